What follows belongs to an exercise in optimizing a design on an open flow for small area and a short achievable clock period; a production flow would make more cautious choices.
At most, simulation tests tie the RTL to the original design; equivalence was not proved.
The runs stand in the order in which they began. Some may have run side by side, so a run need not build on the results above it, and the first need not be the original design.
Some runs may be left out. An edit can pass the tests and still lose a function that they never use.
Only the layout flow was run in runs 2, 7, 9, 16, 20 to 23, 26, 45 and 47; the RTL was not checked for function there.

==> design/flow/constraint.sdc <==
create_clock -name core_clock -period 15.0 [get_ports {clk}]
set_input_delay 3.0000 -clock core_clock [delete_from_list [all_inputs] [get_ports {clk}]]
set_output_delay 3.0000 -clock core_clock [all_outputs]
set_load 0.01 [all_outputs]
==> design/flow/design.v <==
module hsv2rgb (
        input [7:0] h,
        input [7:0] s,
        input [7:0] v,
        output [7:0] r,
        output [7:0] g,
        output [7:0] b
    );
    wire [7:0] region = h / 43;
    wire [7:0] remainder = (h - (region *43)) * 6;
    wire [7:0] p = (v * (255 - s)) >> 8;
    wire [7:0] q = (v * (255 - ((s * remainder) >> 8))) >> 8;
    wire [7:0] t = (v * (255 - ((s * (255 - remainder)) >> 8))) >> 8;
    reg [23:0] out;
    assign {r,g,b} = out;
    always @* begin
        if (s == 0) begin
            out = {v,v,v};
        end
        else begin
            case (region)
                0: begin
                    out = {v,t,p};
                end
                1: begin
                    out = {q,v,p};
                end
                2: begin
                    out = {p,v,t};
                end
                3: begin
                    out = {p,q,v};
                end
                4: begin
                    out = {t,p,v};
                end
                default: begin
                    out = {v,p,q};
                end
            endcase
        end
    end
endmodule
module hsv2rgb_pipe (
        input clk,
        input rst_n,
        input in_valid,
        input [7:0] h,
        input [7:0] s,
        input [7:0] v,
        output reg out_valid,
        output reg [7:0] r,
        output reg [7:0] g,
        output reg [7:0] b
    );
    reg in_valid_q;
    reg [7:0] h_q, s_q, v_q;
    wire [7:0] r_c, g_c, b_c;
    hsv2rgb core (
        .h(h_q),
        .s(s_q),
        .v(v_q),
        .r(r_c),
        .g(g_c),
        .b(b_c)
    );
    always @(posedge clk or negedge rst_n) begin
        if (!rst_n) begin
            in_valid_q <= 1'b0;
            out_valid <= 1'b0;
        end else begin
            in_valid_q <= in_valid;
            out_valid <= in_valid_q;
        end
    end
    always @(posedge clk) begin
        h_q <= h;
        s_q <= s;
        v_q <= v;
        r <= r_c;
        g <= g_c;
        b <= b_c;
    end
endmodule
==> design/flow/run.sh <==
#!/bin/bash
# synth_recipe.tcl (not shown) runs the flow's synth.tcl, then flattens the netlist and writes it again
# the make line also repeats each setting of config.mk as NAME=value (left out here)
make -C /OpenROAD-flow-scripts/flow DESIGN_CONFIG=/design/flow/config.mk WORK_HOME=/design/flow/orfs CLKGATE_MAP_FILE= SYNTH_SCRIPT=/design/flow/synth_recipe.tcl finish
==> design/flow/config.mk <==
export PLATFORM = sky130hd
export DESIGN_NAME = hsv2rgb_pipe
export DESIGN_NICKNAME = hsv2rgb_pipe
export VERILOG_FILES = /design/flow/design.v
export SDC_FILE = /design/flow/constraint.sdc
export NUM_CORES = 4
export LEC_CHECK = 0
export CAP_MARGIN = 20
export CORE_MARGIN = 2
export CORE_UTILIZATION = 40
export SLEW_MARGIN = 20
==> results.cfg, run 1 <==
[yosys]
yosysWarnings = 2
synthCells = 1532
ys_types = 72
syn_area_um2 = 13150
syn_avg_cell_area_um2 = 8.585
ys_seq_area_frac = 0.07686
synth_edf_count = 0
yosysTopAreaCell = fa_1
synthTopCellsByCount = inv_1 (287), fa_1 (195), ha_1 (181)
async_reset_ff_frac = 0.04000
synth_top_area_frac = 0.2968
synth_seq_cells = 50
ys.flop_type = dfxtp_1
ys_top_cells_by_area = fa_1 (30%), ha_1 (17%), inv_1 (8.2%), dfxtp_1 (7.3%), nor2b_1 (5.3%)
yosysMostFrequentCell = inv_1

[cells_and_area]
drive_gt1_frac = 0.05307
register_area_um2 = 1022
nFillCells = 3214
multi_input_area_um2 = 10980
layout.nets = 1966
diodes = 0
syn_to_final_growth_pct = 10.30

[placement]
routabilityCongestion = 0.9370
post-dp-hpwl_mm = 25.31
portBuffers = 51
dp_slack_ps = 232.7

[clock_tree]
clock_path_buffers = 2
clock_latency_ps = 330
cts_tree = built
root_buffer = clkbuf_16
numCtsBuffers = 5
cts_num_sinks = 50
htreeDepth = 2
path_clk_slew_ps = 90

[global_routing]
grt_usage = 0.2098
grt_overflow = 0
grt_pass1_wl_mm = 56.56
antenna_found_initial = 0
grt_max_degree = 33
grt_pass1_vias = 10910

[timing]
setup_ws_ps = 738.9
worst_pin_slew_ps = 1069
relSlewSlack = 0.2861
finalCritPeriodShare = 0.9507
slew_violations = 0
layout_min_cycle_time_ps = 14260
final.setup_skew_ps = 17.16
fmax_mhz = 70.12
setup_viol = 0
final_hold_viol_count = 0

[route]
wl_per_cell_um = 16.85
via_per_inst = 5.140
drt_iter0_markers = 443
via_count = 10310
totalWireLength_mm = 33.80
drc = 0
antenna_left = 0
drt_first_pass_iters = 5

[floorplan]
die-area_um2 = 34350
die_h_um = 185.3
coreArea_um2 = 32450
die_x_um = 185.3
ios = 52
rows = 66
initial_core_util = 0.4053

[critical_path]
r2r_slack_ps = 740
endpoint_kind = flip-flop
cp-startpoint = h_q[3]$_DFF_P_
worst-setup-path-type = reg2reg
required_ps = 15230
startpoint_type = flip-flop
worst-path-max-fanout = 16
max_stage_delay_ps = 560
slowest_stage = fa_1
r2r_start = h_q[3]$_DFF_P_
arrival_ps = 14490

[status]
status = no timing/DRC/antenna violations

[run]
cap_viol_max_count = 0

[worst_hold_path]
hold_class = reg2reg
min-delay-start = in_valid_q$_DFF_PN0_
## per-layer routing
layer,track usage,vias up,part of all wire
met1,0.2839,5145,0.47
met5,0,-,0
li1,-,4883,-
met4,0.05905,0,0.021
met2,0.3494,241,0.47
met3,0.02949,42,0.043
## worst max-delay path: cells and delay by family (launching register included)
kind | cells | cell delay, ps
adder cells (fa/ha/maj) | 16 | 6750
flip-flops | 1 | 420
XOR/XNOR | 4 | 610
multiplexers | 1 | 240
AO/OA/AOI/OAI | 18 | 3620
AND/OR/NAND/NOR | 8 | 1740
buffers and inverters | 10 | 770
## registers in the layout (all words and copies together) (netlist names)
signal      count
s_q             8
r               8
g               8
b               8
in_valid_q      1
out_valid       1
h_q             8
v_q             8
## cell families after synthesis
kind of cell	count (synthesis)	share of synthesized area
AO/OA/AOI/OAI	192	0.1049
XOR/XNOR	67	0.04623
adder cells (fa/ha/maj)	376	0.4690
buffers and inverters	343	0.09836
flip-flops	50	0.07686
multiplexers	5	0.003805
AND/OR/NAND/NOR	499	0.2008
## placed cells by master, fill, tap and decap left out, drive strengths merged, types with 5 or more instances in the layout
cell type        n
o31ai            5
ha             181
mux2i            5
nor2b          112
fa             195
xor2            20
dfxtp           48
a31oi            9
clkbuf           6
and2            74
nor4             6
nor2            48
a211oi           8
nand2b          62
inv            289
nor3            14
a221oi          15
buf             29
a21oi           50
xnor2           46
o21ai           40
nand3           10
and3             6
or2              9
nand2          141
a221o            7
a21o            15
clkdlybuf4s50   51
## worst paths after layout
path / cells after the start / endpoint
min reg2reg: 0 / out_valid$_DFF_PN0_
min: 0 / out_valid$_DFF_PN0_
max in group asynchronous: 1 / in_valid_q$_DFF_PN0_
max: 57 / r[7]$_DFF_P_
min in group asynchronous: 1 / out_valid$_DFF_PN0_
max reg2reg: 57 / r[7]$_DFF_P_
## metrics by stage
| stage | TNS [ps] | hold slack (ps) | cell area, µm² | util | instances |
|---|---|---|---|---|---|
| after floorplan | 0 | 331.2 | 13150 | - | 1532 |
| after detailed placement | 0 | 346.5 | 14190 | 0.4372 | 1994 |
| after global routing | -24.84 | 377.6 | 14510 | 0.4470 | 2006 |
| final | 0 | 364.2 | 14510 | 0.4470 | 2006 |
| after global placement | 0 | 336.2 | 14190 | 0.4372 | 1994 |
| after CTS | 0 | 365.2 | 14330 | 0.4417 | 2002 |
## final cells by class
class                           count  area share
Clock buffer                        6    0.008883
Clock inverter                      2    0.001207
Inverter                          287     0.07426
Multi-Input combinational cell   1139      0.7569
Sequential cell                    50     0.07046
Tap cell                          442     0.03812
Timing Repair Buffer               80     0.05019
## what timing repair did
| action | 4_1_cts | 5_1_grt |
|---|---|---|
| endpoints found under the setup margin | 0 | 24 |
| setup buffers | 0 | 4 |
| hold buffers | 0 | 0 |
| resized for setup | 0 | 33 |
Power of run 1 is not shown: default switching activity piles up to over one toggle a cycle in this logic, so the estimate is an artifact.
==> run 2, diff against run 1 <==
==> design/flow/design.v (replaced) <==
module hsv2rgb_hue (
        input [7:0] h,
        output [2:0] region,
        output [7:0] x
    );
    wire [7:0] rg = h / 43;
    wire [7:0] rem = (h - rg * 43) * 6;
    assign region = rg[2:0];
    assign x = rg[0] ? rem : ~rem;
endmodule
module hsv2rgb_scale (
        input [7:0] a,
        input [7:0] b,
        output [7:0] y
    );
    wire [7:0] nb = ~b;
    wire [15:0] prod = a * nb;
    assign y = prod[15:8];
endmodule
module hsv2rgb_pipe (
        input clk,
        input rst_n,
        input in_valid,
        input [7:0] h,
        input [7:0] s,
        input [7:0] v,
        output reg out_valid,
        output reg [7:0] r,
        output reg [7:0] g,
        output reg [7:0] b
    );
    reg v0, v1;
    reg [7:0] h0, s0, v0d;
    wire [2:0] region;
    wire [7:0] x;
    hsv2rgb_hue hue (.h(h0), .region(region), .x(x));
    wire [15:0] sx = s0 * x;
    wire [7:0] p_c;
    hsv2rgb_scale sp (.a(v0d), .b(s0), .y(p_c));
    reg [7:0] u1, p1, v1d;
    reg [2:0] rg1;
    reg sz1;
    wire [7:0] w_c;
    hsv2rgb_scale sw (.a(v1d), .b(u1), .y(w_c));
    reg [23:0] o;
    always @* begin
        if (sz1) o = {v1d, v1d, v1d};
        else case (rg1)
            3'd0: o = {v1d, w_c, p1};
            3'd1: o = {w_c, v1d, p1};
            3'd2: o = {p1, v1d, w_c};
            3'd3: o = {p1, w_c, v1d};
            3'd4: o = {w_c, p1, v1d};
            default: o = {v1d, p1, w_c};
        endcase
    end
    always @(posedge clk or negedge rst_n) begin
        if (!rst_n) begin
            v0 <= 1'b0;
            v1 <= 1'b0;
            out_valid <= 1'b0;
        end else begin
            v0 <= in_valid;
            v1 <= v0;
            out_valid <= v1;
        end
    end
    always @(posedge clk) begin
        h0 <= h;
        s0 <= s;
        v0d <= v;
        u1 <= sx[15:8];
        p1 <= p_c;
        v1d <= v0d;
        rg1 <= region;
        sz1 <= (s0 == 8'd0);
        {r, g, b} <= o;
    end
endmodule
==> run 2 against run 1 <==
Effect of this change:
- maximum frequency up 37%
- sequential cell count up 29
- wire length down 41%
- highest routed layer unchanged
- count of clock-buffer cells in the layout up 4
- register-to-register slack better by 3800 ps
==> results.cfg, run 2 <==
[cells_and_area]
layout.nets = 1286
mostFrequentLayoutCells = inv_1 (173), ha_1 (121), fa_1 (108)
drive_gt1_frac = 0.02899
syn_to_final_growth_pct = 11.37
layout_commonest_cell = inv_1
post-route-util = 0.4509
diodes = 0
nFillCells = 2208

[timing]
layout_min_cycle_time_ps = 10430
worst_pin_slew_ps = 947.0
setup_tns_ps = 0
fmax_mhz = 95.86
finalCritPeriodShare = 0.6955
relSlewSlack = 0.3641
setup_viol = 0
final_hold_viol_count = 0
rsz0062_at_grt = no
final.setup_skew_ps = 9.782
slew_violations = 0

[critical_path]
cp-startpoint = h0[7]$_DFF_P_
crit_cells = 42
crit_path_frequent_cell = ha_1
r2r_slack_ps = 4570
endpoint = u1[6]$_DFF_P_
r2r.worst_path.cells = 42
arrival_ps = 10670
worst-setup-path-type = reg2reg
path_buf_inv = 6
r2r_start = h0[7]$_DFF_P_
startpoint_type = flip-flop
max_stage_delay_ps = 580
slowest_stage = dfxtp_1
required_ps = 15240
worst-path-max-fanout = 14
endpoint_kind = flip-flop
worstReg2RegEnd = u1[6]$_DFF_P_
path_delay_family = adder cells

[floorplan]
coreArea_um2 = 22500
die_h_um = 154.9
die-area_um2 = 24000
ios = 52
rows = 55
initial_core_util = 0.4048
die_x_um = 154.9

[yosys]
synth_seq_cells = 79
ys_seq_area_frac = 0.1753
ys_top_cells_by_area = fa_1 (24%), dfxtp_1 (17%), ha_1 (17%), inv_1 (7.1%), nor2b_1 (4.9%)
synthXorXnorAreaFrac = 0.04134
synth_top_family_by_area = adder cells
synth_adder_area_share = 0.4035
synth-compound-area-share = 0.1194
synthCells = 998
syn_area_um2 = 9110
synthSimpleGateAreaFrac = 0.1739
yosysTopAreaCell = fa_1
synth_edf_count = 0
ys_types = 66
yosysMostFrequentCell = inv_1
syn_avg_cell_area_um2 = 9.128
ys.flop_type = dfxtp_1
synth.area.mux_share = 0.001099
yosysWarnings = 1
synthTopCellsByCount = inv_1 (173), ha_1 (121), fa_1 (108)
async_reset_ff_frac = 0.03797
synth_top_area_frac = 0.2373

[run]
cap_viol_max_count = 0

[route]
via_per_inst = 5.108
antenna_left = 0
via_count = 6743
drt_first_pass_iters = 5
totalWireLength_mm = 19.98
wl_per_cell_um = 15.14
drt_iter0_markers = 319
drc = 0

[clock_tree]
cts_num_sinks = 79
clock_path_buffers = 2
root_buffer = clkbuf_16
numCtsBuffers = 9
htreeDepth = 3
post_cts_buffers = 0
hold_buffers = 0
path_clk_slew_ps = 70
cts_tree = built
postCtsResizedCells = 0
clock_latency_ps = 350

[global_routing]
grt_pass1_wl_mm = 33.96
grt_pass1_vias = 6874
antenna_found_initial = 0
grt_usage = 0.1757
grt_max_degree = 24
grt_overflow = 0

[placement]
post-dp-hpwl_mm = 15.65
portBuffers = 51
routabilityCongestion = 0.8380

[worst_hold_path]
hold_class = reg2reg

[status]
status = no timing/DRC/antenna violations
## run 2: worst register-to-register path, delay by kind of cell, from the launching register on
family                     cells  cell delay [ps]
AOI/OAI and AO/OA             10             1880
xor gates and xnor gates       5             1080
adders and majority gates     12             4560
buffers and inverters          6              460
DFF                            1              580
and+or+nand+nor                9             1760
## run 2: cells by family after synthesis
logic type / count (synthesis)
DFF: 79
muxes: 1
buffers and inverters: 204
xor gates and xnor gates: 43
and+or+nand+nor: 293
adders and majority gates: 229
AOI/OAI and AO/OA: 149
## run 2: layout make-up
type | count | area, µm² | area share
Sequential cell | 79 | 1597 | 0.1574
Inverter | 173 | 649.4 | 0.06400
Clock inverter | 6 | 52.55 | 0.005179
Clock buffer | 10 | 239.0 | 0.02355
Timing Repair Buffer | 52 | 518.0 | 0.05105
Multi-Input combinational cell | 715 | 6734 | 0.6637
Tap cell | 285 | 356.6 | 0.03515
## run 2: worst min-delay path by stage
| stage | startpoint | end | depth (start not counted) |
|---|---|---|---|
| floorplan | v1$_DFF_PN0_ | out_valid$_DFF_PN0_ | 0 |
| global placement | v1$_DFF_PN0_ | out_valid$_DFF_PN0_ | 0 |
| detailed placement | v1$_DFF_PN0_ | out_valid$_DFF_PN0_ | 0 |
| CTS | v1$_DFF_PN0_ | out_valid$_DFF_PN0_ | 0 |
| global route | v0$_DFF_PN0_ | v1$_DFF_PN0_ | 0 |
| finish | v1$_DFF_PN0_ | out_valid$_DFF_PN0_ | 0 |
## run 2: routing by layer
metal / share of wire / track usage
met5: 0 / 0
met4: 0.014 / 0.04365
met3: 0.050 / 0.03370
met2: 0.47 / 0.2899
met1: 0.46 / 0.2382
## run 2: per-stage QoR
step,cell area (µm²),instances,setup WS (ps),hold WS [ps]
CTS,10150,1320,4549,355.1
detailed placement,9854,1304,4564,340.3
global route,10150,1320,3671,367.8
finish,10150,1320,4568,349.9
floorplan,9110,998,5303,331.2
global placement,9854,1304,4826,335.9
Power of run 2 is left out for the same reason.
==> run 3, diff against run 2 <==
==> design/flow/design.v (replaced) <==
module hsv_mulh (input [7:0] a, input [7:0] b, output [7:0] y);
    wire pp0_0 = a[0] & b[0];
    wire pp0_1 = a[0] & b[1];
    wire pp0_2 = a[0] & b[2];
    wire pp0_3 = a[0] & b[3];
    wire pp0_4 = a[0] & b[4];
    wire pp0_5 = a[0] & b[5];
    wire pp0_6 = a[0] & b[6];
    wire pp0_7 = a[0] & b[7];
    wire pp1_0 = a[1] & b[0];
    wire pp1_1 = a[1] & b[1];
    wire pp1_2 = a[1] & b[2];
    wire pp1_3 = a[1] & b[3];
    wire pp1_4 = a[1] & b[4];
    wire pp1_5 = a[1] & b[5];
    wire pp1_6 = a[1] & b[6];
    wire pp1_7 = a[1] & b[7];
    wire pp2_0 = a[2] & b[0];
    wire pp2_1 = a[2] & b[1];
    wire pp2_2 = a[2] & b[2];
    wire pp2_3 = a[2] & b[3];
    wire pp2_4 = a[2] & b[4];
    wire pp2_5 = a[2] & b[5];
    wire pp2_6 = a[2] & b[6];
    wire pp2_7 = a[2] & b[7];
    wire pp3_0 = a[3] & b[0];
    wire pp3_1 = a[3] & b[1];
    wire pp3_2 = a[3] & b[2];
    wire pp3_3 = a[3] & b[3];
    wire pp3_4 = a[3] & b[4];
    wire pp3_5 = a[3] & b[5];
    wire pp3_6 = a[3] & b[6];
    wire pp3_7 = a[3] & b[7];
    wire pp4_0 = a[4] & b[0];
    wire pp4_1 = a[4] & b[1];
    wire pp4_2 = a[4] & b[2];
    wire pp4_3 = a[4] & b[3];
    wire pp4_4 = a[4] & b[4];
    wire pp4_5 = a[4] & b[5];
    wire pp4_6 = a[4] & b[6];
    wire pp4_7 = a[4] & b[7];
    wire pp5_0 = a[5] & b[0];
    wire pp5_1 = a[5] & b[1];
    wire pp5_2 = a[5] & b[2];
    wire pp5_3 = a[5] & b[3];
    wire pp5_4 = a[5] & b[4];
    wire pp5_5 = a[5] & b[5];
    wire pp5_6 = a[5] & b[6];
    wire pp5_7 = a[5] & b[7];
    wire pp6_0 = a[6] & b[0];
    wire pp6_1 = a[6] & b[1];
    wire pp6_2 = a[6] & b[2];
    wire pp6_3 = a[6] & b[3];
    wire pp6_4 = a[6] & b[4];
    wire pp6_5 = a[6] & b[5];
    wire pp6_6 = a[6] & b[6];
    wire pp6_7 = a[6] & b[7];
    wire pp7_0 = a[7] & b[0];
    wire pp7_1 = a[7] & b[1];
    wire pp7_2 = a[7] & b[2];
    wire pp7_3 = a[7] & b[3];
    wire pp7_4 = a[7] & b[4];
    wire pp7_5 = a[7] & b[5];
    wire pp7_6 = a[7] & b[6];
    wire pp7_7 = a[7] & b[7];
    wire t1, t2;
    hsv_ha ht1 (.a(pp0_6), .b(pp1_5), .s(t1), .co(t2));
    wire t3, t4;
    hsv_fa ft3 (.a(pp0_7), .b(pp1_6), .c(pp2_5), .s(t3), .co(t4));
    wire t5, t6;
    hsv_ha ht5 (.a(pp3_4), .b(pp4_3), .s(t5), .co(t6));
    wire t7, t8;
    hsv_fa ft7 (.a(pp1_7), .b(pp2_6), .c(pp3_5), .s(t7), .co(t8));
    wire t9, t10;
    hsv_ha ht9 (.a(pp4_4), .b(pp5_3), .s(t9), .co(t10));
    wire t11, t12;
    hsv_fa ft11 (.a(pp2_7), .b(pp3_6), .c(pp4_5), .s(t11), .co(t12));
    wire t13, t14;
    hsv_ha ht13 (.a(pp0_4), .b(pp1_3), .s(t13), .co(t14));
    wire t15, t16;
    hsv_fa ft15 (.a(pp0_5), .b(pp1_4), .c(pp2_3), .s(t15), .co(t16));
    wire t17, t18;
    hsv_ha ht17 (.a(pp3_2), .b(pp4_1), .s(t17), .co(t18));
    wire t19, t20;
    hsv_fa ft19 (.a(t1), .b(pp2_4), .c(pp3_3), .s(t19), .co(t20));
    wire t21, t22;
    hsv_fa ft21 (.a(pp4_2), .b(pp5_1), .c(pp6_0), .s(t21), .co(t22));
    wire t23, t24;
    hsv_fa ft23 (.a(t2), .b(t3), .c(t5), .s(t23), .co(t24));
    wire t25, t26;
    hsv_fa ft25 (.a(pp5_2), .b(pp6_1), .c(pp7_0), .s(t25), .co(t26));
    wire t27, t28;
    hsv_fa ft27 (.a(t4), .b(t6), .c(t7), .s(t27), .co(t28));
    wire t29, t30;
    hsv_fa ft29 (.a(t9), .b(pp6_2), .c(pp7_1), .s(t29), .co(t30));
    wire t31, t32;
    hsv_fa ft31 (.a(t8), .b(t10), .c(t11), .s(t31), .co(t32));
    wire t33, t34;
    hsv_fa ft33 (.a(pp5_4), .b(pp6_3), .c(pp7_2), .s(t33), .co(t34));
    wire t35, t36;
    hsv_fa ft35 (.a(t12), .b(pp3_7), .c(pp4_6), .s(t35), .co(t36));
    wire t37, t38;
    hsv_fa ft37 (.a(pp5_5), .b(pp6_4), .c(pp7_3), .s(t37), .co(t38));
    wire t39, t40;
    hsv_fa ft39 (.a(pp4_7), .b(pp5_6), .c(pp6_5), .s(t39), .co(t40));
    wire t41, t42;
    hsv_ha ht41 (.a(pp0_3), .b(pp1_2), .s(t41), .co(t42));
    wire t43, t44;
    hsv_fa ft43 (.a(t13), .b(pp2_2), .c(pp3_1), .s(t43), .co(t44));
    wire t45, t46;
    hsv_fa ft45 (.a(t14), .b(t15), .c(t17), .s(t45), .co(t46));
    wire t47, t48;
    hsv_fa ft47 (.a(t16), .b(t18), .c(t19), .s(t47), .co(t48));
    wire t49, t50;
    hsv_fa ft49 (.a(t20), .b(t22), .c(t23), .s(t49), .co(t50));
    wire t51, t52;
    hsv_fa ft51 (.a(t24), .b(t26), .c(t27), .s(t51), .co(t52));
    wire t53, t54;
    hsv_fa ft53 (.a(t28), .b(t30), .c(t31), .s(t53), .co(t54));
    wire t55, t56;
    hsv_fa ft55 (.a(t32), .b(t34), .c(t35), .s(t55), .co(t56));
    wire t57, t58;
    hsv_fa ft57 (.a(t36), .b(t38), .c(t39), .s(t57), .co(t58));
    wire t59, t60;
    hsv_fa ft59 (.a(t40), .b(pp5_7), .c(pp6_6), .s(t59), .co(t60));
    wire t61, t62;
    hsv_ha ht61 (.a(pp0_2), .b(pp1_1), .s(t61), .co(t62));
    wire t63, t64;
    hsv_fa ft63 (.a(t41), .b(pp2_1), .c(pp3_0), .s(t63), .co(t64));
    wire t65, t66;
    hsv_fa ft65 (.a(t42), .b(t43), .c(pp4_0), .s(t65), .co(t66));
    wire t67, t68;
    hsv_fa ft67 (.a(t44), .b(t45), .c(pp5_0), .s(t67), .co(t68));
    wire t69, t70;
    hsv_fa ft69 (.a(t46), .b(t47), .c(t21), .s(t69), .co(t70));
    wire t71, t72;
    hsv_fa ft71 (.a(t48), .b(t49), .c(t25), .s(t71), .co(t72));
    wire t73, t74;
    hsv_fa ft73 (.a(t50), .b(t51), .c(t29), .s(t73), .co(t74));
    wire t75, t76;
    hsv_fa ft75 (.a(t52), .b(t53), .c(t33), .s(t75), .co(t76));
    wire t77, t78;
    hsv_fa ft77 (.a(t54), .b(t55), .c(t37), .s(t77), .co(t78));
    wire t79, t80;
    hsv_fa ft79 (.a(t56), .b(t57), .c(pp7_4), .s(t79), .co(t80));
    wire t81, t82;
    hsv_fa ft81 (.a(t58), .b(t59), .c(pp7_5), .s(t81), .co(t82));
    wire t83, t84;
    hsv_fa ft83 (.a(t60), .b(pp6_7), .c(pp7_6), .s(t83), .co(t84));
    wire [15:0] ra = {1'b0, t84, t82, t80, t78, t76, t74, t72, t70, t68, t66, t64, t62, t61, pp0_1, pp0_0};
    wire [15:0] rb = {1'b0, pp7_7, t83, t81, t79, t77, t75, t73, t71, t69, t67, t65, t63, pp2_0, pp1_0, 1'b0};
    wire [15:0] sum = ra + rb;
    assign y = sum[15:8];
endmodule
module hsv_fa (input a, input b, input c, output s, output co);
    assign s = a ^ b ^ c;
    assign co = (a & b) | (c & (a ^ b));
endmodule
module hsv_ha (input a, input b, output s, output co);
    assign s = a ^ b;
    assign co = a & b;
endmodule
module hsv_hue (input [7:0] h, input [7:0] s, output [2:0] sel, output [7:0] x);
    wire [2:0] region = (h >= 8'd215) ? 3'd5 : (h >= 8'd172) ? 3'd4 :
                        (h >= 8'd129) ? 3'd3 : (h >= 8'd86) ? 3'd2 :
                        (h >= 8'd43) ? 3'd1 : 3'd0;
    wire [6:0] h3 = h[6:0] + {h[5:0], 1'b0};
    wire [6:0] k3 = h3 - {4'd0, region};
    wire even = ~region[0];
    assign x = {k3 ^ {7{even}}, even};
    assign sel = (s == 8'd0) ? 3'd7 : region;
endmodule
module hsv2rgb_pipe (
        input clk,
        input rst_n,
        input in_valid,
        input [7:0] h,
        input [7:0] s,
        input [7:0] v,
        output reg out_valid,
        output reg [7:0] r,
        output reg [7:0] g,
        output reg [7:0] b
    );
    reg vld0, vld1;
    wire [2:0] sel_c;
    wire [7:0] x_c;
    hsv_hue hue (.h(h), .s(s), .sel(sel_c), .x(x_c));
    reg [2:0] sel0;
    reg [7:0] x0, s0, v0;
    wire [7:0] u_c, p_c;
    hsv_mulh mu (.a(s0), .b(x0), .y(u_c));
    hsv_mulh mp (.a(v0), .b(~s0), .y(p_c));
    reg [2:0] sel1;
    reg [7:0] nu1, p1, v1;
    wire [7:0] w_c;
    hsv_mulh mw (.a(v1), .b(nu1), .y(w_c));
    reg [23:0] o;
    always @* begin
        case (sel1)
            3'd0: o = {v1, w_c, p1};
            3'd1: o = {w_c, v1, p1};
            3'd2: o = {p1, v1, w_c};
            3'd3: o = {p1, w_c, v1};
            3'd4: o = {w_c, p1, v1};
            3'd5: o = {v1, p1, w_c};
            default: o = {v1, v1, v1};
        endcase
    end
    always @(posedge clk or negedge rst_n) begin
        if (!rst_n) begin
            vld0 <= 1'b0;
            vld1 <= 1'b0;
            out_valid <= 1'b0;
        end else begin
            vld0 <= in_valid;
            vld1 <= vld0;
            out_valid <= vld1;
        end
    end
    always @(posedge clk) begin
        sel0 <= sel_c;
        x0 <= x_c;
        s0 <= s;
        v0 <= v;
        sel1 <= sel0;
        nu1 <= ~u_c;
        p1 <= p_c;
        v1 <= v0;
        {r, g, b} <= o;
    end
endmodule
--- a/design/flow/config.mk
+++ b/design/flow/config.mk
@@ -9,3 +9,5 @@
 export CORE_MARGIN = 2
 export CORE_UTILIZATION = 40
 export SLEW_MARGIN = 20
+export SYNTH_HIERARCHICAL = 1
+export SYNTH_MINIMUM_KEEP_SIZE = 0
==> run 3 against run 2 <==
Effect of this change:
- die area is 4.8% lower
- critical path depth is 27 lower
- worst hold slack worse by 16 ps
- count of clock-buffer cells in the layout is 1 lower
- critical path type is now in2reg
==> results.cfg, run 3 <==
[clock_tree]
hold_buffers = 0
numCtsBuffers = 9
clock_latency_ps = 350
cts_num_sinks = 81
root_buffer = clkbuf_16
post_cts_buffers = 0
cts_tree = built
postCtsResizedCells = 0
clock_path_buffers = 2
htreeDepth = 3
path_clk_slew_ps = 70

[route]
wl_per_cell_um = 15.82
drt_iter0_markers = 281
via_per_inst = 5.212
via_count = 6077
drc = 0
antenna_left = 0
totalWireLength_mm = 18.44
drt_first_pass_iters = 4

[global_routing]
grt_pass1_vias = 6251
grt_usage = 0.1740
grt_max_degree = 47
antenna_found_initial = 0
grt_use_met2 = 0.2852
grt_overflow = 0
met3_usage = 0.02892
grt.busiest_layer = met2
grt_pass1_wl_mm = 31.51
use_met1 = 0.2413

[run]
cap_viol_max_count = 0

[critical_path]
arrival_ps = 6640
startpoint_type = input port
worst-setup-path-type = in2reg
worst-path-max-fanout = 10
required_ps = 15220
endpoint_kind = flip-flop

[floorplan]
die-area_um2 = 22840
die_h_um = 151.1
die_x_um = 151.1
rows = 53
ios = 52
coreArea_um2 = 21150
initial_core_util = 0.4094

[yosys]
ys.flop_type = dfxtp_1
syn_avg_cell_area_um2 = 10.27
synth_top_area_frac = 0.2497
synth_edf_count = 0
ys_types = 50
yosysWarnings = 7
synth_seq_cells = 81
syn_area_um2 = 8660
ys_seq_area_frac = 0.1890
async_reset_ff_frac = 0.03704
yosysTopAreaCell = fa_1
synthTopCellsByCount = and2_1 (165), fa_1 (108), dfxtp_1 (78), ha_1 (78)
ys_top_cells_by_area = fa_1 (25%), dfxtp_1 (18%), and2_1 (12%), ha_1 (11%), a211oi_2 (2.2%)
synthCells = 843
yosysMostFrequentCell = and2_1

[cells_and_area]
register_area_um2 = 1637
syn_to_final_growth_pct = 11.70
mostFrequentLayoutCells = and2_1 (165), fa_1 (108), ha_1 (78), dfxtp_1 (78), clkdlybuf4s50_1 (51)
post-route-util = 0.4573
nFillCells = 2000
stdcell_area_um2 = 9673
drive_gt1_frac = 0.09315
final_cells = 1166
layout.nets = 1099
layout_commonest_cell = and2_1
diodes = 0
multi_input_area_um2 = 6710

[timing]
setup_viol = 0
setup_tns_ps = 0
worst_pin_slew_ps = 692.7
layout_min_cycle_time_ps = 6423
whs_ps = 334.4
rsz0062_at_grt = no
setup_ws_ps = 8577
final.setup_skew_ps = 10.18
finalCritPeriodShare = 0.4282
fmax_mhz = 155.7
final_hold_viol_count = 0
relSlewSlack = 0.5382
slew_violations = 0

[placement]
portBuffers = 51
dp_slack_ps = 8168
place_inst = 1150
routabilityCongestion = 0.8157
post-dp-hpwl_mm = 14.36
placed_cell_area_um2 = 9363

[worst_hold_path]
hold_class = reg2reg

[status]
status = no timing/DRC/antenna violations
-- run 3: changes by cell type after synthesis, moves of 11 or more --
| cell | previous run | this run |
|---|---|---|
| xnor2_1 | 28 | 10 |
| inv_1 | 173 | 36 |
| a22oi_1 | 26 | 0 |
| nor2b_1 | 71 | 13 |
| and2_2 | 0 | 18 |
| clkbuf_1 | 26 | 2 |
| o21ai_0 | 26 | 10 |
| ha_1 | 121 | 78 |
| nor2_1 | 40 | 29 |
| and2_1 | 31 | 165 |
| nand2b_1 | 53 | 13 |
| a211oi_2 | 1 | 15 |
| nand2_1 | 61 | 36 |
| a211oi_1 | 3 | 22 |
-- run 3: metal layers --
metal,vias up,wire (µm)
met1,3006,9054
met4,0,193
met3,13,565
li1,2974,-
met5,-,0
met2,84,8626
-- run 3: area by class of cell --
cell class / instances / area share
well taps: 275 / 0.03557
multi-input cells: 703 / 0.6937
repair buffers: 54 / 0.05510
clock inverters: 7 / 0.008796
flip-flops and latches: 81 / 0.1692
inverters: 37 / 0.01436
clock buffers: 9 / 0.02328
-- run 3: cells by family after synthesis --
logic type,Yosys count,synth area share
AOI/OAI and AO/OA,148,0.1399
xor gates and xnor gates,33,0.03858
adders and majority gates,186,0.3624
buffers and inverters,59,0.03612
DFF,81,0.1890
muxes,8,0.009248
and+or+nand+nor,328,0.2248
-- run 3: modules after synthesis (local to each module, per instance) --
module	cells	flip-flops and latches	cell area (µm²)	copies in the design
hsv_ha	1	0	12.51	21
hsv2rgb_pipe	253	81	2868	1
hsv_mulh	127	0	909.6	3
hsv_fa	1	0	20.02	105
hsv_hue	83	0	698.2	1
-- run 3: final timing paths --
| kind | from | end | slack [ps] | depth (start not counted) |
|---|---|---|---|---|
| min in group asynchronous | rst_n | vld0$_DFF_PN0_ | 2830 | 1 |
| worst min-delay path | sel0[2]$_DFF_P_ | sel1[2]$_DFF_P_ | 330 | 0 |
| worst min register to register | sel0[2]$_DFF_P_ | sel1[2]$_DFF_P_ | 330 | 0 |
| max in group asynchronous | rst_n | vld1$_DFF_PN0_ | 12030 | 1 |
| worst max register to register | v1[2]$_DFF_P_ | r[5]$_DFF_P_ | 9890 | 13 |
| worst max-delay path | h[3] | x0[6]$_DFF_P_ | 8580 | 15 |
-- run 3: critical path: stages --
cell and delay [ps]:
clkdlybuf4s50_1 550, inv_1 130, ha_1 190, a211oi_1 290
nor2_1 80, nor3_1 210, a22o_1 630, ha_1 260
inv_1 40, ha_1 200, fa_1 400, a21o_1 190
a21oi_1 180, xnor2_1 190, xnor2_2 80
Power of run 3 is left out for the same reason.
==> run 4, diff against run 3 <==
--- a/design/flow/config.mk
+++ b/design/flow/config.mk
@@ -9,5 +9,3 @@
 export CORE_MARGIN = 2
 export CORE_UTILIZATION = 40
 export SLEW_MARGIN = 20
-export SYNTH_HIERARCHICAL = 1
-export SYNTH_MINIMUM_KEEP_SIZE = 0
==> run 4 against run 3 <==
Effect of this change:
- clock skew is 1.2 ps higher
- register-to-register slack worse by 170 ps
- maximum frequency is 9.0% higher
- still clean
==> results.cfg, run 4 <==
[run]
cap_viol_max_count = 0

[critical_path]
worst-setup-path-type = in2reg
endpoint_kind = flip-flop
slowest_stage = clkdlybuf4s50_1
crit_path_frequent_cell = nor2_1
arrival_ps = 6160
r2r.worst_path.cells = 16
required_ps = 15270
worst-path-max-fanout = 5
startpoint_type = input port
max_stage_delay_ps = 530
path_cells = clkdlybuf4s50_1, inv_1, ha_1, nand2_1, nand2_1, a21oi_1, nor2_1, o21a_1, fa_1, inv_1, ha_1, fa_1, a21oi_1, nor2_1, nor2_1, xor2_1, xnor2_1

[yosys]
syn_avg_cell_area_um2 = 8.671
async_reset_ff_frac = 0.03704
synth_top_area_frac = 0.2576
synthCells = 968
synth_seq_cells = 81
synthTopCellsByCount = inv_1 (182), nand2_1 (109), fa_1 (108)
yosysTopAreaCell = fa_1
yosysMostFrequentCell = inv_1
ys_types = 58
yosysWarnings = 1
ys_top_cells_by_area = fa_1 (26%), dfxtp_1 (19%), ha_1 (12%), inv_1 (8.1%), nand2_1 (4.9%)
ys.flop_type = dfxtp_1
ys_seq_area_frac = 0.1950
syn_area_um2 = 8393
synth_edf_count = 0

[floorplan]
rows = 52
coreArea_um2 = 20430
die_h_um = 148.9
ios = 52
initial_core_util = 0.4108
die_x_um = 148.9
die-area_um2 = 22160

[placement]
dp_slack_ps = 8750
post-dp-hpwl_mm = 13.91
routabilityCongestion = 0.8090
portBuffers = 51

[global_routing]
grt_pass1_wl_mm = 31.42
grt_overflow = 0
grt_use_met2 = 0.3016
grt.busiest_layer = met2
use_met1 = 0.2317
met3_usage = 0.03303
grt_pass1_vias = 6609
grt_usage = 0.1758
antenna_found_initial = 0
grt_max_degree = 50

[clock_tree]
cts_tree = built
htreeDepth = 3
root_buffer = clkbuf_16
numCtsBuffers = 9
clock_latency_ps = 340
path_clk_slew_ps = 50
cts_num_sinks = 81
clock_path_buffers = 2
hold_buffers = 0
post_cts_buffers = 0
postCtsResizedCells = 0

[cells_and_area]
register_area_um2 = 1637
drive_gt1_frac = 0.02979
layout.nets = 1215
mostFrequentLayoutCells = inv_1 (182), nand2_1 (109), fa_1 (108)
post-route-util = 0.4623
multi_input_area_um2 = 5947
diodes = 0
syn_to_final_growth_pct = 12.52
layout_commonest_cell = inv_1
nFillCells = 2076

[status]
status = no timing/DRC/antenna violations

[timing]
worst_pin_slew_ps = 691.0
finalCritPeriodShare = 0.3928
setup_viol = 0
final_hold_viol_count = 0
fmax_mhz = 169.7
setup_tns_ps = 0
relSlewSlack = 0.5376
final.setup_skew_ps = 11.42
setup_ws_ps = 9108
slew_violations = 0
layout_min_cycle_time_ps = 5892
rsz0062_at_grt = no

[route]
via_count = 6330
wl_per_cell_um = 13.95
drt_iter0_markers = 315
totalWireLength_mm = 17.81
via_per_inst = 4.957
drt_first_pass_iters = 5
antenna_left = 0
drc = 0

[worst_hold_path]
hold_class = reg2reg
whs_path_depth = 0
-- run 4: cell types whose count changed after synthesis, sizes merged, moves of 15 or more --
cell	change
a211oi	-34
and2	-125
buf	-16
clkbuf	+27
inv	+145
nand2	+73
nand2b	+15
nor2b	+27
o21ai	+30
-- run 4: per-stage QoR --
stage / std cells / hold WS [ps] / cell area [µm²]
after floorplan: 968 / 309.6 / 8393
after global placement: 1261 / 314.8 / 9153
after detailed placement: 1261 / 314.4 / 9153
after CTS: 1277 / 327.0 / 9444
after global routing: 1277 / 326.9 / 9444
final: 1277 / 326.0 / 9444
-- run 4: final cells by class --
class / count / share of cell area
tap: 270 / 0.03577
sequential: 81 / 0.1733
inverter: 182 / 0.07234
timing repair buffer: 56 / 0.05803
multi-input combinational: 672 / 0.6297
clock inverter: 4 / 0.003710
clock buffer: 12 / 0.02716
-- run 4: per-layer routing --
layer	wire length [µm]	vias to the layer above
met1	8259	3076
met5	0	-
li1	-	3120
met4	148	0
met3	849	12
met2	8552	122
-- run 4: cells by family after synthesis --
family                   share of synthesized area
AO/OA/AOI/OAI                               0.1228
XOR/XNOR                                   0.03011
adder cells (fa/ha/maj)                     0.3739
buffers and inverters                      0.09645
flip-flops                                  0.1950
multiplexers                              0.003578
AND/OR/NAND/NOR                             0.1781
-- run 4: path summary, 6_finish.rpt --
| path | startpoint | to | slack, ps |
|---|---|---|---|
| min in group asynchronous | rst_n | vld1$_DFF_PN0_ | 2830 |
| min | sel0[0]$_SDFF_PN1_ | sel1[0]$_DFF_P_ | 330 |
| max reg2reg | v1[1]$_DFF_P_ | b[7]$_DFF_P_ | 9720 |
| min reg2reg | sel0[0]$_SDFF_PN1_ | sel1[0]$_DFF_P_ | 330 |
| max | h[3] | x0[6]$_DFF_P_ | 9110 |
| max in group asynchronous | rst_n | out_valid$_DFF_PN0_ | 12030 |
-- run 4: worst max-delay path, delay by kind of cell --
kind	cells	cell delay, ps
compound gates	3	510
xor+xnor	2	310
fa+ha+maj	4	1290
buf+inv	3	690
simple gates	5	350
Power of run 4 is not shown: the default activity estimate is doubtful for this run.
==> run 5, diff against run 4 <==
==> design/flow/flow/run.sh (new file) <==
#!/bin/bash
# The standard layout, with plain buffers on the ports instead of the
# delay buffers buffer_ports picks by default.
set -euo pipefail
export BUFFER_PORTS_ARGS="-buffer_cell sky130_fd_sc_hd__buf_2"
bash standard.sh > standard.log 2>&1
==> design/flow/standard.sh (new file) <==
#!/bin/bash
# synth_recipe.tcl (not shown) runs the flow's synth.tcl, then flattens the netlist and writes it again
# the make line also repeats each setting of config.mk as NAME=value (left out here)
make -C /OpenROAD-flow-scripts/flow DESIGN_CONFIG=/design/flow/config.mk WORK_HOME=/design/flow/orfs CLKGATE_MAP_FILE= SYNTH_SCRIPT=/design/flow/synth_recipe.tcl "${@:-finish}"
removed: design/flow/run.sh
==> run 5 against run 4 <==
Effect of this change:
- via count fell by 1.2%
- worst setup slack improved by 400 ps
- sequential cell count did not move
- clock skew fell by 0.67 ps
- worst hold slack improved by 8.2 ps
- first-iteration DRC count fell by 1.6%
- synthesized cell count did not move
- maximum frequency rose by 7.4%
- die area did not move
- critical path type unchanged
- critical endpoint unchanged
==> results.cfg, run 5 <==
[status]
status = no timing/DRC/antenna violations

[route]
totalWireLength_mm = 17.64
dr_wl_met2_mm = 8.202
drt-met1-wl_mm = 8.377
via_count = 6254
wl_per_cell_um = 13.82
topRoutingLayerUsed = met4
drc = 0
drt_iter0_markers = 310
via_per_inst = 4.897
met3_length_um = 846
antenna_left = 0
drt_first_pass_iters = 4

[floorplan]
die_x_um = 148.9
rows = 52
die-area_um2 = 22160
coreArea_um2 = 20430
ios = 52
die_h_um = 148.9
initial_core_util = 0.4108

[yosys]
yosysWarnings = 1
syn_area_um2 = 8393
async_reset_ff_frac = 0.03704
syn_avg_cell_area_um2 = 8.671
synth_top_area_frac = 0.2576
yosysMostFrequentCell = inv_1
synthXorXnorAreaFrac = 0.03011
synthCells = 968
ys.flop_type = dfxtp_1
ys_types = 58
synth-compound-area-share = 0.1228
ys_seq_area_frac = 0.1950
synth_seq_cells = 81
synth_top_family_by_area = adder cells
synthSimpleGateAreaFrac = 0.1781
yosysTopAreaCell = fa_1
ys_top_cells_by_area = fa_1 (26%), dfxtp_1 (19%), ha_1 (12%), inv_1 (8.1%), nand2_1 (4.9%)
synth_adder_area_share = 0.3739
synthTopCellsByCount = inv_1 (182), nand2_1 (109), fa_1 (108)
synth_edf_count = 0
synth.area.mux_share = 0.003578

[critical_path]
max_stage_delay_ps = 480
crit_path_frequent_cell = nor2_1
worst-setup-path-type = in2reg
endpoint_kind = flip-flop
path_buf_inv = 3
worstReg2RegEnd = r[6]$_DFF_P_
r2r_slack_ps = 9760
arrival_ps = 5760
required_ps = 15270
slowest_stage = fa_1
path_delay_family = adder cells
path_cells = buf_2, inv_1, ha_1, nand2_1, nand2_1, a21oi_1, nor2_1, o21a_1, fa_1, inv_1, ha_1, fa_1, a21oi_1, nor2_1, nor2_1, xor2_1, xnor2_1
startpoint_type = input port
r2r_start = v1[0]$_DFF_P_
r2r.worst_path.cells = 16
worst-path-max-fanout = 5

[clock_tree]
postCtsResizedCells = 0
clock_latency_ps = 340
clock_path_buffers = 2
path_clk_slew_ps = 60
htreeDepth = 3
cts_num_sinks = 81
root_buffer = clkbuf_16
numCtsBuffers = 9
cts_tree = built
post_cts_buffers = 0
hold_buffers = 0

[timing]
setup_tns_ps = 0
whs_ps = 334.1
final_hold_viol_count = 0
layout_min_cycle_time_ps = 5487
slew_violations = 0
rsz0062_at_grt = no
fmax_mhz = 182.2
relSlewSlack = 0.4893
setup_viol = 0
final.setup_skew_ps = 10.75
worst_pin_slew_ps = 763.2
finalCritPeriodShare = 0.3658
setup_ws_ps = 9513

[cells_and_area]
layout_commonest_cell = inv_1
nFillCells = 2051
final_cells = 1277
mostFrequentLayoutCells = inv_1 (182), nand2_1 (109), fa_1 (108)
syn_to_final_growth_pct = 9.362
layout.nets = 1215
drive_gt1_frac = 0.07944
diodes = 0

[worst_hold_path]
whs_path_depth = 0
min-delay-start = sel0[1]$_SDFF_PN1_
holdPathEnd = sel1[1]$_DFF_P_
hold_class = reg2reg

[global_routing]
grt_pass1_vias = 6318
antenna_found_initial = 0
grt_overflow = 0
grt_pass1_wl_mm = 30.50
grt_max_degree = 50
grt_usage = 0.1714

[placement]
portBuffers = 51
dp_slack_ps = 9143
routabilityCongestion = 0.8284
place_inst = 1261
post-dp-hpwl_mm = 13.67

[run]
cap_viol_max_count = 0
-- run 5: cell types whose count changed in the layout (fill, tap and decap cells not counted), sizes merged --
cell / change
buf: +51
clkdlybuf4s50: -51
-- run 5: worst max path at each step --
stage / depth (start not counted) / startpoint / end / slack [ps]
after floorplan: 19 / h[4] / x0[6]$_DFF_P_ / 9510
after global placement: 17 / h[3] / x0[6]$_DFF_P_ / 9250
after detailed placement: 17 / h[3] / x0[6]$_DFF_P_ / 9140
after CTS: 17 / h[3] / x0[6]$_DFF_P_ / 9510
after global routing: 17 / h[3] / x0[6]$_DFF_P_ / 9290
final: 17 / h[3] / x0[6]$_DFF_P_ / 9510
-- run 5: cell families after synthesis --
kind of cell | Yosys count
simple gates | 298
flops | 81
compound gates | 157
fa+ha+maj | 186
xor+xnor | 28
buf+inv | 215
mux | 3
-- run 5: routing by layer --
metal	track usage	vias to the layer above
met1	0.2359	2997
met2	0.2826	118
met5	0	-
met3	0.02936	13
li1	-	3126
met4	0.04143	0
-- run 5: cell type report --
class / instances / area [µm²] / area share
Timing Repair Buffer: 56 / 292.8 / 0.03190
Inverter: 182 / 683.2 / 0.07443
Clock buffer: 12 / 246.5 / 0.02685
Tap cell: 270 / 337.8 / 0.03680
Sequential cell: 81 / 1637 / 0.1783
Clock inverter: 4 / 35.03 / 0.003817
Multi-Input combinational cell: 672 / 5947 / 0.6479
-- run 5: stage by stage --
| stage | instance area, µm² | utilization |
|---|---|---|
| after floorplan | 8393 | - |
| after global placement | 8897 | 0.4355 |
| after detailed placement | 8897 | 0.4355 |
| after CTS | 9179 | 0.4493 |
| after global routing | 9179 | 0.4493 |
| final | 9179 | 0.4493 |
Power of run 5 is not shown: the default activity estimate is doubtful for this run.
==> run 6, diff against run 5 <==
==> design/flow/flow/run.sh (replaced) <==
#!/bin/bash
# The standard layout, with plain buffers on the ports, and timing repair
# aiming for setup slack of 11 ns at the design's clock period.
set -euo pipefail
export BUFFER_PORTS_ARGS="-buffer_cell sky130_fd_sc_hd__buf_2"
bash standard.sh SETUP_SLACK_MARGIN=11 finish > standard.log 2>&1
==> run 6 against run 5 <==
Effect of this change:
- still clean
- cell count increased by 3.4%
- area after synthesis unchanged
- critical path depth unchanged
==> results.cfg, run 6 <==
[status]
status = no timing/DRC/antenna violations

[floorplan]
initial_core_util = 0.4108
die-area_um2 = 22160
rows = 52
die_h_um = 148.9
ios = 52
die_x_um = 148.9
coreArea_um2 = 20430

[route]
antenna_left = 0
totalWireLength_mm = 19.11
via_per_inst = 4.963
drt_iter0_markers = 261
wl_per_cell_um = 14.47
drc = 0
via_count = 6551
drt_first_pass_iters = 4

[cells_and_area]
layout.nets = 1258
drive_gt1_frac = 0.2133
layout_commonest_cell = inv_1
stdcell_area_um2 = 10160
syn_to_final_growth_pct = 21.05
diodes = 0
nFillCells = 1988
mostFrequentLayoutCells = inv_1 (171), fa_1 (107), nand2_1 (104)

[timing]
rsz0062_at_grt = yes
setup_viol = 0
fmax_mhz = 194.3
slew_violations = 0
relSlewSlack = 0.5318
final.setup_skew_ps = 14.43
layout_min_cycle_time_ps = 5146
finalCritPeriodShare = 0.3431
worst_pin_slew_ps = 699.8
final_hold_viol_count = 0
setup_tns_ps = 0

[global_routing]
grt_pass1_wl_mm = 32.58
grt_usage = 0.1842
grt_pass1_vias = 6802
grt_overflow = 0
antenna_found_initial = 0
grt_max_degree = 50

[yosys]
synth_edf_count = 0
synth-compound-area-share = 0.1228
synthTopCellsByCount = inv_1 (182), nand2_1 (109), fa_1 (108)
synthSimpleGateAreaFrac = 0.1781
syn_avg_cell_area_um2 = 8.671
yosysMostFrequentCell = inv_1
ys_top_cells_by_area = fa_1 (26%), dfxtp_1 (19%), ha_1 (12%), inv_1 (8.1%), nand2_1 (4.9%)
ys_types = 58
syn_area_um2 = 8393
synth.area.mux_share = 0.003578
ys.flop_type = dfxtp_1
synth_top_area_frac = 0.2576
yosysTopAreaCell = fa_1
synthXorXnorAreaFrac = 0.03011
async_reset_ff_frac = 0.03704
ys_seq_area_frac = 0.1950
synth_adder_area_share = 0.3739
synth_seq_cells = 81
synthCells = 968
synth_top_family_by_area = adder cells
yosysWarnings = 1

[clock_tree]
path_clk_slew_ps = 60
root_buffer = clkbuf_16
hold_buffers = 0
clock_latency_ps = 350
htreeDepth = 3
cts_num_sinks = 81
clock_path_buffers = 2
cts_tree = built
numCtsBuffers = 9

[critical_path]
required_ps = 15280
r2r_slack_ps = 10250
path_cells = buf_12, inv_12, ha_4, nand2_4, nand2_2, a21oi_2, nor2_2, o21a_1, fa_1, inv_2, ha_4, fa_2, a21oi_2, nor2_1, nor2_1, xor2_1, xnor2_1
path_buf_inv = 3
worstReg2RegEnd = r[6]$_DFF_P_
r2r.worst_path.cells = 16
path_delay_family = adder cells
arrival_ps = 5420
r2r_start = nu1[5]$_DFF_P_
startpoint_type = input port
slowest_stage = fa_1
endpoint_kind = flip-flop
max_stage_delay_ps = 500
worst-path-max-fanout = 2
worst-setup-path-type = in2reg

[worst_hold_path]
holdPathEnd = sel1[1]$_DFF_P_
whs_path_depth = 0
hold_class = reg2reg
min-delay-start = sel0[1]$_SDFF_PN1_

[placement]
post-dp-hpwl_mm = 14.02
portBuffers = 51
placed_cell_area_um2 = 9149
routabilityCongestion = 0.8208

[run]
cap_viol_max_count = 0
run 6: cell counts after synthesis:
Identical to the previous run, type by type.
run 6: cells by family (layout without fill, tap and decap cells):
| logic type | count (synthesis) | after routing |
|---|---|---|
| AO/OA/AOI/OAI | 157 | 157 |
| flip-flops | 81 | 81 |
| AND/OR/NAND/NOR | 298 | 298 |
| XOR/XNOR | 28 | 28 |
| multiplexers | 3 | 3 |
| buffers and inverters | 215 | 297 |
| adder cells (fa/ha/maj) | 186 | 186 |
run 6: routing by layer:
| metal | routed length [µm] | global-route usage |
|---|---|---|
| met1 | 8793 | 0.2416 |
| met2 | 9357 | 0.3185 |
| met3 | 646 | 0.02783 |
| met4 | 309 | 0.04905 |
| met5 | 0 | 0 |
run 6: per-stage QoR:
| step | hold WS (ps) | instances | utilization | worst slack [ps] |
|---|---|---|---|---|
| after floorplan | 309.6 | 968 | - | 9673 |
| after global placement | 315.2 | 1259 | 0.4478 | 9106 |
| after detailed placement | 312.1 | 1259 | 0.4478 | 9006 |
| after CTS | 335.5 | 1305 | 0.4840 | 9853 |
| after global routing | 339.4 | 1320 | 0.4973 | 9699 |
| final | 333.5 | 1320 | 0.4973 | 9854 |
run 6: what timing repair did:
item	4_1_cts	5_1_grt
setup endpoints to repair	47	45
pin swaps	36	27
gates resized for setup	73	36
setup buffers	30	15
run 6: worst max path at each step:
stage | startpoint | end | slack (ps) | depth (start not counted)
final | h[3] | x0[6]$_DFF_P_ | 9850 | 17
after global routing | h[3] | x0[6]$_DFF_P_ | 9700 | 17
after CTS | h[3] | x0[6]$_DFF_P_ | 9850 | 17
after detailed placement | h[3] | x0[6]$_DFF_P_ | 9010 | 19
after global placement | h[4] | x0[6]$_DFF_P_ | 9110 | 16
after floorplan | h[3] | x0[6]$_DFF_P_ | 9670 | 16
run 6: area by class of cell:
| type | instances | area, µm² | area share |
|---|---|---|---|
| inverters | 182 | 716.9 | 0.07057 |
| clock inverters | 5 | 40.04 | 0.003941 |
| repair buffers | 99 | 694.4 | 0.06835 |
| clock buffers | 11 | 232.7 | 0.02291 |
| flip-flops and latches | 81 | 1710 | 0.1684 |
| well taps | 270 | 337.8 | 0.03325 |
| multi-input cells | 672 | 6427 | 0.6326 |
Power of run 6 is not shown: default switching activity piles up to over one toggle a cycle in this logic, so the estimate is an artifact.
==> run 7, diff against run 6 <==
--- a/design/flow/design.v
+++ b/design/flow/design.v
@@ -160,15 +160,17 @@
     assign s = a ^ b;
     assign co = a & b;
 endmodule
-module hsv_hue (input [7:0] h, input [7:0] s, output [2:0] sel, output [7:0] x);
+module hsv_hue0 (input [7:0] h, input [7:0] s, output [2:0] sel, output [6:0] h3);
     wire [2:0] region = (h >= 8'd215) ? 3'd5 : (h >= 8'd172) ? 3'd4 :
                         (h >= 8'd129) ? 3'd3 : (h >= 8'd86) ? 3'd2 :
                         (h >= 8'd43) ? 3'd1 : 3'd0;
-    wire [6:0] h3 = h[6:0] + {h[5:0], 1'b0};
-    wire [6:0] k3 = h3 - {4'd0, region};
-    wire even = ~region[0];
+    assign h3 = h[6:0] + {h[5:0], 1'b0};
+    assign sel = (s == 8'd0) ? 3'd7 : region;
+endmodule
+module hsv_hue1 (input [6:0] h3, input [2:0] sel, output [7:0] x);
+    wire [6:0] k3 = h3 - {4'd0, sel};
+    wire even = ~sel[0];
     assign x = {k3 ^ {7{even}}, even};
-    assign sel = (s == 8'd0) ? 3'd7 : region;
 endmodule
 module hsv2rgb_pipe (
         input clk,
@@ -184,12 +186,15 @@
     );
     reg vld0, vld1;
     wire [2:0] sel_c;
+    wire [6:0] h3_c;
+    hsv_hue0 hue0 (.h(h), .s(s), .sel(sel_c), .h3(h3_c));
+    reg [2:0] sel0;
+    reg [6:0] h30;
+    reg [7:0] s0, v0;
     wire [7:0] x_c;
-    hsv_hue hue (.h(h), .s(s), .sel(sel_c), .x(x_c));
-    reg [2:0] sel0;
-    reg [7:0] x0, s0, v0;
+    hsv_hue1 hue1 (.h3(h30), .sel(sel0), .x(x_c));
     wire [7:0] u_c, p_c;
-    hsv_mulh mu (.a(s0), .b(x0), .y(u_c));
+    hsv_mulh mu (.a(s0), .b(x_c), .y(u_c));
     hsv_mulh mp (.a(v0), .b(~s0), .y(p_c));
     reg [2:0] sel1;
     reg [7:0] nu1, p1, v1;
@@ -220,7 +225,7 @@
     end
     always @(posedge clk) begin
         sel0 <= sel_c;
-        x0 <= x_c;
+        h30 <= h3_c;
         s0 <= s;
         v0 <= v;
         sel1 <= sel0;
==> design/flow/flow/run.sh (replaced) <==
#!/bin/bash
# The standard layout, with plain buffers on the ports instead of the
# delay buffers buffer_ports picks by default.
set -euo pipefail
export BUFFER_PORTS_ARGS="-buffer_cell sky130_fd_sc_hd__buf_2"
bash standard.sh > standard.log 2>&1
==> run 7 against run 6 <==
Effect of this change:
- via count down 3.4%
- non-clock buffer count decreased by 45
- first-iteration DRC count grew 20%
- design area is 8.5% lower
- wire length is 4.4% lower
- still clean
- cell count fell by 3.9%
- worst hold slack improved by 17 ps
- global-route usage is 0.85 points lower
==> results.cfg, run 7 <==
[placement]
post-dp-hpwl_mm = 14.27
dp_slack_ps = 8820
routabilityCongestion = 0.7900
portBuffers = 51
placed_cell_area_um2 = 8987

[critical_path]
endpoint_kind = flip-flop
worst-path-max-fanout = 16
startpoint_type = flip-flop
path_buf_inv = 4
path_delay_family = adder cells
arrival_ps = 6370
path_cells = ha_1, inv_1, fa_1, a211o_1, nor3_1, xnor2_1, nand2_1, fa_1, inv_1, fa_1, fa_1, inv_1, fa_1, inv_1, ha_1, a21o_1, a21oi_1, nor2b_1, a211oi_2, a21oi_1, a21o_1, xnor2_1
crit_path_frequent_cell = fa_1
slowest_stage = dfxtp_1
worst-setup-path-type = reg2reg
max_stage_delay_ps = 700
required_ps = 15230

[yosys]
ys.flop_type = dfxtp_1
yosysMostFrequentCell = inv_1
synthTopCellsByCount = inv_1 (175), fa_1 (107), nand2_1 (98)
synth_top_area_frac = 0.2524
ys_top_cells_by_area = fa_1 (25%), dfxtp_1 (18%), ha_1 (12%), inv_1 (7.7%), nand2_1 (4.3%)
synth_seq_cells = 80
ys_types = 63
synth_edf_count = 0
async_reset_ff_frac = 0.03750
synthCells = 954
yosysTopAreaCell = fa_1
syn_area_um2 = 8486
yosysWarnings = 1
ys_seq_area_frac = 0.1905
syn_avg_cell_area_um2 = 8.895

[floorplan]
die_x_um = 149.7
rows = 53
die_h_um = 149.7
ios = 52
coreArea_um2 = 20890
die-area_um2 = 22400
initial_core_util = 0.4062

[cells_and_area]
syn_to_final_growth_pct = 9.540
layout.nets = 1203
mostFrequentLayoutCells = inv_1 (175), fa_1 (107), nand2_1 (98)
drive_gt1_frac = 0.08661
diodes = 0
layout_commonest_cell = inv_1
post-route-util = 0.4450
stdcell_area_um2 = 9295

[timing]
worst_pin_slew_ps = 772.4
final_hold_viol_count = 0
layout_min_cycle_time_ps = 6141
fmax_mhz = 162.8
slew_violations = 0
setup_tns_ps = 0
finalCritPeriodShare = 0.4094
relSlewSlack = 0.4814
final.setup_skew_ps = 8.595
rsz0062_at_grt = no
setup_ws_ps = 8859
setup_viol = 0

[clock_tree]
cts_tree = built
clock_path_buffers = 2
clock_latency_ps = 340
path_clk_slew_ps = 70
hold_buffers = 0
cts_num_sinks = 80
postCtsResizedCells = 0
post_cts_buffers = 0
htreeDepth = 3
numCtsBuffers = 9
root_buffer = clkbuf_16

[run]
cap_viol_max_count = 0

[status]
status = no timing/DRC/antenna violations

[worst_hold_path]
hold_class = reg2reg

[global_routing]
grt_max_degree = 39
grt_overflow = 0
grt_pass1_vias = 6437
grt_usage = 0.1757
grt_pass1_wl_mm = 31.51
antenna_found_initial = 0

[route]
antenna_left = 0
drt_first_pass_iters = 7
via_per_inst = 4.989
wl_per_cell_um = 14.41
totalWireLength_mm = 18.27
drt_iter0_markers = 313
drc = 0
via_count = 6326
run 7: path summary, 6_finish.rpt:
check                                   start                   to  slack [ps]  depth (start not counted)
max in group asynchronous               rst_n       vld1$_DFF_PN0_       12460                          1
hold / removal             sel0[2]$_SDFF_PP1_      sel1[2]$_DFF_P_         350                          0
setup reg to reg           sel0[0]$_SDFF_PP1_       nu1[6]$_DFF_P_        8860                         22
setup / recovery           sel0[0]$_SDFF_PP1_       nu1[6]$_DFF_P_        8860                         22
min in group asynchronous               rst_n  out_valid$_DFF_PN0_        2440                          1
hold reg to reg            sel0[2]$_SDFF_PP1_      sel1[2]$_DFF_P_         350                          0
run 7: kinds of logic after synthesis:
kind of cell,after synthesis,share of synthesized area
XOR/XNOR,33,0.03495
adder cells (fa/ha/maj),188,0.3719
AO/OA/AOI/OAI,159,0.1315
AND/OR/NAND/NOR,282,0.1731
buffers and inverters,207,0.09201
multiplexers,5,0.006046
flip-flops,80,0.1905
run 7: worst register-to-register path, cell delays in order, from the launching register on:
cell      delay (ps)
dfxtp_1          700
ha_1             280
inv_1             60
fa_1             400
a211o_1          310
nor3_1           180
xnor2_1          340
nand2_1          170
fa_1             570
inv_1             50
fa_1             460
fa_1             480
inv_1             50
fa_1             490
inv_1             40
ha_1             320
a21o_1           190
a21oi_1          130
nor2b_1           70
a211oi_2         240
a21oi_1          150
a21o_1           220
xnor2_1          120
run 7: stage by stage:
| stage | std cells | hold WS [ps] |
|---|---|---|
| finish | 1268 | 350.2 |
| global route | 1268 | 352.3 |
| CTS | 1268 | 350.6 |
| detailed placement | 1252 | 340.0 |
| global placement | 1252 | 338.2 |
| floorplan | 954 | 330.8 |
run 7: area by class of cell:
cell class,count,area (µm²)
Fill cell,2069,11590
Multi-Input combinational cell,667,6088
Sequential cell,80,1617
Inverter,176,660.6
Tap cell,275,344.1
Timing Repair Buffer,54,277.8
Clock buffer,9,225.2
Clock inverter,7,82.58
run 7: per-layer routing:
| metal | share of wire | global-route usage | up-vias |
|---|---|---|---|
| li1 | - | - | 3110 |
| met1 | 0.48 | 0.2349 | 3052 |
| met2 | 0.45 | 0.2906 | 146 |
| met3 | 0.045 | 0.03232 | 18 |
| met4 | 0.022 | 0.05236 | 0 |
| met5 | 0 | 0 | - |
Power of run 7 is not shown: the default activity estimate is doubtful for this run.
==> run 8, diff against run 7 <==
--- a/design/flow/design.v
+++ b/design/flow/design.v
@@ -160,17 +160,15 @@
     assign s = a ^ b;
     assign co = a & b;
 endmodule
-module hsv_hue0 (input [7:0] h, input [7:0] s, output [2:0] sel, output [6:0] h3);
+module hsv_hue (input [7:0] h, input [7:0] s, output [2:0] sel, output [7:0] x);
     wire [2:0] region = (h >= 8'd215) ? 3'd5 : (h >= 8'd172) ? 3'd4 :
                         (h >= 8'd129) ? 3'd3 : (h >= 8'd86) ? 3'd2 :
                         (h >= 8'd43) ? 3'd1 : 3'd0;
-    assign h3 = h[6:0] + {h[5:0], 1'b0};
+    wire [6:0] h3 = h[6:0] + {h[5:0], 1'b0};
+    wire [6:0] k3 = h3 - {4'd0, region};
+    wire even = ~region[0];
+    assign x = {k3 ^ {7{even}}, even};
     assign sel = (s == 8'd0) ? 3'd7 : region;
-endmodule
-module hsv_hue1 (input [6:0] h3, input [2:0] sel, output [7:0] x);
-    wire [6:0] k3 = h3 - {4'd0, sel};
-    wire even = ~sel[0];
-    assign x = {k3 ^ {7{even}}, even};
 endmodule
 module hsv2rgb_pipe (
         input clk,
@@ -186,15 +184,12 @@
     );
     reg vld0, vld1;
     wire [2:0] sel_c;
-    wire [6:0] h3_c;
-    hsv_hue0 hue0 (.h(h), .s(s), .sel(sel_c), .h3(h3_c));
+    wire [7:0] x_c;
+    hsv_hue hue (.h(h), .s(s), .sel(sel_c), .x(x_c));
     reg [2:0] sel0;
-    reg [6:0] h30;
-    reg [7:0] s0, v0;
-    wire [7:0] x_c;
-    hsv_hue1 hue1 (.h3(h30), .sel(sel0), .x(x_c));
+    reg [7:0] x0, s0, v0;
     wire [7:0] u_c, p_c;
-    hsv_mulh mu (.a(s0), .b(x_c), .y(u_c));
+    hsv_mulh mu (.a(s0), .b(x0), .y(u_c));
     hsv_mulh mp (.a(v0), .b(~s0), .y(p_c));
     reg [2:0] sel1;
     reg [7:0] nu1, p1, v1;
@@ -225,7 +220,7 @@
     end
     always @(posedge clk) begin
         sel0 <= sel_c;
-        h30 <= h3_c;
+        x0 <= x_c;
         s0 <= s;
         v0 <= v;
         sel1 <= sel0;
==> design/flow/flow/run.sh (replaced) <==
#!/bin/bash
# The standard layout, with plain buffers on the ports, and timing repair
# aiming for setup slack of 10 ns at the design's clock period.
set -euo pipefail
export BUFFER_PORTS_ARGS="-buffer_cell sky130_fd_sc_hd__buf_2"
bash standard.sh SETUP_SLACK_MARGIN=10 finish > standard.log 2>&1
==> run 8 against run 7 <==
Effect of this change:
- first-iteration DRC count is 23% higher
- sequential cell count is 1 higher
- worst hold slack worse by 19 ps
- maximum frequency is 18% higher
- register-to-register slack better by 1100 ps
- design area is 1.6% higher
==> results.cfg, run 8 <==
[yosys]
synth_seq_cells = 81
synthTopCellsByCount = inv_1 (182), nand2_1 (109), fa_1 (108)
async_reset_ff_frac = 0.03704
ys_seq_area_frac = 0.1950
yosysWarnings = 1
synth_top_area_frac = 0.2576
syn_avg_cell_area_um2 = 8.671
synth_edf_count = 0
yosysMostFrequentCell = inv_1
ys_types = 58
syn_area_um2 = 8393
yosysTopAreaCell = fa_1
ys_top_cells_by_area = fa_1 (26%), dfxtp_1 (19%), ha_1 (12%), inv_1 (8.1%), nand2_1 (4.9%)
ys.flop_type = dfxtp_1
synthCells = 968

[placement]
post-dp-hpwl_mm = 13.83
portBuffers = 51
routabilityCongestion = 0.8116

[critical_path]
arrival_ps = 5420
worst-setup-path-type = in2reg
endpoint_kind = flip-flop
required_ps = 15230
startpoint_type = input port
path_cells = buf_12, inv_12, ha_4, nand2_2, nand2_2, a21oi_2, nor2_2, o21a_1, fa_1, inv_2, ha_4, fa_2, a21oi_2, nor2_1, nor2_1, xor2_1, xnor2_1
slowest_stage = fa_1
max_stage_delay_ps = 490
worst-path-max-fanout = 4

[route]
antenna_left = 0
via_count = 6370
drt_iter0_markers = 385
drt_first_pass_iters = 6
drc = 0
totalWireLength_mm = 18.20
via_per_inst = 4.953
wl_per_cell_um = 14.15

[global_routing]
grt_pass1_vias = 6594
grt_overflow = 0
grt_pass1_wl_mm = 31.53
grt_usage = 0.1761
antenna_found_initial = 0
grt_max_degree = 50

[cells_and_area]
multi_input_area_um2 = 6082
layout_commonest_cell = inv_1
register_area_um2 = 1657
nFillCells = 2018
drive_gt1_frac = 0.1270
mostFrequentLayoutCells = inv_1 (177), nand2_1 (106), fa_1 (106)
syn_to_final_growth_pct = 12.48
layout.nets = 1225
diodes = 0

[timing]
fmax_mhz = 192.6
finalCritPeriodShare = 0.3462
worst_pin_slew_ps = 745.6
layout_min_cycle_time_ps = 5193
final.setup_skew_ps = 13.65
setup_tns_ps = 0
rsz0062_at_grt = yes
relSlewSlack = 0.5011
slew_violations = 0
final_hold_viol_count = 0
setup_viol = 0

[clock_tree]
cts_num_sinks = 81
clock_path_buffers = 2
cts_tree = built
clock_latency_ps = 350
htreeDepth = 3
numCtsBuffers = 9
root_buffer = clkbuf_16
path_clk_slew_ps = 70
hold_buffers = 0

[status]
status = no timing/DRC/antenna violations

[run]
cap_viol_max_count = 0

[floorplan]
rows = 52
die_h_um = 148.9
coreArea_um2 = 20430
die-area_um2 = 22160
initial_core_util = 0.4108
ios = 52
die_x_um = 148.9

[worst_hold_path]
hold_class = reg2reg
-- run 8: stage by stage --
stage          hold WS [ps]  area [µm²]  worst slack [ps]  std cells    util
2_1_floorplan         309.6        8439              9670        968       -
5_1_grt               338.1        9440              9717       1286  0.4621
6_report              331.3        9440              9807       1286  0.4621
3_5_place_dp          316.1        8932              8929       1260  0.4372
4_1_cts               332.0        9321              9853       1283  0.4563
3_3_place_gp          314.3        8932              9022       1260  0.4372
-- run 8: timing repair --
action,CTS,global route
setup endpoints to repair,24,23
resized for setup,23,22
setup buffers,8,3
pin swaps,14,10
-- run 8: path summary, 6_finish.rpt --
kind / start / endpoint / slack (ps) / cells past startpoint
setup / recovery: h[3] / x0[6]$_DFF_P_ / 9810 / 17
hold / removal: sel0[1]$_SDFF_PN1_ / sel1[1]$_DFF_P_ / 330 / 0
setup reg to reg: v1[2]$_DFF_P_ / b[6]$_DFF_P_ / 10000 / 16
hold reg to reg: sel0[1]$_SDFF_PN1_ / sel1[1]$_DFF_P_ / 330 / 0
max in group asynchronous: rst_n / vld1$_DFF_PN0_ / 12470 / 1
min in group asynchronous: rst_n / out_valid$_DFF_PN0_ / 2430 / 1
-- run 8: cell type report --
type                    instances  area share
repair buffers                 66     0.04188
inverters                     182     0.07396
clock inverters                 6    0.004771
multi-input cells             672      0.6443
well taps                     270     0.03579
clock buffers                   9     0.02386
flip-flops and latches         81      0.1755
-- run 8: cells by family after synthesis --
family	share of synthesized area
flip-flops	0.1950
XOR/XNOR	0.03011
adder cells (fa/ha/maj)	0.3739
AO/OA/AOI/OAI	0.1228
buffers and inverters	0.09645
multiplexers	0.003578
AND/OR/NAND/NOR	0.1781
-- run 8: worst max-delay path: cells and delay by family --
family / cells / cell delay (ps)
AOI/OAI and AO/OA: 3 / 470
buffers and inverters: 3 / 180
xor gates and xnor gates: 2 / 280
adders and majority gates: 4 / 1140
and+or+nand+nor: 5 / 360
-- run 8: metal layers --
layer	wire length (µm)	global-route usage	vias to the layer above
met5	0	0	-
met4	139	0.03857	0
met3	748	0.03119	12
met2	8601	0.2984	133
met1	8706	0.2367	3082
li1	-	-	3143
Power of run 8 is not shown: default switching activity piles up to over one toggle a cycle in this logic, so the estimate is an artifact.
==> run 9, diff against run 8 <==
--- a/design/flow/design.v
+++ b/design/flow/design.v
@@ -182,51 +182,63 @@
         output reg [7:0] g,
         output reg [7:0] b
     );
-    reg vld0, vld1;
+    reg vld0, vld1, vld2;
+    reg [7:0] h0, s0, v0;
     wire [2:0] sel_c;
     wire [7:0] x_c;
-    hsv_hue hue (.h(h), .s(s), .sel(sel_c), .x(x_c));
-    reg [2:0] sel0;
-    reg [7:0] x0, s0, v0;
+    hsv_hue hue (.h(h0), .s(s0), .sel(sel_c), .x(x_c));
+    reg [2:0] sel1;
+    reg [7:0] x1, s1, v1;
     wire [7:0] u_c, p_c;
-    hsv_mulh mu (.a(s0), .b(x0), .y(u_c));
-    hsv_mulh mp (.a(v0), .b(~s0), .y(p_c));
-    reg [2:0] sel1;
-    reg [7:0] nu1, p1, v1;
+    hsv_mulh mu (.a(s1), .b(x1), .y(u_c));
+    hsv_mulh mp (.a(v1), .b(~s1), .y(p_c));
+    reg [2:0] sel2;
+    reg [7:0] nu2, p2, v2;
     wire [7:0] w_c;
-    hsv_mulh mw (.a(v1), .b(nu1), .y(w_c));
-    reg [23:0] o;
+    hsv_mulh mw (.a(v2), .b(nu2), .y(w_c));
+    reg [2:0] wsel;
+    reg [2:0] vsel;
     always @* begin
-        case (sel1)
-            3'd0: o = {v1, w_c, p1};
-            3'd1: o = {w_c, v1, p1};
-            3'd2: o = {p1, v1, w_c};
-            3'd3: o = {p1, w_c, v1};
-            3'd4: o = {w_c, p1, v1};
-            3'd5: o = {v1, p1, w_c};
-            default: o = {v1, v1, v1};
+        case (sel2)
+            3'd0: begin wsel = 3'b010; vsel = 3'b100; end
+            3'd1: begin wsel = 3'b100; vsel = 3'b010; end
+            3'd2: begin wsel = 3'b001; vsel = 3'b010; end
+            3'd3: begin wsel = 3'b010; vsel = 3'b001; end
+            3'd4: begin wsel = 3'b100; vsel = 3'b001; end
+            3'd5: begin wsel = 3'b001; vsel = 3'b100; end
+            default: begin wsel = 3'b000; vsel = 3'b111; end
         endcase
     end
+    wire [7:0] r_n = vsel[2] ? v2 : p2;
+    wire [7:0] g_n = vsel[1] ? v2 : p2;
+    wire [7:0] b_n = vsel[0] ? v2 : p2;
     always @(posedge clk or negedge rst_n) begin
         if (!rst_n) begin
             vld0 <= 1'b0;
             vld1 <= 1'b0;
+            vld2 <= 1'b0;
             out_valid <= 1'b0;
         end else begin
             vld0 <= in_valid;
             vld1 <= vld0;
-            out_valid <= vld1;
+            vld2 <= vld1;
+            out_valid <= vld2;
         end
     end
     always @(posedge clk) begin
-        sel0 <= sel_c;
-        x0 <= x_c;
+        h0 <= h;
         s0 <= s;
         v0 <= v;
-        sel1 <= sel0;
-        nu1 <= ~u_c;
-        p1 <= p_c;
+        sel1 <= sel_c;
+        x1 <= x_c;
+        s1 <= s0;
         v1 <= v0;
-        {r, g, b} <= o;
+        sel2 <= sel1;
+        nu2 <= ~u_c;
+        p2 <= p_c;
+        v2 <= v1;
+        r <= wsel[2] ? w_c : r_n;
+        g <= wsel[1] ? w_c : g_n;
+        b <= wsel[0] ? w_c : b_n;
     end
 endmodule
==> design/flow/flow/run.sh (replaced) <==
#!/bin/bash
# The standard layout, with plain buffers on the ports instead of the
# delay buffers buffer_ports picks by default.
set -euo pipefail
export BUFFER_PORTS_ARGS="-buffer_cell sky130_fd_sc_hd__buf_2"
bash standard.sh > standard.log 2>&1
==> run 9 against run 8 <==
Effect of this change:
- area after synthesis rose by 5.6%
- via count fell by 1.1%
- non-clock buffer count fell by 14
- synthesized cell count rose by 2.2%
- first-iteration DRC count fell by 22%
- register-to-register slack improved by 390 ps
- sequential share of layout area rose by 4.6 points
- design area rose by 2.5%
- wire length fell by 0.52%
- sequential cell count rose by 25
- cell count rose by 2.1%
==> results.cfg, run 9 <==
[clock_tree]
root_buffer = clkbuf_16
postCtsResizedCells = 0
numCtsBuffers = 9
hold_buffers = 0
htreeDepth = 3
path_clk_slew_ps = 70
post_cts_buffers = 0
cts_num_sinks = 106
clock_path_buffers = 2
clock_latency_ps = 350
cts_tree = built

[critical_path]
endpoint_kind = flip-flop
r2r_slack_ps = 10390
r2r.worst_path.cells = 16
cp-startpoint = s1[4]$_DFF_P_
worst-path-max-fanout = 16
worst-setup-path-type = reg2reg
startpoint_type = flip-flop
arrival_ps = 4880
required_ps = 15280
worstReg2RegEnd = nu2[7]$_DFF_P_
r2r_start = s1[4]$_DFF_P_

[global_routing]
grt_overflow = 0
grt_pass1_wl_mm = 30.88
grt_usage = 0.1605
grt.busiest_layer = met2
grt_pass1_vias = 6395
grt_use_met2 = 0.2663
antenna_found_initial = 0
met3_usage = 0.02240
grt_max_degree = 19
use_met1 = 0.2229

[yosys]
synthTopCellsByCount = inv_1 (217), fa_1 (108), nand2_1 (105)
synth_edf_count = 0
ys_seq_area_frac = 0.2416
async_reset_ff_frac = 0.03774
synth_top_area_frac = 0.2438
syn_avg_cell_area_um2 = 8.966
ys_types = 54
ys.flop_type = dfxtp_1
yosysWarnings = 1
synthCells = 989
ys_top_cells_by_area = fa_1 (24%), dfxtp_1 (23%), ha_1 (11%), inv_1 (9.2%), nand2_1 (4.4%)
yosysMostFrequentCell = inv_1
synth_seq_cells = 106
syn_area_um2 = 8867
yosysTopAreaCell = fa_1

[cells_and_area]
drive_gt1_frac = 0.07164
layout.nets = 1241
mostFrequentLayoutCells = inv_1 (217), fa_1 (108), nand2_1 (105)
layout_commonest_cell = inv_1
syn_to_final_growth_pct = 9.172
diodes = 0

[timing]
slew_violations = 0
setup_viol = 0
layout_min_cycle_time_ps = 4606
final.setup_skew_ps = 7.972
fmax_mhz = 217.1
relSlewSlack = 0.2891
finalCritPeriodShare = 0.3071
final_hold_viol_count = 0
worst_pin_slew_ps = 1064
rsz0062_at_grt = no
whs_ps = 327.5
setup_tns_ps = 0

[worst_hold_path]
min-delay-start = v0[6]$_DFF_P_
whs_path_depth = 0
hold_class = reg2reg
holdPathEnd = v1[6]$_DFF_P_

[floorplan]
die_x_um = 152.9
coreArea_um2 = 21820
initial_core_util = 0.4063
die-area_um2 = 23380
ios = 52
die_h_um = 152.9
rows = 54

[route]
drt_first_pass_iters = 7
antenna_left = 0
via_per_inst = 4.799
totalWireLength_mm = 18.10
drc = 0
wl_per_cell_um = 13.79
drt_iter0_markers = 302
via_count = 6301

[placement]
routabilityCongestion = 0.8478
post-dp-hpwl_mm = 14.49
portBuffers = 51

[status]
status = no timing/DRC/antenna violations

[run]
cap_viol_max_count = 0
-- run 9: layout make-up --
class | count | area, µm²
fill | 2167 | 12140
tap | 280 | 350.3
inverter | 217 | 814.5
clock buffer | 10 | 239.0
timing repair buffer | 52 | 262.8
sequential | 106 | 2142
clock inverter | 6 | 51.30
multi-input combinational | 642 | 5821
-- run 9: routing by layer --
metal / vias up / routed length (µm)
met3: 18 / 571
met1: 3044 / 8937
li1: 3130 / -
met5: - / 0
met4: 0 / 255
met2: 109 / 8335
-- run 9: worst max-delay path by stage --
stage	endpoint
2_1_floorplan	nu2[7]$_DFF_P_
3_3_place_gp	r[4]$_DFF_P_
3_5_place_dp	r[4]$_DFF_P_
4_1_cts	r[4]$_DFF_P_
5_1_grt	r[4]$_DFF_P_
6_report	nu2[7]$_DFF_P_
-- run 9: per-stage QoR --
stage	util	worst slack (ps)	std cells	cell area (µm²)
floorplan	-	10720	989	8867
global placement	0.4303	10400	1297	9390
detailed placement	0.4303	10390	1297	9390
CTS	0.4436	10380	1313	9681
global route	0.4436	10040	1313	9681
finish	0.4436	10390	1313	9681
-- run 9: cells by family (layout without fill, tap and decap cells) --
family                   Yosys count  in the layout  share of synthesized area
AND/OR/NAND/NOR                  295            295                     0.1736
buffers and inverters            241            285                     0.1020
adder cells (fa/ha/maj)          186            186                     0.3539
AO/OA/AOI/OAI                    125            125                    0.09228
flip-flops                       106            106                     0.2416
XOR/XNOR                          28             28                    0.02766
multiplexers                       8              8                   0.009031
-- run 9: worst max-delay path: stages, from the launching register on --
cell and delay [ps]:
dfxtp_1 540, and2_1 270, fa_1 480, inv_1 50, fa_1 480, inv_1 50
fa_1 470, inv_1 50, fa_1 490, inv_1 50, ha_1 340, a21oi_1 150
o21ai_0 120, a21oi_1 200, o211ai_2 180, a2111o_1 440, a31oi_1 150
Power of run 9 is left out for the same reason.
==> run 10: too many edits to list; what changed since run 9 <==
design/flow/design.v: 244 -> 539 lines; modules unchanged: 2
  hsv_han: new, 4 lines
  hsv2rgb_pipe: edited, 72 -> 527 lines, not shown
  removed: hsv_mulh, hsv_hue
==> module hsv_han as of run 10 <==
module hsv_han (input a, input b, output s, output co);
    assign s = ~(a ^ b);
    assign co = a | b;
endmodule
--- a/design/flow/config.mk
+++ b/design/flow/config.mk
@@ -9,3 +9,5 @@
 export CORE_MARGIN = 2
 export CORE_UTILIZATION = 40
 export SLEW_MARGIN = 20
+export SYNTH_HIERARCHICAL = 1
+export SYNTH_MINIMUM_KEEP_SIZE = 0
==> run 10 against run 9 <==
Effect of this change:
- first-iteration DRC count is 43% lower
- wire length is 17% lower
- register-to-register slack better by 80 ps
- sequential cell count stayed put
- critical path type unchanged
- critical endpoint is now nu2[5]$_DFF_P_
==> results.cfg, run 10 <==
[timing]
finalCritPeriodShare = 0.3014
final.setup_skew_ps = 9.702
fmax_mhz = 221.2
slew_violations = 0
worst_pin_slew_ps = 1054
final_hold_viol_count = 0
setup_viol = 0
rsz0062_at_grt = no
setup_ws_ps = 10480
layout_min_cycle_time_ps = 4521
setup_tns_ps = 0
relSlewSlack = 0.2950

[clock_tree]
root_buffer = clkbuf_16
cts_num_sinks = 106
path_clk_slew_ps = 70
hold_buffers = 0
post_cts_buffers = 0
postCtsResizedCells = 0
clock_latency_ps = 360
cts_tree = built
htreeDepth = 3
clock_path_buffers = 2
numCtsBuffers = 9

[worst_hold_path]
min-delay-start = v0[5]$_DFF_P_
hold_class = reg2reg
holdPathEnd = v1[5]$_DFF_P_
whs_path_depth = 0

[yosys]
synth.area.mux_share = 0.03034
synthXorXnorAreaFrac = 0.03359
synth_adder_area_share = 0.4077
ys_types = 54
yosysTopAreaCell = fa_1
yosysWarnings = 7
synth_top_area_frac = 0.3195
synthSimpleGateAreaFrac = 0.1559
synth_edf_count = 0
ys_top_cells_by_area = fa_1 (32%), dfxtp_1 (25%), ha_1 (8.8%), nand2_1 (6.7%), nand2b_1 (5.0%)
synthCells = 765
syn_avg_cell_area_um2 = 10.57
syn_area_um2 = 8084
synth_top_family_by_area = adder cells
synth-compound-area-share = 0.07770
synthTopCellsByCount = nand2_1 (144), fa_1 (129), dfxtp_1 (102)
async_reset_ff_frac = 0.03774
ys.flop_type = dfxtp_1
ys_seq_area_frac = 0.2650
synth_seq_cells = 106
yosysMostFrequentCell = nand2_1

[critical_path]
worst-path-max-fanout = 16
r2r.worst_path.cells = 12
r2r_slack_ps = 10480
worst-setup-path-type = reg2reg
r2r_start = s1[1]$_DFF_P_
required_ps = 15240
endpoint_kind = flip-flop
arrival_ps = 4760
startpoint_type = flip-flop
worstReg2RegEnd = nu2[5]$_DFF_P_

[cells_and_area]
nFillCells = 1969
final_cells = 1086
diodes = 0
layout.nets = 1024
mostFrequentLayoutCells = nand2_1 (144), fa_1 (129), dfxtp_1 (102)
stdcell_area_um2 = 8931
syn_to_final_growth_pct = 10.48
layout_commonest_cell = nand2_1
drive_gt1_frac = 0.1164

[global_routing]
grt_use_met2 = 0.2552
use_met1 = 0.2048
grt_pass1_vias = 5630
grt_pass1_wl_mm = 26.54
grt.busiest_layer = met2
grt_overflow = 0
grt_usage = 0.1529
antenna_found_initial = 0
grt_max_degree = 23
met3_usage = 0.03031

[floorplan]
die_h_um = 146.2
rows = 52
initial_core_util = 0.4034
die-area_um2 = 21360
die_x_um = 146.2
ios = 52
coreArea_um2 = 20040

[route]
via_per_inst = 4.850
totalWireLength_mm = 14.99
antenna_left = 0
wl_per_cell_um = 13.80
drc = 0
drt_first_pass_iters = 4
via_count = 5267
drt_iter0_markers = 171

[placement]
routabilityCongestion = 0.7759
placed_cell_area_um2 = 8612
dp_slack_ps = 10450
post-dp-hpwl_mm = 12.05
portBuffers = 51
place_inst = 1070

[run]
cap_viol_max_count = 0

[status]
status = no timing/DRC/antenna violations
run 10: kinds of logic (layout without fill, tap and decap cells):
family,after synthesis,count (layout)
AND/OR/NAND/NOR,266,266
other,1,21
buffers and inverters,60,91
XOR/XNOR,31,31
AO/OA/AOI/OAI,92,92
adder cells (fa/ha/maj),186,186
multiplexers,23,23
flip-flops,106,106
run 10: layer usage:
metal / vias up / part of all wire
li1: 2554 / -
met1: 2624 / 0.48
met2: 77 / 0.47
met3: 12 / 0.032
met4: 0 / 0.015
met5: - / 0
run 10: layout make-up:
| cell class | instances | area, µm² | share of cell area |
|---|---|---|---|
| clock buffers | 9 | 225.2 | 0.02522 |
| clock inverters | 7 | 88.84 | 0.009947 |
| inverters | 23 | 86.33 | 0.009667 |
| multi-input cells | 619 | 5788 | 0.6481 |
| flip-flops and latches | 106 | 2142 | 0.2398 |
| well taps | 270 | 337.8 | 0.03783 |
| repair buffers | 52 | 262.8 | 0.02942 |
run 10: how the worst max path moves through the flow:
stage / from / end / slack, ps / cells past startpoint
after floorplan: v2[1]$_DFF_P_ / b[6]$_DFF_P_ / 10780 / 14
after global placement: v2[0]$_DFF_P_ / b[6]$_DFF_P_ / 10570 / 13
after detailed placement: s1[1]$_DFF_P_ / nu2[5]$_DFF_P_ / 10450 / 12
after CTS: s1[1]$_DFF_P_ / nu2[5]$_DFF_P_ / 10440 / 12
after global routing: s1[0]$_DFF_P_ / nu2[5]$_DFF_P_ / 10140 / 12
final: s1[1]$_DFF_P_ / nu2[5]$_DFF_P_ / 10480 / 12
run 10: critical path, cell delays in order, from the launching register on:
cell	delay [ps]
dfxtp_1	690
nand2_1	150
fa_1	510
fa_1	560
fa_1	430
fa_1	460
ha_1	300
a211oi_1	300
and3b_1	240
nor3b_2	80
a311oi_1	410
o21bai_1	130
xor2_1	150
run 10: Yosys stat by module, one instance, submodules excluded:
module	copies in the design	cells
hsv2rgb_pipe	1	639
hsv_fa	126	1
run 10: per-stage QoR:
stage	hold WS (ps)	utilization
6_report	328.6	0.4457
5_1_grt	333.9	0.4457
4_1_cts	332.1	0.4454
3_5_place_dp	313.2	0.4298
3_3_place_gp	310.0	0.4296
2_1_floorplan	309.6	-
Power of run 10 is left out for the same reason.
## Run 11: large edit since run 10, in outline
design/flow/design.v: 539 -> 539 lines; modules unchanged: 3
  hsv2rgb_pipe: edited, 527 -> 527 lines, shown in part
==> module hsv2rgb_pipe as of run 11, first 54 of 527 lines <==
module hsv2rgb_pipe (
        input clk,
        input rst_n,
        input in_valid,
        input [7:0] h,
        input [7:0] s,
        input [7:0] v,
        output reg out_valid,
        output reg [7:0] r,
        output reg [7:0] g,
        output reg [7:0] b
    );
    reg vld0, vld1, vld2;
    reg [7:0] h0, s0, v0;
    wire [2:0] region = (h0 >= 8'd215) ? 3'd5 : (h0 >= 8'd172) ? 3'd4 :
                        (h0 >= 8'd129) ? 3'd3 : (h0 >= 8'd86) ? 3'd2 :
                        (h0 >= 8'd43) ? 3'd1 : 3'd0;
    wire [6:0] h3 = h0[6:0] + {h0[5:0], 1'b0};
    wire [6:0] k3 = h3 - {4'd0, region};
    wire even = ~region[0];
    wire [7:0] x_c = {k3 ^ {7{even}}, even};
    wire [2:0] sel_c = (s0 == 8'd0) ? 3'd7 : region;
    reg [2:0] sel1;
    reg [7:0] x1, s1, v1;
    wire [7:0] u_c, p_c;
    wire mu_pp01 = s1[0] & x1[1];
    wire mu_pp02 = s1[0] & x1[2];
    wire mu_pp03 = s1[0] & x1[3];
    wire mu_pp04 = s1[0] & x1[4];
    wire mu_pp05 = s1[0] & x1[5];
    wire mu_pp06 = s1[0] & x1[6];
    wire mu_pp07 = s1[0] & x1[7];
    wire mu_pp10 = s1[1] & x1[0];
    wire mu_pp11 = s1[1] & x1[1];
    wire mu_pp12 = s1[1] & x1[2];
    wire mu_pp13 = s1[1] & x1[3];
    wire mu_pp14 = s1[1] & x1[4];
    wire mu_pp15 = s1[1] & x1[5];
    wire mu_pp16 = s1[1] & x1[6];
    wire mu_pp17 = s1[1] & x1[7];
    wire mu_pp20 = s1[2] & x1[0];
    wire mu_pp21 = s1[2] & x1[1];
    wire mu_pp22 = s1[2] & x1[2];
    wire mu_pp23 = s1[2] & x1[3];
    wire mu_pp24 = s1[2] & x1[4];
    wire mu_pp25 = s1[2] & x1[5];
    wire mu_pp26 = s1[2] & x1[6];
    wire mu_pp27 = s1[2] & x1[7];
    wire mu_pp30 = s1[3] & x1[0];
    wire mu_pp31 = s1[3] & x1[1];
    wire mu_pp32 = s1[3] & x1[2];
    wire mu_pp33 = s1[3] & x1[3];
    wire mu_pp34 = s1[3] & x1[4];
    wire mu_pp35 = s1[3] & x1[5];
==> run 11 against run 10 <==
Effect of this change:
- still clean
- via count up 3.3%
- clock skew barely moved
- synthesized cell count up 1.7%
- non-clock buffer count stayed put
- cell count rose by 0.74%
- critical path depth unchanged
- worst hold slack got worse by 0.99 ps
- die area up 2.6%
- count of clock-buffer cells in the layout grew 2
- sequential share of layout area down 0.49 points
- area after synthesis is 2.6% higher
- critical path type unchanged
- critical endpoint is now g[4]$_DFF_P_
- highest routed layer unchanged
==> results.cfg, run 11 <==
[placement]
routabilityCongestion = 0.8094
post-dp-hpwl_mm = 13.36
dp_slack_ps = 10670
portBuffers = 51

[timing]
worst_pin_slew_ps = 1063
setup_viol = 0
setup_tns_ps = 0
finalCritPeriodShare = 0.2905
setup_ws_ps = 10640
final.setup_skew_ps = 10.19
layout_min_cycle_time_ps = 4357
slew_violations = 0
final_hold_viol_count = 0
rsz0062_at_grt = no
whs_ps = 327.6
relSlewSlack = 0.2885
fmax_mhz = 229.5

[clock_tree]
path_clk_slew_ps = 80
cts_tree = built
post_cts_buffers = 0
postCtsResizedCells = 0
numCtsBuffers = 9
clock_path_buffers = 2
root_buffer = clkbuf_16
cts_num_sinks = 106
clock_latency_ps = 350
htreeDepth = 3
hold_buffers = 0

[worst_hold_path]
hold_class = reg2reg
min-delay-start = v0[3]$_DFF_P_

[global_routing]
grt_pass1_wl_mm = 28.58
antenna_found_initial = 0
grt_overflow = 0
grt_usage = 0.1623
grt_max_degree = 19
grt_pass1_vias = 5799

[yosys]
syn_area_um2 = 8298
ys_seq_area_frac = 0.2581
yosysWarnings = 7
synthTopCellsByCount = and2_1 (121), fa_1 (108), dfxtp_1 (102)
async_reset_ff_frac = 0.03774
synth_edf_count = 0
ys.flop_type = dfxtp_1
synth_adder_area_share = 0.3782
syn_avg_cell_area_um2 = 10.67
synth.area.mux_share = 0.01824
synth-compound-area-share = 0.09620
synthXorXnorAreaFrac = 0.03679
synth_top_family_by_area = adder cells
synthSimpleGateAreaFrac = 0.1906
yosysTopAreaCell = fa_1
ys_types = 53
synth_top_area_frac = 0.2606
ys_top_cells_by_area = fa_1 (26%), dfxtp_1 (25%), ha_1 (12%), and2_1 (9.1%), nor2b_1 (5.9%)
yosysMostFrequentCell = and2_1
synthCells = 778
synth_seq_cells = 106

[floorplan]
die_x_um = 148.0
die_h_um = 148.0
coreArea_um2 = 20300
die-area_um2 = 21910
initial_core_util = 0.4088
ios = 52
rows = 52

[cells_and_area]
mostFrequentLayoutCells = and2_1 (121), fa_1 (108), dfxtp_1 (102)
drive_gt1_frac = 0.1032
diodes = 0
register_area_um2 = 2142
nFillCells = 1976
layout.nets = 1032
multi_input_area_um2 = 5981
layout_commonest_cell = and2_1
syn_to_final_growth_pct = 9.876

[critical_path]
path_delay_family = adder cells
crit_path_frequent_cell = fa_1
path_buf_inv = 0
arrival_ps = 4550
worst-path-max-fanout = 10
cp-startpoint = v2[1]$_DFF_P_
worst-setup-path-type = reg2reg
path_cells = and2_1, fa_1, fa_1, fa_1, fa_1, ha_1, o2111ai_1, nor2_1, o2bb2ai_1, mux2i_1, xor2_1, a21oi_1
endpoint_kind = flip-flop
required_ps = 15200
max_stage_delay_ps = 560
r2r_start = v2[1]$_DFF_P_
slowest_stage = dfxtp_1
startpoint_type = flip-flop

[route]
via_per_inst = 4.974
totalWireLength_mm = 16.49
via_count = 5442
drt_first_pass_iters = 4
drc = 0
wl_per_cell_um = 15.07
antenna_left = 0
drt_iter0_markers = 217

[run]
cap_viol_max_count = 0

[status]
status = no timing/DRC/antenna violations
## run 11: changes by cell type after synthesis, sizes merged, moves of 14 or more
cell    change
and2      +122
nand2     -116
nor2b      +67
nand2b     -59
fa         -21
ha         +21
clkbuf     -14
## run 11: per-layer routing
metal / vias up / GRT usage / wire length (µm)
li1: 2689 / - / -
met5: - / 0 / 0
met2: 78 / 0.2745 / 7822
met3: 22 / 0.02253 / 521
met4: 0 / 0.04429 / 272
met1: 2653 / 0.2191 / 7872
## run 11: Yosys stat by module, one instance, submodules excluded
| module | times used | area, µm² | flip-flops and latches | cells |
|---|---|---|---|---|
| hsv_ha | 21 | 12.51 | 0 | 1 |
| hsv2rgb_pipe | 1 | 5933 | 106 | 652 |
| hsv_fa | 105 | 20.02 | 0 | 1 |
## run 11: area by class of cell
cell class	count	share of cell area
Clock buffer	11	0.02896
Sequential cell	106	0.2349
Timing Repair Buffer	52	0.02882
Inverter	24	0.009881
Clock inverter	5	0.004391
Tap cell	270	0.03705
Multi-Input combinational cell	626	0.6560
## run 11: logic make-up after synthesis
family | Yosys count
fa+ha+maj | 186
compound gates | 122
xor+xnor | 34
mux | 14
buf+inv | 46
simple gates | 270
flops | 106
## run 11: through the flow
stage / area (µm²) / util / instances
2_1_floorplan: 8298 / - / 778
6_report: 9117 / 0.4491 / 1094
3_3_place_gp: 8807 / 0.4339 / 1078
5_1_grt: 9117 / 0.4491 / 1094
3_5_place_dp: 8811 / 0.4340 / 1078
4_1_cts: 9115 / 0.4490 / 1094
## run 11: path summary, 6_finish.rpt
check / end / slack [ps] / depth (start not counted)
min in group asynchronous: out_valid$_DFF_PN0_ / 2440 / 1
setup / recovery: g[4]$_DFF_P_ / 10640 / 12
setup reg to reg: g[4]$_DFF_P_ / 10640 / 12
hold reg to reg: v1[3]$_DFF_P_ / 330 / 0
hold / removal: v1[3]$_DFF_P_ / 330 / 0
max in group asynchronous: vld1$_DFF_PN0_ / 12450 / 1
## run 11: worst register-to-register path: stages (launching register included)
cell       delay [ps]
dfxtp_1           560
and2_1            220
fa_1              450
fa_1              540
fa_1              440
fa_1              480
ha_1              330
o2111ai_1         220
nor2_1            150
o2bb2ai_1         150
mux2i_1           240
xor2_1            310
a21oi_1           130
Power of run 11 is left out for the same reason.
==> run 12, diff against run 11 <==
==> design/flow/design.v: back to that of run 10 <==
==> design/flow/flow/run.sh (replaced) <==
#!/bin/bash
# The standard layout (standard.sh), with plain buffers on the ports
# instead of the delay buffers buffer_ports picks by default, and timing
# repair aiming for 11 ns of setup slack at the design's clock period.
set -euo pipefail
export BUFFER_PORTS_ARGS="-buffer_cell sky130_fd_sc_hd__buf_2"
bash standard.sh SETUP_SLACK_MARGIN=11 finish > standard.log 2>&1
==> run 12 against run 11 <==
Effect of this change:
- worst setup slack improved by 290 ps
- still clean on timing, DRC and antenna
- maximum frequency increased by 7.0%
- sequential cell count stayed put
- design area increased by 8.4%
==> results.cfg, run 12 <==
[status]
status = no timing/DRC/antenna violations

[yosys]
synthCells = 765
syn_area_um2 = 8084
yosysTopAreaCell = fa_1
synth_adder_area_share = 0.4077
syn_avg_cell_area_um2 = 10.57
synthTopCellsByCount = nand2_1 (144), fa_1 (129), dfxtp_1 (102)
synth-compound-area-share = 0.07770
synth_edf_count = 0
synthXorXnorAreaFrac = 0.03359
synth_top_family_by_area = adder cells
ys_top_cells_by_area = fa_1 (32%), dfxtp_1 (25%), ha_1 (8.8%), nand2_1 (6.7%), nand2b_1 (5.0%)
synth_top_area_frac = 0.3195
yosysMostFrequentCell = nand2_1
ys.flop_type = dfxtp_1
synthSimpleGateAreaFrac = 0.1559
yosysWarnings = 7
ys_seq_area_frac = 0.2650
synth_seq_cells = 106
synth.area.mux_share = 0.03034
ys_types = 54
async_reset_ff_frac = 0.03774

[cells_and_area]
syn_to_final_growth_pct = 22.27
nFillCells = 1916
mostFrequentLayoutCells = nand2_1 (135), fa_1 (122), dfxtp_1 (73)
layout_commonest_cell = nand2_1
layout.nets = 1082
diodes = 0
drive_gt1_frac = 0.2700

[clock_tree]
root_buffer = clkbuf_16
clock_path_buffers = 2
numCtsBuffers = 9
path_clk_slew_ps = 70
clock_latency_ps = 360
htreeDepth = 3
cts_num_sinks = 106
cts_tree = built

[critical_path]
path_buf_inv = 1
slowest_stage = fa_1
path_delay_family = adder cells
max_stage_delay_ps = 520
endpoint_kind = flip-flop
arrival_ps = 4280
worst-setup-path-type = reg2reg
startpoint_type = flip-flop
worst-path-max-fanout = 3
crit_path_frequent_cell = fa_1
path_cells = buf_12, nand2_4, fa_1, fa_1, fa_1, fa_1, ha_4, a21oi_4, and3_4, o41a_1, o21bai_2, a21o_1, mux2i_1
required_ps = 15210

[global_routing]
grt_max_degree = 20
use_met1 = 0.2146
grt_overflow = 0
grt_pass1_vias = 5902
antenna_found_initial = 0
grt_pass1_wl_mm = 28.49
grt_use_met2 = 0.2870
grt.busiest_layer = met2
grt_usage = 0.1641
met3_usage = 0.02313

[placement]
routabilityCongestion = 0.7821
post-dp-hpwl_mm = 12.36
portBuffers = 51

[timing]
worst_pin_slew_ps = 731.3
layout_min_cycle_time_ps = 4071
slew_violations = 0
relSlewSlack = 0.5119
setup_tns_ps = 0
rsz0062_at_grt = yes
final.setup_skew_ps = 12.32
finalCritPeriodShare = 0.2714
final_hold_viol_count = 0
fmax_mhz = 245.7
setup_viol = 0

[route]
antenna_left = 0
via_count = 5546
totalWireLength_mm = 16.44
via_per_inst = 4.848
drt_first_pass_iters = 5
wl_per_cell_um = 14.37
drc = 0
drt_iter0_markers = 156

[floorplan]
die_x_um = 146.2
rows = 52
die_h_um = 146.2
ios = 52
die-area_um2 = 21360
initial_core_util = 0.4034
coreArea_um2 = 20040

[worst_hold_path]
hold_class = reg2reg

[run]
cap_viol_max_count = 0
## run 12: cell types whose count changed after synthesis, moves of 8 or more
cell / before / now
nor2_1: 14 / 22
clkbuf_1: 17 / 31
nand2b_1: 6 / 65
and2_1: 121 / 0
ha_1: 78 / 57
fa_1: 108 / 129
nor2b_1: 78 / 11
o21ai_0: 18 / 9
nand2_1: 27 / 144
## run 12: routing by layer
layer	wire (µm)	up-vias	part of all wire
met1	7430	2765	0.45
met5	0	-	0
met2	8215	90	0.50
li1	-	2676	-
met4	281	0	0.017
met3	516	15	0.031
## run 12: layout make-up
cell class / instances / area [µm²] / area share
multi-input cells: 619 / 6162 / 0.6234
flip-flops and latches: 106 / 2248 / 0.2275
repair buffers: 110 / 718.2 / 0.07266
well taps: 270 / 337.8 / 0.03418
clock buffers: 9 / 225.2 / 0.02278
clock inverters: 7 / 106.4 / 0.01076
inverters: 23 / 86.33 / 0.008734
## run 12: final timing paths
| check | start | to | slack, ps | depth (start not counted) |
|---|---|---|---|---|
| max in group asynchronous | rst_n | vld1$_DFF_PN0_ | 12460 | 1 |
| worst max register to register | nu2[6]$_DFF_P_ | r[7]$_DFF_P_ | 10930 | 13 |
| worst max-delay path | nu2[6]$_DFF_P_ | r[7]$_DFF_P_ | 10930 | 13 |
| worst min-delay path | v0[4]$_DFF_P_ | v1[4]$_DFF_P_ | 330 | 0 |
| min in group asynchronous | rst_n | out_valid$_DFF_PN0_ | 2430 | 1 |
| worst min register to register | v0[4]$_DFF_P_ | v1[4]$_DFF_P_ | 330 | 0 |
## run 12: per-stage QoR
step | utilization | hold slack (ps) | area [µm²] | cells | setup slack [ps]
3_3_place_gp | 0.4304 | 311.7 | 8626 | 1069 | 10610
6_report | 0.4933 | 325.1 | 9884 | 1144 | 10930
5_1_grt | 0.4933 | 330.0 | 9884 | 1144 | 10790
3_5_place_dp | 0.4304 | 313.8 | 8626 | 1069 | 10550
4_1_cts | 0.4784 | 327.5 | 9587 | 1131 | 10880
2_1_floorplan | - | 309.6 | 8233 | 785 | 11000
## run 12: what timing repair did
item / 4_1_cts / 5_1_grt
pin swaps: 42 / 42
hold endpoints to repair: 0 / 0
resized for setup: 86 / 39
hold buffers: 0 / 0
endpoints found under the setup margin: 38 / 33
setup buffers: 46 / 12
## run 12: per-module statistics from Yosys (local to each module, per instance)
module	flip-flops and latches	area, µm²	copies in the design
hsv2rgb_pipe	106	5562	1
hsv_fa	0	20.02	126
Power of run 12 is left out for the same reason.
==> run 13, diff against run 12 <==
==> design/flow/design.v: back to that of run 11 <==
==> run 13 against run 12 <==
Effect of this change:
- maximum frequency up 2.0%
- count of clock-buffer cells in the layout up 2
- area after synthesis up 2.6%
- synthesized cell count up 1.7%
- sequential share of layout area up 0.15 points
- worst setup slack better by 80 ps
- largest cell class unchanged
- via count up 1.2%
- design area down 1.9%
- die area up 2.6%
- critical path type unchanged
- non-clock buffer count down 35
- still clean
- global-route usage up 0.11 points
- worst hold slack better by 1.0 ps
==> results.cfg, run 13 <==
[timing]
relSlewSlack = 0.2781
layout_min_cycle_time_ps = 3991
rsz0062_at_grt = yes
setup_ws_ps = 11010
whs_ps = 326.1
setup_viol = 0
slew_violations = 0
fmax_mhz = 250.6
finalCritPeriodShare = 0.2660
final.setup_skew_ps = 10.18
worst_pin_slew_ps = 1079
setup_tns_ps = 0
final_hold_viol_count = 0

[cells_and_area]
layout.nets = 1055
mostFrequentLayoutCells = and2_1 (119), fa_1 (104), dfxtp_1 (78)
layout_commonest_cell = and2_1
final_cells = 1117
syn_to_final_growth_pct = 16.84
stdcell_area_um2 = 9696
nFillCells = 1904
post-route-util = 0.4776
drive_gt1_frac = 0.2102
diodes = 0

[yosys]
synth_edf_count = 0
ys_seq_area_frac = 0.2581
ys_top_cells_by_area = fa_1 (26%), dfxtp_1 (25%), ha_1 (12%), and2_1 (9.1%), nor2b_1 (5.9%)
async_reset_ff_frac = 0.03774
ys_types = 53
syn_area_um2 = 8298
syn_avg_cell_area_um2 = 10.67
synthTopCellsByCount = and2_1 (121), fa_1 (108), dfxtp_1 (102)
ys.flop_type = dfxtp_1
yosysMostFrequentCell = and2_1
synth_seq_cells = 106
yosysTopAreaCell = fa_1
synthCells = 778
yosysWarnings = 7
synth_top_area_frac = 0.2606

[global_routing]
grt.busiest_layer = met2
grt_pass1_vias = 5881
use_met1 = 0.2212
antenna_found_initial = 0
grt_pass1_wl_mm = 29.03
met3_usage = 0.02284
grt_usage = 0.1652
grt_overflow = 0
grt_use_met2 = 0.2813
grt_max_degree = 19

[route]
wl_per_cell_um = 15.34
antenna_left = 0
drc = 0
totalWireLength_mm = 17.14
via_per_inst = 5.026
via_count = 5614
drt_iter0_markers = 203
drt_first_pass_iters = 4

[clock_tree]
clock_latency_ps = 350
hold_buffers = 0
cts_num_sinks = 106
root_buffer = clkbuf_16
htreeDepth = 3
cts_tree = built
clock_path_buffers = 2
path_clk_slew_ps = 70
numCtsBuffers = 9

[floorplan]
die-area_um2 = 21910
die_x_um = 148.0
initial_core_util = 0.4088
coreArea_um2 = 20300
ios = 52
die_h_um = 148.0
rows = 52

[run]
cap_viol_max_count = 0

[critical_path]
worst-setup-path-type = reg2reg
required_ps = 15210
slowest_stage = fa_1
path_buf_inv = 1
arrival_ps = 4200
max_stage_delay_ps = 550
path_cells = and2_4, fa_1, fa_1, fa_1, fa_1, ha_4, o2111ai_4, nor2_2, o2bb2ai_2, mux2i_1, xor2_1, buf_4, mux2i_1
worst-path-max-fanout = 8
endpoint_kind = flip-flop
path_delay_family = adder cells
startpoint_type = flip-flop
crit_path_frequent_cell = fa_1

[status]
status = no timing/DRC/antenna violations

[placement]
routabilityCongestion = 0.8094
post-dp-hpwl_mm = 13.36
placed_cell_area_um2 = 8811
place_inst = 1078
portBuffers = 51
dp_slack_ps = 10670

[worst_hold_path]
hold_class = reg2reg
==> run 13: cell count changes after synthesis, moves of 14 or more <==
cell | before | now
nor2b_1 | 11 | 78
and2_1 | 0 | 121
clkbuf_1 | 31 | 17
nand2b_1 | 65 | 6
ha_1 | 57 | 78
fa_1 | 129 | 108
nand2_1 | 144 | 27
==> run 13: per-module statistics from Yosys, one instance, submodules excluded <==
| module | cells | area (µm²) | flip-flops and latches |
|---|---|---|---|
| hsv_ha | 1 | 12.51 | 0 |
| hsv2rgb_pipe | 652 | 5933 | 106 |
| hsv_fa | 1 | 20.02 | 0 |
==> run 13: path summary, 6_finish.rpt <==
path                                start             endpoint  slack [ps]  cells after the start
max in group asynchronous           rst_n       vld1$_DFF_PN0_       12450                      1
min in group asynchronous           rst_n  out_valid$_DFF_PN0_        2440                      1
min                         v0[1]$_DFF_P_        v1[1]$_DFF_P_         330                      0
min reg2reg                 v0[1]$_DFF_P_        v1[1]$_DFF_P_         330                      0
max reg2reg                nu2[6]$_DFF_P_         b[4]$_DFF_P_       11010                     13
max                        nu2[6]$_DFF_P_         b[4]$_DFF_P_       11010                     13
==> run 13: cell families after synthesis <==
logic type / count (synthesis) / synth area share
multiplexers: 14 / 0.01824
AO/OA/AOI/OAI: 122 / 0.09620
flip-flops: 106 / 0.2581
AND/OR/NAND/NOR: 270 / 0.1906
adder cells (fa/ha/maj): 186 / 0.3782
XOR/XNOR: 34 / 0.03679
buffers and inverters: 46 / 0.02186
==> run 13: layout make-up <==
type / instances / area [µm²] / area share
Timing Repair Buffer: 75 / 435.4 / 0.04491
Inverter: 24 / 90.09 / 0.009292
Tap cell: 270 / 337.8 / 0.03484
Multi-Input combinational cell: 626 / 6309 / 0.6507
Sequential cell: 106 / 2220 / 0.2289
Clock buffer: 11 / 264.0 / 0.02723
Clock inverter: 5 / 40.04 / 0.004130
==> run 13: repair_timing <==
item / CTS / global route
pin swaps: 7 / 19
cloned: 0 / 0
gates resized for setup: 52 / 49
buffers inserted: 3 / 20
endpoints found under the setup margin: 34 / 33
==> run 13: per-layer routing <==
layer | share of wire | vias to the layer above
met2 | 0.49 | 81
met4 | 0.018 | 0
met1 | 0.47 | 2772
met5 | 0 | -
met3 | 0.025 | 26
li1 | - | 2735
Power of run 13 is left out for the same reason.
==> run 14, diff against run 13 <==
==> design/flow/flow/run.sh (replaced) <==
#!/bin/bash
# The standard layout (standard.sh), with plain buffers on the ports
# instead of the delay buffers buffer_ports picks by default.
set -euo pipefail
export BUFFER_PORTS_ARGS="-buffer_cell sky130_fd_sc_hd__buf_1"
bash standard.sh SETUP_SLACK_MARGIN=10.7 finish > standard.log 2>&1
--- a/design/flow/config.mk
+++ b/design/flow/config.mk
@@ -8,6 +8,7 @@
 export CAP_MARGIN = 20
 export CORE_MARGIN = 2
 export CORE_UTILIZATION = 40
+export CTS_BUF_LIST = sky130_fd_sc_hd__clkbuf_8
 export SLEW_MARGIN = 20
 export SYNTH_HIERARCHICAL = 1
 export SYNTH_MINIMUM_KEEP_SIZE = 0
==> run 14 against run 13 <==
Effect of this change:
- still clean
- clock skew grew 7.4 ps
- critical path depth shrank 1
- cell count shrank 2.1%
- global-route usage shrank 0.24 points
- worst setup slack lost 150 ps
- sequential cell count is the same
- wire length shrank 3.4%
- design area shrank 6.7%
- critical path type unchanged
- largest cell class unchanged
==> results.cfg, run 14 <==
[critical_path]
endpoint_kind = flip-flop
max_stage_delay_ps = 570
worst-setup-path-type = reg2reg
endpoint = b[4]$_DFF_P_
required_ps = 15240
r2r.worst_path.cells = 12
r2r_start = v2[0]$_DFF_P_
startpoint_type = flip-flop
r2r_slack_ps = 10860
path_cells = and2_1, fa_1, fa_1, fa_1, fa_1, ha_4, o2111ai_2, nor2_1, o2bb2ai_1, mux2i_1, xor2_1, mux2i_1
cp-startpoint = v2[0]$_DFF_P_
worst-path-max-fanout = 10
slowest_stage = fa_1
arrival_ps = 4380
worstReg2RegEnd = b[4]$_DFF_P_
crit_path_frequent_cell = fa_1

[route]
drt_iter0_markers = 232
totalWireLength_mm = 16.55
drc = 0
via_count = 5497
antenna_left = 0
wl_per_cell_um = 15.13
drt_first_pass_iters = 5
via_per_inst = 5.025

[clock_tree]
hold_buffers = 0
clock_latency_ps = 380
htreeDepth = 3
path_clk_slew_ps = 110
numCtsBuffers = 9
cts_tree = built
cts_num_sinks = 106
root_buffer = clkbuf_8
post_cts_buffers = 0
clock_path_buffers = 2

[timing]
worst_pin_slew_ps = 790.7
setup_viol = 0
final_hold_viol_count = 0
layout_min_cycle_time_ps = 4141
rsz0062_at_grt = yes
relSlewSlack = 0.4624
setup_tns_ps = 0
slew_violations = 0
fmax_mhz = 241.5
final.setup_skew_ps = 17.59
whs_ps = 329.9
finalCritPeriodShare = 0.2761

[floorplan]
ios = 52
rows = 52
die_x_um = 148.0
die_h_um = 148.0
initial_core_util = 0.4088
die-area_um2 = 21910
coreArea_um2 = 20300

[yosys]
ys.flop_type = dfxtp_1
syn_area_um2 = 8298
yosysTopAreaCell = fa_1
synth_top_area_frac = 0.2606
ys_seq_area_frac = 0.2581
ys_top_cells_by_area = fa_1 (26%), dfxtp_1 (25%), ha_1 (12%), and2_1 (9.1%), nor2b_1 (5.9%)
yosysWarnings = 7
yosysMostFrequentCell = and2_1
async_reset_ff_frac = 0.03774
synthTopCellsByCount = and2_1 (121), fa_1 (108), dfxtp_1 (102)
synth_edf_count = 0
synthCells = 778
synth_seq_cells = 106
ys_types = 53
syn_avg_cell_area_um2 = 10.67

[placement]
portBuffers = 51
post-dp-hpwl_mm = 13.25
routabilityCongestion = 0.8176

[global_routing]
grt_overflow = 0
grt_usage = 0.1628
grt_pass1_vias = 5774
grt_pass1_wl_mm = 28.53
antenna_found_initial = 0
grt_max_degree = 19

[run]
cap_viol_max_count = 0

[cells_and_area]
drive_gt1_frac = 0.07524
syn_to_final_growth_pct = 9.002
layout.nets = 1032
diodes = 0
layout_commonest_cell = and2_1
mostFrequentLayoutCells = and2_1 (121), fa_1 (108), dfxtp_1 (83)

[worst_hold_path]
hold_class = reg2reg

[status]
status = no timing/DRC/antenna violations
run 14: cell count changes in the layout (fill, tap and decap cells not counted), sizes merged:
| cell | previous run | this run |
|---|---|---|
| clkbuf | 11 | 10 |
| buf | 75 | 52 |
| clkinv | 2 | 3 |
| inv | 27 | 26 |
| bufinv | 0 | 1 |
run 14: per-layer routing:
layer,global-route usage,wire length [µm],vias up
li1,-,-,2691
met1,0.2222,7838,2669
met2,0.2662,7816,118
met3,0.02901,628,19
met4,0.04762,264,0
met5,0,0,-
run 14: final cells by class:
class                      instances  area, µm²
fill                            1968      11250
multi-input combinational        626       6037
sequential                       106       2171
tap                              270      337.8
timing repair buffer              52      198.9
clock buffer                      10      137.6
inverter                          24      90.09
clock inverter                     6      72.57
run 14: cell families after synthesis:
family / count (synthesis) / share of synthesized area
buf+inv: 46 / 0.02186
fa+ha+maj: 186 / 0.3782
compound gates: 122 / 0.09620
simple gates: 270 / 0.1906
flops: 106 / 0.2581
mux: 14 / 0.01824
xor+xnor: 34 / 0.03679
run 14: how the worst min path moves through the flow:
stage	startpoint	to	slack, ps	cells after the start
after CTS	v0[1]$_DFF_P_	v1[1]$_DFF_P_	340	0
after detailed placement	v0[1]$_DFF_P_	v1[1]$_DFF_P_	310	0
final	v0[2]$_DFF_P_	v1[2]$_DFF_P_	330	0
after global placement	v0[6]$_DFF_P_	v1[6]$_DFF_P_	310	0
after floorplan	sel1[0]$_SDFF_PN1_	sel2[0]$_DFF_P_	310	0
after global routing	v0[2]$_DFF_P_	v1[2]$_DFF_P_	330	0
run 14: repair_timing:
| item | in CTS | in global routing |
|---|---|---|
| cloned | 0 | 0 |
| pin swaps | 0 | 2 |
| resized for setup | 4 | 25 |
| endpoints found under the setup margin | 5 | 30 |
run 14: Yosys stat by module, one instance, submodules excluded:
module,cells inside,copies in the design
hsv2rgb_pipe,652,1
hsv_fa,1,105
hsv_ha,1,21
run 14: through the flow:
stage          std cells  instance area (µm²)  setup WS [ps]  utilization
6_report            1094                 9045          10860       0.4456
5_1_grt             1094                 9045          10640       0.4456
4_1_cts             1093                 8951          10700       0.4410
3_5_place_dp        1077                 8736          10660       0.4304
3_3_place_gp        1077                 8736          10670       0.4304
2_1_floorplan        778                 8298          11020            -
run 14: worst max-delay path, delay by kind of cell, from the launching register on:
family | cells | cell delay (ps)
compound gates | 2 | 310
mux | 2 | 370
flops | 1 | 400
fa+ha+maj | 5 | 2270
xor+xnor | 1 | 320
simple gates | 2 | 300
Power of run 14 is left out for the same reason.
==> run 15, diff against run 14 <==
==> design/flow/flow/run.sh (replaced) <==
#!/bin/bash
# The standard layout (standard.sh), with plain buffers on the ports
# instead of the delay buffers buffer_ports picks by default.
set -euo pipefail
export BUFFER_PORTS_ARGS="-buffer_cell sky130_fd_sc_hd__buf_2"
bash standard.sh  finish > standard.log 2>&1
==> run 15 against run 14 <==
Effect of this change:
- still clean on timing, DRC and antenna
- clock skew is 3.0 ps lower
- cell count did not move
- die area is the same
- worst setup slack lost 220 ps
- worst hold slack gained 4.8 ps
- synthesized cell count did not move
- sequential share of layout area fell by 0.26 points
- via count decreased by 0.42%
- global-route usage decreased by 0.054 points
- maximum frequency decreased by 5.1%
- design area down 0.26%
==> results.cfg, run 15 <==
[status]
status = no timing/DRC/antenna violations

[cells_and_area]
stdcell_area_um2 = 9021
diodes = 0
layout.nets = 1032
layout_commonest_cell = and2_1
syn_to_final_growth_pct = 8.715
drive_gt1_frac = 0.1032
nFillCells = 1981
multi_input_area_um2 = 5981
register_area_um2 = 2142
mostFrequentLayoutCells = and2_1 (121), fa_1 (108), dfxtp_1 (102)

[yosys]
ys.flop_type = dfxtp_1
synthTopCellsByCount = and2_1 (121), fa_1 (108), dfxtp_1 (102)
synth_edf_count = 0
yosysTopAreaCell = fa_1
ys_top_cells_by_area = fa_1 (26%), dfxtp_1 (25%), ha_1 (12%), and2_1 (9.1%), nor2b_1 (5.9%)
async_reset_ff_frac = 0.03774
yosysMostFrequentCell = and2_1
ys_seq_area_frac = 0.2581
synth_top_area_frac = 0.2606
syn_area_um2 = 8298
ys_types = 53
synthCells = 778
synth_seq_cells = 106
syn_avg_cell_area_um2 = 10.67
yosysWarnings = 7

[route]
via_count = 5474
met3_length_um = 396
drt-met1-wl_mm = 7.979
via_per_inst = 5.004
antenna_left = 0
drt_iter0_markers = 251
wl_per_cell_um = 15.10
drc = 0
dr_wl_met2_mm = 7.865
totalWireLength_mm = 16.52
topRoutingLayerUsed = met4
drt_first_pass_iters = 4

[placement]
placed_cell_area_um2 = 8811
post-dp-hpwl_mm = 13.36
routabilityCongestion = 0.8094
portBuffers = 51

[worst_hold_path]
holdPathEnd = v1[2]$_DFF_P_
hold_class = reg2reg
min-delay-start = v0[2]$_DFF_P_
whs_path_depth = 0

[clock_tree]
cts_tree = built
postCtsResizedCells = 0
post_cts_buffers = 0
clock_latency_ps = 390
numCtsBuffers = 9
clock_path_buffers = 2
htreeDepth = 3
hold_buffers = 0
root_buffer = clkbuf_8
path_clk_slew_ps = 110
cts_num_sinks = 106

[floorplan]
coreArea_um2 = 20300
rows = 52
die_h_um = 148.0
initial_core_util = 0.4088
die-area_um2 = 21910
ios = 52
die_x_um = 148.0

[critical_path]
arrival_ps = 4600
r2r_slack_ps = 10640
slowest_stage = dfxtp_1
worstReg2RegEnd = g[4]$_DFF_P_
crit_path_frequent_cell = fa_1
r2r_start = v2[1]$_DFF_P_
r2r.worst_path.cells = 12
path_cells = and2_1, fa_1, fa_1, fa_1, fa_1, ha_1, o2111ai_1, nor2_1, o2bb2ai_1, mux2i_1, xor2_1, a21oi_1
startpoint_type = flip-flop
required_ps = 15240
worst-setup-path-type = reg2reg
max_stage_delay_ps = 570
worst-path-max-fanout = 10
endpoint_kind = flip-flop

[timing]
rsz0062_at_grt = no
final.setup_skew_ps = 14.55
slew_violations = 0
relSlewSlack = 0.2771
layout_min_cycle_time_ps = 4365
setup_tns_ps = 0
worst_pin_slew_ps = 1080
setup_viol = 0
final_hold_viol_count = 0
fmax_mhz = 229.1
finalCritPeriodShare = 0.2910

[run]
cap_viol_max_count = 0

[global_routing]
grt_overflow = 0
grt_pass1_vias = 5808
grt_usage = 0.1623
grt_max_degree = 19
grt_pass1_wl_mm = 28.55
antenna_found_initial = 0
## run 15: cell counts after synthesis
No cell type changed its count.
## run 15: cell families after synthesis
family,synth area share
flops,0.2581
fa+ha+maj,0.3782
buf+inv,0.02186
xor+xnor,0.03679
compound gates,0.09620
simple gates,0.1906
mux,0.01824
## run 15: Yosys stat by module (local to each module, per instance)
module,cell area [µm²],flip-flops and latches
hsv2rgb_pipe,5933,106
hsv_ha,12.51,0
hsv_fa,20.02,0
## run 15: layout make-up
| cell class | count | share of cell area |
|---|---|---|
| Sequential cell | 106 | 0.2374 |
| Timing Repair Buffer | 52 | 0.02913 |
| Clock buffer | 10 | 0.01526 |
| Multi-Input combinational cell | 626 | 0.6630 |
| Inverter | 24 | 0.009986 |
| Clock inverter | 6 | 0.007767 |
| Tap cell | 270 | 0.03745 |
## run 15: how the worst max path moves through the flow
| stage | startpoint | end | slack, ps | depth (start not counted) |
|---|---|---|---|---|
| 2_1_floorplan | s1[7]$_DFF_P_ | p2[4]$_DFF_P_ | 11020 | 13 |
| 3_3_place_gp | v2[1]$_DFF_P_ | r[4]$_DFF_P_ | 10700 | 12 |
| 3_5_place_dp | v2[1]$_DFF_P_ | g[4]$_DFF_P_ | 10670 | 12 |
| 4_1_cts | v2[1]$_DFF_P_ | g[4]$_DFF_P_ | 10650 | 12 |
| 5_1_grt | s1[7]$_DFF_P_ | p2[4]$_DFF_P_ | 10380 | 12 |
| 6_report | v2[1]$_DFF_P_ | g[4]$_DFF_P_ | 10640 | 12 |
## run 15: metal layers
layer	global-route usage	up-vias
li1	-	2687
met1	0.2185	2689
met2	0.2750	76
met3	0.02222	22
met4	0.04476	0
met5	0	-
## run 15: per-stage QoR
stage                     hold slack [ps]  utilization  instances  worst slack [ps]
final                               334.7       0.4444       1094             10640
after floorplan                     309.6            -        778             11020
after global routing                341.9       0.4444       1094             10380
after detailed placement            313.8       0.4340       1078             10670
after global placement              311.2       0.4339       1078             10700
after CTS                           337.9       0.4443       1094             10650
## run 15: worst max-delay path, delay by kind of cell (launching register included)
kind                       cells  cell delay (ps)
adders and majority gates      5             2240
muxes                          1              240
xor gates and xnor gates       1              310
and+or+nand+nor                2              360
AOI/OAI and AO/OA              3              500
DFF                            1              570
Power of run 15 is left out for the same reason.
==> run 16: too many edits to list; what changed since run 15 <==
design/flow/design.v: 539 -> 539 lines; modules unchanged: 3
  hsv2rgb_pipe: edited, 527 -> 527 lines, shown in part
==> module hsv2rgb_pipe as of run 16, first 46 of 527 lines <==
module hsv2rgb_pipe (
        input clk,
        input rst_n,
        input in_valid,
        input [7:0] h,
        input [7:0] s,
        input [7:0] v,
        output reg out_valid,
        output reg [7:0] r,
        output reg [7:0] g,
        output reg [7:0] b
    );
    reg vld0, vld1, vld2;
    reg [7:0] h0, s0, v0;
    wire [2:0] region = (h0 >= 8'd215) ? 3'd5 : (h0 >= 8'd172) ? 3'd4 :
                        (h0 >= 8'd129) ? 3'd3 : (h0 >= 8'd86) ? 3'd2 :
                        (h0 >= 8'd43) ? 3'd1 : 3'd0;
    wire [6:0] h3 = h0[6:0] + {h0[5:0], 1'b0};
    wire [6:0] k3 = h3 - {4'd0, region};
    wire even = ~region[0];
    wire [7:0] x_c = {k3 ^ {7{even}}, even};
    wire [2:0] sel_c = (s0 == 8'd0) ? 3'd7 : region;
    reg [2:0] sel1;
    reg [7:0] x1, s1, v1;
    wire [7:0] u_c, p_c;
    wire mu_pp01 = ~(s1[0] & x1[1]);
    wire mu_pp02 = ~(s1[0] & x1[2]);
    wire mu_pp03 = ~(s1[0] & x1[3]);
    wire mu_pp04 = ~(s1[0] & x1[4]);
    wire mu_pp05 = ~(s1[0] & x1[5]);
    wire mu_pp06 = ~(s1[0] & x1[6]);
    wire mu_pp07 = ~(s1[0] & x1[7]);
    wire mu_pp10 = ~(s1[1] & x1[0]);
    wire mu_pp11 = ~(s1[1] & x1[1]);
    wire mu_pp12 = ~(s1[1] & x1[2]);
    wire mu_pp13 = ~(s1[1] & x1[3]);
    wire mu_pp14 = ~(s1[1] & x1[4]);
    wire mu_pp15 = ~(s1[1] & x1[5]);
    wire mu_pp16 = ~(s1[1] & x1[6]);
    wire mu_pp17 = ~(s1[1] & x1[7]);
    wire mu_pp20 = ~(s1[2] & x1[0]);
    wire mu_pp21 = ~(s1[2] & x1[1]);
    wire mu_pp22 = ~(s1[2] & x1[2]);
    wire mu_pp23 = ~(s1[2] & x1[3]);
    wire mu_pp24 = ~(s1[2] & x1[4]);
    wire mu_pp25 = ~(s1[2] & x1[5]);
==> design/flow/flow/run.sh (replaced) <==
#!/bin/bash
# The standard layout, with plain buffers on the ports instead of the
# delay buffers buffer_ports picks by default.
set -euo pipefail
export BUFFER_PORTS_ARGS="-buffer_cell sky130_fd_sc_hd__buf_2"
bash standard.sh > standard.log 2>&1
--- a/design/flow/config.mk
+++ b/design/flow/config.mk
@@ -8,7 +8,6 @@
 export CAP_MARGIN = 20
 export CORE_MARGIN = 2
 export CORE_UTILIZATION = 40
-export CTS_BUF_LIST = sky130_fd_sc_hd__clkbuf_8
 export SLEW_MARGIN = 20
 export SYNTH_HIERARCHICAL = 1
 export SYNTH_MINIMUM_KEEP_SIZE = 0
==> run 16 against run 15 <==
Effect of this change:
- still clean on timing, DRC and antenna
- clock skew fell by 7.6 ps
- area after synthesis fell by 7.1%
- cell count fell by 6.2%
- critical path type unchanged
- largest cell class unchanged
- highest routed layer unchanged
==> results.cfg, run 16 <==
[critical_path]
crit_path_frequent_cell = fa_1
max_stage_delay_ps = 620
crit_cells = 13
endpoint_kind = flip-flop
slowest_stage = o31ai_1
path_delay_family = adder cells
worst-path-max-fanout = 10
r2r_start = v2[1]$_DFF_P_
r2r_slack_ps = 9700
path_buf_inv = 0
required_ps = 15210
worst-setup-path-type = reg2reg
r2r.worst_path.cells = 13
path_cells = nand2_1, fa_1, fa_1, fa_1, fa_1, fa_1, fa_1, fa_1, ha_1, o21ai_0, nor3_1, o31ai_1, a31oi_1
worstReg2RegEnd = r[6]$_DFF_P_
startpoint_type = flip-flop
arrival_ps = 5500

[global_routing]
antenna_found_initial = 0
grt_pass1_wl_mm = 26.99
grt_overflow = 0
grt_pass1_vias = 5279
grt_max_degree = 20
grt_usage = 0.1668

[yosys]
synthTopCellsByCount = nand2_1 (146), fa_1 (129), dfxtp_1 (102)
ys.flop_type = dfxtp_1
synth_seq_cells = 106
synthCells = 735
ys_top_cells_by_area = fa_1 (34%), dfxtp_1 (26%), nand2_1 (7.1%), ha_1 (5.8%), nand2b_1 (5.3%)
synth_top_area_frac = 0.3350
yosysMostFrequentCell = nand2_1
yosysWarnings = 7
ys_seq_area_frac = 0.2779
async_reset_ff_frac = 0.03774
syn_avg_cell_area_um2 = 10.49
yosysTopAreaCell = fa_1
ys_types = 45
synth_edf_count = 0
syn_area_um2 = 7709

[clock_tree]
clock_latency_ps = 360
numCtsBuffers = 9
root_buffer = clkbuf_16
postCtsResizedCells = 0
cts_num_sinks = 106
path_clk_slew_ps = 70
post_cts_buffers = 0
htreeDepth = 3
clock_path_buffers = 2
hold_buffers = 0
cts_tree = built

[worst_hold_path]
min-delay-start = v0[2]$_DFF_P_
whs_path_depth = 0
holdPathEnd = v1[2]$_DFF_P_
hold_class = reg2reg

[floorplan]
initial_core_util = 0.4094
die_h_um = 142.8
die_x_um = 142.8
die-area_um2 = 20400
coreArea_um2 = 18830
ios = 52
rows = 50

[timing]
worst_pin_slew_ps = 1063
rsz0062_at_grt = no
fmax_mhz = 188.9
final_hold_viol_count = 0
final.setup_skew_ps = 6.959
setup_tns_ps = 0
layout_min_cycle_time_ps = 5295
finalCritPeriodShare = 0.3530
relSlewSlack = 0.2875
whs_ps = 328.2
setup_viol = 0
slew_violations = 0

[status]
status = no timing/DRC/antenna violations

[placement]
portBuffers = 51
routabilityCongestion = 0.8149
post-dp-hpwl_mm = 12.16

[route]
drt_first_pass_iters = 4
wl_per_cell_um = 15.15
via_per_inst = 4.939
via_count = 5067
totalWireLength_mm = 15.54
drc = 0
drt_iter0_markers = 274
antenna_left = 0

[run]
cap_viol_max_count = 0

[cells_and_area]
layout.nets = 953
diodes = 0
layout_commonest_cell = nand2_1
drive_gt1_frac = 0.1201
syn_to_final_growth_pct = 9.706
post-route-util = 0.4491
mostFrequentLayoutCells = nand2_1 (146), fa_1 (129), dfxtp_1 (102)
-- run 16: logic make-up (layout without fill, tap and decap cells) --
kind of cell | Yosys count | after routing | share of synthesized area
compound gates | 76 | 76 | 0.06363
fa+ha+maj | 165 | 165 | 0.3934
buf+inv | 59 | 90 | 0.02938
simple gates | 281 | 281 | 0.1756
xor+xnor | 27 | 27 | 0.03068
flops | 106 | 106 | 0.2779
mux | 21 | 21 | 0.02938
-- run 16: how the worst max path moves through the flow --
stage | start | endpoint | slack (ps)
2_1_floorplan | v2[0]$_DFF_P_ | b[6]$_DFF_P_ | 10140
3_3_place_gp | v2[1]$_DFF_P_ | b[6]$_DFF_P_ | 9830
3_5_place_dp | v2[1]$_DFF_P_ | r[6]$_DFF_P_ | 9690
4_1_cts | v2[1]$_DFF_P_ | r[6]$_DFF_P_ | 9660
5_1_grt | v2[1]$_DFF_P_ | r[6]$_DFF_P_ | 9300
6_report | v2[1]$_DFF_P_ | r[6]$_DFF_P_ | 9700
-- run 16: final cells by class --
type / instances / area, µm²
sequential: 106 / 2142
fill: 1784 / 10370
clock inverter: 6 / 61.31
inverter: 23 / 86.33
clock buffer: 10 / 229.0
multi-input combinational: 570 / 5358
tap: 260 / 325.3
timing repair buffer: 51 / 255.2
-- run 16: metal layers --
layer / routed length (µm) / share of wire / vias to the layer above / global-route usage
met3: 739 / 0.048 / 20 / 0.03320
met1: 7319 / 0.47 / 2496 / 0.2288
met2: 7284 / 0.47 / 123 / 0.2720
met5: 0 / 0 / - / 0
met4: 199 / 0.013 / 0 / 0.04273
li1: - / - / 2428 / -
-- run 16: per-stage QoR --
step / area [µm²] / setup slack (ps) / instances
floorplan: 7709 / 10140 / 735
global placement: 8154 / 9828 / 1010
detailed placement: 8158 / 9686 / 1010
CTS: 8448 / 9659 / 1026
global route: 8457 / 9304 / 1026
finish: 8457 / 9705 / 1026
-- run 16: modules after synthesis, one instance, submodules excluded --
module        cells  area, µm²  flip-flops and latches  times used
hsv_fa            1      20.02                       0         126
hsv2rgb_pipe    609       5186                     106           1
Power of run 16 is left out for the same reason.
==> run 17, diff against run 16 <==
==> design/flow/design.v: back to that of run 11 <==
==> design/flow/flow/run.sh (replaced) <==
#!/bin/bash
# The standard layout (standard.sh), with plain buffers on the ports
# instead of the delay buffers buffer_ports picks by default.
set -euo pipefail
export BUFFER_PORTS_ARGS="-buffer_cell sky130_fd_sc_hd__buf_1"
bash standard.sh SETUP_SLACK_MARGIN=10.9 finish > standard.log 2>&1
--- a/design/flow/config.mk
+++ b/design/flow/config.mk
@@ -8,6 +8,7 @@
 export CAP_MARGIN = 20
 export CORE_MARGIN = 2
 export CORE_UTILIZATION = 40
+export CTS_BUF_LIST = sky130_fd_sc_hd__clkbuf_8
 export SLEW_MARGIN = 20
 export SYNTH_HIERARCHICAL = 1
 export SYNTH_MINIMUM_KEEP_SIZE = 0
==> run 17 against run 16 <==
Effect of this change:
- sequential share of layout area is 1.8 points lower
- area after synthesis up 7.6%
- die area increased by 7.4%
- via count increased by 9.9%
- sequential cell count unchanged
- cell count up 8.5%
- critical path type unchanged
- critical endpoint is now b[4]$_DFF_P_
==> results.cfg, run 17 <==
[route]
drt_iter0_markers = 245
via_count = 5567
wl_per_cell_um = 15.34
drt_first_pass_iters = 6
drc = 0
via_per_inst = 5.002
totalWireLength_mm = 17.07
antenna_left = 0

[yosys]
yosysTopAreaCell = fa_1
ys_seq_area_frac = 0.2581
synth_seq_cells = 106
ys_top_cells_by_area = fa_1 (26%), dfxtp_1 (25%), ha_1 (12%), and2_1 (9.1%), nor2b_1 (5.9%)
syn_area_um2 = 8298
synth_top_area_frac = 0.2606
synth_edf_count = 0
syn_avg_cell_area_um2 = 10.67
async_reset_ff_frac = 0.03774
yosysWarnings = 7
synthTopCellsByCount = and2_1 (121), fa_1 (108), dfxtp_1 (102)
yosysMostFrequentCell = and2_1
ys.flop_type = dfxtp_1
synthCells = 778
ys_types = 53

[clock_tree]
htreeDepth = 3
cts_tree = built
clock_latency_ps = 380
cts_num_sinks = 106
hold_buffers = 0
numCtsBuffers = 9
clock_path_buffers = 2
path_clk_slew_ps = 110
root_buffer = clkbuf_8

[timing]
worst_pin_slew_ps = 812.9
whs_ps = 330.1
final_hold_viol_count = 0
final.setup_skew_ps = 19.73
finalCritPeriodShare = 0.2688
slew_violations = 0
rsz0062_at_grt = yes
fmax_mhz = 248.0
relSlewSlack = 0.4473
layout_min_cycle_time_ps = 4032
setup_tns_ps = 0
setup_viol = 0

[critical_path]
endpoint_kind = flip-flop
path_cells = and2_4, fa_1, fa_1, fa_1, fa_1, ha_4, o2111ai_4, nor2_2, o2bb2ai_2, mux2i_1, xor2_1, buf_4, mux2i_1
r2r_slack_ps = 10970
path_buf_inv = 1
cp-startpoint = v2[2]$_DFF_P_
slowest_stage = fa_1
startpoint_type = flip-flop
worstReg2RegEnd = b[4]$_DFF_P_
max_stage_delay_ps = 550
worst-path-max-fanout = 4
r2r_start = v2[2]$_DFF_P_
required_ps = 15240
crit_path_frequent_cell = fa_1
r2r.worst_path.cells = 13
path_delay_family = adder cells
worst-setup-path-type = reg2reg
arrival_ps = 4270

[cells_and_area]
drive_gt1_frac = 0.1317
diodes = 0
mostFrequentLayoutCells = and2_1 (118), fa_1 (104), dfxtp_1 (78)
syn_to_final_growth_pct = 13.37
layout.nets = 1051
nFillCells = 1943
layout_commonest_cell = and2_1

[global_routing]
grt.busiest_layer = met2
grt_max_degree = 19
grt_use_met2 = 0.2681
grt_pass1_wl_mm = 28.65
met3_usage = 0.02963
grt_pass1_vias = 5796
grt_usage = 0.1635
grt_overflow = 0
antenna_found_initial = 0
use_met1 = 0.2222

[floorplan]
coreArea_um2 = 20300
rows = 52
die_x_um = 148.0
initial_core_util = 0.4088
die-area_um2 = 21910
ios = 52
die_h_um = 148.0

[worst_hold_path]
min-delay-start = v0[1]$_DFF_P_
hold_class = reg2reg
whs_path_depth = 0
holdPathEnd = v1[1]$_DFF_P_

[placement]
routabilityCongestion = 0.8176
portBuffers = 51
post-dp-hpwl_mm = 13.25

[run]
cap_viol_max_count = 0

[status]
status = no timing/DRC/antenna violations
run 17: worst reg2reg max path, cell delays in order (launching register included):
cell	delay, ps
dfxtp_4	370
and2_4	150
fa_1	550
fa_1	430
fa_1	550
fa_1	460
ha_4	310
o2111ai_4	140
nor2_2	160
o2bb2ai_2	130
mux2i_1	230
xor2_1	180
buf_4	150
mux2i_1	70
run 17: worst max-delay path by stage:
stage / endpoint / slack [ps] / depth (start not counted)
6_report: b[4]$_DFF_P_ / 10970 / 13
5_1_grt: b[4]$_DFF_P_ / 10830 / 13
4_1_cts: b[4]$_DFF_P_ / 10880 / 13
3_5_place_dp: b[4]$_DFF_P_ / 10660 / 12
3_3_place_gp: b[4]$_DFF_P_ / 10670 / 12
2_1_floorplan: p2[4]$_DFF_P_ / 11020 / 13
run 17: layout make-up:
class                      count  area, µm²  area share
tap                          270      337.8     0.03591
inverter                      24      90.09    0.009576
clock buffer                  10      137.6     0.01463
clock inverter                 6      72.57    0.007714
sequential                   106       2217      0.2357
timing repair buffer          71      341.6     0.03631
multi-input combinational    626       6211      0.6602
run 17: per-layer routing:
metal / share of wire / vias up
li1: - / 2727
met5: 0 / -
met4: 0.014 / 0
met2: 0.48 / 85
met3: 0.030 / 17
met1: 0.48 / 2738
run 17: timing repair:
item                       CTS  global route
buffers inserted             1            18
pin swaps                    1            21
setup endpoints to repair   30            32
gates resized for setup     24            59
run 17: logic make-up after synthesis:
| family | count (synthesis) | share of synthesized area |
|---|---|---|
| AO/OA/AOI/OAI | 122 | 0.09620 |
| XOR/XNOR | 34 | 0.03679 |
| adder cells (fa/ha/maj) | 186 | 0.3782 |
| buffers and inverters | 46 | 0.02186 |
| flip-flops | 106 | 0.2581 |
| multiplexers | 14 | 0.01824 |
| AND/OR/NAND/NOR | 270 | 0.1906 |
run 17: per-module statistics from Yosys, one instance, submodules excluded:
module,cells inside,cell area [µm²],copies in the design
hsv_ha,1,12.51,21
hsv_fa,1,20.02,105
hsv2rgb_pipe,652,5933,1
run 17: per-stage QoR:
stage	instances	instance area, µm²	worst slack (ps)	util
5_1_grt	1113	9408	10830	0.4634
3_5_place_dp	1077	8736	10660	0.4304
2_1_floorplan	778	8298	11020	-
4_1_cts	1094	9017	10880	0.4442
6_report	1113	9408	10970	0.4634
3_3_place_gp	1077	8736	10670	0.4304
Power of run 17 is left out for the same reason.
==> run 18, diff against run 17 <==
==> design/flow/flow/run.sh (replaced) <==
#!/bin/bash
# The standard layout (standard.sh), with plain buffers on the ports
# instead of the delay buffers buffer_ports picks by default.
set -euo pipefail
export BUFFER_PORTS_ARGS="-buffer_cell sky130_fd_sc_hd__buf_1"
bash standard.sh SETUP_SLACK_MARGIN=11.1 finish > standard.log 2>&1
==> run 18 against run 17 <==
Effect of this change:
- non-clock buffer count up 34
- core utilization up 2.8 points
- via count up 2.1%
- sequential cell count unchanged
- largest cell class unchanged
- highest routed layer unchanged
==> results.cfg, run 18 <==
[critical_path]
endpoint_kind = flip-flop
startpoint_type = flip-flop
path_buf_inv = 2
max_stage_delay_ps = 570
arrival_ps = 4310
worst-setup-path-type = reg2reg
required_ps = 15260
path_delay_family = adder cells
worst-path-max-fanout = 4
path_cells = buf_4, and2_4, fa_2, fa_1, fa_2, fa_1, ha_4, buf_4, and3_4, o221ai_4, and2_4, o2111ai_4, o21ai_1
slowest_stage = fa_2

[clock_tree]
htreeDepth = 3
numCtsBuffers = 9
clock_latency_ps = 390
cts_tree = built
cts_num_sinks = 106
hold_buffers = 0
path_clk_slew_ps = 100
root_buffer = clkbuf_8
clock_path_buffers = 2

[global_routing]
grt_max_degree = 17
grt_pass1_vias = 5879
antenna_found_initial = 0
grt_usage = 0.1646
grt_overflow = 0
grt_pass1_wl_mm = 29.01

[route]
drc = 0
drt_first_pass_iters = 4
via_per_inst = 4.965
antenna_left = 0
drt_iter0_markers = 263
via_count = 5685
wl_per_cell_um = 15.36
totalWireLength_mm = 17.59

[yosys]
yosysMostFrequentCell = and2_1
ys.flop_type = dfxtp_1
synth_edf_count = 0
syn_area_um2 = 8298
ys_seq_area_frac = 0.2581
ys_top_cells_by_area = fa_1 (26%), dfxtp_1 (25%), ha_1 (12%), and2_1 (9.1%), nor2b_1 (5.9%)
synthCells = 778
synth_adder_area_share = 0.3782
async_reset_ff_frac = 0.03774
synth-compound-area-share = 0.09620
yosysWarnings = 7
synth_top_area_frac = 0.2606
synth_top_family_by_area = adder cells
synth.area.mux_share = 0.01824
synthTopCellsByCount = and2_1 (121), fa_1 (108), dfxtp_1 (102)
synthSimpleGateAreaFrac = 0.1906
syn_avg_cell_area_um2 = 10.67
ys_types = 53
synthXorXnorAreaFrac = 0.03679
yosysTopAreaCell = fa_1
synth_seq_cells = 106

[timing]
slew_violations = 0
final.setup_skew_ps = 11.34
relSlewSlack = 0.2780
worst_pin_slew_ps = 1079
rsz0062_at_grt = yes
setup_viol = 0
layout_min_cycle_time_ps = 4058
finalCritPeriodShare = 0.2705
setup_tns_ps = 0
fmax_mhz = 246.4
final_hold_viol_count = 0

[cells_and_area]
nFillCells = 1893
layout_commonest_cell = and2_1
mostFrequentLayoutCells = and2_1 (114), fa_1 (97), dfxtp_1 (77)
stdcell_area_um2 = 9982
syn_to_final_growth_pct = 20.30
layout.nets = 1085
diodes = 0
drive_gt1_frac = 0.2331

[placement]
routabilityCongestion = 0.8651
placed_cell_area_um2 = 8770
post-dp-hpwl_mm = 13.20
portBuffers = 51

[floorplan]
die_h_um = 148.0
ios = 52
die_x_um = 148.0
rows = 52
die-area_um2 = 21910
coreArea_um2 = 20300
initial_core_util = 0.4088

[status]
status = no timing/DRC/antenna violations

[run]
cap_viol_max_count = 0

[worst_hold_path]
hold_class = reg2reg
[run 18: repair_timing]
action	4_1_cts	5_1_grt
gates resized for setup	82	80
endpoints found under the setup margin	38	47
pin swaps	30	58
setup buffers	24	27
[run 18: final timing paths]
check | cells past startpoint | startpoint | to | slack [ps]
min | 0 | v0[2]$_DFF_P_ | v1[2]$_DFF_P_ | 330
min reg2reg | 0 | v0[2]$_DFF_P_ | v1[2]$_DFF_P_ | 330
max reg2reg | 13 | v2[2]$_DFF_P_ | b[5]$_DFF_P_ | 10940
min in group asynchronous | 1 | rst_n | vld0$_DFF_PN0_ | 2420
max in group asynchronous | 1 | rst_n | out_valid$_DFF_PN0_ | 12400
max | 13 | v2[2]$_DFF_P_ | b[5]$_DFF_P_ | 10940
[run 18: final cells by class]
cell class / count / area [µm²] / area share
clock inverters: 5 / 81.33 / 0.008147
well taps: 270 / 337.8 / 0.03384
clock buffers: 9 / 123.9 / 0.01241
inverters: 24 / 90.09 / 0.009025
repair buffers: 105 / 636.9 / 0.06380
multi-input cells: 626 / 6484 / 0.6495
flip-flops and latches: 106 / 2228 / 0.2232
[run 18: cell families (layout without fill, tap and decap cells)]
kind of cell	after synthesis	in the layout
DFF	106	106
and+or+nand+nor	270	270
AOI/OAI and AO/OA	122	122
muxes	14	14
adders and majority gates	186	186
xor gates and xnor gates	34	34
buffers and inverters	46	143
[run 18: per-stage QoR]
step | utilization | hold WS (ps) | instances | worst slack, ps
final | 0.4917 | 327.6 | 1145 | 10940
after global routing | 0.4917 | 338.3 | 1145 | 10830
after CTS | 0.4670 | 329.9 | 1117 | 10910
after detailed placement | 0.4320 | 313.2 | 1079 | 10650
after global placement | 0.4320 | 311.5 | 1079 | 10680
after floorplan | - | 309.6 | 778 | 11100
[run 18: Yosys stat by module, one instance, submodules excluded]
module        flip-flops and latches  copies in the design  cell area [µm²]  cells inside
hsv2rgb_pipe                     106                     1             5933           652
hsv_fa                             0                   105            20.02             1
hsv_ha                             0                    21            12.51             1
[run 18: worst register-to-register path, cell delays in order (launching register included)]
cell	delay [ps]
dfxtp_4	370
buf_4	140
and2_4	140
fa_2	530
fa_1	440
fa_2	570
fa_1	430
ha_4	320
buf_4	120
and3_4	180
o221ai_4	120
and2_4	210
o2111ai_4	240
o21ai_1	120
[run 18: metal layers]
layer	routed length, µm	GRT usage
met4	194	0.03905
met3	405	0.02500
met5	0	0
met1	8264	0.2235
met2	8723	0.2778
Power of run 18 is left out for the same reason.
==> run 19, diff against run 18 <==
==> design/flow/flow/run.sh (replaced) <==
#!/bin/bash
set -euo pipefail
export BUFFER_PORTS_ARGS="-buffer_cell sky130_fd_sc_hd__buf_1"
bash standard.sh SETUP_SLACK_MARGIN=10.7 finish > standard.log 2>&1
==> run 19 against run 18 <==
Effect of this change:
- wire length shrank 5.9%
- highest routed layer unchanged
- critical path depth shrank 1
- critical endpoint is now b[4]$_DFF_P_
- critical path type unchanged
- global-route usage shrank 0.18 points
- still clean on timing, DRC and antenna
==> results.cfg, run 19 <==
[route]
wl_per_cell_um = 15.13
drt_first_pass_iters = 5
via_per_inst = 5.025
totalWireLength_mm = 16.55
via_count = 5497
drc = 0
antenna_left = 0
drt_iter0_markers = 232

[timing]
final.setup_skew_ps = 17.59
fmax_mhz = 241.5
layout_min_cycle_time_ps = 4141
slew_violations = 0
rsz0062_at_grt = yes
final_hold_viol_count = 0
setup_tns_ps = 0
worst_pin_slew_ps = 790.7
finalCritPeriodShare = 0.2761
relSlewSlack = 0.4624
setup_viol = 0

[cells_and_area]
mostFrequentLayoutCells = and2_1 (121), fa_1 (108), dfxtp_1 (83)
syn_to_final_growth_pct = 9.002
nFillCells = 1968
layout.nets = 1032
drive_gt1_frac = 0.07524
layout_commonest_cell = and2_1
diodes = 0

[critical_path]
arrival_ps = 4380
required_ps = 15240
worst-path-max-fanout = 10
worst-setup-path-type = reg2reg
startpoint_type = flip-flop
r2r.worst_path.cells = 12
endpoint_kind = flip-flop

[run]
cap_viol_max_count = 0

[yosys]
ys_top_cells_by_area = fa_1 (26%), dfxtp_1 (25%), ha_1 (12%), and2_1 (9.1%), nor2b_1 (5.9%)
syn_avg_cell_area_um2 = 10.67
yosysMostFrequentCell = and2_1
syn_area_um2 = 8298
synthCells = 778
synthTopCellsByCount = and2_1 (121), fa_1 (108), dfxtp_1 (102)
synth_edf_count = 0
ys_seq_area_frac = 0.2581
ys.flop_type = dfxtp_1
synth_seq_cells = 106
yosysWarnings = 7
synth_top_area_frac = 0.2606
async_reset_ff_frac = 0.03774
yosysTopAreaCell = fa_1
ys_types = 53

[global_routing]
grt_pass1_vias = 5774
grt_pass1_wl_mm = 28.53
grt_overflow = 0
grt_usage = 0.1628
grt_max_degree = 19
antenna_found_initial = 0

[clock_tree]
hold_buffers = 0
cts_num_sinks = 106
clock_latency_ps = 380
clock_path_buffers = 2
cts_tree = built
root_buffer = clkbuf_8
path_clk_slew_ps = 110
numCtsBuffers = 9
post_cts_buffers = 0
htreeDepth = 3

[placement]
routabilityCongestion = 0.8176
post-dp-hpwl_mm = 13.25
portBuffers = 51

[floorplan]
die-area_um2 = 21910
ios = 52
die_h_um = 148.0
coreArea_um2 = 20300
die_x_um = 148.0
rows = 52
initial_core_util = 0.4088

[worst_hold_path]
whs_path_depth = 0
hold_class = reg2reg

[status]
status = no timing/DRC/antenna violations
==> run 19: layer usage <==
layer | up-vias | GRT usage | part of all wire
li1 | 2691 | - | -
met1 | 2669 | 0.2222 | 0.47
met2 | 118 | 0.2662 | 0.47
met3 | 19 | 0.02901 | 0.038
met4 | 0 | 0.04762 | 0.016
met5 | - | 0 | 0
==> run 19: path summary, 6_finish.rpt <==
kind,start,to,slack (ps)
min,v0[2]$_DFF_P_,v1[2]$_DFF_P_,330
max,v2[0]$_DFF_P_,b[4]$_DFF_P_,10860
max reg2reg,v2[0]$_DFF_P_,b[4]$_DFF_P_,10860
min in group asynchronous,rst_n,vld2$_DFF_PN0_,2430
min reg2reg,v0[2]$_DFF_P_,v1[2]$_DFF_P_,330
max in group asynchronous,rst_n,out_valid$_DFF_PN0_,12390
==> run 19: critical path, stage by stage, from the launching register on <==
cell and delay, ps:
dfxtp_4 400, and2_1 180, fa_1 570, fa_1 430, fa_1 520, fa_1 450
ha_4 300, o2111ai_2 160, nor2_1 120, o2bb2ai_1 150, mux2i_1 230, xor2_1 320
mux2i_1 140
==> run 19: cell type report <==
| class | count | area, µm² | share of cell area |
|---|---|---|---|
| well taps | 270 | 337.8 | 0.03735 |
| clock inverters | 6 | 72.57 | 0.008023 |
| clock buffers | 10 | 137.6 | 0.01522 |
| flip-flops and latches | 106 | 2171 | 0.2400 |
| inverters | 24 | 90.09 | 0.009960 |
| multi-input cells | 626 | 6037 | 0.6675 |
| repair buffers | 52 | 198.9 | 0.02199 |
==> run 19: logic make-up after synthesis <==
group           after synthesis  share of synthesized area
buf+inv                      46                    0.02186
fa+ha+maj                   186                     0.3782
simple gates                270                     0.1906
mux                          14                    0.01824
compound gates              122                    0.09620
flops                       106                     0.2581
xor+xnor                     34                    0.03679
==> run 19: repair_timing <==
item | 4_1_cts | 5_1_grt
resized for setup | 4 | 25
pin swaps | 0 | 2
gates cloned | 0 | 0
endpoints found under the setup margin | 5 | 30
==> run 19: stage by stage <==
| stage | setup slack (ps) | hold WS, ps | util | instances | instance area [µm²] |
|---|---|---|---|---|---|
| finish | 10860 | 329.9 | 0.4456 | 1094 | 9045 |
| global route | 10640 | 329.0 | 0.4456 | 1094 | 9045 |
| CTS | 10700 | 335.5 | 0.4410 | 1093 | 8951 |
| detailed placement | 10660 | 312.1 | 0.4304 | 1077 | 8736 |
| global placement | 10670 | 311.2 | 0.4304 | 1077 | 8736 |
| floorplan | 11020 | 309.6 | - | 778 | 8298 |
Power of run 19 is left out for the same reason.
==> run 20, diff against run 19 <==
--- a/design/flow/design.v
+++ b/design/flow/design.v
@@ -182,10 +182,14 @@
     hsv_fa mu_t81_fa (.a(mu_t58), .b(mu_t59), .c(mu_pp75), .s(mu_t81), .co(mu_t82));
     wire mu_t83, mu_t84;
     hsv_fa mu_t83_fa (.a(mu_t60), .b(mu_pp67), .c(mu_pp76), .s(mu_t83), .co(mu_t84));
-    wire [15:0] mu_ra = {1'b0, mu_t84, mu_t82, mu_t80, mu_t78, mu_t76, mu_t74, mu_t72, mu_t70, mu_t68, mu_t66, mu_t64, mu_t62, mu_t61, mu_pp01, 1'b0};
-    wire [15:0] mu_rb = {1'b0, mu_pp77, mu_t83, mu_t81, mu_t79, mu_t77, mu_t75, mu_t73, mu_t71, mu_t69, mu_t67, mu_t65, mu_t63, mu_pp20, mu_pp10, 1'b0};
-    wire [15:0] mu_sum = mu_ra + mu_rb;
-    assign u_c = mu_sum[15:8];
+    wire mu_c2 = mu_pp01 & mu_pp10;
+    wire mu_c3 = (mu_t61 & mu_pp20) | (mu_c2 & (mu_t61 | mu_pp20));
+    wire mu_c4 = (mu_t62 & mu_t63) | (mu_c3 & (mu_t62 | mu_t63));
+    wire mu_c5 = (mu_t64 & mu_t65) | (mu_c4 & (mu_t64 | mu_t65));
+    wire [10:0] mu_ra = {1'b0, mu_t84, mu_t82, mu_t80, mu_t78, mu_t76, mu_t74, mu_t72, mu_t70, mu_t68, mu_t66};
+    wire [10:0] mu_rb = {1'b0, mu_pp77, mu_t83, mu_t81, mu_t79, mu_t77, mu_t75, mu_t73, mu_t71, mu_t69, mu_t67};
+    wire [10:0] mu_sum = mu_ra + mu_rb + {10'd0, mu_c5};
+    assign u_c = mu_sum[10:3];
     wire mp_pp01 = v1[0] & ~s1[1];
     wire mp_pp02 = v1[0] & ~s1[2];
     wire mp_pp03 = v1[0] & ~s1[3];
@@ -333,10 +337,14 @@
     hsv_fa mp_t81_fa (.a(mp_t58), .b(mp_t59), .c(mp_pp75), .s(mp_t81), .co(mp_t82));
     wire mp_t83, mp_t84;
     hsv_fa mp_t83_fa (.a(mp_t60), .b(mp_pp67), .c(mp_pp76), .s(mp_t83), .co(mp_t84));
-    wire [15:0] mp_ra = {1'b0, mp_t84, mp_t82, mp_t80, mp_t78, mp_t76, mp_t74, mp_t72, mp_t70, mp_t68, mp_t66, mp_t64, mp_t62, mp_t61, mp_pp01, 1'b0};
-    wire [15:0] mp_rb = {1'b0, mp_pp77, mp_t83, mp_t81, mp_t79, mp_t77, mp_t75, mp_t73, mp_t71, mp_t69, mp_t67, mp_t65, mp_t63, mp_pp20, mp_pp10, 1'b0};
-    wire [15:0] mp_sum = mp_ra + mp_rb;
-    assign p_c = mp_sum[15:8];
+    wire mp_c2 = mp_pp01 & mp_pp10;
+    wire mp_c3 = (mp_t61 & mp_pp20) | (mp_c2 & (mp_t61 | mp_pp20));
+    wire mp_c4 = (mp_t62 & mp_t63) | (mp_c3 & (mp_t62 | mp_t63));
+    wire mp_c5 = (mp_t64 & mp_t65) | (mp_c4 & (mp_t64 | mp_t65));
+    wire [10:0] mp_ra = {1'b0, mp_t84, mp_t82, mp_t80, mp_t78, mp_t76, mp_t74, mp_t72, mp_t70, mp_t68, mp_t66};
+    wire [10:0] mp_rb = {1'b0, mp_pp77, mp_t83, mp_t81, mp_t79, mp_t77, mp_t75, mp_t73, mp_t71, mp_t69, mp_t67};
+    wire [10:0] mp_sum = mp_ra + mp_rb + {10'd0, mp_c5};
+    assign p_c = mp_sum[10:3];
     reg [2:0] sel2;
     reg [7:0] nu2, p2, v2;
     wire [7:0] w_c;
@@ -487,10 +495,14 @@
     hsv_fa mw_t81_fa (.a(mw_t58), .b(mw_t59), .c(mw_pp75), .s(mw_t81), .co(mw_t82));
     wire mw_t83, mw_t84;
     hsv_fa mw_t83_fa (.a(mw_t60), .b(mw_pp67), .c(mw_pp76), .s(mw_t83), .co(mw_t84));
-    wire [15:0] mw_ra = {1'b0, mw_t84, mw_t82, mw_t80, mw_t78, mw_t76, mw_t74, mw_t72, mw_t70, mw_t68, mw_t66, mw_t64, mw_t62, mw_t61, mw_pp01, 1'b0};
-    wire [15:0] mw_rb = {1'b0, mw_pp77, mw_t83, mw_t81, mw_t79, mw_t77, mw_t75, mw_t73, mw_t71, mw_t69, mw_t67, mw_t65, mw_t63, mw_pp20, mw_pp10, 1'b0};
-    wire [15:0] mw_sum = mw_ra + mw_rb;
-    assign w_c = mw_sum[15:8];
+    wire mw_c2 = mw_pp01 & mw_pp10;
+    wire mw_c3 = (mw_t61 & mw_pp20) | (mw_c2 & (mw_t61 | mw_pp20));
+    wire mw_c4 = (mw_t62 & mw_t63) | (mw_c3 & (mw_t62 | mw_t63));
+    wire mw_c5 = (mw_t64 & mw_t65) | (mw_c4 & (mw_t64 | mw_t65));
+    wire [10:0] mw_ra = {1'b0, mw_t84, mw_t82, mw_t80, mw_t78, mw_t76, mw_t74, mw_t72, mw_t70, mw_t68, mw_t66};
+    wire [10:0] mw_rb = {1'b0, mw_pp77, mw_t83, mw_t81, mw_t79, mw_t77, mw_t75, mw_t73, mw_t71, mw_t69, mw_t67};
+    wire [10:0] mw_sum = mw_ra + mw_rb + {10'd0, mw_c5};
+    assign w_c = mw_sum[10:3];
     reg [2:0] wsel;
     reg [2:0] vsel;
     always @* begin
==> run 20 against run 19 <==
Effect of this change:
- sequential cell count unchanged
- sequential share of layout area increased by 0.48 points
- critical endpoint is now r[5]$_DFF_P_
- register-to-register slack got worse by 70 ps
- core utilization decreased by 0.13 points
- non-clock buffer count increased by 6
- wire length decreased by 2.0%
- clock skew decreased by 5.7 ps
- global-route usage decreased by 0.29 points
- die area decreased by 2.5%
- synthesized cell count decreased by 3.5%
- count of clock-buffer cells in the layout unchanged
==> results.cfg, run 20 <==
[global_routing]
grt_max_degree = 20
grt_pass1_wl_mm = 27.46
grt_usage = 0.1599
grt_pass1_vias = 5451
antenna_found_initial = 0
grt_overflow = 0

[yosys]
synthCells = 751
ys.flop_type = dfxtp_1
yosysWarnings = 7
syn_avg_cell_area_um2 = 10.77
async_reset_ff_frac = 0.03774
ys_types = 52
synth_edf_count = 0
ys_seq_area_frac = 0.2649
syn_area_um2 = 8087
ys_top_cells_by_area = fa_1 (27%), dfxtp_1 (25%), ha_1 (11%), and2_1 (9.4%), nor2b_1 (5.4%)
synth_seq_cells = 106
synth_top_area_frac = 0.2674
yosysTopAreaCell = fa_1
yosysMostFrequentCell = and2_1
synthTopCellsByCount = and2_1 (122), fa_1 (108), dfxtp_1 (102)

[worst_hold_path]
hold_class = reg2reg

[critical_path]
arrival_ps = 4500
required_ps = 15290
startpoint_type = flip-flop
path_cells = and2_1, fa_1, fa_1, fa_1, fa_1, ha_2, a21oi_2, nor2b_2, nor4_4, a211oi_4, or3_1, a31o_1
path_delay_family = adder cells
path_buf_inv = 0
crit_path_frequent_cell = fa_1
max_stage_delay_ps = 560
slowest_stage = fa_1
worst-setup-path-type = reg2reg
worst-path-max-fanout = 10
endpoint_kind = flip-flop

[placement]
routabilityCongestion = 0.8224
post-dp-hpwl_mm = 12.57
portBuffers = 51

[clock_tree]
cts_num_sinks = 106
cts_tree = built
root_buffer = clkbuf_8
htreeDepth = 3
clock_path_buffers = 2
numCtsBuffers = 9
path_clk_slew_ps = 110
clock_latency_ps = 380

[run]
cap_viol_max_count = 0

[route]
drt_iter0_markers = 205
drc = 0
drt_first_pass_iters = 4
via_count = 5151
wl_per_cell_um = 15.12
antenna_left = 0
via_per_inst = 4.801
totalWireLength_mm = 16.23

[floorplan]
die_x_um = 146.2
initial_core_util = 0.4035
rows = 52
coreArea_um2 = 20040
die_h_um = 146.2
die-area_um2 = 21370
ios = 52

[timing]
setup_viol = 0
layout_min_cycle_time_ps = 4209
relSlewSlack = 0.2809
slew_violations = 0
final.setup_skew_ps = 11.85
final_hold_viol_count = 0
worst_pin_slew_ps = 1049
rsz0062_at_grt = yes
fmax_mhz = 237.6
setup_tns_ps = 0
finalCritPeriodShare = 0.2806

[cells_and_area]
layout.nets = 1002
layout_commonest_cell = and2_1
nFillCells = 1958
syn_to_final_growth_pct = 10.09
mostFrequentLayoutCells = and2_1 (122), fa_1 (107), dfxtp_1 (80)
diodes = 0
drive_gt1_frac = 0.09714

[status]
status = no timing/DRC/antenna violations
run 20: cell count changes after synthesis, moves of 7 or more:
cell / before / now
nor2_1: 14 / 25
ha_1: 78 / 69
a211oi_1: 16 / 8
nor2b_1: 78 / 70
mux2_2: 6 / 13
nand4_1: 7 / 0
run 20: kinds of logic (layout without fill, tap and decap cells):
logic type      Yosys count  after routing  share of synthesized area
flops                   106            106                     0.2649
xor+xnor                 31             31                    0.03358
buf+inv                  48            100                    0.02290
compound gates          102            102                    0.08557
simple gates            266            266                     0.1909
mux                      21             21                    0.02801
fa+ha+maj               177            177                     0.3741
run 20: cell type report:
type                       instances  area [µm²]  share of cell area
clock buffer                      10       137.6             0.01546
clock inverter                     6       60.06            0.006746
inverter                          26       97.59             0.01096
multi-input combinational        597        5833              0.6552
sequential                       106        2180              0.2448
tap                              270       337.8             0.03795
timing repair buffer              58       256.5             0.02881
run 20: worst paths after layout:
kind	start	endpoint	slack [ps]	cells after the start
max reg2reg	v2[0]$_DFF_P_	r[5]$_DFF_P_	10790	12
max	v2[0]$_DFF_P_	r[5]$_DFF_P_	10790	12
min in group asynchronous	rst_n	vld1$_DFF_PN0_	2420	1
min	v0[1]$_DFF_P_	v1[1]$_DFF_P_	330	0
max in group asynchronous	rst_n	vld2$_DFF_PN0_	12410	1
min reg2reg	v0[1]$_DFF_P_	v1[1]$_DFF_P_	330	0
run 20: through the flow:
| stage | std cells | area (µm²) | setup WS (ps) | util | hold slack, ps |
|---|---|---|---|---|---|
| after floorplan | 751 | 8087 | 10850 | - | 309.6 |
| after global placement | 1054 | 8558 | 10660 | 0.4271 | 310.0 |
| after detailed placement | 1054 | 8558 | 10570 | 0.4271 | 312.1 |
| after CTS | 1070 | 8768 | 10710 | 0.4376 | 336.1 |
| after global routing | 1073 | 8902 | 10660 | 0.4442 | 344.9 |
| final | 1073 | 8902 | 10790 | 0.4442 | 331.9 |
run 20: per-layer routing:
| metal | global-route usage | vias up | routed length [µm] |
|---|---|---|---|
| met1 | 0.2256 | 2482 | 8062 |
| met4 | 0.04029 | 0 | 196 |
| met5 | 0 | - | 0 |
| met3 | 0.02844 | 15 | 524 |
| li1 | - | 2575 | - |
| met2 | 0.2566 | 79 | 7441 |
run 20: per-module statistics from Yosys (local to each module, per instance):
module | flops+latches | cells | times used | cell area [µm²]
hsv_ha | 0 | 1 | 21 | 12.51
hsv2rgb_pipe | 106 | 625 | 1 | 5722
hsv_fa | 0 | 1 | 105 | 20.02
run 20: repair_timing:
action                     4_1_cts  5_1_grt
gates resized for setup          6       33
setup buffers                    0        3
setup endpoints to repair        6       27
pin swaps                        0        2
hold buffers                     0        0
Power of run 20 is not shown: the default activity estimate is doubtful for this run.
## Run 21: large edit since run 20, in outline
design/flow/design.v: 551 -> 551 lines; modules unchanged: 3
  hsv2rgb_pipe: edited, 539 -> 539 lines, shown in part
==> module hsv2rgb_pipe as of run 21, first 51 of 539 lines <==
module hsv2rgb_pipe (
        input clk,
        input rst_n,
        input in_valid,
        input [7:0] h,
        input [7:0] s,
        input [7:0] v,
        output reg out_valid,
        output reg [7:0] r,
        output reg [7:0] g,
        output reg [7:0] b
    );
    reg vld0, vld1, vld2;
    reg [7:0] h0, s0, v0;
    wire [2:0] region = (h0 >= 8'd215) ? 3'd5 : (h0 >= 8'd172) ? 3'd4 :
                        (h0 >= 8'd129) ? 3'd3 : (h0 >= 8'd86) ? 3'd2 :
                        (h0 >= 8'd43) ? 3'd1 : 3'd0;
    wire [6:0] h3 = h0[6:0] + {h0[5:0], 1'b0};
    wire [6:0] k3 = h3 - {4'd0, region};
    wire even = ~region[0];
    wire [7:0] x_c = {k3 ^ {7{even}}, even};
    wire [2:0] sel_c = (s0 == 8'd0) ? 3'd7 : region;
    reg [2:0] sel1;
    reg [7:0] x1, s1, v1;
    wire [7:0] u_c, p_c;
    wire mu_pp01 = ~(s1[0] & x1[1]);
    wire mu_pp02 = ~(s1[0] & x1[2]);
    wire mu_pp03 = ~(s1[0] & x1[3]);
    wire mu_pp04 = ~(s1[0] & x1[4]);
    wire mu_pp05 = ~(s1[0] & x1[5]);
    wire mu_pp06 = ~(s1[0] & x1[6]);
    wire mu_pp07 = ~(s1[0] & x1[7]);
    wire mu_pp10 = ~(s1[1] & x1[0]);
    wire mu_pp11 = ~(s1[1] & x1[1]);
    wire mu_pp12 = ~(s1[1] & x1[2]);
    wire mu_pp13 = ~(s1[1] & x1[3]);
    wire mu_pp14 = ~(s1[1] & x1[4]);
    wire mu_pp15 = ~(s1[1] & x1[5]);
    wire mu_pp16 = ~(s1[1] & x1[6]);
    wire mu_pp17 = ~(s1[1] & x1[7]);
    wire mu_pp20 = ~(s1[2] & x1[0]);
    wire mu_pp21 = ~(s1[2] & x1[1]);
    wire mu_pp22 = ~(s1[2] & x1[2]);
    wire mu_pp23 = ~(s1[2] & x1[3]);
    wire mu_pp24 = ~(s1[2] & x1[4]);
    wire mu_pp25 = ~(s1[2] & x1[5]);
    wire mu_pp26 = ~(s1[2] & x1[6]);
    wire mu_pp27 = ~(s1[2] & x1[7]);
    wire mu_pp30 = ~(s1[3] & x1[0]);
    wire mu_pp31 = ~(s1[3] & x1[1]);
    wire mu_pp32 = ~(s1[3] & x1[2]);
==> run 21 against run 20 <==
Effect of this change:
- non-clock buffer count grew 21
- critical path depth grew 2
- via count grew 14%
- register-to-register slack gained 50 ps
- first-iteration DRC count grew 11%
- maximum frequency grew 1.1%
- design area grew 7.6%
- cell count grew 13%
- global-route usage grew 0.51 points
- area after synthesis grew 4.6%
- sequential share of layout area shrank 1.1 points
- sequential cell count is the same
- critical endpoint unchanged
- largest cell class unchanged
==> results.cfg, run 21 <==
[global_routing]
grt_usage = 0.1650
grt_pass1_wl_mm = 29.39
grt_pass1_vias = 6125
grt_overflow = 0
grt_max_degree = 20
antenna_found_initial = 0

[clock_tree]
cts_num_sinks = 106
root_buffer = clkbuf_8
numCtsBuffers = 9
hold_buffers = 0
clock_path_buffers = 2
cts_tree = built
path_clk_slew_ps = 110
clock_latency_ps = 380
htreeDepth = 3

[route]
via_per_inst = 4.845
wl_per_cell_um = 14.05
drt_iter0_markers = 228
drc = 0
totalWireLength_mm = 17.05
via_count = 5877
antenna_left = 0
drt_first_pass_iters = 5

[timing]
fmax_mhz = 240.3
setup_ws_ps = 10840
setup_viol = 0
finalCritPeriodShare = 0.2774
final_hold_viol_count = 0
final.setup_skew_ps = 20.15
relSlewSlack = 0.3503
whs_ps = 330.6
layout_min_cycle_time_ps = 4162
slew_violations = 0
setup_tns_ps = 0
rsz0062_at_grt = no
worst_pin_slew_ps = 947.4

[critical_path]
endpoint_kind = flip-flop
path_cells = buf_4, nand2_1, fa_1, fa_1, fa_1, fa_1, inv_1, ha_4, or2_1, a21oi_2, a2111oi_4, o21ai_2, and3_1, o31ai_1
max_stage_delay_ps = 570
slowest_stage = fa_1
crit_path_frequent_cell = fa_1
startpoint_type = flip-flop
worst-setup-path-type = reg2reg
required_ps = 15300
worst-path-max-fanout = 7
arrival_ps = 4460

[worst_hold_path]
hold_class = reg2reg

[yosys]
ys_top_cells_by_area = fa_1 (31%), dfxtp_1 (24%), ha_1 (7.1%), nand2_1 (6.5%), nand2b_1 (4.8%)
async_reset_ff_frac = 0.03774
synth_top_area_frac = 0.3053
ys_seq_area_frac = 0.2532
syn_area_um2 = 8459
synthCells = 864
ys_types = 61
syn_avg_cell_area_um2 = 9.791
yosysTopAreaCell = fa_1
ys.flop_type = dfxtp_1
synth_seq_cells = 106
synthTopCellsByCount = nand2_1 (147), fa_1 (129), dfxtp_1 (102)
yosysMostFrequentCell = nand2_1
synth_edf_count = 0
yosysWarnings = 7

[cells_and_area]
final_cells = 1213
stdcell_area_um2 = 9579
diodes = 0
layout.nets = 1137
drive_gt1_frac = 0.1322
layout_commonest_cell = nand2_1
syn_to_final_growth_pct = 13.24
mostFrequentLayoutCells = nand2_1 (147), fa_1 (129), inv_1 (80)
post-route-util = 0.4586

[floorplan]
die_h_um = 149.4
die-area_um2 = 22330
rows = 53
die_x_um = 149.4
coreArea_um2 = 20890
initial_core_util = 0.4050
ios = 52

[placement]
routabilityCongestion = 0.8215
post-dp-hpwl_mm = 13.37
place_inst = 1172
placed_cell_area_um2 = 8921
dp_slack_ps = 10330
portBuffers = 51

[status]
status = no timing/DRC/antenna violations

[run]
cap_viol_max_count = 0
## run 21: cell types whose count changed after synthesis, moves of 5 or more
cell | before | now
a21oi_1 | 35 | 40
nand2_1 | 24 | 147
o21ai_1 | 0 | 8
inv_1 | 26 | 80
ha_1 | 69 | 48
fa_1 | 108 | 129
nor2b_1 | 70 | 15
and2_1 | 122 | 6
o21ai_0 | 17 | 8
nand4_1 | 0 | 5
clkbuf_1 | 18 | 35
and3_1 | 1 | 7
xnor2_1 | 20 | 13
nand2b_1 | 5 | 65
## run 21: worst paths after layout
check,startpoint,to,slack (ps),depth (start not counted)
min,v0[0]$_DFF_P_,v1[0]$_DFF_P_,330,0
max,nu2[6]$_DFF_P_,r[5]$_DFF_P_,10840,14
min reg2reg,v0[0]$_DFF_P_,v1[0]$_DFF_P_,330,0
max reg2reg,nu2[6]$_DFF_P_,r[5]$_DFF_P_,10840,14
min in group asynchronous,rst_n,out_valid$_DFF_PN0_,2430,1
max in group asynchronous,rst_n,vld1$_DFF_PN0_,12390,1
## run 21: kinds of logic (layout without fill, tap and decap cells)
| family | after synthesis | after routing | share of synthesized area |
|---|---|---|---|
| compound gates | 107 | 107 | 0.08505 |
| fa+ha+maj | 177 | 177 | 0.3763 |
| simple gates | 303 | 303 | 0.1725 |
| xor+xnor | 26 | 26 | 0.02781 |
| other cells | 1 | 21 | 0.0004433 |
| mux | 22 | 22 | 0.02855 |
| buf+inv | 122 | 176 | 0.05620 |
| flops | 106 | 106 | 0.2532 |
## run 21: what timing repair did
item / in CTS / in global routing
setup endpoints to repair: 34 / 28
pin swaps: 1 / 10
resized for setup: 38 / 45
buffers inserted: 4 / 21
## run 21: critical path, delay by kind of cell, from the launching register on
| kind | cells | cell delay, ps |
|---|---|---|
| AO/OA/AOI/OAI | 4 | 800 |
| buffers and inverters | 2 | 180 |
| adder cells (fa/ha/maj) | 5 | 2230 |
| flip-flops | 1 | 400 |
| AND/OR/NAND/NOR | 3 | 450 |
## run 21: cell type report
type	instances	area [µm²]
fillers	2018	11310
multi-input cells	656	6085
flip-flops and latches	106	2240
repair buffers	79	414.1
well taps	275	344.1
inverters	81	304.0
clock buffers	10	137.6
clock inverters	6	55.05
## run 21: metal layers
metal / up-vias / share of wire / wire length [µm] / track usage
li1: 2876 / - / - / -
met1: 2859 / 0.46 / 7904 / 0.2226
met2: 130 / 0.48 / 8216 / 0.2764
met3: 12 / 0.045 / 767 / 0.02744
met4: 0 / 0.0093 / 159 / 0.04381
met5: - / 0 / 0 / 0
Power of run 21 is not shown: default switching activity piles up to over one toggle a cycle in this logic, so the estimate is an artifact.
==> run 22, diff against run 21 <==
==> design/flow/design.v: back to that of run 20 <==
--- a/design/flow/config.mk
+++ b/design/flow/config.mk
@@ -7,7 +7,7 @@
 export LEC_CHECK = 0
 export CAP_MARGIN = 20
 export CORE_MARGIN = 2
-export CORE_UTILIZATION = 40
+export CORE_UTILIZATION = 65
 export CTS_BUF_LIST = sky130_fd_sc_hd__clkbuf_8
 export SLEW_MARGIN = 20
 export SYNTH_HIERARCHICAL = 1
==> run 22 against run 21 <==
Effect of this change:
- global-route usage increased by 9.6 points
- core utilization increased by 27 points
- worst setup slack got worse by 24 ps
- first-iteration DRC count increased by 61%
- critical path depth decreased by 1
- design area decreased by 8.3%
- worst hold slack improved by 1.6 ps
- die area decreased by 40%
- cell count decreased by 20%
==> results.cfg, run 22 <==
[route]
via_per_inst = 5.566
drt_iter0_markers = 366
wl_per_cell_um = 16.48
antenna_left = 0
totalWireLength_mm = 15.96
via_count = 5388
drt_first_pass_iters = 7
drc = 0

[critical_path]
worstReg2RegEnd = r[3]$_DFF_P_
endpoint_kind = flip-flop
worst-setup-path-type = reg2reg
endpoint = r[3]$_DFF_P_
required_ps = 15300
worst-path-max-fanout = 6
arrival_ps = 4490
cp-startpoint = v2[0]$_DFF_P_
r2r_slack_ps = 10810
r2r_start = v2[0]$_DFF_P_
r2r.worst_path.cells = 13
startpoint_type = flip-flop

[yosys]
yosysMostFrequentCell = and2_1
yosysTopAreaCell = fa_1
async_reset_ff_frac = 0.03774
synthTopCellsByCount = and2_1 (122), fa_1 (108), dfxtp_1 (102)
ys_types = 52
syn_avg_cell_area_um2 = 10.77
synth_edf_count = 0
syn_area_um2 = 8087
ys_top_cells_by_area = fa_1 (27%), dfxtp_1 (25%), ha_1 (11%), and2_1 (9.4%), nor2b_1 (5.4%)
synthCells = 751
synth_top_area_frac = 0.2674
ys.flop_type = dfxtp_1
ys_seq_area_frac = 0.2649
yosysWarnings = 7
synth_seq_cells = 106

[timing]
slew_violations = 0
fmax_mhz = 238.9
setup_tns_ps = 0
layout_min_cycle_time_ps = 4186
finalCritPeriodShare = 0.2790
setup_viol = 0
relSlewSlack = 0.2732
final_hold_viol_count = 0
final.setup_skew_ps = 15.27
worst_pin_slew_ps = 1086
rsz0062_at_grt = yes

[clock_tree]
root_buffer = clkbuf_8
clock_path_buffers = 2
cts_tree = built
numCtsBuffers = 9
cts_num_sinks = 106
clock_latency_ps = 390
htreeDepth = 3
path_clk_slew_ps = 120

[global_routing]
grt_pass1_vias = 5776
antenna_found_initial = 0
grt_pass1_wl_mm = 27.26
grt_max_degree = 22
grt_overflow = 0
grt_usage = 0.2607

[floorplan]
ios = 52
die-area_um2 = 13350
die_h_um = 115.5
initial_core_util = 0.6704
die_x_um = 115.5
coreArea_um2 = 12060
rows = 40

[cells_and_area]
nFillCells = 903
multi_input_area_um2 = 5858
diodes = 0
syn_to_final_growth_pct = 8.665
layout.nets = 999
layout_commonest_cell = and2_1
drive_gt1_frac = 0.1013
mostFrequentLayoutCells = and2_1 (122), fa_1 (106), dfxtp_1 (81)
register_area_um2 = 2191

[status]
status = no timing/DRC/antenna violations

[placement]
post-dp-hpwl_mm = 12.64
routabilityCongestion = 0.8664
portBuffers = 51

[run]
cap_viol_max_count = 0

[worst_hold_path]
whs_path_depth = 0
hold_class = reg2reg
holdPathEnd = v1[2]$_DFF_P_
min-delay-start = v0[2]$_DFF_P_
## run 22: cell count changes in the layout (fill, tap and decap cells not counted), sizes merged, moves of 21 or more
cell / delta
and2: +116
buf: -24
conb: -21
fa: -21
ha: +21
inv: -59
nand2: -123
nand2b: -60
nor2b: +55
## run 22: cell families (layout without fill, tap and decap cells)
group,after synthesis,count (layout),share of synthesized area
xor gates and xnor gates,31,31,0.03358
AOI/OAI and AO/OA,102,102,0.08557
DFF,106,106,0.2649
adders and majority gates,177,177,0.3741
buffers and inverters,48,97,0.02290
and+or+nand+nor,266,266,0.1909
muxes,21,21,0.02801
## run 22: per-module statistics from Yosys (local to each module, per instance)
module | copies in the design | cells inside | flip-flops and latches
hsv2rgb_pipe | 1 | 625 | 106
hsv_ha | 21 | 1 | 0
hsv_fa | 105 | 1 | 0
## run 22: cell type report
type | instances | share of cell area
timing repair buffer | 55 | 0.02520
multi-input combinational | 597 | 0.6667
clock buffer | 9 | 0.01410
inverter | 26 | 0.01111
sequential | 106 | 0.2493
clock inverter | 7 | 0.009682
tap | 168 | 0.02392
## run 22: per-stage QoR
step | instance area (µm²) | worst slack (ps) | hold slack [ps] | util | std cells
global route | 8787 | 10660 | 338.5 | 0.7285 | 968
detailed placement | 8401 | 10570 | 312.1 | 0.6965 | 948
global placement | 8401 | 10640 | 310.5 | 0.6965 | 948
CTS | 8630 | 10730 | 338.6 | 0.7155 | 964
finish | 8787 | 10810 | 332.2 | 0.7285 | 968
floorplan | 8087 | 10850 | 309.6 | - | 751
## run 22: repair_timing
| item | CTS | global route |
|---|---|---|
| endpoints found under the setup margin | 21 | 26 |
| pin swaps | 0 | 5 |
| buffers inserted | 0 | 4 |
| resized for setup | 13 | 36 |
| hold buffers | 0 | 0 |
## run 22: worst max-delay path: stages (launching register included)
cell	delay, ps
dfxtp_4	380
buf_4	150
and2_1	130
ha_1	320
fa_1	560
fa_1	440
fa_1	470
ha_1	210
nor2_1	180
a31oi_2	150
o2111ai_4	360
a21boi_2	140
or3_1	350
a31o_2	250
## run 22: layer usage
| layer | vias up | share of wire | global-route usage | wire [µm] |
|---|---|---|---|---|
| met2 | 115 | 0.50 | 0.4538 | 8000 |
| met5 | - | 0 | 0 | 0 |
| met4 | 0 | 0.023 | 0.09076 | 362 |
| met1 | 2671 | 0.44 | 0.3322 | 7053 |
| li1 | 2573 | - | - | - |
| met3 | 29 | 0.034 | 0.04184 | 538 |
Power of run 22 is left out for the same reason.
--- run 23: outline of the changes from run 22 ---
design/flow/design.v: 551 -> 364 lines; modules unchanged: 3
  hsv2rgb_pipe: edited, 539 -> 352 lines, shown in part
==> module hsv2rgb_pipe as of run 23, first 41 of 352 lines <==
module hsv2rgb_pipe (
        input clk,
        input rst_n,
        input in_valid,
        input [7:0] h,
        input [7:0] s,
        input [7:0] v,
        output reg out_valid,
        output reg [7:0] r,
        output reg [7:0] g,
        output reg [7:0] b
    );
    reg vld0, vld1, vld2;
    reg [7:0] h0, s0, v0;
    wire [2:0] region = (h0 >= 8'd215) ? 3'd5 : (h0 >= 8'd172) ? 3'd4 :
                        (h0 >= 8'd129) ? 3'd3 : (h0 >= 8'd86) ? 3'd2 :
                        (h0 >= 8'd43) ? 3'd1 : 3'd0;
    wire [6:0] h3 = h0[6:0] + {h0[5:0], 1'b0};
    wire [6:0] k3 = h3 - {4'd0, region};
    wire even = ~region[0];
    wire [7:0] x_c = {k3 ^ {7{even}}, even};
    wire [2:0] sel_c = (s0 == 8'd0) ? 3'd7 : region;
    reg [2:0] sel1;
    reg [7:0] x1, s1, v1;
    reg [9:0] s31, v31;      
    wire [7:0] u_c, p_c;
    wire mu_one0 = x1[0] & ~x1[1];
    wire mu_two0 = x1[1] & ~x1[0];
    wire mu_thr0 = x1[1] & x1[0];
    wire mu_pp0_1 = ~((mu_one0 & s1[1]) | (mu_two0 & s1[0]) | (mu_thr0 & s31[1]));
    wire mu_pp0_2 = ~((mu_one0 & s1[2]) | (mu_two0 & s1[1]) | (mu_thr0 & s31[2]));
    wire mu_pp0_3 = ~((mu_one0 & s1[3]) | (mu_two0 & s1[2]) | (mu_thr0 & s31[3]));
    wire mu_pp0_4 = ~((mu_one0 & s1[4]) | (mu_two0 & s1[3]) | (mu_thr0 & s31[4]));
    wire mu_pp0_5 = ~((mu_one0 & s1[5]) | (mu_two0 & s1[4]) | (mu_thr0 & s31[5]));
    wire mu_pp0_6 = ~((mu_one0 & s1[6]) | (mu_two0 & s1[5]) | (mu_thr0 & s31[6]));
    wire mu_pp0_7 = ~((mu_one0 & s1[7]) | (mu_two0 & s1[6]) | (mu_thr0 & s31[7]));
    wire mu_pp0_8 = ~((mu_two0 & s1[7]) | (mu_thr0 & s31[8]));
    wire mu_pp0_9 = ~((mu_thr0 & s31[9]));
    wire mu_one1 = x1[2] & ~x1[3];
    wire mu_two1 = x1[3] & ~x1[2];
    wire mu_thr1 = x1[3] & x1[2];
--- a/design/flow/config.mk
+++ b/design/flow/config.mk
@@ -5,9 +5,10 @@
 export SDC_FILE = /design/flow/constraint.sdc
 export NUM_CORES = 4
 export LEC_CHECK = 0
+export ABC_AREA = 1
 export CAP_MARGIN = 20
 export CORE_MARGIN = 2
-export CORE_UTILIZATION = 65
+export CORE_UTILIZATION = 40
 export CTS_BUF_LIST = sky130_fd_sc_hd__clkbuf_8
 export SLEW_MARGIN = 20
 export SYNTH_HIERARCHICAL = 1
==> run 23 against run 22 <==
Effect of this change:
- first-iteration DRC count up 110%
- worst hold slack worse by 1.1 ps
- core utilization down 28 points
- design area up 12%
- sequential cell count up 27
- cell count up 56%
- wire length up 38%
- sequential share of layout area up 2.3 points
- critical path depth down 12
==> results.cfg, run 23 <==
[yosys]
synthSimpleGateAreaFrac = 0.1673
synthCells = 1140
yosysTopAreaCell = dfxtp_1
synth_seq_cells = 133
synth_top_area_frac = 0.2912
ys_top_cells_by_area = dfxtp_1 (29%), fa_1 (12%), ha_1 (9.9%), inv_1 (9.4%), nand2_1 (8.9%)
yosysWarnings = 7
synth_adder_area_share = 0.2184
synth-compound-area-share = 0.1678
ys_types = 45
async_reset_ff_frac = 0.03008
ys_seq_area_frac = 0.3025
synth.area.mux_share = 0
synth_top_family_by_area = adder cells
yosysMostFrequentCell = inv_1
syn_avg_cell_area_um2 = 7.778
synthTopCellsByCount = inv_1 (223), nand2_1 (211), dfxtp_1 (129)
syn_area_um2 = 8867
synth_edf_count = 0
ys.flop_type = dfxtp_1
synthXorXnorAreaFrac = 0.03993

[global_routing]
grt_max_degree = 17
antenna_found_initial = 1
grt_pass1_vias = 7286
grt_pass1_wl_mm = 36.48
grt_overflow = 0
grt_usage = 0.1925

[route]
drt_first_pass_iters = 5
drc = 0
drt_iter0_markers = 751
wl_per_cell_um = 14.53
via_per_inst = 5.061
drt-met1-wl_mm = 10.38
antenna_left = 0
met3_length_mm = 1.365
totalWireLength_mm = 21.96
topRoutingLayerUsed = met4
via_count = 7652
dr_wl_met2_mm = 9.860

[critical_path]
path_delay_family = flip-flops
endpoint_kind = output port
r2r_slack_ps = 11150
required_ps = 12000
arrival_ps = 960
path_buf_inv = 1
path_cells = buf_1
worst-setup-path-type = reg2out
slowest_stage = dfxtp_1
max_stage_delay_ps = 330
startpoint_type = flip-flop
worst-path-max-fanout = 1

[worst_hold_path]
hold_class = reg2reg

[clock_tree]
root_buffer = clkbuf_8
clock_latency_ps = 460
cts_tree = built
cts_num_sinks = 133
hold_buffers = 0
clock_path_buffers = 2
path_clk_slew_ps = 90
htreeDepth = 4
postCtsResizedCells = 0
post_cts_buffers = 0
numCtsBuffers = 17

[timing]
relSlewSlack = 0.3606
setup_viol = 0
setup_tns_ps = 0
layout_min_cycle_time_ps = 3956
finalCritPeriodShare = 0.2637
worst_pin_slew_ps = 952.7
fmax_mhz = 252.8
rsz0062_at_grt = no
final_hold_viol_count = 0
final.setup_skew_ps = 10.44
slew_violations = 0

[cells_and_area]
diodes = 0
drive_gt1_frac = 0.05925
nFillCells = 2232
layout.nets = 1369
largestRegisters = s31 x10, v31 x10, v32 x10
stdcell_area_um2 = 9866
mostFrequentLayoutCells = inv_1 (224), nand2_1 (211), dfxtp_1 (129)
layout_commonest_cell = inv_1
post-route-util = 0.4521
syn_to_final_growth_pct = 11.26

[floorplan]
initial_core_util = 0.4063
ios = 52
coreArea_um2 = 21820
die-area_um2 = 23380
rows = 54
die_x_um = 152.9
die_h_um = 152.9

[placement]
portBuffers = 51
post-dp-hpwl_mm = 17.71
routabilityCongestion = 0.9643
placed_cell_area_um2 = 9432

[status]
status = no timing/DRC/antenna violations

[run]
cap_viol_max_count = 0
==> run 23: cell count changes after synthesis, sizes merged, moves of 66 or more <==
cell	before	now
and2	122	1
inv	26	231
a21oi	35	101
nor2b	70	0
nand2	24	228
o22ai	4	80
==> run 23: cell families (layout without fill, tap and decap cells) <==
group                    Yosys count  after routing
flip-flops                       133            133
adder cells (fa/ha/maj)          123            123
AND/OR/NAND/NOR                  350            350
XOR/XNOR                          37             37
buffers and inverters            239            317
AO/OA/AOI/OAI                    257            257
other                              1             15
==> run 23: stage by stage <==
step | hold slack [ps] | worst slack (ps) | cells
2_1_floorplan | 309.6 | 11620 | 1154
3_3_place_gp | 316.9 | 11290 | 1480
3_5_place_dp | 314.4 | 11170 | 1480
4_1_cts | 333.7 | 11020 | 1512
5_1_grt | 342.2 | 10870 | 1512
6_report | 331.1 | 11040 | 1512
==> run 23: final timing paths <==
kind | endpoint | start | cells past startpoint
worst max-delay path | r[0] | r[0]$_DFF_P_ | 1
worst max register to register | p2[6]$_DFF_P_ | s31[0]$_DFF_P_ | 16
max in group asynchronous | out_valid$_DFF_PN0_ | rst_n | 1
worst min-delay path | sel2[1]$_DFF_P_ | sel1[1]$_SDFF_PN1_ | 0
worst min register to register | sel2[1]$_DFF_P_ | sel1[1]$_SDFF_PN1_ | 0
min in group asynchronous | vld0$_DFF_PN0_ | rst_n | 1
==> run 23: cell type report <==
| class | instances | area (µm²) | share of cell area |
|---|---|---|---|
| multi-input cells | 782 | 5323 | 0.5395 |
| clock buffers | 17 | 234.0 | 0.02372 |
| well taps | 280 | 350.3 | 0.03551 |
| inverters | 232 | 873.3 | 0.08852 |
| flip-flops and latches | 133 | 2683 | 0.2719 |
| clock inverters | 15 | 196.4 | 0.01991 |
| repair buffers | 53 | 206.4 | 0.02093 |
==> run 23: Yosys stat by module (local to each module, per instance) <==
module / area [µm²] / times used / cells inside / flops+latches
hsv2rgb_pipe: 7906 / 1 / 1092 / 133
hsv_fa: 20.02 / 48 / 1 / 0
==> run 23: routing by layer <==
layer	GRT usage	vias up
met5	0	-
met4	0.05467	0
met3	0.03062	32
met2	0.3133	270
met1	0.2660	3498
li1	-	3852
Power of run 23 is not shown: the default activity estimate is doubtful for this run.
## Run 24: large edit since run 23, in outline
design/flow/design.v: 364 -> 554 lines; modules unchanged: 3
  hsv2rgb_pipe: edited, 352 -> 542 lines, shown in part
==> module hsv2rgb_pipe as of run 24, first 54 of 542 lines <==
module hsv2rgb_pipe (
        input clk,
        input rst_n,
        input in_valid,
        input [7:0] h,
        input [7:0] s,
        input [7:0] v,
        output reg out_valid,
        output reg [7:0] r,
        output reg [7:0] g,
        output reg [7:0] b
    );
    reg vld0, vld1, vld2;
    reg [7:0] h0, s0, v0;
    wire [2:0] region = (h0 >= 8'd215) ? 3'd5 : (h0 >= 8'd172) ? 3'd4 :
                        (h0 >= 8'd129) ? 3'd3 : (h0 >= 8'd86) ? 3'd2 :
                        (h0 >= 8'd43) ? 3'd1 : 3'd0;
    wire [6:0] h3 = h0[6:0] + {h0[5:0], 1'b0};
    wire [6:0] k3 = h3 - {4'd0, region};
    wire even = ~region[0];
    wire [7:0] x_c = {k3 ^ {7{even}}, even};
    wire [2:0] sel_c = (s0 == 8'd0) ? 3'd7 : region;
    reg [2:0] sel1;
    reg [7:0] x1, s1;
    reg [7:0] nv1;       
    wire [7:0] u_c, p_c;
    wire mu_pp01 = s1[0] & x1[1];
    wire mu_pp02 = s1[0] & x1[2];
    wire mu_pp03 = s1[0] & x1[3];
    wire mu_pp04 = s1[0] & x1[4];
    wire mu_pp05 = s1[0] & x1[5];
    wire mu_pp06 = s1[0] & x1[6];
    wire mu_pp07 = s1[0] & x1[7];
    wire mu_pp10 = s1[1] & x1[0];
    wire mu_pp11 = s1[1] & x1[1];
    wire mu_pp12 = s1[1] & x1[2];
    wire mu_pp13 = s1[1] & x1[3];
    wire mu_pp14 = s1[1] & x1[4];
    wire mu_pp15 = s1[1] & x1[5];
    wire mu_pp16 = s1[1] & x1[6];
    wire mu_pp17 = s1[1] & x1[7];
    wire mu_pp20 = s1[2] & x1[0];
    wire mu_pp21 = s1[2] & x1[1];
    wire mu_pp22 = s1[2] & x1[2];
    wire mu_pp23 = s1[2] & x1[3];
    wire mu_pp24 = s1[2] & x1[4];
    wire mu_pp25 = s1[2] & x1[5];
    wire mu_pp26 = s1[2] & x1[6];
    wire mu_pp27 = s1[2] & x1[7];
    wire mu_pp30 = s1[3] & x1[0];
    wire mu_pp31 = s1[3] & x1[1];
    wire mu_pp32 = s1[3] & x1[2];
    wire mu_pp33 = s1[3] & x1[3];
    wire mu_pp34 = s1[3] & x1[4];
--- a/design/flow/config.mk
+++ b/design/flow/config.mk
@@ -5,7 +5,6 @@
 export SDC_FILE = /design/flow/constraint.sdc
 export NUM_CORES = 4
 export LEC_CHECK = 0
-export ABC_AREA = 1
 export CAP_MARGIN = 20
 export CORE_MARGIN = 2
 export CORE_UTILIZATION = 40
==> run 24 against run 23 <==
Effect of this change:
- still clean
- cell count is 26% lower
- via count down 27%
- area after synthesis shrank 9.3%
- worst setup slack got worse by 190 ps
- first-iteration DRC count decreased by 60%
- sequential share of layout area decreased by 2.2 points
- synthesized cell count down 28%
- clock skew up 3.1 ps
==> results.cfg, run 24 <==
[floorplan]
die_x_um = 145.8
coreArea_um2 = 19590
initial_core_util = 0.4104
rows = 51
ios = 52
die_h_um = 145.8
die-area_um2 = 21250

[route]
drc = 0
drt_iter0_markers = 297
drt_first_pass_iters = 4
wl_per_cell_um = 15.35
via_per_inst = 5.021
via_count = 5618
totalWireLength_mm = 17.17
antenna_left = 0

[timing]
fmax_mhz = 241.4
final_hold_viol_count = 0
setup_tns_ps = 0
layout_min_cycle_time_ps = 4143
relSlewSlack = 0.4626
slew_violations = 0
final.setup_skew_ps = 13.55
worst_pin_slew_ps = 804.5
rsz0062_at_grt = yes
setup_viol = 0
whs_ps = 340.3
finalCritPeriodShare = 0.2762
setup_ws_ps = 10860

[status]
status = no timing/DRC/antenna violations

[cells_and_area]
diodes = 0
stdcell_area_um2 = 8771
mostFrequentLayoutCells = nor2_1 (160), fa_1 (108), dfxtp_1 (81)
final_cells = 1119
syn_to_final_growth_pct = 9.105
drive_gt1_frac = 0.07377
layout_commonest_cell = nor2_1
layout.nets = 1053
nFillCells = 1916
post-route-util = 0.4477

[worst_hold_path]
hold_class = reg2reg

[critical_path]
startpoint_type = flip-flop
worst-path-max-fanout = 13
r2r_slack_ps = 10860
required_ps = 15340
endpoint_kind = flip-flop
arrival_ps = 4480
worst-setup-path-type = reg2reg

[yosys]
ys_types = 60
ys.flop_type = dfxtp_1
async_reset_ff_frac = 0.03774
synth_edf_count = 0
synth_seq_cells = 106
yosysWarnings = 7
syn_area_um2 = 8039
synth_top_area_frac = 0.2689
syn_avg_cell_area_um2 = 9.792
synthCells = 821
ys_top_cells_by_area = fa_1 (27%), dfxtp_1 (25%), ha_1 (11%), nor2_1 (7.6%), and2_1 (4.7%)
yosysMostFrequentCell = nor2_1
synthTopCellsByCount = nor2_1 (162), fa_1 (108), dfxtp_1 (102)
yosysTopAreaCell = fa_1
ys_seq_area_frac = 0.2665

[clock_tree]
clock_latency_ps = 390
cts_num_sinks = 106
htreeDepth = 3
root_buffer = clkbuf_8
cts_tree = built
hold_buffers = 0
numCtsBuffers = 9
path_clk_slew_ps = 110
clock_path_buffers = 2

[placement]
routabilityCongestion = 0.8358
portBuffers = 51
placed_cell_area_um2 = 8437
dp_slack_ps = 10420
place_inst = 1101
post-dp-hpwl_mm = 13.53

[global_routing]
grt_max_degree = 22
grt_pass1_wl_mm = 28.97
grt_overflow = 0
grt_usage = 0.1675
grt_pass1_vias = 5722
antenna_found_initial = 0

[run]
cap_viol_max_count = 0
## run 24: cell types whose count changed in the layout (fill, tap and decap cells not counted), sizes merged, moves of 15 or more
cell / previous run / this run
inv: 239 / 36
a211oi: 2 / 19
a21oi: 101 / 35
and2: 1 / 61
o21ai: 45 / 18
conb: 15 / 0
xor2: 27 / 9
dfxtp: 129 / 102
o22ai: 80 / 5
nand2: 228 / 30
nor2: 61 / 162
nand3: 45 / 5
fa: 53 / 108
## run 24: layer usage
layer	routed length, µm	part of all wire	GRT usage
met1	8423	0.49	0.2302
met4	208	0.012	0.04118
met5	0	0	0
met3	562	0.033	0.02665
met2	7980	0.46	0.2774
## run 24: worst max-delay path, cell delays in order (launching register included)
cell,delay (ps)
dfxtp_2,420
and2_1,210
fa_1,560
fa_1,430
fa_1,520
fa_1,420
ha_1,300
nand2_1,60
nor3_1,50
o22a_1,220
o31a_1,350
or4b_1,480
nand3_1,80
## run 24: area by class of cell
cell class / instances / area [µm²] / area share
clock buffer: 9 / 123.9 / 0.01412
clock inverter: 7 / 83.83 / 0.009558
inverter: 33 / 123.9 / 0.01412
multi-input combinational: 640 / 5655 / 0.6448
sequential: 106 / 2196 / 0.2504
tap: 265 / 331.6 / 0.03780
timing repair buffer: 59 / 256.5 / 0.02924
## run 24: timing repair
item                                    4_1_cts  5_1_grt
buffers inserted                              0        2
gates resized for setup                      18       26
pin swaps                                     0        4
endpoints found under the setup margin       27       24
## run 24: worst paths after layout
check | from | to | depth (start not counted)
worst max-delay path | s1[0]$_DFF_P_ | u2[3]$_DFF_P_ | 12
worst min-delay path | sel1[1]$_SDFF_PN1_ | sel2[1]$_DFF_P_ | 0
worst max register to register | s1[0]$_DFF_P_ | u2[3]$_DFF_P_ | 12
worst min register to register | sel1[1]$_SDFF_PN1_ | sel2[1]$_DFF_P_ | 0
max in group asynchronous | rst_n | out_valid$_DFF_PN0_ | 1
min in group asynchronous | rst_n | vld1$_DFF_PN0_ | 1
## run 24: logic make-up (layout without fill, tap and decap cells)
family,after synthesis,in the layout,synth area share
muxes,2,2,0.002490
DFF,106,106,0.2665
buffers and inverters,75,108,0.03658
and+or+nand+nor,303,303,0.1754
adders and majority gates,177,177,0.3763
xor gates and xnor gates,23,23,0.02506
AOI/OAI and AO/OA,135,135,0.1177
## run 24: Yosys stat by module (local to each module, per instance)
module        cell area (µm²)  copies in the design  flip-flops and latches
hsv2rgb_pipe             5674                     1                     106
hsv_fa                  20.02                   105                       0
hsv_ha                  12.51                    21                       0
Power of run 24 is not shown: default switching activity piles up to over one toggle a cycle in this logic, so the estimate is an artifact.
==> run 25, diff against run 24 <==
--- a/design/flow/config.mk
+++ b/design/flow/config.mk
@@ -5,6 +5,7 @@
 export SDC_FILE = /design/flow/constraint.sdc
 export NUM_CORES = 4
 export LEC_CHECK = 0
+export ABC_AREA = 1
 export CAP_MARGIN = 20
 export CORE_MARGIN = 2
 export CORE_UTILIZATION = 40
==> run 25 against run 24 <==
Effect of this change:
- sequential cell count unchanged
- count of clock-buffer cells in the layout unchanged
- largest cell class unchanged
- synthesized cell count increased by 19%
- critical path depth increased by 2
- worst setup slack improved by 69 ps
==> results.cfg, run 25 <==
[status]
status = no timing/DRC/antenna violations

[placement]
post-dp-hpwl_mm = 13.75
placed_cell_area_um2 = 8598
place_inst = 1254
portBuffers = 51
routabilityCongestion = 0.8695

[route]
drc = 0
via_per_inst = 4.754
via_count = 6037
drt_iter0_markers = 235
antenna_left = 0
totalWireLength_mm = 17.03
wl_per_cell_um = 13.41
drt_first_pass_iters = 5

[clock_tree]
root_buffer = clkbuf_8
cts_num_sinks = 106
hold_buffers = 0
htreeDepth = 3
path_clk_slew_ps = 110
clock_latency_ps = 390
numCtsBuffers = 9
clock_path_buffers = 2
cts_tree = built

[global_routing]
grt_usage = 0.1686
grt_pass1_wl_mm = 29.76
grt_max_degree = 21
antenna_found_initial = 0
grt_overflow = 0
grt_pass1_vias = 6329

[floorplan]
die_h_um = 147.7
rows = 52
initial_core_util = 0.4081
die_x_um = 147.7
die-area_um2 = 21810
ios = 52
coreArea_um2 = 20230

[cells_and_area]
diodes = 0
layout.nets = 1199
post-route-util = 0.4356
final_cells = 1270
drive_gt1_frac = 0.05500
layout_commonest_cell = nand2_1
mostFrequentLayoutCells = nand2_1 (206), nor2_1 (144), inv_1 (122)
nFillCells = 2009
stdcell_area_um2 = 8813
syn_to_final_growth_pct = 6.743

[yosys]
yosysMostFrequentCell = nand2_1
synth_edf_count = 0
yosysTopAreaCell = fa_1
synthCells = 979
syn_avg_cell_area_um2 = 8.434
synth_top_area_frac = 0.2619
synth_seq_cells = 106
yosysWarnings = 7
ys_seq_area_frac = 0.2594
ys_types = 38
synthTopCellsByCount = nand2_1 (206), nor2_1 (144), inv_1 (122)
ys.flop_type = dfxtp_1
syn_area_um2 = 8257
async_reset_ff_frac = 0.03774
ys_top_cells_by_area = fa_1 (26%), dfxtp_1 (25%), ha_1 (10%), nand2_1 (9.4%), nor2_1 (6.5%)

[timing]
rsz0062_at_grt = no
layout_min_cycle_time_ps = 4074
final_hold_viol_count = 0
setup_viol = 0
final.setup_skew_ps = 8.610
worst_pin_slew_ps = 705.4
fmax_mhz = 245.4
setup_tns_ps = 0
finalCritPeriodShare = 0.2716
slew_violations = 0
relSlewSlack = 0.5291

[critical_path]
worstReg2RegEnd = u2[4]$_DFF_P_
r2r_slack_ps = 10930
max_stage_delay_ps = 770
arrival_ps = 4360
endpoint_kind = flip-flop
required_ps = 15290
slowest_stage = dfxtp_1
r2r.worst_path.cells = 14
cp-startpoint = s1[4]$_DFF_P_
worst-path-max-fanout = 16
startpoint_type = flip-flop
path_cells = nand2_1, inv_1, fa_1, fa_1, fa_1, fa_1, ha_1, nand2_1, nor2_1, a211oi_1, nand2_1, nand3_1, nand2_1, xor2_1
endpoint = u2[4]$_DFF_P_
r2r_start = s1[4]$_DFF_P_
worst-setup-path-type = reg2reg

[run]
cap_viol_max_count = 0

[worst_hold_path]
hold_class = reg2reg
## run 25: cell types whose count changed after synthesis, sizes merged, moves of 9 or more
cell / previous run / this run
nand2: 30 / 219
inv: 33 / 128
and2: 61 / 0
nand3: 5 / 24
o21ai: 18 / 37
a211oi: 19 / 3
nor2: 162 / 146
xor2: 9 / 19
a21o: 11 / 2
## run 25: layout make-up
| cell class | count | area [µm²] | share of cell area |
|---|---|---|---|
| sequential | 106 | 2155 | 0.2445 |
| multi-input combinational | 699 | 5451 | 0.6185 |
| clock inverter | 7 | 73.82 | 0.008376 |
| clock buffer | 9 | 123.9 | 0.01405 |
| timing repair buffer | 51 | 191.4 | 0.02172 |
| tap | 270 | 337.8 | 0.03833 |
| inverter | 128 | 480.5 | 0.05451 |
## run 25: cell families after synthesis
logic type / synth area share
compound gates: 0.06849
xor+xnor: 0.02925
fa+ha+maj: 0.3664
buf+inv: 0.08092
flops: 0.2594
simple gates: 0.1955
## run 25: worst min-delay path by stage
stage / cells after the start / slack, ps / startpoint / to
after floorplan: 0 / 310 / sel1[0]$_SDFF_PN1_ / sel2[0]$_DFF_P_
after global placement: 0 / 340 / vld1$_DFF_PN0_ / vld2$_DFF_PN0_
after detailed placement: 0 / 340 / vld1$_DFF_PN0_ / vld2$_DFF_PN0_
after CTS: 0 / 360 / s0[3]$_DFF_P_ / s1[3]$_DFF_P_
after global routing: 0 / 370 / s0[3]$_DFF_P_ / s1[3]$_DFF_P_
final: 0 / 350 / s0[3]$_DFF_P_ / s1[3]$_DFF_P_
## run 25: stage by stage
step	hold WS (ps)	worst slack, ps
2_1_floorplan	309.6	11000
3_3_place_gp	335.1	10860
3_5_place_dp	337.9	10790
4_1_cts	359.6	10780
5_1_grt	367.4	10700
6_report	352.6	10930
## run 25: repair_timing
action,CTS,global route
buffers inserted,0,0
setup endpoints to repair,0,12
gates resized for setup,0,11
## run 25: routing by layer
layer | routed length (µm) | global-route usage | up-vias
met5 | 0 | 0 | -
met4 | 285 | 0.05144 | 0
met3 | 560 | 0.02654 | 18
met2 | 8078 | 0.2886 | 104
met1 | 8108 | 0.2204 | 2889
li1 | - | - | 3026
## run 25: per-module statistics from Yosys, one instance, submodules excluded
module | flip-flops and latches | times used | area, µm²
hsv2rgb_pipe | 106 | 1 | 5892
hsv_fa | 0 | 105 | 20.02
hsv_ha | 0 | 21 | 12.51
## run 25: critical path: cells and delay by family, from the launching register on
kind / cells / cell delay [ps]
simple gates: 6 / 550
flops: 1 / 770
fa+ha+maj: 5 / 2230
buf+inv: 1 / 90
compound gates: 1 / 190
xor+xnor: 1 / 140
Power of run 25 is left out for the same reason.
--- run 26: outline of the changes from run 25 ---
design/flow/design.v: 554 -> 484 lines; modules unchanged: 3
  hsv_pp4: new, 3 lines
  hsv2rgb_pipe: edited, 542 -> 469 lines, shown in part
==> module hsv_pp4 as of run 26 <==
module hsv_pp4 (input one, input two, input thr, input a, input b, input c, output y);
    assign y = ~((one & a) | (two & b) | (thr & c));
endmodule
==> module hsv2rgb_pipe as of run 26, first 40 of 469 lines <==
module hsv2rgb_pipe (
        input clk,
        input rst_n,
        input in_valid,
        input [7:0] h,
        input [7:0] s,
        input [7:0] v,
        output reg out_valid,
        output reg [7:0] r,
        output reg [7:0] g,
        output reg [7:0] b
    );
    reg vld0, vld1, vld2;
    reg [7:0] h0, s0, v0;
    wire [2:0] region = (h0 >= 8'd215) ? 3'd5 : (h0 >= 8'd172) ? 3'd4 :
                        (h0 >= 8'd129) ? 3'd3 : (h0 >= 8'd86) ? 3'd2 :
                        (h0 >= 8'd43) ? 3'd1 : 3'd0;
    wire [6:0] h3 = h0[6:0] + {h0[5:0], 1'b0};
    wire [6:0] k3 = h3 - {4'd0, region};
    wire even = ~region[0];
    wire [7:0] x_c = {k3 ^ {7{even}}, even};
    wire [2:0] sel_c = (s0 == 8'd0) ? 3'd7 : region;
    reg [2:0] sel1;
    reg [7:0] x1, s1, v1;
    reg [9:0] s31, v31;      
    wire [7:0] u_c, p_c;
    wire mu_one0 = x1[0] & ~x1[1];
    wire mu_two0 = x1[1] & ~x1[0];
    wire mu_thr0 = x1[1] & x1[0];
    wire mu_pp0_1;
    hsv_pp4 mu_pp0_1_g (.one(mu_one0), .two(mu_two0), .thr(mu_thr0), .a(s1[1]), .b(s1[0]), .c(s31[1]), .y(mu_pp0_1));
    wire mu_pp0_2;
    hsv_pp4 mu_pp0_2_g (.one(mu_one0), .two(mu_two0), .thr(mu_thr0), .a(s1[2]), .b(s1[1]), .c(s31[2]), .y(mu_pp0_2));
    wire mu_pp0_3;
    hsv_pp4 mu_pp0_3_g (.one(mu_one0), .two(mu_two0), .thr(mu_thr0), .a(s1[3]), .b(s1[2]), .c(s31[3]), .y(mu_pp0_3));
    wire mu_pp0_4;
    hsv_pp4 mu_pp0_4_g (.one(mu_one0), .two(mu_two0), .thr(mu_thr0), .a(s1[4]), .b(s1[3]), .c(s31[4]), .y(mu_pp0_4));
    wire mu_pp0_5;
    hsv_pp4 mu_pp0_5_g (.one(mu_one0), .two(mu_two0), .thr(mu_thr0), .a(s1[5]), .b(s1[4]), .c(s31[5]), .y(mu_pp0_5));
    wire mu_pp0_6;
--- a/design/flow/config.mk
+++ b/design/flow/config.mk
@@ -5,7 +5,6 @@
 export SDC_FILE = /design/flow/constraint.sdc
 export NUM_CORES = 4
 export LEC_CHECK = 0
-export ABC_AREA = 1
 export CAP_MARGIN = 20
 export CORE_MARGIN = 2
 export CORE_UTILIZATION = 40
==> run 26 against run 25 <==
Effect of this change:
- still clean on timing, DRC and antenna
- area after synthesis is 0.11% lower
- worst hold slack better by 2.6 ps
- worst setup slack worse by 57 ps
- clock skew is 8.6 ps higher
- critical path type unchanged
- highest routed layer unchanged
==> results.cfg, run 26 <==
[placement]
dp_slack_ps = 10830
place_inst = 1148
post-dp-hpwl_mm = 14.77
routabilityCongestion = 0.8954
placed_cell_area_um2 = 8960
portBuffers = 51

[critical_path]
endpoint_kind = flip-flop
r2r_slack_ps = 10870
required_ps = 15300
worst-path-max-fanout = 10
path_delay_family = compound AO/OA/AOI/OAI gates
crit_path_frequent_cell = fa_1
worst-setup-path-type = reg2reg
arrival_ps = 4430
max_stage_delay_ps = 540
slowest_stage = a222oi_1
path_buf_inv = 0
path_cells = and2_1, a222oi_1, fa_1, fa_1, ha_1, a21o_1, a221oi_2, nor2b_1, o21ai_0, a21oi_1, xor2_1, mux2i_1
startpoint_type = flip-flop

[route]
totalWireLength_mm = 19.57
drt_iter0_markers = 1476
antenna_left = 0
drt_first_pass_iters = 12
via_count = 6673
drc = 0
via_per_inst = 5.655
wl_per_cell_um = 16.58

[yosys]
yosysWarnings = 7
ys_types = 57
syn_avg_cell_area_um2 = 10.59
ys.flop_type = dfxtp_1
synth_edf_count = 0
synth_seq_cells = 133
yosysMostFrequentCell = dfxtp_1
yosysTopAreaCell = dfxtp_1
async_reset_ff_frac = 0.03008
synthCells = 779
synth_top_area_frac = 0.3131
ys_top_cells_by_area = dfxtp_1 (31%), a222oi_1 (14%), fa_1 (13%), ha_1 (11%), xnor2_1 (3.1%)
ys_seq_area_frac = 0.3252
syn_area_um2 = 8248
synthTopCellsByCount = dfxtp_1 (129), a222oi_1 (114), ha_1 (70)

[clock_tree]
numCtsBuffers = 17
cts_tree = built
root_buffer = clkbuf_8
clock_latency_ps = 450
hold_buffers = 0
clock_path_buffers = 2
postCtsResizedCells = 0
cts_num_sinks = 133
htreeDepth = 4
post_cts_buffers = 0
path_clk_slew_ps = 80

[timing]
finalCritPeriodShare = 0.2754
fmax_mhz = 242.1
rsz0062_at_grt = no
setup_tns_ps = 0
setup_ws_ps = 10870
setup_viol = 0
final_hold_viol_count = 0
whs_ps = 355.2
layout_min_cycle_time_ps = 4131
final.setup_skew_ps = 17.19
slew_violations = 0
relSlewSlack = 0.3196
worst_pin_slew_ps = 1021

[run]
cap_viol_max_count = 0

[global_routing]
grt_max_degree = 17
grt_overflow = 0
antenna_found_initial = 0
grt_pass1_wl_mm = 32.32
grt_usage = 0.1830
grt_pass1_vias = 6349

[cells_and_area]
stdcell_area_um2 = 9379
layout_commonest_cell = dfxtp_1
post-route-util = 0.4635
layout.nets = 1047
syn_to_final_growth_pct = 13.71
nFillCells = 1955
largestRegisters = s31 x10, v31 x10, v32 x10
diodes = 0
drive_gt1_frac = 0.06154
mostFrequentLayoutCells = dfxtp_1 (129), a222oi_1 (114), ha_1 (70)
final_cells = 1180

[floorplan]
die_x_um = 147.6
rows = 52
ios = 52
die-area_um2 = 21780
die_h_um = 147.6
coreArea_um2 = 20230
initial_core_util = 0.4076

[status]
status = no timing/DRC/antenna violations

[worst_hold_path]
hold_class = reg2reg
## run 26: cell count changes after synthesis, sizes merged, moves of 7 or more
cell / change
mux2i: +18
inv: -84
dfxtp: +27
clkbuf: -30
a222oi: +114
nor2b: +32
a21o: +17
o21bai: +7
xnor2: +23
nor2: -116
nand2: -191
fa: -55
and2: +10
## run 26: worst register-to-register path: stages, from the launching register on
cell and delay, ps:
dfxtp_1 330, and2_1 270, a222oi_1 540, fa_1 510, fa_1 470, ha_1 400, a21o_1 220, a221oi_2 360
nor2b_1 170, o21ai_0 100, a21oi_1 180, xor2_1 320, mux2i_1 130
## run 26: modules after synthesis (local to each module, per instance)
module | flip-flops and latches | area, µm² | cells inside
hsv2rgb_pipe | 133 | 6146 | 617
hsv_fa | 0 | 20.02 | 1
hsv_pp4 | 0 | 10.01 | 1
## run 26: per-layer routing
layer | vias to the layer above | GRT usage | wire length (µm)
li1 | 3258 | - | -
met1 | 3089 | 0.2480 | 8777
met2 | 309 | 0.2900 | 9075
met3 | 17 | 0.03951 | 1485
met4 | 0 | 0.06346 | 232
met5 | - | 0 | 0
## run 26: kinds of logic (layout without fill, tap and decap cells)
group | count (synthesis) | in the layout | share of synthesized area
AOI/OAI and AO/OA | 254 | 254 | 0.2503
other | 2 | 60 | 0.0009105
adders and majority gates | 124 | 124 | 0.2360
DFF | 133 | 133 | 0.3252
buffers and inverters | 55 | 128 | 0.02518
muxes | 19 | 19 | 0.02321
and+or+nand+nor | 149 | 149 | 0.09345
xor gates and xnor gates | 43 | 43 | 0.04566
## run 26: worst paths after layout
check,depth (start not counted),to,from
worst max-delay path,12,r[7]$_DFF_P_,nu2[3]$_DFF_P_
worst min-delay path,0,vld2$_DFF_PN0_,vld1$_DFF_PN0_
worst max register to register,12,r[7]$_DFF_P_,nu2[3]$_DFF_P_
worst min register to register,0,vld2$_DFF_PN0_,vld1$_DFF_PN0_
max in group asynchronous,1,out_valid$_DFF_PN0_,rst_n
min in group asynchronous,1,vld1$_DFF_PN0_,rst_n
## run 26: final cells by class
type / instances / area [µm²] / area share
Multi-Input combinational cell: 649 / 5600 / 0.5971
Sequential cell: 133 / 2683 / 0.2860
Tap cell: 270 / 337.8 / 0.03602
Clock buffer: 17 / 234.0 / 0.02495
Timing Repair Buffer: 52 / 198.9 / 0.02121
Inverter: 44 / 165.2 / 0.01761
Clock inverter: 15 / 160.2 / 0.01708
Power of run 26 is left out for the same reason.
==> run 27, diff against run 26 <==
==> design/flow/design.v: back to that of run 24 <==
==> design/flow/flow/run.sh (replaced) <==
#!/bin/bash
set -euo pipefail
export BUFFER_PORTS_ARGS="-buffer_cell sky130_fd_sc_hd__buf_1"
bash standard.sh SETUP_SLACK_MARGIN=10.9 finish > standard.log 2>&1
==> run 27 against run 26 <==
Effect of this change:
- still clean on timing, DRC and antenna
- non-clock buffer count up 42
- critical path depth unchanged
- cell count down 2.2%
- design area down 0.80%
- wire length down 7.3%
- worst hold slack worse by 17 ps
- register-to-register slack better by 70 ps
- critical path type unchanged
- critical endpoint is now r[6]$_DFF_P_
- largest cell class unchanged
==> results.cfg, run 27 <==
[status]
status = no timing/DRC/antenna violations

[yosys]
syn_avg_cell_area_um2 = 9.792
yosysWarnings = 7
ys_seq_area_frac = 0.2665
yosysTopAreaCell = fa_1
ys_types = 60
ys.flop_type = dfxtp_1
async_reset_ff_frac = 0.03774
synth_seq_cells = 106
synth_top_area_frac = 0.2689
synthTopCellsByCount = nor2_1 (162), fa_1 (108), dfxtp_1 (102)
ys_top_cells_by_area = fa_1 (27%), dfxtp_1 (25%), ha_1 (11%), nor2_1 (7.6%), and2_1 (4.7%)
syn_area_um2 = 8039
yosysMostFrequentCell = nor2_1
synth_edf_count = 0
synthCells = 821

[cells_and_area]
register_area_um2 = 2228
layout.nets = 1088
nFillCells = 1868
diodes = 0
layout_commonest_cell = nor2_1
mostFrequentLayoutCells = nor2_1 (151), fa_1 (104), dfxtp_1 (77)
final_cells = 1154
drive_gt1_frac = 0.1609
syn_to_final_growth_pct = 15.74
multi_input_area_um2 = 5891

[timing]
final.setup_skew_ps = 12.34
finalCritPeriodShare = 0.2711
layout_min_cycle_time_ps = 4066
setup_viol = 0
final_hold_viol_count = 0
slew_violations = 0
rsz0062_at_grt = yes
setup_tns_ps = 0
worst_pin_slew_ps = 893.2
whs_ps = 338.5
fmax_mhz = 245.9
relSlewSlack = 0.4033

[clock_tree]
numCtsBuffers = 9
root_buffer = clkbuf_8
clock_path_buffers = 2
clock_latency_ps = 390
cts_num_sinks = 106
htreeDepth = 3
path_clk_slew_ps = 110
cts_tree = built

[placement]
portBuffers = 51
routabilityCongestion = 0.8778
post-dp-hpwl_mm = 13.82
place_inst = 1099

[worst_hold_path]
hold_class = reg2reg

[critical_path]
r2r_slack_ps = 10930
r2r.worst_path.cells = 12
endpoint = r[6]$_DFF_P_
cp-startpoint = u2[7]$_DFF_P_
r2r_start = u2[7]$_DFF_P_
worst-path-max-fanout = 9
endpoint_kind = flip-flop
startpoint_type = flip-flop
worst-setup-path-type = reg2reg
required_ps = 15260
arrival_ps = 4330
worstReg2RegEnd = r[6]$_DFF_P_

[route]
via_count = 5872
drt_iter0_markers = 359
wl_per_cell_um = 15.71
antenna_left = 0
totalWireLength_mm = 18.13
drc = 0
via_per_inst = 5.088
drt_first_pass_iters = 5

[global_routing]
grt_overflow = 0
grt_pass1_wl_mm = 29.81
grt_usage = 0.1730
grt_pass1_vias = 5971
grt_max_degree = 21
antenna_found_initial = 0

[floorplan]
die_x_um = 145.8
rows = 51
coreArea_um2 = 19590
die-area_um2 = 21250
initial_core_util = 0.4104
ios = 52
die_h_um = 145.8

[run]
cap_viol_max_count = 0
## run 27: what timing repair did
action | in CTS | in global routing
setup buffers | 13 | 26
gates resized for setup | 40 | 65
setup endpoints to repair | 29 | 26
pin swaps | 5 | 36
hold buffers | 0 | 0
## run 27: layout make-up
| class | count | share of cell area |
|---|---|---|
| clock buffers | 9 | 0.01331 |
| well taps | 265 | 0.03564 |
| repair buffers | 94 | 0.05541 |
| multi-input cells | 640 | 0.6331 |
| inverters | 33 | 0.01331 |
| flip-flops and latches | 106 | 0.2395 |
| clock inverters | 7 | 0.009683 |
## run 27: how the worst min path moves through the flow
stage | startpoint | end | slack [ps] | cells past startpoint
floorplan | sel1[0]$_SDFF_PN1_ | sel2[0]$_DFF_P_ | 310 | 0
global placement | sel1[2]$_SDFF_PN1_ | sel2[2]$_DFF_P_ | 310 | 0
detailed placement | sel1[2]$_SDFF_PN1_ | sel2[2]$_DFF_P_ | 310 | 0
CTS | sel1[2]$_SDFF_PN1_ | sel2[2]$_DFF_P_ | 340 | 0
global route | sel1[1]$_SDFF_PN1_ | sel2[1]$_DFF_P_ | 350 | 0
finish | sel1[2]$_SDFF_PN1_ | sel2[2]$_DFF_P_ | 340 | 0
## run 27: kinds of logic after synthesis
family	count (synthesis)	share of synthesized area
mux	2	0.002490
fa+ha+maj	177	0.3763
simple gates	303	0.1754
flops	106	0.2665
buf+inv	75	0.03658
xor+xnor	23	0.02506
compound gates	135	0.1177
## run 27: layer usage
layer,wire length (µm),up-vias,GRT usage
met4,216,0,0.04608
met5,0,-,0
met3,751,16,0.02727
met1,8503,2856,0.2374
li1,-,2855,-
met2,8661,145,0.2858
## run 27: worst max-delay path, cell delays in order, from the launching register on
cell and delay (ps):
dfxtp_4 440, nor2_2 70, fa_1 450, fa_2 590, fa_2 440, fa_1 450, ha_4 300, a21o_1 180
a21o_1 200, o2bb2ai_2 130, a311o_2 370, xnor2_2 230, a21oi_1 90
## run 27: metrics by stage
step	util	cell area (µm²)	worst slack (ps)
floorplan	-	8071	10920
global placement	0.4305	8434	10620
detailed placement	0.4311	8444	10530
CTS	0.4513	8841	10860
global route	0.4749	9304	10760
finish	0.4749	9304	10930
## run 27: Yosys stat by module, one instance, submodules excluded
module        times used  flip-flops and latches  area, µm²
hsv2rgb_pipe           1                     106       5674
hsv_fa               105                       0      20.02
hsv_ha                21                       0      12.51
Power of run 27 is left out for the same reason.
==> run 28, diff against run 27 <==
==> design/flow/flow/run.sh (replaced) <==
#!/bin/bash
set -euo pipefail
export BUFFER_PORTS_ARGS="-buffer_cell sky130_fd_sc_hd__buf_1"
bash standard.sh SETUP_SLACK_MARGIN=11.05 finish > standard.log 2>&1
==> run 28 against run 27 <==
Effect of this change:
- clock skew hardly changed
- sequential share of layout area is 0.25 points lower
- area after synthesis stayed put
- wire length is 3.5% lower
- largest cell class unchanged
- worst setup slack better by 59 ps
==> results.cfg, run 28 <==
[yosys]
synth_top_area_frac = 0.2689
ys_seq_area_frac = 0.2665
ys_types = 60
yosysWarnings = 7
yosysTopAreaCell = fa_1
synthCells = 821
synthTopCellsByCount = nor2_1 (162), fa_1 (108), dfxtp_1 (102)
syn_area_um2 = 8039
yosysMostFrequentCell = nor2_1
ys_top_cells_by_area = fa_1 (27%), dfxtp_1 (25%), ha_1 (11%), nor2_1 (7.6%), and2_1 (4.7%)
syn_avg_cell_area_um2 = 9.792
synth_edf_count = 0
ys.flop_type = dfxtp_1
async_reset_ff_frac = 0.03774
synth_seq_cells = 106

[global_routing]
grt_overflow = 0
grt_pass1_wl_mm = 29.77
grt_pass1_vias = 5943
grt_max_degree = 22
antenna_found_initial = 0
grt_usage = 0.1707

[critical_path]
arrival_ps = 4270
required_ps = 15260
r2r_start = nv2[1]$_DFF_P_
crit_path_frequent_cell = fa_2
worst-path-max-fanout = 5
max_stage_delay_ps = 550
r2r.worst_path.cells = 12
startpoint_type = flip-flop
r2r_slack_ps = 10990
slowest_stage = fa_2
path_cells = nor2_2, fa_2, fa_2, fa_2, fa_2, ha_4, a21o_1, a21oi_4, o2bb2ai_2, a311o_2, xnor2_2, a21oi_1
endpoint_kind = flip-flop
worst-setup-path-type = reg2reg
worstReg2RegEnd = g[6]$_DFF_P_

[timing]
finalCritPeriodShare = 0.2671
whs_ps = 337.7
setup_viol = 0
slew_violations = 0
final_hold_viol_count = 0
relSlewSlack = 0.4459
worst_pin_slew_ps = 829.4
setup_tns_ps = 0
layout_min_cycle_time_ps = 4007
rsz0062_at_grt = yes
fmax_mhz = 249.6
final.setup_skew_ps = 12.14

[clock_tree]
cts_tree = built
numCtsBuffers = 9
clock_latency_ps = 390
htreeDepth = 3
path_clk_slew_ps = 120
hold_buffers = 0
clock_path_buffers = 2
cts_num_sinks = 106
root_buffer = clkbuf_8

[floorplan]
die_h_um = 145.8
ios = 52
die-area_um2 = 21250
rows = 51
coreArea_um2 = 19590
initial_core_util = 0.4104
die_x_um = 145.8

[worst_hold_path]
hold_class = reg2reg
min-delay-start = sel1[2]$_SDFF_PN1_
holdPathEnd = sel2[2]$_DFF_P_
whs_path_depth = 0

[cells_and_area]
layout_commonest_cell = nor2_1
post-route-util = 0.4806
layout.nets = 1092
nFillCells = 1871
drive_gt1_frac = 0.1926
mostFrequentLayoutCells = nor2_1 (142), fa_1 (96), dfxtp_1 (75)
stdcell_area_um2 = 9414
diodes = 0
syn_to_final_growth_pct = 17.11

[route]
via_per_inst = 5.026
drc = 0
drt_iter0_markers = 305
drt_first_pass_iters = 4
wl_per_cell_um = 15.11
via_count = 5820
totalWireLength_mm = 17.50
antenna_left = 0

[placement]
placed_cell_area_um2 = 8469
routabilityCongestion = 0.7889
post-dp-hpwl_mm = 12.99
portBuffers = 51

[status]
status = no timing/DRC/antenna violations

[run]
cap_viol_max_count = 0
-- run 28: cell counts after synthesis --
No cell type changed its count.
-- run 28: final cells by class --
class	count	area, µm²	share of cell area
Clock buffer	9	123.9	0.01316
Multi-Input combinational cell	640	5969	0.6341
Tap cell	265	331.6	0.03522
Clock inverter	7	80.08	0.008506
Sequential cell	106	2231	0.2370
Inverter	33	123.9	0.01316
Timing Repair Buffer	98	554.3	0.05888
-- run 28: critical path: cells and delay by family (launching register included) --
family	cells	cell delay, ps
fa+ha+maj	5	2110
compound gates	5	990
flops	1	390
simple gates	1	140
xor+xnor	1	230
-- run 28: cell families after synthesis --
kind of cell | Yosys count | synth area share
xor gates and xnor gates | 23 | 0.02506
AOI/OAI and AO/OA | 135 | 0.1177
DFF | 106 | 0.2665
muxes | 2 | 0.002490
adders and majority gates | 177 | 0.3763
buffers and inverters | 75 | 0.03658
and+or+nand+nor | 303 | 0.1754
-- run 28: repair_timing --
item                                    in CTS  in global routing
endpoints found under the setup margin      39                 34
setup buffers                               37                  8
gates resized for setup                     64                 56
pin swaps                                   15                 30
-- run 28: routing by layer --
layer  up-vias  global-route usage  routed length [µm]
met5         -                   0                   0
met4         0             0.03775                 197
met1      2813              0.2366                8187
met3        14             0.02351                 662
li1       2872                   -                   -
met2       121              0.2854                8451
-- run 28: Yosys stat by module, one instance, submodules excluded --
module / copies in the design / flops+latches / cells
hsv_ha: 21 / 0 / 1
hsv2rgb_pipe: 1 / 106 / 695
hsv_fa: 105 / 0 / 1
-- run 28: stage by stage --
step,setup WS [ps],std cells
CTS,10950,1150
finish,10990,1158
floorplan,11050,821
global route,10840,1158
global placement,10470,1097
detailed placement,10460,1097
-- run 28: how the worst max path moves through the flow --
stage	to	slack, ps	depth (start not counted)	startpoint
2_1_floorplan	p2[4]$_DFF_P_	11050	13	s1[6]$_DFF_P_
3_3_place_gp	p2[7]$_DFF_P_	10470	12	s1[6]$_DFF_P_
3_5_place_dp	p2[7]$_DFF_P_	10460	12	s1[6]$_DFF_P_
4_1_cts	u2[3]$_DFF_P_	10950	12	s1[0]$_DFF_P_
5_1_grt	u2[3]$_DFF_P_	10840	12	s1[0]$_DFF_P_
6_report	g[6]$_DFF_P_	10990	12	nv2[1]$_DFF_P_
Power of run 28 is left out for the same reason.
==> run 29, diff against run 28 <==
==> design/flow/flow/run.sh (replaced) <==
#!/bin/bash
set -euo pipefail
export BUFFER_PORTS_ARGS="-buffer_cell sky130_fd_sc_hd__buf_1"
bash standard.sh SETUP_SLACK_MARGIN=10.4 finish > standard.log 2>&1
==> run 29 against run 28 <==
Effect of this change:
- still clean on timing, DRC and antenna
- wire length shrank 2.3%
- die area stayed put
- global-route usage increased by 0.14 points
- largest cell class unchanged
- highest routed layer unchanged
==> results.cfg, run 29 <==
[status]
status = no timing/DRC/antenna violations

[critical_path]
path_cells = and2_1, fa_1, fa_1, fa_1, fa_1, ha_1, a21o_1, a21oi_1, o21bai_1, or4_1, nand4_1
slowest_stage = dfxtp_1
arrival_ps = 4700
worst-setup-path-type = reg2reg
required_ps = 15340
crit_path_frequent_cell = fa_1
startpoint_type = flip-flop
worst-path-max-fanout = 16
max_stage_delay_ps = 760
cp-startpoint = s1[3]$_DFF_P_
r2r_start = s1[3]$_DFF_P_
endpoint_kind = flip-flop

[global_routing]
grt_overflow = 0
grt_pass1_wl_mm = 29.82
grt_pass1_vias = 5982
met3_usage = 0.02821
use_met1 = 0.2348
grt_usage = 0.1721
antenna_found_initial = 0
grt_max_degree = 22
grt_use_met2 = 0.2866
grt.busiest_layer = met2

[cells_and_area]
nFillCells = 1936
register_area_um2 = 2157
drive_gt1_frac = 0.05399
multi_input_area_um2 = 5612
syn_to_final_growth_pct = 7.860
layout.nets = 1051
mostFrequentLayoutCells = nor2_1 (162), fa_1 (108), dfxtp_1 (90)
layout_commonest_cell = nor2_1

[yosys]
synth-compound-area-share = 0.1177
ys_top_cells_by_area = fa_1 (27%), dfxtp_1 (25%), ha_1 (11%), nor2_1 (7.6%), and2_1 (4.7%)
synthXorXnorAreaFrac = 0.02506
synthTopCellsByCount = nor2_1 (162), fa_1 (108), dfxtp_1 (102)
synth_top_family_by_area = adder cells
yosysWarnings = 7
ys.flop_type = dfxtp_1
yosysTopAreaCell = fa_1
synth_adder_area_share = 0.3763
yosysMostFrequentCell = nor2_1
async_reset_ff_frac = 0.03774
syn_area_um2 = 8039
synth.area.mux_share = 0.002490
ys_seq_area_frac = 0.2665
synth_seq_cells = 106
synthSimpleGateAreaFrac = 0.1754
syn_avg_cell_area_um2 = 9.792
synth_edf_count = 0
synthCells = 821
synth_top_area_frac = 0.2689
ys_types = 60

[floorplan]
die_x_um = 145.8
die_h_um = 145.8
rows = 51
coreArea_um2 = 19590
initial_core_util = 0.4104
die-area_um2 = 21250
ios = 52

[clock_tree]
numCtsBuffers = 9
clock_path_buffers = 2
clock_latency_ps = 400
path_clk_slew_ps = 110
htreeDepth = 3
post_cts_buffers = 0
root_buffer = clkbuf_8
cts_tree = built
cts_num_sinks = 106

[placement]
routabilityCongestion = 0.8598
portBuffers = 51
post-dp-hpwl_mm = 13.51

[timing]
final_hold_viol_count = 0
fmax_mhz = 229.0
finalCritPeriodShare = 0.2911
slew_violations = 0
rsz0062_at_grt = no
setup_tns_ps = 0
relSlewSlack = 0.4795
final.setup_skew_ps = 14.49
setup_viol = 0
layout_min_cycle_time_ps = 4366
worst_pin_slew_ps = 779.2

[route]
totalWireLength_mm = 17.10
wl_per_cell_um = 15.30
drt_iter0_markers = 339
via_count = 5722
drc = 0
via_per_inst = 5.118
drt_first_pass_iters = 5
antenna_left = 0

[worst_hold_path]
hold_class = reg2reg
min-delay-start = sel1[1]$_SDFF_PN1_

[run]
cap_viol_max_count = 0
==> run 29: worst paths after layout <==
path                                            end  slack [ps]  depth (start not counted)
worst max-delay path                  u2[6]$_DFF_P_       10630                         11
worst min-delay path                sel2[1]$_DFF_P_         330                          0
worst max register to register        u2[6]$_DFF_P_       10630                         11
worst min register to register      sel2[1]$_DFF_P_         330                          0
max in group asynchronous            vld0$_DFF_PN0_       12410                          1
min in group asynchronous       out_valid$_DFF_PN0_        2420                          1
==> run 29: worst max-delay path: cells and delay by family (launching register included) <==
kind / cells / cell delay (ps)
adder cells (fa/ha/maj): 5 / 2260
AND/OR/NAND/NOR: 3 / 800
flip-flops: 1 / 760
AO/OA/AOI/OAI: 3 / 500
==> run 29: kinds of logic after synthesis <==
logic type / Yosys count
AO/OA/AOI/OAI: 135
buffers and inverters: 75
adder cells (fa/ha/maj): 177
flip-flops: 106
XOR/XNOR: 23
multiplexers: 2
AND/OR/NAND/NOR: 303
==> run 29: through the flow <==
stage	setup slack [ps]	cell area (µm²)	hold WS (ps)	utilization	std cells
after floorplan	10700	8039	309.6	-	821
after global placement	10500	8437	312.2	0.4307	1101
after detailed placement	10420	8437	312.1	0.4307	1101
after CTS	10420	8646	328.2	0.4413	1117
after global routing	10410	8668	330.1	0.4425	1117
final	10630	8671	332.5	0.4426	1118
==> run 29: area by class of cell <==
class                           count  area share
Inverter                           33     0.01429
Clock buffer                        9     0.01429
Timing Repair Buffer               57     0.02727
Antenna cell                        1   0.0002886
Sequential cell                   106      0.2488
Clock inverter                      7    0.009668
Tap cell                          265     0.03824
Multi-Input combinational cell    640      0.6472
==> run 29: routing by layer <==
| metal | part of all wire | routed length, µm | up-vias |
|---|---|---|---|
| met4 | 0.013 | 222 | 0 |
| met5 | 0 | 0 | - |
| met1 | 0.49 | 8314 | 2817 |
| li1 | - | - | 2788 |
| met2 | 0.47 | 7988 | 102 |
| met3 | 0.034 | 575 | 15 |
==> run 29: timing repair <==
action                                  CTS  global route
endpoints found under the setup margin    3            23
resized for setup                         1            13
hold buffers                              0             0
cloned                                    0             0
==> run 29: modules after synthesis (local to each module, per instance) <==
| module | flip-flops and latches | cells | cell area (µm²) | copies in the design |
|---|---|---|---|---|
| hsv_fa | 0 | 1 | 20.02 | 105 |
| hsv_ha | 0 | 1 | 12.51 | 21 |
| hsv2rgb_pipe | 106 | 695 | 5674 | 1 |
Power of run 29 is left out for the same reason.
==> run 30, diff against run 29 <==
==> design/flow/flow/run.sh (replaced) <==
#!/bin/bash
set -euo pipefail
export BUFFER_PORTS_ARGS="-buffer_cell sky130_fd_sc_hd__buf_1"
bash standard.sh SETUP_SLACK_MARGIN=10.6 finish > standard.log 2>&1
==> run 30 against run 29 <==
Effect of this change:
- worst hold slack worse by 1.5 ps
- via count grew 0.16%
- non-clock buffer count did not move
- largest cell class unchanged
==> results.cfg, run 30 <==
[timing]
final_hold_viol_count = 0
fmax_mhz = 238.1
final.setup_skew_ps = 13.14
rsz0062_at_grt = yes
finalCritPeriodShare = 0.2800
setup_viol = 0
setup_tns_ps = 0
slew_violations = 0
whs_ps = 331.0
worst_pin_slew_ps = 791.7
layout_min_cycle_time_ps = 4199
relSlewSlack = 0.4711
setup_ws_ps = 10800

[yosys]
ys_seq_area_frac = 0.2665
yosysMostFrequentCell = nor2_1
ys.flop_type = dfxtp_1
synth_seq_cells = 106
ys_types = 60
synthCells = 821
synth-compound-area-share = 0.1177
synth_top_family_by_area = adder cells
synth_top_area_frac = 0.2689
ys_top_cells_by_area = fa_1 (27%), dfxtp_1 (25%), ha_1 (11%), nor2_1 (7.6%), and2_1 (4.7%)
synthXorXnorAreaFrac = 0.02506
async_reset_ff_frac = 0.03774
synthSimpleGateAreaFrac = 0.1754
yosysTopAreaCell = fa_1
syn_avg_cell_area_um2 = 9.792
synth_adder_area_share = 0.3763
yosysWarnings = 7
synthTopCellsByCount = nor2_1 (162), fa_1 (108), dfxtp_1 (102)
synth.area.mux_share = 0.002490
synth_edf_count = 0
syn_area_um2 = 8039

[floorplan]
ios = 52
die_h_um = 145.8
initial_core_util = 0.4104
die-area_um2 = 21250
die_x_um = 145.8
coreArea_um2 = 19590
rows = 51

[cells_and_area]
nFillCells = 1935
syn_to_final_growth_pct = 8.560
layout_commonest_cell = nor2_1
multi_input_area_um2 = 5638
stdcell_area_um2 = 8727
final_cells = 1118
register_area_um2 = 2187
mostFrequentLayoutCells = nor2_1 (162), fa_1 (108), dfxtp_1 (82)
layout.nets = 1051
post-route-util = 0.4455
drive_gt1_frac = 0.06808

[route]
drt_iter0_markers = 324
via_per_inst = 5.126
drc = 0
totalWireLength_mm = 17.16
via_count = 5731
drt_first_pass_iters = 5
antenna_left = 0
wl_per_cell_um = 15.35

[placement]
portBuffers = 51
placed_cell_area_um2 = 8437
dp_slack_ps = 10420
routabilityCongestion = 0.8598
place_inst = 1101
post-dp-hpwl_mm = 13.51

[status]
status = no timing/DRC/antenna violations

[clock_tree]
htreeDepth = 3
numCtsBuffers = 9
path_clk_slew_ps = 110
clock_path_buffers = 2
clock_latency_ps = 390
cts_num_sinks = 106
root_buffer = clkbuf_8
cts_tree = built

[critical_path]
crit_path_frequent_cell = fa_1
r2r.worst_path.cells = 12
required_ps = 15270
cp-startpoint = u2[7]$_DFF_P_
crit_cells = 12
r2r_slack_ps = 10800
startpoint_type = flip-flop
r2r_start = u2[7]$_DFF_P_
endpoint_kind = flip-flop
endpoint = r[6]$_DFF_P_
worst-setup-path-type = reg2reg
worst-path-max-fanout = 8
path_delay_family = adder cells
arrival_ps = 4470
max_stage_delay_ps = 570
worstReg2RegEnd = r[6]$_DFF_P_
slowest_stage = fa_1
path_cells = nor2_1, fa_1, fa_1, fa_1, fa_1, ha_1, a21o_1, a21oi_4, o2bb2ai_1, a311o_2, xnor2_2, a21oi_1
path_buf_inv = 0

[global_routing]
grt_pass1_wl_mm = 29.82
grt_max_degree = 22
grt_usage = 0.1721
use_met1 = 0.2344
antenna_found_initial = 0
grt_use_met2 = 0.2861
grt_pass1_vias = 5984
met3_usage = 0.02884
grt.busiest_layer = met2
grt_overflow = 0

[worst_hold_path]
hold_class = reg2reg

[run]
cap_viol_max_count = 0
-- run 30: cell types whose count changed in the layout (fill, tap and decap cells not counted) --
| cell | change |
|---|---|
| ha_2 | +1 |
| dfxtp_1 | -8 |
| a21oi_4 | +1 |
| a21oi_1 | -1 |
| ha_1 | -1 |
| nor3_2 | +1 |
| xnor2_1 | -1 |
| nor3_1 | -1 |
| xnor2_2 | +1 |
| dfxtp_4 | +8 |
-- run 30: repair_timing --
item	CTS	global route
hold buffers	0	0
resized for setup	14	21
endpoints found under the setup margin	18	22
buffers inserted	0	0
-- run 30: cells by family (layout without fill, tap and decap cells) --
kind of cell             Yosys count  in the layout
multiplexers                       2              2
adder cells (fa/ha/maj)          177            177
AO/OA/AOI/OAI                    135            135
XOR/XNOR                          23             23
other                              0              1
AND/OR/NAND/NOR                  303            303
flip-flops                       106            106
buffers and inverters             75            106
-- run 30: layer usage --
metal	vias to the layer above	routed length, µm
met5	-	0
met4	0	231
met3	17	629
met2	121	8032
met1	2803	8270
li1	2790	-
-- run 30: worst min-delay path by stage --
stage | startpoint | cells past startpoint | end | slack (ps)
after floorplan | sel1[0]$_SDFF_PN1_ | 0 | sel2[0]$_DFF_P_ | 310
after global placement | sel1[1]$_SDFF_PN1_ | 0 | sel2[1]$_DFF_P_ | 310
after detailed placement | sel1[0]$_SDFF_PN1_ | 0 | sel2[0]$_DFF_P_ | 310
after CTS | sel1[1]$_SDFF_PN1_ | 0 | sel2[1]$_DFF_P_ | 330
after global routing | sel1[1]$_SDFF_PN1_ | 0 | sel2[1]$_DFF_P_ | 330
final | sel1[1]$_SDFF_PN1_ | 0 | sel2[1]$_DFF_P_ | 330
-- run 30: cell type report --
type / count / share of cell area
Multi-Input combinational cell: 640 / 0.6460
Clock inverter: 7 / 0.009606
Antenna cell: 1 / 0.0002867
Timing Repair Buffer: 57 / 0.02710
Sequential cell: 106 / 0.2506
Tap cell: 265 / 0.03799
Inverter: 33 / 0.01419
Clock buffer: 9 / 0.01419
-- run 30: worst reg2reg max path, cell delays in order, from the launching register on --
cell and delay (ps):
dfxtp_2 430, nor2_1 100, fa_1 500, fa_1 430, fa_1 570, fa_1 420, ha_1 350, a21o_1 240
a21oi_4 210, o2bb2ai_1 120, a311o_2 410, xnor2_2 200, a21oi_1 100
-- run 30: modules after synthesis (local to each module, per instance) --
module,flip-flops and latches,cells inside,copies in the design
hsv_fa,0,1,105
hsv_ha,0,1,21
hsv2rgb_pipe,106,695,1
Power of run 30 is left out for the same reason.
==> run 31, diff against run 30 <==
==> design/flow/flow/run.sh (replaced) <==
#!/bin/bash
set -euo pipefail
export BUFFER_PORTS_ARGS="-buffer_cell sky130_fd_sc_hd__buf_1"
bash standard.sh SETUP_SLACK_MARGIN=10.8 finish > standard.log 2>&1
==> run 31 against run 30 <==
Effect of this change:
- first-iteration DRC count grew 8.3%
- still clean
- wire length is 3.7% higher
- worst setup slack better by 140 ps
- count of clock-buffer cells in the layout did not move
- largest cell class unchanged
- sequential cell count did not move
- clock skew decreased by 2.0 ps
==> results.cfg, run 31 <==
[clock_tree]
hold_buffers = 0
root_buffer = clkbuf_8
clock_latency_ps = 390
cts_num_sinks = 106
cts_tree = built
clock_path_buffers = 2
htreeDepth = 3
numCtsBuffers = 9
path_clk_slew_ps = 110

[floorplan]
rows = 51
die_x_um = 145.8
die-area_um2 = 21250
coreArea_um2 = 19590
die_h_um = 145.8
ios = 52
initial_core_util = 0.4104

[critical_path]
max_stage_delay_ps = 540
worstReg2RegEnd = p2[4]$_DFF_P_
cp-startpoint = nv1[1]$_DFF_P_
endpoint_kind = flip-flop
arrival_ps = 4390
path_cells = nor2_4, fa_1, fa_1, fa_1, fa_1, ha_1, nor2b_1, o2111ai_1, a211oi_2, or4_4, a21oi_2, xnor2_1
slowest_stage = fa_1
r2r_slack_ps = 10940
r2r.worst_path.cells = 12
worst-path-max-fanout = 9
r2r_start = nv1[1]$_DFF_P_
worst-setup-path-type = reg2reg
required_ps = 15320
startpoint_type = flip-flop
endpoint = p2[4]$_DFF_P_
crit_path_frequent_cell = fa_1

[timing]
relSlewSlack = 0.4040
fmax_mhz = 246.2
final.setup_skew_ps = 11.16
rsz0062_at_grt = yes
worst_pin_slew_ps = 892.2
final_hold_viol_count = 0
layout_min_cycle_time_ps = 4062
setup_tns_ps = 0
finalCritPeriodShare = 0.2708
slew_violations = 0
setup_viol = 0
setup_ws_ps = 10940

[placement]
routabilityCongestion = 0.8657
place_inst = 1100
post-dp-hpwl_mm = 13.60
dp_slack_ps = 10260
portBuffers = 51

[yosys]
async_reset_ff_frac = 0.03774
synthXorXnorAreaFrac = 0.02506
synth.area.mux_share = 0.002490
synth_edf_count = 0
ys_seq_area_frac = 0.2665
synthSimpleGateAreaFrac = 0.1754
ys.flop_type = dfxtp_1
synth_top_family_by_area = adder cells
synth_top_area_frac = 0.2689
synthTopCellsByCount = nor2_1 (162), fa_1 (108), dfxtp_1 (102)
ys_top_cells_by_area = fa_1 (27%), dfxtp_1 (25%), ha_1 (11%), nor2_1 (7.6%), and2_1 (4.7%)
synthCells = 821
synth-compound-area-share = 0.1177
syn_avg_cell_area_um2 = 9.792
synth_adder_area_share = 0.3763
yosysMostFrequentCell = nor2_1
synth_seq_cells = 106
ys_types = 60
yosysTopAreaCell = fa_1
syn_area_um2 = 8039
yosysWarnings = 7

[cells_and_area]
layout_commonest_cell = nor2_1
nFillCells = 1890
diodes = 0
syn_to_final_growth_pct = 12.54
mostFrequentLayoutCells = nor2_1 (156), fa_1 (107), dfxtp_1 (79)
layout.nets = 1080
drive_gt1_frac = 0.1203
final_cells = 1146

[route]
via_count = 5891
antenna_left = 0
drt_iter0_markers = 351
totalWireLength_mm = 17.80
drc = 0
wl_per_cell_um = 15.53
via_per_inst = 5.140
drt_first_pass_iters = 5

[global_routing]
grt_usage = 0.1726
grt_overflow = 0
grt_pass1_wl_mm = 29.60
grt_pass1_vias = 5921
antenna_found_initial = 0
grt_max_degree = 22

[run]
cap_viol_max_count = 0

[worst_hold_path]
whs_path_depth = 0
hold_class = reg2reg

[status]
status = no timing/DRC/antenna violations
[run 31: layout make-up]
class,instances,area (µm²),area share
well taps,265,331.6,0.03665
multi-input cells,640,5713,0.6314
repair buffers,86,455.4,0.05034
flip-flops and latches,106,2221,0.2455
inverters,33,123.9,0.01369
clock buffers,9,123.9,0.01369
clock inverters,7,78.83,0.008712
[run 31: layer usage]
layer	up-vias	GRT usage	wire length, µm
met2	147	0.2927	8350
met5	-	0	0
li1	2846	-	-
met1	2885	0.2293	8466
met3	13	0.02665	772
met4	0	0.04853	208
[run 31: repair_timing]
item | 4_1_cts | 5_1_grt
endpoints found under the setup margin | 30 | 27
setup buffers | 2 | 28
pin swaps | 0 | 6
gates resized for setup | 31 | 39
[run 31: logic make-up after synthesis]
family / Yosys count
mux: 2
compound gates: 135
flops: 106
xor+xnor: 23
buf+inv: 75
simple gates: 303
fa+ha+maj: 177
[run 31: through the flow]
stage | util | hold slack (ps) | area [µm²]
after CTS | 0.4454 | 350.7 | 8726
after global routing | 0.4618 | 360.2 | 9047
after global placement | 0.4301 | 310.9 | 8426
after floorplan | - | 309.6 | 8049
final | 0.4618 | 346.1 | 9047
after detailed placement | 0.4308 | 318.6 | 8439
[run 31: critical path, delay by kind of cell (launching register included)]
kind,cells,cell delay [ps]
flops,1,410
compound gates,3,460
fa+ha+maj,5,2210
simple gates,3,790
xor+xnor,1,130
[run 31: worst min path at each step]
| stage | startpoint | endpoint |
|---|---|---|
| final | sel1[2]$_SDFF_PN1_ | sel2[2]$_DFF_P_ |
| after global routing | v0[6]$_DFF_P_ | nv1[6]$_DFF_P_ |
| after CTS | sel1[1]$_SDFF_PN1_ | sel2[1]$_DFF_P_ |
| after detailed placement | sel1[1]$_SDFF_PN1_ | sel2[1]$_DFF_P_ |
| after global placement | sel1[1]$_SDFF_PN1_ | sel2[1]$_DFF_P_ |
| after floorplan | sel1[0]$_SDFF_PN1_ | sel2[0]$_DFF_P_ |
[run 31: Yosys stat by module, one instance, submodules excluded]
module        times used  cell area [µm²]  cells inside
hsv_fa               105            20.02             1
hsv2rgb_pipe           1             5674           695
hsv_ha                21            12.51             1
Power of run 31 is not shown: the default activity estimate is doubtful for this run.
==> run 32: too many edits to list; what changed since run 31 <==
design/flow/design.v: 554 -> 554 lines; modules unchanged: 3
  hsv2rgb_pipe: edited, 542 -> 542 lines, not shown
==> design/flow/flow/run.sh (replaced) <==
#!/bin/bash
set -euo pipefail
export BUFFER_PORTS_ARGS="-buffer_cell sky130_fd_sc_hd__buf_1"
bash standard.sh SETUP_SLACK_MARGIN=10.7 finish > standard.log 2>&1
==> run 32 against run 31 <==
Effect of this change:
- via count decreased by 2.8%
- highest routed layer unchanged
- core utilization decreased by 1.7 points
- cell count decreased by 2.6%
- worst hold slack improved by 3.7 ps
- largest cell class unchanged
- die area unchanged
- clock skew increased by 9.3 ps
- critical path type unchanged
- worst setup slack got worse by 46 ps
==> results.cfg, run 32 <==
[worst_hold_path]
min-delay-start = s0[1]$_DFF_P_
holdPathEnd = s1[1]$_DFF_P_
whs_path_depth = 0
hold_class = reg2reg

[timing]
setup_tns_ps = 0
relSlewSlack = 0.4391
layout_min_cycle_time_ps = 4108
rsz0062_at_grt = no
fmax_mhz = 243.4
finalCritPeriodShare = 0.2739
final_hold_viol_count = 0
setup_viol = 0
final.setup_skew_ps = 20.49
worst_pin_slew_ps = 839.7
slew_violations = 0
whs_ps = 349.8

[floorplan]
coreArea_um2 = 19590
die-area_um2 = 21250
rows = 51
die_x_um = 145.8
die_h_um = 145.8
ios = 52
initial_core_util = 0.4104

[placement]
post-dp-hpwl_mm = 13.55
place_inst = 1100
portBuffers = 51
routabilityCongestion = 0.8508
placed_cell_area_um2 = 8432

[critical_path]
arrival_ps = 4370
endpoint_kind = flip-flop
worstReg2RegEnd = r[6]$_DFF_P_
r2r_slack_ps = 10890
startpoint_type = flip-flop
r2r.worst_path.cells = 12
r2r_start = u2[7]$_DFF_P_
worst-path-max-fanout = 8
worst-setup-path-type = reg2reg
required_ps = 15260
cp-startpoint = u2[7]$_DFF_P_

[cells_and_area]
layout.nets = 1050
final_cells = 1116
syn_to_final_growth_pct = 8.296
nFillCells = 1963
stdcell_area_um2 = 8706
mostFrequentLayoutCells = nor2_1 (161), fa_1 (108), dfxtp_1 (85)
drive_gt1_frac = 0.06228
layout_commonest_cell = nor2_1
diodes = 0

[clock_tree]
cts_num_sinks = 106
clock_path_buffers = 2
cts_tree = built
post_cts_buffers = 0
numCtsBuffers = 9
path_clk_slew_ps = 110
htreeDepth = 3
postCtsResizedCells = 7
clock_latency_ps = 400
root_buffer = clkbuf_8
hold_buffers = 0

[yosys]
synth_seq_cells = 106
syn_avg_cell_area_um2 = 9.792
synthTopCellsByCount = nor2_1 (162), fa_1 (108), dfxtp_1 (102)
async_reset_ff_frac = 0.03774
ys_seq_area_frac = 0.2665
synth_edf_count = 0
yosysMostFrequentCell = nor2_1
synth_top_area_frac = 0.2689
ys.flop_type = dfxtp_1
yosysWarnings = 7
ys_top_cells_by_area = fa_1 (27%), dfxtp_1 (25%), ha_1 (11%), nor2_1 (7.6%), and2_1 (4.7%)
synthCells = 821
syn_area_um2 = 8039
yosysTopAreaCell = fa_1
ys_types = 60

[route]
via_count = 5727
wl_per_cell_um = 15.59
drt_first_pass_iters = 5
drc = 0
via_per_inst = 5.132
drt_iter0_markers = 349
antenna_left = 0
totalWireLength_mm = 17.40

[global_routing]
grt_max_degree = 23
grt_overflow = 0
antenna_found_initial = 0
grt_usage = 0.1706
grt_pass1_wl_mm = 29.77
grt_pass1_vias = 5940

[status]
status = no timing/DRC/antenna violations

[run]
cap_viol_max_count = 0
==> run 32: cell counts after synthesis <==
No cell type changed its count.
==> run 32: modules after synthesis (local to each module, per instance) <==
module,cells inside,cell area [µm²],times used
hsv_ha,1,12.51,21
hsv2rgb_pipe,695,5674,1
hsv_fa,1,20.02,105
==> run 32: area by class of cell <==
cell class                 count  area (µm²)  share of cell area
clock inverter                 7       91.34             0.01049
clock buffer                   9       123.9             0.01423
sequential                   106        2176              0.2499
inverter                      33       123.9             0.01423
tap                          265       331.6             0.03809
multi-input combinational    640        5630              0.6467
timing repair buffer          56       229.0             0.02630
==> run 32: critical path, stage by stage, from the launching register on <==
cell	delay (ps)
dfxtp_2	420
nor2_1	90
fa_1	500
fa_1	410
fa_1	510
fa_1	410
ha_1	350
a21o_1	240
a21oi_4	220
o2bb2ai_1	130
a311o_2	410
xnor2_2	180
a21oi_1	100
==> run 32: worst max path at each step <==
stage	cells past startpoint	end	slack, ps
after floorplan	13	b[7]$_DFF_P_	10830
after global placement	12	r[7]$_DFF_P_	10600
after detailed placement	12	r[6]$_DFF_P_	10520
after CTS	12	r[6]$_DFF_P_	10750
after global routing	12	r[6]$_DFF_P_	10700
final	12	r[6]$_DFF_P_	10890
==> run 32: cells by family (layout without fill, tap and decap cells) <==
| family | count (synthesis) | after routing | share of synthesized area |
|---|---|---|---|
| buffers and inverters | 75 | 105 | 0.03658 |
| AOI/OAI and AO/OA | 135 | 135 | 0.1177 |
| and+or+nand+nor | 303 | 303 | 0.1754 |
| DFF | 106 | 106 | 0.2665 |
| muxes | 2 | 2 | 0.002490 |
| adders and majority gates | 177 | 177 | 0.3763 |
| xor gates and xnor gates | 23 | 23 | 0.02506 |
==> run 32: through the flow <==
step	setup slack (ps)	util
after floorplan	10830	-
after global placement	10600	0.4303
after detailed placement	10520	0.4304
after CTS	10750	0.4420
after global routing	10700	0.4444
final	10890	0.4444
==> run 32: routing by layer <==
layer	routed length (µm)	GRT usage	vias to the layer above	share of wire
met2	8194	0.2899	136	0.47
met3	665	0.02226	15	0.038
met4	207	0.03971	0	0.012
met1	8328	0.2324	2790	0.48
met5	0	0	-	0
li1	-	-	2786	-
Power of run 32 is not shown: the default activity estimate is doubtful for this run.
==> run 33, diff against run 32 <==
--- a/design/flow/config.mk
+++ b/design/flow/config.mk
@@ -8,7 +8,7 @@
 export CAP_MARGIN = 20
 export CORE_MARGIN = 2
 export CORE_UTILIZATION = 40
-export CTS_BUF_LIST = sky130_fd_sc_hd__clkbuf_8
+export CTS_BUF_LIST = sky130_fd_sc_hd__clkbuf_8 sky130_fd_sc_hd__clkbuf_16
 export SLEW_MARGIN = 20
 export SYNTH_HIERARCHICAL = 1
 export SYNTH_MINIMUM_KEEP_SIZE = 0
==> run 33 against run 32 <==
Effect of this change:
- area after synthesis did not move
- clock skew fell by 6.4 ps
- core utilization rose by 0.49 points
- sequential share of layout area fell by 0.34 points
- register-to-register slack barely moved
- worst hold slack got worse by 4.6 ps
- worst setup slack improved by 11 ps
- critical path depth did not move
- maximum frequency rose by 0.28%
- count of clock-buffer cells in the layout did not move
- sequential cell count did not move
- largest cell class unchanged
==> results.cfg, run 33 <==
[status]
status = no timing/DRC/antenna violations

[worst_hold_path]
hold_class = reg2reg
min-delay-start = s0[1]$_DFF_P_

[placement]
post-dp-hpwl_mm = 13.55
portBuffers = 51
routabilityCongestion = 0.8508
place_inst = 1100

[critical_path]
crit_cells = 12
path_delay_family = adder cells
r2r.worst_path.cells = 12
required_ps = 15220
worstReg2RegEnd = r[6]$_DFF_P_
path_buf_inv = 0
endpoint_kind = flip-flop
crit_path_frequent_cell = fa_1
cp-startpoint = u2[7]$_DFF_P_
r2r_start = u2[7]$_DFF_P_
path_cells = nor2_1, fa_1, fa_1, fa_1, fa_1, ha_1, a21o_1, a21oi_4, o2bb2ai_1, a311o_2, xnor2_2, a21oi_1
slowest_stage = fa_1
r2r_slack_ps = 10900
endpoint = r[6]$_DFF_P_
arrival_ps = 4310
worst-path-max-fanout = 8
startpoint_type = flip-flop
max_stage_delay_ps = 510
worst-setup-path-type = reg2reg

[cells_and_area]
final_cells = 1116
layout_commonest_cell = nor2_1
mostFrequentLayoutCells = nor2_1 (161), fa_1 (108), dfxtp_1 (86)
diodes = 0
layout.nets = 1050
drive_gt1_frac = 0.06110
syn_to_final_growth_pct = 9.479
nFillCells = 1943

[run]
cap_viol_max_count = 0

[yosys]
synth_edf_count = 0
synthTopCellsByCount = nor2_1 (162), fa_1 (108), dfxtp_1 (102)
syn_avg_cell_area_um2 = 9.792
synth_seq_cells = 106
ys_seq_area_frac = 0.2665
async_reset_ff_frac = 0.03774
ys.flop_type = dfxtp_1
ys_top_cells_by_area = fa_1 (27%), dfxtp_1 (25%), ha_1 (11%), nor2_1 (7.6%), and2_1 (4.7%)
yosysTopAreaCell = fa_1
yosysWarnings = 7
yosysMostFrequentCell = nor2_1
synthCells = 821
synth_top_area_frac = 0.2689
ys_types = 60
syn_area_um2 = 8039

[floorplan]
initial_core_util = 0.4104
coreArea_um2 = 19590
ios = 52
rows = 51
die_h_um = 145.8
die_x_um = 145.8
die-area_um2 = 21250

[clock_tree]
htreeDepth = 3
cts_tree = built
clock_latency_ps = 370
numCtsBuffers = 9
path_clk_slew_ps = 80
post_cts_buffers = 0
clock_path_buffers = 2
root_buffer = clkbuf_16
cts_num_sinks = 106

[route]
via_count = 5693
via_per_inst = 5.101
drt_first_pass_iters = 5
drt-met1-wl_mm = 8.243
antenna_left = 0
drt_iter0_markers = 387
dr_wl_met2_mm = 8.225
totalWireLength_mm = 17.31
met3_length_um = 659
drc = 0
wl_per_cell_um = 15.51
topRoutingLayerUsed = met4

[timing]
slew_violations = 0
fmax_mhz = 244.1
setup_tns_ps = 0
layout_min_cycle_time_ps = 4097
finalCritPeriodShare = 0.2731
worst_pin_slew_ps = 812.8
final.setup_skew_ps = 14.06
rsz0062_at_grt = no
setup_viol = 0
final_hold_viol_count = 0
relSlewSlack = 0.4570

[global_routing]
antenna_found_initial = 0
grt_overflow = 0
grt_max_degree = 23
grt_usage = 0.1713
grt_pass1_wl_mm = 29.81
grt_pass1_vias = 5933
-- run 33: cell counts after synthesis --
No cell type changed its count.
-- run 33: worst register-to-register path: stages (launching register included) --
cell	delay (ps)
dfxtp_2	410
nor2_1	90
fa_1	500
fa_1	410
fa_1	510
fa_1	410
ha_1	350
a21o_1	240
a21oi_4	220
o2bb2ai_1	130
a311o_2	410
xnor2_2	180
a21oi_1	100
-- run 33: cell type report --
| type | instances | area, µm² | area share |
|---|---|---|---|
| clock inverters | 7 | 91.34 | 0.01038 |
| flip-flops and latches | 106 | 2170 | 0.2465 |
| repair buffers | 56 | 229.0 | 0.02602 |
| multi-input cells | 640 | 5630 | 0.6397 |
| inverters | 33 | 123.9 | 0.01407 |
| clock buffers | 9 | 225.2 | 0.02559 |
| well taps | 265 | 331.6 | 0.03767 |
-- run 33: worst min path at each step --
stage / to / slack [ps] / cells past startpoint
3_3_place_gp: vld1$_DFF_PN0_ / 340 / 0
5_1_grt: s1[1]$_DFF_P_ / 350 / 0
4_1_cts: vld2$_DFF_PN0_ / 350 / 0
6_report: s1[1]$_DFF_P_ / 350 / 0
2_1_floorplan: sel2[0]$_DFF_P_ / 310 / 0
3_5_place_dp: vld2$_DFF_PN0_ / 340 / 0
-- run 33: modules after synthesis, one instance, submodules excluded --
module / flip-flops and latches / copies in the design
hsv2rgb_pipe: 106 / 1
hsv_fa: 0 / 105
hsv_ha: 0 / 21
-- run 33: kinds of logic (layout without fill, tap and decap cells) --
logic type	count (synthesis)	after routing	share of synthesized area
adders and majority gates	177	177	0.3763
AOI/OAI and AO/OA	135	135	0.1177
and+or+nand+nor	303	303	0.1754
muxes	2	2	0.002490
xor gates and xnor gates	23	23	0.02506
buffers and inverters	75	105	0.03658
DFF	106	106	0.2665
-- run 33: per-stage QoR --
step	cell area, µm²	setup WS (ps)	hold WS [ps]	util
2_1_floorplan	8039	10830	309.6	-
3_5_place_dp	8432	10520	336.4	0.4304
3_3_place_gp	8429	10600	335.7	0.4303
5_1_grt	8801	10700	349.1	0.4493
6_report	8801	10900	345.2	0.4493
4_1_cts	8758	10700	353.3	0.4471
-- run 33: repair_timing --
item                                    in CTS  in global routing
hold buffers                                 0                  0
gates resized for setup                      6                 18
endpoints found under the setup margin       8                 19
-- run 33: metal layers --
layer | vias to the layer above | GRT usage
met5 | - | 0
li1 | 2782 | -
met4 | 0 | 0.04706
met1 | 2763 | 0.2342
met3 | 14 | 0.02038
met2 | 134 | 0.2882
Power of run 33 is not shown: the default activity estimate is doubtful for this run.
==> run 34, diff against run 33 <==
--- a/design/flow/config.mk
+++ b/design/flow/config.mk
@@ -8,7 +8,8 @@
 export CAP_MARGIN = 20
 export CORE_MARGIN = 2
 export CORE_UTILIZATION = 40
-export CTS_BUF_LIST = sky130_fd_sc_hd__clkbuf_8 sky130_fd_sc_hd__clkbuf_16
+export CTS_BUF_LIST = sky130_fd_sc_hd__clkbuf_8
+export CTS_CLUSTER_SIZE = 15
 export SLEW_MARGIN = 20
 export SYNTH_HIERARCHICAL = 1
 export SYNTH_MINIMUM_KEEP_SIZE = 0
==> run 34 against run 33 <==
Effect of this change:
- still clean
- maximum frequency fell by 0.28%
- wire length up 0.47%
- synthesized cell count unchanged
- sequential cell count did not move
- register-to-register slack hardly changed
- cell count unchanged
- area after synthesis unchanged
- global-route usage fell by 0.075 points
- critical path depth stayed put
- critical path type unchanged
==> results.cfg, run 34 <==
[yosys]
synth_edf_count = 0
ys_types = 60
ys.flop_type = dfxtp_1
yosysMostFrequentCell = nor2_1
ys_top_cells_by_area = fa_1 (27%), dfxtp_1 (25%), ha_1 (11%), nor2_1 (7.6%), and2_1 (4.7%)
syn_area_um2 = 8039
synthTopCellsByCount = nor2_1 (162), fa_1 (108), dfxtp_1 (102)
synthCells = 821
yosysTopAreaCell = fa_1
synth_top_area_frac = 0.2689
ys_seq_area_frac = 0.2665
synth_seq_cells = 106
syn_avg_cell_area_um2 = 9.792
async_reset_ff_frac = 0.03774
yosysWarnings = 7

[timing]
layout_min_cycle_time_ps = 4108
worst_pin_slew_ps = 839.7
fmax_mhz = 243.4
whs_ps = 349.8
rsz0062_at_grt = no
final.setup_skew_ps = 20.49
finalCritPeriodShare = 0.2739
slew_violations = 0
relSlewSlack = 0.4391
setup_tns_ps = 0
final_hold_viol_count = 0
setup_viol = 0

[critical_path]
path_delay_family = adder cells
required_ps = 15260
arrival_ps = 4370
startpoint_type = flip-flop
max_stage_delay_ps = 510
worstReg2RegEnd = r[6]$_DFF_P_
worst-setup-path-type = reg2reg
r2r.worst_path.cells = 12
slowest_stage = fa_1
cp-startpoint = u2[7]$_DFF_P_
r2r_start = u2[7]$_DFF_P_
endpoint = r[6]$_DFF_P_
path_cells = nor2_1, fa_1, fa_1, fa_1, fa_1, ha_1, a21o_1, a21oi_4, o2bb2ai_1, a311o_2, xnor2_2, a21oi_1
endpoint_kind = flip-flop
r2r_slack_ps = 10890
crit_path_frequent_cell = fa_1
path_buf_inv = 0
crit_cells = 12
worst-path-max-fanout = 8

[global_routing]
grt_pass1_wl_mm = 29.77
antenna_found_initial = 0
grt_usage = 0.1706
grt_max_degree = 23
grt_overflow = 0
grt_pass1_vias = 5940

[worst_hold_path]
whs_path_depth = 0
hold_class = reg2reg

[floorplan]
die-area_um2 = 21250
rows = 51
initial_core_util = 0.4104
die_x_um = 145.8
die_h_um = 145.8
coreArea_um2 = 19590
ios = 52

[cells_and_area]
final_cells = 1116
layout_commonest_cell = nor2_1
drive_gt1_frac = 0.06228
mostFrequentLayoutCells = nor2_1 (161), fa_1 (108), dfxtp_1 (85)
diodes = 0
syn_to_final_growth_pct = 8.296
post-route-util = 0.4444
layout.nets = 1050

[clock_tree]
cts_num_sinks = 106
clock_latency_ps = 400
root_buffer = clkbuf_8
hold_buffers = 0
numCtsBuffers = 9
path_clk_slew_ps = 110
clock_path_buffers = 2
cts_tree = built
htreeDepth = 3

[route]
wl_per_cell_um = 15.59
via_count = 5727
drc = 0
drt_first_pass_iters = 5
antenna_left = 0
via_per_inst = 5.132
totalWireLength_mm = 17.40
drt_iter0_markers = 349

[status]
status = no timing/DRC/antenna violations

[placement]
post-dp-hpwl_mm = 13.55
routabilityCongestion = 0.8508
portBuffers = 51
place_inst = 1100

[run]
cap_viol_max_count = 0
==> run 34: cell count changes in the layout (fill, tap and decap cells not counted) <==
| cell | delta |
|---|---|
| clkbuf_8 | +9 |
| clkbuf_16 | -9 |
| dfxtp_2 | -1 |
| dfxtp_4 | +2 |
| dfxtp_1 | -1 |
==> run 34: area by class of cell <==
type	instances	area [µm²]
Sequential cell	106	2176
Clock inverter	7	91.34
Timing Repair Buffer	56	229.0
Clock buffer	9	123.9
Fill cell	1963	10880
Inverter	33	123.9
Tap cell	265	331.6
Multi-Input combinational cell	640	5630
==> run 34: worst register-to-register path: cells and delay by family (launching register included) <==
family	cells	cell delay, ps
and+or+nand+nor	1	90
DFF	1	420
AOI/OAI and AO/OA	5	1100
adders and majority gates	5	2180
xor gates and xnor gates	1	180
==> run 34: per-stage QoR <==
stage	setup WS (ps)	instance area (µm²)
2_1_floorplan	10830	8039
3_3_place_gp	10600	8429
3_5_place_dp	10520	8432
4_1_cts	10750	8658
5_1_grt	10700	8706
6_report	10890	8706
==> run 34: modules after synthesis (local to each module, per instance) <==
module,flip-flops and latches,area [µm²],cells inside,copies in the design
hsv2rgb_pipe,106,5674,695,1
hsv_fa,0,20.02,1,105
hsv_ha,0,12.51,1,21
==> run 34: cell families (layout without fill, tap and decap cells) <==
kind of cell             count (synthesis)  after routing  synth area share
AO/OA/AOI/OAI                          135            135            0.1177
XOR/XNOR                                23             23           0.02506
adder cells (fa/ha/maj)                177            177            0.3763
AND/OR/NAND/NOR                        303            303            0.1754
buffers and inverters                   75            105           0.03658
flip-flops                             106            106            0.2665
multiplexers                             2              2          0.002490
==> run 34: how the worst min path moves through the flow <==
| stage | start | to | slack [ps] |
|---|---|---|---|
| after floorplan | sel1[0]$_SDFF_PN1_ | sel2[0]$_DFF_P_ | 310 |
| after global placement | vld0$_DFF_PN0_ | vld1$_DFF_PN0_ | 340 |
| final | s0[1]$_DFF_P_ | s1[1]$_DFF_P_ | 350 |
| after global routing | s0[1]$_DFF_P_ | s1[1]$_DFF_P_ | 350 |
| after detailed placement | vld1$_DFF_PN0_ | vld2$_DFF_PN0_ | 340 |
| after CTS | s0[1]$_DFF_P_ | s1[1]$_DFF_P_ | 360 |
==> run 34: metal layers <==
metal  global-route usage  vias up  wire, µm
met5                    0        -         0
met3              0.02226       15       665
met2               0.2899      136      8194
met4              0.03971        0       207
met1               0.2324     2790      8328
li1                     -     2786         -
==> run 34: repair_timing <==
action                     4_1_cts  5_1_grt
setup buffers                    0        0
setup endpoints to repair        8       15
resized for setup                7       20
Power of run 34 is not shown: the default activity estimate is doubtful for this run.
==> run 35, diff against run 34 <==
--- a/design/flow/config.mk
+++ b/design/flow/config.mk
@@ -9,7 +9,7 @@
 export CORE_MARGIN = 2
 export CORE_UTILIZATION = 40
 export CTS_BUF_LIST = sky130_fd_sc_hd__clkbuf_8
-export CTS_CLUSTER_SIZE = 15
+export CTS_CLUSTER_SIZE = 22
 export SLEW_MARGIN = 20
 export SYNTH_HIERARCHICAL = 1
 export SYNTH_MINIMUM_KEEP_SIZE = 0
==> run 35 against run 34 <==
Effect of this change:
- sequential cell count is the same
- design area is the same
- critical endpoint unchanged
- register-to-register slack is essentially flat
- die area is the same
- worst hold slack is the same
- core utilization is the same
- cell count is the same
- largest cell class unchanged
==> results.cfg, run 35 <==
[status]
status = no timing/DRC/antenna violations

[cells_and_area]
drive_gt1_frac = 0.06228
layout.nets = 1050
register_area_um2 = 2176
multi_input_area_um2 = 5630
diodes = 0
mostFrequentLayoutCells = nor2_1 (161), fa_1 (108), dfxtp_1 (85)
nFillCells = 1963
layout_commonest_cell = nor2_1
syn_to_final_growth_pct = 8.296

[clock_tree]
numCtsBuffers = 9
cts_tree = built
root_buffer = clkbuf_8
clock_latency_ps = 400
clock_path_buffers = 2
htreeDepth = 3
post_cts_buffers = 0
path_clk_slew_ps = 110
cts_num_sinks = 106

[route]
wl_per_cell_um = 15.59
drt_first_pass_iters = 5
drt_iter0_markers = 349
antenna_left = 0
totalWireLength_mm = 17.40
via_per_inst = 5.132
via_count = 5727
drc = 0

[critical_path]
worst-path-max-fanout = 8
r2r.worst_path.cells = 12
cp-startpoint = u2[7]$_DFF_P_
required_ps = 15260
arrival_ps = 4370
startpoint_type = flip-flop
r2r_start = u2[7]$_DFF_P_
worst-setup-path-type = reg2reg
endpoint_kind = flip-flop

[yosys]
syn_area_um2 = 8039
ys_types = 60
synth_edf_count = 0
synthTopCellsByCount = nor2_1 (162), fa_1 (108), dfxtp_1 (102)
synthCells = 821
syn_avg_cell_area_um2 = 9.792
yosysWarnings = 7
synth_top_area_frac = 0.2689
yosysMostFrequentCell = nor2_1
ys_top_cells_by_area = fa_1 (27%), dfxtp_1 (25%), ha_1 (11%), nor2_1 (7.6%), and2_1 (4.7%)
ys_seq_area_frac = 0.2665
async_reset_ff_frac = 0.03774
ys.flop_type = dfxtp_1
synth_seq_cells = 106
yosysTopAreaCell = fa_1

[floorplan]
coreArea_um2 = 19590
die_h_um = 145.8
ios = 52
initial_core_util = 0.4104
die-area_um2 = 21250
rows = 51
die_x_um = 145.8

[worst_hold_path]
min-delay-start = s0[1]$_DFF_P_
hold_class = reg2reg
whs_path_depth = 0

[timing]
fmax_mhz = 243.4
final.setup_skew_ps = 20.49
finalCritPeriodShare = 0.2739
relSlewSlack = 0.4391
rsz0062_at_grt = no
slew_violations = 0
worst_pin_slew_ps = 839.7
layout_min_cycle_time_ps = 4108
final_hold_viol_count = 0
setup_viol = 0
setup_tns_ps = 0

[placement]
portBuffers = 51
post-dp-hpwl_mm = 13.55
routabilityCongestion = 0.8508

[global_routing]
grt_overflow = 0
grt_usage = 0.1706
grt_pass1_wl_mm = 29.77
antenna_found_initial = 0
grt_pass1_vias = 5940
grt_max_degree = 23

[run]
cap_viol_max_count = 0
run 35: cell counts in the layout (fill, tap and decap cells not counted):
No cell type changed its count.
run 35: Yosys stat by module (local to each module, per instance):
module	area (µm²)	times used	flip-flops and latches
hsv2rgb_pipe	5674	1	106
hsv_fa	20.02	105	0
hsv_ha	12.51	21	0
run 35: logic make-up after synthesis:
logic type | share of synthesized area
AOI/OAI and AO/OA | 0.1177
buffers and inverters | 0.03658
and+or+nand+nor | 0.1754
DFF | 0.2665
xor gates and xnor gates | 0.02506
muxes | 0.002490
adders and majority gates | 0.3763
run 35: final cells by class:
| class | instances | area share |
|---|---|---|
| Sequential cell | 106 | 0.2499 |
| Timing Repair Buffer | 56 | 0.02630 |
| Clock buffer | 9 | 0.01423 |
| Inverter | 33 | 0.01423 |
| Clock inverter | 7 | 0.01049 |
| Tap cell | 265 | 0.03809 |
| Multi-Input combinational cell | 640 | 0.6467 |
run 35: layer usage:
layer,up-vias,track usage,part of all wire
li1,2786,-,-
met1,2790,0.2324,0.48
met2,136,0.2899,0.47
met3,15,0.02226,0.038
met4,0,0.03971,0.012
met5,-,0,0
run 35: final timing paths:
check | endpoint | slack, ps
min | s1[1]$_DFF_P_ | 350
max in group asynchronous | vld1$_DFF_PN0_ | 12420
min in group asynchronous | vld0$_DFF_PN0_ | 2400
max reg2reg | r[6]$_DFF_P_ | 10890
min reg2reg | s1[1]$_DFF_P_ | 350
max | r[6]$_DFF_P_ | 10890
run 35: through the flow:
| stage | hold WS (ps) | cell area, µm² | util | cells | setup WS, ps |
|---|---|---|---|---|---|
| 2_1_floorplan | 309.6 | 8039 | - | 821 | 10830 |
| 3_3_place_gp | 335.7 | 8429 | 0.4303 | 1100 | 10600 |
| 3_5_place_dp | 336.4 | 8432 | 0.4304 | 1100 | 10520 |
| 4_1_cts | 358.7 | 8658 | 0.4420 | 1116 | 10750 |
| 5_1_grt | 354.1 | 8706 | 0.4444 | 1116 | 10700 |
| 6_report | 349.8 | 8706 | 0.4444 | 1116 | 10890 |
run 35: critical path, cell delays in order, from the launching register on:
cell and delay, ps:
dfxtp_2 420, nor2_1 90, fa_1 500, fa_1 410, fa_1 510, fa_1 410, ha_1 350, a21o_1 240
a21oi_4 220, o2bb2ai_1 130, a311o_2 410, xnor2_2 180, a21oi_1 100
run 35: timing repair:
action                                  in CTS  in global routing
cloned                                       0                  0
hold buffers                                 0                  0
gates resized for setup                      7                 20
endpoints found under the setup margin       8                 15
Power of run 35 is not shown: the default activity estimate is doubtful for this run.
==> run 36, diff against run 35 <==
--- a/design/flow/config.mk
+++ b/design/flow/config.mk
@@ -8,8 +8,6 @@
 export CAP_MARGIN = 20
 export CORE_MARGIN = 2
 export CORE_UTILIZATION = 40
-export CTS_BUF_LIST = sky130_fd_sc_hd__clkbuf_8
-export CTS_CLUSTER_SIZE = 22
 export SLEW_MARGIN = 20
 export SYNTH_HIERARCHICAL = 1
 export SYNTH_MINIMUM_KEEP_SIZE = 0
==> run 36 against run 35 <==
Effect of this change:
- largest cell class unchanged
- sequential cell count did not move
- wire length is 0.47% lower
- core utilization grew 0.49 points
- worst setup slack better by 11 ps
- still clean on timing, DRC and antenna
==> results.cfg, run 36 <==
[floorplan]
ios = 52
rows = 51
die_h_um = 145.8
coreArea_um2 = 19590
die_x_um = 145.8
die-area_um2 = 21250
initial_core_util = 0.4104

[timing]
setup_viol = 0
final_hold_viol_count = 0
relSlewSlack = 0.4570
worst_pin_slew_ps = 812.8
layout_min_cycle_time_ps = 4097
slew_violations = 0
finalCritPeriodShare = 0.2731
final.setup_skew_ps = 14.06
fmax_mhz = 244.1
setup_tns_ps = 0
rsz0062_at_grt = no

[critical_path]
slowest_stage = fa_1
arrival_ps = 4310
crit_path_frequent_cell = fa_1
max_stage_delay_ps = 510
worst-setup-path-type = reg2reg
path_buf_inv = 0
startpoint_type = flip-flop
worstReg2RegEnd = r[6]$_DFF_P_
required_ps = 15220
endpoint_kind = flip-flop
path_delay_family = adder cells
worst-path-max-fanout = 8
r2r_start = u2[7]$_DFF_P_
path_cells = nor2_1, fa_1, fa_1, fa_1, fa_1, ha_1, a21o_1, a21oi_4, o2bb2ai_1, a311o_2, xnor2_2, a21oi_1
r2r_slack_ps = 10900
r2r.worst_path.cells = 12

[placement]
placed_cell_area_um2 = 8432
routabilityCongestion = 0.8508
place_inst = 1100
portBuffers = 51
post-dp-hpwl_mm = 13.55

[yosys]
synth_edf_count = 0
synth-compound-area-share = 0.1177
synthTopCellsByCount = nor2_1 (162), fa_1 (108), dfxtp_1 (102)
synth.area.mux_share = 0.002490
syn_area_um2 = 8039
ys.flop_type = dfxtp_1
ys_top_cells_by_area = fa_1 (27%), dfxtp_1 (25%), ha_1 (11%), nor2_1 (7.6%), and2_1 (4.7%)
synth_adder_area_share = 0.3763
synth_top_family_by_area = adder cells
syn_avg_cell_area_um2 = 9.792
synthSimpleGateAreaFrac = 0.1754
synth_seq_cells = 106
synthXorXnorAreaFrac = 0.02506
ys_types = 60
yosysWarnings = 7
yosysMostFrequentCell = nor2_1
synthCells = 821
ys_seq_area_frac = 0.2665
yosysTopAreaCell = fa_1
synth_top_area_frac = 0.2689
async_reset_ff_frac = 0.03774

[cells_and_area]
drive_gt1_frac = 0.06110
nFillCells = 1943
final_cells = 1116
multi_input_area_um2 = 5630
register_area_um2 = 2170
diodes = 0
layout.nets = 1050
mostFrequentLayoutCells = nor2_1 (161), fa_1 (108), dfxtp_1 (86)
stdcell_area_um2 = 8801
post-route-util = 0.4493
syn_to_final_growth_pct = 9.479
layout_commonest_cell = nor2_1

[global_routing]
grt_pass1_wl_mm = 29.81
antenna_found_initial = 0
grt_pass1_vias = 5933
grt_max_degree = 23
grt_overflow = 0
grt_usage = 0.1713

[clock_tree]
path_clk_slew_ps = 80
cts_num_sinks = 106
cts_tree = built
clock_path_buffers = 2
root_buffer = clkbuf_16
htreeDepth = 3
clock_latency_ps = 370
numCtsBuffers = 9

[status]
status = no timing/DRC/antenna violations

[worst_hold_path]
min-delay-start = s0[1]$_DFF_P_
hold_class = reg2reg
whs_path_depth = 0
holdPathEnd = s1[1]$_DFF_P_

[route]
drc = 0
antenna_left = 0
totalWireLength_mm = 17.31
wl_per_cell_um = 15.51
via_per_inst = 5.101
via_count = 5693
drt_first_pass_iters = 5
drt_iter0_markers = 387

[run]
cap_viol_max_count = 0
## run 36: cell counts after synthesis
No cell type changed its count.
## run 36: worst reg2reg max path, delay by kind of cell, from the launching register on
kind	cells	cell delay, ps
AOI/OAI and AO/OA	5	1100
and+or+nand+nor	1	90
xor gates and xnor gates	1	180
adders and majority gates	5	2180
DFF	1	410
## run 36: per-stage QoR
stage / setup WS (ps) / hold WS (ps)
6_report: 10900 / 345.2
5_1_grt: 10700 / 349.1
4_1_cts: 10700 / 353.3
3_5_place_dp: 10520 / 336.4
3_3_place_gp: 10600 / 335.7
2_1_floorplan: 10830 / 309.6
## run 36: Yosys stat by module, one instance, submodules excluded
module | area (µm²) | flops+latches
hsv2rgb_pipe | 5674 | 106
hsv_fa | 20.02 | 0
hsv_ha | 12.51 | 0
## run 36: routing by layer
metal  vias to the layer above  global-route usage  share of wire
met5                         -                   0              0
met4                         0             0.04706          0.011
met3                        14             0.02038          0.038
met2                       134              0.2882           0.48
met1                      2763              0.2342           0.48
li1                       2782                   -              -
## run 36: logic make-up (layout without fill, tap and decap cells)
| family | after synthesis | count (layout) |
|---|---|---|
| compound gates | 135 | 135 |
| xor+xnor | 23 | 23 |
| fa+ha+maj | 177 | 177 |
| buf+inv | 75 | 105 |
| flops | 106 | 106 |
| mux | 2 | 2 |
| simple gates | 303 | 303 |
## run 36: worst max path at each step
stage | endpoint | slack [ps] | cells after the start | startpoint
after floorplan | b[7]$_DFF_P_ | 10830 | 13 | nv2[1]$_DFF_P_
after global placement | r[7]$_DFF_P_ | 10600 | 12 | nv2[2]$_DFF_P_
after detailed placement | r[6]$_DFF_P_ | 10520 | 12 | nv2[2]$_DFF_P_
after CTS | r[6]$_DFF_P_ | 10700 | 12 | u2[7]$_DFF_P_
after global routing | r[6]$_DFF_P_ | 10700 | 12 | u2[7]$_DFF_P_
final | r[6]$_DFF_P_ | 10900 | 12 | u2[7]$_DFF_P_
## run 36: cell type report
cell class                      instances  area share
Tap cell                              265     0.03767
Timing Repair Buffer                   56     0.02602
Clock buffer                            9     0.02559
Sequential cell                       106      0.2465
Clock inverter                          7     0.01038
Inverter                               33     0.01407
Multi-Input combinational cell        640      0.6397
## run 36: repair_timing
item / in CTS / in global routing
setup buffers: 0 / 0
hold buffers: 0 / 0
endpoints found under the setup margin: 8 / 19
gates resized for setup: 6 / 18
gates cloned: 0 / 0
Power of run 36 is not shown: the default activity estimate is doubtful for this run.
==> run 37, diff against run 36 <==
==> design/flow/flow/run.sh (replaced) <==
#!/bin/bash
set -euo pipefail
export BUFFER_PORTS_ARGS="-buffer_cell sky130_fd_sc_hd__buf_1"
bash standard.sh SETUP_SLACK_MARGIN=10.8 finish > standard.log 2>&1
==> run 37 against run 36 <==
Effect of this change:
- critical path depth did not move
- sequential cell count did not move
- die area did not move
- clock skew fell by 1.1 ps
- still clean on timing, DRC and antenna
- via count rose by 0.95%
- first-iteration DRC count fell by 6.2%
- synthesized cell count did not move
- highest routed layer unchanged
==> results.cfg, run 37 <==
[route]
wl_per_cell_um = 15.53
via_per_inst = 5.140
antenna_left = 0
drc = 0
via_count = 5747
drt-met1-wl_mm = 8.348
dr_wl_met2_mm = 8.231
totalWireLength_mm = 17.37
met3_length_um = 569
drt_first_pass_iters = 5
topRoutingLayerUsed = met4
drt_iter0_markers = 363

[critical_path]
arrival_ps = 4260
worst-path-max-fanout = 11
endpoint_kind = flip-flop
worst-setup-path-type = reg2reg
startpoint_type = flip-flop
required_ps = 15220

[cells_and_area]
nFillCells = 1945
layout_commonest_cell = nor2_1
mostFrequentLayoutCells = nor2_1 (161), fa_1 (108), dfxtp_1 (82)
register_area_um2 = 2185
syn_to_final_growth_pct = 9.914
diodes = 0
drive_gt1_frac = 0.06917
layout.nets = 1052
multi_input_area_um2 = 5635

[worst_hold_path]
hold_class = reg2reg

[timing]
fmax_mhz = 247.3
setup_tns_ps = 0
worst_pin_slew_ps = 821.4
final.setup_skew_ps = 12.98
slew_violations = 0
relSlewSlack = 0.4513
finalCritPeriodShare = 0.2695
layout_min_cycle_time_ps = 4043
whs_ps = 344.2
rsz0062_at_grt = yes
final_hold_viol_count = 0
setup_viol = 0

[yosys]
synth_seq_cells = 106
yosysMostFrequentCell = nor2_1
ys.flop_type = dfxtp_1
ys_seq_area_frac = 0.2665
async_reset_ff_frac = 0.03774
yosysWarnings = 7
synth_edf_count = 0
synthTopCellsByCount = nor2_1 (162), fa_1 (108), dfxtp_1 (102)
yosysTopAreaCell = fa_1
ys_types = 60
syn_area_um2 = 8039
synth_top_area_frac = 0.2689
synthCells = 821
ys_top_cells_by_area = fa_1 (27%), dfxtp_1 (25%), ha_1 (11%), nor2_1 (7.6%), and2_1 (4.7%)
syn_avg_cell_area_um2 = 9.792

[clock_tree]
clock_latency_ps = 370
hold_buffers = 0
root_buffer = clkbuf_16
numCtsBuffers = 9
cts_num_sinks = 106
path_clk_slew_ps = 80
htreeDepth = 3
cts_tree = built
clock_path_buffers = 2

[floorplan]
die-area_um2 = 21250
die_h_um = 145.8
initial_core_util = 0.4104
rows = 51
die_x_um = 145.8
ios = 52
coreArea_um2 = 19590

[status]
status = no timing/DRC/antenna violations

[global_routing]
grt_max_degree = 23
grt_pass1_wl_mm = 29.82
grt_usage = 0.1714
grt_overflow = 0
antenna_found_initial = 0
grt_pass1_vias = 5932

[placement]
post-dp-hpwl_mm = 13.55
portBuffers = 51
routabilityCongestion = 0.8508

[run]
cap_viol_max_count = 0
## run 37: changes by cell type in the layout (fill, tap and decap cells not counted)
cell / previous run / this run
dfxtp_1: 86 / 82
a211oi_2: 0 / 1
buf_4: 5 / 7
dfxtp_4: 3 / 7
a211oi_1: 19 / 18
## run 37: timing repair
item | CTS | global route
endpoints found under the setup margin | 18 | 22
resized for setup | 10 | 23
pin swaps | 0 | 1
cloned | 0 | 0
buffers inserted | 0 | 2
## run 37: cells by family after synthesis
family,Yosys count,synth area share
AND/OR/NAND/NOR,303,0.1754
adder cells (fa/ha/maj),177,0.3763
AO/OA/AOI/OAI,135,0.1177
flip-flops,106,0.2665
buffers and inverters,75,0.03658
XOR/XNOR,23,0.02506
multiplexers,2,0.002490
## run 37: path summary, 6_finish.rpt
check	start	endpoint	slack, ps	cells after the start
worst max-delay path	nv2[1]$_DFF_P_	g[7]$_DFF_P_	10960	12
worst min-delay path	s0[1]$_DFF_P_	s1[1]$_DFF_P_	340	0
worst max register to register	nv2[1]$_DFF_P_	g[7]$_DFF_P_	10960	12
max in group asynchronous	rst_n	vld1$_DFF_PN0_	12370	1
min in group asynchronous	rst_n	vld0$_DFF_PN0_	2450	1
worst min register to register	s0[1]$_DFF_P_	s1[1]$_DFF_P_	340	0
## run 37: area by class of cell
cell class,instances,share of cell area
clock buffers,9,0.02549
clock inverters,7,0.01034
inverters,33,0.01402
multi-input cells,640,0.6378
flip-flops and latches,106,0.2472
well taps,265,0.03752
repair buffers,58,0.02761
## run 37: through the flow
stage	util	std cells	setup slack, ps	instance area, µm²
after floorplan	-	821	10830	8039
after global placement	0.4303	1100	10600	8429
after detailed placement	0.4304	1100	10520	8432
after CTS	0.4473	1116	10780	8763
after global routing	0.4510	1118	10760	8836
final	0.4510	1118	10960	8836
## run 37: critical path, cell delays in order, from the launching register on
cell and delay (ps):
dfxtp_4 380, nor2_1 150, fa_1 460, fa_1 410
fa_1 510, fa_1 410, ha_1 350, a21o_1 240
a21oi_4 180, o2bb2ai_1 120, a311o_2 410, a21oi_2 190
a21oi_1 100
## run 37: per-module statistics from Yosys (local to each module, per instance)
| module | cells | area [µm²] | copies in the design |
|---|---|---|---|
| hsv_ha | 1 | 12.51 | 21 |
| hsv2rgb_pipe | 695 | 5674 | 1 |
| hsv_fa | 1 | 20.02 | 105 |
## run 37: routing by layer
layer,GRT usage,vias up
met1,0.2345,2815
met3,0.02038,16
met4,0.04706,0
met5,0,-
met2,0.2882,128
li1,-,2788
Power of run 37 is not shown: the default activity estimate is doubtful for this run.
==> run 38, diff against run 37 <==
==> design/flow/flow/run.sh (replaced) <==
#!/bin/bash
set -euo pipefail
export BUFFER_PORTS_ARGS="-buffer_cell sky130_fd_sc_hd__buf_1"
bash standard.sh SETUP_SLACK_MARGIN=10.95 finish > standard.log 2>&1
==> run 38 against run 37 <==
Effect of this change:
- still clean on timing, DRC and antenna
- via count grew 0.44%
- cell count is 0.54% higher
- wire length grew 0.33%
- clock skew is 2.9 ps lower
- count of clock-buffer cells in the layout is the same
- non-clock buffer count up 6
- register-to-register slack better by 140 ps
- synthesized cell count is the same
- core utilization up 0.68 points
- area after synthesis is the same
- design area increased by 1.5%
- largest cell class unchanged
- highest routed layer unchanged
==> results.cfg, run 38 <==
[placement]
portBuffers = 51
routabilityCongestion = 0.8954
post-dp-hpwl_mm = 13.41

[yosys]
ys_top_cells_by_area = fa_1 (27%), dfxtp_1 (25%), ha_1 (11%), nor2_1 (7.6%), and2_1 (4.7%)
ys_types = 60
yosysWarnings = 7
synth_edf_count = 0
yosysMostFrequentCell = nor2_1
synthTopCellsByCount = nor2_1 (162), fa_1 (108), dfxtp_1 (102)
synth_seq_cells = 106
syn_avg_cell_area_um2 = 9.792
synth_top_area_frac = 0.2689
syn_area_um2 = 8039
async_reset_ff_frac = 0.03774
ys.flop_type = dfxtp_1
synthCells = 821
yosysTopAreaCell = fa_1
ys_seq_area_frac = 0.2665

[timing]
relSlewSlack = 0.4021
layout_min_cycle_time_ps = 3898
rsz0062_at_grt = yes
setup_viol = 0
slew_violations = 0
finalCritPeriodShare = 0.2599
setup_tns_ps = 0
fmax_mhz = 256.6
final.setup_skew_ps = 10.06
final_hold_viol_count = 0
worst_pin_slew_ps = 895.0

[floorplan]
die_h_um = 145.8
ios = 52
initial_core_util = 0.4104
die_x_um = 145.8
coreArea_um2 = 19590
die-area_um2 = 21250
rows = 51

[route]
wl_per_cell_um = 15.50
drc = 0
met3_length_um = 662
via_per_inst = 5.135
drt_iter0_markers = 415
drt_first_pass_iters = 5
totalWireLength_mm = 17.42
topRoutingLayerUsed = met4
antenna_left = 0
drt-met1-wl_mm = 8.449
via_count = 5772
dr_wl_met2_mm = 8.023

[critical_path]
worst-setup-path-type = reg2reg
startpoint_type = flip-flop
r2r_start = u2[4]$_DFF_P_
r2r.worst_path.cells = 11
arrival_ps = 4130
worst-path-max-fanout = 8
required_ps = 15230
worstReg2RegEnd = r[4]$_DFF_P_
r2r_slack_ps = 11100
endpoint_kind = flip-flop

[cells_and_area]
multi_input_area_um2 = 5700
layout.nets = 1058
layout_commonest_cell = nor2_1
nFillCells = 1900
syn_to_final_growth_pct = 11.58
register_area_um2 = 2201
mostFrequentLayoutCells = nor2_1 (159), fa_1 (107), dfxtp_1 (81)
drive_gt1_frac = 0.08731
diodes = 0

[global_routing]
antenna_found_initial = 0
grt_usage = 0.1724
grt_pass1_wl_mm = 29.74
grt_overflow = 0
grt_pass1_vias = 5968
grt_max_degree = 23

[clock_tree]
clock_latency_ps = 360
cts_num_sinks = 106
hold_buffers = 0
path_clk_slew_ps = 80
cts_tree = built
root_buffer = clkbuf_16
numCtsBuffers = 9
clock_path_buffers = 2
htreeDepth = 3

[worst_hold_path]
holdPathEnd = s1[3]$_DFF_P_
hold_class = reg2reg
min-delay-start = s0[3]$_DFF_P_
whs_path_depth = 0

[run]
cap_viol_max_count = 0

[status]
status = no timing/DRC/antenna violations
==> run 38: cell counts after synthesis <==
No cell type changed its count.
==> run 38: metal layers <==
metal / GRT usage / up-vias
met5: 0 / -
met4: 0.04559 / 0
met3: 0.03166 / 22
met2: 0.2811 / 132
met1: 0.2368 / 2817
li1: - / 2801
==> run 38: worst max path at each step <==
stage	from	to	slack, ps	cells past startpoint
2_1_floorplan	u2[6]$_DFF_P_	b[7]$_DFF_P_	10950	14
3_5_place_dp	nv2[2]$_DFF_P_	r[7]$_DFF_P_	10680	12
4_1_cts	nv2[0]$_DFF_P_	r[7]$_DFF_P_	10920	12
5_1_grt	nv2[2]$_DFF_P_	r[4]$_DFF_P_	10930	12
6_report	u2[4]$_DFF_P_	r[4]$_DFF_P_	11100	11
3_3_place_gp	nv2[2]$_DFF_P_	r[7]$_DFF_P_	10750	12
==> run 38: cell families after synthesis <==
family | count (synthesis) | synth area share
fa+ha+maj | 177 | 0.3763
simple gates | 303 | 0.1754
flops | 106 | 0.2665
xor+xnor | 23 | 0.02506
mux | 2 | 0.002490
buf+inv | 75 | 0.03658
compound gates | 135 | 0.1177
==> run 38: area by class of cell <==
type,instances,area share
clock buffers,9,0.02511
clock inverters,7,0.009625
inverters,33,0.01381
multi-input cells,640,0.6355
flip-flops and latches,106,0.2454
well taps,265,0.03696
repair buffers,64,0.03362
==> run 38: per-stage QoR <==
stage | instance area [µm²] | utilization | setup slack (ps) | cells | hold WS [ps]
3_5_place_dp | 8426 | 0.4301 | 10680 | 1099 | 337.1
6_report | 8970 | 0.4579 | 11100 | 1124 | 344.2
2_1_floorplan | 8049 | - | 10950 | 821 | 309.6
4_1_cts | 8788 | 0.4486 | 10920 | 1115 | 345.6
5_1_grt | 8970 | 0.4579 | 10930 | 1124 | 350.5
3_3_place_gp | 8426 | 0.4301 | 10750 | 1099 | 333.9
==> run 38: what timing repair did <==
action	CTS	global route
setup endpoints to repair	25	26
buffers inserted	0	9
resized for setup	26	28
hold endpoints to repair	0	0
pin swaps	0	4
==> run 38: per-module statistics from Yosys, one instance, submodules excluded <==
module | times used | area (µm²) | flops+latches
hsv_ha | 21 | 12.51 | 0
hsv_fa | 105 | 20.02 | 0
hsv2rgb_pipe | 1 | 5674 | 106
==> run 38: worst max-delay path, stage by stage, from the launching register on <==
cell and delay (ps):
dfxtp_1 520, nor2_1 110, fa_1 570, fa_1 450, fa_1 450, ha_1 240
a211oi_1 190, nand2_1 130, o221ai_2 330, o211ai_2 200, and4_1 220, nor3_1 370
Power of run 38 is not shown: the default activity estimate is doubtful for this run.
==> run 39, diff against run 38 <==
==> design/flow/flow/run.sh (replaced) <==
#!/bin/bash
set -euo pipefail
export BUFFER_PORTS_ARGS="-buffer_cell sky130_fd_sc_hd__buf_1"
bash standard.sh SETUP_SLACK_MARGIN=10.8 finish > standard.log 2>&1
--- a/design/flow/config.mk
+++ b/design/flow/config.mk
@@ -5,6 +5,7 @@
 export SDC_FILE = /design/flow/constraint.sdc
 export NUM_CORES = 4
 export LEC_CHECK = 0
+export ABC_AREA = 1
 export CAP_MARGIN = 20
 export CORE_MARGIN = 2
 export CORE_UTILIZATION = 40
==> run 39 against run 38 <==
Effect of this change:
- still clean
- worst hold slack better by 2.0 ps
- critical endpoint is now u2[7]$_DFF_P_
- sequential cell count stayed put
- design area decreased by 0.70%
==> results.cfg, run 39 <==
[critical_path]
r2r.worst_path.cells = 15
startpoint_type = flip-flop
required_ps = 15250
arrival_ps = 4180
worst-setup-path-type = reg2reg
endpoint_kind = flip-flop
worst-path-max-fanout = 12

[timing]
layout_min_cycle_time_ps = 3928
finalCritPeriodShare = 0.2619
fmax_mhz = 254.6
rsz0062_at_grt = no
whs_ps = 346.2
setup_tns_ps = 0
slew_violations = 0
final_hold_viol_count = 0
setup_viol = 0
worst_pin_slew_ps = 732.5
final.setup_skew_ps = 8.800
relSlewSlack = 0.5110

[clock_tree]
cts_tree = built
hold_buffers = 0
clock_path_buffers = 2
post_cts_buffers = 0
path_clk_slew_ps = 80
numCtsBuffers = 9
postCtsResizedCells = 0
cts_num_sinks = 106
root_buffer = clkbuf_16
clock_latency_ps = 360
htreeDepth = 3

[worst_hold_path]
hold_class = reg2reg
whs_path_depth = 0

[floorplan]
die_x_um = 147.7
ios = 52
coreArea_um2 = 20230
die-area_um2 = 21810
die_h_um = 147.7
rows = 52
initial_core_util = 0.4081

[route]
antenna_left = 0
drt_iter0_markers = 344
totalWireLength_mm = 17.35
wl_per_cell_um = 13.66
via_count = 6057
via_per_inst = 4.769
drc = 0
drt_first_pass_iters = 5

[cells_and_area]
syn_to_final_growth_pct = 7.880
layout_commonest_cell = nand2_1
mostFrequentLayoutCells = nand2_1 (206), nor2_1 (144), inv_1 (122)
layout.nets = 1199
post-route-util = 0.4402
diodes = 0
drive_gt1_frac = 0.05100
final_cells = 1270

[global_routing]
grt_usage = 0.1711
grt_max_degree = 21
grt_overflow = 0
antenna_found_initial = 0
grt_pass1_wl_mm = 29.99
grt_pass1_vias = 6147

[yosys]
syn_avg_cell_area_um2 = 8.434
synth_top_area_frac = 0.2619
yosysWarnings = 7
synthCells = 979
yosysTopAreaCell = fa_1
synthTopCellsByCount = nand2_1 (206), nor2_1 (144), inv_1 (122)
synth_seq_cells = 106
ys_types = 38
synth_edf_count = 0
ys.flop_type = dfxtp_1
async_reset_ff_frac = 0.03774
ys_seq_area_frac = 0.2594
yosysMostFrequentCell = nand2_1
syn_area_um2 = 8257
ys_top_cells_by_area = fa_1 (26%), dfxtp_1 (25%), ha_1 (10%), nand2_1 (9.4%), nor2_1 (6.5%)

[placement]
routabilityCongestion = 0.8546
portBuffers = 51
post-dp-hpwl_mm = 13.75
place_inst = 1254

[run]
cap_viol_max_count = 0

[status]
status = no timing/DRC/antenna violations
run 39: cell types whose count changed after synthesis, sizes merged, moves of 8 or more:
| cell | change |
|---|---|
| and2 | -61 |
| nand2 | +189 |
| a21o | -9 |
| xor2 | +10 |
| a211oi | -16 |
| o21ai | +19 |
| nor2 | -16 |
| nand3 | +19 |
| xnor2 | -8 |
| inv | +95 |
| nor2b | -8 |
run 39: path summary, 6_finish.rpt:
path | startpoint | endpoint | slack (ps)
min reg2reg | s0[6]$_DFF_P_ | s1[6]$_DFF_P_ | 350
max in group asynchronous | rst_n | vld0$_DFF_PN0_ | 12370
max reg2reg | s1[0]$_DFF_P_ | u2[7]$_DFF_P_ | 11070
max | s1[0]$_DFF_P_ | u2[7]$_DFF_P_ | 11070
min in group asynchronous | rst_n | vld1$_DFF_PN0_ | 2460
min | s0[6]$_DFF_P_ | s1[6]$_DFF_P_ | 350
run 39: cell type report:
type | count | area [µm²]
Tap cell | 270 | 337.8
Inverter | 128 | 480.5
Multi-Input combinational cell | 699 | 5451
Timing Repair Buffer | 51 | 191.4
Clock inverter | 7 | 71.32
Clock buffer | 9 | 225.2
Sequential cell | 106 | 2150
Fill cell | 1995 | 11330
run 39: routing by layer:
layer,share of wire,vias to the layer above,wire [µm],GRT usage
met3,0.043,14,753,0.02901
met5,0,-,0,0
li1,-,3026,-,-
met1,0.48,2885,8251,0.2309
met2,0.47,132,8174,0.2893
met4,0.0099,0,172,0.03894
run 39: modules after synthesis, one instance, submodules excluded:
module / copies in the design / cell area [µm²] / cells
hsv2rgb_pipe: 1 / 5892 / 853
hsv_fa: 105 / 20.02 / 1
hsv_ha: 21 / 12.51 / 1
run 39: metrics by stage:
stage	cell area, µm²	setup slack, ps
after detailed placement	8598	10930
after global placement	8598	11060
after CTS	8895	10920
after floorplan	8257	11150
after global routing	8907	10810
final	8907	11070
run 39: critical path, cell delays in order, from the launching register on:
cell and delay, ps:
dfxtp_1 700, nand2_1 100, inv_1 100, fa_1 410, fa_1 400, fa_1 520, fa_1 430, ha_1 360
a21oi_1 190, nor2_1 60, a211oi_1 180, nand2_1 110, nand2_1 90, nand2_1 70, nand2_1 60, nand2_1 40
run 39: cells by family (layout without fill, tap and decap cells):
logic type / after synthesis / in the layout / share of synthesized area
adders and majority gates: 177 / 177 / 0.3664
DFF: 106 / 106 / 0.2594
and+or+nand+nor: 402 / 402 / 0.1955
xor gates and xnor gates: 25 / 25 / 0.02925
buffers and inverters: 174 / 195 / 0.08092
AOI/OAI and AO/OA: 95 / 95 / 0.06849
Power of run 39 is not shown: default switching activity piles up to over one toggle a cycle in this logic, so the estimate is an artifact.
==> run 40, diff against run 39 <==
==> design/flow/flow/run.sh (replaced) <==
#!/bin/bash
set -euo pipefail
export BUFFER_PORTS_ARGS="-buffer_cell sky130_fd_sc_hd__buf_1"
bash standard.sh SETUP_SLACK_MARGIN=11.05 finish > standard.log 2>&1
--- a/design/flow/config.mk
+++ b/design/flow/config.mk
@@ -5,7 +5,6 @@
 export SDC_FILE = /design/flow/constraint.sdc
 export NUM_CORES = 4
 export LEC_CHECK = 0
-export ABC_AREA = 1
 export CAP_MARGIN = 20
 export CORE_MARGIN = 2
 export CORE_UTILIZATION = 40
==> run 40 against run 39 <==
Effect of this change:
- die area is 2.6% lower
- non-clock buffer count up 20
- core utilization rose by 2.3 points
- clock skew grew 1.9 ps
- first-iteration DRC count increased by 1.7%
- highest routed layer unchanged
==> results.cfg, run 40 <==
[status]
status = no timing/DRC/antenna violations

[floorplan]
die_x_um = 145.8
ios = 52
rows = 51
die_h_um = 145.8
coreArea_um2 = 19590
initial_core_util = 0.4104
die-area_um2 = 21250

[yosys]
synth_seq_cells = 106
syn_avg_cell_area_um2 = 9.792
ys_top_cells_by_area = fa_1 (27%), dfxtp_1 (25%), ha_1 (11%), nor2_1 (7.6%), and2_1 (4.7%)
synth_edf_count = 0
ys_types = 60
ys_seq_area_frac = 0.2665
yosysMostFrequentCell = nor2_1
async_reset_ff_frac = 0.03774
yosysWarnings = 7
synthTopCellsByCount = nor2_1 (162), fa_1 (108), dfxtp_1 (102)
syn_area_um2 = 8039
synth_top_area_frac = 0.2689
ys.flop_type = dfxtp_1
synthCells = 821
yosysTopAreaCell = fa_1

[timing]
slew_violations = 0
fmax_mhz = 258.8
finalCritPeriodShare = 0.2576
worst_pin_slew_ps = 819.9
relSlewSlack = 0.4523
setup_tns_ps = 0
setup_viol = 0
rsz0062_at_grt = yes
layout_min_cycle_time_ps = 3865
final_hold_viol_count = 0
final.setup_skew_ps = 10.72

[route]
drt_iter0_markers = 350
totalWireLength_mm = 17.54
via_count = 5785
drt_first_pass_iters = 5
wl_per_cell_um = 15.49
antenna_left = 0
via_per_inst = 5.110
drc = 0

[clock_tree]
clock_latency_ps = 360
htreeDepth = 3
root_buffer = clkbuf_16
cts_num_sinks = 106
hold_buffers = 0
clock_path_buffers = 2
path_clk_slew_ps = 80
numCtsBuffers = 9
cts_tree = built

[cells_and_area]
layout.nets = 1066
mostFrequentLayoutCells = nor2_1 (159), fa_1 (106), dfxtp_1 (72)
drive_gt1_frac = 0.1107
diodes = 0
layout_commonest_cell = nor2_1
syn_to_final_growth_pct = 12.79

[critical_path]
path_cells = buf_1
path_buf_inv = 1
max_stage_delay_ps = 340
worst-setup-path-type = reg2out
endpoint_kind = output port
startpoint_type = flip-flop
path_delay_family = flip-flops
worst-path-max-fanout = 1
slowest_stage = dfxtp_1
required_ps = 12000
arrival_ps = 860

[run]
cap_viol_max_count = 0

[worst_hold_path]
hold_class = reg2reg

[global_routing]
grt_usage = 0.1725
antenna_found_initial = 0
grt_pass1_wl_mm = 29.84
grt_max_degree = 21
grt_overflow = 0
grt_pass1_vias = 5879

[placement]
routabilityCongestion = 0.8294
portBuffers = 51
post-dp-hpwl_mm = 13.26
run 40: final timing paths:
path                                from             endpoint  slack [ps]  cells past startpoint
max                         g[7]$_DFF_P_                 g[7]       11140                      1
min                        s0[1]$_DFF_P_        s1[1]$_DFF_P_         350                      0
max reg2reg                u2[7]$_DFF_P_         g[6]$_DFF_P_       11170                     12
min reg2reg                s0[1]$_DFF_P_        s1[1]$_DFF_P_         350                      0
max in group asynchronous          rst_n  out_valid$_DFF_PN0_       12350                      1
min in group asynchronous          rst_n       vld0$_DFF_PN0_        2460                      1
run 40: repair_timing:
item	4_1_cts	5_1_grt
endpoints found under the setup margin	28	24
gates cloned	0	1
resized for setup	33	38
buffers inserted	2	13
pin swaps	0	6
run 40: kinds of logic after synthesis:
family | Yosys count | share of synthesized area
and+or+nand+nor | 303 | 0.1754
adders and majority gates | 177 | 0.3763
AOI/OAI and AO/OA | 135 | 0.1177
DFF | 106 | 0.2665
buffers and inverters | 75 | 0.03658
xor gates and xnor gates | 23 | 0.02506
muxes | 2 | 0.002490
run 40: through the flow:
step / utilization / setup WS, ps / cells / hold slack (ps) / instance area, µm²
after floorplan: - / 11060 / 821 / 309.6 / 8065
after global placement: 0.4311 / 10750 / 1100 / 336.4 / 8444
after detailed placement: 0.4311 / 10720 / 1100 / 336.3 / 8444
after CTS: 0.4505 / 11050 / 1118 / 351.3 / 8825
after global routing: 0.4629 / 11030 / 1132 / 361.7 / 9067
final: 0.4629 / 11140 / 1132 / 346.6 / 9067
run 40: per-module statistics from Yosys (local to each module, per instance):
module	area [µm²]	copies in the design	flip-flops and latches	cells inside
hsv2rgb_pipe	5674	1	106	695
hsv_fa	20.02	105	0	1
hsv_ha	12.51	21	0	1
run 40: layer usage:
metal	GRT usage	share of wire	vias to the layer above
li1	-	-	2816
met1	0.2413	0.47	2813
met2	0.2821	0.47	136
met3	0.02445	0.041	20
met4	0.04412	0.016	0
met5	0	0	-
run 40: layout make-up:
class,instances,area [µm²]
Fill cell,1856,10520
Multi-Input combinational cell,641,5739
Sequential cell,106,2225
Timing Repair Buffer,71,354.1
Tap cell,265,331.6
Clock buffer,9,225.2
Inverter,33,123.9
Clock inverter,7,68.82
Power of run 40 is left out for the same reason.
==> run 41, diff against run 40 <==
==> design/flow/flow/run.sh (replaced) <==
#!/bin/bash
set -euo pipefail
export BUFFER_PORTS_ARGS="-buffer_cell sky130_fd_sc_hd__buf_1"
bash standard.sh SETUP_SLACK_MARGIN=11.2 finish > standard.log 2>&1
==> run 41 against run 40 <==
Effect of this change:
- still clean on timing, DRC and antenna
- maximum frequency is 0.62% higher
- worst setup slack better by 24 ps
- design area is 7.4% higher
- first-iteration DRC count is 0.29% lower
- worst hold slack worse by 23 ps
- highest routed layer unchanged
==> results.cfg, run 41 <==
[worst_hold_path]
hold_class = reg2reg

[timing]
final_hold_viol_count = 0
slew_violations = 0
rsz0062_at_grt = yes
finalCritPeriodShare = 0.2560
setup_viol = 0
whs_ps = 323.5
layout_min_cycle_time_ps = 3841
relSlewSlack = 0.4453
worst_pin_slew_ps = 830.3
final.setup_skew_ps = 6.645
fmax_mhz = 260.4
setup_tns_ps = 0

[floorplan]
coreArea_um2 = 19590
die_h_um = 145.8
initial_core_util = 0.4104
die_x_um = 145.8
die-area_um2 = 21250
rows = 51
ios = 52

[critical_path]
path_buf_inv = 1
max_stage_delay_ps = 370
path_delay_family = flip-flops
arrival_ps = 840
required_ps = 12000
startpoint_type = flip-flop
worst-setup-path-type = reg2out
endpoint_kind = output port
slowest_stage = dfrtp_1
worst-path-max-fanout = 1
path_cells = clkbuf_2

[clock_tree]
clock_path_buffers = 2
hold_buffers = 0
clock_latency_ps = 350
htreeDepth = 3
root_buffer = clkbuf_16
numCtsBuffers = 9
cts_num_sinks = 106
cts_tree = built
path_clk_slew_ps = 80

[status]
status = no timing/DRC/antenna violations

[global_routing]
grt_pass1_vias = 6111
grt_pass1_wl_mm = 30.46
grt_usage = 0.1761
grt_overflow = 0
grt_max_degree = 21
antenna_found_initial = 0

[yosys]
syn_avg_cell_area_um2 = 9.792
syn_area_um2 = 8039
synthTopCellsByCount = nor2_1 (162), fa_1 (108), dfxtp_1 (102)
synth_seq_cells = 106
ys.flop_type = dfxtp_1
yosysWarnings = 7
ys_top_cells_by_area = fa_1 (27%), dfxtp_1 (25%), ha_1 (11%), nor2_1 (7.6%), and2_1 (4.7%)
yosysMostFrequentCell = nor2_1
synth_top_area_frac = 0.2689
ys_types = 60
async_reset_ff_frac = 0.03774
ys_seq_area_frac = 0.2665
yosysTopAreaCell = fa_1
synthCells = 821
synth_edf_count = 0

[placement]
portBuffers = 51
routabilityCongestion = 0.8431
post-dp-hpwl_mm = 13.74

[cells_and_area]
diodes = 0
mostFrequentLayoutCells = nor2_1 (150), fa_1 (98), and2_1 (61), dfxtp_1 (61), ha_1 (57)
layout.nets = 1104
drive_gt1_frac = 0.2265
layout_commonest_cell = nor2_1
syn_to_final_growth_pct = 21.09

[route]
drt_iter0_markers = 349
totalWireLength_mm = 18.51
drt_first_pass_iters = 4
via_per_inst = 5.115
wl_per_cell_um = 15.82
via_count = 5984
antenna_left = 0
drc = 0

[run]
cap_viol_max_count = 0
-- run 41: cell types whose count changed in the layout (fill, tap and decap cells not counted), moves of 8 or more --
| cell | previous run | this run |
|---|---|---|
| buf_6 | 0 | 12 |
| nor2_1 | 159 | 150 |
| dfxtp_1 | 72 | 61 |
| buf_1 | 51 | 26 |
| buf_4 | 19 | 51 |
| buf_2 | 0 | 16 |
| fa_1 | 106 | 98 |
| dfxtp_2 | 12 | 21 |
| fa_2 | 2 | 10 |
-- run 41: metal layers --
| layer | GRT usage | wire length, µm | part of all wire |
|---|---|---|---|
| met1 | 0.2389 | 8668 | 0.47 |
| met2 | 0.2976 | 8973 | 0.48 |
| met3 | 0.02382 | 571 | 0.031 |
| met4 | 0.04510 | 295 | 0.016 |
| met5 | 0 | 0 | 0 |
-- run 41: logic make-up (layout without fill, tap and decap cells) --
kind of cell,Yosys count,count (layout),synth area share
adders and majority gates,177,177,0.3763
and+or+nand+nor,303,303,0.1754
buffers and inverters,75,158,0.03658
AOI/OAI and AO/OA,135,136,0.1177
muxes,2,2,0.002490
DFF,106,106,0.2665
xor gates and xnor gates,23,23,0.02506
-- run 41: through the flow --
step	cells	setup WS, ps	area, µm²	util
3_5_place_dp	1102	10680	8523	0.4351
2_1_floorplan	821	11170	8178	-
4_1_cts	1148	11130	9295	0.4745
5_1_grt	1170	11030	9734	0.4969
6_report	1170	11160	9734	0.4969
3_3_place_gp	1102	10750	8523	0.4351
-- run 41: area by class of cell --
class | count | area, µm²
Multi-Input combinational cell | 641 | 5971
Sequential cell | 106 | 2243
Clock inverter | 7 | 93.84
Fill cell | 1842 | 9856
Timing Repair Buffer | 109 | 745.7
Inverter | 33 | 123.9
Clock buffer | 9 | 225.2
Tap cell | 265 | 331.6
-- run 41: timing repair --
action	in CTS	in global routing
pin swaps	11	36
setup buffers	29	22
cloned	1	0
gates resized for setup	84	69
endpoints found under the setup margin	56	56
-- run 41: modules after synthesis (local to each module, per instance) --
module        times used  flops+latches
hsv_fa               105              0
hsv_ha                21              0
hsv2rgb_pipe           1            106
-- run 41: path summary, 6_finish.rpt --
kind	from	endpoint	slack, ps	depth (start not counted)
setup / recovery	out_valid$_DFF_PN0_	out_valid	11160	1
hold / removal	sel1[0]$_SDFF_PN1_	sel2[0]$_DFF_P_	320	0
setup reg to reg	nv2[4]$_DFF_P_	b[6]$_DFF_P_	11160	12
hold reg to reg	sel1[0]$_SDFF_PN1_	sel2[0]$_DFF_P_	320	0
max in group asynchronous	rst_n	out_valid$_DFF_PN0_	12360	1
min in group asynchronous	rst_n	vld0$_DFF_PN0_	2460	1
Power of run 41 is left out for the same reason.
==> run 42, diff against run 41 <==
==> design/flow/flow/run.sh (replaced) <==
#!/bin/bash
set -euo pipefail
export BUFFER_PORTS_ARGS="-buffer_cell sky130_fd_sc_hd__buf_1"
bash standard.sh SETUP_SLACK_MARGIN=11.1 finish > standard.log 2>&1
--- a/design/flow/config.mk
+++ b/design/flow/config.mk
@@ -5,6 +5,7 @@
 export SDC_FILE = /design/flow/constraint.sdc
 export NUM_CORES = 4
 export LEC_CHECK = 0
+export ABC_AREA = 1
 export CAP_MARGIN = 20
 export CORE_MARGIN = 2
 export CORE_UTILIZATION = 40
==> run 42 against run 41 <==
Effect of this change:
- non-clock buffer count fell by 52
- count of clock-buffer cells in the layout stayed put
- register-to-register slack improved by 120 ps
- critical endpoint unchanged
- via count grew 1.4%
- highest routed layer unchanged
==> results.cfg, run 42 <==
[global_routing]
grt_pass1_wl_mm = 30.10
grt_max_degree = 21
grt_overflow = 0
grt_pass1_vias = 6171
grt_usage = 0.1715
antenna_found_initial = 0

[timing]
final.setup_skew_ps = 6.919
relSlewSlack = 0.5691
slew_violations = 0
setup_viol = 0
layout_min_cycle_time_ps = 3845
setup_tns_ps = 0
rsz0062_at_grt = yes
fmax_mhz = 260.1
worst_pin_slew_ps = 646.4
finalCritPeriodShare = 0.2563
final_hold_viol_count = 0
setup_ws_ps = 11150

[floorplan]
initial_core_util = 0.4081
coreArea_um2 = 20230
ios = 52
die-area_um2 = 21810
die_h_um = 147.7
die_x_um = 147.7
rows = 52

[clock_tree]
root_buffer = clkbuf_16
hold_buffers = 0
cts_num_sinks = 106
numCtsBuffers = 9
clock_latency_ps = 360
htreeDepth = 3
path_clk_slew_ps = 80
cts_tree = built
clock_path_buffers = 2

[critical_path]
startpoint_type = flip-flop
path_buf_inv = 1
slowest_stage = dfrtp_1
path_delay_family = flip-flops
arrival_ps = 850
required_ps = 12000
max_stage_delay_ps = 370
path_cells = buf_1
worst-path-max-fanout = 1
endpoint_kind = output port
worst-setup-path-type = reg2out

[cells_and_area]
mostFrequentLayoutCells = nand2_1 (206), nor2_1 (140), inv_1 (122)
drive_gt1_frac = 0.08250
nFillCells = 1985
diodes = 0
syn_to_final_growth_pct = 9.486
layout_commonest_cell = nand2_1
stdcell_area_um2 = 9040
layout.nets = 1205
post-route-util = 0.4468

[placement]
portBuffers = 51
dp_slack_ps = 10930
placed_cell_area_um2 = 8598
post-dp-hpwl_mm = 13.75
routabilityCongestion = 0.8546

[yosys]
synth_seq_cells = 106
synthCells = 979
synth_edf_count = 0
syn_area_um2 = 8257
synth_top_area_frac = 0.2619
ys_seq_area_frac = 0.2594
ys_top_cells_by_area = fa_1 (26%), dfxtp_1 (25%), ha_1 (10%), nand2_1 (9.4%), nor2_1 (6.5%)
syn_avg_cell_area_um2 = 8.434
ys_types = 38
yosysMostFrequentCell = nand2_1
ys.flop_type = dfxtp_1
synthTopCellsByCount = nand2_1 (206), nor2_1 (144), inv_1 (122)
async_reset_ff_frac = 0.03774
yosysTopAreaCell = fa_1
yosysWarnings = 7

[run]
cap_viol_max_count = 0

[route]
drc = 0
drt_iter0_markers = 330
wl_per_cell_um = 13.66
via_per_inst = 4.754
drt_first_pass_iters = 5
totalWireLength_mm = 17.43
via_count = 6066
antenna_left = 0

[worst_hold_path]
hold_class = reg2reg

[status]
status = no timing/DRC/antenna violations
-- run 42: path summary, 6_finish.rpt --
| kind | from | endpoint | slack, ps | cells after the start |
|---|---|---|---|---|
| worst max-delay path | out_valid$_DFF_PN0_ | out_valid | 11150 | 1 |
| worst min-delay path | s0[6]$_DFF_P_ | s1[6]$_DFF_P_ | 340 | 0 |
| worst max register to register | u2[5]$_DFF_P_ | g[4]$_DFF_P_ | 11280 | 15 |
| worst min register to register | s0[6]$_DFF_P_ | s1[6]$_DFF_P_ | 340 | 0 |
| max in group asynchronous | rst_n | vld0$_DFF_PN0_ | 12370 | 1 |
| min in group asynchronous | rst_n | vld1$_DFF_PN0_ | 2460 | 1 |
-- run 42: cell families after synthesis --
family | Yosys count | share of synthesized area
xor+xnor | 25 | 0.02925
compound gates | 95 | 0.06849
buf+inv | 174 | 0.08092
fa+ha+maj | 177 | 0.3664
flops | 106 | 0.2594
simple gates | 402 | 0.1955
-- run 42: timing repair --
action,in CTS,in global routing
buffers inserted,0,6
setup endpoints to repair,16,29
pin swaps,0,2
gates resized for setup,8,37
gates cloned,0,0
-- run 42: area by class of cell --
type | count | area [µm²] | area share
sequential | 106 | 2198 | 0.2432
multi-input combinational | 699 | 5490 | 0.6073
clock buffer | 9 | 225.2 | 0.02491
timing repair buffer | 57 | 236.5 | 0.02616
clock inverter | 7 | 71.32 | 0.007889
tap | 270 | 337.8 | 0.03737
inverter | 128 | 480.5 | 0.05315
-- run 42: metal layers --
| metal | part of all wire | GRT usage | routed length (µm) |
|---|---|---|---|
| met5 | 0 | 0 | 0 |
| met3 | 0.049 | 0.03025 | 856 |
| met2 | 0.47 | 0.2891 | 8210 |
| met1 | 0.47 | 0.2309 | 8169 |
| met4 | 0.011 | 0.04038 | 191 |
-- run 42: worst register-to-register path, stage by stage (launching register included) --
cell and delay, ps:
dfxtp_2 440, nor2_1 70, ha_1 310, fa_1 410, fa_1 520, fa_1 430, ha_1 350, a21oi_2 200
nor2_1 70, a211oi_2 280, nand2_4 110, nand2_2 70, nand2_2 50, xor2_2 160, nand2_1 60, o21ai_0 70
-- run 42: metrics by stage --
stage	hold WS, ps	std cells
3_5_place_dp	338.8	1254
2_1_floorplan	309.6	979
6_report	340.5	1276
3_3_place_gp	335.4	1254
5_1_grt	355.5	1276
4_1_cts	350.4	1270
-- run 42: per-module statistics from Yosys (local to each module, per instance) --
module / flip-flops and latches / area (µm²) / cells
hsv_fa: 0 / 20.02 / 1
hsv2rgb_pipe: 106 / 5892 / 853
hsv_ha: 0 / 12.51 / 1
Power of run 42 is left out for the same reason.
==> run 43, diff against run 42 <==
==> design/flow/flow/run.sh (replaced) <==
#!/bin/bash
set -euo pipefail
export BUFFER_PORTS_ARGS="-buffer_cell sky130_fd_sc_hd__buf_1"
bash standard.sh SETUP_SLACK_MARGIN=10.95 finish > standard.log 2>&1
==> run 43 against run 42 <==
Effect of this change:
- worst setup slack hardly changed
- cell count is 0.47% lower
- first-iteration DRC count decreased by 0.61%
- design area decreased by 1.3%
- via count shrank 0.20%
- critical path type unchanged
==> results.cfg, run 43 <==
[status]
status = no timing/DRC/antenna violations

[timing]
final_hold_viol_count = 0
slew_violations = 0
relSlewSlack = 0.5705
finalCritPeriodShare = 0.2564
layout_min_cycle_time_ps = 3845
final.setup_skew_ps = 6.623
setup_viol = 0
setup_tns_ps = 0
rsz0062_at_grt = yes
fmax_mhz = 260.0
worst_pin_slew_ps = 644.3

[global_routing]
grt_pass1_wl_mm = 29.99
grt_overflow = 0
grt_max_degree = 21
antenna_found_initial = 0
grt_usage = 0.1711
grt_pass1_vias = 6147

[yosys]
synthTopCellsByCount = nand2_1 (206), nor2_1 (144), inv_1 (122)
syn_area_um2 = 8257
ys_top_cells_by_area = fa_1 (26%), dfxtp_1 (25%), ha_1 (10%), nand2_1 (9.4%), nor2_1 (6.5%)
ys_types = 38
async_reset_ff_frac = 0.03774
yosysMostFrequentCell = nand2_1
yosysTopAreaCell = fa_1
synth_seq_cells = 106
ys.flop_type = dfxtp_1
synth_edf_count = 0
syn_avg_cell_area_um2 = 8.434
synthCells = 979
yosysWarnings = 7
synth_top_area_frac = 0.2619
ys_seq_area_frac = 0.2594

[clock_tree]
htreeDepth = 3
path_clk_slew_ps = 80
numCtsBuffers = 9
clock_latency_ps = 360
cts_tree = built
cts_num_sinks = 106
root_buffer = clkbuf_16
clock_path_buffers = 2

[floorplan]
ios = 52
die_x_um = 147.7
rows = 52
die-area_um2 = 21810
coreArea_um2 = 20230
die_h_um = 147.7
initial_core_util = 0.4081

[route]
drt_iter0_markers = 328
wl_per_cell_um = 13.66
via_count = 6054
antenna_left = 0
totalWireLength_mm = 17.35
drc = 0
via_per_inst = 4.767
drt_first_pass_iters = 5

[cells_and_area]
nFillCells = 1992
drive_gt1_frac = 0.06200
stdcell_area_um2 = 8924
post-route-util = 0.4410
mostFrequentLayoutCells = nand2_1 (206), nor2_1 (144), inv_1 (122)
diodes = 0
layout.nets = 1199
syn_to_final_growth_pct = 8.077
layout_commonest_cell = nand2_1

[placement]
placed_cell_area_um2 = 8598
portBuffers = 51
post-dp-hpwl_mm = 13.75
routabilityCongestion = 0.8546

[critical_path]
path_delay_family = flip-flops
worst-setup-path-type = reg2out
worst-path-max-fanout = 1
r2r_start = u2[5]$_DFF_P_
endpoint_kind = output port
max_stage_delay_ps = 370
arrival_ps = 850
worstReg2RegEnd = g[4]$_DFF_P_
r2r_slack_ps = 11170
path_buf_inv = 1
startpoint_type = flip-flop
slowest_stage = dfrtp_1
path_cells = buf_1
required_ps = 12000
r2r.worst_path.cells = 15

[worst_hold_path]
holdPathEnd = s1[6]$_DFF_P_
whs_path_depth = 0
min-delay-start = s0[6]$_DFF_P_
hold_class = reg2reg

[run]
cap_viol_max_count = 0
## run 43: cell counts after synthesis
No cell type changed its count.
## run 43: worst max path at each step
| stage | startpoint | end | slack [ps] | cells after the start |
|---|---|---|---|---|
| finish | out_valid$_DFF_PN0_ | out_valid | 11150 | 1 |
| global route | nv2[1]$_DFF_P_ | g[4]$_DFF_P_ | 10920 | 15 |
| detailed placement | nv2[1]$_DFF_P_ | g[4]$_DFF_P_ | 10930 | 15 |
| floorplan | nv2[2]$_DFF_P_ | g[4]$_DFF_P_ | 11150 | 16 |
| global placement | nv2[0]$_DFF_P_ | g[4]$_DFF_P_ | 11060 | 15 |
| CTS | nv2[3]$_DFF_P_ | g[4]$_DFF_P_ | 10970 | 15 |
## run 43: kinds of logic (layout without fill, tap and decap cells)
kind of cell             Yosys count  count (layout)  share of synthesized area
AO/OA/AOI/OAI                     95              95                    0.06849
flip-flops                       106             106                     0.2594
AND/OR/NAND/NOR                  402             402                     0.1955
buffers and inverters            174             195                    0.08092
adder cells (fa/ha/maj)          177             177                     0.3664
XOR/XNOR                          25              25                    0.02925
## run 43: area by class of cell
cell class	instances	area [µm²]	area share
multi-input combinational	699	5455	0.6113
sequential	106	2162	0.2423
inverter	128	480.5	0.05384
tap	270	337.8	0.03786
clock buffer	9	225.2	0.02524
timing repair buffer	51	191.4	0.02145
clock inverter	7	71.32	0.007992
## run 43: worst register-to-register path: stages (launching register included)
cell and delay, ps:
dfxtp_1 490, nor2_1 100, fa_1 470, fa_1 410, fa_1 520, fa_1 410
ha_1 370, nand2_1 120, nor2_1 60, a211oi_2 230, nand2_4 110, nand2_2 70
nand2_2 50, xor2_2 160, nand2_1 60, o21ai_0 80
## run 43: through the flow
step	hold slack, ps	setup WS (ps)	instances
finish	341.4	11150	1270
global route	355.5	10920	1270
CTS	350.4	10970	1270
detailed placement	338.8	10930	1254
global placement	335.4	11060	1254
floorplan	309.6	11150	979
## run 43: what timing repair did
action | CTS | global route
gates cloned | 0 | 0
hold buffers | 0 | 0
hold endpoints to repair | 0 | 0
setup buffers | 0 | 0
setup endpoints to repair | 4 | 23
resized for setup | 3 | 15
## run 43: layer usage
layer	wire, µm	part of all wire	vias up	global-route usage
met4	173	0.010	0	0.03894
li1	-	-	3026	-
met2	8169	0.47	148	0.2893
met3	769	0.044	14	0.02901
met1	8235	0.47	2866	0.2309
met5	0	0	-	0
## run 43: modules after synthesis (local to each module, per instance)
module,cells inside,cell area (µm²),times used,flip-flops and latches
hsv_ha,1,12.51,21,0
hsv2rgb_pipe,853,5892,1,106
hsv_fa,1,20.02,105,0
Power of run 43 is left out for the same reason.
==> run 44, diff against run 43 <==
--- a/design/flow/config.mk
+++ b/design/flow/config.mk
@@ -9,6 +9,7 @@
 export CAP_MARGIN = 20
 export CORE_MARGIN = 2
 export CORE_UTILIZATION = 40
+export PLACE_DENSITY = 0.8
 export SLEW_MARGIN = 20
 export SYNTH_HIERARCHICAL = 1
 export SYNTH_MINIMUM_KEEP_SIZE = 0
==> run 44 against run 43 <==
Effect of this change:
- still clean
- core utilization is 0.056 points higher
- wire length shrank 2.4%
- area after synthesis stayed put
- die area unchanged
- design area grew 0.13%
- sequential share of layout area is essentially flat
- critical path type is now reg2reg
==> results.cfg, run 44 <==
[global_routing]
grt_pass1_vias = 6462
antenna_found_initial = 0
grt_max_degree = 24
grt_overflow = 0
grt_pass1_wl_mm = 29.08
grt_usage = 0.1632

[cells_and_area]
syn_to_final_growth_pct = 8.213
drive_gt1_frac = 0.06000
mostFrequentLayoutCells = nand2_1 (206), nor2_1 (144), inv_1 (122)
diodes = 0
layout_commonest_cell = nand2_1
layout.nets = 1199
post-route-util = 0.4416
final_cells = 1270

[clock_tree]
root_buffer = clkbuf_16
cts_tree = built
post_cts_buffers = 0
htreeDepth = 3
clock_latency_ps = 360
numCtsBuffers = 9
cts_num_sinks = 106
clock_path_buffers = 2
hold_buffers = 0
path_clk_slew_ps = 80

[critical_path]
worstReg2RegEnd = g[4]$_DFF_P_
startpoint_type = flip-flop
worst-setup-path-type = reg2reg
arrival_ps = 4080
path_cells = nor2_1, fa_1, fa_1, fa_1, fa_1, ha_1, nand2_1, nor2_1, a211oi_1, nand2_4, nand2_2, nand2_2, xor2_2, nand2_1, o21ai_0
required_ps = 15220
r2r.worst_path.cells = 15
crit_path_frequent_cell = fa_1
endpoint_kind = flip-flop
r2r_slack_ps = 11150
slowest_stage = fa_1
r2r_start = nv2[2]$_DFF_P_
max_stage_delay_ps = 510
cp-startpoint = nv2[2]$_DFF_P_
worst-path-max-fanout = 11

[timing]
finalCritPeriodShare = 0.2570
whs_ps = 340.1
final_hold_viol_count = 0
layout_min_cycle_time_ps = 3855
relSlewSlack = 0.5582
slew_violations = 0
final.setup_skew_ps = 8.355
fmax_mhz = 259.4
setup_tns_ps = 0
setup_viol = 0
rsz0062_at_grt = no
worst_pin_slew_ps = 661.8

[floorplan]
rows = 52
initial_core_util = 0.4081
ios = 52
coreArea_um2 = 20230
die_x_um = 147.7
die_h_um = 147.7
die-area_um2 = 21810

[placement]
portBuffers = 51
routabilityCongestion = 0.9054
place_inst = 1254
post-dp-hpwl_mm = 13.54

[route]
drc = 0
wl_per_cell_um = 13.33
totalWireLength_mm = 16.93
drt_iter0_markers = 576
via_per_inst = 4.950
via_count = 6286
drt_first_pass_iters = 6
antenna_left = 0

[yosys]
async_reset_ff_frac = 0.03774
yosysMostFrequentCell = nand2_1
synth_edf_count = 0
ys.flop_type = dfxtp_1
yosysTopAreaCell = fa_1
synthTopCellsByCount = nand2_1 (206), nor2_1 (144), inv_1 (122)
ys_types = 38
syn_avg_cell_area_um2 = 8.434
yosysWarnings = 7
synth_top_area_frac = 0.2619
synth_seq_cells = 106
syn_area_um2 = 8257
ys_top_cells_by_area = fa_1 (26%), dfxtp_1 (25%), ha_1 (10%), nand2_1 (9.4%), nor2_1 (6.5%)
synthCells = 979
ys_seq_area_frac = 0.2594

[worst_hold_path]
holdPathEnd = s1[6]$_DFF_P_
min-delay-start = s0[6]$_DFF_P_
whs_path_depth = 0
hold_class = reg2reg

[status]
status = no timing/DRC/antenna violations

[run]
cap_viol_max_count = 0
==> run 44: worst max-delay path by stage <==
stage | endpoint | slack, ps | cells after the start
4_1_cts | g[4]$_DFF_P_ | 11030 | 15
5_1_grt | u2[7]$_DFF_P_ | 10920 | 15
3_3_place_gp | g[4]$_DFF_P_ | 11100 | 15
2_1_floorplan | g[4]$_DFF_P_ | 11150 | 16
6_report | g[4]$_DFF_P_ | 11150 | 15
3_5_place_dp | g[4]$_DFF_P_ | 11030 | 15
==> run 44: final cells by class <==
type                       count  area [µm²]
multi-input combinational    699        5446
fill                        1898       11300
inverter                     128       480.5
sequential                   106        2162
timing repair buffer          51       191.4
tap                          270       337.8
clock buffer                   9       225.2
clock inverter                 7       91.34
==> run 44: through the flow <==
stage / cell area, µm² / setup WS, ps
2_1_floorplan: 8257 / 11150
4_1_cts: 8915 / 11030
3_5_place_dp: 8598 / 11030
6_report: 8935 / 11150
3_3_place_gp: 8598 / 11100
5_1_grt: 8935 / 10920
==> run 44: repair_timing <==
| item | CTS | global route |
|---|---|---|
| endpoints found under the hold margin | 0 | 0 |
| gates resized for setup | 0 | 16 |
| setup endpoints to repair | 0 | 19 |
==> run 44: modules after synthesis, one instance, submodules excluded <==
| module | cells inside | cell area (µm²) | flip-flops and latches | copies in the design |
|---|---|---|---|---|
| hsv_fa | 1 | 20.02 | 0 | 105 |
| hsv_ha | 1 | 12.51 | 0 | 21 |
| hsv2rgb_pipe | 853 | 5892 | 106 | 1 |
==> run 44: logic make-up (layout without fill, tap and decap cells) <==
kind of cell,count (synthesis),in the layout,synth area share
buffers and inverters,174,195,0.08092
adder cells (fa/ha/maj),177,177,0.3664
XOR/XNOR,25,25,0.02925
AO/OA/AOI/OAI,95,95,0.06849
AND/OR/NAND/NOR,402,402,0.1955
flip-flops,106,106,0.2594
==> run 44: routing by layer <==
layer / global-route usage / up-vias / wire, µm
met1: 0.2093 / 2990 / 7290
li1: - / 3031 / -
met2: 0.2830 / 246 / 8208
met4: 0.04327 / 0 / 195
met5: 0 / - / 0
met3: 0.03148 / 19 / 1237
==> run 44: critical path: cells and delay by family, from the launching register on <==
kind | cells | cell delay (ps)
AOI/OAI and AO/OA | 2 | 380
xor gates and xnor gates | 1 | 160
adders and majority gates | 5 | 2150
DFF | 1 | 460
and+or+nand+nor | 7 | 550
Power of run 44 is left out for the same reason.
## Run 45: large edit since run 44, in outline
design/flow/design.v: 554 -> 554 lines; modules unchanged: 3
  hsv2rgb_pipe: edited, 542 -> 542 lines, shown in part
==> module hsv2rgb_pipe as of run 45, first 52 of 542 lines <==
module hsv2rgb_pipe (
        input clk,
        input rst_n,
        input in_valid,
        input [7:0] h,
        input [7:0] s,
        input [7:0] v,
        output reg out_valid,
        output reg [7:0] r,
        output reg [7:0] g,
        output reg [7:0] b
    );
    reg vld0, vld1, vld2;
    reg [7:0] h0, s0, v0;
    wire [2:0] region = (h0 >= 8'd215) ? 3'd5 : (h0 >= 8'd172) ? 3'd4 :
                        (h0 >= 8'd129) ? 3'd3 : (h0 >= 8'd86) ? 3'd2 :
                        (h0 >= 8'd43) ? 3'd1 : 3'd0;
    wire [6:0] h3 = h0[6:0] + {h0[5:0], 1'b0};
    wire [6:0] k3 = h3 - {4'd0, region};
    wire even = ~region[0];
    wire [7:0] x_c = {k3 ^ {7{even}}, even};
    wire [2:0] sel_c = (s0 == 8'd0) ? 3'd7 : region;
    reg [2:0] sel1;
    reg [7:0] x1, s1;
    reg [7:0] nv1;       
    wire [7:0] u_c, p_c;
    wire mu_pp01 = ~(s1[0] & x1[1]);
    wire mu_pp02 = ~(s1[0] & x1[2]);
    wire mu_pp03 = ~(s1[0] & x1[3]);
    wire mu_pp04 = ~(s1[0] & x1[4]);
    wire mu_pp05 = ~(s1[0] & x1[5]);
    wire mu_pp06 = ~(s1[0] & x1[6]);
    wire mu_pp07 = ~(s1[0] & x1[7]);
    wire mu_pp10 = ~(s1[1] & x1[0]);
    wire mu_pp11 = ~(s1[1] & x1[1]);
    wire mu_pp12 = ~(s1[1] & x1[2]);
    wire mu_pp13 = ~(s1[1] & x1[3]);
    wire mu_pp14 = ~(s1[1] & x1[4]);
    wire mu_pp15 = ~(s1[1] & x1[5]);
    wire mu_pp16 = ~(s1[1] & x1[6]);
    wire mu_pp17 = ~(s1[1] & x1[7]);
    wire mu_pp20 = ~(s1[2] & x1[0]);
    wire mu_pp21 = ~(s1[2] & x1[1]);
    wire mu_pp22 = ~(s1[2] & x1[2]);
    wire mu_pp23 = ~(s1[2] & x1[3]);
    wire mu_pp24 = ~(s1[2] & x1[4]);
    wire mu_pp25 = ~(s1[2] & x1[5]);
    wire mu_pp26 = ~(s1[2] & x1[6]);
    wire mu_pp27 = ~(s1[2] & x1[7]);
    wire mu_pp30 = ~(s1[3] & x1[0]);
    wire mu_pp31 = ~(s1[3] & x1[1]);
    wire mu_pp32 = ~(s1[3] & x1[2]);
--- a/design/flow/config.mk
+++ b/design/flow/config.mk
@@ -9,7 +9,6 @@
 export CAP_MARGIN = 20
 export CORE_MARGIN = 2
 export CORE_UTILIZATION = 40
-export PLACE_DENSITY = 0.8
 export SLEW_MARGIN = 20
 export SYNTH_HIERARCHICAL = 1
 export SYNTH_MINIMUM_KEEP_SIZE = 0
==> run 45 against run 44 <==
Effect of this change:
- sequential cell count stayed put
- first-iteration DRC count down 40%
- count of clock-buffer cells in the layout unchanged
- design area up 4.3%
- sequential share of layout area decreased by 1.1 points
- cell count increased by 4.6%
- die area rose by 1.9%
- worst hold slack worse by 3.5 ps
- global-route usage grew 0.52 points
- via count shrank 0.62%
- worst setup slack worse by 40 ps
==> results.cfg, run 45 <==
[placement]
routabilityCongestion = 0.8157
dp_slack_ps = 10920
post-dp-hpwl_mm = 14.27
placed_cell_area_um2 = 8930
portBuffers = 51

[cells_and_area]
mostFrequentLayoutCells = nand2_1 (329), inv_1 (138), fa_1 (129)
drive_gt1_frac = 0.06926
layout_commonest_cell = nand2_1
nFillCells = 2090
syn_to_final_growth_pct = 10.72
layout.nets = 1253
diodes = 0
stdcell_area_um2 = 9318

[clock_tree]
root_buffer = clkbuf_16
clock_latency_ps = 360
htreeDepth = 3
cts_num_sinks = 106
path_clk_slew_ps = 90
numCtsBuffers = 9
hold_buffers = 0
cts_tree = built
clock_path_buffers = 2

[yosys]
async_reset_ff_frac = 0.03774
synthTopCellsByCount = nand2_1 (329), inv_1 (150), fa_1 (129)
synth_edf_count = 0
ys_seq_area_frac = 0.2545
syn_avg_cell_area_um2 = 8.535
synthSimpleGateAreaFrac = 0.1939
synth_top_area_frac = 0.3069
yosysTopAreaCell = fa_1
synthCells = 986
yosysWarnings = 7
ys.flop_type = dfxtp_1
synth_adder_area_share = 0.3782
syn_area_um2 = 8416
synth_seq_cells = 106
synthXorXnorAreaFrac = 0.02364
synth_top_family_by_area = adder cells
ys_top_cells_by_area = fa_1 (31%), dfxtp_1 (24%), nand2_1 (15%), ha_1 (7.1%), inv_1 (6.7%)
ys_types = 40
synth-compound-area-share = 0.06765
yosysMostFrequentCell = nand2_1
synth.area.mux_share = 0

[critical_path]
path_cells = buf_1
max_stage_delay_ps = 360
endpoint_kind = output port
worst-path-max-fanout = 1
slowest_stage = dfxtp_1
arrival_ps = 890
path_buf_inv = 1
startpoint_type = flip-flop
worst-setup-path-type = reg2out
required_ps = 12000
path_delay_family = flip-flops

[floorplan]
die_h_um = 149.1
die_x_um = 149.1
die-area_um2 = 22220
rows = 53
ios = 52
initial_core_util = 0.4042
coreArea_um2 = 20820

[global_routing]
grt_pass1_vias = 6239
grt_pass1_wl_mm = 29.93
grt_usage = 0.1684
antenna_found_initial = 0
grt_overflow = 0
grt_max_degree = 22

[status]
status = no timing/DRC/antenna violations

[timing]
final_hold_viol_count = 0
rsz0062_at_grt = no
relSlewSlack = 0.5027
setup_ws_ps = 11110
setup_tns_ps = 0
slew_violations = 0
final.setup_skew_ps = 11.21
finalCritPeriodShare = 0.2596
layout_min_cycle_time_ps = 3894
fmax_mhz = 256.8
worst_pin_slew_ps = 745.8
setup_viol = 0

[route]
via_per_inst = 4.701
drt_first_pass_iters = 5
drc = 0
wl_per_cell_um = 13.11
drt_iter0_markers = 343
via_count = 6247
antenna_left = 0
totalWireLength_mm = 17.43

[run]
cap_viol_max_count = 0

[worst_hold_path]
hold_class = reg2reg
==> run 45: changes by cell type after synthesis, moves of 3 or more <==
cell,before,now
ha_1,69,48
o21ai_2,1,4
a21oi_1,28,31
o21a_1,4,0
fa_1,108,129
o31ai_1,4,1
clkbuf_1,39,13
inv_1,122,150
nand2_1,206,329
nor2_1,144,25
buf_4,0,3
==> run 45: final timing paths <==
path	start	to	slack (ps)	cells past startpoint
max in group asynchronous	rst_n	out_valid$_DFF_PN0_	12370	1
max	b[7]$_DFF_P_	b[7]	11110	1
min in group asynchronous	rst_n	vld2$_DFF_PN0_	2440	1
max reg2reg	nv2[3]$_DFF_P_	g[4]$_DFF_P_	11140	17
min reg2reg	s0[3]$_DFF_P_	s1[3]$_DFF_P_	340	0
min	s0[3]$_DFF_P_	s1[3]$_DFF_P_	340	0
==> run 45: Yosys stat by module (local to each module, per instance) <==
module	cell area (µm²)	flip-flops and latches
hsv_fa	20.02	0
hsv2rgb_pipe	5893	106
==> run 45: metal layers <==
metal  global-route usage  routed length [µm]  vias up
met1               0.2324                8257     2997
met3              0.02538                 685       12
met2               0.2823                8241      139
met4              0.03619                 244        0
met5                    0                   0        -
li1                     -                   -     3099
==> run 45: area by class of cell <==
| cell class | count | area (µm²) | area share |
|---|---|---|---|
| sequential | 106 | 2151 | 0.2308 |
| clock inverter | 7 | 81.33 | 0.008728 |
| multi-input combinational | 722 | 5714 | 0.6133 |
| inverter | 157 | 595.6 | 0.06392 |
| timing repair buffer | 53 | 206.4 | 0.02216 |
| tap | 275 | 344.1 | 0.03693 |
| clock buffer | 9 | 225.2 | 0.02417 |
==> run 45: metrics by stage <==
step	hold WS, ps	cells	util
CTS	342.3	1327	0.4439
detailed placement	336.5	1311	0.4289
global placement	334.8	1311	0.4289
global route	349.0	1329	0.4475
floorplan	309.6	1006	-
finish	336.6	1329	0.4475
==> run 45: repair_timing <==
item | 4_1_cts | 5_1_grt
gates resized for setup | 3 | 28
pin swaps | 0 | 1
cloned | 0 | 0
buffers inserted | 0 | 2
setup endpoints to repair | 5 | 18
==> run 45: kinds of logic (layout without fill, tap and decap cells) <==
group / Yosys count / after routing
AOI/OAI and AO/OA: 95 / 95
xor gates and xnor gates: 21 / 21
adders and majority gates: 177 / 177
buffers and inverters: 178 / 226
DFF: 106 / 106
other: 1 / 21
and+or+nand+nor: 408 / 408
Power of run 45 is left out for the same reason.
==> run 46, diff against run 45 <==
==> design/flow/design.v: back to that of run 32 <==
--- a/design/flow/config.mk
+++ b/design/flow/config.mk
@@ -6,9 +6,9 @@
 export NUM_CORES = 4
 export LEC_CHECK = 0
 export ABC_AREA = 1
-export CAP_MARGIN = 20
+export CAP_MARGIN = 5
 export CORE_MARGIN = 2
 export CORE_UTILIZATION = 40
-export SLEW_MARGIN = 20
+export SLEW_MARGIN = 5
 export SYNTH_HIERARCHICAL = 1
 export SYNTH_MINIMUM_KEEP_SIZE = 0
==> run 46 against run 45 <==
Effect of this change:
- count of clock-buffer cells in the layout stayed put
- core utilization is 0.65 points lower
- cell count is 4.4% lower
- area after synthesis is 1.9% lower
- wire length is 0.46% lower
- critical path type unchanged
- highest routed layer unchanged
==> results.cfg, run 46 <==
[status]
status = no timing/DRC/antenna violations

[timing]
final_hold_viol_count = 0
layout_min_cycle_time_ps = 3845
final.setup_skew_ps = 6.623
rsz0062_at_grt = yes
worst_pin_slew_ps = 644.3
whs_ps = 341.4
setup_tns_ps = 0
finalCritPeriodShare = 0.2564
fmax_mhz = 260.0
slew_violations = 0
relSlewSlack = 0.5705
setup_viol = 0

[clock_tree]
root_buffer = clkbuf_16
clock_latency_ps = 360
cts_num_sinks = 106
clock_path_buffers = 2
cts_tree = built
post_cts_buffers = 0
htreeDepth = 3
numCtsBuffers = 9
path_clk_slew_ps = 80

[placement]
post-dp-hpwl_mm = 13.75
routabilityCongestion = 0.8546
portBuffers = 51

[floorplan]
initial_core_util = 0.4081
ios = 52
die_h_um = 147.7
coreArea_um2 = 20230
rows = 52
die-area_um2 = 21810
die_x_um = 147.7

[yosys]
async_reset_ff_frac = 0.03774
syn_avg_cell_area_um2 = 8.434
synthTopCellsByCount = nand2_1 (206), nor2_1 (144), inv_1 (122)
ys_top_cells_by_area = fa_1 (26%), dfxtp_1 (25%), ha_1 (10%), nand2_1 (9.4%), nor2_1 (6.5%)
yosysWarnings = 7
synth_edf_count = 0
synth_seq_cells = 106
synth_top_area_frac = 0.2619
ys_types = 38
ys_seq_area_frac = 0.2594
syn_area_um2 = 8257
synthCells = 979
yosysMostFrequentCell = nand2_1
ys.flop_type = dfxtp_1
yosysTopAreaCell = fa_1

[route]
via_per_inst = 4.767
drt_first_pass_iters = 5
drt_iter0_markers = 328
topRoutingLayerUsed = met4
antenna_left = 0
drt-met1-wl_mm = 8.235
drc = 0
via_count = 6054
totalWireLength_mm = 17.35
met3_length_um = 769
wl_per_cell_um = 13.66
dr_wl_met2_mm = 8.169

[critical_path]
required_ps = 12000
max_stage_delay_ps = 370
arrival_ps = 850
slowest_stage = dfrtp_1
path_cells = buf_1
endpoint_kind = output port
r2r_start = u2[5]$_DFF_P_
worst-setup-path-type = reg2out
cp-startpoint = out_valid$_DFF_PN0_
worst-path-max-fanout = 1
startpoint_type = flip-flop
path_delay_family = flip-flops
path_buf_inv = 1

[global_routing]
grt_max_degree = 21
antenna_found_initial = 0
grt_overflow = 0
grt_pass1_wl_mm = 29.99
grt_pass1_vias = 6147
grt_usage = 0.1711

[cells_and_area]
mostFrequentLayoutCells = nand2_1 (206), nor2_1 (144), inv_1 (122)
layout_commonest_cell = nand2_1
diodes = 0
syn_to_final_growth_pct = 8.077
nFillCells = 1992
drive_gt1_frac = 0.06200
layout.nets = 1199

[worst_hold_path]
hold_class = reg2reg
min-delay-start = s0[6]$_DFF_P_

[run]
cap_viol_max_count = 0
[run 46: cell types whose count changed after synthesis, sizes merged, moves of 3 or more]
| cell | change |
|---|---|
| clkbuf | +26 |
| fa | -21 |
| ha | +21 |
| inv | -28 |
| nand2 | -121 |
| nand3 | -3 |
| nor2 | +121 |
| o21a | +4 |
| o31ai | +3 |
| xor2 | +3 |
[run 46: path summary, 6_finish.rpt]
path / depth (start not counted) / end / slack, ps
setup / recovery: 1 / out_valid / 11150
hold / removal: 0 / s1[6]$_DFF_P_ / 340
setup reg to reg: 15 / g[4]$_DFF_P_ / 11170
hold reg to reg: 0 / s1[6]$_DFF_P_ / 340
max in group asynchronous: 1 / vld0$_DFF_PN0_ / 12370
min in group asynchronous: 1 / vld1$_DFF_PN0_ / 2460
[run 46: area by class of cell]
| type | count | area (µm²) | share of cell area |
|---|---|---|---|
| Multi-Input combinational cell | 699 | 5455 | 0.6113 |
| Sequential cell | 106 | 2162 | 0.2423 |
| Inverter | 128 | 480.5 | 0.05384 |
| Tap cell | 270 | 337.8 | 0.03786 |
| Clock buffer | 9 | 225.2 | 0.02524 |
| Timing Repair Buffer | 51 | 191.4 | 0.02145 |
| Clock inverter | 7 | 71.32 | 0.007992 |
[run 46: per-module statistics from Yosys (local to each module, per instance)]
| module | flops+latches | area, µm² | cells | times used |
|---|---|---|---|---|
| hsv_fa | 0 | 20.02 | 1 | 105 |
| hsv_ha | 0 | 12.51 | 1 | 21 |
| hsv2rgb_pipe | 106 | 5892 | 853 | 1 |
[run 46: routing by layer]
| metal | track usage | vias up |
|---|---|---|
| met1 | 0.2309 | 2866 |
| met2 | 0.2893 | 148 |
| li1 | - | 3026 |
| met5 | 0 | - |
| met3 | 0.02901 | 14 |
| met4 | 0.03894 | 0 |
[run 46: repair_timing]
item | CTS | global route
setup endpoints to repair | 4 | 23
gates resized for setup | 3 | 15
hold buffers | 0 | 0
[run 46: per-stage QoR]
| step | cells | setup WS, ps | cell area [µm²] | util |
|---|---|---|---|---|
| 3_3_place_gp | 1254 | 11060 | 8598 | 0.4249 |
| 3_5_place_dp | 1254 | 10930 | 8598 | 0.4249 |
| 5_1_grt | 1270 | 10920 | 8924 | 0.4410 |
| 6_report | 1270 | 11150 | 8924 | 0.4410 |
| 4_1_cts | 1270 | 10970 | 8899 | 0.4398 |
| 2_1_floorplan | 979 | 11150 | 8257 | - |
[run 46: cell families after synthesis]
logic type | synth area share
and+or+nand+nor | 0.1955
adders and majority gates | 0.3664
buffers and inverters | 0.08092
DFF | 0.2594
AOI/OAI and AO/OA | 0.06849
xor gates and xnor gates | 0.02925
Power of run 46 is left out for the same reason.
==> run 47, diff against run 46 <==
--- a/design/flow/design.v
+++ b/design/flow/design.v
@@ -186,11 +186,10 @@
     wire mu_c2 = mu_pp01 & mu_pp10;
     wire mu_c3 = (mu_t61 & mu_pp20) | (mu_c2 & (mu_t61 | mu_pp20));
     wire mu_c4 = (mu_t62 & mu_t63) | (mu_c3 & (mu_t62 | mu_t63));
-    wire mu_c5 = (mu_t64 & mu_t65) | (mu_c4 & (mu_t64 | mu_t65));
-    wire [10:0] mu_ra = {1'b0, mu_t84, mu_t82, mu_t80, mu_t78, mu_t76, mu_t74, mu_t72, mu_t70, mu_t68, mu_t66};
-    wire [10:0] mu_rb = {1'b0, mu_pp77, mu_t83, mu_t81, mu_t79, mu_t77, mu_t75, mu_t73, mu_t71, mu_t69, mu_t67};
-    wire [10:0] mu_sum = mu_ra + mu_rb + {10'd0, mu_c5};
-    assign u_c = mu_sum[10:3];
+    wire [11:0] mu_ra = {1'b0, mu_t84, mu_t82, mu_t80, mu_t78, mu_t76, mu_t74, mu_t72, mu_t70, mu_t68, mu_t66, mu_t64};
+    wire [11:0] mu_rb = {1'b0, mu_pp77, mu_t83, mu_t81, mu_t79, mu_t77, mu_t75, mu_t73, mu_t71, mu_t69, mu_t67, mu_t65};
+    wire [11:0] mu_sum = mu_ra + mu_rb + {11'd0, mu_c4};
+    assign u_c = mu_sum[11:4];
     wire mp_pp01 = ~(nv1[0] | s1[1]);
     wire mp_pp02 = ~(nv1[0] | s1[2]);
     wire mp_pp03 = ~(nv1[0] | s1[3]);
@@ -341,11 +340,10 @@
     wire mp_c2 = mp_pp01 & mp_pp10;
     wire mp_c3 = (mp_t61 & mp_pp20) | (mp_c2 & (mp_t61 | mp_pp20));
     wire mp_c4 = (mp_t62 & mp_t63) | (mp_c3 & (mp_t62 | mp_t63));
-    wire mp_c5 = (mp_t64 & mp_t65) | (mp_c4 & (mp_t64 | mp_t65));
-    wire [10:0] mp_ra = {1'b0, mp_t84, mp_t82, mp_t80, mp_t78, mp_t76, mp_t74, mp_t72, mp_t70, mp_t68, mp_t66};
-    wire [10:0] mp_rb = {1'b0, mp_pp77, mp_t83, mp_t81, mp_t79, mp_t77, mp_t75, mp_t73, mp_t71, mp_t69, mp_t67};
-    wire [10:0] mp_sum = mp_ra + mp_rb + {10'd0, mp_c5};
-    assign p_c = mp_sum[10:3];
+    wire [11:0] mp_ra = {1'b0, mp_t84, mp_t82, mp_t80, mp_t78, mp_t76, mp_t74, mp_t72, mp_t70, mp_t68, mp_t66, mp_t64};
+    wire [11:0] mp_rb = {1'b0, mp_pp77, mp_t83, mp_t81, mp_t79, mp_t77, mp_t75, mp_t73, mp_t71, mp_t69, mp_t67, mp_t65};
+    wire [11:0] mp_sum = mp_ra + mp_rb + {11'd0, mp_c4};
+    assign p_c = mp_sum[11:4];
     reg [2:0] sel2;
     reg [7:0] u2, p2;
     reg [7:0] nv2;       
@@ -500,11 +498,10 @@
     wire mw_c2 = mw_pp01 & mw_pp10;
     wire mw_c3 = (mw_t61 & mw_pp20) | (mw_c2 & (mw_t61 | mw_pp20));
     wire mw_c4 = (mw_t62 & mw_t63) | (mw_c3 & (mw_t62 | mw_t63));
-    wire mw_c5 = (mw_t64 & mw_t65) | (mw_c4 & (mw_t64 | mw_t65));
-    wire [10:0] mw_ra = {1'b0, mw_t84, mw_t82, mw_t80, mw_t78, mw_t76, mw_t74, mw_t72, mw_t70, mw_t68, mw_t66};
-    wire [10:0] mw_rb = {1'b0, mw_pp77, mw_t83, mw_t81, mw_t79, mw_t77, mw_t75, mw_t73, mw_t71, mw_t69, mw_t67};
-    wire [10:0] mw_sum = mw_ra + mw_rb + {10'd0, mw_c5};
-    assign w_c = mw_sum[10:3];
+    wire [11:0] mw_ra = {1'b0, mw_t84, mw_t82, mw_t80, mw_t78, mw_t76, mw_t74, mw_t72, mw_t70, mw_t68, mw_t66, mw_t64};
+    wire [11:0] mw_rb = {1'b0, mw_pp77, mw_t83, mw_t81, mw_t79, mw_t77, mw_t75, mw_t73, mw_t71, mw_t69, mw_t67, mw_t65};
+    wire [11:0] mw_sum = mw_ra + mw_rb + {11'd0, mw_c4};
+    assign w_c = mw_sum[11:4];
     reg [2:0] wsel;
     reg [2:0] vsel;
     always @* begin
--- a/design/flow/config.mk
+++ b/design/flow/config.mk
@@ -6,9 +6,9 @@
 export NUM_CORES = 4
 export LEC_CHECK = 0
 export ABC_AREA = 1
-export CAP_MARGIN = 5
+export CAP_MARGIN = 20
 export CORE_MARGIN = 2
 export CORE_UTILIZATION = 40
-export SLEW_MARGIN = 5
+export SLEW_MARGIN = 20
 export SYNTH_HIERARCHICAL = 1
 export SYNTH_MINIMUM_KEEP_SIZE = 0
==> run 47 against run 46 <==
Effect of this change:
- wire length rose by 1.1%
- via count increased by 1.7%
- still clean
- non-clock buffer count rose by 2
- register-to-register slack is essentially flat
- die area up 0.83%
- design area grew 0.69%
- count of clock-buffer cells in the layout grew 1
==> results.cfg, run 47 <==
[floorplan]
ios = 52
rows = 52
coreArea_um2 = 20360
die_h_um = 148.3
die_x_um = 148.3
die-area_um2 = 21990
initial_core_util = 0.4089

[yosys]
ys.flop_type = dfxtp_1
synthTopCellsByCount = nand2_1 (214), nor2_1 (150), inv_1 (117)
syn_area_um2 = 8327
ys_seq_area_frac = 0.2573
yosysWarnings = 7
ys_types = 38
ys_top_cells_by_area = fa_1 (26%), dfxtp_1 (25%), ha_1 (11%), nand2_1 (9.6%), nor2_1 (6.8%)
synth_top_area_frac = 0.2597
yosysTopAreaCell = fa_1
synthCells = 988
syn_avg_cell_area_um2 = 8.428
synth_edf_count = 0
synth_seq_cells = 106
yosysMostFrequentCell = nand2_1
async_reset_ff_frac = 0.03774

[global_routing]
antenna_found_initial = 0
grt_overflow = 0
grt_pass1_wl_mm = 30.60
grt_max_degree = 19
grt_usage = 0.1733
grt_pass1_vias = 6357

[clock_tree]
numCtsBuffers = 9
path_clk_slew_ps = 70
htreeDepth = 3
clock_path_buffers = 2
post_cts_buffers = 0
clock_latency_ps = 360
cts_num_sinks = 106
root_buffer = clkbuf_16
cts_tree = built

[route]
antenna_left = 0
via_count = 6154
drc = 0
wl_per_cell_um = 13.70
drt_iter0_markers = 423
via_per_inst = 4.808
totalWireLength_mm = 17.54
drt_first_pass_iters = 5

[run]
cap_viol_max_count = 0

[timing]
relSlewSlack = 0.5171
rsz0062_at_grt = no
finalCritPeriodShare = 0.2565
setup_viol = 0
slew_violations = 0
worst_pin_slew_ps = 724.3
final_hold_viol_count = 0
final.setup_skew_ps = 15.74
setup_tns_ps = 0
fmax_mhz = 260.0
layout_min_cycle_time_ps = 3847

[cells_and_area]
stdcell_area_um2 = 8985
syn_to_final_growth_pct = 7.904
layout_commonest_cell = nand2_1
mostFrequentLayoutCells = nand2_1 (214), nor2_1 (150), inv_1 (117)
diodes = 0
layout.nets = 1212
drive_gt1_frac = 0.05644

[critical_path]
max_stage_delay_ps = 340
endpoint_kind = output port
startpoint_type = flip-flop
arrival_ps = 850
required_ps = 12000
path_cells = buf_1
cp-startpoint = r[3]$_DFF_P_
path_buf_inv = 1
worst-path-max-fanout = 1
slowest_stage = dfxtp_1
worst-setup-path-type = reg2out
r2r_start = nv2[0]$_DFF_P_
path_delay_family = flip-flops

[placement]
placed_cell_area_um2 = 8672
post-dp-hpwl_mm = 14.09
portBuffers = 51
routabilityCongestion = 0.8443

[worst_hold_path]
hold_class = reg2reg
min-delay-start = sel1[2]$_SDFF_PN1_

[status]
status = no timing/DRC/antenna violations
[run 47: changes by cell type in the layout (fill, tap and decap cells not counted), sizes merged, moves of 4 or more]
| cell | change |
|---|---|
| o21ai | +8 |
| o31ai | -4 |
| inv | -8 |
| nand3 | -5 |
| nor2 | +5 |
| o21bai | +4 |
| nand3b | +4 |
[run 47: worst paths after layout]
path                                   end  slack (ps)  cells past startpoint
max                                   r[3]       11150                      1
min                        sel2[2]$_DFF_P_         330                      0
max reg2reg                   g[7]$_DFF_P_       11170                     16
min reg2reg                sel2[2]$_DFF_P_         330                      0
max in group asynchronous   vld0$_DFF_PN0_       12350                      1
min in group asynchronous   vld2$_DFF_PN0_        2470                      1
[run 47: logic make-up (layout without fill, tap and decap cells)]
family	after synthesis	after routing	synth area share
AOI/OAI and AO/OA	102	102	0.07288
buffers and inverters	168	190	0.07844
DFF	106	106	0.2573
and+or+nand+nor	407	407	0.1937
xor gates and xnor gates	25	25	0.02990
adders and majority gates	180	180	0.3678
[run 47: through the flow]
step	util	hold WS, ps	worst slack, ps	cells
final	0.4412	329.7	11150	1280
after global routing	0.4412	338.0	10960	1280
after CTS	0.4401	330.8	10970	1280
after detailed placement	0.4258	312.1	10920	1264
after global placement	0.4258	313.5	11020	1264
after floorplan	-	309.6	11180	988
[run 47: area by class of cell]
class	count	area, µm²
clock inverter	6	48.80
fill	2031	11380
tap	270	337.8
clock buffer	10	239.0
inverter	121	454.2
timing repair buffer	53	206.4
multi-input combinational	714	5537
sequential	106	2162
[run 47: per-module statistics from Yosys (local to each module, per instance)]
module	cell area (µm²)	flops+latches
hsv_ha	12.51	0
hsv_fa	20.02	0
hsv2rgb_pipe	5962	106
[run 47: repair_timing]
action                     in CTS  in global routing
setup endpoints to repair       4                 26
gates resized for setup         2                 15
hold buffers                    0                  0
[run 47: metal layers]
layer	vias to the layer above	global-route usage	share of wire
li1	3063	-	-
met1	2947	0.2322	0.46
met2	120	0.2931	0.49
met3	24	0.02577	0.035
met4	0	0.04952	0.019
met5	-	0	0
Power of run 47 is left out for the same reason.
==> run 48, diff against run 47 <==
--- a/design/flow/design.v
+++ b/design/flow/design.v
@@ -33,72 +33,71 @@
     wire [7:0] x_c = {k3 ^ {7{even}}, even};
     wire [2:0] sel_c = (s0 == 8'd0) ? 3'd7 : region;
     reg [2:0] sel1;
-    reg [7:0] x1, s1;
-    reg [7:0] nv1;       
-    wire [7:0] u_c, p_c;
-    wire mu_pp01 = s1[0] & x1[1];
-    wire mu_pp02 = s1[0] & x1[2];
-    wire mu_pp03 = s1[0] & x1[3];
-    wire mu_pp04 = s1[0] & x1[4];
-    wire mu_pp05 = s1[0] & x1[5];
-    wire mu_pp06 = s1[0] & x1[6];
-    wire mu_pp07 = s1[0] & x1[7];
-    wire mu_pp10 = s1[1] & x1[0];
-    wire mu_pp11 = s1[1] & x1[1];
-    wire mu_pp12 = s1[1] & x1[2];
-    wire mu_pp13 = s1[1] & x1[3];
-    wire mu_pp14 = s1[1] & x1[4];
-    wire mu_pp15 = s1[1] & x1[5];
-    wire mu_pp16 = s1[1] & x1[6];
-    wire mu_pp17 = s1[1] & x1[7];
-    wire mu_pp20 = s1[2] & x1[0];
-    wire mu_pp21 = s1[2] & x1[1];
-    wire mu_pp22 = s1[2] & x1[2];
-    wire mu_pp23 = s1[2] & x1[3];
-    wire mu_pp24 = s1[2] & x1[4];
-    wire mu_pp25 = s1[2] & x1[5];
-    wire mu_pp26 = s1[2] & x1[6];
-    wire mu_pp27 = s1[2] & x1[7];
-    wire mu_pp30 = s1[3] & x1[0];
-    wire mu_pp31 = s1[3] & x1[1];
-    wire mu_pp32 = s1[3] & x1[2];
-    wire mu_pp33 = s1[3] & x1[3];
-    wire mu_pp34 = s1[3] & x1[4];
-    wire mu_pp35 = s1[3] & x1[5];
-    wire mu_pp36 = s1[3] & x1[6];
-    wire mu_pp37 = s1[3] & x1[7];
-    wire mu_pp40 = s1[4] & x1[0];
-    wire mu_pp41 = s1[4] & x1[1];
-    wire mu_pp42 = s1[4] & x1[2];
-    wire mu_pp43 = s1[4] & x1[3];
-    wire mu_pp44 = s1[4] & x1[4];
-    wire mu_pp45 = s1[4] & x1[5];
-    wire mu_pp46 = s1[4] & x1[6];
-    wire mu_pp47 = s1[4] & x1[7];
-    wire mu_pp50 = s1[5] & x1[0];
-    wire mu_pp51 = s1[5] & x1[1];
-    wire mu_pp52 = s1[5] & x1[2];
-    wire mu_pp53 = s1[5] & x1[3];
-    wire mu_pp54 = s1[5] & x1[4];
-    wire mu_pp55 = s1[5] & x1[5];
-    wire mu_pp56 = s1[5] & x1[6];
-    wire mu_pp57 = s1[5] & x1[7];
-    wire mu_pp60 = s1[6] & x1[0];
-    wire mu_pp61 = s1[6] & x1[1];
-    wire mu_pp62 = s1[6] & x1[2];
-    wire mu_pp63 = s1[6] & x1[3];
-    wire mu_pp64 = s1[6] & x1[4];
-    wire mu_pp65 = s1[6] & x1[5];
-    wire mu_pp66 = s1[6] & x1[6];
-    wire mu_pp67 = s1[6] & x1[7];
-    wire mu_pp70 = s1[7] & x1[0];
-    wire mu_pp71 = s1[7] & x1[1];
-    wire mu_pp72 = s1[7] & x1[2];
-    wire mu_pp73 = s1[7] & x1[3];
-    wire mu_pp74 = s1[7] & x1[4];
-    wire mu_pp75 = s1[7] & x1[5];
-    wire mu_pp76 = s1[7] & x1[6];
-    wire mu_pp77 = s1[7] & x1[7];
+    reg [7:0] nx1, ns1, nv1;     
+    wire [7:0] u_c;
+    wire mu_pp01 = ~(ns1[0] | nx1[1]);
+    wire mu_pp02 = ~(ns1[0] | nx1[2]);
+    wire mu_pp03 = ~(ns1[0] | nx1[3]);
+    wire mu_pp04 = ~(ns1[0] | nx1[4]);
+    wire mu_pp05 = ~(ns1[0] | nx1[5]);
+    wire mu_pp06 = ~(ns1[0] | nx1[6]);
+    wire mu_pp07 = ~(ns1[0] | nx1[7]);
+    wire mu_pp10 = ~(ns1[1] | nx1[0]);
+    wire mu_pp11 = ~(ns1[1] | nx1[1]);
+    wire mu_pp12 = ~(ns1[1] | nx1[2]);
+    wire mu_pp13 = ~(ns1[1] | nx1[3]);
+    wire mu_pp14 = ~(ns1[1] | nx1[4]);
+    wire mu_pp15 = ~(ns1[1] | nx1[5]);
+    wire mu_pp16 = ~(ns1[1] | nx1[6]);
+    wire mu_pp17 = ~(ns1[1] | nx1[7]);
+    wire mu_pp20 = ~(ns1[2] | nx1[0]);
+    wire mu_pp21 = ~(ns1[2] | nx1[1]);
+    wire mu_pp22 = ~(ns1[2] | nx1[2]);
+    wire mu_pp23 = ~(ns1[2] | nx1[3]);
+    wire mu_pp24 = ~(ns1[2] | nx1[4]);
+    wire mu_pp25 = ~(ns1[2] | nx1[5]);
+    wire mu_pp26 = ~(ns1[2] | nx1[6]);
+    wire mu_pp27 = ~(ns1[2] | nx1[7]);
+    wire mu_pp30 = ~(ns1[3] | nx1[0]);
+    wire mu_pp31 = ~(ns1[3] | nx1[1]);
+    wire mu_pp32 = ~(ns1[3] | nx1[2]);
+    wire mu_pp33 = ~(ns1[3] | nx1[3]);
+    wire mu_pp34 = ~(ns1[3] | nx1[4]);
+    wire mu_pp35 = ~(ns1[3] | nx1[5]);
+    wire mu_pp36 = ~(ns1[3] | nx1[6]);
+    wire mu_pp37 = ~(ns1[3] | nx1[7]);
+    wire mu_pp40 = ~(ns1[4] | nx1[0]);
+    wire mu_pp41 = ~(ns1[4] | nx1[1]);
+    wire mu_pp42 = ~(ns1[4] | nx1[2]);
+    wire mu_pp43 = ~(ns1[4] | nx1[3]);
+    wire mu_pp44 = ~(ns1[4] | nx1[4]);
+    wire mu_pp45 = ~(ns1[4] | nx1[5]);
+    wire mu_pp46 = ~(ns1[4] | nx1[6]);
+    wire mu_pp47 = ~(ns1[4] | nx1[7]);
+    wire mu_pp50 = ~(ns1[5] | nx1[0]);
+    wire mu_pp51 = ~(ns1[5] | nx1[1]);
+    wire mu_pp52 = ~(ns1[5] | nx1[2]);
+    wire mu_pp53 = ~(ns1[5] | nx1[3]);
+    wire mu_pp54 = ~(ns1[5] | nx1[4]);
+    wire mu_pp55 = ~(ns1[5] | nx1[5]);
+    wire mu_pp56 = ~(ns1[5] | nx1[6]);
+    wire mu_pp57 = ~(ns1[5] | nx1[7]);
+    wire mu_pp60 = ~(ns1[6] | nx1[0]);
+    wire mu_pp61 = ~(ns1[6] | nx1[1]);
+    wire mu_pp62 = ~(ns1[6] | nx1[2]);
+    wire mu_pp63 = ~(ns1[6] | nx1[3]);
+    wire mu_pp64 = ~(ns1[6] | nx1[4]);
+    wire mu_pp65 = ~(ns1[6] | nx1[5]);
+    wire mu_pp66 = ~(ns1[6] | nx1[6]);
+    wire mu_pp67 = ~(ns1[6] | nx1[7]);
+    wire mu_pp70 = ~(ns1[7] | nx1[0]);
+    wire mu_pp71 = ~(ns1[7] | nx1[1]);
+    wire mu_pp72 = ~(ns1[7] | nx1[2]);
+    wire mu_pp73 = ~(ns1[7] | nx1[3]);
+    wire mu_pp74 = ~(ns1[7] | nx1[4]);
+    wire mu_pp75 = ~(ns1[7] | nx1[5]);
+    wire mu_pp76 = ~(ns1[7] | nx1[6]);
+    wire mu_pp77 = ~(ns1[7] | nx1[7]);
     wire mu_t1, mu_t2;
     hsv_ha mu_t1_ha (.a(mu_pp06), .b(mu_pp15), .s(mu_t1), .co(mu_t2));
     wire mu_t3, mu_t4;
@@ -186,73 +185,78 @@
     wire mu_c2 = mu_pp01 & mu_pp10;
     wire mu_c3 = (mu_t61 & mu_pp20) | (mu_c2 & (mu_t61 | mu_pp20));
     wire mu_c4 = (mu_t62 & mu_t63) | (mu_c3 & (mu_t62 | mu_t63));
-    wire [11:0] mu_ra = {1'b0, mu_t84, mu_t82, mu_t80, mu_t78, mu_t76, mu_t74, mu_t72, mu_t70, mu_t68, mu_t66, mu_t64};
-    wire [11:0] mu_rb = {1'b0, mu_pp77, mu_t83, mu_t81, mu_t79, mu_t77, mu_t75, mu_t73, mu_t71, mu_t69, mu_t67, mu_t65};
-    wire [11:0] mu_sum = mu_ra + mu_rb + {11'd0, mu_c4};
-    assign u_c = mu_sum[11:4];
-    wire mp_pp01 = ~(nv1[0] | s1[1]);
-    wire mp_pp02 = ~(nv1[0] | s1[2]);
-    wire mp_pp03 = ~(nv1[0] | s1[3]);
-    wire mp_pp04 = ~(nv1[0] | s1[4]);
-    wire mp_pp05 = ~(nv1[0] | s1[5]);
-    wire mp_pp06 = ~(nv1[0] | s1[6]);
-    wire mp_pp07 = ~(nv1[0] | s1[7]);
-    wire mp_pp10 = ~(nv1[1] | s1[0]);
-    wire mp_pp11 = ~(nv1[1] | s1[1]);
-    wire mp_pp12 = ~(nv1[1] | s1[2]);
-    wire mp_pp13 = ~(nv1[1] | s1[3]);
-    wire mp_pp14 = ~(nv1[1] | s1[4]);
-    wire mp_pp15 = ~(nv1[1] | s1[5]);
-    wire mp_pp16 = ~(nv1[1] | s1[6]);
-    wire mp_pp17 = ~(nv1[1] | s1[7]);
-    wire mp_pp20 = ~(nv1[2] | s1[0]);
-    wire mp_pp21 = ~(nv1[2] | s1[1]);
-    wire mp_pp22 = ~(nv1[2] | s1[2]);
-    wire mp_pp23 = ~(nv1[2] | s1[3]);
-    wire mp_pp24 = ~(nv1[2] | s1[4]);
-    wire mp_pp25 = ~(nv1[2] | s1[5]);
-    wire mp_pp26 = ~(nv1[2] | s1[6]);
-    wire mp_pp27 = ~(nv1[2] | s1[7]);
-    wire mp_pp30 = ~(nv1[3] | s1[0]);
-    wire mp_pp31 = ~(nv1[3] | s1[1]);
-    wire mp_pp32 = ~(nv1[3] | s1[2]);
-    wire mp_pp33 = ~(nv1[3] | s1[3]);
-    wire mp_pp34 = ~(nv1[3] | s1[4]);
-    wire mp_pp35 = ~(nv1[3] | s1[5]);
-    wire mp_pp36 = ~(nv1[3] | s1[6]);
-    wire mp_pp37 = ~(nv1[3] | s1[7]);
-    wire mp_pp40 = ~(nv1[4] | s1[0]);
-    wire mp_pp41 = ~(nv1[4] | s1[1]);
-    wire mp_pp42 = ~(nv1[4] | s1[2]);
-    wire mp_pp43 = ~(nv1[4] | s1[3]);
-    wire mp_pp44 = ~(nv1[4] | s1[4]);
-    wire mp_pp45 = ~(nv1[4] | s1[5]);
-    wire mp_pp46 = ~(nv1[4] | s1[6]);
-    wire mp_pp47 = ~(nv1[4] | s1[7]);
-    wire mp_pp50 = ~(nv1[5] | s1[0]);
-    wire mp_pp51 = ~(nv1[5] | s1[1]);
-    wire mp_pp52 = ~(nv1[5] | s1[2]);
-    wire mp_pp53 = ~(nv1[5] | s1[3]);
-    wire mp_pp54 = ~(nv1[5] | s1[4]);
-    wire mp_pp55 = ~(nv1[5] | s1[5]);
-    wire mp_pp56 = ~(nv1[5] | s1[6]);
-    wire mp_pp57 = ~(nv1[5] | s1[7]);
-    wire mp_pp60 = ~(nv1[6] | s1[0]);
-    wire mp_pp61 = ~(nv1[6] | s1[1]);
-    wire mp_pp62 = ~(nv1[6] | s1[2]);
-    wire mp_pp63 = ~(nv1[6] | s1[3]);
-    wire mp_pp64 = ~(nv1[6] | s1[4]);
-    wire mp_pp65 = ~(nv1[6] | s1[5]);
-    wire mp_pp66 = ~(nv1[6] | s1[6]);
-    wire mp_pp67 = ~(nv1[6] | s1[7]);
-    wire mp_pp70 = ~(nv1[7] | s1[0]);
-    wire mp_pp71 = ~(nv1[7] | s1[1]);
-    wire mp_pp72 = ~(nv1[7] | s1[2]);
-    wire mp_pp73 = ~(nv1[7] | s1[3]);
-    wire mp_pp74 = ~(nv1[7] | s1[4]);
-    wire mp_pp75 = ~(nv1[7] | s1[5]);
-    wire mp_pp76 = ~(nv1[7] | s1[6]);
-    wire mp_pp77 = ~(nv1[7] | s1[7]);
+    wire mu_c5 = (mu_t64 & mu_t65) | (mu_c4 & (mu_t64 | mu_t65));
+    wire [10:0] mu_ra = {1'b0, mu_t84, mu_t82, mu_t80, mu_t78, mu_t76, mu_t74, mu_t72, mu_t70, mu_t68, mu_t66};
+    wire [10:0] mu_rb = {1'b0, mu_pp77, mu_t83, mu_t81, mu_t79, mu_t77, mu_t75, mu_t73, mu_t71, mu_t69, mu_t67};
+    wire [10:0] mu_sum = mu_ra + mu_rb + {10'd0, mu_c5};
+    assign u_c = mu_sum[10:3];
+    reg [2:0] sel2;
+    reg [7:0] u2, s2;
+    reg [7:0] nv2;       
+    wire [7:0] p_c, w_c;
+    wire mp_pp01 = ~(nv2[0] | s2[1]);
+    wire mp_pp02 = ~(nv2[0] | s2[2]);
+    wire mp_pp03 = ~(nv2[0] | s2[3]);
+    wire mp_pp04 = ~(nv2[0] | s2[4]);
+    wire mp_pp05 = ~(nv2[0] | s2[5]);
+    wire mp_pp06 = ~(nv2[0] | s2[6]);
+    wire mp_pp07 = ~(nv2[0] | s2[7]);
+    wire mp_pp10 = ~(nv2[1] | s2[0]);
+    wire mp_pp11 = ~(nv2[1] | s2[1]);
+    wire mp_pp12 = ~(nv2[1] | s2[2]);
+    wire mp_pp13 = ~(nv2[1] | s2[3]);
+    wire mp_pp14 = ~(nv2[1] | s2[4]);
+    wire mp_pp15 = ~(nv2[1] | s2[5]);
+    wire mp_pp16 = ~(nv2[1] | s2[6]);
+    wire mp_pp17 = ~(nv2[1] | s2[7]);
+    wire mp_pp20 = ~(nv2[2] | s2[0]);
+    wire mp_pp21 = ~(nv2[2] | s2[1]);
+    wire mp_pp22 = ~(nv2[2] | s2[2]);
+    wire mp_pp23 = ~(nv2[2] | s2[3]);
+    wire mp_pp24 = ~(nv2[2] | s2[4]);
+    wire mp_pp25 = ~(nv2[2] | s2[5]);
+    wire mp_pp26 = ~(nv2[2] | s2[6]);
+    wire mp_pp27 = ~(nv2[2] | s2[7]);
+    wire mp_pp30 = ~(nv2[3] | s2[0]);
+    wire mp_pp31 = ~(nv2[3] | s2[1]);
+    wire mp_pp32 = ~(nv2[3] | s2[2]);
+    wire mp_pp33 = ~(nv2[3] | s2[3]);
+    wire mp_pp34 = ~(nv2[3] | s2[4]);
+    wire mp_pp35 = ~(nv2[3] | s2[5]);
+    wire mp_pp36 = ~(nv2[3] | s2[6]);
+    wire mp_pp37 = ~(nv2[3] | s2[7]);
+    wire mp_pp40 = ~(nv2[4] | s2[0]);
+    wire mp_pp41 = ~(nv2[4] | s2[1]);
+    wire mp_pp42 = ~(nv2[4] | s2[2]);
+    wire mp_pp43 = ~(nv2[4] | s2[3]);
+    wire mp_pp44 = ~(nv2[4] | s2[4]);
+    wire mp_pp45 = ~(nv2[4] | s2[5]);
+    wire mp_pp46 = ~(nv2[4] | s2[6]);
+    wire mp_pp47 = ~(nv2[4] | s2[7]);
+    wire mp_pp50 = ~(nv2[5] | s2[0]);
+    wire mp_pp51 = ~(nv2[5] | s2[1]);
+    wire mp_pp52 = ~(nv2[5] | s2[2]);
+    wire mp_pp53 = ~(nv2[5] | s2[3]);
+    wire mp_pp54 = ~(nv2[5] | s2[4]);
+    wire mp_pp55 = ~(nv2[5] | s2[5]);
+    wire mp_pp56 = ~(nv2[5] | s2[6]);
+    wire mp_pp57 = ~(nv2[5] | s2[7]);
+    wire mp_pp60 = ~(nv2[6] | s2[0]);
+    wire mp_pp61 = ~(nv2[6] | s2[1]);
+    wire mp_pp62 = ~(nv2[6] | s2[2]);
+    wire mp_pp63 = ~(nv2[6] | s2[3]);
+    wire mp_pp64 = ~(nv2[6] | s2[4]);
+    wire mp_pp65 = ~(nv2[6] | s2[5]);
+    wire mp_pp66 = ~(nv2[6] | s2[6]);
+    wire mp_pp67 = ~(nv2[6] | s2[7]);
+    wire mp_pp70 = ~(nv2[7] | s2[0]);
+    wire mp_pp71 = ~(nv2[7] | s2[1]);
+    wire mp_pp72 = ~(nv2[7] | s2[2]);
+    wire mp_pp73 = ~(nv2[7] | s2[3]);
+    wire mp_pp74 = ~(nv2[7] | s2[4]);
+    wire mp_pp75 = ~(nv2[7] | s2[5]);
+    wire mp_pp76 = ~(nv2[7] | s2[6]);
+    wire mp_pp77 = ~(nv2[7] | s2[7]);
     wire mp_t1, mp_t2;
     hsv_ha mp_t1_ha (.a(mp_pp06), .b(mp_pp15), .s(mp_t1), .co(mp_t2));
     wire mp_t3, mp_t4;
@@ -340,14 +344,11 @@
     wire mp_c2 = mp_pp01 & mp_pp10;
     wire mp_c3 = (mp_t61 & mp_pp20) | (mp_c2 & (mp_t61 | mp_pp20));
     wire mp_c4 = (mp_t62 & mp_t63) | (mp_c3 & (mp_t62 | mp_t63));
-    wire [11:0] mp_ra = {1'b0, mp_t84, mp_t82, mp_t80, mp_t78, mp_t76, mp_t74, mp_t72, mp_t70, mp_t68, mp_t66, mp_t64};
-    wire [11:0] mp_rb = {1'b0, mp_pp77, mp_t83, mp_t81, mp_t79, mp_t77, mp_t75, mp_t73, mp_t71, mp_t69, mp_t67, mp_t65};
-    wire [11:0] mp_sum = mp_ra + mp_rb + {11'd0, mp_c4};
-    assign p_c = mp_sum[11:4];
-    reg [2:0] sel2;
-    reg [7:0] u2, p2;
-    reg [7:0] nv2;       
-    wire [7:0] w_c;
+    wire mp_c5 = (mp_t64 & mp_t65) | (mp_c4 & (mp_t64 | mp_t65));
+    wire [10:0] mp_ra = {1'b0, mp_t84, mp_t82, mp_t80, mp_t78, mp_t76, mp_t74, mp_t72, mp_t70, mp_t68, mp_t66};
+    wire [10:0] mp_rb = {1'b0, mp_pp77, mp_t83, mp_t81, mp_t79, mp_t77, mp_t75, mp_t73, mp_t71, mp_t69, mp_t67};
+    wire [10:0] mp_sum = mp_ra + mp_rb + {10'd0, mp_c5};
+    assign p_c = mp_sum[10:3];
     wire mw_pp01 = ~(nv2[0] | u2[1]);
     wire mw_pp02 = ~(nv2[0] | u2[2]);
     wire mw_pp03 = ~(nv2[0] | u2[3]);
@@ -498,10 +499,11 @@
     wire mw_c2 = mw_pp01 & mw_pp10;
     wire mw_c3 = (mw_t61 & mw_pp20) | (mw_c2 & (mw_t61 | mw_pp20));
     wire mw_c4 = (mw_t62 & mw_t63) | (mw_c3 & (mw_t62 | mw_t63));
-    wire [11:0] mw_ra = {1'b0, mw_t84, mw_t82, mw_t80, mw_t78, mw_t76, mw_t74, mw_t72, mw_t70, mw_t68, mw_t66, mw_t64};
-    wire [11:0] mw_rb = {1'b0, mw_pp77, mw_t83, mw_t81, mw_t79, mw_t77, mw_t75, mw_t73, mw_t71, mw_t69, mw_t67, mw_t65};
-    wire [11:0] mw_sum = mw_ra + mw_rb + {11'd0, mw_c4};
-    assign w_c = mw_sum[11:4];
+    wire mw_c5 = (mw_t64 & mw_t65) | (mw_c4 & (mw_t64 | mw_t65));
+    wire [10:0] mw_ra = {1'b0, mw_t84, mw_t82, mw_t80, mw_t78, mw_t76, mw_t74, mw_t72, mw_t70, mw_t68, mw_t66};
+    wire [10:0] mw_rb = {1'b0, mw_pp77, mw_t83, mw_t81, mw_t79, mw_t77, mw_t75, mw_t73, mw_t71, mw_t69, mw_t67};
+    wire [10:0] mw_sum = mw_ra + mw_rb + {10'd0, mw_c5};
+    assign w_c = mw_sum[10:3];
     reg [2:0] wsel;
     reg [2:0] vsel;
     always @* begin
@@ -516,9 +518,10 @@
         endcase
     end
     wire [7:0] v2 = ~nv2;
-    wire [7:0] r_n = vsel[2] ? v2 : p2;
-    wire [7:0] g_n = vsel[1] ? v2 : p2;
-    wire [7:0] b_n = vsel[0] ? v2 : p2;
+    wire [2:0] psel = ~(wsel | vsel);
+    wire [7:0] r_c = ({8{wsel[2]}} & w_c) | ({8{vsel[2]}} & v2) | ({8{psel[2]}} & p_c);
+    wire [7:0] g_c = ({8{wsel[1]}} & w_c) | ({8{vsel[1]}} & v2) | ({8{psel[1]}} & p_c);
+    wire [7:0] b_c = ({8{wsel[0]}} & w_c) | ({8{vsel[0]}} & v2) | ({8{psel[0]}} & p_c);
     always @(posedge clk or negedge rst_n) begin
         if (!rst_n) begin
             vld0 <= 1'b0;
@@ -537,15 +540,15 @@
         s0 <= s;
         v0 <= v;
         sel1 <= sel_c;
-        x1 <= x_c;
-        s1 <= s0;
+        nx1 <= ~x_c;
+        ns1 <= ~s0;
         nv1 <= ~v0;
         sel2 <= sel1;
         u2 <= u_c;
-        p2 <= p_c;
+        s2 <= ~ns1;
         nv2 <= nv1;
-        r <= wsel[2] ? w_c : r_n;
-        g <= wsel[1] ? w_c : g_n;
-        b <= wsel[0] ? w_c : b_n;
+        r <= r_c;
+        g <= g_c;
+        b <= b_c;
     end
 endmodule
==> design/flow/flow/run.sh (replaced) <==
#!/bin/bash
set -euo pipefail
export BUFFER_PORTS_ARGS="-buffer_cell sky130_fd_sc_hd__buf_1"
bash standard.sh SETUP_SLACK_MARGIN=11.1 finish > standard.log 2>&1
==> run 48 against run 47 <==
Effect of this change:
- count of clock-buffer cells in the layout is 1 higher
- critical path depth is the same
- die area is 3.8% lower
- area after synthesis down 4.0%
- non-clock buffer count increased by 12
- core utilization grew 1.3 points
- critical path type unchanged
==> results.cfg, run 48 <==
[critical_path]
endpoint = r[2]
path_cells = buf_1
path_delay_family = flip-flops
slowest_stage = dfxtp_1
worstReg2RegEnd = r[7]$_DFF_P_
arrival_ps = 860
required_ps = 12000
max_stage_delay_ps = 340
worst-setup-path-type = reg2out
path_buf_inv = 1
startpoint_type = flip-flop
r2r_start = nv2[1]$_DFF_P_
r2r.worst_path.cells = 13
worst-path-max-fanout = 1
crit_cells = 1
r2r_slack_ps = 11270
endpoint_kind = output port
cp-startpoint = r[2]$_DFF_P_

[yosys]
ys_types = 35
yosysMostFrequentCell = nor2_1
syn_avg_cell_area_um2 = 8.609
yosysWarnings = 7
async_reset_ff_frac = 0.03774
ys_seq_area_frac = 0.2678
syn_area_um2 = 7998
ys_top_cells_by_area = fa_1 (27%), dfxtp_1 (26%), ha_1 (11%), nor2_1 (9.5%), nand2_1 (6.8%)
ys.flop_type = dfxtp_1
synthTopCellsByCount = nor2_1 (203), nand2_1 (145), fa_1 (108)
yosysTopAreaCell = fa_1
synth_seq_cells = 106
synth_edf_count = 0
synth_top_area_frac = 0.2703
synthCells = 929

[floorplan]
initial_core_util = 0.4096
die_x_um = 145.4
die_h_um = 145.4
rows = 51
coreArea_um2 = 19530
die-area_um2 = 21140
ios = 52

[global_routing]
grt_usage = 0.1657
grt_pass1_wl_mm = 28.53
grt_max_degree = 18
grt_pass1_vias = 6049
grt_overflow = 0
antenna_found_initial = 0

[route]
wl_per_cell_um = 13.42
via_per_inst = 4.947
drt_first_pass_iters = 5
totalWireLength_mm = 16.59
via_count = 6115
antenna_left = 0
drt_iter0_markers = 269
drc = 0

[timing]
slew_violations = 0
final_hold_viol_count = 0
final.setup_skew_ps = 7.019
layout_min_cycle_time_ps = 3858
whs_ps = 325.1
finalCritPeriodShare = 0.2572
relSlewSlack = 0.4370
setup_tns_ps = 0
rsz0062_at_grt = no
fmax_mhz = 259.2
setup_viol = 0
worst_pin_slew_ps = 844.5
setup_ws_ps = 11140

[placement]
post-dp-hpwl_mm = 13.53
dp_slack_ps = 10810
routabilityCongestion = 0.9138
portBuffers = 51

[cells_and_area]
diodes = 0
drive_gt1_frac = 0.07415
layout_commonest_cell = nor2_1
syn_to_final_growth_pct = 10.78
nFillCells = 1958
mostFrequentLayoutCells = nor2_1 (202), nand2_1 (145), fa_1 (108)
layout.nets = 1171

[clock_tree]
clock_latency_ps = 350
clock_path_buffers = 2
cts_num_sinks = 106
path_clk_slew_ps = 70
htreeDepth = 3
root_buffer = clkbuf_16
cts_tree = built
numCtsBuffers = 9

[worst_hold_path]
hold_class = reg2reg

[status]
status = no timing/DRC/antenna violations

[run]
cap_viol_max_count = 0
-- run 48: cell count changes after synthesis, sizes merged, moves of 4 or more --
cell    delta
a21oi      -5
buf        -6
inv       -34
nand2     -69
nand3     +47
nand3b     -4
nor2      +54
o211ai     -6
o21ai     -32
-- run 48: cell families after synthesis --
logic type	synth area share
buf+inv	0.05898
compound gates	0.04521
flops	0.2678
fa+ha+maj	0.3783
simple gates	0.2225
xor+xnor	0.02722
-- run 48: how the worst min path moves through the flow --
stage / slack [ps] / start / cells past startpoint / to
2_1_floorplan: 310 / nv1[0]$_DFF_P_ / 0 / nv2[0]$_DFF_P_
3_3_place_gp: 310 / nv1[4]$_DFF_P_ / 0 / nv2[4]$_DFF_P_
3_5_place_dp: 310 / nv1[2]$_DFF_P_ / 0 / nv2[2]$_DFF_P_
4_1_cts: 330 / nv1[2]$_DFF_P_ / 0 / nv2[2]$_DFF_P_
5_1_grt: 330 / nv1[2]$_DFF_P_ / 0 / nv2[2]$_DFF_P_
6_report: 330 / nv1[0]$_DFF_P_ / 0 / nv2[0]$_DFF_P_
-- run 48: final cells by class --
cell class                 count  area [µm²]  share of cell area
multi-input combinational    698        5440              0.6140
sequential                   106        2180              0.2460
tap                          265       331.6             0.03742
inverter                      87       326.6             0.03686
timing repair buffer          65       296.5             0.03347
clock buffer                  11       232.7             0.02627
clock inverter                 4       52.55            0.005931
-- run 48: metal layers --
metal  up-vias  global-route usage  wire [µm]
li1       2969                   -          -
met1      2970              0.2212       7585
met2       158              0.2806       7989
met3        18             0.02508        743
met4         0             0.04853        271
met5         -                   0          0
-- run 48: through the flow --
step | area, µm² | std cells | utilization
global placement | 8376 | 1207 | 0.4289
finish | 8860 | 1236 | 0.4537
CTS | 8683 | 1222 | 0.4447
floorplan | 8000 | 929 | -
global route | 8860 | 1236 | 0.4537
detailed placement | 8376 | 1207 | 0.4289
-- run 48: modules after synthesis (local to each module, per instance) --
module / copies in the design / area, µm²
hsv_fa: 105 / 20.02
hsv2rgb_pipe: 1 / 5633
hsv_ha: 21 / 12.51
-- run 48: repair_timing --
item                       CTS  global route
setup endpoints to repair   19            21
setup buffers                0            14
hold buffers                 0             0
gates resized for setup     14            22
Power of run 48 is left out for the same reason.
==> run 49, diff against run 48 <==
==> design/flow/flow/run.sh (replaced) <==
#!/bin/bash
set -euo pipefail
export BUFFER_PORTS_ARGS="-buffer_cell sky130_fd_sc_hd__buf_1"
bash standard.sh SETUP_SLACK_MARGIN=10.95 finish > standard.log 2>&1
==> run 49 against run 48 <==
Effect of this change:
- first-iteration DRC count up 45%
- core utilization fell by 0.73 points
- count of clock-buffer cells in the layout is the same
- critical path type unchanged
==> results.cfg, run 49 <==
[placement]
portBuffers = 51
routabilityCongestion = 0.8832
post-dp-hpwl_mm = 13.72

[critical_path]
path_cells = buf_1
r2r.worst_path.cells = 13
worst-path-max-fanout = 1
max_stage_delay_ps = 320
endpoint_kind = output port
arrival_ps = 840
r2r_slack_ps = 11200
worstReg2RegEnd = b[2]$_DFF_P_
path_delay_family = flip-flops
r2r_start = nv2[1]$_DFF_P_
path_buf_inv = 1
worst-setup-path-type = reg2out
startpoint_type = flip-flop
slowest_stage = dfxtp_1
required_ps = 12000

[floorplan]
die-area_um2 = 21140
initial_core_util = 0.4096
die_x_um = 145.4
rows = 51
die_h_um = 145.4
coreArea_um2 = 19530
ios = 52

[yosys]
synthXorXnorAreaFrac = 0.02722
yosysMostFrequentCell = nor2_1
yosysWarnings = 7
ys.flop_type = dfxtp_1
ys_seq_area_frac = 0.2678
syn_area_um2 = 7998
syn_avg_cell_area_um2 = 8.609
synth_seq_cells = 106
synth.area.mux_share = 0
yosysTopAreaCell = fa_1
ys_top_cells_by_area = fa_1 (27%), dfxtp_1 (26%), ha_1 (11%), nor2_1 (9.5%), nand2_1 (6.8%)
synth-compound-area-share = 0.04521
async_reset_ff_frac = 0.03774
synth_top_area_frac = 0.2703
synth_top_family_by_area = adder cells
synthSimpleGateAreaFrac = 0.2225
synthCells = 929
synth_adder_area_share = 0.3783
synth_edf_count = 0
synthTopCellsByCount = nor2_1 (203), nand2_1 (145), fa_1 (108)
ys_types = 35

[route]
antenna_left = 0
via_count = 6016
drt_first_pass_iters = 5
via_per_inst = 4.919
drt_iter0_markers = 391
wl_per_cell_um = 13.86
totalWireLength_mm = 16.95
drc = 0

[clock_tree]
hold_buffers = 0
cts_tree = built
numCtsBuffers = 9
post_cts_buffers = 0
htreeDepth = 3
cts_num_sinks = 106
root_buffer = clkbuf_16
clock_path_buffers = 2
path_clk_slew_ps = 70
clock_latency_ps = 350

[timing]
final_hold_viol_count = 0
relSlewSlack = 0.4143
rsz0062_at_grt = no
layout_min_cycle_time_ps = 3841
slew_violations = 0
setup_viol = 0
worst_pin_slew_ps = 878.5
fmax_mhz = 260.3
finalCritPeriodShare = 0.2561
setup_tns_ps = 0
final.setup_skew_ps = 9.306

[worst_hold_path]
holdPathEnd = nv2[0]$_DFF_P_
hold_class = reg2reg
whs_path_depth = 0
min-delay-start = nv1[0]$_DFF_P_

[cells_and_area]
mostFrequentLayoutCells = nor2_1 (203), nand2_1 (145), fa_1 (108)
diodes = 0
drive_gt1_frac = 0.05115
layout_commonest_cell = nor2_1
nFillCells = 1999
syn_to_final_growth_pct = 8.996
layout.nets = 1157

[global_routing]
grt_max_degree = 19
grt_pass1_wl_mm = 29.93
grt_usage = 0.1738
antenna_found_initial = 0
grt_pass1_vias = 6255
grt_overflow = 0

[run]
cap_viol_max_count = 0

[status]
status = no timing/DRC/antenna violations
==> run 49: stage by stage <==
stage               setup WS, ps  std cells  utilization  cell area, µm²  hold slack [ps]
floorplan                  11040        929            -            7998            309.6
global placement           10890       1207       0.4289            8376            311.6
detailed placement         10790       1207       0.4289            8376            312.1
CTS                        10970       1223       0.4444            8678            327.9
global route               10950       1223       0.4464            8717            337.8
finish                     11160       1223       0.4464            8717            325.6
==> run 49: metal layers <==
layer / GRT usage / part of all wire
met5: 0 / 0
met2: 0.2950 / 0.48
met1: 0.2339 / 0.46
met4: 0.05147 / 0.014
met3: 0.02226 / 0.041
==> run 49: kinds of logic (layout without fill, tap and decap cells) <==
family,Yosys count,after routing
xor+xnor,24,24
flops,106,106
fa+ha+maj,177,177
simple gates,437,437
buf+inv,125,154
compound gates,60,60
==> run 49: worst max path at each step <==
stage / from / endpoint / slack, ps / cells after the start
after global placement: nv2[3]$_DFF_P_ / r[7]$_DFF_P_ / 10890 / 12
after CTS: u2[7]$_DFF_P_ / g[7]$_DFF_P_ / 10970 / 12
after floorplan: nv2[3]$_DFF_P_ / b[2]$_DFF_P_ / 11040 / 15
final: g[2]$_DFF_P_ / g[2] / 11160 / 1
after global routing: nv2[2]$_DFF_P_ / g[7]$_DFF_P_ / 10950 / 12
after detailed placement: nv2[4]$_DFF_P_ / g[7]$_DFF_P_ / 10790 / 12
==> run 49: layout make-up <==
class                   instances  area (µm²)  area share
clock inverters                 5       42.54    0.004880
multi-input cells             698        5400      0.6195
well taps                     265       331.6     0.03804
flip-flops and latches        106        2172      0.2492
repair buffers                 51       191.4     0.02196
clock buffers                  11       252.7     0.02899
inverters                      87       326.6     0.03746
==> run 49: modules after synthesis, one instance, submodules excluded <==
module	cells	area (µm²)
hsv_ha	1	12.51
hsv_fa	1	20.02
hsv2rgb_pipe	803	5633
==> run 49: repair_timing <==
action,in CTS,in global routing
pin swaps,0,0
endpoints found under the setup margin,14,17
gates resized for setup,6,17
hold endpoints to repair,0,0
Power of run 49 is left out for the same reason.
==> run 50, diff against run 49 <==
==> design/flow/flow/run.sh (replaced) <==
#!/bin/bash
set -euo pipefail
export BUFFER_PORTS_ARGS="-buffer_cell sky130_fd_sc_hd__buf_1"
bash standard.sh SETUP_SLACK_MARGIN=10.8 finish > standard.log 2>&1
==> run 50 against run 49 <==
Effect of this change:
- cell count did not move
- area after synthesis did not move
- sequential cell count stayed put
- non-clock buffer count unchanged
- first-iteration DRC count decreased by 7.7%
- wire length up 0.24%
- die area unchanged
- critical path type is now reg2reg
- critical path depth up 12
- design area fell by 0.24%
- count of clock-buffer cells in the layout is the same
==> results.cfg, run 50 <==
[floorplan]
die_x_um = 145.4
coreArea_um2 = 19530
die_h_um = 145.4
ios = 52
die-area_um2 = 21140
rows = 51
initial_core_util = 0.4096

[route]
via_per_inst = 4.930
via_count = 6030
wl_per_cell_um = 13.89
antenna_left = 0
drt_iter0_markers = 361
drt_first_pass_iters = 7
drc = 0
totalWireLength_mm = 16.99

[yosys]
synthCells = 929
ys_types = 35
synth_seq_cells = 106
synth_edf_count = 0
synth_top_area_frac = 0.2703
syn_avg_cell_area_um2 = 8.609
yosysMostFrequentCell = nor2_1
syn_area_um2 = 7998
async_reset_ff_frac = 0.03774
ys_seq_area_frac = 0.2678
yosysTopAreaCell = fa_1
ys_top_cells_by_area = fa_1 (27%), dfxtp_1 (26%), ha_1 (11%), nor2_1 (9.5%), nand2_1 (6.8%)
synthTopCellsByCount = nor2_1 (203), nand2_1 (145), fa_1 (108)
yosysWarnings = 7
ys.flop_type = dfxtp_1

[critical_path]
worst-path-max-fanout = 8
max_stage_delay_ps = 520
path_buf_inv = 0
path_cells = nor2_1, fa_1, fa_1, fa_1, fa_1, ha_1, nand2_1, nor2_1, a211oi_1, nand2_2, or2_2, nand3_1, nand3_1
r2r_start = s2[6]$_DFF_P_
crit_path_frequent_cell = fa_1
r2r_slack_ps = 11060
worst-setup-path-type = reg2reg
r2r.worst_path.cells = 13
slowest_stage = dfxtp_1
endpoint = b[2]$_DFF_P_
endpoint_kind = flip-flop
cp-startpoint = s2[6]$_DFF_P_
required_ps = 15240
startpoint_type = flip-flop
path_delay_family = adder cells
arrival_ps = 4180
crit_cells = 13
worstReg2RegEnd = b[2]$_DFF_P_

[timing]
final_hold_viol_count = 0
relSlewSlack = 0.4219
fmax_mhz = 254.0
final.setup_skew_ps = 9.109
setup_tns_ps = 0
setup_viol = 0
layout_min_cycle_time_ps = 3938
worst_pin_slew_ps = 867.1
whs_ps = 326.3
slew_violations = 0
finalCritPeriodShare = 0.2625
rsz0062_at_grt = no

[clock_tree]
clock_path_buffers = 2
clock_latency_ps = 350
cts_tree = built
hold_buffers = 0
path_clk_slew_ps = 70
cts_num_sinks = 106
htreeDepth = 3
root_buffer = clkbuf_16
numCtsBuffers = 9

[cells_and_area]
drive_gt1_frac = 0.04384
layout.nets = 1157
syn_to_final_growth_pct = 8.730
layout_commonest_cell = nor2_1
mostFrequentLayoutCells = nor2_1 (203), nand2_1 (145), fa_1 (108)
diodes = 0
post-route-util = 0.4453

[global_routing]
antenna_found_initial = 0
grt_pass1_vias = 6255
grt_overflow = 0
grt_max_degree = 19
grt_pass1_wl_mm = 29.93
grt_usage = 0.1738

[worst_hold_path]
hold_class = reg2reg

[status]
status = no timing/DRC/antenna violations

[placement]
routabilityCongestion = 0.8832
post-dp-hpwl_mm = 13.72
portBuffers = 51

[run]
cap_viol_max_count = 0
[run 50: how the worst min path moves through the flow]
stage / slack, ps / to / cells past startpoint / start
CTS: 330 / nv2[2]$_DFF_P_ / 0 / nv1[2]$_DFF_P_
finish: 330 / nv2[2]$_DFF_P_ / 0 / nv1[2]$_DFF_P_
global route: 340 / sel2[1]$_DFF_P_ / 0 / sel1[1]$_SDFF_PN1_
detailed placement: 310 / nv2[2]$_DFF_P_ / 0 / nv1[2]$_DFF_P_
floorplan: 310 / nv2[0]$_DFF_P_ / 0 / nv1[0]$_DFF_P_
global placement: 310 / nv2[6]$_DFF_P_ / 0 / nv1[6]$_DFF_P_
[run 50: routing by layer]
metal	wire length, µm	track usage	up-vias
li1	-	-	2945
met1	8027	0.2339	2959
met2	8153	0.2950	111
met3	569	0.02226	15
met4	238	0.05147	0
met5	0	0	-
[run 50: logic make-up after synthesis]
logic type               count (synthesis)  share of synthesized area
AND/OR/NAND/NOR                        437                     0.2225
adder cells (fa/ha/maj)                177                     0.3783
buffers and inverters                  125                    0.05898
flip-flops                             106                     0.2678
AO/OA/AOI/OAI                           60                    0.04521
XOR/XNOR                                24                    0.02722
[run 50: repair_timing]
action | CTS | global route
setup buffers | 0 | 0
gates resized for setup | 3 | 11
pin swaps | 0 | 0
endpoints found under the setup margin | 3 | 18
[run 50: cell type report]
| type | instances | area (µm²) |
|---|---|---|
| clock inverter | 5 | 42.54 |
| clock buffer | 11 | 252.7 |
| timing repair buffer | 51 | 191.4 |
| multi-input combinational | 698 | 5388 |
| inverter | 87 | 326.6 |
| fill | 2004 | 10830 |
| sequential | 106 | 2163 |
| tap | 265 | 331.6 |
[run 50: through the flow]
| step | setup WS [ps] | std cells | cell area [µm²] |
|---|---|---|---|
| floorplan | 11040 | 929 | 7998 |
| global placement | 10890 | 1207 | 8376 |
| detailed placement | 10790 | 1207 | 8376 |
| CTS | 10830 | 1223 | 8675 |
| global route | 10810 | 1223 | 8696 |
| finish | 11060 | 1223 | 8696 |
[run 50: per-module statistics from Yosys, one instance, submodules excluded]
module        area (µm²)  copies in the design
hsv2rgb_pipe        5633                     1
hsv_fa             20.02                   105
hsv_ha             12.51                    21
Power of run 50 is left out for the same reason.
==> run 51, diff against run 50 <==
==> design/flow/flow/run.sh (replaced) <==
#!/bin/bash
set -euo pipefail
export BUFFER_PORTS_ARGS="-buffer_cell sky130_fd_sc_hd__buf_1"
bash standard.sh SETUP_SLACK_MARGIN=10.95 finish > standard.log 2>&1
--- a/design/flow/config.mk
+++ b/design/flow/config.mk
@@ -9,6 +9,7 @@
 export CAP_MARGIN = 20
 export CORE_MARGIN = 2
 export CORE_UTILIZATION = 40
+export CTS_BUF_LIST = sky130_fd_sc_hd__clkbuf_8
 export SLEW_MARGIN = 20
 export SYNTH_HIERARCHICAL = 1
 export SYNTH_MINIMUM_KEEP_SIZE = 0
==> run 51 against run 50 <==
Effect of this change:
- maximum frequency rose by 1.3%
- sequential share of layout area increased by 0.31 points
- area after synthesis unchanged
- critical path depth is 12 lower
- critical path type is now reg2out
- cell count about the same
- highest routed layer unchanged
==> results.cfg, run 51 <==
[yosys]
ys_top_cells_by_area = fa_1 (27%), dfxtp_1 (26%), ha_1 (11%), nor2_1 (9.5%), nand2_1 (6.8%)
yosysTopAreaCell = fa_1
synth_top_family_by_area = adder cells
synth_seq_cells = 106
synth.area.mux_share = 0
ys_types = 35
synthTopCellsByCount = nor2_1 (203), nand2_1 (145), fa_1 (108)
synth_top_area_frac = 0.2703
synthSimpleGateAreaFrac = 0.2225
yosysWarnings = 7
ys.flop_type = dfxtp_1
yosysMostFrequentCell = nor2_1
syn_avg_cell_area_um2 = 8.609
synth_edf_count = 0
ys_seq_area_frac = 0.2678
async_reset_ff_frac = 0.03774
synthXorXnorAreaFrac = 0.02722
synth-compound-area-share = 0.04521
syn_area_um2 = 7998
synthCells = 929
synth_adder_area_share = 0.3783

[timing]
finalCritPeriodShare = 0.2592
slew_violations = 0
worst_pin_slew_ps = 879.8
setup_tns_ps = 0
rsz0062_at_grt = no
layout_min_cycle_time_ps = 3888
whs_ps = 329.5
final_hold_viol_count = 0
setup_viol = 0
relSlewSlack = 0.4134
final.setup_skew_ps = 11.80
fmax_mhz = 257.2

[cells_and_area]
diodes = 0
layout.nets = 1158
stdcell_area_um2 = 8623
mostFrequentLayoutCells = nor2_1 (203), nand2_1 (145), fa_1 (108)
drive_gt1_frac = 0.05214
syn_to_final_growth_pct = 7.822
layout_commonest_cell = nor2_1

[floorplan]
ios = 52
initial_core_util = 0.4096
rows = 51
die_h_um = 145.4
die-area_um2 = 21140
coreArea_um2 = 19530
die_x_um = 145.4

[route]
antenna_left = 0
drt_iter0_markers = 380
wl_per_cell_um = 13.81
via_per_inst = 4.926
totalWireLength_mm = 16.90
drt_first_pass_iters = 5
via_count = 6029
drc = 0

[clock_tree]
clock_path_buffers = 2
path_clk_slew_ps = 90
root_buffer = clkbuf_8
numCtsBuffers = 9
htreeDepth = 3
cts_tree = built
cts_num_sinks = 106
clock_latency_ps = 380

[critical_path]
path_buf_inv = 1
path_cells = buf_1
max_stage_delay_ps = 340
path_delay_family = flip-flops
slowest_stage = dfxtp_1
required_ps = 12000
worst-setup-path-type = reg2out
r2r_slack_ps = 11190
arrival_ps = 890
worst-path-max-fanout = 1
endpoint_kind = output port
startpoint_type = flip-flop

[placement]
post-dp-hpwl_mm = 13.72
routabilityCongestion = 0.8832
placed_cell_area_um2 = 8376
portBuffers = 51

[global_routing]
grt_overflow = 0
grt_max_degree = 19
grt_usage = 0.1727
grt_pass1_vias = 6242
grt_pass1_wl_mm = 29.84
antenna_found_initial = 0

[run]
cap_viol_max_count = 0

[status]
status = no timing/DRC/antenna violations

[worst_hold_path]
hold_class = reg2reg
-- run 51: cell counts after synthesis --
No cell type changed its count.
-- run 51: what timing repair did --
item | 4_1_cts | 5_1_grt
gates resized for setup | 6 | 17
setup buffers | 0 | 1
hold buffers | 0 | 0
setup endpoints to repair | 15 | 17
-- run 51: final timing paths --
path,end,start,cells after the start
setup / recovery,r[5],r[5]$_DFF_P_,1
hold / removal,nv2[0]$_DFF_P_,nv1[0]$_DFF_P_,0
setup reg to reg,b[2]$_DFF_P_,nv2[1]$_DFF_P_,13
hold reg to reg,nv2[0]$_DFF_P_,nv1[0]$_DFF_P_,0
max in group asynchronous,vld2$_DFF_PN0_,rst_n,1
min in group asynchronous,out_valid$_DFF_PN0_,rst_n,1
-- run 51: layout make-up --
type                    count  area [µm²]
multi-input cells         698        5400
inverters                  87       326.6
fillers                  2007       10900
well taps                 265       331.6
clock buffers              11       151.4
clock inverters             5       42.54
flip-flops and latches    106        2172
repair buffers             52       198.9
-- run 51: cells by family after synthesis --
kind of cell,after synthesis
buffers and inverters,125
and+or+nand+nor,437
adders and majority gates,177
xor gates and xnor gates,24
AOI/OAI and AO/OA,60
DFF,106
-- run 51: Yosys stat by module (local to each module, per instance) --
module | flops+latches | cells | area (µm²) | copies in the design
hsv_ha | 0 | 1 | 12.51 | 21
hsv2rgb_pipe | 106 | 803 | 5633 | 1
hsv_fa | 0 | 1 | 20.02 | 105
-- run 51: stage by stage --
step                instances  setup slack, ps    util
global route             1224            10950  0.4416
CTS                      1223            10970  0.4393
global placement         1207            10890  0.4289
finish                   1224            11110  0.4416
floorplan                 929            11040       -
detailed placement       1207            10790  0.4289
-- run 51: layer usage --
layer	vias to the layer above	global-route usage	routed length, µm
met5	-	0	0
met4	0	0.04069	176
met3	11	0.02665	678
met2	121	0.2922	8133
met1	2953	0.2345	7912
li1	2944	-	-
Power of run 51 is left out for the same reason.

[afterwards: timing with drivers on the ports]
Ports are ideal in the flow. The routed layouts listed here were re-timed in OpenROAD. Step 1: set_driving_cell puts a clkbuf_16 on clk and a buf_2 on each other input, an assumption about the parent block. Step 2, shift: input delay + t, output delay - t, t = (earliest + latest rising clock arrival at the registers) / 2. This alone moves slack from input paths to output paths. Three values: ideal, step 1, step 2; two values: the first two.
| run | shift t [ns] | setup WS [ns] | cell pins on the clock port's net |
|---|---|---|---|
| run 1 | 0.369 | 0.739 / 0.739 / 0.739 | 1 |
| run 2 | 0.386 | 4.568 / 4.568 / 4.568 | 1 |
| run 3 | 0.391 | 8.577 / 8.597 / 8.206 | 1 |
| run 4 | 0.380 | 9.108 / 9.128 / 8.748 | 1 |
| run 5 | 0.383 | 9.513 / 9.539 / 9.156 | 1 |
| run 6 | 0.391 | 9.854 / 9.831 / 9.440 | 1 |
| run 7 | 0.388 | 8.859 / 8.859 / 8.859 | 1 |
| run 8 | 0.384 | 9.807 / 9.791 / 9.407 | 1 |
| run 9 | 0.387 | 10.394 / 10.394 / 10.394 | 1 |
| run 10 | 0.393 | 10.479 / 10.479 / 10.479 | 1 |
| run 11 | 0.389 | 10.643 / 10.643 / 10.643 | 1 |
| run 12 | 0.392 | 10.929 / 10.929 / 10.929 | 1 |
| run 13 | 0.389 | 11.010 / 11.010 / 11.010 | 1 |
| run 14 | 0.409 | 10.859 / 10.859 / 10.859 | 1 |
| run 15 | 0.415 | 10.635 / 10.635 / 10.635 | 1 |
| run 16 | 0.396 | 9.705 / 9.705 / 9.705 | 1 |
| run 17 | 0.413 | 10.968 / 10.968 / 10.968 | 1 |
| run 18 | 0.417 | 10.942 / 10.942 / 10.942 | 1 |
| run 19 | 0.409 | 10.859 / 10.859 / 10.859 | 1 |
| run 20 | 0.413 | 10.791 / 10.791 / 10.791 | 1 |
| run 21 | 0.413 | 10.838 / 10.838 / 10.838 | 1 |
| run 22 | 0.420 | 10.814 / 10.814 / 10.814 | 1 |
| run 23 | 0.495 | 11.044 / 11.004 / 11.148 | 1 |
| run 24 | 0.425 | 10.857 / 10.857 / 10.857 | 1 |
| run 25 | 0.423 | 10.926 / 10.926 / 10.926 | 1 |
| run 26 | 0.479 | 10.869 / 10.869 / 10.869 | 1 |
| run 27 | 0.421 | 10.934 / 10.934 / 10.934 | 1 |
| run 28 | 0.420 | 10.994 / 10.994 / 10.994 | 1 |
| run 29 | 0.423 | 10.634 / 10.634 / 10.634 | 1 |
| run 30 | 0.424 | 10.801 / 10.801 / 10.801 | 1 |
| run 31 | 0.427 | 10.938 / 10.938 / 10.938 | 1 |
| run 32 | 0.426 | 10.892 / 10.892 / 10.892 | 1 |
| run 33 | 0.401 | 10.903 / 10.903 / 10.903 | 1 |
| run 34 | 0.426 | 10.892 / 10.892 / 10.892 | 1 |
| run 35 | 0.426 | 10.892 / 10.892 / 10.892 | 1 |
| run 36 | 0.401 | 10.903 / 10.903 / 10.903 | 1 |
| run 37 | 0.400 | 10.957 / 10.957 / 10.957 | 1 |
| run 38 | 0.400 | 11.102 / 11.083 / 11.102 | 1 |
| run 39 | 0.397 | 11.072 / 11.072 / 11.072 | 1 |
| run 40 | 0.399 | 11.135 / 11.091 / 11.169 | 1 |
| run 41 | 0.392 | 11.159 / 11.115 / 11.160 | 1 |
| run 42 | 0.396 | 11.155 / 11.111 / 11.283 | 1 |
| run 43 | 0.397 | 11.154 / 11.110 / 11.172 | 1 |
| run 44 | 0.396 | 11.145 / 11.111 / 11.145 | 1 |
| run 45 | 0.392 | 11.106 / 11.063 / 11.141 | 1 |
| run 46 | 0.397 | 11.154 / 11.110 / 11.172 | 1 |
| run 47 | 0.389 | 11.153 / 11.113 / 11.167 | 1 |
| run 48 | 0.392 | 11.142 / 11.098 / 11.273 | 1 |
| run 49 | 0.389 | 11.159 / 11.118 / 11.200 | 1 |
| run 50 | 0.390 | 11.063 / 11.063 / 11.063 | 1 |
| run 51 | 0.416 | 11.112 / 11.074 / 11.185 | 1 |
After both steps every run listed still meets setup and hold. For run 6, which loses most, drivers alone change the setup slack by -0.023 ns; drivers and shift together by -0.414 ns.
